This is an optimization exercise on Yosys and OpenROAD, whose aim is small area and a short achievable clock period, not a production implementation.
At most, simulation tests tie the RTL to the original design; equivalence was not proved.
The runs stand in the order in which they began. Some may have run side by side, so a run need not build on the results above it, and the first need not be the original design.
Some runs may be left out. An edit can pass the tests and still lose a function that they never use.
Function not checked in runs 1 to 15, 22 to 25, 29, 31, 34, 35 and 40: the RTL went through the layout flow alone.
Power is estimated from default activity; no workload was simulated.

### design/flow/run.sh
#!/bin/bash
# synth_recipe.tcl (not shown) runs the flow's synth.tcl, then flattens the netlist and writes it again
# the make line also repeats each setting of config.mk as NAME=value (left out here)
make -C /OpenROAD-flow-scripts/flow DESIGN_CONFIG=/design/flow/config.mk WORK_HOME=/design/flow/orfs CLKGATE_MAP_FILE= SYNTH_SCRIPT=/design/flow/synth_recipe.tcl finish
### design/flow/config.mk
export PLATFORM = sky130hd
export DESIGN_NAME = datapathB_behavioral
export DESIGN_NICKNAME = datapathB_behavioral
export VERILOG_FILES = /design/flow/design.v
export SDC_FILE = /design/flow/constraint.sdc
export NUM_CORES = 4
export LEC_CHECK = 0
export CAP_MARGIN = 20
export CORE_MARGIN = 2
export CORE_UTILIZATION = 40
export SLEW_MARGIN = 20
### design/flow/constraint.sdc
create_clock -name core_clock -period 6.0 [get_ports {CLK}]
set_input_delay 1.2000 -clock core_clock [delete_from_list [all_inputs] [get_ports {CLK}]]
set_output_delay 1.2000 -clock core_clock [all_outputs]
set_load 0.01 [all_outputs]
### design/flow/design.v
module datapathB_behavioral
			#(parameter WLx = 8, parameter WLc = 8)
			( input signed [WLx-1:0] x,
			  input signed [WLc-1:0] a, b, c,
			  input CLK,
			  output reg signed [(WLx+WLc+WLc)+1:0] outR
			);
			reg signed [(WLx+WLc-1):0] mulR1;
			reg signed [(WLx+WLc):0] addR;
			reg signed [((WLx+WLc+WLc)):0] mulR2;
			reg signed [WLx-1:0] xD1, xD2;
			reg signed [WLc-1:0] bD1, cD1, cD2, cD3;
			always @(posedge CLK) begin
			xD1 <= x;
			xD2 <= xD1;
			bD1 <= b;
			cD1 <= c;
			cD2 <= cD1;
			cD3 <= cD2;
			mulR1 <= a * x;
			addR <= mulR1 + bD1;
			mulR2 <= addR * xD2;
			outR <= mulR2 + cD3;
			end
endmodule
==> results of run 1 <==
-- through the flow --
stage	hold WS, ns	util [%]	setup slack, ns	area, um2	std cells
finish	0.3214	45.92	0.7525	14010	1778
detailed placement	0.3121	43.91	0.3285	13400	1746
global placement	0.3116	43.91	0.3612	13400	1746
global route	0.3361	45.92	0.4984	14010	1778
floorplan	0.3096	-	1.062	12350	1303
CTS	0.3259	45.92	0.7867	14010	1778
-- per-layer routing --
metal / part of all wire (%) / vias up / wire, um / global-route usage [%]
met5: 0 / - / 0 / 0
met4: 1.8 / 0 / 423 / 4.943
met3: 2.5 / 24 / 574 / 2.674
met2: 49 / 105 / 11320 / 27.03
met1: 47 / 4044 / 10970 / 19.14
li1: - / 4304 / - / -
-- synthesized netlist by cell type, drive strengths merged (8+ instances only) --
| cell | number |
|---|---|
| nor3 | 17 |
| a21o | 23 |
| nand2 | 71 |
| o21ai | 41 |
| nor2 | 61 |
| inv | 250 |
| a21oi | 52 |
| nor2b | 8 |
| dfxtp | 132 |
| fa | 166 |
| clkbuf | 12 |
| xor2 | 14 |
| a311oi | 8 |
| a211oi | 9 |
| ha | 117 |
| or3 | 8 |
| o21a | 11 |
| nand3 | 15 |
| and2 | 139 |
| xnor2 | 48 |
| nand2b | 20 |
-- flip-flops by register name, indices dropped and copies added, names as in the netlist, 16 cells and up --
register	count
mulR1	16
outR	26
mulR2	25
addR	17
-- worst register-to-register path: cells and delay by family, from the launching register on --
family,cells,cell delay (ns)
buf+inv,1,0.13
flops,1,0.63
compound gates,3,0.83
fa+ha+maj,5,2.48
simple gates,4,0.78
-- kinds of logic (layout without fill, tap and decap cells) --
kind of cell	after synthesis	count (layout)	share of synthesized area [%]
buf+inv	265	344	8.074
simple gates	367	367	16.17
flops	132	132	21.40
fa+ha+maj	283	283	38.76
xor+xnor	62	62	4.397
compound gates	194	194	11.20
-- area by class of cell --
cell class	instances	area (um2)
clock buffers	18	439.2
fillers	2894	16500
inverters	250	938.4
repair buffers	62	610.6
clock inverters	14	173.9
multi-input cells	906	8711
well taps	396	495.5
flip-flops and latches	132	2643
-- worst paths after layout --
check	startpoint	endpoint	slack [ns]	depth (start not counted)
min	cD1[0]	cD2[0]	0.32	0
max reg2reg	xD2[2]	mulR2[24]	1.02	13
max	x[7]	mulR1[14]	0.75	16
min reg2reg	cD1[0]	cD2[0]	0.32	0
==> impl_metrics.json, run 1 <==
{
  "synth_cell_types": 76,
  "async_flop_share_pct": 0,
  "placeableCoreArea_mm2": 0.03051,
  "hold_viol_final": 0,
  "floorplan.die.height_um": 179.7,
  "post_cts_hold_buffer_count": 0,
  "detail_route.iter0.violations": 336,
  "remaining_drc_errors": 0,
  "global_route.usage.total_pct": 15.37,
  "timing.critical_path.required_ns": 6.34,
  "run_status": "no timing/DRC/antenna violations",
  "worst-path-max-fanout": 7,
  "crit_chain": "clkdlybuf4s50_1, inv_1, nor2_1, fa_1, inv_1, fa_1, inv_1, fa_1, inv_1, fa_1, inv_1, ha_1, or3_1, a311oi_1, nor2_1, o311ai_1",
  "setup_viol_count_final": 0,
  "period_share_pct": 87.46,
  "slowest_stage": "sky130_fd_sc_hd__clkdlybuf4s50_1",
  "critical-path-top-cell-by-count": "sky130_fd_sc_hd__inv_1",
  "rsz0062_at_grt": "false",
  "clock-skew-final_ns": 0.01025,
  "cts-htree-levels": 4,
  "largest_stage_delay_on_the_critical_path_ns": 0.55,
  "antenna-diode-count": 0,
  "finalSetupTns_ns": 0,
  "post_synthesis_average_cell_area_um2": 9.479,
  "slew_headroom_pct": 56.86,
  "clock-root-buffer": "sky130_fd_sc_hd__clkbuf_16",
  "placement_rows": 64,
  "nets": 1685,
  "synth_area_mm2": 0.01235,
  "clk-insertion-delay-late_ns": 0.43,
  "clk_pin_slew_ns": 0.06,
  "max_cap_viol_count": 0,
  "finalWeightedCongestion": 0.8176,
  "timing_max_transition_violations_final": 0,
  "largest_net_degree_at_the_start_of_global_routing": 19,
  "io_buffers": 58,
  "cts-root-to-sink-buffers": 2,
  "layout_commonest_cell": "sky130_fd_sc_hd__inv_1",
  "timing.setup.critical_path_class": "in -> reg",
  "fp.dieW_um": 179.7,
  "io_pins": 59,
  "netlist_instances": 1303,
  "cp_top_family": "adder cells",
  "grt_antenna_before_repair": 0,
  "share_of_cells_above_drive_strength_1_pct": 4.342,
  "detail-route-antenna-nets": 0,
  "ys_seq_area_share_pct": 21.40,
  "syn_to_final_growth_pct": 13.44,
  "critical_path.n_buffers_inverters": 6,
  "yosys_warnings": 1,
  "grt_first_pass_wirelength_um": 40840,
  "crit_path_start_kind": "input port",
  "vias_per_cell": 4.768,
  "synth_area_leader_cell": "sky130_fd_sc_hd__fa_1",
  "yosys.area.top_type_share_pct": 26.91,
  "initial_core_util_pct": 40.48,
  "drt_wl_total_um": 23280,
  "routed_wire_length_per_instance_um": 13.09,
  "layout.cells.most_common_list": "sky130_fd_sc_hd__inv_1 (250), sky130_fd_sc_hd__fa_1 (166), sky130_fd_sc_hd__and2_1 (139)",
  "routed-via-count": 8477,
  "first_global_vias": 8828,
  "synth_top_cells_by_area": "sky130_fd_sc_hd__fa_1 (27%), sky130_fd_sc_hd__dfxtp_1 (21%), sky130_fd_sc_hd__ha_1 (12%), sky130_fd_sc_hd__inv_1 (7.6%), sky130_fd_sc_hd__and2_1 (7.0%)",
  "drtPass1Iterations": 4,
  "cts_made_buffers": 17,
  "timing.critical_path.to_type": "flop",
  "cts_resized": 0,
  "final_period_minus_worst_setup_slack_ns": 5.247,
  "clock-sinks": 132,
  "tritoncts": "yes",
  "timing.hold.worst.class": "reg -> reg",
  "synth_seq_cells": 132,
  "tightest_slew_ns": 0.6463,
  "total_die_area_mm2": 0.03230,
  "clock.fmax_mhz": 190.6,
  "synth_enable_flop_cells": 0,
  "grt-ovfl-total": 0,
  "critical_path_arrival_ns": 5.58,
  "synth-main-ff-cell": "sky130_fd_sc_hd__dfxtp_1",
  "dp.final_hpwl_um": 19110,
  "cts_setup_buffers": 0
}
Power of run 1 is left out: the tool's default activity adds up to more than one toggle a clock period on the data nets, which glitch-free logic cannot reach.
==> inputs of run 2 (changes only) <==
==> design/flow/design.v (replaced) <==
module datapathB_behavioral
			#(parameter WLx = 8, parameter WLc = 8)
			( input signed [WLx-1:0] x,
			  input signed [WLc-1:0] a, b, c,
			  input CLK,
			  output signed [(WLx+WLc+WLc)+1:0] outR
			);
			reg signed [WLx-1:0] x1, x2;
			reg signed [WLc-1:0] a1, b1, c1, c2;
			reg signed [16:0] y2;
			reg signed [22:0] z3, z4;
			always @(posedge CLK) begin
			x1 <= x; a1 <= a; b1 <= b; c1 <= c;
			x2 <= x1; c2 <= c1;
			y2 <= a1 * x1 + b1;
			z3 <= y2 * x2 + c2;
			z4 <= z3;
			end
			assign outR = {{3{z4[22]}}, z4};
endmodule
==> impl_metrics.json, run 2 <==
{
  "floorplan.die.height_um": 160.5,
  "rsz0062_at_grt": "false",
  "detail_route.iter0.violations": 234,
  "worst-path-max-fanout": 17,
  "timing.critical_path.to_type": "flop",
  "dp.final_hpwl_um": 14100,
  "multi_input_comb_area_mm2": 0.006798,
  "placement_rows": 57,
  "clock-sinks": 111,
  "grt-ovfl-total": 0,
  "ys_seq_area_share_pct": 22.68,
  "timing.setup.critical_path_class": "reg -> reg",
  "finalSetupTns_ns": 0,
  "synth_area_leader_cell": "sky130_fd_sc_hd__fa_1",
  "timing.hold.worst.class": "reg -> reg",
  "routed_wire_length_per_instance_um": 12.95,
  "io_pins": 59,
  "placeableCoreArea_mm2": 0.02418,
  "finalWeightedCongestion": 0.8274,
  "cts_made_buffers": 9,
  "post_synthesis_average_cell_area_um2": 10.52,
  "io_buffers": 58,
  "first_global_vias": 6467,
  "layout_commonest_cell": "sky130_fd_sc_hd__inv_1",
  "period_share_pct": 88.95,
  "final_period_minus_worst_setup_slack_ns": 5.337,
  "synth_area_mm2": 0.009797,
  "clk_pin_slew_ns": 0.08,
  "share_of_cells_above_drive_strength_1_pct": 1.715,
  "slew_headroom_pct": 54.20,
  "run_status": "no timing/DRC/antenna violations",
  "remaining_drc_errors": 0,
  "max_cap_viol_count": 0,
  "cts_setup_buffers": 0,
  "tightest_slew_ns": 0.6863,
  "drtPass1Iterations": 4,
  "setup_viol_count_final": 0,
  "grt_first_pass_wirelength_um": 30870,
  "largest_net_degree_at_the_start_of_global_routing": 20,
  "initial_core_util_pct": 40.52,
  "yosys_warnings": 1,
  "grt_antenna_before_repair": 0,
  "synth-main-ff-cell": "sky130_fd_sc_hd__dfxtp_1",
  "yosys.area.top_type_share_pct": 37.80,
  "nets": 1291,
  "cts_resized": 0,
  "clock-skew-final_ns": 0.01147,
  "clock.fmax_mhz": 187.4,
  "critical_path_arrival_ns": 5.63,
  "synth_enable_flop_cells": 0,
  "detail-route-antenna-nets": 0,
  "hold_viol_final": 0,
  "antenna-diode-count": 0,
  "async_flop_share_pct": 0,
  "timing_max_transition_violations_final": 0,
  "final-seq-area_mm2": 0.002222,
  "cts-root-to-sink-buffers": 2,
  "timing.critical_path.required_ns": 6.30,
  "registers_with_the_most_flip_flops": "z3 (23), z4 (23), y2 (17)",
  "synthMostInstantiatedCell": "sky130_fd_sc_hd__inv_1",
  "n_fill_cell": 2273,
  "post_cts_hold_buffer_count": 0,
  "crit_path_start_kind": "flop",
  "layout.cells.most_common_list": "sky130_fd_sc_hd__inv_1 (190), sky130_fd_sc_hd__fa_1 (185), sky130_fd_sc_hd__dfxtp_1 (111)",
  "cts-htree-levels": 3,
  "global_route.usage.total_pct": 14.76,
  "tritoncts": "yes",
  "vias_per_cell": 4.544,
  "synth_cell_types": 34,
  "fp.dieW_um": 160.5,
  "clock-root-buffer": "sky130_fd_sc_hd__clkbuf_16",
  "synth_seq_cells": 111,
  "clk-insertion-delay-late_ns": 0.36,
  "syn_to_final_growth_pct": 12.31,
  "drt_wl_total_um": 17030,
  "routed-via-count": 5975,
  "netlist_instances": 931,
  "total_die_area_mm2": 0.02576,
  "synth_top_cells_by_area": "sky130_fd_sc_hd__fa_1 (38%), sky130_fd_sc_hd__dfxtp_1 (23%), sky130_fd_sc_hd__ha_1 (11%), sky130_fd_sc_hd__inv_1 (7.3%), sky130_fd_sc_hd__and2_1 (6.7%)",
  "synth.cells.most_frequent": "sky130_fd_sc_hd__inv_1 (190), sky130_fd_sc_hd__fa_1 (185), sky130_fd_sc_hd__dfxtp_1 (111)"
}
[run 2: layout make-up]
cell class / count / area share [%]
clock buffers: 10 / 2.081
clock inverters: 6 / 0.5003
inverters: 190 / 6.482
multi-input cells: 616 / 61.78
flip-flops and latches: 111 / 20.20
well taps: 324 / 3.684
repair buffers: 58 / 5.276
[run 2: metrics by stage]
stage          utilization (%)  hold slack, ns  std cells  worst slack, ns  cell area (um2)
2_1_floorplan                -          0.3096        931           0.9516             9797
3_3_place_gp             44.34          0.3103       1299           0.7895            10720
3_5_place_dp             44.34          0.3121       1299           0.6837            10720
4_1_cts                  45.51          0.3265       1315           0.6682            11000
5_1_grt                  45.51          0.3358       1315           0.3834            11000
6_report                 45.51          0.3283       1315           0.6632            11000
[run 2: cells by family (layout without fill, tap and decap cells)]
group	after synthesis	after routing	share of synthesized area, %
AO/OA/AOI/OAI	58	58	3.717
XOR/XNOR	43	43	3.844
flip-flops	111	111	22.68
buffers and inverters	204	264	7.931
adder cells (fa/ha/maj)	272	272	48.91
AND/OR/NAND/NOR	243	243	12.91
[run 2: per-layer routing]
layer	part of all wire, %	GRT usage, %	vias up
li1	-	-	2898
met1	48	20.23	2960
met2	47	24.71	101
met3	3.8	2.247	16
met4	1.2	3.604	0
met5	0	0	-
[run 2: worst max-delay path: stages, from the launching register on]
cell	delay, ns
sky130_fd_sc_hd__dfxtp_1	0.66
sky130_fd_sc_hd__nand2_1	0.14
sky130_fd_sc_hd__fa_1	0.52
sky130_fd_sc_hd__inv_1	0.05
sky130_fd_sc_hd__fa_1	0.50
sky130_fd_sc_hd__inv_1	0.05
sky130_fd_sc_hd__fa_1	0.44
sky130_fd_sc_hd__fa_1	0.51
sky130_fd_sc_hd__inv_1	0.05
sky130_fd_sc_hd__fa_1	0.43
sky130_fd_sc_hd__ha_1	0.36
sky130_fd_sc_hd__a21oi_1	0.17
sky130_fd_sc_hd__o22ai_1	0.14
sky130_fd_sc_hd__o41a_1	0.40
sky130_fd_sc_hd__a21o_1	0.22
sky130_fd_sc_hd__a2111o_1	0.42
sky130_fd_sc_hd__o211ai_2	0.09
sky130_fd_sc_hd__xnor2_1	0.12
[run 2: worst paths after layout]
| path | start | endpoint | slack (ns) | cells after the start |
|---|---|---|---|---|
| worst max-delay path | x2[0] | z3[15] | 0.66 | 17 |
| worst min-delay path | z3[0] | z4[0] | 0.33 | 0 |
| worst max register to register | x2[0] | z3[15] | 0.66 | 17 |
| worst min register to register | z3[0] | z4[0] | 0.33 | 0 |
Power of run 2 is left out for the same reason.
==> inputs of run 3 (changes only) <==
==> design/flow/design.v (replaced) <==
module datapathB_behavioral
  #(parameter WLx = 8, parameter WLc = 8)
  ( input signed [WLx-1:0] x,
    input signed [WLc-1:0] a, b, c,
    input CLK,
    output signed [(WLx+WLc+WLc)+1:0] outR
  );
  wire s1_1;
  wire s1_2;
  wire s1_3;
  wire s1_4;
  wire s1_5;
  wire s1_6;
  wire s1_7;
  wire s1_8;
  wire s1_9;
  wire s1_10;
  wire s1_11;
  wire s1_12;
  wire s1_13;
  wire s1_14;
  wire s1_15;
  wire s1_16;
  wire s1_17;
  wire s1_18;
  wire s1_19;
  wire s1_20;
  wire s1_21;
  wire s1_22;
  wire s1_23;
  wire s1_24;
  wire s1_25;
  wire s1_26;
  wire s1_27;
  wire s1_28;
  wire s1_29;
  wire s1_30;
  wire s1_31;
  wire s1_32;
  wire s1_33;
  wire s1_34;
  wire s1_35;
  wire s1_36;
  wire s1_37;
  wire s1_38;
  wire s1_39;
  wire s1_40;
  wire s1_41;
  wire s1_42;
  wire s1_43;
  wire s1_44;
  wire s1_45;
  wire s1_46;
  wire s1_47;
  wire s1_48;
  wire s1_49;
  wire s1_50;
  wire s1_51;
  wire s1_52;
  wire s1_53;
  wire s1_54;
  wire s1_55;
  wire s1_56;
  wire s1_57;
  wire s1_58;
  wire s1_59;
  wire s1_60;
  wire s1_61;
  wire s1_62;
  wire s1_63;
  wire s1_64;
  wire s1_65;
  wire s1_66;
  wire s1_67;
  wire s1_68;
  wire s1_69;
  wire s1_70;
  wire s1_71;
  wire s1_72;
  wire s1_73;
  wire s1_74;
  wire s1_75;
  wire s1_76;
  wire s1_77;
  wire s1_78;
  wire s1_79;
  wire s1_80;
  wire s1_81;
  wire s1_82;
  wire s1_83;
  wire s1_84;
  wire s1_85;
  wire s1_86;
  wire s1_87;
  wire s1_88;
  wire s1_89;
  wire s1_90;
  wire s1_91;
  wire s1_92;
  wire s1_93;
  wire s1_94;
  wire s1_95;
  wire s1_96;
  wire s1_97;
  wire s1_98;
  wire s1_99;
  wire s1_100;
  wire s1_101;
  wire s1_102;
  wire s1_103;
  wire s1_104;
  wire s1_105;
  wire s1_106;
  wire s1_107;
  wire s1_108;
  wire s1_109;
  wire s1_110;
  wire s1_111;
  wire s1_112;
  wire s1_113;
  wire s1_114;
  wire s1_115;
  wire s1_116;
  assign s1_1 = x1[0];
  assign s1_2 = x1[1] & ~x1[0];
  assign s1_3 = x1[1];
  assign s1_4 = ((a1[0] & s1_1) ^ s1_3);
  assign s1_5 = (((a1[1] & s1_1) | (a1[0] & s1_2)) ^ s1_3);
  assign s1_6 = (((a1[2] & s1_1) | (a1[1] & s1_2)) ^ s1_3);
  assign s1_7 = (((a1[3] & s1_1) | (a1[2] & s1_2)) ^ s1_3);
  assign s1_8 = (((a1[4] & s1_1) | (a1[3] & s1_2)) ^ s1_3);
  assign s1_9 = (((a1[5] & s1_1) | (a1[4] & s1_2)) ^ s1_3);
  assign s1_10 = (((a1[6] & s1_1) | (a1[5] & s1_2)) ^ s1_3);
  assign s1_11 = (((a1[7] & s1_1) | (a1[6] & s1_2)) ^ s1_3);
  assign s1_12 = (((a1[7] & s1_1) | (a1[7] & s1_2)) ^ s1_3);
  assign s1_13 = ~s1_12;
  assign s1_14 = x1[2] ^ x1[1];
  assign s1_15 = (x1[3] & ~x1[2] & ~x1[1]) | (~x1[3] & x1[2] & x1[1]);
  assign s1_16 = x1[3];
  assign s1_17 = ((a1[0] & s1_14) ^ s1_16);
  assign s1_18 = (((a1[1] & s1_14) | (a1[0] & s1_15)) ^ s1_16);
  assign s1_19 = (((a1[2] & s1_14) | (a1[1] & s1_15)) ^ s1_16);
  assign s1_20 = (((a1[3] & s1_14) | (a1[2] & s1_15)) ^ s1_16);
  assign s1_21 = (((a1[4] & s1_14) | (a1[3] & s1_15)) ^ s1_16);
  assign s1_22 = (((a1[5] & s1_14) | (a1[4] & s1_15)) ^ s1_16);
  assign s1_23 = (((a1[6] & s1_14) | (a1[5] & s1_15)) ^ s1_16);
  assign s1_24 = (((a1[7] & s1_14) | (a1[6] & s1_15)) ^ s1_16);
  assign s1_25 = (((a1[7] & s1_14) | (a1[7] & s1_15)) ^ s1_16);
  assign s1_26 = ~s1_25;
  assign s1_27 = x1[4] ^ x1[3];
  assign s1_28 = (x1[5] & ~x1[4] & ~x1[3]) | (~x1[5] & x1[4] & x1[3]);
  assign s1_29 = x1[5];
  assign s1_30 = ((a1[0] & s1_27) ^ s1_29);
  assign s1_31 = (((a1[1] & s1_27) | (a1[0] & s1_28)) ^ s1_29);
  assign s1_32 = (((a1[2] & s1_27) | (a1[1] & s1_28)) ^ s1_29);
  assign s1_33 = (((a1[3] & s1_27) | (a1[2] & s1_28)) ^ s1_29);
  assign s1_34 = (((a1[4] & s1_27) | (a1[3] & s1_28)) ^ s1_29);
  assign s1_35 = (((a1[5] & s1_27) | (a1[4] & s1_28)) ^ s1_29);
  assign s1_36 = (((a1[6] & s1_27) | (a1[5] & s1_28)) ^ s1_29);
  assign s1_37 = (((a1[7] & s1_27) | (a1[6] & s1_28)) ^ s1_29);
  assign s1_38 = (((a1[7] & s1_27) | (a1[7] & s1_28)) ^ s1_29);
  assign s1_39 = ~s1_38;
  assign s1_40 = x1[6] ^ x1[5];
  assign s1_41 = (x1[7] & ~x1[6] & ~x1[5]) | (~x1[7] & x1[6] & x1[5]);
  assign s1_42 = x1[7];
  assign s1_43 = ((a1[0] & s1_40) ^ s1_42);
  assign s1_44 = (((a1[1] & s1_40) | (a1[0] & s1_41)) ^ s1_42);
  assign s1_45 = (((a1[2] & s1_40) | (a1[1] & s1_41)) ^ s1_42);
  assign s1_46 = (((a1[3] & s1_40) | (a1[2] & s1_41)) ^ s1_42);
  assign s1_47 = (((a1[4] & s1_40) | (a1[3] & s1_41)) ^ s1_42);
  assign s1_48 = (((a1[5] & s1_40) | (a1[4] & s1_41)) ^ s1_42);
  assign s1_49 = (((a1[6] & s1_40) | (a1[5] & s1_41)) ^ s1_42);
  assign s1_50 = (((a1[7] & s1_40) | (a1[6] & s1_41)) ^ s1_42);
  assign s1_51 = (((a1[7] & s1_40) | (a1[7] & s1_41)) ^ s1_42);
  assign s1_52 = ~s1_51;
  assign s1_53 = s1_8 ^ s1_19;
  assign s1_54 = s1_8 & s1_19;
  assign s1_55 = s1_9 ^ s1_20;
  assign s1_56 = s1_9 & s1_20;
  assign s1_57 = s1_10 ^ s1_21 ^ s1_32;
  assign s1_58 = (s1_10 & s1_21) | (s1_10 & s1_32) | (s1_21 & s1_32);
  assign s1_59 = s1_43 ^ s1_42;
  assign s1_60 = s1_43 & s1_42;
  assign s1_61 = s1_11 ^ s1_22 ^ s1_33;
  assign s1_62 = (s1_11 & s1_22) | (s1_11 & s1_33) | (s1_22 & s1_33);
  assign s1_63 = s1_44 ^ ~b1[7] ^ 1'b1;
  assign s1_64 = (s1_44 & ~b1[7]) | (s1_44 & 1'b1) | (~b1[7] & 1'b1);
  assign s1_65 = s1_13 ^ s1_23 ^ s1_34;
  assign s1_66 = (s1_13 & s1_23) | (s1_13 & s1_34) | (s1_23 & s1_34);
  assign s1_67 = s1_24 ^ s1_35;
  assign s1_68 = s1_24 & s1_35;
  assign s1_69 = s1_6 ^ s1_17;
  assign s1_70 = s1_6 & s1_17;
  assign s1_71 = s1_7 ^ s1_18;
  assign s1_72 = s1_7 & s1_18;
  assign s1_73 = s1_30 ^ s1_29 ^ b1[4];
  assign s1_74 = (s1_30 & s1_29) | (s1_30 & b1[4]) | (s1_29 & b1[4]);
  assign s1_75 = s1_31 ^ b1[5] ^ s1_55;
  assign s1_76 = (s1_31 & b1[5]) | (s1_31 & s1_55) | (b1[5] & s1_55);
  assign s1_77 = b1[6] ^ s1_57 ^ s1_59;
  assign s1_78 = (b1[6] & s1_57) | (b1[6] & s1_59) | (s1_57 & s1_59);
  assign s1_79 = s1_61 ^ s1_63 ^ s1_58;
  assign s1_80 = (s1_61 & s1_63) | (s1_61 & s1_58) | (s1_63 & s1_58);
  assign s1_81 = s1_45 ^ s1_65 ^ s1_62;
  assign s1_82 = (s1_45 & s1_65) | (s1_45 & s1_62) | (s1_65 & s1_62);
  assign s1_83 = s1_46 ^ 1'b1 ^ s1_67;
  assign s1_84 = (s1_46 & 1'b1) | (s1_46 & s1_67) | (1'b1 & s1_67);
  assign s1_85 = s1_26 ^ s1_36 ^ s1_47;
  assign s1_86 = (s1_26 & s1_36) | (s1_26 & s1_47) | (s1_36 & s1_47);
  assign s1_87 = s1_37 ^ s1_48;
  assign s1_88 = s1_37 & s1_48;
  assign s1_89 = s1_4 ^ s1_3;
  assign s1_90 = s1_4 & s1_3;
  assign s1_91 = s1_5 ^ b1[1];
  assign s1_92 = s1_5 & b1[1];
  assign s1_93 = s1_16 ^ b1[2] ^ s1_69;
  assign s1_94 = (s1_16 & b1[2]) | (s1_16 & s1_69) | (b1[2] & s1_69);
  assign s1_95 = b1[3] ^ s1_71 ^ s1_70;
  assign s1_96 = (b1[3] & s1_71) | (b1[3] & s1_70) | (s1_71 & s1_70);
  assign s1_97 = s1_53 ^ s1_73 ^ s1_72;
  assign s1_98 = (s1_53 & s1_73) | (s1_53 & s1_72) | (s1_73 & s1_72);
  assign s1_99 = s1_54 ^ s1_75 ^ s1_74;
  assign s1_100 = (s1_54 & s1_75) | (s1_54 & s1_74) | (s1_75 & s1_74);
  assign s1_101 = s1_56 ^ s1_77 ^ s1_76;
  assign s1_102 = (s1_56 & s1_77) | (s1_56 & s1_76) | (s1_77 & s1_76);
  assign s1_103 = s1_60 ^ s1_79 ^ s1_78;
  assign s1_104 = (s1_60 & s1_79) | (s1_60 & s1_78) | (s1_79 & s1_78);
  assign s1_105 = s1_64 ^ s1_81 ^ s1_80;
  assign s1_106 = (s1_64 & s1_81) | (s1_64 & s1_80) | (s1_81 & s1_80);
  assign s1_107 = s1_66 ^ s1_83 ^ s1_82;
  assign s1_108 = (s1_66 & s1_83) | (s1_66 & s1_82) | (s1_83 & s1_82);
  assign s1_109 = s1_68 ^ s1_85 ^ s1_84;
  assign s1_110 = (s1_68 & s1_85) | (s1_68 & s1_84) | (s1_85 & s1_84);
  assign s1_111 = 1'b1 ^ s1_87 ^ s1_86;
  assign s1_112 = (1'b1 & s1_87) | (1'b1 & s1_86) | (s1_87 & s1_86);
  assign s1_113 = s1_39 ^ s1_49 ^ s1_88;
  assign s1_114 = (s1_39 & s1_49) | (s1_39 & s1_88) | (s1_49 & s1_88);
  assign s1_115 = s1_50 ^ 1'b1;
  assign s1_116 = s1_50 & 1'b1;
  wire s2_1;
  wire s2_2;
  wire s2_3;
  wire s2_4;
  wire s2_5;
  wire s2_6;
  wire s2_7;
  wire s2_8;
  wire s2_9;
  wire s2_10;
  wire s2_11;
  wire s2_12;
  wire s2_13;
  wire s2_14;
  wire s2_15;
  wire s2_16;
  wire s2_17;
  wire s2_18;
  wire s2_19;
  wire s2_20;
  wire s2_21;
  wire s2_22;
  wire s2_23;
  wire s2_24;
  wire s2_25;
  wire s2_26;
  wire s2_27;
  wire s2_28;
  wire s2_29;
  wire s2_30;
  wire s2_31;
  wire s2_32;
  wire s2_33;
  wire s2_34;
  wire s2_35;
  wire s2_36;
  wire s2_37;
  wire s2_38;
  wire s2_39;
  wire s2_40;
  wire s2_41;
  wire s2_42;
  wire s2_43;
  wire s2_44;
  wire s2_45;
  wire s2_46;
  wire s2_47;
  wire s2_48;
  wire s2_49;
  wire s2_50;
  wire s2_51;
  wire s2_52;
  wire s2_53;
  wire s2_54;
  wire s2_55;
  wire s2_56;
  wire s2_57;
  wire s2_58;
  wire s2_59;
  wire s2_60;
  wire s2_61;
  wire s2_62;
  wire s2_63;
  wire s2_64;
  wire s2_65;
  wire s2_66;
  wire s2_67;
  wire s2_68;
  wire s2_69;
  wire s2_70;
  wire s2_71;
  wire s2_72;
  wire s2_73;
  wire s2_74;
  wire s2_75;
  wire s2_76;
  wire s2_77;
  wire s2_78;
  wire s2_79;
  wire s2_80;
  wire s2_81;
  wire s2_82;
  wire s2_83;
  wire s2_84;
  wire s2_85;
  wire s2_86;
  wire s2_87;
  wire s2_88;
  wire s2_89;
  wire s2_90;
  wire s2_91;
  wire s2_92;
  wire s2_93;
  wire s2_94;
  wire s2_95;
  wire s2_96;
  wire s2_97;
  wire s2_98;
  wire s2_99;
  wire s2_100;
  wire s2_101;
  wire s2_102;
  wire s2_103;
  wire s2_104;
  wire s2_105;
  wire s2_106;
  wire s2_107;
  wire s2_108;
  wire s2_109;
  wire s2_110;
  wire s2_111;
  wire s2_112;
  wire s2_113;
  wire s2_114;
  wire s2_115;
  wire s2_116;
  wire s2_117;
  wire s2_118;
  wire s2_119;
  wire s2_120;
  wire s2_121;
  wire s2_122;
  wire s2_123;
  wire s2_124;
  wire s2_125;
  wire s2_126;
  wire s2_127;
  wire s2_128;
  wire s2_129;
  wire s2_130;
  wire s2_131;
  wire s2_132;
  wire s2_133;
  wire s2_134;
  wire s2_135;
  wire s2_136;
  wire s2_137;
  wire s2_138;
  wire s2_139;
  wire s2_140;
  wire s2_141;
  wire s2_142;
  wire s2_143;
  wire s2_144;
  wire s2_145;
  wire s2_146;
  wire s2_147;
  wire s2_148;
  wire s2_149;
  wire s2_150;
  wire s2_151;
  wire s2_152;
  wire s2_153;
  wire s2_154;
  wire s2_155;
  wire s2_156;
  wire s2_157;
  wire s2_158;
  wire s2_159;
  wire s2_160;
  wire s2_161;
  wire s2_162;
  wire s2_163;
  wire s2_164;
  wire s2_165;
  wire s2_166;
  wire s2_167;
  wire s2_168;
  wire s2_169;
  wire s2_170;
  wire s2_171;
  wire s2_172;
  wire s2_173;
  wire s2_174;
  wire s2_175;
  wire s2_176;
  wire s2_177;
  wire s2_178;
  wire s2_179;
  wire s2_180;
  wire s2_181;
  wire s2_182;
  wire s2_183;
  wire s2_184;
  wire s2_185;
  wire s2_186;
  wire s2_187;
  wire s2_188;
  wire s2_189;
  wire s2_190;
  wire s2_191;
  wire s2_192;
  wire s2_193;
  wire s2_194;
  wire s2_195;
  wire s2_196;
  wire s2_197;
  wire s2_198;
  wire s2_199;
  wire s2_200;
  wire s2_201;
  wire s2_202;
  wire s2_203;
  wire s2_204;
  wire s2_205;
  wire s2_206;
  wire s2_207;
  wire s2_208;
  wire s2_209;
  wire s2_210;
  wire s2_211;
  wire s2_212;
  assign s2_1 = x2[0];
  assign s2_2 = x2[1] & ~x2[0];
  assign s2_3 = x2[1];
  assign s2_4 = ((y2[0] & s2_1) ^ s2_3);
  assign s2_5 = (((y2[1] & s2_1) | (y2[0] & s2_2)) ^ s2_3);
  assign s2_6 = (((y2[2] & s2_1) | (y2[1] & s2_2)) ^ s2_3);
  assign s2_7 = (((y2[3] & s2_1) | (y2[2] & s2_2)) ^ s2_3);
  assign s2_8 = (((y2[4] & s2_1) | (y2[3] & s2_2)) ^ s2_3);
  assign s2_9 = (((y2[5] & s2_1) | (y2[4] & s2_2)) ^ s2_3);
  assign s2_10 = (((y2[6] & s2_1) | (y2[5] & s2_2)) ^ s2_3);
  assign s2_11 = (((y2[7] & s2_1) | (y2[6] & s2_2)) ^ s2_3);
  assign s2_12 = (((y2[8] & s2_1) | (y2[7] & s2_2)) ^ s2_3);
  assign s2_13 = (((y2[9] & s2_1) | (y2[8] & s2_2)) ^ s2_3);
  assign s2_14 = (((y2[10] & s2_1) | (y2[9] & s2_2)) ^ s2_3);
  assign s2_15 = (((y2[11] & s2_1) | (y2[10] & s2_2)) ^ s2_3);
  assign s2_16 = (((y2[12] & s2_1) | (y2[11] & s2_2)) ^ s2_3);
  assign s2_17 = (((y2[13] & s2_1) | (y2[12] & s2_2)) ^ s2_3);
  assign s2_18 = (((y2[14] & s2_1) | (y2[13] & s2_2)) ^ s2_3);
  assign s2_19 = (((y2[15] & s2_1) | (y2[14] & s2_2)) ^ s2_3);
  assign s2_20 = (((y2[15] & s2_1) | (y2[15] & s2_2)) ^ s2_3);
  assign s2_21 = ~s2_20;
  assign s2_22 = x2[2] ^ x2[1];
  assign s2_23 = (x2[3] & ~x2[2] & ~x2[1]) | (~x2[3] & x2[2] & x2[1]);
  assign s2_24 = x2[3];
  assign s2_25 = ((y2[0] & s2_22) ^ s2_24);
  assign s2_26 = (((y2[1] & s2_22) | (y2[0] & s2_23)) ^ s2_24);
  assign s2_27 = (((y2[2] & s2_22) | (y2[1] & s2_23)) ^ s2_24);
  assign s2_28 = (((y2[3] & s2_22) | (y2[2] & s2_23)) ^ s2_24);
  assign s2_29 = (((y2[4] & s2_22) | (y2[3] & s2_23)) ^ s2_24);
  assign s2_30 = (((y2[5] & s2_22) | (y2[4] & s2_23)) ^ s2_24);
  assign s2_31 = (((y2[6] & s2_22) | (y2[5] & s2_23)) ^ s2_24);
  assign s2_32 = (((y2[7] & s2_22) | (y2[6] & s2_23)) ^ s2_24);
  assign s2_33 = (((y2[8] & s2_22) | (y2[7] & s2_23)) ^ s2_24);
  assign s2_34 = (((y2[9] & s2_22) | (y2[8] & s2_23)) ^ s2_24);
  assign s2_35 = (((y2[10] & s2_22) | (y2[9] & s2_23)) ^ s2_24);
  assign s2_36 = (((y2[11] & s2_22) | (y2[10] & s2_23)) ^ s2_24);
  assign s2_37 = (((y2[12] & s2_22) | (y2[11] & s2_23)) ^ s2_24);
  assign s2_38 = (((y2[13] & s2_22) | (y2[12] & s2_23)) ^ s2_24);
  assign s2_39 = (((y2[14] & s2_22) | (y2[13] & s2_23)) ^ s2_24);
  assign s2_40 = (((y2[15] & s2_22) | (y2[14] & s2_23)) ^ s2_24);
  assign s2_41 = (((y2[15] & s2_22) | (y2[15] & s2_23)) ^ s2_24);
  assign s2_42 = ~s2_41;
  assign s2_43 = x2[4] ^ x2[3];
  assign s2_44 = (x2[5] & ~x2[4] & ~x2[3]) | (~x2[5] & x2[4] & x2[3]);
  assign s2_45 = x2[5];
  assign s2_46 = ((y2[0] & s2_43) ^ s2_45);
  assign s2_47 = (((y2[1] & s2_43) | (y2[0] & s2_44)) ^ s2_45);
  assign s2_48 = (((y2[2] & s2_43) | (y2[1] & s2_44)) ^ s2_45);
  assign s2_49 = (((y2[3] & s2_43) | (y2[2] & s2_44)) ^ s2_45);
  assign s2_50 = (((y2[4] & s2_43) | (y2[3] & s2_44)) ^ s2_45);
  assign s2_51 = (((y2[5] & s2_43) | (y2[4] & s2_44)) ^ s2_45);
  assign s2_52 = (((y2[6] & s2_43) | (y2[5] & s2_44)) ^ s2_45);
  assign s2_53 = (((y2[7] & s2_43) | (y2[6] & s2_44)) ^ s2_45);
  assign s2_54 = (((y2[8] & s2_43) | (y2[7] & s2_44)) ^ s2_45);
  assign s2_55 = (((y2[9] & s2_43) | (y2[8] & s2_44)) ^ s2_45);
  assign s2_56 = (((y2[10] & s2_43) | (y2[9] & s2_44)) ^ s2_45);
  assign s2_57 = (((y2[11] & s2_43) | (y2[10] & s2_44)) ^ s2_45);
  assign s2_58 = (((y2[12] & s2_43) | (y2[11] & s2_44)) ^ s2_45);
  assign s2_59 = (((y2[13] & s2_43) | (y2[12] & s2_44)) ^ s2_45);
  assign s2_60 = (((y2[14] & s2_43) | (y2[13] & s2_44)) ^ s2_45);
  assign s2_61 = (((y2[15] & s2_43) | (y2[14] & s2_44)) ^ s2_45);
  assign s2_62 = (((y2[15] & s2_43) | (y2[15] & s2_44)) ^ s2_45);
  assign s2_63 = ~s2_62;
  assign s2_64 = x2[6] ^ x2[5];
  assign s2_65 = (x2[7] & ~x2[6] & ~x2[5]) | (~x2[7] & x2[6] & x2[5]);
  assign s2_66 = x2[7];
  assign s2_67 = ((y2[0] & s2_64) ^ s2_66);
  assign s2_68 = (((y2[1] & s2_64) | (y2[0] & s2_65)) ^ s2_66);
  assign s2_69 = (((y2[2] & s2_64) | (y2[1] & s2_65)) ^ s2_66);
  assign s2_70 = (((y2[3] & s2_64) | (y2[2] & s2_65)) ^ s2_66);
  assign s2_71 = (((y2[4] & s2_64) | (y2[3] & s2_65)) ^ s2_66);
  assign s2_72 = (((y2[5] & s2_64) | (y2[4] & s2_65)) ^ s2_66);
  assign s2_73 = (((y2[6] & s2_64) | (y2[5] & s2_65)) ^ s2_66);
  assign s2_74 = (((y2[7] & s2_64) | (y2[6] & s2_65)) ^ s2_66);
  assign s2_75 = (((y2[8] & s2_64) | (y2[7] & s2_65)) ^ s2_66);
  assign s2_76 = (((y2[9] & s2_64) | (y2[8] & s2_65)) ^ s2_66);
  assign s2_77 = (((y2[10] & s2_64) | (y2[9] & s2_65)) ^ s2_66);
  assign s2_78 = (((y2[11] & s2_64) | (y2[10] & s2_65)) ^ s2_66);
  assign s2_79 = (((y2[12] & s2_64) | (y2[11] & s2_65)) ^ s2_66);
  assign s2_80 = (((y2[13] & s2_64) | (y2[12] & s2_65)) ^ s2_66);
  assign s2_81 = (((y2[14] & s2_64) | (y2[13] & s2_65)) ^ s2_66);
  assign s2_82 = (((y2[15] & s2_64) | (y2[14] & s2_65)) ^ s2_66);
  assign s2_83 = (((y2[15] & s2_64) | (y2[15] & s2_65)) ^ s2_66);
  assign s2_84 = ~s2_83;
  assign s2_85 = s2_8 ^ s2_27;
  assign s2_86 = s2_8 & s2_27;
  assign s2_87 = s2_9 ^ s2_28;
  assign s2_88 = s2_9 & s2_28;
  assign s2_89 = s2_10 ^ s2_29 ^ s2_48;
  assign s2_90 = (s2_10 & s2_29) | (s2_10 & s2_48) | (s2_29 & s2_48);
  assign s2_91 = s2_67 ^ s2_66;
  assign s2_92 = s2_67 & s2_66;
  assign s2_93 = s2_11 ^ s2_30 ^ s2_49;
  assign s2_94 = (s2_11 & s2_30) | (s2_11 & s2_49) | (s2_30 & s2_49);
  assign s2_95 = s2_68 ^ ~c2[7] ^ 1'b1;
  assign s2_96 = (s2_68 & ~c2[7]) | (s2_68 & 1'b1) | (~c2[7] & 1'b1);
  assign s2_97 = s2_12 ^ s2_31 ^ s2_50;
  assign s2_98 = (s2_12 & s2_31) | (s2_12 & s2_50) | (s2_31 & s2_50);
  assign s2_99 = s2_69 ^ 1'b1;
  assign s2_100 = s2_69 & 1'b1;
  assign s2_101 = s2_13 ^ s2_32 ^ s2_51;
  assign s2_102 = (s2_13 & s2_32) | (s2_13 & s2_51) | (s2_32 & s2_51);
  assign s2_103 = s2_70 ^ 1'b1;
  assign s2_104 = s2_70 & 1'b1;
  assign s2_105 = s2_14 ^ s2_33 ^ s2_52;
  assign s2_106 = (s2_14 & s2_33) | (s2_14 & s2_52) | (s2_33 & s2_52);
  assign s2_107 = s2_71 ^ 1'b1;
  assign s2_108 = s2_71 & 1'b1;
  assign s2_109 = s2_15 ^ s2_34 ^ s2_53;
  assign s2_110 = (s2_15 & s2_34) | (s2_15 & s2_53) | (s2_34 & s2_53);
  assign s2_111 = s2_72 ^ 1'b1;
  assign s2_112 = s2_72 & 1'b1;
  assign s2_113 = s2_16 ^ s2_35 ^ s2_54;
  assign s2_114 = (s2_16 & s2_35) | (s2_16 & s2_54) | (s2_35 & s2_54);
  assign s2_115 = s2_73 ^ 1'b1;
  assign s2_116 = s2_73 & 1'b1;
  assign s2_117 = s2_17 ^ s2_36 ^ s2_55;
  assign s2_118 = (s2_17 & s2_36) | (s2_17 & s2_55) | (s2_36 & s2_55);
  assign s2_119 = s2_74 ^ 1'b1;
  assign s2_120 = s2_74 & 1'b1;
  assign s2_121 = s2_18 ^ s2_37 ^ s2_56;
  assign s2_122 = (s2_18 & s2_37) | (s2_18 & s2_56) | (s2_37 & s2_56);
  assign s2_123 = s2_75 ^ 1'b1;
  assign s2_124 = s2_75 & 1'b1;
  assign s2_125 = s2_19 ^ s2_38 ^ s2_57;
  assign s2_126 = (s2_19 & s2_38) | (s2_19 & s2_57) | (s2_38 & s2_57);
  assign s2_127 = s2_76 ^ 1'b1;
  assign s2_128 = s2_76 & 1'b1;
  assign s2_129 = s2_21 ^ s2_39 ^ s2_58;
  assign s2_130 = (s2_21 & s2_39) | (s2_21 & s2_58) | (s2_39 & s2_58);
  assign s2_131 = s2_40 ^ s2_59;
  assign s2_132 = s2_40 & s2_59;
  assign s2_133 = s2_6 ^ s2_25;
  assign s2_134 = s2_6 & s2_25;
  assign s2_135 = s2_7 ^ s2_26;
  assign s2_136 = s2_7 & s2_26;
  assign s2_137 = s2_46 ^ s2_45 ^ c2[4];
  assign s2_138 = (s2_46 & s2_45) | (s2_46 & c2[4]) | (s2_45 & c2[4]);
  assign s2_139 = s2_47 ^ c2[5] ^ s2_87;
  assign s2_140 = (s2_47 & c2[5]) | (s2_47 & s2_87) | (c2[5] & s2_87);
  assign s2_141 = c2[6] ^ s2_89 ^ s2_91;
  assign s2_142 = (c2[6] & s2_89) | (c2[6] & s2_91) | (s2_89 & s2_91);
  assign s2_143 = s2_93 ^ s2_95 ^ s2_90;
  assign s2_144 = (s2_93 & s2_95) | (s2_93 & s2_90) | (s2_95 & s2_90);
  assign s2_145 = s2_97 ^ s2_99 ^ s2_94;
  assign s2_146 = (s2_97 & s2_99) | (s2_97 & s2_94) | (s2_99 & s2_94);
  assign s2_147 = s2_101 ^ s2_103 ^ s2_98;
  assign s2_148 = (s2_101 & s2_103) | (s2_101 & s2_98) | (s2_103 & s2_98);
  assign s2_149 = s2_105 ^ s2_107 ^ s2_102;
  assign s2_150 = (s2_105 & s2_107) | (s2_105 & s2_102) | (s2_107 & s2_102);
  assign s2_151 = s2_109 ^ s2_111 ^ s2_106;
  assign s2_152 = (s2_109 & s2_111) | (s2_109 & s2_106) | (s2_111 & s2_106);
  assign s2_153 = s2_113 ^ s2_115 ^ s2_110;
  assign s2_154 = (s2_113 & s2_115) | (s2_113 & s2_110) | (s2_115 & s2_110);
  assign s2_155 = s2_117 ^ s2_119 ^ s2_114;
  assign s2_156 = (s2_117 & s2_119) | (s2_117 & s2_114) | (s2_119 & s2_114);
  assign s2_157 = s2_121 ^ s2_123 ^ s2_118;
  assign s2_158 = (s2_121 & s2_123) | (s2_121 & s2_118) | (s2_123 & s2_118);
  assign s2_159 = s2_125 ^ s2_127 ^ s2_122;
  assign s2_160 = (s2_125 & s2_127) | (s2_125 & s2_122) | (s2_127 & s2_122);
  assign s2_161 = s2_77 ^ s2_129 ^ s2_126;
  assign s2_162 = (s2_77 & s2_129) | (s2_77 & s2_126) | (s2_129 & s2_126);
  assign s2_163 = s2_78 ^ 1'b1 ^ s2_131;
  assign s2_164 = (s2_78 & 1'b1) | (s2_78 & s2_131) | (1'b1 & s2_131);
  assign s2_165 = s2_42 ^ s2_60 ^ s2_79;
  assign s2_166 = (s2_42 & s2_60) | (s2_42 & s2_79) | (s2_60 & s2_79);
  assign s2_167 = s2_61 ^ s2_80;
  assign s2_168 = s2_61 & s2_80;
  assign s2_169 = s2_4 ^ s2_3;
  assign s2_170 = s2_4 & s2_3;
  assign s2_171 = s2_5 ^ c2[1];
  assign s2_172 = s2_5 & c2[1];
  assign s2_173 = s2_24 ^ c2[2] ^ s2_133;
  assign s2_174 = (s2_24 & c2[2]) | (s2_24 & s2_133) | (c2[2] & s2_133);
  assign s2_175 = c2[3] ^ s2_135 ^ s2_134;
  assign s2_176 = (c2[3] & s2_135) | (c2[3] & s2_134) | (s2_135 & s2_134);
  assign s2_177 = s2_85 ^ s2_137 ^ s2_136;
  assign s2_178 = (s2_85 & s2_137) | (s2_85 & s2_136) | (s2_137 & s2_136);
  assign s2_179 = s2_86 ^ s2_139 ^ s2_138;
  assign s2_180 = (s2_86 & s2_139) | (s2_86 & s2_138) | (s2_139 & s2_138);
  assign s2_181 = s2_88 ^ s2_141 ^ s2_140;
  assign s2_182 = (s2_88 & s2_141) | (s2_88 & s2_140) | (s2_141 & s2_140);
  assign s2_183 = s2_92 ^ s2_143 ^ s2_142;
  assign s2_184 = (s2_92 & s2_143) | (s2_92 & s2_142) | (s2_143 & s2_142);
  assign s2_185 = s2_96 ^ s2_145 ^ s2_144;
  assign s2_186 = (s2_96 & s2_145) | (s2_96 & s2_144) | (s2_145 & s2_144);
  assign s2_187 = s2_100 ^ s2_147 ^ s2_146;
  assign s2_188 = (s2_100 & s2_147) | (s2_100 & s2_146) | (s2_147 & s2_146);
  assign s2_189 = s2_104 ^ s2_149 ^ s2_148;
  assign s2_190 = (s2_104 & s2_149) | (s2_104 & s2_148) | (s2_149 & s2_148);
  assign s2_191 = s2_108 ^ s2_151 ^ s2_150;
  assign s2_192 = (s2_108 & s2_151) | (s2_108 & s2_150) | (s2_151 & s2_150);
  assign s2_193 = s2_112 ^ s2_153 ^ s2_152;
  assign s2_194 = (s2_112 & s2_153) | (s2_112 & s2_152) | (s2_153 & s2_152);
  assign s2_195 = s2_116 ^ s2_155 ^ s2_154;
  assign s2_196 = (s2_116 & s2_155) | (s2_116 & s2_154) | (s2_155 & s2_154);
  assign s2_197 = s2_120 ^ s2_157 ^ s2_156;
  assign s2_198 = (s2_120 & s2_157) | (s2_120 & s2_156) | (s2_157 & s2_156);
  assign s2_199 = s2_124 ^ s2_159 ^ s2_158;
  assign s2_200 = (s2_124 & s2_159) | (s2_124 & s2_158) | (s2_159 & s2_158);
  assign s2_201 = s2_128 ^ s2_161 ^ s2_160;
  assign s2_202 = (s2_128 & s2_161) | (s2_128 & s2_160) | (s2_161 & s2_160);
  assign s2_203 = s2_130 ^ s2_163 ^ s2_162;
  assign s2_204 = (s2_130 & s2_163) | (s2_130 & s2_162) | (s2_163 & s2_162);
  assign s2_205 = s2_132 ^ s2_165 ^ s2_164;
  assign s2_206 = (s2_132 & s2_165) | (s2_132 & s2_164) | (s2_165 & s2_164);
  assign s2_207 = 1'b1 ^ s2_167 ^ s2_166;
  assign s2_208 = (1'b1 & s2_167) | (1'b1 & s2_166) | (s2_167 & s2_166);
  assign s2_209 = s2_63 ^ s2_81 ^ s2_168;
  assign s2_210 = (s2_63 & s2_81) | (s2_63 & s2_168) | (s2_81 & s2_168);
  assign s2_211 = s2_82 ^ 1'b1;
  assign s2_212 = s2_82 & 1'b1;
  reg [7:0] x1, a1, b1, c1, x2, c2;
  reg [15:0] y2;
  reg [22:0] z3, z4;
  wire [15:0] yA = {1'b1, s1_52, s1_115, s1_113, s1_111, s1_109, s1_107, s1_105, s1_103, s1_101, s1_99, s1_97, s1_95, s1_93, s1_91, b1[0]};
  wire [15:0] yB = {1'b0, s1_116, s1_114, s1_112, s1_110, s1_108, s1_106, s1_104, s1_102, s1_100, s1_98, s1_96, s1_94, s1_92, s1_90, s1_89};
  wire [22:0] zA = {s2_84, s2_211, s2_209, s2_207, s2_205, s2_203, s2_201, s2_199, s2_197, s2_195, s2_193, s2_191, s2_189, s2_187, s2_185, s2_183, s2_181, s2_179, s2_177, s2_175, s2_173, s2_171, c2[0]};
  wire [22:0] zB = {s2_212, s2_210, s2_208, s2_206, s2_204, s2_202, s2_200, s2_198, s2_196, s2_194, s2_192, s2_190, s2_188, s2_186, s2_184, s2_182, s2_180, s2_178, s2_176, s2_174, s2_172, s2_170, s2_169};
  always @(posedge CLK) begin
    x1 <= x; a1 <= a; b1 <= b; c1 <= c;
    x2 <= x1; c2 <= c1;
    y2 <= yA + yB;
    z3 <= zA + zB;
    z4 <= z3;
  end
  assign outR = {{3{z4[22]}}, z4};
endmodule
==> impl_metrics.json, run 3 <==
{
  "run_status": "no timing/DRC/antenna violations",
  "antenna-diode-count": 0,
  "cp_top_family": "adder cells",
  "finalSetupTns_ns": 0,
  "critical-path-top-cell-by-count": "sky130_fd_sc_hd__fa_1",
  "netlist_instances": 1140,
  "synth_area_leader_cell": "sky130_fd_sc_hd__dfxtp_1",
  "layout_commonest_cell": "sky130_fd_sc_hd__a21oi_1",
  "rr_startpoint": "x2[3]",
  "clock-skew-final_ns": 0.01199,
  "rsz0062_at_grt": "false",
  "setup_slack_ns": 0.6859,
  "placed_cell_area_mm2": 0.009848,
  "yosys_warnings": 1,
  "yosys.area_share.simple_pct": 12.91,
  "io_pins": 59,
  "routed-via-count": 7787,
  "synth_fa_ha_area_share_pct": 24.38,
  "post_synthesis_average_cell_area_um2": 8.041,
  "min_from": "z3[18]",
  "cts_made_buffers": 9,
  "grt_first_pass_wirelength_um": 35670,
  "tritoncts": "yes",
  "post_cts_hold_buffer_count": 0,
  "synth_top_cells_by_area": "sky130_fd_sc_hd__dfxtp_1 (24%), sky130_fd_sc_hd__fa_1 (14%), sky130_fd_sc_hd__ha_1 (8.3%), sky130_fd_sc_hd__a21oi_1 (6.7%), sky130_fd_sc_hd__nand2_1 (4.5%)",
  "clk_pin_slew_ns": 0.08,
  "drt_wl_total_um": 21010,
  "grt_antenna_before_repair": 0,
  "async_flop_share_pct": 0,
  "total_die_area_mm2": 0.02414,
  "synth_seq_cells": 110,
  "place_worst_setup_slack_ns": 0.7144,
  "syn_to_final_growth_pct": 11.14,
  "routed_wire_length_per_instance_um": 14.80,
  "tightest_slew_ns": 0.8006,
  "crit_chain": "nand2_1, o22ai_1, nor2_1, o21ai_0, fa_1, inv_1, fa_1, fa_1, ha_1, a21oi_2, and2_4, or4b_1, a41o_1, o31a_1, xor2_1",
  "largest_net_degree_at_the_start_of_global_routing": 48,
  "remaining_drc_errors": 0,
  "synth_top_family_by_area": "adder cells",
  "slowest_stage": "sky130_fd_sc_hd__dfxtp_1",
  "timing.setup.critical_path_class": "reg -> reg",
  "setup_viol_count_final": 0,
  "placeableCoreArea_mm2": 0.02257,
  "registers_with_the_most_flip_flops": "z3 (23), z4 (23), y2 (16)",
  "r2r_cells": 15,
  "critical_path.n_buffers_inverters": 1,
  "detail_route.iter0.violations": 444,
  "clk-insertion-delay-late_ns": 0.36,
  "share_of_cells_above_drive_strength_1_pct": 3.524,
  "placement_rows": 55,
  "cts-root-to-sink-buffers": 2,
  "timing.critical_path.to_type": "flop",
  "max_cap_viol_count": 0,
  "fin_area_mm2": 0.01019,
  "layout.cells.most_common_list": "sky130_fd_sc_hd__a21oi_1 (123), sky130_fd_sc_hd__nand2_1 (111), sky130_fd_sc_hd__dfxtp_1 (109)",
  "timing.critical_path.required_ns": 6.25,
  "complex_gate_fraction_of_the_synthesized_area_pct": 24.09,
  "worst-path-max-fanout": 18,
  "cts_resized": 0,
  "dp.final_hpwl_um": 15600,
  "initial_core_util_pct": 40.61,
  "detail-route-antenna-nets": 0,
  "clock-root-buffer": "sky130_fd_sc_hd__clkbuf_16",
  "fp.dieW_um": 155.4,
  "slew_headroom_pct": 46.55,
  "synth_enable_flop_cells": 0,
  "io_buffers": 58,
  "timing.critical_path.from": "x2[3]",
  "first_global_vias": 7264,
  "finalWeightedCongestion": 0.8564,
  "cts-htree-levels": 3,
  "period_share_pct": 88.57,
  "global_route.usage.total_pct": 17.93,
  "ys_seq_area_share_pct": 24.02,
  "floorplan.die.height_um": 155.4,
  "yosys.area_share.xor_xnor_pct": 5.829,
  "synthMostInstantiatedCell": "sky130_fd_sc_hd__a21oi_1",
  "grt-ovfl-total": 0,
  "clock-sinks": 110,
  "nets": 1286,
  "synth_area_mm2": 0.009166,
  "worstHoldPathCells": 0,
  "synth_cell_types": 55,
  "yosys.area.top_type_share_pct": 24.02,
  "largest_stage_delay_on_the_critical_path_ns": 0.72,
  "synth-main-ff-cell": "sky130_fd_sc_hd__dfxtp_1",
  "crit_path_start_kind": "flop",
  "vias_per_cell": 5.484,
  "critical_path_arrival_ns": 5.56,
  "timing.hold.worst.class": "reg -> reg",
  "cts_setup_buffers": 0,
  "synth.cells.most_frequent": "sky130_fd_sc_hd__a21oi_1 (123), sky130_fd_sc_hd__nand2_1 (111), sky130_fd_sc_hd__dfxtp_1 (110)",
  "hold_viol_final": 0,
  "worstSetupPathDepth": 15,
  "timing_max_transition_violations_final": 0,
  "drtPass1Iterations": 5,
  "final_period_minus_worst_setup_slack_ns": 5.314,
  "clock.fmax_mhz": 188.2,
  "yosys-mux-area-fraction_pct": 0.5597,
  "fin_worst_hold_slack_ns": 0.3230
}
==> run 3: changes by cell type after synthesis, sizes merged, moves of 26 or more <==
cell and delta:
a21oi +101, nand2 +33, inv -88, fa -123
a22oi +30, and2 -97, o22ai +34, ha -26
nor2 +54, o21ai +56, clkbuf +65
==> run 3: layout make-up <==
cell class	count	area, um2
Tap cell	285	356.6
Inverter	104	390.4
Clock inverter	7	113.9
Fill cell	2224	12380
Multi-Input combinational cell	833	6212
Sequential cell	110	2203
Clock buffer	9	225.2
Timing Repair Buffer	72	685.7
==> run 3: path summary, 6_finish.rpt <==
check             endpoint  slack [ns]
setup reg to reg    z3[16]        0.69
hold reg to reg     z4[18]        0.32
setup / recovery    z3[16]        0.69
hold / removal      z4[18]        0.32
==> run 3: stage by stage <==
| stage | instances | util [%] |
|---|---|---|
| finish | 1420 | 45.13 |
| global route | 1420 | 45.13 |
| CTS | 1420 | 45.13 |
| detailed placement | 1404 | 43.63 |
| global placement | 1404 | 43.63 |
| floorplan | 1140 | - |
==> run 3: cell families after synthesis <==
group                      count (synthesis)
AOI/OAI and AO/OA                        353
xor gates and xnor gates                  61
adders and majority gates                146
buffers and inverters                    197
DFF                                      110
muxes                                      5
and+or+nand+nor                          268
==> run 3: worst reg2reg max path, cell delays in order (launching register included) <==
cell and delay (ns):
sky130_fd_sc_hd__dfxtp_1 0.72, sky130_fd_sc_hd__nand2_1 0.49, sky130_fd_sc_hd__o22ai_1 0.26, sky130_fd_sc_hd__nor2_1 0.08, sky130_fd_sc_hd__o21ai_0 0.37, sky130_fd_sc_hd__fa_1 0.49
sky130_fd_sc_hd__inv_1 0.09, sky130_fd_sc_hd__fa_1 0.41, sky130_fd_sc_hd__fa_1 0.46, sky130_fd_sc_hd__ha_1 0.36, sky130_fd_sc_hd__a21oi_2 0.18, sky130_fd_sc_hd__and2_4 0.18
sky130_fd_sc_hd__or4b_1 0.46, sky130_fd_sc_hd__a41o_1 0.27, sky130_fd_sc_hd__o31a_1 0.25, sky130_fd_sc_hd__xor2_1 0.14
==> run 3: metal layers <==
layer	routed length (um)	share of wire (%)	GRT usage, %	up-vias
met1	9849	47	23.58	3643
met2	9854	47	30.21	200
met3	848	4.0	2.591	36
li1	-	-	-	3908
met4	460	2.2	6.116	0
met5	0	0	0	-
Power of run 3 is left out for the same reason.
==> inputs of run 4 (changes only) <==
--- a/design/flow/config.mk
+++ b/design/flow/config.mk
@@ -6,6 +6,8 @@
 export NUM_CORES = 4
 export LEC_CHECK = 0
+export ABC_CLOCK_PERIOD_IN_PS = 4000
 export CAP_MARGIN = 20
 export CORE_MARGIN = 2
 export CORE_UTILIZATION = 40
+export SETUP_SLACK_MARGIN = 2.0
 export SLEW_MARGIN = 20
==> impl_metrics.json, run 4 <==
{
  "syn_to_final_growth_pct": 28.57,
  "floorplan.die.height_um": 155.4,
  "yosys-mux-area-fraction_pct": 0.5597,
  "final_period_minus_worst_setup_slack_ns": 4.545,
  "nets": 1367,
  "worst-path-max-fanout": 7,
  "registers_with_the_most_flip_flops": "z3 (23), z4 (23), y2 (16)",
  "global_route.usage.total_pct": 19.62,
  "initial_core_util_pct": 40.61,
  "tritoncts": "yes",
  "timing.reg2reg.setup_slack_ns": 1.46,
  "fin_worst_hold_slack_ns": 0.3243,
  "detail-route-antenna-nets": 0,
  "synth_enable_flop_cells": 0,
  "finalWeightedCongestion": 0.8742,
  "cts-root-to-sink-buffers": 2,
  "ys_seq_area_share_pct": 24.02,
  "post_synthesis_average_cell_area_um2": 8.041,
  "drt_wl_total_um": 24100,
  "grt-ovfl-total": 0,
  "period_share_pct": 75.75,
  "worstReg2RegEnd": "z3[16]",
  "antenna-diode-count": 0,
  "clk_pin_slew_ns": 0.08,
  "hold_viol_final": 0,
  "async_flop_share_pct": 0,
  "cts_made_buffers": 9,
  "synth_area_leader_cell": "sky130_fd_sc_hd__dfxtp_1",
  "detail_route.iter0.violations": 500,
  "yosys.area.top_type_share_pct": 24.02,
  "io_buffers": 58,
  "tightest_slew_ns": 0.7451,
  "max_cap_viol_count": 0,
  "clock-skew-final_ns": 0.01886,
  "yosys.area_share.simple_pct": 12.91,
  "placement_rows": 55,
  "routed-via-count": 8342,
  "clk-insertion-delay-late_ns": 0.36,
  "placeableCoreArea_mm2": 0.02257,
  "finalSetupTns_ns": 0,
  "synth_seq_cells": 110,
  "min_from": "z3[13]",
  "whs_endpoint": "z4[13]",
  "timing.hold.worst.class": "reg -> reg",
  "clock-sinks": 110,
  "yosys_warnings": 1,
  "dp.final_hpwl_um": 15740,
  "synth-main-ff-cell": "sky130_fd_sc_hd__dfxtp_1",
  "slew_headroom_pct": 50.26,
  "io_pins": 59,
  "layout_commonest_cell": "sky130_fd_sc_hd__a21oi_1",
  "synth_fa_ha_area_share_pct": 24.38,
  "synth_area_mm2": 0.009166,
  "synth_top_family_by_area": "adder cells",
  "synth_top_cells_by_area": "sky130_fd_sc_hd__dfxtp_1 (24%), sky130_fd_sc_hd__fa_1 (14%), sky130_fd_sc_hd__ha_1 (8.3%), sky130_fd_sc_hd__a21oi_1 (6.7%), sky130_fd_sc_hd__nand2_1 (4.5%)",
  "grt_antenna_before_repair": 0,
  "timing.critical_path.to_type": "flop",
  "timing.setup.critical_path_class": "reg -> reg",
  "r2r_cells": 17,
  "netlist_instances": 1140,
  "drtPass1Iterations": 5,
  "post_cts_hold_buffer_count": 0,
  "worstHoldPathCells": 0,
  "crit_path_start_kind": "flop",
  "total_die_area_mm2": 0.02414,
  "largest_net_degree_at_the_start_of_global_routing": 38,
  "critical_path_arrival_ns": 4.80,
  "layout.cells.most_common_list": "sky130_fd_sc_hd__a21oi_1 (109), sky130_fd_sc_hd__nand2_1 (102), sky130_fd_sc_hd__inv_1 (92)",
  "rr_startpoint": "x2[1]",
  "fp.dieW_um": 155.4,
  "timing.critical_path.required_ns": 6.25,
  "setup_viol_count_final": 0,
  "first_global_vias": 7726,
  "yosys.area_share.xor_xnor_pct": 5.829,
  "remaining_drc_errors": 0,
  "grt_first_pass_wirelength_um": 38730,
  "rsz0062_at_grt": "true",
  "timing_max_transition_violations_final": 0,
  "share_of_cells_above_drive_strength_1_pct": 22.45,
  "synth_cell_types": 55,
  "complex_gate_fraction_of_the_synthesized_area_pct": 24.09,
  "cts-htree-levels": 3,
  "clock.fmax_mhz": 220.0,
  "synth.cells.most_frequent": "sky130_fd_sc_hd__a21oi_1 (123), sky130_fd_sc_hd__nand2_1 (111), sky130_fd_sc_hd__dfxtp_1 (110)",
  "vias_per_cell": 5.558,
  "run_status": "no timing/DRC/antenna violations",
  "routed_wire_length_per_instance_um": 16.05,
  "clock-root-buffer": "sky130_fd_sc_hd__clkbuf_16",
  "synthMostInstantiatedCell": "sky130_fd_sc_hd__a21oi_1"
}
## run 4: cell type report
type	count	area, um2
fillers	2053	10790
multi-input cells	834	7010
flip-flops and latches	110	2261
repair buffers	152	1466
inverters	104	396.6
well taps	285	356.6
clock buffers	10	239.0
clock inverters	6	55.05
## run 4: how the worst max path moves through the flow
stage                     slack (ns)  endpoint   from  cells past startpoint
final                           1.46    z3[16]  x2[1]                     17
after global routing            1.35    z3[12]  x2[1]                     18
after CTS                       1.47    z3[16]  x2[1]                     17
after detailed placement        0.98    z3[22]  x2[4]                     15
after global placement          1.11    z3[16]  x2[1]                     16
after floorplan                 1.51    z3[16]  x2[2]                     18
## run 4: cell families (layout without fill, tap and decap cells)
family	after synthesis	count (layout)
flip-flops	110	110
multiplexers	5	5
XOR/XNOR	61	61
buffers and inverters	197	272
AO/OA/AOI/OAI	353	353
AND/OR/NAND/NOR	268	269
adder cells (fa/ha/maj)	146	146
## run 4: worst max-delay path, stage by stage, from the launching register on
cell                      delay (ns)
sky130_fd_sc_hd__dfxtp_4        0.35
sky130_fd_sc_hd__buf_12         0.13
sky130_fd_sc_hd__xor2_2         0.17
sky130_fd_sc_hd__and2_4         0.18
sky130_fd_sc_hd__buf_6          0.13
sky130_fd_sc_hd__a22oi_2        0.13
sky130_fd_sc_hd__o21ai_2        0.10
sky130_fd_sc_hd__fa_1           0.54
sky130_fd_sc_hd__inv_2          0.05
sky130_fd_sc_hd__fa_1           0.53
sky130_fd_sc_hd__fa_1           0.46
sky130_fd_sc_hd__ha_4           0.28
sky130_fd_sc_hd__a21oi_4        0.13
sky130_fd_sc_hd__and2_4         0.16
sky130_fd_sc_hd__or4b_4         0.46
sky130_fd_sc_hd__a41o_1         0.27
sky130_fd_sc_hd__o31a_1         0.26
sky130_fd_sc_hd__xor2_1         0.14
## run 4: timing repair
action                     CTS  global route
buffers inserted            45            29
resized for setup          146            77
cloned                       5             0
pin swaps                   73            78
setup endpoints to repair   26            22
## run 4: metrics by stage
step	util [%]	instances	setup WS, ns	instance area (um2)
2_1_floorplan	-	1140	1.511	9349
3_3_place_gp	44.17	1406	1.112	9971
3_5_place_dp	44.17	1406	0.9816	9971
4_1_cts	49.83	1472	1.474	11250
5_1_grt	52.21	1501	1.345	11790
6_report	52.21	1501	1.455	11790
## run 4: metal layers
metal | track usage, % | vias up | wire, um
li1 | - | 4076 | -
met1 | 25.44 | 3903 | 10540
met2 | 33.57 | 309 | 11680
met3 | 2.563 | 54 | 1202
met4 | 6.990 | 0 | 670
met5 | 0 | - | 0
Power of run 4 is left out for the same reason.
==> inputs of run 5 (changes only) <==
--- a/design/flow/config.mk
+++ b/design/flow/config.mk
@@ -6,8 +6,8 @@
 export NUM_CORES = 4
 export LEC_CHECK = 0
-export ABC_CLOCK_PERIOD_IN_PS = 4000
+export ABC_CLOCK_PERIOD_IN_PS = 3000
 export CAP_MARGIN = 20
 export CORE_MARGIN = 2
 export CORE_UTILIZATION = 40
-export SETUP_SLACK_MARGIN = 2.0
+export SETUP_SLACK_MARGIN = 3.0
 export SLEW_MARGIN = 20
==> impl_metrics.json, run 5 <==
{
  "n_fill_cell": 2031,
  "worstSetupPathDepth": 16,
  "crit_chain": "buf_6, buf_4, and2_4, a22oi_2, o21ai_1, fa_1, inv_2, fa_1, fa_1, ha_4, a21oi_4, and2_4, or4b_4, a41o_1, o31a_1, xor2_1",
  "detail-route-antenna-nets": 0,
  "synth_seq_cells": 110,
  "grt-ovfl-total": 0,
  "total_die_area_mm2": 0.02414,
  "timing.critical_path.to_type": "flop",
  "synth_area_mm2": 0.009166,
  "global_route.usage.total_pct": 19.69,
  "antenna-diode-count": 0,
  "timing.critical_path.required_ns": 6.25,
  "largest_net_degree_at_the_start_of_global_routing": 48,
  "tritoncts": "yes",
  "setup_viol_count_final": 0,
  "crit_path_start_kind": "flop",
  "clk_pin_slew_ns": 0.08,
  "largest_stage_delay_on_the_critical_path_ns": 0.55,
  "syn_to_final_growth_pct": 34.02,
  "timing.setup.critical_path_class": "reg -> reg",
  "r2r_cells": 16,
  "layout_commonest_cell": "sky130_fd_sc_hd__a21oi_1",
  "rr_startpoint": "x2[3]",
  "routed-via-count": 8357,
  "clk-insertion-delay-late_ns": 0.37,
  "timing.reg2reg.setup_slack_ns": 1.64,
  "synth.cells.most_frequent": "sky130_fd_sc_hd__a21oi_1 (123), sky130_fd_sc_hd__nand2_1 (111), sky130_fd_sc_hd__dfxtp_1 (110)",
  "initial_core_util_pct": 40.61,
  "most_crowded_layer_gr": "met2",
  "grt_antenna_before_repair": 0,
  "synth-main-ff-cell": "sky130_fd_sc_hd__dfxtp_1",
  "dp.final_hpwl_um": 15870,
  "final-seq-area_mm2": 0.002271,
  "drt_wl_total_um": 23760,
  "rsz0062_at_grt": "true",
  "place_worst_setup_slack_ns": 0.8042,
  "multi_input_comb_area_mm2": 0.007259,
  "critPathCapture": "z3[16]",
  "ys_seq_area_share_pct": 24.02,
  "detail_route.iter0.violations": 449,
  "post_synthesis_average_cell_area_um2": 8.041,
  "final-instance-count-excl-fill": 1527,
  "period_share_pct": 72.67,
  "placement_rows": 55,
  "hold_viol_final": 0,
  "run_status": "no timing/DRC/antenna violations",
  "clock-root-buffer": "sky130_fd_sc_hd__clkbuf_16",
  "critical-path-top-cell-by-count": "sky130_fd_sc_hd__fa_1",
  "synthMostInstantiatedCell": "sky130_fd_sc_hd__a21oi_1",
  "remaining_drc_errors": 0,
  "grt_use_met2_pct": 33.86,
  "max_cap_viol_count": 0,
  "fp.dieW_um": 155.4,
  "registers_with_the_most_flip_flops": "z3 (23), z4 (23), y2 (16)",
  "cp_top_family": "adder cells",
  "placeableCoreArea_mm2": 0.02257,
  "synth_cell_types": 55,
  "slew_headroom_pct": 56.25,
  "clock.fmax_mhz": 229.3,
  "io_buffers": 58,
  "worst-path-max-fanout": 7,
  "grt_first_pass_wirelength_um": 38880,
  "finalWeightedCongestion": 0.8943,
  "floorplan.die.height_um": 155.4,
  "met1_usage_pct": 25.21,
  "critical_path_arrival_ns": 4.61,
  "timing.hold.worst.class": "reg -> reg",
  "slowest_stage": "sky130_fd_sc_hd__fa_1",
  "routed_wire_length_per_instance_um": 15.56,
  "async_flop_share_pct": 0,
  "vias_per_cell": 5.473,
  "critical_path.n_buffers_inverters": 3,
  "yosys_warnings": 1,
  "drtPass1Iterations": 5,
  "dp_cells": 1407,
  "cts-root-to-sink-buffers": 2,
  "share_of_cells_above_drive_strength_1_pct": 27.05,
  "placed_cell_area_mm2": 0.01012,
  "finalSetupTns_ns": 0,
  "layout.cells.most_common_list": "sky130_fd_sc_hd__a21oi_1 (103), sky130_fd_sc_hd__nand2_1 (101), sky130_fd_sc_hd__inv_1 (85)",
  "synth_enable_flop_cells": 0,
  "post_cts_hold_buffer_count": 0,
  "fin_area_mm2": 0.01228,
  "tightest_slew_ns": 0.6553,
  "yosys.area.top_type_share_pct": 24.02,
  "cts-htree-levels": 3,
  "synth_top_cells_by_area": "sky130_fd_sc_hd__dfxtp_1 (24%), sky130_fd_sc_hd__fa_1 (14%), sky130_fd_sc_hd__ha_1 (8.3%), sky130_fd_sc_hd__a21oi_1 (6.7%), sky130_fd_sc_hd__nand2_1 (4.5%)",
  "clock-skew-final_ns": 0.01319,
  "timing.critical_path.from": "x2[3]",
  "min_from": "z3[9]",
  "netlist_instances": 1140,
  "setup_slack_ns": 1.640,
  "first_global_vias": 7899,
  "nets": 1393,
  "clock-sinks": 110,
  "worstReg2RegEnd": "z3[16]",
  "final_period_minus_worst_setup_slack_ns": 4.360,
  "cts_made_buffers": 9,
  "synth_area_leader_cell": "sky130_fd_sc_hd__dfxtp_1",
  "timing_max_transition_violations_final": 0,
  "gr-usage-met3_pct": 3.120,
  "io_pins": 59
}
## run 5: cell types whose count changed in the layout (fill, tap and decap cells not counted), sizes merged
cell | before | now
buf | 91 | 121
bufbuf | 3 | 0
clkbuf | 10 | 9
clkinv | 5 | 4
clkinvlp | 2 | 3
inv | 103 | 104
nor2 | 76 | 75
## run 5: per-layer routing
metal / routed length [um] / part of all wire, % / vias up
met3: 1021 / 4.3 / 37
li1: - / - / 4125
met5: 0 / 0 / -
met2: 11620 / 49 / 226
met1: 10570 / 44 / 3969
met4: 544 / 2.3 / 0
## run 5: logic make-up (layout without fill, tap and decap cells)
| family | count (synthesis) | in the layout | share of synthesized area (%) |
|---|---|---|---|
| AOI/OAI and AO/OA | 353 | 353 | 24.09 |
| and+or+nand+nor | 268 | 268 | 12.91 |
| buffers and inverters | 197 | 299 | 8.204 |
| adders and majority gates | 146 | 146 | 24.38 |
| DFF | 110 | 110 | 24.02 |
| xor gates and xnor gates | 61 | 61 | 5.829 |
| muxes | 5 | 5 | 0.5597 |
## run 5: what timing repair did
item	in CTS	in global routing
pin swaps	88	89
gates resized for setup	190	83
endpoints found under the setup margin	33	31
buffers inserted	72	32
## run 5: worst min path at each step
stage             end  cells after the start
2_1_floorplan   c2[0]                      0
3_3_place_gp   z4[14]                      0
3_5_place_dp    c2[2]                      0
4_1_cts         z4[2]                      0
5_1_grt         z4[3]                      0
6_report        z4[9]                      0
## run 5: stage by stage
stage | util (%) | hold slack [ns]
5_1_grt | 54.42 | 0.3345
6_report | 54.42 | 0.3278
2_1_floorplan | - | 0.3096
3_3_place_gp | 44.85 | 0.3101
4_1_cts | 51.78 | 0.3314
3_5_place_dp | 44.85 | 0.3121
## run 5: layout make-up
type / instances / area share, %
inverter: 104 / 3.310
tap: 285 / 2.903
timing repair buffer: 179 / 13.78
clock inverter: 7 / 0.5908
sequential: 110 / 18.49
clock buffer: 9 / 1.833
multi-input combinational: 833 / 59.10
Power of run 5 is left out for the same reason.
==> run 6: too many edits to list; what changed since run 5 <==
design/flow/design.v: 679 -> 613 lines; modules unchanged: 0
  datapathB_behavioral: edited, 679 -> 613 lines, shown in part
==> module datapathB_behavioral as of run 6, first 105 of 613 lines <==
module datapathB_behavioral
  #(parameter WLx = 8, parameter WLc = 8)
  ( input signed [WLx-1:0] x,
    input signed [WLc-1:0] a, b, c,
    input CLK,
    output signed [(WLx+WLc+WLc)+1:0] outR
  );
  reg [11:0] ex1, ex2; reg [7:0] c1, c2; reg [15:0] yA1, yB1, y2; reg [22:0] zA3, zB3, z4;
  wire [11:0] ex0 = {x[7], ((x[7] & ~x[6] & ~x[5]) | (~x[7] & x[6] & x[5])), (x[6] ^ x[5]), x[5], ((x[5] & ~x[4] & ~x[3]) | (~x[5] & x[4] & x[3])), (x[4] ^ x[3]), x[3], ((x[3] & ~x[2] & ~x[1]) | (~x[3] & x[2] & x[1])), (x[2] ^ x[1]), x[1], (x[1] & ~x[0]), x[0]};
  wire n_1;
  wire n_2;
  wire n_3;
  wire n_4;
  wire n_5;
  wire n_6;
  wire n_7;
  wire n_8;
  wire n_9;
  wire n_10;
  wire n_11;
  wire n_12;
  wire n_13;
  wire n_14;
  wire n_15;
  wire n_16;
  wire n_17;
  wire n_18;
  wire n_19;
  wire n_20;
  wire n_21;
  wire n_22;
  wire n_23;
  wire n_24;
  wire n_25;
  wire n_26;
  wire n_27;
  wire n_28;
  wire n_29;
  wire n_30;
  wire n_31;
  wire n_32;
  wire n_33;
  wire n_34;
  wire n_35;
  wire n_36;
  wire n_37;
  wire n_38;
  wire n_39;
  wire n_40;
  wire n_41;
  wire n_42;
  wire n_43;
  wire n_44;
  wire n_45;
  wire n_46;
  wire n_47;
  wire n_48;
  wire n_49;
  wire n_50;
  wire n_51;
  wire n_52;
  wire n_53;
  wire n_54;
  wire n_55;
  wire n_56;
  wire n_57;
  wire n_58;
  wire n_59;
  wire n_60;
  wire n_61;
  wire n_62;
  wire n_63;
  wire n_64;
  wire n_65;
  wire n_66;
  wire n_67;
  wire n_68;
  wire n_69;
  wire n_70;
  wire n_71;
  wire n_72;
  wire n_73;
  wire n_74;
  wire n_75;
  wire n_76;
  wire n_77;
  wire n_78;
  wire n_79;
  wire n_80;
  wire n_81;
  wire n_82;
  wire n_83;
  wire n_84;
  wire n_85;
  wire n_86;
  wire n_87;
  wire n_88;
  wire n_89;
  wire n_90;
  wire n_91;
  wire n_92;
  wire n_93;
  wire n_94;
  wire n_95;
  wire n_96;
--- a/design/flow/config.mk
+++ b/design/flow/config.mk
@@ -6,8 +6,7 @@
 export NUM_CORES = 4
 export LEC_CHECK = 0
-export ABC_CLOCK_PERIOD_IN_PS = 3000
 export CAP_MARGIN = 20
 export CORE_MARGIN = 2
 export CORE_UTILIZATION = 40
-export SETUP_SLACK_MARGIN = 3.0
+export SETUP_SLACK_MARGIN = 2.5
 export SLEW_MARGIN = 20
==> impl_metrics.json, run 6 <==
{
  "final_period_minus_worst_setup_slack_ns": 3.403,
  "synth_cell_types": 57,
  "worst-path-max-fanout": 20,
  "largest_net_degree_at_the_start_of_global_routing": 33,
  "timing_max_transition_violations_final": 0,
  "synth.cells.most_frequent": "sky130_fd_sc_hd__dfxtp_1 (155), sky130_fd_sc_hd__inv_1 (103), sky130_fd_sc_hd__xnor2_1 (86)",
  "final-instance-count-excl-fill": 1376,
  "power_switching_mw": 2.492,
  "netlist_instances": 1038,
  "grt-ovfl-total": 0,
  "io_pins": 59,
  "run_status": "no timing/DRC/antenna violations",
  "vias_per_cell": 4.951,
  "registers_with_the_most_flip_flops": "z4 (23), zA3 (23), zB3 (23)",
  "yosys.area.top_type_share_pct": 32.68,
  "setup_viol_count_final": 0,
  "first_global_vias": 6500,
  "timing.hold.worst.class": "reg -> reg",
  "synth_area_mm2": 0.009495,
  "intPower_mw": 3.815,
  "antenna-diode-count": 0,
  "post_cts_hold_buffer_count": 0,
  "detail_route.iter0.violations": 357,
  "clk-insertion-delay-late_ns": 0.43,
  "hold_viol_final": 0,
  "setup_slack_ns": 2.597,
  "cts_made_buffers": 17,
  "drt_wl_total_um": 18740,
  "share_of_cells_above_drive_strength_1_pct": 7.001,
  "synthMostInstantiatedCell": "sky130_fd_sc_hd__dfxtp_1",
  "timing.setup.critical_path_class": "in -> reg",
  "floorplan.die.height_um": 158.1,
  "tightest_slew_ns": 0.9877,
  "clock-skew-final_ns": 0.009540,
  "timing.critical_path.required_ns": 6.31,
  "placement_rows": 56,
  "critical_path_arrival_ns": 3.71,
  "crit_path_start_kind": "input port",
  "synth_seq_cells": 155,
  "ir_worst_vdd_v": 0.0002500,
  "routed-via-count": 6813,
  "slew_headroom_pct": 34.06,
  "dp_cells": 1337,
  "placed_cell_area_mm2": 0.01018,
  "power.combinational.fraction_pct": 54.0,
  "clock-sinks": 155,
  "async_flop_share_pct": 0,
  "ys_seq_area_share_pct": 32.68,
  "fp.dieW_um": 158.1,
  "tritoncts": "yes",
  "grt_antenna_before_repair": 0,
  "post_synthesis_average_cell_area_um2": 9.148,
  "leakage_nw": 4.657,
  "seq_power_share_pct": 27.3,
  "initial_core_util_pct": 40.57,
  "cts-root-to-sink-buffers": 2,
  "yosys_warnings": 1,
  "drtPass1Iterations": 5,
  "syn_to_final_growth_pct": 15.73,
  "finish.utilization_pct": 46.96,
  "synth-main-ff-cell": "sky130_fd_sc_hd__dfxtp_1",
  "rsz0062_at_grt": "false",
  "global_route.usage.total_pct": 16.00,
  "detail-route-antenna-nets": 0,
  "finalWeightedCongestion": 0.8362,
  "synth_top_cells_by_area": "sky130_fd_sc_hd__dfxtp_1 (33%), sky130_fd_sc_hd__fa_1 (13%), sky130_fd_sc_hd__xnor2_1 (7.9%), sky130_fd_sc_hd__ha_1 (7.6%), sky130_fd_sc_hd__a22oi_1 (4.7%)",
  "power.density_mw_per_mm2": 574.0,
  "io_buffers": 58,
  "layout.cells.most_common_list": "sky130_fd_sc_hd__dfxtp_1 (155), sky130_fd_sc_hd__inv_1 (103), sky130_fd_sc_hd__xnor2_1 (86)",
  "switching_share_pct": 39.51,
  "routed_wire_length_per_instance_um": 13.62,
  "grt_first_pass_wirelength_um": 31950,
  "finalSetupTns_ns": 0,
  "layout_commonest_cell": "sky130_fd_sc_hd__dfxtp_1",
  "timing.critical_path.to_type": "flop",
  "fin_area_mm2": 0.01099,
  "clk_pin_slew_ns": 0.06,
  "synth_enable_flop_cells": 0,
  "nets": 1197,
  "remaining_drc_errors": 0,
  "power_frac_clock_pct": 18.7,
  "cts-htree-levels": 4,
  "clock.fmax_mhz": 293.9,
  "place_worst_setup_slack_ns": 1.398,
  "placeableCoreArea_mm2": 0.02340,
  "max_cap_viol_count": 0,
  "synth_area_leader_cell": "sky130_fd_sc_hd__dfxtp_1",
  "period_share_pct": 56.72,
  "clock-root-buffer": "sky130_fd_sc_hd__clkbuf_16",
  "dp.final_hpwl_um": 13420,
  "total_die_area_mm2": 0.02499
}
## run 6: changes by cell type after synthesis, sizes merged, moves of 19 or more
cell	delta
nor2	-23
a22oi	+30
dfxtp	+45
xnor2	+53
o22ai	-19
a21oi	-59
nand2	-40
## run 6: layer usage
metal	vias to the layer above	GRT usage (%)	part of all wire [%]
met4	0	5.405	1.6
met5	-	0	0
met2	126	26.11	47
li1	3479	-	-
met3	22	3.312	3.3
met1	3186	21.14	48
## run 6: final timing paths
check                           slack, ns  startpoint  endpoint  cells past startpoint
worst max-delay path                 2.60        x[4]    yA1[8]                     10
worst min-delay path                 0.33       c1[2]     c2[2]                      0
worst max register to register       2.85      ex2[5]   zA3[16]                      6
worst min register to register       0.33       c1[2]     c2[2]                      0
## run 6: layout make-up
| class | count | area (um2) |
|---|---|---|
| multi-input cells | 695 | 5673 |
| clock inverters | 13 | 214.0 |
| fillers | 2224 | 12410 |
| inverters | 104 | 395.4 |
| clock buffers | 19 | 442.9 |
| repair buffers | 71 | 762.0 |
| flip-flops and latches | 155 | 3103 |
| well taps | 319 | 399.1 |
## run 6: repair_timing
action                                  4_1_cts  5_1_grt
endpoints found under the setup margin       16        7
hold endpoints to repair                      0        0
pin swaps                                     0        1
gates cloned                                  3        1
buffers inserted                              0        3
gates resized for setup                      27       26
## run 6: kinds of logic after synthesis
kind of cell,count (synthesis),synth area share (%)
buffers and inverters,188,7.722
AOI/OAI and AO/OA,257,17.49
muxes,6,0.6720
adders and majority gates,138,22.61
and+or+nand+nor,184,8.684
DFF,155,32.68
xor gates and xnor gates,110,10.15
## run 6: through the flow
stage,hold slack [ns],power (mW)
after floorplan,0.3096,4.360
after global placement,0.3103,5.107
after detailed placement,0.3121,5.156
after CTS,0.3264,6.367
after global routing,0.3306,6.970
final,0.3255,6.308
## run 6: worst max-delay path, stage by stage
cell,delay (ns)
sky130_fd_sc_hd__dlygate4sd2_1,0.28
sky130_fd_sc_hd__buf_12,0.17
sky130_fd_sc_hd__maj3_2,0.29
sky130_fd_sc_hd__o22ai_1,0.16
sky130_fd_sc_hd__a21oi_1,0.08
sky130_fd_sc_hd__fa_1,0.50
sky130_fd_sc_hd__inv_1,0.05
sky130_fd_sc_hd__fa_1,0.50
sky130_fd_sc_hd__inv_1,0.05
sky130_fd_sc_hd__fa_1,0.43
## run 6: power by group through the flow
stage	registers [mW]	logic, mW	clock network [mW]
floorplan	1.62	2.74	0
global placement	1.74	3.37	0
detailed placement	1.74	3.41	0
CTS	1.72	3.44	1.20
global route	1.76	3.96	1.25
finish	1.72	3.41	1.18
==> inputs of run 7 (changes only) <==
--- a/design/flow/design.v
+++ b/design/flow/design.v
@@ -6,6 +6,5 @@
     output signed [(WLx+WLc+WLc)+1:0] outR
   );
-  reg [11:0] ex1, ex2; reg [7:0] c1, c2; reg [15:0] yA1, yB1, y2; reg [22:0] zA3, zB3, z4;
-  wire [11:0] ex0 = {x[7], ((x[7] & ~x[6] & ~x[5]) | (~x[7] & x[6] & x[5])), (x[6] ^ x[5]), x[5], ((x[5] & ~x[4] & ~x[3]) | (~x[5] & x[4] & x[3])), (x[4] ^ x[3]), x[3], ((x[3] & ~x[2] & ~x[1]) | (~x[3] & x[2] & x[1])), (x[2] ^ x[1]), x[1], (x[1] & ~x[0]), x[0]};
+  reg [11:0] ex1, ex2; reg [7:0] a1, b1, c1, c2; reg [15:0] y2; reg [22:0] zA3, zB3, z4;
   wire n_1;
   wire n_2;
@@ -304,40 +303,40 @@
   wire n_295;
   wire n_296;
-  assign n_1 = ((a[0] & ex0[0]) ^ ex0[2]);
-  assign n_2 = (((a[1] & ex0[0]) | (a[0] & ex0[1])) ^ ex0[2]);
-  assign n_3 = (((a[2] & ex0[0]) | (a[1] & ex0[1])) ^ ex0[2]);
-  assign n_4 = (((a[3] & ex0[0]) | (a[2] & ex0[1])) ^ ex0[2]);
-  assign n_5 = (((a[4] & ex0[0]) | (a[3] & ex0[1])) ^ ex0[2]);
-  assign n_6 = (((a[5] & ex0[0]) | (a[4] & ex0[1])) ^ ex0[2]);
-  assign n_7 = (((a[6] & ex0[0]) | (a[5] & ex0[1])) ^ ex0[2]);
-  assign n_8 = (((a[7] & ex0[0]) | (a[6] & ex0[1])) ^ ex0[2]);
-  assign n_9 = ~((((a[7] & ex0[0]) | (a[7] & ex0[1])) ^ ex0[2]));
-  assign n_10 = ((a[0] & ex0[3]) ^ ex0[5]);
-  assign n_11 = (((a[1] & ex0[3]) | (a[0] & ex0[4])) ^ ex0[5]);
-  assign n_12 = (((a[2] & ex0[3]) | (a[1] & ex0[4])) ^ ex0[5]);
-  assign n_13 = (((a[3] & ex0[3]) | (a[2] & ex0[4])) ^ ex0[5]);
-  assign n_14 = (((a[4] & ex0[3]) | (a[3] & ex0[4])) ^ ex0[5]);
-  assign n_15 = (((a[5] & ex0[3]) | (a[4] & ex0[4])) ^ ex0[5]);
-  assign n_16 = (((a[6] & ex0[3]) | (a[5] & ex0[4])) ^ ex0[5]);
-  assign n_17 = (((a[7] & ex0[3]) | (a[6] & ex0[4])) ^ ex0[5]);
-  assign n_18 = ~((((a[7] & ex0[3]) | (a[7] & ex0[4])) ^ ex0[5]));
-  assign n_19 = ((a[0] & ex0[6]) ^ ex0[8]);
-  assign n_20 = (((a[1] & ex0[6]) | (a[0] & ex0[7])) ^ ex0[8]);
-  assign n_21 = (((a[2] & ex0[6]) | (a[1] & ex0[7])) ^ ex0[8]);
-  assign n_22 = (((a[3] & ex0[6]) | (a[2] & ex0[7])) ^ ex0[8]);
-  assign n_23 = (((a[4] & ex0[6]) | (a[3] & ex0[7])) ^ ex0[8]);
-  assign n_24 = (((a[5] & ex0[6]) | (a[4] & ex0[7])) ^ ex0[8]);
-  assign n_25 = (((a[6] & ex0[6]) | (a[5] & ex0[7])) ^ ex0[8]);
-  assign n_26 = (((a[7] & ex0[6]) | (a[6] & ex0[7])) ^ ex0[8]);
-  assign n_27 = ~((((a[7] & ex0[6]) | (a[7] & ex0[7])) ^ ex0[8]));
-  assign n_28 = ((a[0] & ex0[9]) ^ ex0[11]);
-  assign n_29 = (((a[1] & ex0[9]) | (a[0] & ex0[10])) ^ ex0[11]);
-  assign n_30 = (((a[2] & ex0[9]) | (a[1] & ex0[10])) ^ ex0[11]);
-  assign n_31 = (((a[3] & ex0[9]) | (a[2] & ex0[10])) ^ ex0[11]);
-  assign n_32 = (((a[4] & ex0[9]) | (a[3] & ex0[10])) ^ ex0[11]);
-  assign n_33 = (((a[5] & ex0[9]) | (a[4] & ex0[10])) ^ ex0[11]);
-  assign n_34 = (((a[6] & ex0[9]) | (a[5] & ex0[10])) ^ ex0[11]);
-  assign n_35 = (((a[7] & ex0[9]) | (a[6] & ex0[10])) ^ ex0[11]);
-  assign n_36 = ~((((a[7] & ex0[9]) | (a[7] & ex0[10])) ^ ex0[11]));
+  assign n_1 = ((a1[0] & ex1[0]) ^ ex1[2]);
+  assign n_2 = (((a1[1] & ex1[0]) | (a1[0] & ex1[1])) ^ ex1[2]);
+  assign n_3 = (((a1[2] & ex1[0]) | (a1[1] & ex1[1])) ^ ex1[2]);
+  assign n_4 = (((a1[3] & ex1[0]) | (a1[2] & ex1[1])) ^ ex1[2]);
+  assign n_5 = (((a1[4] & ex1[0]) | (a1[3] & ex1[1])) ^ ex1[2]);
+  assign n_6 = (((a1[5] & ex1[0]) | (a1[4] & ex1[1])) ^ ex1[2]);
+  assign n_7 = (((a1[6] & ex1[0]) | (a1[5] & ex1[1])) ^ ex1[2]);
+  assign n_8 = (((a1[7] & ex1[0]) | (a1[6] & ex1[1])) ^ ex1[2]);
+  assign n_9 = ~((((a1[7] & ex1[0]) | (a1[7] & ex1[1])) ^ ex1[2]));
+  assign n_10 = ((a1[0] & ex1[3]) ^ ex1[5]);
+  assign n_11 = (((a1[1] & ex1[3]) | (a1[0] & ex1[4])) ^ ex1[5]);
+  assign n_12 = (((a1[2] & ex1[3]) | (a1[1] & ex1[4])) ^ ex1[5]);
+  assign n_13 = (((a1[3] & ex1[3]) | (a1[2] & ex1[4])) ^ ex1[5]);
+  assign n_14 = (((a1[4] & ex1[3]) | (a1[3] & ex1[4])) ^ ex1[5]);
+  assign n_15 = (((a1[5] & ex1[3]) | (a1[4] & ex1[4])) ^ ex1[5]);
+  assign n_16 = (((a1[6] & ex1[3]) | (a1[5] & ex1[4])) ^ ex1[5]);
+  assign n_17 = (((a1[7] & ex1[3]) | (a1[6] & ex1[4])) ^ ex1[5]);
+  assign n_18 = ~((((a1[7] & ex1[3]) | (a1[7] & ex1[4])) ^ ex1[5]));
+  assign n_19 = ((a1[0] & ex1[6]) ^ ex1[8]);
+  assign n_20 = (((a1[1] & ex1[6]) | (a1[0] & ex1[7])) ^ ex1[8]);
+  assign n_21 = (((a1[2] & ex1[6]) | (a1[1] & ex1[7])) ^ ex1[8]);
+  assign n_22 = (((a1[3] & ex1[6]) | (a1[2] & ex1[7])) ^ ex1[8]);
+  assign n_23 = (((a1[4] & ex1[6]) | (a1[3] & ex1[7])) ^ ex1[8]);
+  assign n_24 = (((a1[5] & ex1[6]) | (a1[4] & ex1[7])) ^ ex1[8]);
+  assign n_25 = (((a1[6] & ex1[6]) | (a1[5] & ex1[7])) ^ ex1[8]);
+  assign n_26 = (((a1[7] & ex1[6]) | (a1[6] & ex1[7])) ^ ex1[8]);
+  assign n_27 = ~((((a1[7] & ex1[6]) | (a1[7] & ex1[7])) ^ ex1[8]));
+  assign n_28 = ((a1[0] & ex1[9]) ^ ex1[11]);
+  assign n_29 = (((a1[1] & ex1[9]) | (a1[0] & ex1[10])) ^ ex1[11]);
+  assign n_30 = (((a1[2] & ex1[9]) | (a1[1] & ex1[10])) ^ ex1[11]);
+  assign n_31 = (((a1[3] & ex1[9]) | (a1[2] & ex1[10])) ^ ex1[11]);
+  assign n_32 = (((a1[4] & ex1[9]) | (a1[3] & ex1[10])) ^ ex1[11]);
+  assign n_33 = (((a1[5] & ex1[9]) | (a1[4] & ex1[10])) ^ ex1[11]);
+  assign n_34 = (((a1[6] & ex1[9]) | (a1[5] & ex1[10])) ^ ex1[11]);
+  assign n_35 = (((a1[7] & ex1[9]) | (a1[6] & ex1[10])) ^ ex1[11]);
+  assign n_36 = ~((((a1[7] & ex1[9]) | (a1[7] & ex1[10])) ^ ex1[11]));
   assign n_37 = n_5 ^ n_12;
   assign n_38 = n_5 & n_12;
@@ -346,10 +345,10 @@
   assign n_41 = n_7 ^ n_14 ^ n_21;
   assign n_42 = (n_7 & n_14) | (n_7 & n_21) | (n_14 & n_21);
-  assign n_43 = n_28 ^ ex0[11];
-  assign n_44 = n_28 & ex0[11];
+  assign n_43 = n_28 ^ ex1[11];
+  assign n_44 = n_28 & ex1[11];
   assign n_45 = n_8 ^ n_15 ^ n_22;
   assign n_46 = (n_8 & n_15) | (n_8 & n_22) | (n_15 & n_22);
-  assign n_47 = n_29 ^ ~b[7] ^ 1'b1;
-  assign n_48 = (n_29 & ~b[7]) | (n_29 & 1'b1) | (~b[7] & 1'b1);
+  assign n_47 = n_29 ^ ~b1[7] ^ 1'b1;
+  assign n_48 = (n_29 & ~b1[7]) | (n_29 & 1'b1) | (~b1[7] & 1'b1);
   assign n_49 = n_9 ^ n_16 ^ n_23;
   assign n_50 = (n_9 & n_16) | (n_9 & n_23) | (n_16 & n_23);
@@ -360,10 +359,10 @@
   assign n_55 = n_4 ^ n_11;
   assign n_56 = n_4 & n_11;
-  assign n_57 = n_19 ^ ex0[8] ^ b[4];
-  assign n_58 = (n_19 & ex0[8]) | (n_19 & b[4]) | (ex0[8] & b[4]);
-  assign n_59 = n_20 ^ b[5] ^ n_39;
-  assign n_60 = (n_20 & b[5]) | (n_20 & n_39) | (b[5] & n_39);
-  assign n_61 = b[6] ^ n_41 ^ n_43;
-  assign n_62 = (b[6] & n_41) | (b[6] & n_43) | (n_41 & n_43);
+  assign n_57 = n_19 ^ ex1[8] ^ b1[4];
+  assign n_58 = (n_19 & ex1[8]) | (n_19 & b1[4]) | (ex1[8] & b1[4]);
+  assign n_59 = n_20 ^ b1[5] ^ n_39;
+  assign n_60 = (n_20 & b1[5]) | (n_20 & n_39) | (b1[5] & n_39);
+  assign n_61 = b1[6] ^ n_41 ^ n_43;
+  assign n_62 = (b1[6] & n_41) | (b1[6] & n_43) | (n_41 & n_43);
   assign n_63 = n_45 ^ n_47 ^ n_42;
   assign n_64 = (n_45 & n_47) | (n_45 & n_42) | (n_47 & n_42);
@@ -376,12 +375,12 @@
   assign n_71 = n_26 ^ n_33;
   assign n_72 = n_26 & n_33;
-  assign n_73 = n_1 ^ ex0[2];
-  assign n_74 = n_1 & ex0[2];
-  assign n_75 = n_2 ^ b[1];
-  assign n_76 = n_2 & b[1];
-  assign n_77 = ex0[5] ^ b[2] ^ n_53;
-  assign n_78 = (ex0[5] & b[2]) | (ex0[5] & n_53) | (b[2] & n_53);
-  assign n_79 = b[3] ^ n_55 ^ n_54;
-  assign n_80 = (b[3] & n_55) | (b[3] & n_54) | (n_55 & n_54);
+  assign n_73 = n_1 ^ ex1[2];
+  assign n_74 = n_1 & ex1[2];
+  assign n_75 = n_2 ^ b1[1];
+  assign n_76 = n_2 & b1[1];
+  assign n_77 = ex1[5] ^ b1[2] ^ n_53;
+  assign n_78 = (ex1[5] & b1[2]) | (ex1[5] & n_53) | (b1[2] & n_53);
+  assign n_79 = b1[3] ^ n_55 ^ n_54;
+  assign n_80 = (b1[3] & n_55) | (b1[3] & n_54) | (n_55 & n_54);
   assign n_81 = n_37 ^ n_57 ^ n_56;
   assign n_82 = (n_37 & n_57) | (n_37 & n_56) | (n_57 & n_56);
@@ -600,11 +599,11 @@
   assign n_295 = n_167 ^ 1'b1;
   assign n_296 = n_167 & 1'b1;
-  wire [15:0] yA = {1'b1, n_36, n_99, n_97, n_95, n_93, n_91, n_89, n_87, n_85, n_83, n_81, n_79, n_77, n_75, b[0]};
+  wire [15:0] yA = {1'b1, n_36, n_99, n_97, n_95, n_93, n_91, n_89, n_87, n_85, n_83, n_81, n_79, n_77, n_75, b1[0]};
   wire [15:0] yB = {1'b0, n_100, n_98, n_96, n_94, n_92, n_90, n_88, n_86, n_84, n_82, n_80, n_78, n_76, n_74, n_73};
   wire [22:0] zA = {n_168, n_295, n_293, n_291, n_289, n_287, n_285, n_283, n_281, n_279, n_277, n_275, n_273, n_271, n_269, n_267, n_265, n_263, n_261, n_259, n_257, n_255, c2[0]};
   wire [22:0] zB = {n_296, n_294, n_292, n_290, n_288, n_286, n_284, n_282, n_280, n_278, n_276, n_274, n_272, n_270, n_268, n_266, n_264, n_262, n_260, n_258, n_256, n_254, n_253};
   always @(posedge CLK) begin
-    ex1 <= ex0; c1 <= c; yA1 <= yA; yB1 <= yB;
-    ex2 <= ex1; c2 <= c1; y2 <= yA1 + yB1;
+    ex1 <= {x[7], ((x[7] & ~x[6] & ~x[5]) | (~x[7] & x[6] & x[5])), (x[6] ^ x[5]), x[5], ((x[5] & ~x[4] & ~x[3]) | (~x[5] & x[4] & x[3])), (x[4] ^ x[3]), x[3], ((x[3] & ~x[2] & ~x[1]) | (~x[3] & x[2] & x[1])), (x[2] ^ x[1]), x[1], (x[1] & ~x[0]), x[0]}; a1 <= a; b1 <= b; c1 <= c;
+    ex2 <= ex1; c2 <= c1; y2 <= yA + yB;
     zA3 <= zA; zB3 <= zB;
     z4 <= zA3 + zB3;
==> impl_metrics.json, run 7 <==
{
  "run_status": "no timing/DRC/antenna violations",
  "timing.critical_path.to_type": "flop",
  "placement_rows": 53,
  "remaining_drc_errors": 0,
  "drtPass1Iterations": 5,
  "cts-root-to-sink-buffers": 2,
  "yosys.area.top_type_share_pct": 33.50,
  "fp.dieW_um": 149.1,
  "drt_wl_total_um": 16220,
  "post_synthesis_average_cell_area_um2": 9.961,
  "slew_headroom_pct": 31.29,
  "synth_cell_types": 48,
  "place_worst_setup_slack_ns": 2.016,
  "syn_to_final_growth_pct": 18.81,
  "grt-ovfl-total": 0,
  "fin_worst_hold_slack_ns": 0.3244,
  "initial_core_util_pct": 40.47,
  "slowest_stage": "sky130_fd_sc_hd__fa_1",
  "rsz0062_at_grt": "true",
  "final_period_minus_worst_setup_slack_ns": 3.664,
  "detail_route.iter0.violations": 228,
  "finalWeightedCongestion": 0.7973,
  "global_route.usage.total_pct": 15.77,
  "timing.setup.critical_path_class": "reg -> reg",
  "layout_commonest_cell": "sky130_fd_sc_hd__dfxtp_1",
  "ys_seq_area_share_pct": 33.50,
  "cts_made_buffers": 17,
  "clk-insertion-delay-late_ns": 0.42,
  "grt_first_pass_wirelength_um": 27810,
  "routed-via-count": 5600,
  "synth_seq_cells": 141,
  "total_die_area_mm2": 0.02224,
  "tritoncts": "yes",
  "netlist_instances": 846,
  "synth.cells.most_frequent": "sky130_fd_sc_hd__dfxtp_1 (141), sky130_fd_sc_hd__inv_1 (110), sky130_fd_sc_hd__a22oi_1 (88)",
  "largest_stage_delay_on_the_critical_path_ns": 0.52,
  "synthMostInstantiatedCell": "sky130_fd_sc_hd__dfxtp_1",
  "async_flop_share_pct": 0,
  "crit_chain": "a22oi_2, xnor2_2, fa_1, fa_1, inv_1, fa_1, inv_2, ha_4, a2111oi_4, o21ai_2, a31o_4, a21oi_4, o21ai_2, xor2_1",
  "nets": 1019,
  "placeableCoreArea_mm2": 0.02082,
  "layout.cells.most_common_list": "sky130_fd_sc_hd__dfxtp_1 (125), sky130_fd_sc_hd__inv_1 (106), sky130_fd_sc_hd__a22oi_1 (81)",
  "synth_area_leader_cell": "sky130_fd_sc_hd__dfxtp_1",
  "registers_with_the_most_flip_flops": "z4 (23), zA3 (23), zB3 (23)",
  "period_share_pct": 61.07,
  "placed_cell_area_mm2": 0.009160,
  "io_pins": 59,
  "clock.fmax_mhz": 272.9,
  "critical-path-top-cell-by-count": "sky130_fd_sc_hd__fa_1",
  "clk_pin_slew_ns": 0.06,
  "critical_path_arrival_ns": 3.97,
  "vias_per_cell": 4.857,
  "antenna-diode-count": 0,
  "clock-skew-final_ns": 0.007987,
  "first_global_vias": 5659,
  "hold_viol_final": 0,
  "tightest_slew_ns": 1.029,
  "fin_area_mm2": 0.01001,
  "synth_top_cells_by_area": "sky130_fd_sc_hd__dfxtp_1 (33%), sky130_fd_sc_hd__fa_1 (15%), sky130_fd_sc_hd__ha_1 (8.5%), sky130_fd_sc_hd__xnor2_1 (8.4%), sky130_fd_sc_hd__a22oi_1 (7.8%)",
  "max_cap_viol_count": 0,
  "floorplan.die.height_um": 149.1,
  "finalSetupTns_ns": 0,
  "detail-route-antenna-nets": 0,
  "timing_max_transition_violations_final": 0,
  "post_cts_hold_buffer_count": 0,
  "yosys_warnings": 1,
  "dp.final_hpwl_um": 12310,
  "crit_path_start_kind": "flop",
  "setup_slack_ns": 2.336,
  "clock-sinks": 141,
  "largest_net_degree_at_the_start_of_global_routing": 18,
  "share_of_cells_above_drive_strength_1_pct": 10.25,
  "io_buffers": 58,
  "grt_antenna_before_repair": 0,
  "timing.hold.worst.class": "reg -> reg",
  "synth_area_mm2": 0.008427,
  "worst-path-max-fanout": 4,
  "routed_wire_length_per_instance_um": 14.07,
  "synth_enable_flop_cells": 0,
  "synth-main-ff-cell": "sky130_fd_sc_hd__dfxtp_1",
  "cts-htree-levels": 4,
  "timing.critical_path.required_ns": 6.31,
  "clock-root-buffer": "sky130_fd_sc_hd__clkbuf_16",
  "setup_viol_count_final": 0
}
## run 7: changes by cell type in the layout (fill, tap and decap cells not counted), moves of 11 or more
cell / before / now
sky130_fd_sc_hd__a21oi_1: 62 / 24
sky130_fd_sc_hd__a22oi_1: 60 / 81
sky130_fd_sc_hd__clkdlybuf4s50_1: 42 / 58
sky130_fd_sc_hd__dfxtp_1: 155 / 125
sky130_fd_sc_hd__dfxtp_4: 0 / 11
sky130_fd_sc_hd__maj3_1: 15 / 0
sky130_fd_sc_hd__nand2_1: 71 / 18
sky130_fd_sc_hd__nor2_1: 52 / 15
sky130_fd_sc_hd__o21ai_0: 56 / 23
sky130_fd_sc_hd__o22ai_1: 14 / 1
sky130_fd_sc_hd__xor2_1: 24 / 55
## run 7: cells by family (layout without fill, tap and decap cells)
family	Yosys count	in the layout	share of synthesized area, %
fa+ha+maj	119	119	23.19
simple gates	83	83	5.211
xor+xnor	137	137	14.24
flops	141	141	33.50
mux	2	2	0.2524
buf+inv	177	209	8.136
compound gates	187	187	15.47
## run 7: repair_timing
action                                 4_1_cts  5_1_grt
buffers inserted                             8        2
setup endpoints to repair                    7       13
pin swaps                                   14        5
endpoints found under the hold margin        0        0
resized for setup                           35       16
## run 7: critical path: cells and delay by family (launching register included)
family                     cells  cell delay, ns
AOI/OAI and AO/OA              6            1.13
adders and majority gates      4            1.72
buffers and inverters          2            0.09
DFF                            1            0.37
xor gates and xnor gates       2            0.24
## run 7: final cells by class
| type | instances | area [um2] |
|---|---|---|
| tap | 275 | 344.1 |
| sequential | 141 | 2870 |
| fill | 1951 | 10810 |
| multi-input combinational | 528 | 5096 |
| timing repair buffer | 68 | 655.6 |
| clock inverter | 11 | 192.7 |
| inverter | 111 | 420.4 |
| clock buffer | 19 | 432.9 |
## run 7: routing by layer
| layer | share of wire [%] | wire length [um] | track usage (%) | up-vias |
|---|---|---|---|---|
| met5 | 0 | 0 | 0 | - |
| li1 | - | - | - | 2837 |
| met2 | 47 | 7647 | 26.41 | 108 |
| met3 | 2.9 | 476 | 3.058 | 29 |
| met4 | 2.1 | 345 | 6.476 | 0 |
| met1 | 48 | 7752 | 20.00 | 2626 |
## run 7: worst paths after layout
check	endpoint	slack [ns]	start	cells after the start
max	y2[13]	2.34	a1[6]	14
min	c2[7]	0.32	c1[7]	0
max reg2reg	y2[13]	2.34	a1[6]	14
min reg2reg	c2[7]	0.32	c1[7]	0
## run 7: metrics by stage
| stage | util, % | cells |
|---|---|---|
| final | 48.08 | 1153 |
| after global routing | 48.08 | 1153 |
| after CTS | 47.73 | 1151 |
| after detailed placement | 43.99 | 1113 |
| after global placement | 43.99 | 1113 |
| after floorplan | - | 846 |
Power of run 7 is not shown: the default activity estimate is doubtful for this run.
==> inputs of run 8 (changes only) <==
--- a/design/flow/config.mk
+++ b/design/flow/config.mk
@@ -9,4 +9,6 @@
 export CORE_MARGIN = 2
 export CORE_UTILIZATION = 40
+export CTS_BUF_LIST = sky130_fd_sc_hd__clkbuf_4 sky130_fd_sc_hd__clkbuf_8
+export CTS_CLUSTER_SIZE = 20
 export SETUP_SLACK_MARGIN = 2.5
 export SLEW_MARGIN = 20
==> impl_metrics.json, run 8 <==
{
  "slowest_stage": "sky130_fd_sc_hd__fa_1",
  "fin_worst_hold_slack_ns": 0.3286,
  "grt_first_pass_wirelength_um": 27470,
  "rr_startpoint": "ex1[6]",
  "placement_rows": 53,
  "floorplan.die.height_um": 149.1,
  "yosys_warnings": 1,
  "timing.setup.critical_path_class": "reg -> reg",
  "run_status": "no timing/DRC/antenna violations",
  "routed_wire_length_per_instance_um": 14.00,
  "rsz0062_at_grt": "true",
  "global_route.usage.total_pct": 15.52,
  "share_of_cells_above_drive_strength_1_pct": 11.24,
  "layout_commonest_cell": "sky130_fd_sc_hd__dfxtp_1",
  "fp.dieW_um": 149.1,
  "synthMostInstantiatedCell": "sky130_fd_sc_hd__dfxtp_1",
  "most_crowded_layer_gr": "met2",
  "gr-usage-met3_pct": 3.242,
  "period_share_pct": 61.21,
  "finish.utilization_pct": 47.46,
  "yosys.area_share.xor_xnor_pct": 14.24,
  "yosys.area.top_type_share_pct": 33.50,
  "cts-htree-levels": 4,
  "clock.fmax_mhz": 272.3,
  "worst-path-max-fanout": 6,
  "timing.critical_path.to_type": "flop",
  "largest_stage_delay_on_the_critical_path_ns": 0.49,
  "timing.critical_path.required_ns": 6.34,
  "slew_headroom_pct": 30.25,
  "hold_viol_final": 0,
  "synth-main-ff-cell": "sky130_fd_sc_hd__dfxtp_1",
  "largest_net_degree_at_the_start_of_global_routing": 18,
  "vias_per_cell": 4.817,
  "synth_cell_types": 48,
  "drt_wl_total_um": 16190,
  "grt_antenna_before_repair": 0,
  "io_buffers": 58,
  "crit_path_start_kind": "flop",
  "netlist_instances": 846,
  "whs_endpoint": "c2[2]",
  "synth_fa_ha_area_share_pct": 23.19,
  "remaining_drc_errors": 0,
  "clk-insertion-delay-late_ns": 0.45,
  "nets": 1022,
  "worstReg2RegEnd": "y2[13]",
  "grt_use_met2_pct": 26.04,
  "grt-ovfl-total": 0,
  "antenna-diode-count": 0,
  "cts_made_buffers": 17,
  "timing_max_transition_violations_final": 0,
  "post_synthesis_average_cell_area_um2": 9.961,
  "timing.hold.worst.class": "reg -> reg",
  "cp_top_family": "adder cells",
  "initial_core_util_pct": 40.47,
  "final_period_minus_worst_setup_slack_ns": 3.672,
  "clock-root-buffer": "sky130_fd_sc_hd__clkbuf_8",
  "syn_to_final_growth_pct": 17.28,
  "finalSetupTns_ns": 0,
  "met1_usage_pct": 19.80,
  "io_pins": 59,
  "synth_top_cells_by_area": "sky130_fd_sc_hd__dfxtp_1 (33%), sky130_fd_sc_hd__fa_1 (15%), sky130_fd_sc_hd__ha_1 (8.5%), sky130_fd_sc_hd__xnor2_1 (8.4%), sky130_fd_sc_hd__a22oi_1 (7.8%)",
  "first_global_vias": 5671,
  "synth.cells.most_frequent": "sky130_fd_sc_hd__dfxtp_1 (141), sky130_fd_sc_hd__inv_1 (110), sky130_fd_sc_hd__a22oi_1 (88)",
  "placeableCoreArea_mm2": 0.02082,
  "detail_route.iter0.violations": 211,
  "drtPass1Iterations": 5,
  "dp.final_hpwl_um": 12310,
  "async_flop_share_pct": 0,
  "critical-path-top-cell-by-count": "sky130_fd_sc_hd__fa_1",
  "timing.reg2reg.setup_slack_ns": 2.33,
  "total_die_area_mm2": 0.02224,
  "synth_seq_cells": 141,
  "yosys.area_share.simple_pct": 5.212,
  "setup_viol_count_final": 0,
  "tritoncts": "yes",
  "synth_top_family_by_area": "adder cells",
  "synth_enable_flop_cells": 0,
  "registers_with_the_most_flip_flops": "z4 (23), zA3 (23), zB3 (23)",
  "min_from": "c1[2]",
  "clk_pin_slew_ns": 0.07,
  "tightest_slew_ns": 1.045,
  "detail-route-antenna-nets": 0,
  "r2r_cells": 14,
  "clock-skew-final_ns": 0.009876,
  "finalWeightedCongestion": 0.7973,
  "ys_seq_area_share_pct": 33.50,
  "critical_path.n_buffers_inverters": 2,
  "layout.cells.most_common_list": "sky130_fd_sc_hd__dfxtp_1 (125), sky130_fd_sc_hd__inv_1 (105), sky130_fd_sc_hd__xnor2_1 (80)",
  "yosys-mux-area-fraction_pct": 0.2524,
  "synth_area_leader_cell": "sky130_fd_sc_hd__dfxtp_1",
  "critical_path_arrival_ns": 4.01,
  "max_cap_viol_count": 0,
  "crit_chain": "a22oi_2, xnor2_1, fa_1, fa_1, inv_1, fa_1, inv_2, ha_4, a2111oi_4, o21ai_2, a31o_4, a21oi_4, o21ai_2, xor2_1",
  "routed-via-count": 5568,
  "worstHoldPathCells": 0,
  "synth_area_mm2": 0.008427,
  "cts-root-to-sink-buffers": 2,
  "worstSetupPathDepth": 14,
  "post_cts_hold_buffer_count": 0,
  "complex_gate_fraction_of_the_synthesized_area_pct": 15.47,
  "clock-sinks": 141
}
-- run 8: cell counts after synthesis --
Identical to the previous run, type by type.
-- run 8: layer usage --
metal / routed length (um) / part of all wire (%) / vias to the layer above
li1: - / - / 2840
met4: 295 / 1.8 / 0
met1: 7705 / 48 / 2609
met3: 480 / 3.0 / 21
met2: 7705 / 48 / 98
met5: 0 / 0 / -
-- run 8: worst max-delay path by stage --
stage | from | slack (ns) | endpoint
after floorplan | ex1[6] | 2.34 | y2[13]
after global placement | ex1[5] | 2.04 | y2[14]
after detailed placement | ex1[5] | 2.02 | y2[13]
after CTS | ex1[0] | 2.35 | y2[13]
after global routing | a1[3] | 2.22 | y2[13]
final | ex1[6] | 2.33 | y2[13]
-- run 8: worst register-to-register path, delay by kind of cell (launching register included) --
kind / cells / cell delay, ns
compound gates: 6 / 1.11
xor+xnor: 2 / 0.30
flops: 1 / 0.38
fa+ha+maj: 4 / 1.69
buf+inv: 2 / 0.09
-- run 8: per-stage QoR --
step / worst slack [ns] / cell area (um2) / instances
CTS: 2.346 / 9743 / 1152
finish: 2.328 / 9883 / 1156
floorplan: 2.340 / 8539 / 846
global route: 2.216 / 9883 / 1156
detailed placement: 2.016 / 9160 / 1113
global placement: 2.040 / 9160 / 1113
-- run 8: logic make-up (layout without fill, tap and decap cells) --
logic type,Yosys count,in the layout
XOR/XNOR,137,137
buffers and inverters,177,212
adder cells (fa/ha/maj),119,119
multiplexers,2,2
AND/OR/NAND/NOR,83,83
AO/OA/AOI/OAI,187,187
flip-flops,141,141
-- run 8: what timing repair did --
action                     CTS  global route
pin swaps                   14            19
buffers inserted             9             4
gates resized for setup     30            29
setup endpoints to repair    7            13
-- run 8: layout make-up --
| class | count | area [um2] |
|---|---|---|
| Clock buffer | 19 | 249.0 |
| Clock inverter | 11 | 192.7 |
| Fill cell | 1969 | 10940 |
| Inverter | 111 | 420.4 |
| Multi-Input combinational cell | 528 | 5122 |
| Sequential cell | 141 | 2873 |
| Tap cell | 275 | 344.1 |
| Timing Repair Buffer | 71 | 681.9 |
Power of run 8 is not shown: the default activity estimate is doubtful for this run.
==> inputs of run 9 (changes only) <==
--- a/design/flow/config.mk
+++ b/design/flow/config.mk
@@ -9,6 +9,6 @@
 export CORE_MARGIN = 2
 export CORE_UTILIZATION = 40
-export CTS_BUF_LIST = sky130_fd_sc_hd__clkbuf_4 sky130_fd_sc_hd__clkbuf_8
-export CTS_CLUSTER_SIZE = 20
+export CTS_BUF_LIST = sky130_fd_sc_hd__clkbuf_8
+export CTS_CLUSTER_SIZE = 40
 export SETUP_SLACK_MARGIN = 2.5
 export SLEW_MARGIN = 20
==> impl_metrics.json, run 9 <==
{
  "placement_rows": 53,
  "finalSetupTns_ns": 0,
  "cts_made_buffers": 17,
  "met1_usage_pct": 19.86,
  "global_route.usage.total_pct": 15.52,
  "worst-path-max-fanout": 6,
  "timing.setup.critical_path_class": "reg -> reg",
  "critical_path.n_buffers_inverters": 2,
  "io_buffers": 58,
  "yosys_warnings": 1,
  "rsz0062_at_grt": "true",
  "ys_seq_area_share_pct": 33.50,
  "dp_cells": 1113,
  "timing_max_transition_violations_final": 0,
  "initial_core_util_pct": 40.47,
  "detail-route-antenna-nets": 0,
  "synth-main-ff-cell": "sky130_fd_sc_hd__dfxtp_1",
  "clock.fmax_mhz": 272.3,
  "hold_viol_final": 0,
  "rr_startpoint": "ex1[6]",
  "timing.critical_path.to_type": "flop",
  "largest_stage_delay_on_the_critical_path_ns": 0.49,
  "synth_cell_types": 48,
  "run_status": "no timing/DRC/antenna violations",
  "tritoncts": "yes",
  "final-instance-count-excl-fill": 1156,
  "crit_chain": "a22oi_2, xnor2_1, fa_1, fa_1, inv_1, fa_1, inv_2, ha_4, a2111oi_4, o21ai_2, a31o_4, a21oi_4, o21ai_2, xor2_1",
  "clock-skew-final_ns": 0.01059,
  "synth_area_leader_cell": "sky130_fd_sc_hd__dfxtp_1",
  "grt_antenna_before_repair": 0,
  "timing.reg2reg.setup_slack_ns": 2.33,
  "fp.dieW_um": 149.1,
  "finalWeightedCongestion": 0.7973,
  "n_fill_cell": 1972,
  "routed-via-count": 5605,
  "registers_with_the_most_flip_flops": "z4 (23), zA3 (23), zB3 (23)",
  "post_synthesis_average_cell_area_um2": 9.961,
  "floorplan.die.height_um": 149.1,
  "worstSetupPathDepth": 14,
  "async_flop_share_pct": 0,
  "cts-root-to-sink-buffers": 2,
  "slowest_stage": "sky130_fd_sc_hd__fa_1",
  "netlist_instances": 846,
  "first_global_vias": 5683,
  "remaining_drc_errors": 0,
  "clk-insertion-delay-late_ns": 0.46,
  "clock-sinks": 141,
  "setup_viol_count_final": 0,
  "largest_net_degree_at_the_start_of_global_routing": 18,
  "timing.critical_path.from": "ex1[6]",
  "cts-htree-levels": 4,
  "synth_area_mm2": 0.008427,
  "synthMostInstantiatedCell": "sky130_fd_sc_hd__dfxtp_1",
  "placeableCoreArea_mm2": 0.02082,
  "routed_wire_length_per_instance_um": 14.02,
  "clk_pin_slew_ns": 0.08,
  "worstReg2RegEnd": "y2[13]",
  "slew_headroom_pct": 29.90,
  "final_period_minus_worst_setup_slack_ns": 3.672,
  "vias_per_cell": 4.849,
  "detail_route.iter0.violations": 214,
  "critical-path-top-cell-by-count": "sky130_fd_sc_hd__fa_1",
  "syn_to_final_growth_pct": 17.19,
  "period_share_pct": 61.20,
  "grt_use_met2_pct": 25.99,
  "clock-root-buffer": "sky130_fd_sc_hd__clkbuf_8",
  "timing.hold.worst.class": "reg -> reg",
  "nets": 1022,
  "layout_commonest_cell": "sky130_fd_sc_hd__dfxtp_1",
  "grt-ovfl-total": 0,
  "finish.utilization_pct": 47.43,
  "synth.cells.most_frequent": "sky130_fd_sc_hd__dfxtp_1 (141), sky130_fd_sc_hd__inv_1 (110), sky130_fd_sc_hd__a22oi_1 (88)",
  "most_crowded_layer_gr": "met2",
  "timing.critical_path.required_ns": 6.34,
  "gr-usage-met3_pct": 3.242,
  "yosys.area.top_type_share_pct": 33.50,
  "post_cts_hold_buffer_count": 0,
  "synth_seq_cells": 141,
  "max_cap_viol_count": 0,
  "drt_wl_total_um": 16210,
  "antenna-diode-count": 0,
  "r2r_cells": 14,
  "io_pins": 59,
  "synth_top_cells_by_area": "sky130_fd_sc_hd__dfxtp_1 (33%), sky130_fd_sc_hd__fa_1 (15%), sky130_fd_sc_hd__ha_1 (8.5%), sky130_fd_sc_hd__xnor2_1 (8.4%), sky130_fd_sc_hd__a22oi_1 (7.8%)",
  "grt_first_pass_wirelength_um": 27490,
  "critical_path_arrival_ns": 4.01,
  "layout.cells.most_common_list": "sky130_fd_sc_hd__dfxtp_1 (125), sky130_fd_sc_hd__inv_1 (107), sky130_fd_sc_hd__xnor2_1 (80)",
  "critPathCapture": "y2[13]",
  "drtPass1Iterations": 4,
  "cp_top_family": "adder cells",
  "tightest_slew_ns": 1.050,
  "synth_enable_flop_cells": 0,
  "share_of_cells_above_drive_strength_1_pct": 11.01,
  "total_die_area_mm2": 0.02224,
  "crit_path_start_kind": "flop",
  "dp.final_hpwl_um": 12310
}
-- run 9: cell counts after synthesis --
Identical to the previous run, type by type.
-- run 9: repair_timing --
action | CTS | global route
pin swaps | 14 | 19
buffers inserted | 9 | 4
resized for setup | 30 | 29
endpoints found under the setup margin | 7 | 13
-- run 9: final cells by class --
class / count / area (um2) / area share (%)
clock buffer: 17 / 234.0 / 2.369
clock inverter: 13 / 200.2 / 2.027
timing repair buffer: 71 / 681.9 / 6.905
tap: 275 / 344.1 / 3.484
multi-input combinational: 528 / 5122 / 51.87
inverter: 111 / 420.4 / 4.257
sequential: 141 / 2873 / 29.09
-- run 9: routing by layer --
layer / wire, um / vias to the layer above / part of all wire, %
li1: - / 2837 / -
met4: 301 / 0 / 1.9
met5: 0 / - / 0
met2: 7680 / 114 / 47
met3: 503 / 24 / 3.1
met1: 7726 / 2630 / 48
-- run 9: metrics by stage --
stage	hold slack [ns]	worst slack, ns	cell area, um2
2_1_floorplan	0.3096	2.340	8539
3_3_place_gp	0.3121	2.040	9160
3_5_place_dp	0.3132	2.016	9160
4_1_cts	0.3323	2.346	9736
5_1_grt	0.3381	2.216	9876
6_report	0.3287	2.328	9876
-- run 9: how the worst min path moves through the flow --
stage | from | to | slack (ns) | cells after the start
2_1_floorplan | c1[0] | c2[0] | 0.31 | 0
3_3_place_gp | c1[3] | c2[3] | 0.31 | 0
3_5_place_dp | c1[2] | c2[2] | 0.31 | 0
4_1_cts | c1[2] | c2[2] | 0.33 | 0
5_1_grt | c1[3] | c2[3] | 0.34 | 0
6_report | c1[2] | c2[2] | 0.33 | 0
-- run 9: worst register-to-register path, stage by stage (launching register included) --
cell	delay, ns
sky130_fd_sc_hd__dfxtp_4	0.38
sky130_fd_sc_hd__a22oi_2	0.20
sky130_fd_sc_hd__xnor2_1	0.16
sky130_fd_sc_hd__fa_1	0.48
sky130_fd_sc_hd__fa_1	0.49
sky130_fd_sc_hd__inv_1	0.05
sky130_fd_sc_hd__fa_1	0.49
sky130_fd_sc_hd__inv_2	0.04
sky130_fd_sc_hd__ha_4	0.23
sky130_fd_sc_hd__a2111oi_4	0.31
sky130_fd_sc_hd__o21ai_2	0.13
sky130_fd_sc_hd__a31o_4	0.25
sky130_fd_sc_hd__a21oi_4	0.14
sky130_fd_sc_hd__o21ai_2	0.09
sky130_fd_sc_hd__xor2_1	0.14
-- run 9: kinds of logic after synthesis --
kind of cell	after synthesis	synth area share, %
muxes	2	0.2524
DFF	141	33.50
AOI/OAI and AO/OA	187	15.47
adders and majority gates	119	23.19
xor gates and xnor gates	137	14.24
buffers and inverters	177	8.136
and+or+nand+nor	83	5.211
Power of run 9 is not shown: the default activity estimate is doubtful for this run.
==> inputs of run 10 (changes only) <==
--- a/design/flow/design.v
+++ b/design/flow/design.v
@@ -6,5 +6,8 @@
     output signed [(WLx+WLc+WLc)+1:0] outR
   );
-  reg [11:0] ex1, ex2; reg [7:0] a1, b1, c1, c2; reg [15:0] y2; reg [22:0] zA3, zB3, z4;
+  reg [11:0] ex1; reg [7:0] a1, b1, c1, c2;
+  reg [11:0] ex2;
+  reg [7:0] ylo2; reg [7:0] yhA2, yhB2; reg cy2;
+  reg [5:0] zlo3; reg [16:0] zhA3, zhB3; reg cz3; reg [22:0] z4;
   wire n_1;
   wire n_2;
@@ -601,11 +604,15 @@
   wire [15:0] yA = {1'b1, n_36, n_99, n_97, n_95, n_93, n_91, n_89, n_87, n_85, n_83, n_81, n_79, n_77, n_75, b1[0]};
   wire [15:0] yB = {1'b0, n_100, n_98, n_96, n_94, n_92, n_90, n_88, n_86, n_84, n_82, n_80, n_78, n_76, n_74, n_73};
+  wire [8:0] ylo = yA[7:0] + yB[7:0];
+  wire [15:0] y2 = {yhA2 + yhB2 + cy2, ylo2};
   wire [22:0] zA = {n_168, n_295, n_293, n_291, n_289, n_287, n_285, n_283, n_281, n_279, n_277, n_275, n_273, n_271, n_269, n_267, n_265, n_263, n_261, n_259, n_257, n_255, c2[0]};
   wire [22:0] zB = {n_296, n_294, n_292, n_290, n_288, n_286, n_284, n_282, n_280, n_278, n_276, n_274, n_272, n_270, n_268, n_266, n_264, n_262, n_260, n_258, n_256, n_254, n_253};
+  wire [6:0] zlo = zA[5:0] + zB[5:0];
   always @(posedge CLK) begin
     ex1 <= {x[7], ((x[7] & ~x[6] & ~x[5]) | (~x[7] & x[6] & x[5])), (x[6] ^ x[5]), x[5], ((x[5] & ~x[4] & ~x[3]) | (~x[5] & x[4] & x[3])), (x[4] ^ x[3]), x[3], ((x[3] & ~x[2] & ~x[1]) | (~x[3] & x[2] & x[1])), (x[2] ^ x[1]), x[1], (x[1] & ~x[0]), x[0]}; a1 <= a; b1 <= b; c1 <= c;
-    ex2 <= ex1; c2 <= c1; y2 <= yA + yB;
-    zA3 <= zA; zB3 <= zB;
-    z4 <= zA3 + zB3;
+    ex2 <= ex1; c2 <= c1;
+    ylo2 <= ylo[7:0]; cy2 <= ylo[8]; yhA2 <= yA[15:8]; yhB2 <= yB[15:8];
+    zlo3 <= zlo[5:0]; cz3 <= zlo[6]; zhA3 <= zA[22:6]; zhB3 <= zB[22:6];
+    z4 <= {zhA3 + zhB3 + cz3, zlo3};
   end
   assign outR = {{3{z4[22]}}, z4};
--- a/design/flow/config.mk
+++ b/design/flow/config.mk
@@ -11,4 +11,4 @@
 export CTS_BUF_LIST = sky130_fd_sc_hd__clkbuf_8
 export CTS_CLUSTER_SIZE = 40
-export SETUP_SLACK_MARGIN = 2.5
+export SETUP_SLACK_MARGIN = 3.0
 export SLEW_MARGIN = 20
==> impl_metrics.json, run 10 <==
{
  "period_share_pct": 59.41,
  "timing_max_transition_violations_final": 0,
  "run_status": "no timing/DRC/antenna violations",
  "yosys.area.top_type_share_pct": 33.19,
  "netlist_instances": 867,
  "synth_enable_flop_cells": 0,
  "drt_wl_total_um": 16660,
  "final_period_minus_worst_setup_slack_ns": 3.565,
  "placement_rows": 53,
  "clk_pin_slew_ns": 0.07,
  "finalWeightedCongestion": 0.8201,
  "remaining_drc_errors": 0,
  "synthMostInstantiatedCell": "sky130_fd_sc_hd__dfxtp_1",
  "total_die_area_mm2": 0.02276,
  "final-instance-count-excl-fill": 1199,
  "post_cts_hold_buffer_count": 0,
  "clock-sinks": 143,
  "routed_wire_length_per_instance_um": 13.89,
  "largest_net_degree_at_the_start_of_global_routing": 21,
  "detail-route-antenna-nets": 0,
  "drtPass1Iterations": 5,
  "clock.fmax_mhz": 280.5,
  "post_synthesis_average_cell_area_um2": 9.949,
  "synth_cell_types": 57,
  "largest_reg_flops": 23,
  "floorplan.die.height_um": 150.9,
  "synth-main-ff-cell": "sky130_fd_sc_hd__dfxtp_1",
  "rsz0062_at_grt": "true",
  "timing.critical_path.to_type": "flop",
  "io_buffers": 58,
  "slew_headroom_pct": 30.39,
  "crit_path_start_kind": "flop",
  "setup_viol_count_final": 0,
  "cts-htree-levels": 4,
  "global_route.usage.total_pct": 15.73,
  "antenna-diode-count": 0,
  "tritoncts": "yes",
  "timing.setup.critical_path_class": "reg -> reg",
  "timing.reg2reg.setup_slack_ns": 2.44,
  "detail_route.iter0.violations": 281,
  "async_flop_share_pct": 0,
  "placeableCoreArea_mm2": 0.02109,
  "clock-root-buffer": "sky130_fd_sc_hd__clkbuf_8",
  "first_global_vias": 5949,
  "n_fill_cell": 1970,
  "grt-ovfl-total": 0,
  "yosys_warnings": 1,
  "fp.dieW_um": 150.9,
  "hold_viol_final": 0,
  "max_cap_viol_count": 0,
  "layout_commonest_cell": "sky130_fd_sc_hd__dfxtp_1",
  "ys_seq_area_share_pct": 33.19,
  "grt_first_pass_wirelength_um": 28530,
  "clock-skew-final_ns": 0.009337,
  "worst-path-max-fanout": 5,
  "tightest_slew_ns": 1.043,
  "synth_area_leader_cell": "sky130_fd_sc_hd__dfxtp_1",
  "cts_made_buffers": 17,
  "synth_top_cells_by_area": "sky130_fd_sc_hd__dfxtp_1 (33%), sky130_fd_sc_hd__fa_1 (15%), sky130_fd_sc_hd__xnor2_1 (9.6%), sky130_fd_sc_hd__ha_1 (8.0%), sky130_fd_sc_hd__a22oi_1 (7.0%)",
  "dp.final_hpwl_um": 12320,
  "timing.hold.worst.class": "reg -> reg",
  "io_pins": 59,
  "max_flop_register": "z4",
  "finalSetupTns_ns": 0,
  "routed-via-count": 5881,
  "vias_per_cell": 4.905,
  "syn_to_final_growth_pct": 22.00,
  "timing.critical_path.required_ns": 6.39,
  "nets": 1066,
  "initial_core_util_pct": 40.90,
  "cts-root-to-sink-buffers": 2,
  "synth_area_mm2": 0.008626,
  "grt_antenna_before_repair": 0,
  "critical_path_arrival_ns": 3.95,
  "registers_with_the_most_flip_flops": "z4 (23), zhA3 (17), zhB3 (17)",
  "fin_worst_hold_slack_ns": 0.3294,
  "synth.cells.most_frequent": "sky130_fd_sc_hd__dfxtp_1 (143), sky130_fd_sc_hd__inv_1 (114), sky130_fd_sc_hd__xnor2_1 (95)",
  "synth_seq_cells": 143,
  "layout.cells.most_common_list": "sky130_fd_sc_hd__dfxtp_1 (116), sky130_fd_sc_hd__inv_1 (104), sky130_fd_sc_hd__xnor2_1 (84)",
  "dp_cells": 1143,
  "share_of_cells_above_drive_strength_1_pct": 18.29,
  "clk-insertion-delay-late_ns": 0.44
}
-- run 10: cell types whose count changed after synthesis, moves of 7 or more --
| cell | change |
|---|---|
| sky130_fd_sc_hd__xor2_1 | -20 |
| sky130_fd_sc_hd__clkbuf_1 | -15 |
| sky130_fd_sc_hd__xnor2_1 | +14 |
| sky130_fd_sc_hd__nand2_1 | +13 |
| sky130_fd_sc_hd__nor2_1 | +10 |
| sky130_fd_sc_hd__a22oi_1 | -8 |
| sky130_fd_sc_hd__a211oi_1 | +7 |
| sky130_fd_sc_hd__a31oi_1 | -7 |
| sky130_fd_sc_hd__nor3_1 | +7 |
| sky130_fd_sc_hd__o21ai_0 | -7 |
| sky130_fd_sc_hd__o221ai_1 | +7 |
-- run 10: cells by family after synthesis --
logic type / count (synthesis) / synth area share, %
buf+inv: 174 / 7.963
flops: 143 / 33.19
xor+xnor: 131 / 13.30
compound gates: 186 / 15.61
fa+ha+maj: 121 / 23.30
mux: 2 / 0.2466
simple gates: 110 / 6.397
-- run 10: worst paths after layout --
| path | from | to | cells after the start |
|---|---|---|---|
| max | cy2 | zhA3[10] | 13 |
| min | zlo3[5] | z4[5] | 0 |
| max reg2reg | cy2 | zhA3[10] | 13 |
| min reg2reg | zlo3[5] | z4[5] | 0 |
-- run 10: final cells by class --
cell class                 count  area (um2)  share of cell area, %
multi-input combinational    550        5509                  52.35
sequential                   143        2939                  27.93
timing repair buffer          84       787.0                  7.478
inverter                     116       446.7                  4.244
tap                          275       344.1                  3.270
clock inverter                14       264.0                  2.509
clock buffer                  17       234.0                  2.223
-- run 10: through the flow --
step,instance area (um2),setup WS [ns],util [%]
4_1_cts,10250,2.431,48.62
2_1_floorplan,8792,2.556,-
3_5_place_dp,9419,2.278,44.67
6_report,10520,2.435,49.91
5_1_grt,10520,2.304,49.91
3_3_place_gp,9419,2.300,44.67
-- run 10: critical path, stage by stage (launching register included) --
cell	delay, ns
sky130_fd_sc_hd__dfxtp_2	0.34
sky130_fd_sc_hd__fa_2	0.23
sky130_fd_sc_hd__inv_2	0.04
sky130_fd_sc_hd__fa_2	0.35
sky130_fd_sc_hd__nand2b_4	0.20
sky130_fd_sc_hd__a21o_4	0.25
sky130_fd_sc_hd__a211oi_2	0.21
sky130_fd_sc_hd__a21boi_2	0.23
sky130_fd_sc_hd__xnor2_2	0.09
sky130_fd_sc_hd__fa_1	0.55
sky130_fd_sc_hd__inv_1	0.05
sky130_fd_sc_hd__fa_2	0.52
sky130_fd_sc_hd__fa_1	0.40
sky130_fd_sc_hd__inv_1	0.06
-- run 10: timing repair --
action / CTS / global route
hold endpoints to repair: 0 / 0
pin swaps: 26 / 28
resized for setup: 68 / 41
setup endpoints to repair: 33 / 30
setup buffers: 15 / 10
-- run 10: routing by layer --
layer	wire [um]	global-route usage, %	vias to the layer above
met5	0	0	-
met4	272	5.701	0
met3	597	3.253	14
met2	8019	25.82	126
met1	7766	20.59	2784
li1	-	-	2957
Power of run 10 is not shown: the default activity estimate is doubtful for this run.
==> inputs of run 11 (changes only) <==
--- a/design/flow/design.v
+++ b/design/flow/design.v
@@ -6,8 +6,5 @@
     output signed [(WLx+WLc+WLc)+1:0] outR
   );
-  reg [11:0] ex1; reg [7:0] a1, b1, c1, c2;
-  reg [11:0] ex2;
-  reg [7:0] ylo2; reg [7:0] yhA2, yhB2; reg cy2;
-  reg [5:0] zlo3; reg [16:0] zhA3, zhB3; reg cz3; reg [22:0] z4;
+  reg [11:0] ex1, ex2; reg [7:0] a1, b1, c1, c2; reg [15:0] y2; reg [22:0] zA3, zB3, z4;
   wire n_1;
   wire n_2;
@@ -604,15 +601,11 @@
   wire [15:0] yA = {1'b1, n_36, n_99, n_97, n_95, n_93, n_91, n_89, n_87, n_85, n_83, n_81, n_79, n_77, n_75, b1[0]};
   wire [15:0] yB = {1'b0, n_100, n_98, n_96, n_94, n_92, n_90, n_88, n_86, n_84, n_82, n_80, n_78, n_76, n_74, n_73};
-  wire [8:0] ylo = yA[7:0] + yB[7:0];
-  wire [15:0] y2 = {yhA2 + yhB2 + cy2, ylo2};
   wire [22:0] zA = {n_168, n_295, n_293, n_291, n_289, n_287, n_285, n_283, n_281, n_279, n_277, n_275, n_273, n_271, n_269, n_267, n_265, n_263, n_261, n_259, n_257, n_255, c2[0]};
   wire [22:0] zB = {n_296, n_294, n_292, n_290, n_288, n_286, n_284, n_282, n_280, n_278, n_276, n_274, n_272, n_270, n_268, n_266, n_264, n_262, n_260, n_258, n_256, n_254, n_253};
-  wire [6:0] zlo = zA[5:0] + zB[5:0];
   always @(posedge CLK) begin
     ex1 <= {x[7], ((x[7] & ~x[6] & ~x[5]) | (~x[7] & x[6] & x[5])), (x[6] ^ x[5]), x[5], ((x[5] & ~x[4] & ~x[3]) | (~x[5] & x[4] & x[3])), (x[4] ^ x[3]), x[3], ((x[3] & ~x[2] & ~x[1]) | (~x[3] & x[2] & x[1])), (x[2] ^ x[1]), x[1], (x[1] & ~x[0]), x[0]}; a1 <= a; b1 <= b; c1 <= c;
-    ex2 <= ex1; c2 <= c1;
-    ylo2 <= ylo[7:0]; cy2 <= ylo[8]; yhA2 <= yA[15:8]; yhB2 <= yB[15:8];
-    zlo3 <= zlo[5:0]; cz3 <= zlo[6]; zhA3 <= zA[22:6]; zhB3 <= zB[22:6];
-    z4 <= {zhA3 + zhB3 + cz3, zlo3};
+    ex2 <= ex1; c2 <= c1; y2 <= yA + yB;
+    zA3 <= zA; zB3 <= zB;
+    z4 <= zA3 + zB3;
   end
   assign outR = {{3{z4[22]}}, z4};
==> design/flow/flow/run.sh (new file) <==
#!/bin/bash
# Standard ORFS layout, with two changes: full adders are left to ABC instead of being
# mapped to fa/ha cells, and the port buffers are buf_2 instead of the delay buffer
# buffer_ports picks by default. Every port still gets its own buffer.
set -euo pipefail
export ADDER_MAP_FILE=
export BUFFER_PORTS_ARGS="-buffer_cell sky130_fd_sc_hd__buf_2"
bash standard.sh > standard_flow.log 2>&1
==> design/flow/standard.sh (new file) <==
#!/bin/bash
# synth_recipe.tcl (not shown) runs the flow's synth.tcl, then flattens the netlist and writes it again
# the make line also repeats each setting of config.mk as NAME=value (left out here)
make -C /OpenROAD-flow-scripts/flow DESIGN_CONFIG=/design/flow/config.mk WORK_HOME=/design/flow/orfs CLKGATE_MAP_FILE= SYNTH_SCRIPT=/design/flow/synth_recipe.tcl "${@:-finish}"
--- a/design/flow/config.mk
+++ b/design/flow/config.mk
@@ -11,4 +11,4 @@
 export CTS_BUF_LIST = sky130_fd_sc_hd__clkbuf_8
 export CTS_CLUSTER_SIZE = 40
-export SETUP_SLACK_MARGIN = 3.0
+export SETUP_SLACK_MARGIN = 2.5
 export SLEW_MARGIN = 20
removed: design/flow/run.sh
==> impl_metrics.json, run 11 <==
{
  "timing.critical_path.required_ns": 6.34,
  "timing.setup.critical_path_class": "reg -> reg",
  "cts-root-to-sink-buffers": 2,
  "placeableCoreArea_mm2": 0.02089,
  "layout.cells.most_common_list": "sky130_fd_sc_hd__xnor2_1 (238), sky130_fd_sc_hd__dfxtp_1 (117), sky130_fd_sc_hd__a22oi_1 (81)",
  "timing.critical_path.to_type": "flop",
  "cts-htree-levels": 4,
  "critPathCapture": "z4[22]",
  "cts_made_buffers": 17,
  "registers_with_the_most_flip_flops": "z4 (23), zA3 (23), zB3 (23)",
  "post_synthesis_average_cell_area_um2": 9.217,
  "synthMostInstantiatedCell": "sky130_fd_sc_hd__xnor2_1",
  "async_flop_share_pct": 0,
  "netlist_instances": 919,
  "total_die_area_mm2": 0.02236,
  "tightest_slew_ns": 1.080,
  "p_total_mw": 6.578,
  "synth_area_leader_cell": "sky130_fd_sc_hd__dfxtp_1",
  "synth_enable_flop_cells": 0,
  "slew_headroom_pct": 27.89,
  "routed_wire_length_per_instance_um": 12.92,
  "period_share_pct": 64.25,
  "synth_cell_types": 58,
  "final_period_minus_worst_setup_slack_ns": 3.855,
  "synth.cells.most_frequent": "sky130_fd_sc_hd__xnor2_1 (248), sky130_fd_sc_hd__dfxtp_1 (141), sky130_fd_sc_hd__a22oi_1 (88)",
  "ir_worst_vdd_v": 0.0002266,
  "grt_first_pass_wirelength_um": 27410,
  "floorplan.die.height_um": 149.5,
  "timing.reg2reg.setup_slack_ns": 2.14,
  "power.density_mw_per_mm2": 650.8,
  "run_status": "no timing/DRC/antenna violations",
  "synth_seq_cells": 141,
  "detail_route.iter0.violations": 252,
  "clk-insertion-delay-late_ns": 0.45,
  "io_buffers": 58,
  "setup_viol_count_final": 0,
  "io_pins": 59,
  "layout_commonest_cell": "sky130_fd_sc_hd__xnor2_1",
  "yosys.area.top_type_share_pct": 33.32,
  "clock-root-buffer": "sky130_fd_sc_hd__clkbuf_8",
  "grt-ovfl-total": 0,
  "dp.final_hpwl_um": 11690,
  "finalWeightedCongestion": 0.8492,
  "clock.fmax_mhz": 259.4,
  "largest_net_degree_at_the_start_of_global_routing": 19,
  "ys_seq_area_share_pct": 33.32,
  "leakage_nw": 3.703,
  "clock-skew-final_ns": 0.01401,
  "drtPass1Iterations": 5,
  "timing_max_transition_violations_final": 0,
  "grt_antenna_before_repair": 1,
  "fp.dieW_um": 149.5,
  "nets": 1009,
  "worst-path-max-fanout": 3,
  "clk_pin_slew_ns": 0.08,
  "antenna-diode-count": 0,
  "max_cap_viol_count": 0,
  "remaining_drc_errors": 0,
  "crit_path_start_kind": "flop",
  "synth_top_cells_by_area": "sky130_fd_sc_hd__dfxtp_1 (33%), sky130_fd_sc_hd__xnor2_1 (26%), sky130_fd_sc_hd__a22oi_1 (7.8%), sky130_fd_sc_hd__maj3_1 (5.3%), sky130_fd_sc_hd__xor2_1 (5.1%)",
  "synth-main-ff-cell": "sky130_fd_sc_hd__dfxtp_1",
  "share_of_cells_above_drive_strength_1_pct": 23.86,
  "placement_rows": 53,
  "rsz0062_at_grt": "true",
  "r2r_cells": 14,
  "vias_per_cell": 4.922,
  "initial_core_util_pct": 40.55,
  "min_from": "c1[0]",
  "routed-via-count": 6221,
  "timing.critical_path.from": "zB3[10]",
  "syn_to_final_growth_pct": 19.32,
  "drt_wl_total_um": 16330,
  "n_fill_cell": 1954,
  "detail-route-antenna-nets": 0,
  "first_global_vias": 5765,
  "hold_viol_final": 0,
  "critical_path_arrival_ns": 4.20,
  "synth_area_mm2": 0.008471,
  "global_route.usage.total_pct": 15.07,
  "tritoncts": "yes",
  "timing.hold.worst.class": "reg -> reg",
  "rr_startpoint": "zB3[10]",
  "worstReg2RegEnd": "z4[22]",
  "yosys_warnings": 1,
  "clock-sinks": 141,
  "finalSetupTns_ns": 0
}
## run 11: worst min-delay path by stage
stage             end  slack [ns]  cells after the start
6_report        c2[0]        0.33                      0
5_1_grt        zA3[0]        0.34                      0
4_1_cts         c2[0]        0.33                      0
3_5_place_dp    c2[0]        0.31                      0
3_3_place_gp    c2[6]        0.31                      0
2_1_floorplan  zA3[0]        0.31                      0
## run 11: per-layer routing
| metal | vias up | GRT usage (%) | part of all wire, % |
|---|---|---|---|
| li1 | 3257 | - | - |
| met1 | 2833 | 19.44 | 47 |
| met2 | 115 | 25.02 | 47 |
| met3 | 16 | 3.598 | 4.0 |
| met4 | 0 | 4.429 | 1.2 |
| met5 | - | 0 | 0 |
## run 11: cells by family (layout without fill, tap and decap cells)
logic type      count (synthesis)  after routing  synth area share (%)
xor+xnor                      301            301                 31.73
flops                         141            141                 33.32
fa+ha+maj                      53             53                 6.381
mux                             6              6                0.7533
compound gates                197            197                 16.37
buf+inv                        74            144                 3.634
simple gates                  147            147                 7.814
## run 11: area by class of cell
cell class                 instances  area (um2)  share of cell area [%]
multi-input combinational        704        5753                   56.92
sequential                       141        2883                   28.52
timing repair buffer             100       629.4                   6.227
tap                              275       344.1                   3.404
clock buffer                      17       234.0                   2.315
clock inverter                    15       219.0                   2.166
inverter                          12       45.04                  0.4457
## run 11: critical path: stages (launching register included)
cell and delay (ns):
sky130_fd_sc_hd__dfxtp_4 0.36, sky130_fd_sc_hd__a31oi_4 0.16, sky130_fd_sc_hd__nor2_1 0.06, sky130_fd_sc_hd__maj3_1 0.35, sky130_fd_sc_hd__maj3_2 0.34, sky130_fd_sc_hd__a2111o_1 0.32, sky130_fd_sc_hd__o31ai_2 0.08, sky130_fd_sc_hd__nor3_2 0.07
sky130_fd_sc_hd__maj3_2 0.31, sky130_fd_sc_hd__maj3_2 0.31, sky130_fd_sc_hd__maj3_2 0.31, sky130_fd_sc_hd__maj3_2 0.32, sky130_fd_sc_hd__maj3_2 0.31, sky130_fd_sc_hd__maj3_2 0.30, sky130_fd_sc_hd__xnor2_1 0.12
## run 11: what timing repair did
item	CTS	global route
setup buffers	23	19
endpoints found under the setup margin	9	8
gates resized for setup	57	36
pin swaps	33	31
hold buffers	0	0
## run 11: power breakdown
group	switching, mW	internal (mW)	leakage [nW]
registers	0.344	1.32	1.19
clock network	0.372	0.494	0.228
logic	1.85	2.20	2.28
total	2.56	4.01	3.70
## run 11: metrics by stage
stage                     hold slack, ns  utilization (%)  cells  instance area (um2)  setup slack (ns)
after floorplan                   0.3095                -    919                 8597             2.238
after global placement            0.3095            42.79   1190                 8939             1.690
after detailed placement          0.3132            42.79   1190                 8939             1.637
after CTS                         0.3304            46.86   1245                 9789             2.118
after global routing              0.3370            48.39   1264                10110             2.009
final                             0.3277            48.39   1264                10110             2.145
==> run 12: too many edits to list; what changed since run 11 <==
design/flow/design.v: 612 -> 415 lines; modules unchanged: 0
  datapathB_behavioral: edited, 612 -> 415 lines, shown in part
==> module datapathB_behavioral, changes in run 12, first 90 of 632 lines <==
@@ -6,5 +6,8 @@
     output signed [(WLx+WLc+WLc)+1:0] outR
   );
-  reg [11:0] ex1, ex2; reg [7:0] a1, b1, c1, c2; reg [15:0] y2; reg [22:0] zA3, zB3, z4;
+  reg [11:0] ex1, ex2; reg [7:0] c1, c2; reg [8:0] w1;
+  reg [15:0] yA1, yB1, y2;
+  reg [22:0] zA3, zB3, z4; reg [8:0] w3;
+  wire [11:0] ex0 = {x[7], ((x[7] & ~x[6] & ~x[5]) | (~x[7] & x[6] & x[5])), (x[6] ^ x[5]), x[5], ((x[5] & ~x[4] & ~x[3]) | (~x[5] & x[4] & x[3])), (x[4] ^ x[3]), x[3], ((x[3] & ~x[2] & ~x[1]) | (~x[3] & x[2] & x[1])), (x[2] ^ x[1]), x[1], (x[1] & ~x[0]), x[0]};
   wire n_1;
   wire n_2;
@@ -199,413 +202,213 @@
   wire n_191;
   wire n_192;
-  wire n_193;
-  wire n_194;
-  wire n_195;
-  wire n_196;
-  wire n_197;
-  wire n_198;
-  wire n_199;
-  wire n_200;
-  wire n_201;
-  wire n_202;
-  wire n_203;
-  wire n_204;
-  wire n_205;
-  wire n_206;
-  wire n_207;
-  wire n_208;
-  wire n_209;
-  wire n_210;
-  wire n_211;
-  wire n_212;
-  wire n_213;
-  wire n_214;
-  wire n_215;
-  wire n_216;
-  wire n_217;
-  wire n_218;
-  wire n_219;
-  wire n_220;
-  wire n_221;
-  wire n_222;
-  wire n_223;
-  wire n_224;
-  wire n_225;
-  wire n_226;
-  wire n_227;
-  wire n_228;
-  wire n_229;
-  wire n_230;
-  wire n_231;
-  wire n_232;
-  wire n_233;
-  wire n_234;
-  wire n_235;
-  wire n_236;
-  wire n_237;
-  wire n_238;
-  wire n_239;
-  wire n_240;
-  wire n_241;
-  wire n_242;
-  wire n_243;
-  wire n_244;
-  wire n_245;
-  wire n_246;
-  wire n_247;
-  wire n_248;
-  wire n_249;
-  wire n_250;
-  wire n_251;
-  wire n_252;
-  wire n_253;
-  wire n_254;
-  wire n_255;
-  wire n_256;
-  wire n_257;
-  wire n_258;
-  wire n_259;
-  wire n_260;
-  wire n_261;
-  wire n_262;
-  wire n_263;
-  wire n_264;
-  wire n_265;
-  wire n_266;
-  wire n_267;
-  wire n_268;
-  wire n_269;
==> design/flow/flow/run.sh (replaced) <==
#!/bin/bash
# Standard ORFS layout (standard.sh), except that every port gets a buf_2 as its port
# buffer instead of the delay buffer that buffer_ports picks by default.
set -euo pipefail
export BUFFER_PORTS_ARGS="-buffer_cell sky130_fd_sc_hd__buf_2"
bash standard.sh > standard_flow.log 2>&1
--- a/design/flow/config.mk
+++ b/design/flow/config.mk
@@ -11,4 +11,4 @@
 export CTS_BUF_LIST = sky130_fd_sc_hd__clkbuf_8
 export CTS_CLUSTER_SIZE = 40
-export SETUP_SLACK_MARGIN = 2.5
+export SETUP_SLACK_MARGIN = 3.0
 export SLEW_MARGIN = 20
==> impl_metrics.json, run 12 <==
{
  "layout.cells.most_common_list": "sky130_fd_sc_hd__dfxtp_1 (166), sky130_fd_sc_hd__nand2_1 (85), sky130_fd_sc_hd__ha_1 (69)",
  "detail-route-antenna-nets": 0,
  "timing.reg2reg.setup_slack_ns": 3.19,
  "min_from": "ex1[10]",
  "cts-htree-levels": 4,
  "yosys_warnings": 1,
  "rsz0062_at_grt": "false",
  "vias_per_cell": 4.956,
  "r2r_cells": 9,
  "nets": 1178,
  "post_synthesis_average_cell_area_um2": 9.517,
  "layout_commonest_cell": "sky130_fd_sc_hd__dfxtp_1",
  "crit_path_start_kind": "input port",
  "timing.critical_path.required_ns": 6.34,
  "dp.final_hpwl_um": 13330,
  "p_total_mw": 6.080,
  "synth_enable_flop_cells": 0,
  "detail_route.iter0.violations": 331,
  "worstSetupPathDepth": 7,
  "worst-path-max-fanout": 35,
  "clk-insertion-delay-late_ns": 0.45,
  "remaining_drc_errors": 0,
  "ir_worst_vdd_v": 0.0002403,
  "clock-sinks": 167,
  "synth-main-ff-cell": "sky130_fd_sc_hd__dfxtp_1",
  "clock-skew-final_ns": 0.01636,
  "fp.dieW_um": 160.2,
  "io_buffers": 58,
  "yosys.area.top_type_share_pct": 34.24,
  "cts_made_buffers": 17,
  "placement_rows": 57,
  "n_fill_cell": 2353,
  "hold_viol_final": 0,
  "tightest_slew_ns": 1.111,
  "syn_to_final_growth_pct": 7.983,
  "synth.cells.most_frequent": "sky130_fd_sc_hd__dfxtp_1 (167), sky130_fd_sc_hd__nand2_1 (85), sky130_fd_sc_hd__ha_1 (69)",
  "clock.fmax_mhz": 353.3,
  "timing.hold.worst.class": "reg -> reg",
  "critPathCapture": "yA1[7]",
  "antenna-diode-count": 0,
  "rr_startpoint": "zA3[2]",
  "largest_net_degree_at_the_start_of_global_routing": 55,
  "floorplan.die.height_um": 160.2,
  "netlist_instances": 1026,
  "registers_with_the_most_flip_flops": "z4 (23), zA3 (23), zB3 (20)",
  "tritoncts": "yes",
  "share_of_cells_above_drive_strength_1_pct": 10.18,
  "finalSetupTns_ns": 0,
  "clock-root-buffer": "sky130_fd_sc_hd__clkbuf_8",
  "critical_path.n_buffers_inverters": 3,
  "global_route.usage.total_pct": 14.90,
  "power.density_mw_per_mm2": 576.6,
  "drt_wl_total_um": 18210,
  "timing.critical_path.to_type": "flop",
  "period_share_pct": 47.17,
  "timing_max_transition_violations_final": 0,
  "slew_headroom_pct": 25.85,
  "async_flop_share_pct": 0,
  "critical_path_arrival_ns": 3.17,
  "final_period_minus_worst_setup_slack_ns": 2.830,
  "cp_top_family": "adder cells",
  "crit_chain": "buf_4, inv_1, nor3_1, a21oi_1, fa_1, inv_1, fa_1",
  "io_pins": 59,
  "initial_core_util_pct": 40.39,
  "synth_seq_cells": 167,
  "drtPass1Iterations": 5,
  "cts_setup_buffers": 0,
  "leakage_nw": 4.448,
  "ys_seq_area_share_pct": 34.24,
  "routed-via-count": 6716,
  "first_global_vias": 6404,
  "setup_viol_count_final": 0,
  "max_cap_viol_count": 0,
  "slowest_stage": "sky130_fd_sc_hd__fa_1",
  "finalWeightedCongestion": 0.7832,
  "grt_antenna_before_repair": 0,
  "largest_stage_delay_on_the_critical_path_ns": 0.55,
  "run_status": "no timing/DRC/antenna violations",
  "timing.setup.critical_path_class": "in -> reg",
  "worstReg2RegEnd": "z4[15]",
  "timing.critical_path.from": "x[1]",
  "clk_pin_slew_ns": 0.09,
  "grt_first_pass_wirelength_um": 31350,
  "grt-ovfl-total": 0,
  "placeableCoreArea_mm2": 0.02418,
  "synth_area_mm2": 0.009764,
  "routed_wire_length_per_instance_um": 13.44,
  "synth_top_cells_by_area": "sky130_fd_sc_hd__dfxtp_1 (34%), sky130_fd_sc_hd__fa_1 (12%), sky130_fd_sc_hd__ha_1 (8.8%), sky130_fd_sc_hd__xnor2_1 (5.5%), sky130_fd_sc_hd__xor2_1 (5.4%)",
  "synth_area_leader_cell": "sky130_fd_sc_hd__dfxtp_1",
  "synth_cell_types": 57,
  "total_die_area_mm2": 0.02568,
  "synthMostInstantiatedCell": "sky130_fd_sc_hd__dfxtp_1",
  "cts-root-to-sink-buffers": 2
}
run 12: cell types whose count changed after synthesis, sizes merged, moves of 35 or more:
cell,delta
xnor2,-188
maj3,-35
nand2,+39
ha,+69
fa,+58
inv,+48
run 12: metrics by stage:
stage          cells  setup WS (ns)  util, %  instance area, um2  hold WS [ns]
2_1_floorplan   1026          3.004        -                9827        0.3096
3_3_place_gp    1323          2.400    41.81               10110        0.3105
3_5_place_dp    1323          2.361    41.81               10110        0.3121
4_1_cts         1355          3.043    43.59               10540        0.3325
5_1_grt         1355          3.049    43.61               10540        0.3395
6_report        1355          3.170    43.61               10540        0.3309
run 12: power by group:
part           internal, mW  switching, mW
Sequential             1.53          0.273
Combinational          1.56           1.87
Clock                 0.419          0.420
run 12: area by class of cell:
| type | count | area (um2) | share of cell area [%] |
|---|---|---|---|
| Clock buffer | 17 | 234.0 | 2.219 |
| Timing Repair Buffer | 59 | 309.0 | 2.931 |
| Clock inverter | 15 | 190.2 | 1.804 |
| Tap cell | 324 | 405.4 | 3.845 |
| Sequential cell | 167 | 3344 | 31.72 |
| Inverter | 60 | 225.2 | 2.136 |
| Multi-Input combinational cell | 713 | 5836 | 55.35 |
run 12: what timing repair did:
action / 4_1_cts / 5_1_grt
resized for setup: 3 / 2
hold buffers: 0 / 0
endpoints found under the setup margin: 4 / 3
run 12: worst min path at each step:
| stage | to | cells after the start | slack, ns |
|---|---|---|---|
| after floorplan | c2[0] | 0 | 0.31 |
| after global placement | ex2[1] | 0 | 0.31 |
| after detailed placement | c2[0] | 0 | 0.31 |
| after CTS | c2[5] | 0 | 0.33 |
| after global routing | ex2[10] | 0 | 0.34 |
| final | ex2[10] | 0 | 0.33 |
run 12: layer usage:
layer	global-route usage, %	vias to the layer above	share of wire, %
li1	-	3470	-
met1	20.35	3104	50
met2	24.07	132	46
met3	3.013	10	3.5
met4	4.136	0	0.97
met5	0	-	0
run 12: cell families (layout without fill, tap and decap cells):
| kind of cell | after synthesis | count (layout) | synth area share [%] |
|---|---|---|---|
| buffers and inverters | 146 | 151 | 6.035 |
| and+or+nand+nor | 189 | 189 | 8.842 |
| adders and majority gates | 145 | 145 | 22.58 |
| xor gates and xnor gates | 121 | 121 | 10.85 |
| muxes | 3 | 3 | 0.3075 |
| DFF | 167 | 167 | 34.24 |
| AOI/OAI and AO/OA | 255 | 255 | 17.15 |
==> inputs of run 13 (changes only) <==
==> design/flow/run.sh (new file) <==
#!/bin/bash
# synth_recipe.tcl (not shown) runs the flow's synth.tcl, then flattens the netlist and writes it again
# the make line also repeats each setting of config.mk as NAME=value (left out here)
make -C /OpenROAD-flow-scripts/flow DESIGN_CONFIG=/design/flow/config.mk WORK_HOME=/design/flow/orfs CLKGATE_MAP_FILE= SYNTH_SCRIPT=/design/flow/synth_recipe.tcl finish
removed: design/flow/flow/run.sh
removed: design/flow/standard.sh
==> impl_metrics.json, run 13 <==
{
  "run_status": "no timing/DRC/antenna violations",
  "timing_max_transition_violations_final": 0,
  "netlist_instances": 1026,
  "period_share_pct": 49.11,
  "timing.critical_path.required_ns": 6.33,
  "drt_wl_total_um": 17810,
  "rsz0062_at_grt": "true",
  "place_worst_setup_slack_ns": 1.822,
  "global_route.usage.total_pct": 14.42,
  "grt-ovfl-total": 0,
  "drtPass1Iterations": 7,
  "io_pins": 59,
  "yosys_warnings": 1,
  "clock-skew-final_ns": 0.01802,
  "vias_per_cell": 4.909,
  "worstHoldPathCells": 0,
  "tritoncts": "yes",
  "timing.hold.worst.class": "reg -> reg",
  "remaining_drc_errors": 0,
  "finalWeightedCongestion": 0.7954,
  "tightest_slew_ns": 1.083,
  "routed_wire_length_per_instance_um": 13.12,
  "nets": 1180,
  "clock-sinks": 167,
  "whs_endpoint": "c2[0]",
  "synth_top_cells_by_area": "sky130_fd_sc_hd__dfxtp_1 (34%), sky130_fd_sc_hd__fa_1 (12%), sky130_fd_sc_hd__ha_1 (8.8%), sky130_fd_sc_hd__xnor2_1 (5.5%), sky130_fd_sc_hd__xor2_1 (5.4%)",
  "dp.final_hpwl_um": 13170,
  "async_flop_share_pct": 0,
  "synth_area_mm2": 0.009764,
  "critical_path_arrival_ns": 3.28,
  "cts_setup_buffers": 0,
  "detail-route-antenna-nets": 0,
  "total_die_area_mm2": 0.02568,
  "first_global_vias": 6342,
  "grt_first_pass_wirelength_um": 30530,
  "timing.setup.critical_path_class": "in -> reg",
  "synthMostInstantiatedCell": "sky130_fd_sc_hd__dfxtp_1",
  "synth.cells.most_frequent": "sky130_fd_sc_hd__dfxtp_1 (167), sky130_fd_sc_hd__nand2_1 (85), sky130_fd_sc_hd__ha_1 (69)",
  "rr_startpoint": "zA3[2]",
  "clock.fmax_mhz": 339.3,
  "layout_commonest_cell": "sky130_fd_sc_hd__dfxtp_1",
  "dp_cells": 1325,
  "detail_route.iter0.violations": 381,
  "ir_worst_vdd_v": 0.0002496,
  "floorplan.die.height_um": 160.2,
  "initial_core_util_pct": 40.39,
  "worstReg2RegEnd": "z4[15]",
  "clk_pin_slew_ns": 0.09,
  "synth_enable_flop_cells": 0,
  "final_period_minus_worst_setup_slack_ns": 2.947,
  "placeableCoreArea_mm2": 0.02418,
  "setup_slack_ns": 3.053,
  "slew_headroom_pct": 27.70,
  "share_of_cells_above_drive_strength_1_pct": 5.518,
  "antenna-diode-count": 0,
  "timing.critical_path.from": "a[6]",
  "ys_seq_area_share_pct": 34.24,
  "crit_path_start_kind": "input port",
  "cts-htree-levels": 4,
  "routed-via-count": 6661,
  "p_total_mw": 6.077,
  "placement_rows": 57,
  "synth-main-ff-cell": "sky130_fd_sc_hd__dfxtp_1",
  "worst-path-max-fanout": 14,
  "leakage_nw": 4.455,
  "r2r_cells": 9,
  "final-instance-count-excl-fill": 1357,
  "min_from": "c1[0]",
  "synth_seq_cells": 167,
  "power.density_mw_per_mm2": 565.8,
  "finalSetupTns_ns": 0,
  "timing.reg2reg.setup_slack_ns": 3.22,
  "hold_viol_final": 0,
  "syn_to_final_growth_pct": 10.01,
  "synth_cell_types": 57,
  "post_synthesis_average_cell_area_um2": 9.517,
  "fp.dieW_um": 160.2,
  "cts-root-to-sink-buffers": 2,
  "registers_with_the_most_flip_flops": "z4 (23), zA3 (23), zB3 (20)",
  "synth_area_leader_cell": "sky130_fd_sc_hd__dfxtp_1",
  "clk-insertion-delay-late_ns": 0.46,
  "yosys.area.top_type_share_pct": 34.24,
  "cts_made_buffers": 17,
  "largest_net_degree_at_the_start_of_global_routing": 55,
  "grt_antenna_before_repair": 0,
  "max_cap_viol_count": 0,
  "layout.cells.most_common_list": "sky130_fd_sc_hd__dfxtp_1 (166), sky130_fd_sc_hd__nand2_1 (85), sky130_fd_sc_hd__ha_1 (69)",
  "clock-root-buffer": "sky130_fd_sc_hd__clkbuf_8",
  "io_buffers": 58,
  "timing.critical_path.to_type": "flop",
  "setup_viol_count_final": 0
}
==> run 13: logic make-up after synthesis <==
| logic type | Yosys count | synth area share (%) |
|---|---|---|
| and+or+nand+nor | 189 | 8.842 |
| buffers and inverters | 146 | 6.035 |
| xor gates and xnor gates | 121 | 10.85 |
| adders and majority gates | 145 | 22.58 |
| muxes | 3 | 0.3075 |
| AOI/OAI and AO/OA | 255 | 17.15 |
| DFF | 167 | 34.24 |
==> run 13: cell type report <==
cell class	count	area [um2]
clock inverters	15	133.9
fillers	2328	13440
well taps	324	405.4
repair buffers	61	563.0
inverters	60	225.2
flip-flops and latches	167	3344
clock buffers	17	234.0
multi-input cells	713	5836
==> run 13: repair_timing <==
action                     4_1_cts  5_1_grt
resized for setup               20       16
hold buffers                     0        0
setup endpoints to repair       18        9
==> run 13: worst max-delay path, stage by stage <==
cell and delay [ns]:
sky130_fd_sc_hd__dlygate4sd2_1 0.61, sky130_fd_sc_hd__nand2_1 0.16, sky130_fd_sc_hd__o211ai_1 0.18, sky130_fd_sc_hd__o21ai_0 0.13, sky130_fd_sc_hd__o21ai_2 0.09, sky130_fd_sc_hd__fa_1 0.42
sky130_fd_sc_hd__inv_1 0.08, sky130_fd_sc_hd__fa_1 0.41
==> run 13: stage by stage <==
step | utilization (%) | hold slack, ns | area (um2)
final | 44.43 | 0.3291 | 10740
after global routing | 44.43 | 0.3326 | 10740
after CTS | 44.54 | 0.3260 | 10770
after detailed placement | 43.03 | 0.3121 | 10400
after global placement | 43.03 | 0.3105 | 10400
after floorplan | - | 0.3096 | 9827
==> run 13: power breakdown <==
group / internal (mW) / leakage (nW) / switching [mW]
combinational: 1.65 / 2.86 / 1.88
clock: 0.305 / 0.186 / 0.437
sequential: 1.53 / 1.41 / 0.272
==> run 13: worst max path at each step <==
| stage | endpoint | cells past startpoint |
|---|---|---|
| floorplan | yA1[8] | 9 |
| global placement | yA1[7] | 7 |
| detailed placement | yA1[7] | 7 |
| CTS | yA1[7] | 7 |
| global route | yA1[8] | 8 |
| finish | yA1[8] | 8 |
==> run 13: routing by layer <==
layer / track usage (%) / part of all wire [%] / vias to the layer above
met5: 0 / 0 / -
met4: 4.177 / 0.94 / 0
met3: 2.883 / 2.9 / 12
met2: 23.14 / 46 / 105
met1: 19.75 / 50 / 3071
li1: - / - / 3473
==> inputs of run 14 (changes only) <==
--- a/design/flow/design.v
+++ b/design/flow/design.v
@@ -6,8 +6,9 @@
     output signed [(WLx+WLc+WLc)+1:0] outR
   );
-  reg [11:0] ex1, ex2; reg [7:0] c1, c2; reg [8:0] w1;
+  reg [11:0] ex2; reg [7:0] x1, c1, c2; reg [8:0] w1;
   reg [15:0] yA1, yB1, y2;
   reg [22:0] zA3, zB3, z4; reg [8:0] w3;
   wire [11:0] ex0 = {x[7], ((x[7] & ~x[6] & ~x[5]) | (~x[7] & x[6] & x[5])), (x[6] ^ x[5]), x[5], ((x[5] & ~x[4] & ~x[3]) | (~x[5] & x[4] & x[3])), (x[4] ^ x[3]), x[3], ((x[3] & ~x[2] & ~x[1]) | (~x[3] & x[2] & x[1])), (x[2] ^ x[1]), x[1], (x[1] & ~x[0]), x[0]};
+  wire [11:0] ex1 = {x1[7], ((x1[7] & ~x1[6] & ~x1[5]) | (~x1[7] & x1[6] & x1[5])), (x1[6] ^ x1[5]), x1[5], ((x1[5] & ~x1[4] & ~x1[3]) | (~x1[5] & x1[4] & x1[3])), (x1[4] ^ x1[3]), x1[3], ((x1[3] & ~x1[2] & ~x1[1]) | (~x1[3] & x1[2] & x1[1])), (x1[2] ^ x1[1]), x1[1], (x1[1] & ~x1[0]), x1[0]};
   wire n_1;
   wire n_2;
@@ -407,5 +408,5 @@
   wire [22:0] s3c = (zA3 & zB3) | (zA3 & W2) | (zB3 & W2);
   always @(posedge CLK) begin
-    ex1 <= ex0; w1 <= w0; c1 <= c; yA1 <= yA; yB1 <= yB;
+    x1 <= x; w1 <= w0; c1 <= c; yA1 <= yA; yB1 <= yB;
     ex2 <= ex1; c2 <= c1; y2 <= s1s + {s1c[14:0], 1'b0};
     zA3 <= zA; zB3 <= zB; w3 <= w2;
==> design/flow/flow/run.sh (new file) <==
#!/bin/bash
# Standard ORFS layout (standard.sh), except that every port gets a buf_2 as its port
# buffer instead of the delay buffer that buffer_ports picks by default.
set -euo pipefail
export BUFFER_PORTS_ARGS="-buffer_cell sky130_fd_sc_hd__buf_2"
bash standard.sh > standard_flow.log 2>&1
==> design/flow/standard.sh (new file) <==
#!/bin/bash
# synth_recipe.tcl (not shown) runs the flow's synth.tcl, then flattens the netlist and writes it again
# the make line also repeats each setting of config.mk as NAME=value (left out here)
make -C /OpenROAD-flow-scripts/flow DESIGN_CONFIG=/design/flow/config.mk WORK_HOME=/design/flow/orfs CLKGATE_MAP_FILE= SYNTH_SCRIPT=/design/flow/synth_recipe.tcl "${@:-finish}"
--- a/design/flow/config.mk
+++ b/design/flow/config.mk
@@ -11,4 +11,4 @@
 export CTS_BUF_LIST = sky130_fd_sc_hd__clkbuf_8
 export CTS_CLUSTER_SIZE = 40
-export SETUP_SLACK_MARGIN = 3.0
+export SETUP_SLACK_MARGIN = 3.7
 export SLEW_MARGIN = 20
removed: design/flow/run.sh
==> impl_metrics.json, run 14 <==
{
  "routed_wire_length_per_instance_um": 14.24,
  "grt-ovfl-total": 0,
  "placement_rows": 56,
  "synth_top_cells_by_area": "sky130_fd_sc_hd__dfxtp_1 (34%), sky130_fd_sc_hd__fa_1 (12%), sky130_fd_sc_hd__ha_1 (9.1%), sky130_fd_sc_hd__xnor2_1 (6.5%), sky130_fd_sc_hd__xor2_1 (5.3%)",
  "nets": 1162,
  "share_of_cells_above_drive_strength_1_pct": 23.94,
  "setup_slack_ns": 3.343,
  "timing.critical_path.required_ns": 6.40,
  "tightest_slew_ns": 1.025,
  "synth_area_mm2": 0.009467,
  "hold_viol_final": 0,
  "timing.hold.worst.class": "reg -> reg",
  "antenna-diode-count": 0,
  "detail_route.iter0.violations": 409,
  "post_synthesis_average_cell_area_um2": 9.800,
  "routed-via-count": 6709,
  "synth_fa_ha_area_share_pct": 22.55,
  "n_fill_cell": 2165,
  "setup_viol_count_final": 0,
  "yosys.area_share.simple_pct": 7.296,
  "complex_gate_fraction_of_the_synthesized_area_pct": 17.08,
  "dp_cells": 1269,
  "yosys.area.top_type_share_pct": 34.47,
  "synthMostInstantiatedCell": "sky130_fd_sc_hd__dfxtp_1",
  "netlist_instances": 966,
  "synth_cell_types": 57,
  "timing_max_transition_violations_final": 0,
  "clock-skew-final_ns": 0.01451,
  "synth_area_leader_cell": "sky130_fd_sc_hd__dfxtp_1",
  "final-instance-count-excl-fill": 1334,
  "yosys.area_share.xor_xnor_pct": 11.75,
  "placeableCoreArea_mm2": 0.02333,
  "critical_path_arrival_ns": 3.06,
  "yosys_warnings": 1,
  "timing.setup.critical_path_class": "in -> reg",
  "period_share_pct": 44.29,
  "rsz0062_at_grt": "true",
  "timing.critical_path.from": "x[3]",
  "async_flop_share_pct": 0,
  "synth-main-ff-cell": "sky130_fd_sc_hd__dfxtp_1",
  "worstReg2RegEnd": "z4[21]",
  "clock-sinks": 163,
  "crit_path_start_kind": "input port",
  "synth.cells.most_frequent": "sky130_fd_sc_hd__dfxtp_1 (163), sky130_fd_sc_hd__xnor2_1 (70), sky130_fd_sc_hd__ha_1 (69), sky130_fd_sc_hd__inv_1 (69), sky130_fd_sc_hd__nand2_1 (63)",
  "finalSetupTns_ns": 0,
  "cts_made_buffers": 17,
  "place_worst_setup_slack_ns": 2.265,
  "dp.final_hpwl_um": 13250,
  "registers_with_the_most_flip_flops": "z4 (23), zA3 (23), zB3 (20)",
  "fp.dieW_um": 157.8,
  "initial_core_util_pct": 40.57,
  "worst-path-max-fanout": 7,
  "syn_to_final_growth_pct": 18.12,
  "drtPass1Iterations": 6,
  "timing.reg2reg.setup_slack_ns": 3.45,
  "tritoncts": "yes",
  "r2r_cells": 9,
  "first_global_vias": 6412,
  "clock.fmax_mhz": 376.3,
  "post_cts_hold_buffer_count": 0,
  "total_die_area_mm2": 0.02491,
  "run_status": "no timing/DRC/antenna violations",
  "cts-root-to-sink-buffers": 2,
  "clk-insertion-delay-late_ns": 0.45,
  "clock-root-buffer": "sky130_fd_sc_hd__clkbuf_8",
  "ys_seq_area_share_pct": 34.47,
  "clk_pin_slew_ns": 0.10,
  "io_buffers": 58,
  "synth_enable_flop_cells": 0,
  "largest_net_degree_at_the_start_of_global_routing": 33,
  "synth_seq_cells": 163,
  "layout_commonest_cell": "sky130_fd_sc_hd__dfxtp_1",
  "slew_headroom_pct": 31.58,
  "grt_antenna_before_repair": 0,
  "layout.cells.most_common_list": "sky130_fd_sc_hd__dfxtp_1 (148), sky130_fd_sc_hd__xnor2_1 (69), sky130_fd_sc_hd__inv_1 (63)",
  "timing.critical_path.to_type": "flop",
  "floorplan.die.height_um": 157.8,
  "synth_top_family_by_area": "adder cells",
  "vias_per_cell": 5.029,
  "yosys-mux-area-fraction_pct": 0.2115,
  "drt_wl_total_um": 19000,
  "remaining_drc_errors": 0,
  "final_period_minus_worst_setup_slack_ns": 2.657,
  "finalWeightedCongestion": 0.8152,
  "grt_first_pass_wirelength_um": 31240,
  "cts-htree-levels": 4,
  "rr_startpoint": "w3[2]",
  "io_pins": 59,
  "max_cap_viol_count": 0,
  "critPathCapture": "yA1[8]",
  "global_route.usage.total_pct": 15.63,
  "detail-route-antenna-nets": 0
}
[run 14: changes by cell type after synthesis, sizes merged, moves of 4 or more]
| cell | delta |
|---|---|
| nor2 | -19 |
| o22ai | -9 |
| maj3 | -7 |
| clkbuf | -16 |
| dfxtp | -4 |
| xnor2 | +9 |
| inv | +9 |
| o21ai | -18 |
| nor3 | -5 |
| a221oi | +7 |
| nand3 | +12 |
| nand2 | -23 |
[run 14: logic make-up (layout without fill, tap and decap cells)]
logic type / Yosys count / count (layout)
xor gates and xnor gates: 127 / 127
muxes: 2 / 2
buffers and inverters: 143 / 192
DFF: 163 / 163
and+or+nand+nor: 150 / 150
AOI/OAI and AO/OA: 243 / 243
adders and majority gates: 138 / 138
[run 14: what timing repair did]
action | in CTS | in global routing
pin swaps | 47 | 31
setup buffers | 26 | 4
resized for setup | 95 | 50
endpoints found under the setup margin | 60 | 40
endpoints found under the hold margin | 0 | 0
gates cloned | 3 | 0
[run 14: layout make-up]
class | instances | area [um2] | area share [%]
multi-input cells | 660 | 6076 | 54.34
flip-flops and latches | 163 | 3284 | 29.37
clock inverters | 15 | 161.4 | 1.443
well taps | 319 | 399.1 | 3.569
inverters | 69 | 270.3 | 2.417
clock buffers | 17 | 234.0 | 2.092
repair buffers | 91 | 757.0 | 6.770
[run 14: critical path, cell delays in order]
cell and delay (ns):
sky130_fd_sc_hd__buf_16 0.12, sky130_fd_sc_hd__buf_4 0.14, sky130_fd_sc_hd__nand2_1 0.09, sky130_fd_sc_hd__nand2_1 0.06, sky130_fd_sc_hd__a21oi_1 0.23, sky130_fd_sc_hd__o21ai_1 0.13, sky130_fd_sc_hd__fa_2 0.55, sky130_fd_sc_hd__inv_2 0.04
sky130_fd_sc_hd__fa_2 0.50
[run 14: worst min path at each step]
stage                     cells past startpoint    end  slack (ns)  startpoint
after floorplan                               0  c2[0]        0.31       c1[0]
after global placement                        0  c2[0]        0.31       c1[0]
after detailed placement                      0  c2[1]        0.31       c1[1]
after CTS                                     0  c2[1]        0.34       c1[1]
after global routing                          0  c2[0]        0.35       c1[0]
final                                         0  c2[1]        0.34       c1[1]
[run 14: through the flow]
step	hold slack (ns)	utilization (%)	instance area [um2]
finish	0.3352	47.92	11180
floorplan	0.3096	-	9687
global placement	0.3117	42.41	9894
global route	0.3536	47.92	11180
detailed placement	0.3121	42.41	9894
CTS	0.3357	46.93	10950
[run 14: layer usage]
metal,routed length (um),global-route usage [%],up-vias
li1,-,-,3364
met1,8956,20.33,3198
met2,9202,26.81,133
met3,637,2.382,14
met4,198,4.589,0
met5,0,0,-
Power of run 14 is not shown: the default activity estimate is doubtful for this run.
==> inputs of run 15 (changes only) <==
--- a/design/flow/config.mk
+++ b/design/flow/config.mk
@@ -11,4 +11,4 @@
 export CTS_BUF_LIST = sky130_fd_sc_hd__clkbuf_8
 export CTS_CLUSTER_SIZE = 40
-export SETUP_SLACK_MARGIN = 3.7
+export SETUP_SLACK_MARGIN = 3.3
 export SLEW_MARGIN = 20
==> impl_metrics.json, run 15 <==
{
  "finalWeightedCongestion": 0.8206,
  "setup_viol_count_final": 0,
  "io_pins": 59,
  "worst-path-max-fanout": 23,
  "registers_with_the_most_flip_flops": "z4 (23), zA3 (23), zB3 (20)",
  "tightest_slew_ns": 1.095,
  "synth-main-ff-cell": "sky130_fd_sc_hd__dfxtp_1",
  "synth_area_leader_cell": "sky130_fd_sc_hd__dfxtp_1",
  "total_die_area_mm2": 0.02491,
  "share_of_cells_above_drive_strength_1_pct": 13.04,
  "grt_antenna_before_repair": 0,
  "timing.setup.critical_path_class": "in -> reg",
  "first_global_vias": 6145,
  "fp.dieW_um": 157.8,
  "clock-skew-final_ns": 0.01388,
  "cts_made_buffers": 17,
  "final_period_minus_worst_setup_slack_ns": 2.635,
  "remaining_drc_errors": 0,
  "io_buffers": 58,
  "clk_pin_slew_ns": 0.10,
  "clock-sinks": 163,
  "cts-root-to-sink-buffers": 2,
  "detail_route.iter0.violations": 455,
  "dp.final_hpwl_um": 13210,
  "fin_worst_hold_slack_ns": 0.3353,
  "timing_max_transition_violations_final": 0,
  "synth_cell_types": 57,
  "timing.critical_path.required_ns": 6.41,
  "run_status": "no timing/DRC/antenna violations",
  "clock.fmax_mhz": 379.5,
  "synthMostInstantiatedCell": "sky130_fd_sc_hd__dfxtp_1",
  "synth.cells.most_frequent": "sky130_fd_sc_hd__dfxtp_1 (163), sky130_fd_sc_hd__xnor2_1 (70), sky130_fd_sc_hd__ha_1 (69), sky130_fd_sc_hd__inv_1 (69), sky130_fd_sc_hd__nand2_1 (63)",
  "antenna-diode-count": 0,
  "rsz0062_at_grt": "true",
  "ys_seq_area_share_pct": 34.47,
  "synth_area_mm2": 0.009467,
  "critical_path_arrival_ns": 3.04,
  "largest_net_degree_at_the_start_of_global_routing": 39,
  "timing.critical_path.to_type": "flop",
  "timing.hold.worst.class": "reg -> reg",
  "synth_enable_flop_cells": 0,
  "crit_path_start_kind": "input port",
  "grt-ovfl-total": 0,
  "netlist_instances": 966,
  "period_share_pct": 43.92,
  "slew_headroom_pct": 26.93,
  "placeableCoreArea_mm2": 0.02333,
  "clk-insertion-delay-late_ns": 0.46,
  "syn_to_final_growth_pct": 10.51,
  "hold_viol_final": 0,
  "yosys.area.top_type_share_pct": 34.47,
  "clock-root-buffer": "sky130_fd_sc_hd__clkbuf_8",
  "grt_first_pass_wirelength_um": 29950,
  "yosys_warnings": 1,
  "drtPass1Iterations": 5,
  "layout.cells.most_common_list": "sky130_fd_sc_hd__dfxtp_1 (162), sky130_fd_sc_hd__xnor2_1 (70), sky130_fd_sc_hd__inv_1 (68)",
  "global_route.usage.total_pct": 15.15,
  "tritoncts": "yes",
  "max_cap_viol_count": 0,
  "finalSetupTns_ns": 0,
  "routed-via-count": 6472,
  "floorplan.die.height_um": 157.8,
  "post_cts_hold_buffer_count": 0,
  "post_synthesis_average_cell_area_um2": 9.800,
  "layout_commonest_cell": "sky130_fd_sc_hd__dfxtp_1",
  "synth_top_cells_by_area": "sky130_fd_sc_hd__dfxtp_1 (34%), sky130_fd_sc_hd__fa_1 (12%), sky130_fd_sc_hd__ha_1 (9.1%), sky130_fd_sc_hd__xnor2_1 (6.5%), sky130_fd_sc_hd__xor2_1 (5.3%)",
  "routed_wire_length_per_instance_um": 13.85,
  "cts-htree-levels": 4,
  "drt_wl_total_um": 18120,
  "initial_core_util_pct": 40.57,
  "async_flop_share_pct": 0,
  "detail-route-antenna-nets": 0,
  "placement_rows": 56,
  "synth_seq_cells": 163,
  "nets": 1136,
  "vias_per_cell": 4.948
}
run 15: cell counts after synthesis:
No cell type changed its count.
run 15: repair_timing:
| action | in CTS | in global routing |
|---|---|---|
| endpoints found under the setup margin | 17 | 18 |
| setup buffers | 0 | 5 |
| gates cloned | 0 | 1 |
| pin swaps | 0 | 5 |
| resized for setup | 14 | 23 |
run 15: worst paths after layout:
kind / start / end / slack (ns) / cells past startpoint
worst min-delay path: c1[1] / c2[1] / 0.34 / 0
worst max register to register: zA3[2] / z4[21] / 3.40 / 9
worst max-delay path: x[4] / yA1[8] / 3.36 / 8
worst min register to register: c1[1] / c2[1] / 0.34 / 0
run 15: critical path: stages:
cell and delay [ns]:
sky130_fd_sc_hd__buf_6 0.15, sky130_fd_sc_hd__xor2_2 0.19, sky130_fd_sc_hd__and2_4 0.15, sky130_fd_sc_hd__a22oi_1 0.15, sky130_fd_sc_hd__o21ai_1 0.12, sky130_fd_sc_hd__fa_1 0.52, sky130_fd_sc_hd__inv_1 0.05, sky130_fd_sc_hd__fa_2 0.50
run 15: final cells by class:
type                    count  area, um2
multi-input cells         660       5702
inverters                  69      262.8
clock buffers              17      234.0
flip-flops and latches    163       3267
clock inverters            15      190.2
well taps                 319      399.1
repair buffers             65      406.6
fillers                  2218      12870
run 15: cells by family after synthesis:
family / share of synthesized area (%)
xor+xnor: 11.75
fa+ha+maj: 22.55
compound gates: 17.08
buf+inv: 6.648
mux: 0.2115
simple gates: 7.296
flops: 34.47
run 15: layer usage:
layer  track usage (%)  up-vias  routed length [um]
li1                  -     3311                   -
met1             20.01     3008                8697
met2             24.62      132                8413
met3             2.820       21                 701
met4             5.758        0                 309
met5                 0        -                   0
run 15: stage by stage:
step,setup WS (ns),std cells,utilization [%],area [um2]
3_3_place_gp,2.342,1270,42.02,9803
3_5_place_dp,2.285,1270,42.02,9803
2_1_floorplan,3.003,966,-,9574
6_report,3.365,1308,44.84,10460
4_1_cts,3.291,1302,44.07,10280
5_1_grt,3.277,1308,44.84,10460
Power of run 15 is not shown: the default activity estimate is doubtful for this run.
==> inputs of run 16 (changes only) <==
--- a/design/flow/design.v
+++ b/design/flow/design.v
@@ -399,6 +399,6 @@
   wire [22:0] zA = {n_132, n_131, n_191, n_189, n_187, n_185, n_183, n_181, n_179, n_177, n_175, n_173, n_171, n_169, n_167, n_165, n_163, n_161, n_99, n_68, n_67, n_66, n_65};
   wire [22:0] zB = {1'b0, n_192, n_190, n_188, n_186, n_184, n_182, n_180, n_178, n_176, n_174, n_172, n_170, n_168, n_166, n_164, n_162, n_160, n_159, n_83, n_82, 1'b0, 1'b0};
-  wire signed [8:0] w0 = $signed({b[7], b}) + $signed({2'b00, {ex0[11], 1'b0, ex0[8], 1'b0, ex0[5], 1'b0, ex0[2]}});
-  wire signed [8:0] w2 = $signed({c2[7], c2}) + $signed({2'b00, {ex2[11], 1'b0, ex2[8], 1'b0, ex2[5], 1'b0, ex2[2]}});
+  wire [8:0] w0 = {b[7], b} + {2'b00, {ex0[11], 1'b0, ex0[8], 1'b0, ex0[5], 1'b0, ex0[2]}};
+  wire [8:0] w2 = {c2[7], c2} + {2'b00, {ex2[11], 1'b0, ex2[8], 1'b0, ex2[5], 1'b0, ex2[2]}};
   wire [15:0] W1 = {{7{w1[8]}}, w1} + 16'd43776;
   wire [22:0] W2 = {{14{w3[8]}}, w3} + 23'd2818048;
==> impl_metrics.json, run 16 <==
{
  "run_status": "no timing/DRC/antenna violations",
  "met1_usage_pct": 20.01,
  "timing.critical_path.to_type": "flop",
  "critical_path_arrival_ns": 3.04,
  "final_period_minus_worst_setup_slack_ns": 2.635,
  "total_die_area_mm2": 0.02491,
  "synth_enable_flop_cells": 0,
  "n_fill_cell": 2218,
  "nets": 1136,
  "placement_rows": 56,
  "complex_gate_fraction_of_the_synthesized_area_pct": 17.08,
  "largest_stage_delay_on_the_critical_path_ns": 0.52,
  "fp.dieW_um": 157.8,
  "registers_with_the_most_flip_flops": "z4 (23), zA3 (23), zB3 (20)",
  "synth-main-ff-cell": "sky130_fd_sc_hd__dfxtp_1",
  "timing.critical_path.required_ns": 6.41,
  "vias_per_cell": 4.948,
  "yosys.area_share.xor_xnor_pct": 11.75,
  "synthMostInstantiatedCell": "sky130_fd_sc_hd__dfxtp_1",
  "crit_path_start_kind": "input port",
  "synth_fa_ha_area_share_pct": 22.55,
  "ys_seq_area_share_pct": 34.47,
  "io_pins": 59,
  "grt_first_pass_wirelength_um": 29950,
  "synth_seq_cells": 163,
  "synth_top_cells_by_area": "sky130_fd_sc_hd__dfxtp_1 (34%), sky130_fd_sc_hd__fa_1 (12%), sky130_fd_sc_hd__ha_1 (9.1%), sky130_fd_sc_hd__xnor2_1 (6.5%), sky130_fd_sc_hd__xor2_1 (5.3%)",
  "tritoncts": "yes",
  "cts_made_buffers": 17,
  "initial_core_util_pct": 40.57,
  "grt_antenna_before_repair": 0,
  "period_share_pct": 43.92,
  "dp_cells": 1270,
  "netlist_instances": 966,
  "timing_max_transition_violations_final": 0,
  "slowest_stage": "sky130_fd_sc_hd__fa_1",
  "first_global_vias": 6145,
  "yosys.area.top_type_share_pct": 34.47,
  "routed-via-count": 6472,
  "async_flop_share_pct": 0,
  "remaining_drc_errors": 0,
  "post_synthesis_average_cell_area_um2": 9.800,
  "yosys-mux-area-fraction_pct": 0.2115,
  "worst-path-max-fanout": 23,
  "timing.setup.critical_path_class": "in -> reg",
  "crit_chain": "buf_6, xor2_2, and2_4, a22oi_1, o21ai_1, fa_1, inv_1, fa_2",
  "timing.hold.worst.class": "reg -> reg",
  "layout.cells.most_common_list": "sky130_fd_sc_hd__dfxtp_1 (162), sky130_fd_sc_hd__xnor2_1 (70), sky130_fd_sc_hd__inv_1 (68)",
  "clock.fmax_mhz": 379.5,
  "slew_headroom_pct": 26.93,
  "floorplan.die.height_um": 157.8,
  "routed_wire_length_per_instance_um": 13.85,
  "share_of_cells_above_drive_strength_1_pct": 13.04,
  "most_crowded_layer_gr": "met2",
  "synth_cell_types": 57,
  "rsz0062_at_grt": "true",
  "grt-ovfl-total": 0,
  "yosys_warnings": 1,
  "grt_use_met2_pct": 24.62,
  "dp.final_hpwl_um": 13210,
  "finalWeightedCongestion": 0.8206,
  "synth_top_family_by_area": "adder cells",
  "gr-usage-met3_pct": 2.820,
  "hold_viol_final": 0,
  "layout_commonest_cell": "sky130_fd_sc_hd__dfxtp_1",
  "final-instance-count-excl-fill": 1308,
  "cts-root-to-sink-buffers": 2,
  "antenna-diode-count": 0,
  "cts-htree-levels": 4,
  "r2r_cells": 9,
  "clock-root-buffer": "sky130_fd_sc_hd__clkbuf_8",
  "synth_area_leader_cell": "sky130_fd_sc_hd__dfxtp_1",
  "placeableCoreArea_mm2": 0.02333,
  "synth_area_mm2": 0.009467,
  "yosys.area_share.simple_pct": 7.296,
  "clock-sinks": 163,
  "drt_wl_total_um": 18120,
  "largest_net_degree_at_the_start_of_global_routing": 39,
  "worstHoldPathCells": 0,
  "global_route.usage.total_pct": 15.15,
  "syn_to_final_growth_pct": 10.51,
  "clk-insertion-delay-late_ns": 0.46,
  "max_cap_viol_count": 0,
  "finalSetupTns_ns": 0,
  "setup_viol_count_final": 0,
  "synth.cells.most_frequent": "sky130_fd_sc_hd__dfxtp_1 (163), sky130_fd_sc_hd__xnor2_1 (70), sky130_fd_sc_hd__ha_1 (69), sky130_fd_sc_hd__inv_1 (69), sky130_fd_sc_hd__nand2_1 (63)",
  "clock-skew-final_ns": 0.01388,
  "clk_pin_slew_ns": 0.10,
  "detail_route.iter0.violations": 455,
  "drtPass1Iterations": 5,
  "io_buffers": 58,
  "detail-route-antenna-nets": 0,
  "tightest_slew_ns": 1.095
}
## run 16: cell counts in the layout (fill, tap and decap cells not counted)
No cell type changed its count.
## run 16: path summary, 6_finish.rpt
path | startpoint | to | slack, ns
setup reg to reg | zA3[2] | z4[21] | 3.40
hold reg to reg | c1[1] | c2[1] | 0.34
hold / removal | c1[1] | c2[1] | 0.34
setup / recovery | x[4] | yA1[8] | 3.36
## run 16: worst max-delay path, delay by kind of cell
family / cells / cell delay (ns)
adder cells (fa/ha/maj): 2 / 1.02
AO/OA/AOI/OAI: 2 / 0.27
buffers and inverters: 2 / 0.20
XOR/XNOR: 1 / 0.19
AND/OR/NAND/NOR: 1 / 0.15
## run 16: cell families after synthesis
family / count (synthesis)
AOI/OAI and AO/OA: 243
xor gates and xnor gates: 127
adders and majority gates: 138
buffers and inverters: 143
DFF: 163
muxes: 2
and+or+nand+nor: 150
## run 16: timing repair
item	CTS	global route
endpoints found under the hold margin	0	0
gates cloned	0	1
hold buffers	0	0
setup endpoints to repair	17	18
gates resized for setup	14	23
setup buffers	0	5
pin swaps	0	5
## run 16: metrics by stage
step / setup WS, ns / area, um2 / hold WS, ns / util [%]
floorplan: 3.003 / 9574 / 0.3096 / -
finish: 3.365 / 10460 / 0.3353 / 44.84
global placement: 2.342 / 9803 / 0.3121 / 42.02
detailed placement: 2.285 / 9803 / 0.3128 / 42.02
global route: 3.277 / 10460 / 0.3396 / 44.84
CTS: 3.291 / 10280 / 0.3367 / 44.07
## run 16: layer usage
metal  wire length [um]  up-vias
li1                   -     3311
met1               8697     3008
met2               8413      132
met3                701       21
met4                309        0
met5                  0        -
## run 16: final cells by class
type | count | area (um2) | area share (%)
multi-input combinational | 660 | 5702 | 54.50
sequential | 163 | 3267 | 31.23
timing repair buffer | 65 | 406.6 | 3.887
tap | 319 | 399.1 | 3.815
inverter | 69 | 262.8 | 2.512
clock buffer | 17 | 234.0 | 2.237
clock inverter | 15 | 190.2 | 1.818
Power of run 16 is not shown: the default activity estimate is doubtful for this run.
==> inputs of run 17 (changes only) <==
--- a/design/flow/design.v
+++ b/design/flow/design.v
@@ -6,7 +6,8 @@
     output signed [(WLx+WLc+WLc)+1:0] outR
   );
-  reg [11:0] ex2; reg [7:0] x1, c1, c2; reg [8:0] w1;
+  reg [7:0] x1, c1, c2; reg [8:0] w1;
+  reg [11:0] ex2;
   reg [15:0] yA1, yB1, y2;
-  reg [22:0] zA3, zB3, z4; reg [8:0] w3;
+  reg [6:0] zlo3; reg [15:0] zA3, zB3; reg cyk3, clo3; reg [1:0] wh3; reg [22:0] z4;
   wire [11:0] ex0 = {x[7], ((x[7] & ~x[6] & ~x[5]) | (~x[7] & x[6] & x[5])), (x[6] ^ x[5]), x[5], ((x[5] & ~x[4] & ~x[3]) | (~x[5] & x[4] & x[3])), (x[4] ^ x[3]), x[3], ((x[3] & ~x[2] & ~x[1]) | (~x[3] & x[2] & x[1])), (x[2] ^ x[1]), x[1], (x[1] & ~x[0]), x[0]};
   wire [11:0] ex1 = {x1[7], ((x1[7] & ~x1[6] & ~x1[5]) | (~x1[7] & x1[6] & x1[5])), (x1[6] ^ x1[5]), x1[5], ((x1[5] & ~x1[4] & ~x1[3]) | (~x1[5] & x1[4] & x1[3])), (x1[4] ^ x1[3]), x1[3], ((x1[3] & ~x1[2] & ~x1[1]) | (~x1[3] & x1[2] & x1[1])), (x1[2] ^ x1[1]), x1[1], (x1[1] & ~x1[0]), x1[0]};
@@ -402,14 +403,20 @@
   wire [8:0] w2 = {c2[7], c2} + {2'b00, {ex2[11], 1'b0, ex2[8], 1'b0, ex2[5], 1'b0, ex2[2]}};
   wire [15:0] W1 = {{7{w1[8]}}, w1} + 16'd43776;
-  wire [22:0] W2 = {{14{w3[8]}}, w3} + 23'd2818048;
   wire [15:0] s1s = yA1 ^ yB1 ^ W1;
   wire [15:0] s1c = (yA1 & yB1) | (yA1 & W1) | (yB1 & W1);
-  wire [22:0] s3s = zA3 ^ zB3 ^ W2;
-  wire [22:0] s3c = (zA3 & zB3) | (zA3 & W2) | (zB3 & W2);
+  wire [6:0] Wl = w2[6:0];
+  wire [6:0] ls = zA[6:0] ^ zB[6:0] ^ Wl;
+  wire [6:0] lc = (zA[6:0] & zB[6:0]) | (zA[6:0] & Wl) | (zB[6:0] & Wl);
+  wire [7:0] lo = ls + {lc[5:0], 1'b0};
+  wire [22:0] W2f = {{14{wh3[1]}}, wh3, 7'd0} + 23'd2818048;
+  wire [15:0] Wh = W2f[22:7];
+  wire [15:0] hs = zA3 ^ zB3 ^ Wh;
+  wire [15:0] hc = (zA3 & zB3) | (zA3 & Wh) | (zB3 & Wh);
+  wire [16:0] hsum = {hs, 1'b1} + {hc[14:0], cyk3, clo3};
   always @(posedge CLK) begin
     x1 <= x; w1 <= w0; c1 <= c; yA1 <= yA; yB1 <= yB;
     ex2 <= ex1; c2 <= c1; y2 <= s1s + {s1c[14:0], 1'b0};
-    zA3 <= zA; zB3 <= zB; w3 <= w2;
-    z4 <= s3s + {s3c[21:0], 1'b0};
+    zlo3 <= lo[6:0]; clo3 <= lo[7]; cyk3 <= lc[6]; wh3 <= w2[8:7]; zA3 <= zA[22:7]; zB3 <= zB[22:7];
+    z4 <= {hsum[16:1], zlo3};
   end
   assign outR = {{3{z4[22]}}, z4};
==> design/flow/flow/run.sh (replaced) <==
#!/bin/bash
# Standard ORFS layout (standard.sh) with two changes: every port gets a buf_2 as its port
# buffer instead of the delay buffer that buffer_ports picks by default, and full adders
# are left to ABC instead of being mapped to fa/ha cells (ADDER_MAP_FILE empty).
set -euo pipefail
export BUFFER_PORTS_ARGS="-buffer_cell sky130_fd_sc_hd__buf_2"
export ADDER_MAP_FILE=
bash standard.sh > standard_flow.log 2>&1
==> impl_metrics.json, run 17 <==
{
  "post_synthesis_average_cell_area_um2": 8.396,
  "synth_area_leader_cell": "sky130_fd_sc_hd__dfxtp_1",
  "synth.cells.most_frequent": "sky130_fd_sc_hd__xnor2_1 (208), sky130_fd_sc_hd__dfxtp_1 (153), sky130_fd_sc_hd__nor2_1 (88)",
  "drt_wl_total_um": 21910,
  "crit_chain": "xnor3_2, nor2_2, a21oi_2, o311a_4, a21o_1, nand3b_1, buf_4, nand2_2, a31o_2, a22oi_2, o2111ai_2, a211oi_2, nand3b_1, xnor2_1",
  "synth_cell_types": 85,
  "nets": 1307,
  "fin_area_mm2": 0.01212,
  "synth_area_mm2": 0.01040,
  "largest_net_degree_at_the_start_of_global_routing": 44,
  "share_of_cells_above_drive_strength_1_pct": 22.38,
  "remaining_drc_errors": 0,
  "critical_path_arrival_ns": 3.48,
  "routed_wire_length_per_instance_um": 13.51,
  "syn_to_final_growth_pct": 16.54,
  "place_worst_setup_slack_ns": 2.484,
  "synth_enable_flop_cells": 0,
  "post_cts_hold_buffer_count": 0,
  "met1_usage_pct": 21.21,
  "timing.critical_path.required_ns": 6.32,
  "rr_startpoint": "w1[5]",
  "power.density_mw_per_mm2": 586.2,
  "finalSetupTns_ns": 0,
  "drtPass1Iterations": 5,
  "vias_per_cell": 5.285,
  "timing_max_transition_violations_final": 0,
  "layout_commonest_cell": "sky130_fd_sc_hd__xnor2_1",
  "netlist_instances": 1239,
  "io_pins": 59,
  "timing.setup.critical_path_class": "reg -> reg",
  "min_from": "c1[4]",
  "floorplan.die.height_um": 165.3,
  "synthMostInstantiatedCell": "sky130_fd_sc_hd__xnor2_1",
  "registers_with_the_most_flip_flops": "z4 (23), y2 (16), zA3 (16)",
  "io_buffers": 58,
  "timing.hold.worst.class": "reg -> reg",
  "max_cap_viol_count": 0,
  "worstHoldPathCells": 0,
  "placement_rows": 59,
  "rsz0062_at_grt": "true",
  "tightest_slew_ns": 0.6094,
  "r2r_cells": 14,
  "max_flop_register": "z4",
  "detail-route-antenna-nets": 0,
  "initial_core_util_pct": 40.38,
  "grt_antenna_before_repair": 0,
  "timing.critical_path.to_type": "flop",
  "clk-insertion-delay-late_ns": 0.45,
  "clock-root-buffer": "sky130_fd_sc_hd__clkbuf_8",
  "final_period_minus_worst_setup_slack_ns": 3.162,
  "synth-main-ff-cell": "sky130_fd_sc_hd__dfxtp_1",
  "cts-root-to-sink-buffers": 2,
  "grt_first_pass_wirelength_um": 36720,
  "whs_endpoint": "c2[4]",
  "placeableCoreArea_mm2": 0.02576,
  "crit_path_start_kind": "flop",
  "yosys.area.top_type_share_pct": 29.44,
  "detail_route.iter0.violations": 602,
  "synth_top_cells_by_area": "sky130_fd_sc_hd__dfxtp_1 (29%), sky130_fd_sc_hd__xnor2_1 (18%), sky130_fd_sc_hd__xor2_1 (5.6%), sky130_fd_sc_hd__maj3_1 (5.3%), sky130_fd_sc_hd__a22oi_1 (5.1%)",
  "clock.fmax_mhz": 316.3,
  "run_status": "no timing/DRC/antenna violations",
  "first_global_vias": 7814,
  "clock-skew-final_ns": 0.01540,
  "largest_stage_delay_on_the_critical_path_ns": 0.49,
  "worst-path-max-fanout": 6,
  "critical-path-top-cell-by-count": "sky130_fd_sc_hd__nand3b_1",
  "leakage_nw": 4.435,
  "ir_worst_vdd_v": 0.0002959,
  "tritoncts": "yes",
  "total_die_area_mm2": 0.02731,
  "clock-sinks": 153,
  "largest_reg_flops": 23,
  "antenna-diode-count": 0,
  "yosys_warnings": 1,
  "n_fill_cell": 2474,
  "global_route.usage.total_pct": 16.22,
  "synth_seq_cells": 153,
  "p_total_mw": 7.107,
  "grt_use_met2_pct": 27.46,
  "setup_viol_count_final": 0,
  "cp_top_family": "compound AO/OA/AOI/OAI gates",
  "worstReg2RegEnd": "y2[13]",
  "clk_pin_slew_ns": 0.09,
  "grt-ovfl-total": 0,
  "async_flop_share_pct": 0,
  "routed-via-count": 8573,
  "cts_made_buffers": 17,
  "dp.final_hpwl_um": 15340,
  "ys_seq_area_share_pct": 29.44,
  "timing.reg2reg.setup_slack_ns": 2.84,
  "finalWeightedCongestion": 0.8205,
  "cts-htree-levels": 4,
  "setup_slack_ns": 2.838,
  "placed_cell_area_mm2": 0.01088,
  "slew_headroom_pct": 59.22,
  "gr-usage-met3_pct": 2.997,
  "most_crowded_layer_gr": "met2",
  "layout.cells.most_common_list": "sky130_fd_sc_hd__xnor2_1 (205), sky130_fd_sc_hd__dfxtp_1 (115), sky130_fd_sc_hd__nor2_1 (83)",
  "fp.dieW_um": 165.3,
  "critical_path.n_buffers_inverters": 1,
  "hold_viol_final": 0,
  "slowest_stage": "sky130_fd_sc_hd__xnor3_2",
  "period_share_pct": 52.70
}
-- run 17: cell count changes after synthesis, moves of 10 or more --
| cell | previous run | this run |
|---|---|---|
| sky130_fd_sc_hd__a21oi_1 | 59 | 72 |
| sky130_fd_sc_hd__and2_1 | 3 | 16 |
| sky130_fd_sc_hd__clkbuf_1 | 44 | 69 |
| sky130_fd_sc_hd__dfxtp_1 | 163 | 153 |
| sky130_fd_sc_hd__fa_1 | 58 | 0 |
| sky130_fd_sc_hd__ha_1 | 69 | 0 |
| sky130_fd_sc_hd__inv_1 | 69 | 23 |
| sky130_fd_sc_hd__maj3_1 | 11 | 55 |
| sky130_fd_sc_hd__nand2_1 | 63 | 85 |
| sky130_fd_sc_hd__nor2_1 | 28 | 88 |
| sky130_fd_sc_hd__o21ai_0 | 38 | 51 |
| sky130_fd_sc_hd__o22ai_1 | 9 | 23 |
| sky130_fd_sc_hd__o31ai_1 | 4 | 15 |
| sky130_fd_sc_hd__xnor2_1 | 70 | 208 |
-- run 17: logic make-up after synthesis --
group / Yosys count / synth area share [%]
adders and majority gates: 59 / 5.725
DFF: 153 / 29.44
muxes: 10 / 1.010
xor gates and xnor gates: 277 / 23.74
buffers and inverters: 122 / 4.835
and+or+nand+nor: 281 / 12.69
AOI/OAI and AO/OA: 337 / 22.55
-- run 17: what timing repair did --
action / 4_1_cts / 5_1_grt
pin swaps: 27 / 32
endpoints found under the setup margin: 24 / 22
gates cloned: 2 / 0
resized for setup: 81 / 47
setup buffers: 30 / 22
-- run 17: where the power goes --
group | leakage, nW | internal [mW] | switching [mW] | total (mW)
clock network | 0.181 | 0.306 | 0.405 | 0.711
registers | 1.30 | 1.44 | 0.452 | 1.89
logic | 2.96 | 2.34 | 2.17 | 4.50
-- run 17: worst max-delay path by stage --
stage	start	depth (start not counted)	endpoint	slack (ns)
floorplan	yA1[2]	13	y2[13]	3.07
global route	w1[7]	14	y2[13]	2.62
detailed placement	ex2[2]	13	zlo3[6]	2.48
CTS	yA1[2]	13	y2[13]	2.80
finish	w1[5]	14	y2[13]	2.84
global placement	ex2[2]	13	zlo3[6]	2.57
-- run 17: per-layer routing --
layer | share of wire, % | vias to the layer above
met2 | 49 | 135
met1 | 47 | 4007
met4 | 1.0 | 0
met3 | 3.0 | 16
met5 | 0 | -
li1 | - | 4415
-- run 17: metrics by stage --
| step | hold WS (ns) | cells | utilization (%) |
|---|---|---|---|
| after floorplan | 0.3096 | 1239 | - |
| after global placement | 0.3120 | 1536 | 42.22 |
| after detailed placement | 0.3121 | 1536 | 42.22 |
| after CTS | 0.3288 | 1600 | 45.84 |
| after global routing | 0.3353 | 1622 | 47.05 |
| final | 0.3239 | 1622 | 47.05 |
-- run 17: area by class of cell --
cell class / instances / area, um2 / share of cell area, %
Timing Repair Buffer: 114 / 800.8 / 6.605
Tap cell: 335 / 419.2 / 3.458
Clock inverter: 14 / 112.6 / 0.9289
Inverter: 24 / 95.09 / 0.7844
Sequential cell: 153 / 3161 / 26.07
Multi-Input combinational cell: 964 / 7287 / 60.11
Clock buffer: 18 / 247.7 / 2.044
-- run 17: worst reg2reg max path, delay by kind of cell (launching register included) --
kind / cells / cell delay, ns
AOI/OAI and AO/OA: 7 / 1.42
and+or+nand+nor: 4 / 0.53
DFF: 1 / 0.35
xor gates and xnor gates: 2 / 0.57
buffers and inverters: 1 / 0.17
==> inputs of run 18 (changes only) <==
==> design/flow/flow/run.sh (replaced) <==
#!/bin/bash
# Standard ORFS layout (standard.sh), except that every port gets a buf_1 as its port
# buffer instead of the delay buffer that buffer_ports picks by default.
set -euo pipefail
export BUFFER_PORTS_ARGS="-buffer_cell sky130_fd_sc_hd__buf_1"
bash standard.sh > standard_flow.log 2>&1
--- a/design/flow/config.mk
+++ b/design/flow/config.mk
@@ -10,5 +10,6 @@
 export CORE_UTILIZATION = 40
 export CTS_BUF_LIST = sky130_fd_sc_hd__clkbuf_8
-export CTS_CLUSTER_SIZE = 40
+export CTS_CLUSTER_DIAMETER = 200
+export CTS_CLUSTER_SIZE = 80
 export SETUP_SLACK_MARGIN = 3.3
 export SLEW_MARGIN = 20
==> impl_metrics.json, run 18 <==
{
  "synth-main-ff-cell": "sky130_fd_sc_hd__dfxtp_1",
  "global_route.usage.total_pct": 15.47,
  "io_buffers": 58,
  "timing.hold.worst.class": "reg -> reg",
  "io_pins": 59,
  "initial_core_util_pct": 40.90,
  "registers_with_the_most_flip_flops": "z4 (23), y2 (16), zA3 (16)",
  "placeableCoreArea_mm2": 0.02271,
  "first_global_vias": 6286,
  "vias_per_cell": 5.035,
  "crit_path_start_kind": "input port",
  "cp_top_family": "adder cells",
  "yosys.area.top_type_share_pct": 32.97,
  "grt-ovfl-total": 0,
  "synth_top_cells_by_area": "sky130_fd_sc_hd__dfxtp_1 (33%), sky130_fd_sc_hd__fa_1 (13%), sky130_fd_sc_hd__ha_1 (9.3%), sky130_fd_sc_hd__xor2_1 (6.1%), sky130_fd_sc_hd__xnor2_1 (5.7%)",
  "largest_reg_flops": 23,
  "cts-htree-levels": 4,
  "multi_input_comb_area_mm2": 0.005707,
  "layout.cells.most_common_list": "sky130_fd_sc_hd__dfxtp_1 (135), sky130_fd_sc_hd__inv_1 (81), sky130_fd_sc_hd__ha_1 (69)",
  "post_cts_hold_buffer_count": 0,
  "floorplan.die.height_um": 156.4,
  "period_share_pct": 44.18,
  "detail-route-antenna-nets": 0,
  "power.density_mw_per_mm2": 570.7,
  "synthMostInstantiatedCell": "sky130_fd_sc_hd__dfxtp_1",
  "seq_power_share_pct": 28.4,
  "synth_area_leader_cell": "sky130_fd_sc_hd__dfxtp_1",
  "synth.cells.most_frequent": "sky130_fd_sc_hd__dfxtp_1 (153), sky130_fd_sc_hd__inv_1 (82), sky130_fd_sc_hd__ha_1 (69)",
  "timing.critical_path.required_ns": 6.40,
  "max_flop_register": "z4",
  "share_of_cells_above_drive_strength_1_pct": 11.39,
  "intPower_mw": 3.448,
  "p_total_mw": 5.966,
  "power_switching_mw": 2.517,
  "fp.dieW_um": 156.4,
  "routed_wire_length_per_instance_um": 14.06,
  "remaining_drc_errors": 0,
  "cts_made_buffers": 17,
  "drt_wl_total_um": 18210,
  "timing_max_transition_violations_final": 0,
  "synth_cell_types": 59,
  "total_die_area_mm2": 0.02446,
  "clk_pin_slew_ns": 0.07,
  "grt_antenna_before_repair": 0,
  "ir_worst_vdd_v": 0.0002283,
  "cts-root-to-sink-buffers": 2,
  "rsz0062_at_grt": "false",
  "leakage_nw": 4.399,
  "nets": 1158,
  "hold_viol_final": 0,
  "critical_path.n_buffers_inverters": 3,
  "clock.fmax_mhz": 377.2,
  "dp.final_hpwl_um": 13260,
  "tightest_slew_ns": 0.6874,
  "final_period_minus_worst_setup_slack_ns": 2.651,
  "run_status": "no timing/DRC/antenna violations",
  "tritoncts": "yes",
  "largest_stage_delay_on_the_critical_path_ns": 0.52,
  "clock-sinks": 153,
  "timing.setup.critical_path_class": "in -> reg",
  "synth_seq_cells": 153,
  "worst-path-max-fanout": 8,
  "synth_enable_flop_cells": 0,
  "n_fill_cell": 2177,
  "placement_rows": 55,
  "detail_route.iter0.violations": 326,
  "slowest_stage": "sky130_fd_sc_hd__fa_1",
  "timing.critical_path.to_type": "flop",
  "grt_first_pass_wirelength_um": 30480,
  "final-seq-area_mm2": 0.003108,
  "async_flop_share_pct": 0,
  "clock-skew-final_ns": 0.01583,
  "synth_area_mm2": 0.009289,
  "largest_net_degree_at_the_start_of_global_routing": 36,
  "clk-insertion-delay-late_ns": 0.46,
  "switching_share_pct": 42.20,
  "antenna-diode-count": 0,
  "finalWeightedCongestion": 0.8213,
  "finalSetupTns_ns": 0,
  "syn_to_final_growth_pct": 12.54,
  "crit_chain": "buf_6, buf_12, xor2_2, and2_4, a22oi_2, o21ai_2, fa_1, inv_2, fa_2",
  "ys_seq_area_share_pct": 32.97,
  "dp_cells": 1247,
  "routed-via-count": 6520,
  "post_synthesis_average_cell_area_um2": 9.586,
  "setup_viol_count_final": 0,
  "yosys_warnings": 1,
  "clock-root-buffer": "sky130_fd_sc_hd__clkbuf_8",
  "critical_path_arrival_ns": 3.05,
  "final-instance-count-excl-fill": 1295,
  "power.combinational.fraction_pct": 57.4,
  "slew_headroom_pct": 54.18,
  "drtPass1Iterations": 6,
  "netlist_instances": 969,
  "max_cap_viol_count": 0,
  "power_frac_clock_pct": 14.2,
  "layout_commonest_cell": "sky130_fd_sc_hd__dfxtp_1"
}
[run 18: changes by cell type in the layout (fill, tap and decap cells not counted), sizes merged, moves of 17 or more]
| cell | delta |
|---|---|
| a21oi | -17 |
| inv | +55 |
| nor2 | -63 |
| fa | +59 |
| ha | +69 |
| xnor2 | -148 |
| maj3 | -48 |
| nand2 | -22 |
| buf | -38 |
[run 18: cells by family after synthesis]
family          count (synthesis)  synth area share (%)
buf+inv                       153                 6.681
compound gates                243                 17.31
simple gates                  155                 7.947
mux                             1                0.1078
xor+xnor                      125                 11.79
flops                         153                 32.97
fa+ha+maj                     139                 23.20
[run 18: worst reg2reg max path, cell delays in order (launching register included)]
cell                       delay, ns
sky130_fd_sc_hd__dfxtp_4        0.45
sky130_fd_sc_hd__a22oi_2        0.11
sky130_fd_sc_hd__xnor2_1        0.14
sky130_fd_sc_hd__ha_1           0.33
sky130_fd_sc_hd__fa_1           0.49
sky130_fd_sc_hd__fa_1           0.50
sky130_fd_sc_hd__ha_1           0.32
sky130_fd_sc_hd__o21ai_1        0.09
sky130_fd_sc_hd__nand2b_1       0.06
[run 18: repair_timing]
item	CTS	global route
gates cloned	1	2
endpoints found under the setup margin	11	14
buffers inserted	7	6
gates resized for setup	26	55
pin swaps	0	6
[run 18: power by group through the flow]
stage	clock network [mW]	logic [mW]	registers (mW)
after floorplan	0	2.82	1.60
after global placement	0	3.32	1.72
after detailed placement	0	3.39	1.72
after CTS	0.876	3.43	1.69
after global routing	0.917	3.95	1.75
final	0.847	3.42	1.70
[run 18: layout make-up]
cell class                      count  share of cell area (%)
Clock buffer                       18                   2.370
Tap cell                          285                   3.411
Inverter                           83                   3.016
Multi-Input combinational cell    663                   54.59
Sequential cell                   153                   29.73
Timing Repair Buffer               79                   5.015
Clock inverter                     14                   1.867
[run 18: path summary, 6_finish.rpt]
check / from / slack (ns) / cells after the start / endpoint
setup / recovery: x[4] / 3.35 / 9 / yA1[7]
hold / removal: zlo3[3] / 0.33 / 0 / z4[3]
setup reg to reg: ex2[1] / 3.42 / 8 / clo3
hold reg to reg: zlo3[3] / 0.33 / 0 / z4[3]
[run 18: stage by stage]
step | area [um2] | setup slack, ns | hold WS, ns | utilization, %
2_1_floorplan | 9399 | 3.074 | 0.3096 | -
3_3_place_gp | 9620 | 2.568 | 0.3103 | 42.36
3_5_place_dp | 9620 | 2.541 | 0.3121 | 42.36
4_1_cts | 10200 | 3.292 | 0.3318 | 44.91
5_1_grt | 10450 | 3.293 | 0.3383 | 46.03
6_report | 10450 | 3.349 | 0.3297 | 46.03
[run 18: layer usage]
metal | wire length (um) | vias up | track usage [%]
met5 | 0 | - | 0
met4 | 305 | 0 | 7.602
met3 | 710 | 19 | 2.465
met2 | 8719 | 145 | 25.61
met1 | 8475 | 3000 | 19.67
li1 | - | 3356 | -
==> inputs of run 19 (changes only) <==
==> design/flow/flow/run.sh (replaced) <==
#!/bin/bash
# Standard ORFS layout (standard.sh) with two changes: every port gets a buf_1 as its port
# buffer instead of the delay buffer that buffer_ports picks by default, and Yosys's synth
# skips its generic ABC pass before full adders are extracted (SYNTH_ARGS=-noabc), so the
# adder cells are found on the design's own XOR/majority structure.
set -euo pipefail
export BUFFER_PORTS_ARGS="-buffer_cell sky130_fd_sc_hd__buf_1"
export SYNTH_ARGS="-noabc"
bash standard.sh > standard_flow.log 2>&1
--- a/design/flow/config.mk
+++ b/design/flow/config.mk
@@ -10,6 +10,5 @@
 export CORE_UTILIZATION = 40
 export CTS_BUF_LIST = sky130_fd_sc_hd__clkbuf_8
-export CTS_CLUSTER_DIAMETER = 200
-export CTS_CLUSTER_SIZE = 80
+export CTS_CLUSTER_SIZE = 40
 export SETUP_SLACK_MARGIN = 3.3
 export SLEW_MARGIN = 20
==> impl_metrics.json, run 19 <==
{
  "remaining_drc_errors": 0,
  "netlist_instances": 918,
  "timing.critical_path.required_ns": 6.33,
  "dp_cells": 1196,
  "routed_wire_length_per_instance_um": 14.23,
  "timing.reg2reg.setup_slack_ns": 3.39,
  "synth_cell_types": 48,
  "placed_cell_area_mm2": 0.009552,
  "worst-path-max-fanout": 51,
  "tightest_slew_ns": 0.7400,
  "cts-htree-levels": 4,
  "critical-path-top-cell-by-count": "sky130_fd_sc_hd__fa_1",
  "grt_first_pass_wirelength_um": 29730,
  "final_period_minus_worst_setup_slack_ns": 2.683,
  "critical_path_arrival_ns": 3.01,
  "largest_stage_delay_on_the_critical_path_ns": 0.54,
  "setup_slack_ns": 3.317,
  "clock-skew-final_ns": 0.01732,
  "registers_with_the_most_flip_flops": "z4 (23), y2 (16), zA3 (16)",
  "clock.fmax_mhz": 372.8,
  "cts-root-to-sink-buffers": 2,
  "finalWeightedCongestion": 0.8128,
  "finalSetupTns_ns": 0,
  "floorplan.die.height_um": 155.6,
  "synth_enable_flop_cells": 0,
  "timing_max_transition_violations_final": 0,
  "setup_viol_count_final": 0,
  "complex_gate_fraction_of_the_synthesized_area_pct": 17.92,
  "clock-sinks": 153,
  "total_die_area_mm2": 0.02420,
  "synth_area_mm2": 0.009188,
  "yosys.area.top_type_share_pct": 33.34,
  "n_fill_cell": 2150,
  "drt_wl_total_um": 17570,
  "ys_seq_area_share_pct": 33.34,
  "timing.critical_path.to_type": "flop",
  "clk-insertion-delay-late_ns": 0.45,
  "timing.setup.critical_path_class": "in -> reg",
  "place_worst_setup_slack_ns": 2.160,
  "largest_reg_flops": 23,
  "placeableCoreArea_mm2": 0.02257,
  "synth_fa_ha_area_share_pct": 25.03,
  "routed-via-count": 6420,
  "cp_top_family": "adder cells",
  "vias_per_cell": 5.198,
  "yosys_warnings": 1,
  "largest_net_degree_at_the_start_of_global_routing": 52,
  "power.density_mw_per_mm2": 573.1,
  "hold_viol_final": 0,
  "dp.final_hpwl_um": 12790,
  "drtPass1Iterations": 5,
  "io_pins": 59,
  "post_synthesis_average_cell_area_um2": 10.01,
  "first_global_vias": 6140,
  "initial_core_util_pct": 40.70,
  "slew_headroom_pct": 50.67,
  "run_status": "no timing/DRC/antenna violations",
  "synth_area_leader_cell": "sky130_fd_sc_hd__dfxtp_1",
  "layout_commonest_cell": "sky130_fd_sc_hd__dfxtp_1",
  "placement_rows": 55,
  "post_cts_hold_buffer_count": 0,
  "timing.hold.worst.class": "reg -> reg",
  "syn_to_final_growth_pct": 12.62,
  "synth_top_family_by_area": "adder cells",
  "synth.cells.most_frequent": "sky130_fd_sc_hd__dfxtp_1 (153), sky130_fd_sc_hd__xnor2_1 (90), sky130_fd_sc_hd__a21oi_1 (70)",
  "clock-root-buffer": "sky130_fd_sc_hd__clkbuf_8",
  "tritoncts": "yes",
  "period_share_pct": 44.71,
  "global_route.usage.total_pct": 15.02,
  "antenna-diode-count": 0,
  "grt-ovfl-total": 0,
  "critical_path.n_buffers_inverters": 1,
  "yosys.area_share.simple_pct": 7.667,
  "detail-route-antenna-nets": 0,
  "crit_path_start_kind": "input port",
  "slowest_stage": "sky130_fd_sc_hd__fa_1",
  "final-instance-count-excl-fill": 1235,
  "synth_seq_cells": 153,
  "layout.cells.most_common_list": "sky130_fd_sc_hd__dfxtp_1 (139), sky130_fd_sc_hd__xnor2_1 (88), sky130_fd_sc_hd__a21oi_1 (64)",
  "nets": 1098,
  "detail_route.iter0.violations": 348,
  "grt_antenna_before_repair": 0,
  "cts_made_buffers": 17,
  "ir_worst_vdd_v": 0.0002600,
  "yosys.area_share.xor_xnor_pct": 11.34,
  "synthMostInstantiatedCell": "sky130_fd_sc_hd__dfxtp_1",
  "clk_pin_slew_ns": 0.08,
  "yosys-mux-area-fraction_pct": 0.2179,
  "share_of_cells_above_drive_strength_1_pct": 11.79,
  "max_cap_viol_count": 0,
  "io_buffers": 58,
  "synth_top_cells_by_area": "sky130_fd_sc_hd__dfxtp_1 (33%), sky130_fd_sc_hd__fa_1 (14%), sky130_fd_sc_hd__ha_1 (8.6%), sky130_fd_sc_hd__xnor2_1 (8.6%), sky130_fd_sc_hd__a22oi_1 (4.9%)",
  "rsz0062_at_grt": "true",
  "fp.dieW_um": 155.6,
  "synth-main-ff-cell": "sky130_fd_sc_hd__dfxtp_1",
  "max_flop_register": "z4",
  "crit_chain": "buf_8, and2_4, a21oi_1, o22ai_1, a21oi_2, fa_1, fa_1",
  "async_flop_share_pct": 0,
  "fin_area_mm2": 0.01035,
  "leakage_nw": 4.047
}
## run 19: routing by layer
metal / vias to the layer above / GRT usage [%] / wire length (um)
li1: 3244 / - / -
met1: 3030 / 19.85 / 8341
met2: 126 / 24.72 / 8320
met3: 20 / 2.778 / 638
met4: 0 / 5.330 / 267
met5: - / 0 / 0
## run 19: kinds of logic (layout without fill, tap and decap cells)
logic type      count (synthesis)  count (layout)
flops                         153             153
fa+ha+maj                     149             149
mux                             2               2
other cells                     1               6
compound gates                250             250
simple gates                  143             143
buf+inv                       101             128
xor+xnor                      119             119
## run 19: power by group
part / internal, mW / switching [mW] / leakage, nW
Sequential: 1.44 / 0.267 / 1.29
Clock: 0.466 / 0.381 / 0.216
Combinational: 1.58 / 1.80 / 2.54
## run 19: path summary, 6_finish.rpt
path,start,endpoint,depth (start not counted)
max,x[5],yA1[7],7
min,zlo3[1],z4[1],0
max reg2reg,ex2[2],clo3,9
min reg2reg,zlo3[1],z4[1],0
## run 19: final cells by class
type / instances / area (um2) / share of cell area [%]
Clock inverter: 14 / 192.7 / 1.862
Multi-Input combinational cell: 669 / 5922 / 57.23
Tap cell: 285 / 356.6 / 3.446
Clock buffer: 18 / 247.7 / 2.394
Sequential cell: 153 / 3098 / 29.94
Inverter: 24 / 92.59 / 0.8948
Timing Repair Buffer: 72 / 437.9 / 4.232
## run 19: through the flow
stage	hold slack (ns)	total power, mW	utilization (%)
2_1_floorplan	0.3096	4.323	-
3_3_place_gp	0.3119	4.900	42.32
3_5_place_dp	0.3121	4.959	42.32
4_1_cts	0.3319	5.884	44.83
5_1_grt	0.3385	6.550	45.84
6_report	0.3279	5.931	45.84
## run 19: timing repair
action	CTS	global route
endpoints found under the hold margin	0	0
pin swaps	6	8
setup buffers	2	4
gates cloned	0	1
endpoints found under the setup margin	24	13
gates resized for setup	43	44
## run 19: worst reg2reg max path, delay by kind of cell (launching register included)
kind	cells	cell delay, ns
XOR/XNOR	1	0.15
AND/OR/NAND/NOR	1	0.07
AO/OA/AOI/OAI	1	0.10
flip-flops	1	0.33
adder cells (fa/ha/maj)	4	1.57
buffers and inverters	2	0.28
==> inputs of run 20 (changes only) <==
==> design/flow/flow/run.sh (replaced) <==
#!/bin/bash
# Standard ORFS layout (standard.sh), except that every port gets a buf_2 as its port
# buffer instead of the delay buffer that buffer_ports picks by default.
set -euo pipefail
export BUFFER_PORTS_ARGS="-buffer_cell sky130_fd_sc_hd__buf_2"
bash standard.sh > standard_flow.log 2>&1
==> impl_metrics.json, run 20 <==
{
  "run_status": "no timing/DRC/antenna violations",
  "timing.critical_path.to_type": "flop",
  "cts_made_buffers": 17,
  "routed_wire_length_per_instance_um": 13.74,
  "max_cap_viol_count": 0,
  "whs_endpoint": "c2[2]",
  "grt_first_pass_wirelength_um": 30730,
  "setup_slack_ns": 3.375,
  "hold_viol_final": 0,
  "worstReg2RegEnd": "clo3",
  "dp_cells": 1244,
  "cts-root-to-sink-buffers": 2,
  "synth_top_cells_by_area": "sky130_fd_sc_hd__dfxtp_1 (33%), sky130_fd_sc_hd__fa_1 (13%), sky130_fd_sc_hd__ha_1 (9.3%), sky130_fd_sc_hd__xor2_1 (6.1%), sky130_fd_sc_hd__xnor2_1 (5.7%)",
  "registers_with_the_most_flip_flops": "z4 (23), y2 (16), zA3 (16)",
  "finalWeightedCongestion": 0.8374,
  "period_share_pct": 43.76,
  "critical_path_arrival_ns": 3.03,
  "timing_max_transition_violations_final": 0,
  "share_of_cells_above_drive_strength_1_pct": 13.44,
  "post_synthesis_average_cell_area_um2": 9.586,
  "yosys.area.top_type_share_pct": 32.97,
  "clock-skew-final_ns": 0.01175,
  "place_worst_setup_slack_ns": 2.378,
  "remaining_drc_errors": 0,
  "io_pins": 59,
  "synth.cells.most_frequent": "sky130_fd_sc_hd__dfxtp_1 (153), sky130_fd_sc_hd__inv_1 (82), sky130_fd_sc_hd__ha_1 (69)",
  "layout_commonest_cell": "sky130_fd_sc_hd__dfxtp_1",
  "worst-path-max-fanout": 38,
  "synth_area_leader_cell": "sky130_fd_sc_hd__dfxtp_1",
  "tightest_slew_ns": 0.6353,
  "layout.cells.most_common_list": "sky130_fd_sc_hd__dfxtp_1 (138), sky130_fd_sc_hd__inv_1 (82), sky130_fd_sc_hd__ha_1 (69)",
  "final-instance-count-excl-fill": 1282,
  "synth_enable_flop_cells": 0,
  "synthMostInstantiatedCell": "sky130_fd_sc_hd__dfxtp_1",
  "power.density_mw_per_mm2": 576.7,
  "clk-insertion-delay-late_ns": 0.45,
  "clock.fmax_mhz": 380.9,
  "power.combinational.fraction_pct": 57.4,
  "initial_core_util_pct": 40.90,
  "timing.hold.worst.class": "reg -> reg",
  "setup_viol_count_final": 0,
  "intPower_mw": 3.437,
  "global_route.usage.total_pct": 15.43,
  "synth_area_mm2": 0.009289,
  "placeableCoreArea_mm2": 0.02271,
  "floorplan.die.height_um": 156.4,
  "yosys_warnings": 1,
  "total_die_area_mm2": 0.02446,
  "n_fill_cell": 2195,
  "grt_antenna_before_repair": 0,
  "syn_to_final_growth_pct": 10.67,
  "netlist_instances": 969,
  "power_frac_clock_pct": 14.1,
  "rsz0062_at_grt": "true",
  "rr_startpoint": "ex2[0]",
  "detail-route-antenna-nets": 0,
  "synth_cell_types": 59,
  "first_global_vias": 6436,
  "slew_headroom_pct": 57.49,
  "clock-sinks": 153,
  "ir_worst_vdd_v": 0.0002199,
  "seq_power_share_pct": 28.5,
  "largest_reg_flops": 23,
  "largest_net_degree_at_the_start_of_global_routing": 39,
  "final_period_minus_worst_setup_slack_ns": 2.625,
  "synth-main-ff-cell": "sky130_fd_sc_hd__dfxtp_1",
  "drt_wl_total_um": 17610,
  "vias_per_cell": 5.124,
  "clk_pin_slew_ns": 0.08,
  "finalSetupTns_ns": 0,
  "max_flop_register": "z4",
  "fp.dieW_um": 156.4,
  "nets": 1145,
  "tritoncts": "yes",
  "ys_seq_area_share_pct": 32.97,
  "drtPass1Iterations": 5,
  "detail_route.iter0.violations": 315,
  "async_flop_share_pct": 0,
  "power_switching_mw": 2.491,
  "worstHoldPathCells": 0,
  "dp.final_hpwl_um": 13240,
  "io_buffers": 58,
  "placement_rows": 55,
  "timing.reg2reg.setup_slack_ns": 3.39,
  "synth_seq_cells": 153,
  "antenna-diode-count": 0,
  "r2r_cells": 9,
  "switching_share_pct": 42.02,
  "p_total_mw": 5.929,
  "min_from": "c1[2]",
  "clock-root-buffer": "sky130_fd_sc_hd__clkbuf_8",
  "grt-ovfl-total": 0,
  "leakage_nw": 4.416,
  "routed-via-count": 6569,
  "crit_path_start_kind": "input port",
  "cts-htree-levels": 4,
  "timing.setup.critical_path_class": "in -> reg",
  "timing.critical_path.required_ns": 6.40,
  "post_cts_hold_buffer_count": 0
}
==> run 20: critical path, stage by stage <==
cell,delay [ns]
sky130_fd_sc_hd__buf_16,0.15
sky130_fd_sc_hd__xor2_2,0.19
sky130_fd_sc_hd__and2_4,0.15
sky130_fd_sc_hd__a22oi_1,0.14
sky130_fd_sc_hd__o21ai_1,0.11
sky130_fd_sc_hd__fa_1,0.49
sky130_fd_sc_hd__inv_1,0.05
sky130_fd_sc_hd__fa_2,0.51
==> run 20: final cells by class <==
type                            count  area, um2  area share, %
Inverter                           83      315.3          3.067
Sequential cell                   153       3102          30.17
Multi-Input combinational cell    663       5672          55.17
Tap cell                          285      356.6          3.469
Clock inverter                     15      200.2          1.947
Timing Repair Buffer               66      400.4          3.895
Clock buffer                       17      234.0          2.276
==> run 20: stage by stage <==
step	hold slack (ns)	util (%)	instance area, um2
5_1_grt	0.3352	45.27	10280
6_report	0.3285	45.27	10280
4_1_cts	0.3319	44.78	10170
2_1_floorplan	0.3096	-	9399
3_5_place_dp	0.3128	42.58	9671
3_3_place_gp	0.3119	42.58	9671
==> run 20: how the worst max path moves through the flow <==
stage          cells after the start  slack [ns]      to   start
6_report                           8        3.37  yA1[7]    x[3]
5_1_grt                           11        3.25    clo3  ex2[8]
4_1_cts                            9        3.30    clo3  ex2[0]
3_5_place_dp                       9        2.38  yA1[7]    x[3]
3_3_place_gp                       9        2.41  yA1[7]    x[3]
2_1_floorplan                      8        3.07  yA1[8]    x[5]
==> run 20: timing repair <==
item                                    in CTS  in global routing
resized for setup                           17                 28
endpoints found under the setup margin      14                  6
cloned                                       0                  0
setup buffers                                4                  2
==> run 20: power by group through the flow <==
stage,Clock [mW],Combinational (mW),Sequential [mW]
floorplan,0,2.82,1.60
global placement,0,3.36,1.71
detailed placement,0,3.40,1.71
CTS,0.862,3.43,1.69
global route,0.911,3.97,1.74
finish,0.837,3.40,1.69
==> run 20: per-layer routing <==
layer / vias up / GRT usage (%) / wire length [um]
met4: 0 / 6.247 / 396
met5: - / 0 / 0
met2: 152 / 25.28 / 8310
met1: 3070 / 20.20 / 8205
li1: 3322 / - / -
met3: 25 / 2.714 / 702
==> run 20: cell families after synthesis <==
family,Yosys count,synth area share (%)
AO/OA/AOI/OAI,243,17.31
XOR/XNOR,125,11.79
adder cells (fa/ha/maj),139,23.20
buffers and inverters,153,6.681
flip-flops,153,32.97
multiplexers,1,0.1078
AND/OR/NAND/NOR,155,7.947
==> inputs of run 21 (changes only) <==
--- a/design/flow/config.mk
+++ b/design/flow/config.mk
@@ -8,7 +8,7 @@
 export CAP_MARGIN = 20
 export CORE_MARGIN = 2
-export CORE_UTILIZATION = 40
+export CORE_UTILIZATION = 55
 export CTS_BUF_LIST = sky130_fd_sc_hd__clkbuf_8
 export CTS_CLUSTER_SIZE = 40
-export SETUP_SLACK_MARGIN = 3.3
+export SETUP_SLACK_MARGIN = 3.45
 export SLEW_MARGIN = 20
==> impl_metrics.json, run 21 <==
{
  "placeableCoreArea_mm2": 0.01652,
  "power_switching_mw": 2.603,
  "intPower_mw": 3.488,
  "synth_top_cells_by_area": "sky130_fd_sc_hd__dfxtp_1 (33%), sky130_fd_sc_hd__fa_1 (13%), sky130_fd_sc_hd__ha_1 (9.3%), sky130_fd_sc_hd__xor2_1 (6.1%), sky130_fd_sc_hd__xnor2_1 (5.7%)",
  "layout_commonest_cell": "sky130_fd_sc_hd__dfxtp_1",
  "setup_viol_count_final": 0,
  "largest_stage_delay_on_the_critical_path_ns": 0.52,
  "grt-ovfl-total": 0,
  "largest_reg_flops": 23,
  "drtPass1Iterations": 5,
  "registers_with_the_most_flip_flops": "z4 (23), y2 (16), zA3 (16)",
  "synth.cells.most_frequent": "sky130_fd_sc_hd__dfxtp_1 (153), sky130_fd_sc_hd__inv_1 (82), sky130_fd_sc_hd__ha_1 (69)",
  "nets": 1154,
  "tightest_slew_ns": 0.6842,
  "switching_share_pct": 42.73,
  "cts_made_buffers": 17,
  "final_period_minus_worst_setup_slack_ns": 2.558,
  "synth_area_mm2": 0.009289,
  "critical_path_arrival_ns": 2.94,
  "power_frac_clock_pct": 12.8,
  "clock-skew-final_ns": 0.01870,
  "clock-root-buffer": "sky130_fd_sc_hd__clkbuf_8",
  "layout.cells.most_common_list": "sky130_fd_sc_hd__dfxtp_1 (136), sky130_fd_sc_hd__inv_1 (80), sky130_fd_sc_hd__xor2_1 (63)",
  "share_of_cells_above_drive_strength_1_pct": 17.69,
  "io_buffers": 58,
  "slew_headroom_pct": 54.22,
  "fp.dieW_um": 134.0,
  "rr_startpoint": "ex2[5]",
  "crit_chain": "buf_16, xor2_2, and2_4, a22oi_2, o21ai_1, fa_1, inv_2, fa_2",
  "critical_path.n_buffers_inverters": 2,
  "max_flop_register": "z4",
  "cts-root-to-sink-buffers": 2,
  "first_global_vias": 6445,
  "netlist_instances": 969,
  "synth-main-ff-cell": "sky130_fd_sc_hd__dfxtp_1",
  "total_die_area_mm2": 0.01794,
  "clock-sinks": 153,
  "seq_power_share_pct": 27.8,
  "min_from": "zlo3[6]",
  "timing.reg2reg.setup_slack_ns": 3.47,
  "timing_max_transition_violations_final": 0,
  "grt_first_pass_wirelength_um": 30430,
  "timing.critical_path.required_ns": 6.38,
  "synth_area_leader_cell": "sky130_fd_sc_hd__dfxtp_1",
  "synth_seq_cells": 153,
  "post_cts_hold_buffer_count": 0,
  "yosys.area.top_type_share_pct": 32.97,
  "remaining_drc_errors": 0,
  "post_synthesis_average_cell_area_um2": 9.586,
  "cp_top_family": "adder cells",
  "timing.setup.critical_path_class": "in -> reg",
  "placement_rows": 47,
  "setup_slack_ns": 3.442,
  "dp_cells": 1179,
  "slowest_stage": "sky130_fd_sc_hd__fa_2",
  "syn_to_final_growth_pct": 13.55,
  "worstHoldPathCells": 0,
  "ir_worst_vdd_v": 0.0002752,
  "floorplan.die.height_um": 134.0,
  "worstReg2RegEnd": "clo3",
  "detail_route.iter0.violations": 298,
  "final-instance-count-excl-fill": 1226,
  "period_share_pct": 42.63,
  "detail-route-antenna-nets": 0,
  "drt_wl_total_um": 18330,
  "finalSetupTns_ns": 0,
  "hold_viol_final": 0,
  "finish.utilization_pct": 63.83,
  "yosys_warnings": 1,
  "finalWeightedCongestion": 0.9327,
  "tritoncts": "yes",
  "max_cap_viol_count": 0,
  "synth_enable_flop_cells": 0,
  "clock.fmax_mhz": 391.0,
  "vias_per_cell": 5.423,
  "whs_endpoint": "z4[6]",
  "async_flop_share_pct": 0,
  "synthMostInstantiatedCell": "sky130_fd_sc_hd__dfxtp_1",
  "antenna-diode-count": 0,
  "initial_core_util_pct": 56.21,
  "dp.final_hpwl_um": 13680,
  "power.density_mw_per_mm2": 577.4,
  "timing.critical_path.to_type": "flop",
  "largest_net_degree_at_the_start_of_global_routing": 36,
  "io_pins": 59,
  "ys_seq_area_share_pct": 32.97,
  "cts-htree-levels": 4,
  "power.combinational.fraction_pct": 59.4,
  "fin_worst_hold_slack_ns": 0.3319,
  "synth_cell_types": 59,
  "run_status": "no timing/DRC/antenna violations",
  "leakage_nw": 4.526,
  "place_worst_setup_slack_ns": 2.371,
  "global_route.usage.total_pct": 20.85,
  "timing.hold.worst.class": "reg -> reg",
  "routed_wire_length_per_instance_um": 14.95,
  "clk_pin_slew_ns": 0.08,
  "rsz0062_at_grt": "true",
  "routed-via-count": 6648,
  "grt_antenna_before_repair": 0,
  "crit_path_start_kind": "input port",
  "r2r_cells": 11,
  "clk-insertion-delay-late_ns": 0.44,
  "worst-path-max-fanout": 8
}
-- run 21: changes by cell type in the layout (fill, tap and decap cells not counted), moves of 4 or more --
cell	before	now
sky130_fd_sc_hd__ha_4	0	5
sky130_fd_sc_hd__nor2_1	26	22
sky130_fd_sc_hd__buf_4	8	13
sky130_fd_sc_hd__a22oi_1	60	54
sky130_fd_sc_hd__clkinvlp_4	4	0
sky130_fd_sc_hd__buf_2	52	48
sky130_fd_sc_hd__nor2_2	0	4
sky130_fd_sc_hd__ha_1	69	62
sky130_fd_sc_hd__a22oi_2	2	8
sky130_fd_sc_hd__a21oi_1	53	49
-- run 21: how the worst max path moves through the flow --
stage	from	end	slack (ns)	depth (start not counted)
floorplan	x[5]	yA1[8]	3.07	8
global placement	x[3]	yA1[7]	2.42	9
detailed placement	x[3]	yA1[7]	2.37	9
CTS	ex2[2]	clo3	3.37	11
global route	ex2[5]	clo3	3.37	11
finish	x[3]	yA1[7]	3.44	8
-- run 21: power groups by stage --
stage                     registers, mW  logic [mW]  clock network (mW)
final                              1.69        3.62               0.782
after global routing               1.74        4.12               0.843
after CTS                          1.69        3.49               0.811
after detailed placement           1.71        3.42                   0
after global placement             1.70        3.36                   0
after floorplan                    1.60        2.86                   0
-- run 21: area by class of cell --
| cell class | count | area [um2] |
|---|---|---|
| Timing Repair Buffer | 75 | 568.0 |
| Fill cell | 1386 | 5977 |
| Sequential cell | 153 | 3112 |
| Clock inverter | 14 | 162.7 |
| Inverter | 83 | 311.5 |
| Tap cell | 220 | 275.3 |
| Clock buffer | 18 | 247.7 |
| Multi-Input combinational cell | 663 | 5871 |
-- run 21: metal layers --
layer  share of wire, %  global-route usage, %
met1                 42                  24.07
met2                 53                  39.34
met3                3.4                  3.023
met4                1.2                  6.974
met5                  0                      0
-- run 21: cells by family after synthesis --
| group | Yosys count | share of synthesized area (%) |
|---|---|---|
| mux | 1 | 0.1078 |
| simple gates | 155 | 7.947 |
| fa+ha+maj | 139 | 23.20 |
| xor+xnor | 125 | 11.79 |
| compound gates | 243 | 17.31 |
| buf+inv | 153 | 6.681 |
| flops | 153 | 32.97 |
-- run 21: metrics by stage --
step | total power [mW] | cell area [um2]
finish | 6.090 | 10550
global route | 6.697 | 10550
CTS | 5.991 | 10230
detailed placement | 5.136 | 9619
global placement | 5.065 | 9619
floorplan | 4.460 | 9500
-- run 21: what timing repair did --
item / in CTS / in global routing
cloned: 1 / 1
buffers inserted: 4 / 9
setup endpoints to repair: 23 / 16
gates resized for setup: 46 / 55
pin swaps: 2 / 11
==> inputs of run 22 (changes only) <==
--- a/design/flow/design.v
+++ b/design/flow/design.v
@@ -204,4 +204,266 @@
   wire n_191;
   wire n_192;
+  wire n_193;
+  wire n_194;
+  wire n_195;
+  wire n_196;
+  wire n_197;
+  wire n_198;
+  wire n_199;
+  wire n_200;
+  wire n_201;
+  wire n_202;
+  wire n_203;
+  wire n_204;
+  wire n_205;
+  wire n_206;
+  wire n_207;
+  wire n_208;
+  wire n_209;
+  wire n_210;
+  wire n_211;
+  wire n_212;
+  wire n_213;
+  wire n_214;
+  wire n_215;
+  wire n_216;
+  wire n_217;
+  wire n_218;
+  wire n_219;
+  wire n_220;
+  wire n_221;
+  wire n_222;
+  wire n_223;
+  wire n_224;
+  wire n_225;
+  wire n_226;
+  wire n_227;
+  wire n_228;
+  wire n_229;
+  wire n_230;
+  wire n_231;
+  wire n_232;
+  wire n_233;
+  wire n_234;
+  wire n_235;
+  wire n_236;
+  wire n_237;
+  wire n_238;
+  wire n_239;
+  wire n_240;
+  wire n_241;
+  wire n_242;
+  wire n_243;
+  wire n_244;
+  wire n_245;
+  wire n_246;
+  wire n_247;
+  wire n_248;
+  wire n_249;
+  wire n_250;
+  wire n_251;
+  wire n_252;
+  wire n_253;
+  wire n_254;
+  wire n_255;
+  wire n_256;
+  wire n_257;
+  wire n_258;
+  wire n_259;
+  wire n_260;
+  wire n_261;
+  wire n_262;
+  wire n_263;
+  wire n_264;
+  wire n_265;
+  wire n_266;
+  wire n_267;
+  wire n_268;
+  wire n_269;
+  wire n_270;
+  wire n_271;
+  wire n_272;
+  wire n_273;
+  wire n_274;
+  wire n_275;
+  wire n_276;
+  wire n_277;
+  wire n_278;
+  wire n_279;
+  wire n_280;
+  wire n_281;
+  wire n_282;
+  wire n_283;
+  wire n_284;
+  wire n_285;
+  wire n_286;
+  wire n_287;
+  wire n_288;
+  wire n_289;
+  wire n_290;
+  wire n_291;
+  wire n_292;
+  wire n_293;
+  wire n_294;
+  wire n_295;
+  wire n_296;
+  wire n_297;
+  wire n_298;
+  wire n_299;
+  wire n_300;
+  wire n_301;
+  wire n_302;
+  wire n_303;
+  wire n_304;
+  wire n_305;
+  wire n_306;
+  wire n_307;
+  wire n_308;
+  wire n_309;
+  wire n_310;
+  wire n_311;
+  wire n_312;
+  wire n_313;
+  wire n_314;
+  wire n_315;
+  wire n_316;
+  wire n_317;
+  wire n_318;
+  wire n_319;
+  wire n_320;
+  wire n_321;
+  wire n_322;
+  wire n_323;
+  wire n_324;
+  wire n_325;
+  wire n_326;
+  wire n_327;
+  wire n_328;
+  wire n_329;
+  wire n_330;
+  wire n_331;
+  wire n_332;
+  wire n_333;
+  wire n_334;
+  wire n_335;
+  wire n_336;
+  wire n_337;
+  wire n_338;
+  wire n_339;
+  wire n_340;
+  wire n_341;
+  wire n_342;
+  wire n_343;
+  wire n_344;
+  wire n_345;
+  wire n_346;
+  wire n_347;
+  wire n_348;
+  wire n_349;
+  wire n_350;
+  wire n_351;
+  wire n_352;
+  wire n_353;
+  wire n_354;
+  wire n_355;
+  wire n_356;
+  wire n_357;
+  wire n_358;
+  wire n_359;
+  wire n_360;
+  wire n_361;
+  wire n_362;
+  wire n_363;
+  wire n_364;
+  wire n_365;
+  wire n_366;
+  wire n_367;
+  wire n_368;
+  wire n_369;
+  wire n_370;
+  wire n_371;
+  wire n_372;
+  wire n_373;
+  wire n_374;
+  wire n_375;
+  wire n_376;
+  wire n_377;
+  wire n_378;
+  wire n_379;
+  wire n_380;
+  wire n_381;
+  wire n_382;
+  wire n_383;
+  wire n_384;
+  wire n_385;
+  wire n_386;
+  wire n_387;
+  wire n_388;
+  wire n_389;
+  wire n_390;
+  wire n_391;
+  wire n_392;
+  wire n_393;
+  wire n_394;
+  wire n_395;
+  wire n_396;
+  wire n_397;
+  wire n_398;
+  wire n_399;
+  wire n_400;
+  wire n_401;
+  wire n_402;
+  wire n_403;
+  wire n_404;
+  wire n_405;
+  wire n_406;
+  wire n_407;
+  wire n_408;
+  wire n_409;
+  wire n_410;
+  wire n_411;
+  wire n_412;
+  wire n_413;
+  wire n_414;
+  wire n_415;
+  wire n_416;
+  wire n_417;
+  wire n_418;
+  wire n_419;
+  wire n_420;
+  wire n_421;
+  wire n_422;
+  wire n_423;
+  wire n_424;
+  wire n_425;
+  wire n_426;
+  wire n_427;
+  wire n_428;
+  wire n_429;
+  wire n_430;
+  wire n_431;
+  wire n_432;
+  wire n_433;
+  wire n_434;
+  wire n_435;
+  wire n_436;
+  wire n_437;
+  wire n_438;
+  wire n_439;
+  wire n_440;
+  wire n_441;
+  wire n_442;
+  wire n_443;
+  wire n_444;
+  wire n_445;
+  wire n_446;
+  wire n_447;
+  wire n_448;
+  wire n_449;
+  wire n_450;
+  wire n_451;
+  wire n_452;
+  wire n_453;
+  wire n_454;
   assign n_1 = ((a[0] & ex0[0]) ^ ex0[2]);
   assign n_2 = (((a[1] & ex0[0]) | (a[0] & ex0[1])) ^ ex0[2]);
@@ -396,4 +658,266 @@
   assign n_191 = n_115 ^ n_130;
   assign n_192 = n_115 & n_130;
+  assign n_193 = s1s[0] ^ 1'b0;
+  assign n_194 = s1s[1] ^ s1c[0];
+  assign n_195 = s1s[2] ^ s1c[1];
+  assign n_196 = s1s[3] ^ s1c[2];
+  assign n_197 = s1s[4] ^ s1c[3];
+  assign n_198 = s1s[5] ^ s1c[4];
+  assign n_199 = s1s[6] ^ s1c[5];
+  assign n_200 = s1s[7] ^ s1c[6];
+  assign n_201 = s1s[8] ^ s1c[7];
+  assign n_202 = s1s[9] ^ s1c[8];
+  assign n_203 = s1s[10] ^ s1c[9];
+  assign n_204 = s1s[11] ^ s1c[10];
+  assign n_205 = s1s[12] ^ s1c[11];
+  assign n_206 = s1s[13] ^ s1c[12];
+  assign n_207 = s1s[14] ^ s1c[13];
+  assign n_208 = s1s[15] ^ s1c[14];
+  assign n_209 = s1s[0] & 1'b0;
+  assign n_210 = s1s[1] & s1c[0];
+  assign n_211 = s1s[2] & s1c[1];
+  assign n_212 = s1s[3] & s1c[2];
+  assign n_213 = s1s[4] & s1c[3];
+  assign n_214 = s1s[5] & s1c[4];
+  assign n_215 = s1s[6] & s1c[5];
+  assign n_216 = s1s[7] & s1c[6];
+  assign n_217 = s1s[8] & s1c[7];
+  assign n_218 = s1s[9] & s1c[8];
+  assign n_219 = s1s[10] & s1c[9];
+  assign n_220 = s1s[11] & s1c[10];
+  assign n_221 = s1s[12] & s1c[11];
+  assign n_222 = s1s[13] & s1c[12];
+  assign n_223 = s1s[14] & s1c[13];
+  assign n_224 = s1s[15] & s1c[14];
+  assign n_225 = n_210 | (n_194 & n_209);
+  assign n_226 = n_194 & n_193;
+  assign n_227 = n_212 | (n_196 & n_211);
+  assign n_228 = n_196 & n_195;
+  assign n_229 = n_214 | (n_198 & n_213);
+  assign n_230 = n_198 & n_197;
+  assign n_231 = n_216 | (n_200 & n_215);
+  assign n_232 = n_200 & n_199;
+  assign n_233 = n_218 | (n_202 & n_217);
+  assign n_234 = n_202 & n_201;
+  assign n_235 = n_220 | (n_204 & n_219);
+  assign n_236 = n_204 & n_203;
+  assign n_237 = n_222 | (n_206 & n_221);
+  assign n_238 = n_206 & n_205;
+  assign n_239 = n_224 | (n_208 & n_223);
+  assign n_240 = n_208 & n_207;
+  assign n_241 = n_211 | (n_195 & n_225);
+  assign n_242 = n_195 & n_226;
+  assign n_243 = n_227 | (n_228 & n_225);
+  assign n_244 = n_228 & n_226;
+  assign n_245 = n_215 | (n_199 & n_229);
+  assign n_246 = n_199 & n_230;
+  assign n_247 = n_231 | (n_232 & n_229);
+  assign n_248 = n_232 & n_230;
+  assign n_249 = n_219 | (n_203 & n_233);
+  assign n_250 = n_203 & n_234;
+  assign n_251 = n_235 | (n_236 & n_233);
+  assign n_252 = n_236 & n_234;
+  assign n_253 = n_223 | (n_207 & n_237);
+  assign n_254 = n_207 & n_238;
+  assign n_255 = n_239 | (n_240 & n_237);
+  assign n_256 = n_240 & n_238;
+  assign n_257 = n_213 | (n_197 & n_243);
+  assign n_258 = n_197 & n_244;
+  assign n_259 = n_229 | (n_230 & n_243);
+  assign n_260 = n_230 & n_244;
+  assign n_261 = n_245 | (n_246 & n_243);
+  assign n_262 = n_246 & n_244;
+  assign n_263 = n_247 | (n_248 & n_243);
+  assign n_264 = n_248 & n_244;
+  assign n_265 = n_221 | (n_205 & n_251);
+  assign n_266 = n_205 & n_252;
+  assign n_267 = n_237 | (n_238 & n_251);
+  assign n_268 = n_238 & n_252;
+  assign n_269 = n_253 | (n_254 & n_251);
+  assign n_270 = n_254 & n_252;
+  assign n_271 = n_255 | (n_256 & n_251);
+  assign n_272 = n_256 & n_252;
+  assign n_273 = n_217 | (n_201 & n_263);
+  assign n_274 = n_201 & n_264;
+  assign n_275 = n_233 | (n_234 & n_263);
+  assign n_276 = n_234 & n_264;
+  assign n_277 = n_249 | (n_250 & n_263);
+  assign n_278 = n_250 & n_264;
+  assign n_279 = n_251 | (n_252 & n_263);
+  assign n_280 = n_252 & n_264;
+  assign n_281 = n_265 | (n_266 & n_263);
+  assign n_282 = n_266 & n_264;
+  assign n_283 = n_267 | (n_268 & n_263);
+  assign n_284 = n_268 & n_264;
+  assign n_285 = n_269 | (n_270 & n_263);
+  assign n_286 = n_270 & n_264;
+  assign n_287 = n_271 | (n_272 & n_263);
+  assign n_288 = n_272 & n_264;
+  assign n_289 = n_194 ^ n_209;
+  assign n_290 = n_195 ^ n_225;
+  assign n_291 = n_196 ^ n_241;
+  assign n_292 = n_197 ^ n_243;
+  assign n_293 = n_198 ^ n_257;
+  assign n_294 = n_199 ^ n_259;
+  assign n_295 = n_200 ^ n_261;
+  assign n_296 = n_201 ^ n_263;
+  assign n_297 = n_202 ^ n_273;
+  assign n_298 = n_203 ^ n_275;
+  assign n_299 = n_204 ^ n_277;
+  assign n_300 = n_205 ^ n_279;
+  assign n_301 = n_206 ^ n_281;
+  assign n_302 = n_207 ^ n_283;
+  assign n_303 = n_208 ^ n_285;
+  assign n_304 = ls[0] ^ 1'b0;
+  assign n_305 = ls[1] ^ lc[0];
+  assign n_306 = ls[2] ^ lc[1];
+  assign n_307 = ls[3] ^ lc[2];
+  assign n_308 = ls[4] ^ lc[3];
+  assign n_309 = ls[5] ^ lc[4];
+  assign n_310 = ls[6] ^ lc[5];
+  assign n_311 = ls[0] & 1'b0;
+  assign n_312 = ls[1] & lc[0];
+  assign n_313 = ls[2] & lc[1];
+  assign n_314 = ls[3] & lc[2];
+  assign n_315 = ls[4] & lc[3];
+  assign n_316 = ls[5] & lc[4];
+  assign n_317 = ls[6] & lc[5];
+  assign n_318 = n_312 | (n_305 & n_311);
+  assign n_319 = n_305 & n_304;
+  assign n_320 = n_314 | (n_307 & n_313);
+  assign n_321 = n_307 & n_306;
+  assign n_322 = n_316 | (n_309 & n_315);
+  assign n_323 = n_309 & n_308;
+  assign n_324 = n_313 | (n_306 & n_318);
+  assign n_325 = n_306 & n_319;
+  assign n_326 = n_320 | (n_321 & n_318);
+  assign n_327 = n_321 & n_319;
+  assign n_328 = n_317 | (n_310 & n_322);
+  assign n_329 = n_310 & n_323;
+  assign n_330 = n_315 | (n_308 & n_326);
+  assign n_331 = n_308 & n_327;
+  assign n_332 = n_322 | (n_323 & n_326);
+  assign n_333 = n_323 & n_327;
+  assign n_334 = n_328 | (n_329 & n_326);
+  assign n_335 = n_329 & n_327;
+  assign n_336 = n_305 ^ n_311;
+  assign n_337 = n_306 ^ n_318;
+  assign n_338 = n_307 ^ n_324;
+  assign n_339 = n_308 ^ n_326;
+  assign n_340 = n_309 ^ n_330;
+  assign n_341 = n_310 ^ n_332;
+  assign n_342 = hs[0] ^ cyk3;
+  assign n_343 = hs[1] ^ hc[0];
+  assign n_344 = hs[2] ^ hc[1];
+  assign n_345 = hs[3] ^ hc[2];
+  assign n_346 = hs[4] ^ hc[3];
+  assign n_347 = hs[5] ^ hc[4];
+  assign n_348 = hs[6] ^ hc[5];
+  assign n_349 = hs[7] ^ hc[6];
+  assign n_350 = hs[8] ^ hc[7];
+  assign n_351 = hs[9] ^ hc[8];
+  assign n_352 = hs[10] ^ hc[9];
+  assign n_353 = hs[11] ^ hc[10];
+  assign n_354 = hs[12] ^ hc[11];
+  assign n_355 = hs[13] ^ hc[12];
+  assign n_356 = hs[14] ^ hc[13];
+  assign n_357 = hs[15] ^ hc[14];
+  assign n_358 = hs[0] & cyk3;
+  assign n_359 = hs[1] & hc[0];
+  assign n_360 = hs[2] & hc[1];
+  assign n_361 = hs[3] & hc[2];
+  assign n_362 = hs[4] & hc[3];
+  assign n_363 = hs[5] & hc[4];
+  assign n_364 = hs[6] & hc[5];
+  assign n_365 = hs[7] & hc[6];
+  assign n_366 = hs[8] & hc[7];
+  assign n_367 = hs[9] & hc[8];
+  assign n_368 = hs[10] & hc[9];
+  assign n_369 = hs[11] & hc[10];
+  assign n_370 = hs[12] & hc[11];
+  assign n_371 = hs[13] & hc[12];
+  assign n_372 = hs[14] & hc[13];
+  assign n_373 = hs[15] & hc[14];
+  assign n_374 = n_358 | (n_342 & clo3);
+  assign n_375 = n_359 | (n_343 & n_374);
+  assign n_376 = n_343 & n_342;
+  assign n_377 = n_361 | (n_345 & n_360);
+  assign n_378 = n_345 & n_344;
+  assign n_379 = n_363 | (n_347 & n_362);
+  assign n_380 = n_347 & n_346;
+  assign n_381 = n_365 | (n_349 & n_364);
+  assign n_382 = n_349 & n_348;
+  assign n_383 = n_367 | (n_351 & n_366);
+  assign n_384 = n_351 & n_350;
+  assign n_385 = n_369 | (n_353 & n_368);
+  assign n_386 = n_353 & n_352;
+  assign n_387 = n_371 | (n_355 & n_370);
+  assign n_388 = n_355 & n_354;
+  assign n_389 = n_373 | (n_357 & n_372);
+  assign n_390 = n_357 & n_356;
+  assign n_391 = n_360 | (n_344 & n_375);
+  assign n_392 = n_344 & n_376;
+  assign n_393 = n_377 | (n_378 & n_375);
+  assign n_394 = n_378 & n_376;
+  assign n_395 = n_364 | (n_348 & n_379);
+  assign n_396 = n_348 & n_380;
+  assign n_397 = n_381 | (n_382 & n_379);
+  assign n_398 = n_382 & n_380;
+  assign n_399 = n_368 | (n_352 & n_383);
+  assign n_400 = n_352 & n_384;
+  assign n_401 = n_385 | (n_386 & n_383);
+  assign n_402 = n_386 & n_384;
+  assign n_403 = n_372 | (n_356 & n_387);
+  assign n_404 = n_356 & n_388;
+  assign n_405 = n_389 | (n_390 & n_387);
+  assign n_406 = n_390 & n_388;
+  assign n_407 = n_362 | (n_346 & n_393);
+  assign n_408 = n_346 & n_394;
+  assign n_409 = n_379 | (n_380 & n_393);
+  assign n_410 = n_380 & n_394;
+  assign n_411 = n_395 | (n_396 & n_393);
+  assign n_412 = n_396 & n_394;
+  assign n_413 = n_397 | (n_398 & n_393);
+  assign n_414 = n_398 & n_394;
+  assign n_415 = n_370 | (n_354 & n_401);
+  assign n_416 = n_354 & n_402;
+  assign n_417 = n_387 | (n_388 & n_401);
+  assign n_418 = n_388 & n_402;
+  assign n_419 = n_403 | (n_404 & n_401);
+  assign n_420 = n_404 & n_402;
+  assign n_421 = n_405 | (n_406 & n_401);
+  assign n_422 = n_406 & n_402;
+  assign n_423 = n_366 | (n_350 & n_413);
+  assign n_424 = n_350 & n_414;
+  assign n_425 = n_383 | (n_384 & n_413);
+  assign n_426 = n_384 & n_414;
+  assign n_427 = n_399 | (n_400 & n_413);
+  assign n_428 = n_400 & n_414;
+  assign n_429 = n_401 | (n_402 & n_413);
+  assign n_430 = n_402 & n_414;
+  assign n_431 = n_415 | (n_416 & n_413);
+  assign n_432 = n_416 & n_414;
+  assign n_433 = n_417 | (n_418 & n_413);
+  assign n_434 = n_418 & n_414;
+  assign n_435 = n_419 | (n_420 & n_413);
+  assign n_436 = n_420 & n_414;
+  assign n_437 = n_421 | (n_422 & n_413);
+  assign n_438 = n_422 & n_414;
+  assign n_439 = n_342 ^ clo3;
+  assign n_440 = n_343 ^ n_374;
+  assign n_441 = n_344 ^ n_375;
+  assign n_442 = n_345 ^ n_391;
+  assign n_443 = n_346 ^ n_393;
+  assign n_444 = n_347 ^ n_407;
+  assign n_445 = n_348 ^ n_409;
+  assign n_446 = n_349 ^ n_411;
+  assign n_447 = n_350 ^ n_413;
+  assign n_448 = n_351 ^ n_423;
+  assign n_449 = n_352 ^ n_425;
+  assign n_450 = n_353 ^ n_427;
+  assign n_451 = n_354 ^ n_429;
+  assign n_452 = n_355 ^ n_431;
+  assign n_453 = n_356 ^ n_433;
+  assign n_454 = n_357 ^ n_435;
   wire [15:0] yA = {1'b0, n_36, n_35, n_63, n_61, n_59, n_57, n_55, n_53, n_51, n_49, n_19, n_4, n_3, n_2, n_1};
   wire [15:0] yB = {1'b0, 1'b0, n_64, n_62, n_60, n_58, n_56, n_54, n_52, n_50, n_48, n_47, n_11, n_10, 1'b0, 1'b0};
@@ -408,13 +932,14 @@
   wire [6:0] ls = zA[6:0] ^ zB[6:0] ^ Wl;
   wire [6:0] lc = (zA[6:0] & zB[6:0]) | (zA[6:0] & Wl) | (zB[6:0] & Wl);
-  wire [7:0] lo = ls + {lc[5:0], 1'b0};
   wire [22:0] W2f = {{14{wh3[1]}}, wh3, 7'd0} + 23'd2818048;
   wire [15:0] Wh = W2f[22:7];
   wire [15:0] hs = zA3 ^ zB3 ^ Wh;
   wire [15:0] hc = (zA3 & zB3) | (zA3 & Wh) | (zB3 & Wh);
-  wire [16:0] hsum = {hs, 1'b1} + {hc[14:0], cyk3, clo3};
+  wire [15:0] ysum = {n_303, n_302, n_301, n_300, n_299, n_298, n_297, n_296, n_295, n_294, n_293, n_292, n_291, n_290, n_289, n_193};
+  wire [7:0] lo = {n_334, n_341, n_340, n_339, n_338, n_337, n_336, n_304};
+  wire [16:1] hsum = {n_454, n_453, n_452, n_451, n_450, n_449, n_448, n_447, n_446, n_445, n_444, n_443, n_442, n_441, n_440, n_439};
   always @(posedge CLK) begin
     x1 <= x; w1 <= w0; c1 <= c; yA1 <= yA; yB1 <= yB;
-    ex2 <= ex1; c2 <= c1; y2 <= s1s + {s1c[14:0], 1'b0};
+    ex2 <= ex1; c2 <= c1; y2 <= ysum;
     zlo3 <= lo[6:0]; clo3 <= lo[7]; cyk3 <= lc[6]; wh3 <= w2[8:7]; zA3 <= zA[22:7]; zB3 <= zB[22:7];
     z4 <= {hsum[16:1], zlo3};
--- a/design/flow/config.mk
+++ b/design/flow/config.mk
@@ -8,7 +8,7 @@
 export CAP_MARGIN = 20
 export CORE_MARGIN = 2
-export CORE_UTILIZATION = 55
+export CORE_UTILIZATION = 40
 export CTS_BUF_LIST = sky130_fd_sc_hd__clkbuf_8
 export CTS_CLUSTER_SIZE = 40
-export SETUP_SLACK_MARGIN = 3.45
+export SETUP_SLACK_MARGIN = 3.3
 export SLEW_MARGIN = 20
==> impl_metrics.json, run 22 <==
{
  "switching_share_pct": 41.30,
  "clock-root-buffer": "sky130_fd_sc_hd__clkbuf_8",
  "timing_max_transition_violations_final": 0,
  "hold_viol_final": 0,
  "synth_area_mm2": 0.009071,
  "period_share_pct": 45.83,
  "fp.dieW_um": 154.6,
  "timing.critical_path.required_ns": 6.35,
  "timing.setup.critical_path_class": "reg -> reg",
  "clock-sinks": 153,
  "synth_top_cells_by_area": "sky130_fd_sc_hd__dfxtp_1 (34%), sky130_fd_sc_hd__fa_1 (15%), sky130_fd_sc_hd__ha_1 (9.2%), sky130_fd_sc_hd__xnor2_1 (5.6%), sky130_fd_sc_hd__a22oi_1 (5.2%)",
  "yosys.area.top_type_share_pct": 33.77,
  "synth_seq_cells": 153,
  "initial_core_util_pct": 40.44,
  "worst-path-max-fanout": 3,
  "first_global_vias": 5877,
  "synth_enable_flop_cells": 0,
  "timing.critical_path.to_type": "flop",
  "global_route.usage.total_pct": 14.55,
  "synthMostInstantiatedCell": "sky130_fd_sc_hd__dfxtp_1",
  "ir_worst_vdd_v": 0.0002069,
  "detail_route.iter0.violations": 312,
  "slew_headroom_pct": 63.06,
  "io_buffers": 58,
  "max_flop_register": "z4",
  "async_flop_share_pct": 0,
  "clk_pin_slew_ns": 0.10,
  "finalWeightedCongestion": 0.7980,
  "vias_per_cell": 4.942,
  "grt_antenna_before_repair": 0,
  "synth_cell_types": 56,
  "nets": 1116,
  "tightest_slew_ns": 0.5534,
  "intPower_mw": 3.389,
  "registers_with_the_most_flip_flops": "z4 (23), y2 (16), zA3 (16)",
  "leakage_nw": 4.548,
  "synth.cells.most_frequent": "sky130_fd_sc_hd__dfxtp_1 (153), sky130_fd_sc_hd__inv_1 (108), sky130_fd_sc_hd__ha_1 (67)",
  "setup_viol_count_final": 0,
  "max_cap_viol_count": 0,
  "n_fill_cell": 2103,
  "synth_area_leader_cell": "sky130_fd_sc_hd__dfxtp_1",
  "layout_commonest_cell": "sky130_fd_sc_hd__dfxtp_1",
  "syn_to_final_growth_pct": 13.85,
  "share_of_cells_above_drive_strength_1_pct": 19.11,
  "final_period_minus_worst_setup_slack_ns": 2.750,
  "cts_made_buffers": 17,
  "critical_path_arrival_ns": 3.10,
  "netlist_instances": 925,
  "power.combinational.fraction_pct": 55.6,
  "dp.final_hpwl_um": 12490,
  "placeableCoreArea_mm2": 0.02243,
  "ys_seq_area_share_pct": 33.77,
  "synth-main-ff-cell": "sky130_fd_sc_hd__dfxtp_1",
  "crit_path_start_kind": "flop",
  "drt_wl_total_um": 16900,
  "placement_rows": 55,
  "run_status": "no timing/DRC/antenna violations",
  "power_frac_clock_pct": 15.2,
  "tritoncts": "yes",
  "drtPass1Iterations": 5,
  "clock-skew-final_ns": 0.01884,
  "io_pins": 59,
  "cts-htree-levels": 4,
  "grt_first_pass_wirelength_um": 28260,
  "finalSetupTns_ns": 0,
  "timing.reg2reg.setup_slack_ns": 3.25,
  "cts-root-to-sink-buffers": 2,
  "seq_power_share_pct": 29.1,
  "clk-insertion-delay-late_ns": 0.46,
  "clock.fmax_mhz": 363.7,
  "remaining_drc_errors": 0,
  "yosys_warnings": 1,
  "grt-ovfl-total": 0,
  "layout.cells.most_common_list": "sky130_fd_sc_hd__dfxtp_1 (135), sky130_fd_sc_hd__inv_1 (105), sky130_fd_sc_hd__ha_1 (63)",
  "detail-route-antenna-nets": 0,
  "timing.hold.worst.class": "reg -> reg",
  "p_total_mw": 5.774,
  "post_synthesis_average_cell_area_um2": 9.807,
  "routed_wire_length_per_instance_um": 13.54,
  "largest_reg_flops": 23,
  "rsz0062_at_grt": "true",
  "power.density_mw_per_mm2": 559.1,
  "power_switching_mw": 2.385,
  "antenna-diode-count": 0,
  "largest_net_degree_at_the_start_of_global_routing": 36,
  "total_die_area_mm2": 0.02390,
  "routed-via-count": 6167,
  "floorplan.die.height_um": 154.6
}
run 22: changes by cell type after synthesis, moves of 8 or more:
cell	delta
sky130_fd_sc_hd__inv_1	+26
sky130_fd_sc_hd__nor2_1	+9
sky130_fd_sc_hd__nand2_1	-12
sky130_fd_sc_hd__buf_2	-8
sky130_fd_sc_hd__clkbuf_1	+13
sky130_fd_sc_hd__xor2_1	-12
sky130_fd_sc_hd__o21ai_1	-14
sky130_fd_sc_hd__a21oi_1	-20
run 22: metrics by stage:
step                      worst slack [ns]  cells  cell area [um2]  hold WS (ns)  utilization, %
after global placement               2.562   1200             9480        0.3108           42.26
final                                3.250   1248            10330        0.3281           46.03
after global routing                 3.131   1248            10330        0.3390           46.03
after floorplan                      3.021    925             9210        0.3096               -
after detailed placement             2.486   1200             9480        0.3121           42.26
after CTS                            3.262   1238            10050        0.3346           44.81
run 22: logic make-up after synthesis:
| group | share of synthesized area [%] |
|---|---|
| AND/OR/NAND/NOR | 6.607 |
| AO/OA/AOI/OAI | 15.43 |
| buffers and inverters | 7.779 |
| XOR/XNOR | 10.72 |
| adder cells (fa/ha/maj) | 24.80 |
| flip-flops | 33.77 |
| multiplexers | 0.8966 |
run 22: power groups by stage:
stage	Clock, mW	Combinational [mW]	Sequential, mW
after floorplan	0	2.50	1.59
after global placement	0	2.94	1.70
after detailed placement	0	3.02	1.70
after CTS	0.906	3.11	1.67
after global routing	0.949	3.72	1.72
final	0.880	3.21	1.68
run 22: routing by layer:
layer	wire length [um]	part of all wire, %	global-route usage [%]	vias up
li1	-	-	-	3126
met3	606	3.6	3.418	15
met2	8114	48	24.15	117
met1	7998	47	18.86	2909
met4	175	1.0	4.541	0
met5	0	0	0	-
run 22: final timing paths:
check,from,end,cells after the start
setup reg to reg,zA3[0],z4[16],10
hold / removal,zlo3[2],z4[2],0
hold reg to reg,zlo3[2],z4[2],0
setup / recovery,zA3[0],z4[16],10
run 22: cell type report:
type,instances,area [um2],share of cell area (%)
Multi-Input combinational cell,594,5514,53.39
Clock buffer,17,234.0,2.266
Tap cell,285,356.6,3.453
Clock inverter,15,227.7,2.205
Sequential cell,153,3113,30.14
Timing Repair Buffer,76,474.2,4.592
Inverter,108,407.9,3.950
run 22: timing repair:
item	CTS	global route
pin swaps	4	18
gates resized for setup	30	53
cloned	0	0
endpoints found under the setup margin	21	17
hold buffers	0	0
buffers inserted	6	10
run 22: worst max-delay path, stage by stage, from the launching register on:
cell and delay, ns:
sky130_fd_sc_hd__dfxtp_2 0.33, sky130_fd_sc_hd__fa_1 0.55, sky130_fd_sc_hd__fa_2 0.19, sky130_fd_sc_hd__inv_2 0.04, sky130_fd_sc_hd__fa_2 0.33, sky130_fd_sc_hd__nand3b_1 0.22, sky130_fd_sc_hd__a21oi_2 0.23, sky130_fd_sc_hd__o21ai_2 0.08
sky130_fd_sc_hd__and2_4 0.17, sky130_fd_sc_hd__fa_1 0.37, sky130_fd_sc_hd__xnor2_1 0.13
==> run 23: too many edits to list; what changed since run 22 <==
design/flow/design.v: 948 -> 896 lines; modules unchanged: 0
  datapathB_behavioral: edited, 948 -> 896 lines, shown in part
==> module datapathB_behavioral, changes in run 23, first 64 of 448 lines <==
@@ -440,30 +440,4 @@
   wire n_427;
   wire n_428;
-  wire n_429;
-  wire n_430;
-  wire n_431;
-  wire n_432;
-  wire n_433;
-  wire n_434;
-  wire n_435;
-  wire n_436;
-  wire n_437;
-  wire n_438;
-  wire n_439;
-  wire n_440;
-  wire n_441;
-  wire n_442;
-  wire n_443;
-  wire n_444;
-  wire n_445;
-  wire n_446;
-  wire n_447;
-  wire n_448;
-  wire n_449;
-  wire n_450;
-  wire n_451;
-  wire n_452;
-  wire n_453;
-  wire n_454;
   assign n_1 = ((a[0] & ex0[0]) ^ ex0[2]);
   assign n_2 = (((a[1] & ex0[0]) | (a[0] & ex0[1])) ^ ex0[2]);
@@ -706,218 +680,192 @@
   assign n_239 = n_224 | (n_208 & n_223);
   assign n_240 = n_208 & n_207;
-  assign n_241 = n_211 | (n_195 & n_225);
-  assign n_242 = n_195 & n_226;
-  assign n_243 = n_227 | (n_228 & n_225);
-  assign n_244 = n_228 & n_226;
-  assign n_245 = n_215 | (n_199 & n_229);
-  assign n_246 = n_199 & n_230;
-  assign n_247 = n_231 | (n_232 & n_229);
-  assign n_248 = n_232 & n_230;
-  assign n_249 = n_219 | (n_203 & n_233);
-  assign n_250 = n_203 & n_234;
-  assign n_251 = n_235 | (n_236 & n_233);
-  assign n_252 = n_236 & n_234;
-  assign n_253 = n_223 | (n_207 & n_237);
-  assign n_254 = n_207 & n_238;
-  assign n_255 = n_239 | (n_240 & n_237);
-  assign n_256 = n_240 & n_238;
-  assign n_257 = n_213 | (n_197 & n_243);
-  assign n_258 = n_197 & n_244;
-  assign n_259 = n_229 | (n_230 & n_243);
-  assign n_260 = n_230 & n_244;
-  assign n_261 = n_245 | (n_246 & n_243);
-  assign n_262 = n_246 & n_244;
-  assign n_263 = n_247 | (n_248 & n_243);
-  assign n_264 = n_248 & n_244;
-  assign n_265 = n_221 | (n_205 & n_251);
-  assign n_266 = n_205 & n_252;
-  assign n_267 = n_237 | (n_238 & n_251);
-  assign n_268 = n_238 & n_252;
-  assign n_269 = n_253 | (n_254 & n_251);
-  assign n_270 = n_254 & n_252;
==> impl_metrics.json, run 23 <==
{
  "run_status": "no timing/DRC/antenna violations",
  "initial_core_util_pct": 40.97,
  "cts_made_buffers": 17,
  "synth_seq_cells": 153,
  "syn_to_final_growth_pct": 15.38,
  "synth.cells.most_frequent": "sky130_fd_sc_hd__dfxtp_1 (153), sky130_fd_sc_hd__inv_1 (109), sky130_fd_sc_hd__fa_1 (75)",
  "dp_cells": 1155,
  "timing_max_transition_violations_final": 0,
  "detail-route-antenna-nets": 0,
  "clock-sinks": 153,
  "drt_wl_total_um": 16710,
  "floorplan.die.height_um": 154.0,
  "routed_wire_length_per_instance_um": 13.71,
  "largest_reg_flops": 23,
  "rr_startpoint": "y2[1]",
  "placement_rows": 54,
  "synthMostInstantiatedCell": "sky130_fd_sc_hd__dfxtp_1",
  "max_flop_register": "z4",
  "worstReg2RegEnd": "zlo3[6]",
  "fin_area_mm2": 0.01038,
  "detail_route.iter0.violations": 323,
  "min_from": "c1[2]",
  "period_share_pct": 48.40,
  "largest_net_degree_at_the_start_of_global_routing": 34,
  "synth_cell_types": 48,
  "crit_path_start_kind": "flop",
  "power.density_mw_per_mm2": 538.9,
  "ir_worst_vdd_v": 0.0001860,
  "synth_enable_flop_cells": 0,
  "fp.dieW_um": 154.0,
  "finalSetupTns_ns": 0,
  "nets": 1098,
  "dp.final_hpwl_um": 12220,
  "ys_seq_area_share_pct": 34.05,
  "netlist_instances": 880,
  "post_cts_hold_buffer_count": 0,
  "grt-ovfl-total": 0,
  "cts-htree-levels": 4,
  "post_synthesis_average_cell_area_um2": 10.22,
  "setup_viol_count_final": 0,
  "io_pins": 59,
  "worstHoldPathCells": 0,
  "layout.cells.most_common_list": "sky130_fd_sc_hd__dfxtp_1 (133), sky130_fd_sc_hd__inv_1 (105), sky130_fd_sc_hd__fa_1 (66)",
  "yosys.area.top_type_share_pct": 34.05,
  "clk-insertion-delay-late_ns": 0.46,
  "final_period_minus_worst_setup_slack_ns": 2.904,
  "synth-main-ff-cell": "sky130_fd_sc_hd__dfxtp_1",
  "layout_commonest_cell": "sky130_fd_sc_hd__dfxtp_1",
  "total_die_area_mm2": 0.02371,
  "critical_path_arrival_ns": 3.26,
  "antenna-diode-count": 0,
  "clock.fmax_mhz": 344.3,
  "io_buffers": 58,
  "r2r_cells": 11,
  "drtPass1Iterations": 4,
  "placed_cell_area_mm2": 0.009390,
  "remaining_drc_errors": 0,
  "timing.critical_path.required_ns": 6.36,
  "global_route.usage.total_pct": 14.70,
  "registers_with_the_most_flip_flops": "z4 (23), y2 (16), zA3 (16)",
  "finalWeightedCongestion": 0.8499,
  "vias_per_cell": 4.858,
  "tightest_slew_ns": 0.5520,
  "slew_headroom_pct": 63.15,
  "final-instance-count-excl-fill": 1219,
  "yosys_warnings": 1,
  "synth_top_cells_by_area": "sky130_fd_sc_hd__dfxtp_1 (34%), sky130_fd_sc_hd__fa_1 (17%), sky130_fd_sc_hd__ha_1 (8.9%), sky130_fd_sc_hd__xor2_1 (5.7%), sky130_fd_sc_hd__xnor2_1 (5.3%)",
  "placeableCoreArea_mm2": 0.02196,
  "fin_worst_hold_slack_ns": 0.3302,
  "worst-path-max-fanout": 7,
  "rsz0062_at_grt": "true",
  "first_global_vias": 5907,
  "routed-via-count": 5922,
  "timing.critical_path.to_type": "flop",
  "async_flop_share_pct": 0,
  "hold_viol_final": 0,
  "clock-skew-final_ns": 0.01689,
  "timing.reg2reg.setup_slack_ns": 3.10,
  "grt_antenna_before_repair": 0,
  "whs_endpoint": "c2[2]",
  "clock-root-buffer": "sky130_fd_sc_hd__clkbuf_8",
  "synth_area_leader_cell": "sky130_fd_sc_hd__dfxtp_1",
  "leakage_nw": 4.567,
  "tritoncts": "yes",
  "clk_pin_slew_ns": 0.09,
  "share_of_cells_above_drive_strength_1_pct": 23.32,
  "grt_first_pass_wirelength_um": 28400,
  "timing.setup.critical_path_class": "reg -> reg",
  "cts-root-to-sink-buffers": 2,
  "synth_area_mm2": 0.008996,
  "n_fill_cell": 2027,
  "max_cap_viol_count": 0,
  "timing.hold.worst.class": "reg -> reg"
}
## run 23: changes by cell type in the layout (fill, tap and decap cells not counted), sizes merged, moves of 5 or more
cell / previous run / this run
xor2: 53 / 59
nand3: 17 / 2
mux2: 1 / 11
buf: 75 / 91
mux2i: 7 / 2
nand2: 52 / 43
nor2: 36 / 16
fa: 66 / 75
a21oi: 38 / 45
## run 23: per-stage QoR
stage	setup WS [ns]	utilization (%)	total power, mW
global route	2.945	47.27	6.281
CTS	3.096	46.23	5.428
global placement	2.310	42.76	4.451
finish	3.096	47.27	5.594
floorplan	2.962	-	3.921
detailed placement	2.248	42.76	4.529
## run 23: final cells by class
cell class | instances | area, um2 | area share, %
clock buffer | 18 | 247.7 | 2.387
clock inverter | 14 | 127.6 | 1.229
inverter | 109 | 409.1 | 3.942
multi-input combinational | 553 | 5525 | 53.23
sequential | 153 | 3123 | 30.09
tap | 280 | 350.3 | 3.375
timing repair buffer | 92 | 596.8 | 5.750
## run 23: per-layer routing
metal | track usage (%) | up-vias | wire [um]
met2 | 24.45 | 95 | 8080
met5 | 0 | - | 0
met4 | 5.518 | 0 | 308
met1 | 19.07 | 2815 | 7844
li1 | - | 2991 | -
met3 | 2.706 | 21 | 474
## run 23: critical path: stages, from the launching register on
cell and delay, ns:
sky130_fd_sc_hd__dfxtp_4 0.38, sky130_fd_sc_hd__a22oi_2 0.19, sky130_fd_sc_hd__xor2_1 0.18, sky130_fd_sc_hd__fa_1 0.45, sky130_fd_sc_hd__inv_1 0.09, sky130_fd_sc_hd__fa_1 0.45, sky130_fd_sc_hd__ha_4 0.30, sky130_fd_sc_hd__nand2_1 0.05
sky130_fd_sc_hd__nor2_1 0.10, sky130_fd_sc_hd__a211oi_2 0.05, sky130_fd_sc_hd__fa_2 0.52, sky130_fd_sc_hd__inv_1 0.03
## run 23: how the worst max path moves through the flow
stage	start	endpoint	depth (start not counted)
floorplan	x[1]	yA1[8]	7
CTS	y2[5]	zlo3[6]	11
global placement	ex2[5]	zlo3[6]	11
finish	y2[1]	zlo3[6]	11
global route	ex2[0]	zlo3[6]	11
detailed placement	ex2[5]	zlo3[6]	11
## run 23: logic make-up after synthesis
| family | after synthesis | synth area share (%) |
|---|---|---|
| mux | 13 | 1.599 |
| flops | 153 | 34.05 |
| xor+xnor | 113 | 11.00 |
| buf+inv | 174 | 8.136 |
| compound gates | 190 | 14.12 |
| fa+ha+maj | 147 | 26.48 |
| simple gates | 90 | 4.618 |
## run 23: power by group
| part | switching, mW | internal (mW) | leakage [nW] |
|---|---|---|---|
| Sequential | 0.225 | 1.45 | 1.30 |
| Combinational | 1.66 | 1.53 | 3.08 |
| Clock | 0.410 | 0.315 | 0.188 |
## run 23: what timing repair did
action | 4_1_cts | 5_1_grt
buffers inserted | 24 | 8
gates resized for setup | 61 | 46
endpoints found under the setup margin | 29 | 23
pin swaps | 13 | 18
==> inputs of run 24 (changes only) <==
--- a/design/flow/design.v
+++ b/design/flow/design.v
@@ -9,5 +9,5 @@
   reg [11:0] ex2;
   reg [15:0] yA1, yB1, y2;
-  reg [6:0] zlo3; reg [15:0] zA3, zB3; reg cyk3, clo3; reg [1:0] wh3; reg [22:0] z4;
+  reg [5:0] zlo3; reg [16:0] zA3, zB3; reg cyk3, clo3; reg [2:0] wh3; reg [22:0] z4;
   wire [11:0] ex0 = {x[7], ((x[7] & ~x[6] & ~x[5]) | (~x[7] & x[6] & x[5])), (x[6] ^ x[5]), x[5], ((x[5] & ~x[4] & ~x[3]) | (~x[5] & x[4] & x[3])), (x[4] ^ x[3]), x[3], ((x[3] & ~x[2] & ~x[1]) | (~x[3] & x[2] & x[1])), (x[2] ^ x[1]), x[1], (x[1] & ~x[0]), x[0]};
   wire [11:0] ex1 = {x1[7], ((x1[7] & ~x1[6] & ~x1[5]) | (~x1[7] & x1[6] & x1[5])), (x1[6] ^ x1[5]), x1[5], ((x1[5] & ~x1[4] & ~x1[3]) | (~x1[5] & x1[4] & x1[3])), (x1[4] ^ x1[3]), x1[3], ((x1[3] & ~x1[2] & ~x1[1]) | (~x1[3] & x1[2] & x1[1])), (x1[2] ^ x1[1]), x1[1], (x1[1] & ~x1[0]), x1[0]};
@@ -204,240 +204,4 @@
   wire n_191;
   wire n_192;
-  wire n_193;
-  wire n_194;
-  wire n_195;
-  wire n_196;
-  wire n_197;
-  wire n_198;
-  wire n_199;
-  wire n_200;
-  wire n_201;
-  wire n_202;
-  wire n_203;
-  wire n_204;
-  wire n_205;
-  wire n_206;
-  wire n_207;
-  wire n_208;
-  wire n_209;
-  wire n_210;
-  wire n_211;
-  wire n_212;
-  wire n_213;
-  wire n_214;
-  wire n_215;
-  wire n_216;
-  wire n_217;
-  wire n_218;
-  wire n_219;
-  wire n_220;
-  wire n_221;
-  wire n_222;
-  wire n_223;
-  wire n_224;
-  wire n_225;
-  wire n_226;
-  wire n_227;
-  wire n_228;
-  wire n_229;
-  wire n_230;
-  wire n_231;
-  wire n_232;
-  wire n_233;
-  wire n_234;
-  wire n_235;
-  wire n_236;
-  wire n_237;
-  wire n_238;
-  wire n_239;
-  wire n_240;
-  wire n_241;
-  wire n_242;
-  wire n_243;
-  wire n_244;
-  wire n_245;
-  wire n_246;
-  wire n_247;
-  wire n_248;
-  wire n_249;
-  wire n_250;
-  wire n_251;
-  wire n_252;
-  wire n_253;
-  wire n_254;
-  wire n_255;
-  wire n_256;
-  wire n_257;
-  wire n_258;
-  wire n_259;
-  wire n_260;
-  wire n_261;
-  wire n_262;
-  wire n_263;
-  wire n_264;
-  wire n_265;
-  wire n_266;
-  wire n_267;
-  wire n_268;
-  wire n_269;
-  wire n_270;
-  wire n_271;
-  wire n_272;
-  wire n_273;
-  wire n_274;
-  wire n_275;
-  wire n_276;
-  wire n_277;
-  wire n_278;
-  wire n_279;
-  wire n_280;
-  wire n_281;
-  wire n_282;
-  wire n_283;
-  wire n_284;
-  wire n_285;
-  wire n_286;
-  wire n_287;
-  wire n_288;
-  wire n_289;
-  wire n_290;
-  wire n_291;
-  wire n_292;
-  wire n_293;
-  wire n_294;
-  wire n_295;
-  wire n_296;
-  wire n_297;
-  wire n_298;
-  wire n_299;
-  wire n_300;
-  wire n_301;
-  wire n_302;
-  wire n_303;
-  wire n_304;
-  wire n_305;
-  wire n_306;
-  wire n_307;
-  wire n_308;
-  wire n_309;
-  wire n_310;
-  wire n_311;
-  wire n_312;
-  wire n_313;
-  wire n_314;
-  wire n_315;
-  wire n_316;
-  wire n_317;
-  wire n_318;
-  wire n_319;
-  wire n_320;
-  wire n_321;
-  wire n_322;
-  wire n_323;
-  wire n_324;
-  wire n_325;
-  wire n_326;
-  wire n_327;
-  wire n_328;
-  wire n_329;
-  wire n_330;
-  wire n_331;
-  wire n_332;
-  wire n_333;
-  wire n_334;
-  wire n_335;
-  wire n_336;
-  wire n_337;
-  wire n_338;
-  wire n_339;
-  wire n_340;
-  wire n_341;
-  wire n_342;
-  wire n_343;
-  wire n_344;
-  wire n_345;
-  wire n_346;
-  wire n_347;
-  wire n_348;
-  wire n_349;
-  wire n_350;
-  wire n_351;
-  wire n_352;
-  wire n_353;
-  wire n_354;
-  wire n_355;
-  wire n_356;
-  wire n_357;
-  wire n_358;
-  wire n_359;
-  wire n_360;
-  wire n_361;
-  wire n_362;
-  wire n_363;
-  wire n_364;
-  wire n_365;
-  wire n_366;
-  wire n_367;
-  wire n_368;
-  wire n_369;
-  wire n_370;
-  wire n_371;
-  wire n_372;
-  wire n_373;
-  wire n_374;
-  wire n_375;
-  wire n_376;
-  wire n_377;
-  wire n_378;
-  wire n_379;
-  wire n_380;
-  wire n_381;
-  wire n_382;
-  wire n_383;
-  wire n_384;
-  wire n_385;
-  wire n_386;
-  wire n_387;
-  wire n_388;
-  wire n_389;
-  wire n_390;
-  wire n_391;
-  wire n_392;
-  wire n_393;
-  wire n_394;
-  wire n_395;
-  wire n_396;
-  wire n_397;
-  wire n_398;
-  wire n_399;
-  wire n_400;
-  wire n_401;
-  wire n_402;
-  wire n_403;
-  wire n_404;
-  wire n_405;
-  wire n_406;
-  wire n_407;
-  wire n_408;
-  wire n_409;
-  wire n_410;
-  wire n_411;
-  wire n_412;
-  wire n_413;
-  wire n_414;
-  wire n_415;
-  wire n_416;
-  wire n_417;
-  wire n_418;
-  wire n_419;
-  wire n_420;
-  wire n_421;
-  wire n_422;
-  wire n_423;
-  wire n_424;
-  wire n_425;
-  wire n_426;
-  wire n_427;
-  wire n_428;
   assign n_1 = ((a[0] & ex0[0]) ^ ex0[2]);
   assign n_2 = (((a[1] & ex0[0]) | (a[0] & ex0[1])) ^ ex0[2]);
@@ -632,240 +396,4 @@
   assign n_191 = n_115 ^ n_130;
   assign n_192 = n_115 & n_130;
-  assign n_193 = s1s[0] ^ 1'b0;
-  assign n_194 = s1s[1] ^ s1c[0];
-  assign n_195 = s1s[2] ^ s1c[1];
-  assign n_196 = s1s[3] ^ s1c[2];
-  assign n_197 = s1s[4] ^ s1c[3];
-  assign n_198 = s1s[5] ^ s1c[4];
-  assign n_199 = s1s[6] ^ s1c[5];
-  assign n_200 = s1s[7] ^ s1c[6];
-  assign n_201 = s1s[8] ^ s1c[7];
-  assign n_202 = s1s[9] ^ s1c[8];
-  assign n_203 = s1s[10] ^ s1c[9];
-  assign n_204 = s1s[11] ^ s1c[10];
-  assign n_205 = s1s[12] ^ s1c[11];
-  assign n_206 = s1s[13] ^ s1c[12];
-  assign n_207 = s1s[14] ^ s1c[13];
-  assign n_208 = s1s[15] ^ s1c[14];
-  assign n_209 = s1s[0] & 1'b0;
-  assign n_210 = s1s[1] & s1c[0];
-  assign n_211 = s1s[2] & s1c[1];
-  assign n_212 = s1s[3] & s1c[2];
-  assign n_213 = s1s[4] & s1c[3];
-  assign n_214 = s1s[5] & s1c[4];
-  assign n_215 = s1s[6] & s1c[5];
-  assign n_216 = s1s[7] & s1c[6];
-  assign n_217 = s1s[8] & s1c[7];
-  assign n_218 = s1s[9] & s1c[8];
-  assign n_219 = s1s[10] & s1c[9];
-  assign n_220 = s1s[11] & s1c[10];
-  assign n_221 = s1s[12] & s1c[11];
-  assign n_222 = s1s[13] & s1c[12];
-  assign n_223 = s1s[14] & s1c[13];
-  assign n_224 = s1s[15] & s1c[14];
-  assign n_225 = n_210 | (n_194 & n_209);
-  assign n_226 = n_194 & n_193;
-  assign n_227 = n_212 | (n_196 & n_211);
-  assign n_228 = n_196 & n_195;
-  assign n_229 = n_214 | (n_198 & n_213);
-  assign n_230 = n_198 & n_197;
-  assign n_231 = n_216 | (n_200 & n_215);
-  assign n_232 = n_200 & n_199;
-  assign n_233 = n_218 | (n_202 & n_217);
-  assign n_234 = n_202 & n_201;
-  assign n_235 = n_220 | (n_204 & n_219);
-  assign n_236 = n_204 & n_203;
-  assign n_237 = n_222 | (n_206 & n_221);
-  assign n_238 = n_206 & n_205;
-  assign n_239 = n_224 | (n_208 & n_223);
-  assign n_240 = n_208 & n_207;
-  assign n_241 = n_227 | (n_228 & n_225);
-  assign n_242 = n_228 & n_226;
-  assign n_243 = n_231 | (n_232 & n_229);
-  assign n_244 = n_232 & n_230;
-  assign n_245 = n_235 | (n_236 & n_233);
-  assign n_246 = n_236 & n_234;
-  assign n_247 = n_239 | (n_240 & n_237);
-  assign n_248 = n_240 & n_238;
-  assign n_249 = n_243 | (n_244 & n_241);
-  assign n_250 = n_244 & n_242;
-  assign n_251 = n_247 | (n_248 & n_245);
-  assign n_252 = n_248 & n_246;
-  assign n_253 = n_251 | (n_252 & n_249);
-  assign n_254 = n_252 & n_250;
-  assign n_255 = n_245 | (n_246 & n_249);
-  assign n_256 = n_246 & n_250;
-  assign n_257 = n_229 | (n_230 & n_241);
-  assign n_258 = n_230 & n_242;
-  assign n_259 = n_233 | (n_234 & n_249);
-  assign n_260 = n_234 & n_250;
-  assign n_261 = n_237 | (n_238 & n_255);
-  assign n_262 = n_238 & n_256;
-  assign n_263 = n_211 | (n_195 & n_225);
-  assign n_264 = n_195 & n_226;
-  assign n_265 = n_213 | (n_197 & n_241);
-  assign n_266 = n_197 & n_242;
-  assign n_267 = n_215 | (n_199 & n_257);
-  assign n_268 = n_199 & n_258;
-  assign n_269 = n_217 | (n_201 & n_249);
-  assign n_270 = n_201 & n_250;
-  assign n_271 = n_219 | (n_203 & n_259);
-  assign n_272 = n_203 & n_260;
-  assign n_273 = n_221 | (n_205 & n_255);
-  assign n_274 = n_205 & n_256;
-  assign n_275 = n_223 | (n_207 & n_261);
-  assign n_276 = n_207 & n_262;
-  assign n_277 = n_194 ^ n_209;
-  assign n_278 = n_195 ^ n_225;
-  assign n_279 = n_196 ^ n_263;
-  assign n_280 = n_197 ^ n_241;
-  assign n_281 = n_198 ^ n_265;
-  assign n_282 = n_199 ^ n_257;
-  assign n_283 = n_200 ^ n_267;
-  assign n_284 = n_201 ^ n_249;
-  assign n_285 = n_202 ^ n_269;
-  assign n_286 = n_203 ^ n_259;
-  assign n_287 = n_204 ^ n_271;
-  assign n_288 = n_205 ^ n_255;
-  assign n_289 = n_206 ^ n_273;
-  assign n_290 = n_207 ^ n_261;
-  assign n_291 = n_208 ^ n_275;
-  assign n_292 = ls[0] ^ 1'b0;
-  assign n_293 = ls[1] ^ lc[0];
-  assign n_294 = ls[2] ^ lc[1];
-  assign n_295 = ls[3] ^ lc[2];
-  assign n_296 = ls[4] ^ lc[3];
-  assign n_297 = ls[5] ^ lc[4];
-  assign n_298 = ls[6] ^ lc[5];
-  assign n_299 = ls[0] & 1'b0;
-  assign n_300 = ls[1] & lc[0];
-  assign n_301 = ls[2] & lc[1];
-  assign n_302 = ls[3] & lc[2];
-  assign n_303 = ls[4] & lc[3];
-  assign n_304 = ls[5] & lc[4];
-  assign n_305 = ls[6] & lc[5];
-  assign n_306 = n_300 | (n_293 & n_299);
-  assign n_307 = n_293 & n_292;
-  assign n_308 = n_302 | (n_295 & n_301);
-  assign n_309 = n_295 & n_294;
-  assign n_310 = n_304 | (n_297 & n_303);
-  assign n_311 = n_297 & n_296;
-  assign n_312 = n_308 | (n_309 & n_306);
-  assign n_313 = n_309 & n_307;
-  assign n_314 = n_310 | (n_311 & n_312);
-  assign n_315 = n_311 & n_313;
-  assign n_316 = n_301 | (n_294 & n_306);
-  assign n_317 = n_294 & n_307;
-  assign n_318 = n_303 | (n_296 & n_312);
-  assign n_319 = n_296 & n_313;
-  assign n_320 = n_305 | (n_298 & n_314);
-  assign n_321 = n_298 & n_315;
-  assign n_322 = n_293 ^ n_299;
-  assign n_323 = n_294 ^ n_306;
-  assign n_324 = n_295 ^ n_316;
-  assign n_325 = n_296 ^ n_312;
-  assign n_326 = n_297 ^ n_318;
-  assign n_327 = n_298 ^ n_314;
-  assign n_328 = hs[0] ^ cyk3;
-  assign n_329 = hs[1] ^ hc[0];
-  assign n_330 = hs[2] ^ hc[1];
-  assign n_331 = hs[3] ^ hc[2];
-  assign n_332 = hs[4] ^ hc[3];
-  assign n_333 = hs[5] ^ hc[4];
-  assign n_334 = hs[6] ^ hc[5];
-  assign n_335 = hs[7] ^ hc[6];
-  assign n_336 = hs[8] ^ hc[7];
-  assign n_337 = hs[9] ^ hc[8];
-  assign n_338 = hs[10] ^ hc[9];
-  assign n_339 = hs[11] ^ hc[10];
-  assign n_340 = hs[12] ^ hc[11];
-  assign n_341 = hs[13] ^ hc[12];
-  assign n_342 = hs[14] ^ hc[13];
-  assign n_343 = hs[15] ^ hc[14];
-  assign n_344 = hs[0] & cyk3;
-  assign n_345 = hs[1] & hc[0];
-  assign n_346 = hs[2] & hc[1];
-  assign n_347 = hs[3] & hc[2];
-  assign n_348 = hs[4] & hc[3];
-  assign n_349 = hs[5] & hc[4];
-  assign n_350 = hs[6] & hc[5];
-  assign n_351 = hs[7] & hc[6];
-  assign n_352 = hs[8] & hc[7];
-  assign n_353 = hs[9] & hc[8];
-  assign n_354 = hs[10] & hc[9];
-  assign n_355 = hs[11] & hc[10];
-  assign n_356 = hs[12] & hc[11];
-  assign n_357 = hs[13] & hc[12];
-  assign n_358 = hs[14] & hc[13];
-  assign n_359 = hs[15] & hc[14];
-  assign n_360 = n_344 | (n_328 & clo3);
-  assign n_361 = n_345 | (n_329 & n_360);
-  assign n_362 = n_329 & n_328;
-  assign n_363 = n_347 | (n_331 & n_346);
-  assign n_364 = n_331 & n_330;
-  assign n_365 = n_349 | (n_333 & n_348);
-  assign n_366 = n_333 & n_332;
-  assign n_367 = n_351 | (n_335 & n_350);
-  assign n_368 = n_335 & n_334;
-  assign n_369 = n_353 | (n_337 & n_352);
-  assign n_370 = n_337 & n_336;
-  assign n_371 = n_355 | (n_339 & n_354);
-  assign n_372 = n_339 & n_338;
-  assign n_373 = n_357 | (n_341 & n_356);
-  assign n_374 = n_341 & n_340;
-  assign n_375 = n_359 | (n_343 & n_358);
-  assign n_376 = n_343 & n_342;
-  assign n_377 = n_363 | (n_364 & n_361);
-  assign n_378 = n_364 & n_362;
-  assign n_379 = n_367 | (n_368 & n_365);
-  assign n_380 = n_368 & n_366;
-  assign n_381 = n_371 | (n_372 & n_369);
-  assign n_382 = n_372 & n_370;
-  assign n_383 = n_375 | (n_376 & n_373);
-  assign n_384 = n_376 & n_374;
-  assign n_385 = n_379 | (n_380 & n_377);
-  assign n_386 = n_380 & n_378;
-  assign n_387 = n_383 | (n_384 & n_381);
-  assign n_388 = n_384 & n_382;
-  assign n_389 = n_387 | (n_388 & n_385);
-  assign n_390 = n_388 & n_386;
-  assign n_391 = n_381 | (n_382 & n_385);
-  assign n_392 = n_382 & n_386;
-  assign n_393 = n_365 | (n_366 & n_377);
-  assign n_394 = n_366 & n_378;
-  assign n_395 = n_369 | (n_370 & n_385);
-  assign n_396 = n_370 & n_386;
-  assign n_397 = n_373 | (n_374 & n_391);
-  assign n_398 = n_374 & n_392;
-  assign n_399 = n_346 | (n_330 & n_361);
-  assign n_400 = n_330 & n_362;
-  assign n_401 = n_348 | (n_332 & n_377);
-  assign n_402 = n_332 & n_378;
-  assign n_403 = n_350 | (n_334 & n_393);
-  assign n_404 = n_334 & n_394;
-  assign n_405 = n_352 | (n_336 & n_385);
-  assign n_406 = n_336 & n_386;
-  assign n_407 = n_354 | (n_338 & n_395);
-  assign n_408 = n_338 & n_396;
-  assign n_409 = n_356 | (n_340 & n_391);
-  assign n_410 = n_340 & n_392;
-  assign n_411 = n_358 | (n_342 & n_397);
-  assign n_412 = n_342 & n_398;
-  assign n_413 = n_328 ^ clo3;
-  assign n_414 = n_329 ^ n_360;
-  assign n_415 = n_330 ^ n_361;
-  assign n_416 = n_331 ^ n_399;
-  assign n_417 = n_332 ^ n_377;
-  assign n_418 = n_333 ^ n_401;
-  assign n_419 = n_334 ^ n_393;
-  assign n_420 = n_335 ^ n_403;
-  assign n_421 = n_336 ^ n_385;
-  assign n_422 = n_337 ^ n_405;
-  assign n_423 = n_338 ^ n_395;
-  assign n_424 = n_339 ^ n_407;
-  assign n_425 = n_340 ^ n_391;
-  assign n_426 = n_341 ^ n_409;
-  assign n_427 = n_342 ^ n_397;
-  assign n_428 = n_343 ^ n_411;
   wire [15:0] yA = {1'b0, n_36, n_35, n_63, n_61, n_59, n_57, n_55, n_53, n_51, n_49, n_19, n_4, n_3, n_2, n_1};
   wire [15:0] yB = {1'b0, 1'b0, n_64, n_62, n_60, n_58, n_56, n_54, n_52, n_50, n_48, n_47, n_11, n_10, 1'b0, 1'b0};
@@ -877,19 +405,18 @@
   wire [15:0] s1s = yA1 ^ yB1 ^ W1;
   wire [15:0] s1c = (yA1 & yB1) | (yA1 & W1) | (yB1 & W1);
-  wire [6:0] Wl = w2[6:0];
-  wire [6:0] ls = zA[6:0] ^ zB[6:0] ^ Wl;
-  wire [6:0] lc = (zA[6:0] & zB[6:0]) | (zA[6:0] & Wl) | (zB[6:0] & Wl);
-  wire [22:0] W2f = {{14{wh3[1]}}, wh3, 7'd0} + 23'd2818048;
-  wire [15:0] Wh = W2f[22:7];
-  wire [15:0] hs = zA3 ^ zB3 ^ Wh;
-  wire [15:0] hc = (zA3 & zB3) | (zA3 & Wh) | (zB3 & Wh);
-  wire [15:0] ysum = {n_291, n_290, n_289, n_288, n_287, n_286, n_285, n_284, n_283, n_282, n_281, n_280, n_279, n_278, n_277, n_193};
-  wire [7:0] lo = {n_320, n_327, n_326, n_325, n_324, n_323, n_322, n_292};
-  wire [16:1] hsum = {n_428, n_427, n_426, n_425, n_424, n_423, n_422, n_421, n_420, n_419, n_418, n_417, n_416, n_415, n_414, n_413};
+  wire [5:0] Wl = w2[5:0];
+  wire [5:0] ls = zA[5:0] ^ zB[5:0] ^ Wl;
+  wire [5:0] lc = (zA[5:0] & zB[5:0]) | (zA[5:0] & Wl) | (zB[5:0] & Wl);
+  wire [6:0] lo = ls + {lc[4:0], 1'b0};
+  wire [22:0] W2f = {{14{wh3[2]}}, wh3, 6'd0} + 23'd2818048;
+  wire [16:0] Wh = W2f[22:6];
+  wire [16:0] hs = zA3 ^ zB3 ^ Wh;
+  wire [16:0] hc = (zA3 & zB3) | (zA3 & Wh) | (zB3 & Wh);
+  wire [17:0] hsum = {hs, 1'b1} + {hc[15:0], cyk3, clo3};
   always @(posedge CLK) begin
     x1 <= x; w1 <= w0; c1 <= c; yA1 <= yA; yB1 <= yB;
-    ex2 <= ex1; c2 <= c1; y2 <= ysum;
-    zlo3 <= lo[6:0]; clo3 <= lo[7]; cyk3 <= lc[6]; wh3 <= w2[8:7]; zA3 <= zA[22:7]; zB3 <= zB[22:7];
-    z4 <= {hsum[16:1], zlo3};
+    ex2 <= ex1; c2 <= c1; y2 <= s1s + {s1c[14:0], 1'b0};
+    zlo3 <= lo[5:0]; clo3 <= lo[6]; cyk3 <= lc[5]; wh3 <= w2[8:6]; zA3 <= zA[22:6]; zB3 <= zB[22:6];
+    z4 <= {hsum[17:1], zlo3};
   end
   assign outR = {{3{z4[22]}}, z4};
==> impl_metrics.json, run 24 <==
{
  "run_status": "no timing/DRC/antenna violations",
  "share_of_cells_above_drive_strength_1_pct": 12.49,
  "post_cts_hold_buffer_count": 0,
  "period_share_pct": 43.52,
  "synth.cells.most_frequent": "sky130_fd_sc_hd__dfxtp_1 (155), sky130_fd_sc_hd__inv_1 (82), sky130_fd_sc_hd__ha_1 (69)",
  "cts-htree-levels": 4,
  "vias_per_cell": 5.024,
  "timing.critical_path.to_type": "flop",
  "floorplan.die.height_um": 157.6,
  "detail_route.iter0.violations": 385,
  "grt_first_pass_wirelength_um": 31040,
  "rsz0062_at_grt": "true",
  "slowest_stage": "sky130_fd_sc_hd__fa_1",
  "total_die_area_mm2": 0.02483,
  "layout.cells.most_common_list": "sky130_fd_sc_hd__dfxtp_1 (145), sky130_fd_sc_hd__inv_1 (81), sky130_fd_sc_hd__nand2_1 (64), sky130_fd_sc_hd__ha_1 (64)",
  "drt_wl_total_um": 18280,
  "max_flop_register": "z4",
  "synth_enable_flop_cells": 0,
  "final_period_minus_worst_setup_slack_ns": 2.611,
  "async_flop_share_pct": 0,
  "critical_path.n_buffers_inverters": 3,
  "cts_made_buffers": 17,
  "remaining_drc_errors": 0,
  "tightest_slew_ns": 1.028,
  "clk-insertion-delay-late_ns": 0.46,
  "synth_seq_cells": 155,
  "largest_stage_delay_on_the_critical_path_ns": 0.42,
  "placeableCoreArea_mm2": 0.02333,
  "crit_path_start_kind": "input port",
  "finalWeightedCongestion": 0.8254,
  "synth_area_mm2": 0.009435,
  "routed-via-count": 6752,
  "timing.critical_path.required_ns": 6.34,
  "crit_chain": "buf_16, clkinvlp_4, buf_4, or3_1, o21ai_0, a21oi_1, ha_2, fa_1",
  "yosys.area.top_type_share_pct": 32.89,
  "timing_max_transition_violations_final": 0,
  "nets": 1173,
  "hold_viol_final": 0,
  "slew_headroom_pct": 31.37,
  "grt-ovfl-total": 0,
  "cp_top_family": "adder cells",
  "clk_pin_slew_ns": 0.09,
  "timing.hold.worst.class": "reg -> reg",
  "timing.setup.critical_path_class": "in -> reg",
  "post_synthesis_average_cell_area_um2": 9.464,
  "synth_area_leader_cell": "sky130_fd_sc_hd__dfxtp_1",
  "max_cap_viol_count": 0,
  "io_pins": 59,
  "grt_antenna_before_repair": 0,
  "first_global_vias": 6499,
  "clock.fmax_mhz": 382.9,
  "worst-path-max-fanout": 19,
  "setup_viol_count_final": 0,
  "fin_area_mm2": 0.01045,
  "critical_path_arrival_ns": 2.95,
  "ys_seq_area_share_pct": 32.89,
  "global_route.usage.total_pct": 15.47,
  "tritoncts": "yes",
  "placed_cell_area_mm2": 0.009829,
  "synth-main-ff-cell": "sky130_fd_sc_hd__dfxtp_1",
  "final-instance-count-excl-fill": 1344,
  "registers_with_the_most_flip_flops": "z4 (23), zA3 (17)",
  "antenna-diode-count": 0,
  "yosys_warnings": 1,
  "initial_core_util_pct": 40.44,
  "finalSetupTns_ns": 0,
  "synthMostInstantiatedCell": "sky130_fd_sc_hd__dfxtp_1",
  "clock-skew-final_ns": 0.01143,
  "drtPass1Iterations": 5,
  "fp.dieW_um": 157.6,
  "routed_wire_length_per_instance_um": 13.60,
  "largest_net_degree_at_the_start_of_global_routing": 39,
  "io_buffers": 58,
  "netlist_instances": 997,
  "synth_top_cells_by_area": "sky130_fd_sc_hd__dfxtp_1 (33%), sky130_fd_sc_hd__fa_1 (13%), sky130_fd_sc_hd__ha_1 (9.1%), sky130_fd_sc_hd__xnor2_1 (5.8%), sky130_fd_sc_hd__xor2_1 (5.6%)",
  "dp_cells": 1302,
  "dp.final_hpwl_um": 13560,
  "syn_to_final_growth_pct": 10.73,
  "largest_reg_flops": 23,
  "synth_cell_types": 58,
  "detail-route-antenna-nets": 0,
  "cts-root-to-sink-buffers": 2,
  "clock-root-buffer": "sky130_fd_sc_hd__clkbuf_8",
  "clock-sinks": 155,
  "placement_rows": 56,
  "layout_commonest_cell": "sky130_fd_sc_hd__dfxtp_1"
}
==> run 24: metal layers <==
metal / wire [um] / vias up / share of wire (%) / GRT usage (%)
met3: 695 / 21 / 3.8 / 2.874
li1: - / 3434 / - / -
met4: 270 / 0 / 1.5 / 5.281
met1: 8746 / 3167 / 48 / 20.30
met2: 8566 / 130 / 47 / 25.64
met5: 0 / - / 0 / 0
==> run 24: area by class of cell <==
| class | count | area [um2] |
|---|---|---|
| fillers | 2259 | 12880 |
| multi-input cells | 688 | 5774 |
| flip-flops and latches | 155 | 3123 |
| repair buffers | 68 | 431.7 |
| well taps | 319 | 399.1 |
| inverters | 82 | 311.5 |
| clock buffers | 17 | 234.0 |
| clock inverters | 15 | 173.9 |
==> run 24: per-stage QoR <==
stage,utilization (%),setup WS (ns),hold WS (ns)
final,44.78,3.389,0.3318
after global routing,44.78,3.274,0.3363
after CTS,44.18,3.275,0.3348
after detailed placement,42.13,2.281,0.3121
after global placement,42.13,2.365,0.3106
after floorplan,-,3.005,0.3096
==> run 24: cell families (layout without fill, tap and decap cells) <==
group	Yosys count	after routing	synth area share (%)
XOR/XNOR	122	122	11.32
adder cells (fa/ha/maj)	139	139	22.84
AO/OA/AOI/OAI	249	249	17.21
multiplexers	1	1	0.1061
flip-flops	155	155	32.89
AND/OR/NAND/NOR	177	177	9.097
buffers and inverters	154	182	6.538
==> run 24: timing repair <==
action	CTS	global route
setup buffers	4	5
resized for setup	17	19
cloned	0	1
pin swaps	0	4
endpoints found under the setup margin	18	10
==> run 24: worst paths after layout <==
kind | slack, ns | to | cells past startpoint | from
worst max-delay path | 3.39 | yA1[9] | 8 | x[3]
worst min-delay path | 0.33 | z4[3] | 0 | zlo3[3]
worst max register to register | 3.40 | clo3 | 8 | ex2[8]
worst min register to register | 0.33 | z4[3] | 0 | zlo3[3]
Power of run 24 is not shown: the default activity estimate is doubtful for this run.
==> inputs of run 25 (changes only) <==
--- a/design/flow/config.mk
+++ b/design/flow/config.mk
@@ -6,4 +6,5 @@
 export NUM_CORES = 4
 export LEC_CHECK = 0
+export ABC_AREA = 1
 export CAP_MARGIN = 20
 export CORE_MARGIN = 2
==> impl_metrics.json, run 25 <==
{
  "run_status": "no timing/DRC/antenna violations",
  "remaining_drc_errors": 0,
  "synth.cells.most_frequent": "sky130_fd_sc_hd__inv_1 (169), sky130_fd_sc_hd__dfxtp_1 (155), sky130_fd_sc_hd__nand2_1 (151)",
  "route.layer.met1.wl_um": 7954,
  "io_buffers": 58,
  "synth_cell_types": 32,
  "max_cap_viol_count": 0,
  "synth-main-ff-cell": "sky130_fd_sc_hd__dfxtp_1",
  "largest_reg_flops": 23,
  "clock-sinks": 155,
  "period_share_pct": 44.36,
  "grt-ovfl-total": 0,
  "synth_area_leader_cell": "sky130_fd_sc_hd__dfxtp_1",
  "final_period_minus_worst_setup_slack_ns": 2.662,
  "tritoncts": "yes",
  "timing.setup.critical_path_class": "in -> reg",
  "finalWeightedCongestion": 0.8771,
  "max_flop_register": "z4",
  "clk-insertion-delay-late_ns": 0.46,
  "cts_made_buffers": 17,
  "nets": 1233,
  "highest_layer": "met4",
  "registers_with_the_most_flip_flops": "z4 (23), zA3 (17)",
  "share_of_cells_above_drive_strength_1_pct": 13.46,
  "ys_seq_area_share_pct": 34.52,
  "grt_first_pass_wirelength_um": 28650,
  "largest_net_degree_at_the_start_of_global_routing": 19,
  "antenna-diode-count": 0,
  "vias_per_cell": 4.748,
  "clock.fmax_mhz": 375.7,
  "tightest_slew_ns": 1.007,
  "floorplan.die.height_um": 153.9,
  "worst-path-max-fanout": 7,
  "syn_to_final_growth_pct": 13.25,
  "rr_startpoint": "ex2[5]",
  "crit_path_start_kind": "input port",
  "synth_area_mm2": 0.008989,
  "global_route.usage.total_pct": 15.08,
  "drt_wl_total_um": 17340,
  "total_die_area_mm2": 0.02369,
  "critical_path_arrival_ns": 3.01,
  "met3_routed_wirelength_um": 607,
  "fp.dieW_um": 153.9,
  "routed_wire_length_per_instance_um": 12.70,
  "synth_seq_cells": 155,
  "dp.final_hpwl_um": 13590,
  "rsz0062_at_grt": "false",
  "hold_viol_final": 0,
  "yosys.area.top_type_share_pct": 34.52,
  "detail_route.iter0.violations": 376,
  "fin_worst_hold_slack_ns": 0.3266,
  "first_global_vias": 6250,
  "layout.cells.most_common_list": "sky130_fd_sc_hd__inv_1 (162), sky130_fd_sc_hd__dfxtp_1 (151), sky130_fd_sc_hd__nand2_1 (150)",
  "setup_slack_ns": 3.338,
  "finalSetupTns_ns": 0,
  "clock-root-buffer": "sky130_fd_sc_hd__clkbuf_8",
  "clock-skew-final_ns": 0.007666,
  "clk_pin_slew_ns": 0.08,
  "setup_viol_count_final": 0,
  "timing.critical_path.to_type": "flop",
  "drtPass1Iterations": 4,
  "layout_commonest_cell": "sky130_fd_sc_hd__inv_1",
  "post_synthesis_average_cell_area_um2": 8.980,
  "post_cts_hold_buffer_count": 0,
  "slew_headroom_pct": 32.75,
  "placeableCoreArea_mm2": 0.02196,
  "route.met2.wl_um": 8462,
  "timing_max_transition_violations_final": 0,
  "synth_top_cells_by_area": "sky130_fd_sc_hd__dfxtp_1 (35%), sky130_fd_sc_hd__fa_1 (13%), sky130_fd_sc_hd__xor2_1 (12%), sky130_fd_sc_hd__ha_1 (9.6%), sky130_fd_sc_hd__inv_1 (7.1%)",
  "detail-route-antenna-nets": 0,
  "timing.hold.worst.class": "reg -> reg",
  "synthMostInstantiatedCell": "sky130_fd_sc_hd__inv_1",
  "yosys_warnings": 1,
  "routed-via-count": 6481,
  "timing.critical_path.required_ns": 6.35,
  "netlist_instances": 1001,
  "min_from": "c1[4]",
  "synth_enable_flop_cells": 0,
  "place_worst_setup_slack_ns": 2.738,
  "io_pins": 59,
  "placement_rows": 54,
  "cts-root-to-sink-buffers": 2,
  "grt_antenna_before_repair": 0,
  "cts-htree-levels": 4,
  "initial_core_util_pct": 40.93,
  "timing.critical_path.from": "x[2]",
  "async_flop_share_pct": 0
}
==> run 25: worst max-delay path, cell delays in order <==
cell                      delay (ns)
sky130_fd_sc_hd__buf_2          0.12
sky130_fd_sc_hd__or2_4          0.27
sky130_fd_sc_hd__nand2_4        0.08
sky130_fd_sc_hd__nand2_4        0.08
sky130_fd_sc_hd__o22ai_2        0.11
sky130_fd_sc_hd__xor2_1         0.11
sky130_fd_sc_hd__fa_1           0.56
sky130_fd_sc_hd__inv_2          0.04
sky130_fd_sc_hd__fa_1           0.43
==> run 25: area by class of cell <==
class	instances	area, um2
inverter	171	670.6
clock buffer	18	247.7
timing repair buffer	74	434.2
multi-input combinational	653	5185
sequential	155	3113
tap	280	350.3
clock inverter	14	178.9
fill	2114	11780
==> run 25: cells by family (layout without fill, tap and decap cells) <==
| group | count (synthesis) | count (layout) | share of synthesized area (%) |
|---|---|---|---|
| compound gates | 152 | 152 | 10.02 |
| xor+xnor | 126 | 126 | 12.28 |
| flops | 155 | 155 | 34.52 |
| simple gates | 244 | 244 | 11.32 |
| mux | 3 | 3 | 0.3758 |
| buf+inv | 193 | 277 | 8.742 |
| fa+ha+maj | 128 | 128 | 22.74 |
==> run 25: metal layers <==
| metal | GRT usage (%) | up-vias |
|---|---|---|
| met5 | 0 | - |
| met4 | 5.563 | 0 |
| met3 | 3.326 | 19 |
| met2 | 26.77 | 137 |
| met1 | 17.89 | 2976 |
| li1 | - | 3349 |
==> run 25: per-stage QoR <==
step	cells	util, %	instance area, um2
3_3_place_gp	1317	43.36	9520
4_1_cts	1351	45.42	9973
3_5_place_dp	1317	43.36	9520
2_1_floorplan	1001	-	9024
5_1_grt	1365	46.36	10180
6_report	1365	46.36	10180
==> run 25: worst paths after layout <==
kind / slack [ns] / end / depth (start not counted)
max: 3.34 / yA1[7] / 9
min: 0.33 / c2[4] / 0
max reg2reg: 3.45 / clo3 / 12
min reg2reg: 0.33 / c2[4] / 0
==> run 25: timing repair <==
action / CTS / global route
setup buffers: 2 / 14
resized for setup: 5 / 27
setup endpoints to repair: 6 / 4
pin swaps: 0 / 12
Power of run 25 is not shown: the default activity estimate is doubtful for this run.
==> inputs of run 26 (changes only) <==
--- a/design/flow/design.v
+++ b/design/flow/design.v
@@ -9,5 +9,5 @@
   reg [11:0] ex2;
   reg [15:0] yA1, yB1, y2;
-  reg [5:0] zlo3; reg [16:0] zA3, zB3; reg cyk3, clo3; reg [2:0] wh3; reg [22:0] z4;
+  reg [6:0] zlo3; reg [15:0] zA3, zB3; reg cyk3, clo3; reg [1:0] wh3; reg [22:0] z4;
   wire [11:0] ex0 = {x[7], ((x[7] & ~x[6] & ~x[5]) | (~x[7] & x[6] & x[5])), (x[6] ^ x[5]), x[5], ((x[5] & ~x[4] & ~x[3]) | (~x[5] & x[4] & x[3])), (x[4] ^ x[3]), x[3], ((x[3] & ~x[2] & ~x[1]) | (~x[3] & x[2] & x[1])), (x[2] ^ x[1]), x[1], (x[1] & ~x[0]), x[0]};
   wire [11:0] ex1 = {x1[7], ((x1[7] & ~x1[6] & ~x1[5]) | (~x1[7] & x1[6] & x1[5])), (x1[6] ^ x1[5]), x1[5], ((x1[5] & ~x1[4] & ~x1[3]) | (~x1[5] & x1[4] & x1[3])), (x1[4] ^ x1[3]), x1[3], ((x1[3] & ~x1[2] & ~x1[1]) | (~x1[3] & x1[2] & x1[1])), (x1[2] ^ x1[1]), x1[1], (x1[1] & ~x1[0]), x1[0]};
@@ -405,18 +405,18 @@
   wire [15:0] s1s = yA1 ^ yB1 ^ W1;
   wire [15:0] s1c = (yA1 & yB1) | (yA1 & W1) | (yB1 & W1);
-  wire [5:0] Wl = w2[5:0];
-  wire [5:0] ls = zA[5:0] ^ zB[5:0] ^ Wl;
-  wire [5:0] lc = (zA[5:0] & zB[5:0]) | (zA[5:0] & Wl) | (zB[5:0] & Wl);
-  wire [6:0] lo = ls + {lc[4:0], 1'b0};
-  wire [22:0] W2f = {{14{wh3[2]}}, wh3, 6'd0} + 23'd2818048;
-  wire [16:0] Wh = W2f[22:6];
-  wire [16:0] hs = zA3 ^ zB3 ^ Wh;
-  wire [16:0] hc = (zA3 & zB3) | (zA3 & Wh) | (zB3 & Wh);
-  wire [17:0] hsum = {hs, 1'b1} + {hc[15:0], cyk3, clo3};
+  wire [6:0] Wl = w2[6:0];
+  wire [6:0] ls = zA[6:0] ^ zB[6:0] ^ Wl;
+  wire [6:0] lc = (zA[6:0] & zB[6:0]) | (zA[6:0] & Wl) | (zB[6:0] & Wl);
+  wire [7:0] lo = ls + {lc[5:0], 1'b0};
+  wire [22:0] W2f = {{14{wh3[1]}}, wh3, 7'd0} + 23'd2818048;
+  wire [15:0] Wh = W2f[22:7];
+  wire [15:0] hs = zA3 ^ zB3 ^ Wh;
+  wire [15:0] hc = (zA3 & zB3) | (zA3 & Wh) | (zB3 & Wh);
+  wire [16:0] hsum = {hs, 1'b1} + {hc[14:0], cyk3, clo3};
   always @(posedge CLK) begin
     x1 <= x; w1 <= w0; c1 <= c; yA1 <= yA; yB1 <= yB;
     ex2 <= ex1; c2 <= c1; y2 <= s1s + {s1c[14:0], 1'b0};
-    zlo3 <= lo[5:0]; clo3 <= lo[6]; cyk3 <= lc[5]; wh3 <= w2[8:6]; zA3 <= zA[22:6]; zB3 <= zB[22:6];
-    z4 <= {hsum[17:1], zlo3};
+    zlo3 <= lo[6:0]; clo3 <= lo[7]; cyk3 <= lc[6]; wh3 <= w2[8:7]; zA3 <= zA[22:7]; zB3 <= zB[22:7];
+    z4 <= {hsum[16:1], zlo3};
   end
   assign outR = {{3{z4[22]}}, z4};
==> impl_metrics.json, run 26 <==
{
  "synth_top_cells_by_area": "sky130_fd_sc_hd__dfxtp_1 (33%), sky130_fd_sc_hd__fa_1 (13%), sky130_fd_sc_hd__nand2_1 (11%), sky130_fd_sc_hd__ha_1 (9.3%), sky130_fd_sc_hd__xor2_1 (9.2%)",
  "grt_antenna_before_repair": 0,
  "io_pins": 59,
  "synth.cells.most_frequent": "sky130_fd_sc_hd__nand2_1 (264), sky130_fd_sc_hd__inv_1 (224), sky130_fd_sc_hd__dfxtp_1 (153)",
  "antenna-diode-count": 0,
  "finish.utilization_pct": 46.22,
  "ys_seq_area_share_pct": 33.13,
  "first_global_vias": 6869,
  "dp_cells": 1441,
  "share_of_cells_above_drive_strength_1_pct": 13.38,
  "largest_net_degree_at_the_start_of_global_routing": 19,
  "layout.cells.most_common_list": "sky130_fd_sc_hd__nand2_1 (262), sky130_fd_sc_hd__inv_1 (209), sky130_fd_sc_hd__dfxtp_1 (142)",
  "max_flop_register": "z4",
  "tightest_slew_ns": 0.5788,
  "yosys.area.top_type_share_pct": 33.13,
  "timing_max_transition_violations_final": 0,
  "grt-ovfl-total": 0,
  "nets": 1351,
  "largest_stage_delay_on_the_critical_path_ns": 0.55,
  "yosys_warnings": 1,
  "syn_to_final_growth_pct": 13.18,
  "placeableCoreArea_mm2": 0.02264,
  "grt_first_pass_wirelength_um": 31250,
  "timing.critical_path.required_ns": 6.35,
  "io_buffers": 58,
  "synth_area_leader_cell": "sky130_fd_sc_hd__dfxtp_1",
  "async_flop_share_pct": 0,
  "drt_wl_total_um": 18330,
  "cts-root-to-sink-buffers": 2,
  "synthMostInstantiatedCell": "sky130_fd_sc_hd__nand2_1",
  "remaining_drc_errors": 0,
  "post_cts_hold_buffer_count": 0,
  "n_fill_cell": 2250,
  "total_die_area_mm2": 0.02435,
  "dp.final_hpwl_um": 14590,
  "finalWeightedCongestion": 0.9011,
  "final_period_minus_worst_setup_slack_ns": 2.702,
  "netlist_instances": 1121,
  "synth_seq_cells": 153,
  "worst-path-max-fanout": 4,
  "slew_headroom_pct": 61.42,
  "clock-skew-final_ns": 0.01122,
  "clock.fmax_mhz": 370.1,
  "detail_route.iter0.violations": 333,
  "rsz0062_at_grt": "true",
  "timing.hold.worst.class": "reg -> reg",
  "routed_wire_length_per_instance_um": 12.32,
  "final-seq-area_mm2": 0.003092,
  "initial_core_util_pct": 40.84,
  "clock-root-buffer": "sky130_fd_sc_hd__clkbuf_8",
  "tritoncts": "yes",
  "drtPass1Iterations": 5,
  "clock-sinks": 153,
  "routed-via-count": 6954,
  "cts-htree-levels": 4,
  "timing.setup.critical_path_class": "reg -> reg",
  "clk-insertion-delay-late_ns": 0.46,
  "synth_area_mm2": 0.009246,
  "floorplan.die.height_um": 156.0,
  "finalSetupTns_ns": 0,
  "run_status": "no timing/DRC/antenna violations",
  "max_cap_viol_count": 0,
  "post_synthesis_average_cell_area_um2": 8.248,
  "largest_reg_flops": 23,
  "synth_enable_flop_cells": 0,
  "critical_path_arrival_ns": 3.06,
  "clk_pin_slew_ns": 0.08,
  "detail-route-antenna-nets": 0,
  "timing.critical_path.to_type": "flop",
  "final-instance-count-excl-fill": 1488,
  "hold_viol_final": 0,
  "multi_input_comb_area_mm2": 0.005308,
  "crit_chain": "clkinvlp_4, o22ai_4, xor2_2, fa_1, inv_1, fa_1, ha_4, a21o_1, inv_1, nand2_1, xor2_1",
  "slowest_stage": "sky130_fd_sc_hd__fa_1",
  "global_route.usage.total_pct": 16.18,
  "crit_path_start_kind": "flop",
  "fp.dieW_um": 156.0,
  "synth_cell_types": 29,
  "setup_viol_count_final": 0,
  "layout_commonest_cell": "sky130_fd_sc_hd__nand2_1",
  "placement_rows": 55,
  "synth-main-ff-cell": "sky130_fd_sc_hd__dfxtp_1",
  "cts_made_buffers": 17,
  "registers_with_the_most_flip_flops": "z4 (23), y2 (16), zA3 (16)",
  "period_share_pct": 45.03,
  "vias_per_cell": 4.673
}
-- run 26: per-stage QoR --
stage	setup WS, ns	hold WS (ns)	cell area (um2)
after floorplan	3.127	0.3096	9333
after CTS	3.269	0.3276	10380
after global placement	2.748	0.3118	9806
after detailed placement	2.699	0.3121	9806
final	3.298	0.3261	10470
after global routing	3.209	0.3381	10470
-- run 26: routing by layer --
layer	vias up	routed length, um	part of all wire (%)	global-route usage (%)
li1	3631	-	-	-
met1	3159	8208	45	18.69
met2	121	8976	49	28.95
met3	43	566	3.1	3.083
met4	0	582	3.2	7.383
met5	-	0	0	0
-- run 26: worst max-delay path: cells and delay by family (launching register included) --
kind	cells	cell delay, ns
compound gates	2	0.38
xor+xnor	2	0.25
fa+ha+maj	3	1.28
buf+inv	3	0.25
flops	1	0.37
simple gates	1	0.06
-- run 26: logic make-up (layout without fill, tap and decap cells) --
group	Yosys count	in the layout	synth area share, %
AOI/OAI and AO/OA	128	128	8.214
buffers and inverters	251	333	10.85
DFF	153	153	33.13
xor gates and xnor gates	106	106	10.04
muxes	3	3	0.3653
and+or+nand+nor	352	352	15.29
adders and majority gates	128	128	22.11
-- run 26: final timing paths --
check               start      end  slack (ns)  depth (start not counted)
setup reg to reg   ex2[0]  zlo3[6]        3.30                         11
setup / recovery   ex2[0]  zlo3[6]        3.30                         11
hold reg to reg   zlo3[6]    z4[6]        0.33                          0
hold / removal    zlo3[6]    z4[6]        0.33                          0
-- run 26: timing repair --
item	CTS	global route
pin swaps	1	10
resized for setup	19	32
endpoints found under the setup margin	7	9
buffers inserted	14	1
-- run 26: final cells by class --
class	instances	share of cell area [%]
inverters	228	8.620
well taps	285	3.407
clock inverters	15	1.483
multi-input cells	717	50.72
clock buffers	17	2.236
flip-flops and latches	153	29.54
repair buffers	73	3.993
Power of run 26 is not shown: the default activity estimate is doubtful for this run.
--- run 27: outline of the changes from run 26 ---
design/flow/design.v: 423 -> 474 lines; modules unchanged: 0
  datapathB_behavioral: edited, 423 -> 474 lines, shown in part
==> module datapathB_behavioral, changes in run 27, first 74 of 442 lines <==
@@ -8,8 +8,52 @@
   reg [7:0] x1, c1, c2; reg [8:0] w1;
   reg [11:0] ex2;
-  reg [15:0] yA1, yB1, y2;
-  reg [6:0] zlo3; reg [15:0] zA3, zB3; reg cyk3, clo3; reg [1:0] wh3; reg [22:0] z4;
+  reg [15:0] y2; reg [33:0] t1r;
+  reg [5:0] zlo3; reg [16:0] zA3, zB3; reg cyk3, clo3; reg [2:0] wh3; reg [22:0] z4;
   wire [11:0] ex0 = {x[7], ((x[7] & ~x[6] & ~x[5]) | (~x[7] & x[6] & x[5])), (x[6] ^ x[5]), x[5], ((x[5] & ~x[4] & ~x[3]) | (~x[5] & x[4] & x[3])), (x[4] ^ x[3]), x[3], ((x[3] & ~x[2] & ~x[1]) | (~x[3] & x[2] & x[1])), (x[2] ^ x[1]), x[1], (x[1] & ~x[0]), x[0]};
   wire [11:0] ex1 = {x1[7], ((x1[7] & ~x1[6] & ~x1[5]) | (~x1[7] & x1[6] & x1[5])), (x1[6] ^ x1[5]), x1[5], ((x1[5] & ~x1[4] & ~x1[3]) | (~x1[5] & x1[4] & x1[3])), (x1[4] ^ x1[3]), x1[3], ((x1[3] & ~x1[2] & ~x1[1]) | (~x1[3] & x1[2] & x1[1])), (x1[2] ^ x1[1]), x1[1], (x1[1] & ~x1[0]), x1[0]};
+  wire m_1;
+  wire m_2;
+  wire m_3;
+  wire m_4;
+  wire m_5;
+  wire m_6;
+  wire m_7;
+  wire m_8;
+  wire m_9;
+  wire m_10;
+  wire m_11;
+  wire m_12;
+  wire m_13;
+  wire m_14;
+  wire m_15;
+  wire m_16;
+  wire m_17;
+  wire m_18;
+  wire m_19;
+  wire m_20;
+  wire m_21;
+  wire m_22;
+  wire m_23;
+  wire m_24;
+  wire m_25;
+  wire m_26;
+  wire m_27;
+  wire m_28;
+  wire m_29;
+  wire m_30;
+  wire m_31;
+  wire m_32;
+  wire m_33;
+  wire m_34;
+  wire m_35;
+  wire m_36;
+  wire m_37;
+  wire m_38;
+  wire m_39;
+  wire m_40;
+  wire m_41;
+  wire m_42;
+  wire m_43;
+  wire m_44;
   wire n_1;
   wire n_2;
@@ -186,22 +230,4 @@
   wire n_173;
   wire n_174;
-  wire n_175;
-  wire n_176;
-  wire n_177;
-  wire n_178;
-  wire n_179;
-  wire n_180;
-  wire n_181;
-  wire n_182;
-  wire n_183;
-  wire n_184;
-  wire n_185;
-  wire n_186;
-  wire n_187;
-  wire n_188;
-  wire n_189;
-  wire n_190;
--- a/design/flow/config.mk
+++ b/design/flow/config.mk
@@ -12,4 +12,4 @@
 export CTS_BUF_LIST = sky130_fd_sc_hd__clkbuf_8
 export CTS_CLUSTER_SIZE = 40
-export SETUP_SLACK_MARGIN = 3.3
+export SETUP_SLACK_MARGIN = 3.5
 export SLEW_MARGIN = 20
==> impl_metrics.json, run 27 <==
{
  "clock-skew-final_ns": 0.009191,
  "final_period_minus_worst_setup_slack_ns": 2.497,
  "routed-via-count": 6561,
  "grt_antenna_before_repair": 0,
  "io_pins": 59,
  "layout_commonest_cell": "sky130_fd_sc_hd__inv_1",
  "synth.cells.most_frequent": "sky130_fd_sc_hd__inv_1 (182), sky130_fd_sc_hd__dfxtp_1 (162), sky130_fd_sc_hd__nand2_1 (145)",
  "tritoncts": "yes",
  "placed_cell_area_mm2": 0.009694,
  "first_global_vias": 6535,
  "post_cts_hold_buffer_count": 0,
  "place_worst_setup_slack_ns": 3.138,
  "syn_to_final_growth_pct": 14.95,
  "dp.final_hpwl_um": 14140,
  "antenna-diode-count": 0,
  "max_cap_viol_count": 0,
  "registers_with_the_most_flip_flops": "t1r (34), z4 (23), zA3 (17)",
  "routed_wire_length_per_instance_um": 12.94,
  "cts-htree-levels": 4,
  "synth_area_leader_cell": "sky130_fd_sc_hd__dfxtp_1",
  "hold_viol_final": 0,
  "largest_stage_delay_on_the_critical_path_ns": 0.52,
  "timing_max_transition_violations_final": 0,
  "run_status": "no timing/DRC/antenna violations",
  "clk_pin_slew_ns": 0.10,
  "timing.hold.worst.class": "reg -> reg",
  "clock-root-buffer": "sky130_fd_sc_hd__clkbuf_8",
  "synth_enable_flop_cells": 0,
  "async_flop_share_pct": 0,
  "remaining_drc_errors": 0,
  "placement_rows": 55,
  "detail_route.iter0.violations": 321,
  "route.met2.wl_um": 8973,
  "detail-route-antenna-nets": 0,
  "tightest_slew_ns": 0.9645,
  "finalWeightedCongestion": 0.9087,
  "crit_chain": "fa_1, inv_1, fa_1, inv_2, ha_4, nand2_4, nor2_1, nand3_1, nand3_2, nand2_1, inv_1, nor2_1",
  "worst-path-max-fanout": 4,
  "timing.setup.critical_path_class": "reg -> reg",
  "synthMostInstantiatedCell": "sky130_fd_sc_hd__inv_1",
  "cts_made_buffers": 17,
  "vias_per_cell": 4.703,
  "initial_core_util_pct": 40.64,
  "drtPass1Iterations": 4,
  "synth_seq_cells": 162,
  "drt_wl_total_um": 18050,
  "rsz0062_at_grt": "true",
  "layout.cells.most_common_list": "sky130_fd_sc_hd__inv_1 (171), sky130_fd_sc_hd__dfxtp_1 (151), sky130_fd_sc_hd__nand2_1 (141)",
  "highest_layer": "met4",
  "total_die_area_mm2": 0.02416,
  "fin_worst_hold_slack_ns": 0.3312,
  "global_route.usage.total_pct": 15.65,
  "fin_area_mm2": 0.01054,
  "post_synthesis_average_cell_area_um2": 8.975,
  "netlist_instances": 1022,
  "clock.fmax_mhz": 400.5,
  "grt-ovfl-total": 0,
  "ys_seq_area_share_pct": 35.36,
  "largest_reg_flops": 34,
  "floorplan.die.height_um": 155.4,
  "crit_path_start_kind": "flop",
  "fp.dieW_um": 155.4,
  "yosys.area.top_type_share_pct": 35.36,
  "cts-root-to-sink-buffers": 2,
  "slowest_stage": "sky130_fd_sc_hd__fa_1",
  "io_buffers": 58,
  "route.layer.met1.wl_um": 8146,
  "grt_first_pass_wirelength_um": 30200,
  "synth-main-ff-cell": "sky130_fd_sc_hd__dfxtp_1",
  "slew_headroom_pct": 35.61,
  "clock-sinks": 162,
  "critical_path_arrival_ns": 2.86,
  "finalSetupTns_ns": 0,
  "synth_cell_types": 34,
  "max_flop_register": "t1r",
  "timing.critical_path.required_ns": 6.36,
  "yosys_warnings": 1,
  "nets": 1257,
  "placeableCoreArea_mm2": 0.02257,
  "cp_top_family": "adder cells",
  "period_share_pct": 41.61,
  "share_of_cells_above_drive_strength_1_pct": 16.76,
  "synth_top_cells_by_area": "sky130_fd_sc_hd__dfxtp_1 (35%), sky130_fd_sc_hd__fa_1 (13%), sky130_fd_sc_hd__xor2_1 (12%), sky130_fd_sc_hd__ha_1 (9.4%), sky130_fd_sc_hd__inv_1 (7.4%)",
  "critical_path.n_buffers_inverters": 3,
  "synth_area_mm2": 0.009173,
  "largest_net_degree_at_the_start_of_global_routing": 19,
  "timing.critical_path.to_type": "flop",
  "setup_slack_ns": 3.503,
  "clk-insertion-delay-late_ns": 0.47,
  "met3_routed_wirelength_um": 554,
  "setup_viol_count_final": 0
}
-- run 27: stage by stage --
step	std cells	util, %
3_5_place_dp	1344	42.95
2_1_floorplan	1022	-
4_1_cts	1385	45.41
3_3_place_gp	1344	42.95
6_report	1395	46.71
5_1_grt	1395	46.71
-- run 27: final cells by class --
class                           count  area (um2)
Clock buffer                       17       234.0
Sequential cell                   162        3264
Inverter                          185       716.9
Multi-Input combinational cell    654        5364
Tap cell                          285       356.6
Clock inverter                     15       172.7
Timing Repair Buffer               77       435.4
Fill cell                        2192       12030
-- run 27: timing repair --
item	4_1_cts	5_1_grt
endpoints found under the setup margin	11	21
setup buffers	9	10
gates resized for setup	25	48
cloned	0	0
pin swaps	5	19
-- run 27: per-layer routing --
metal	track usage, %	vias up
met1	18.22	3003
li1	-	3415
met5	0	-
met3	3.649	24
met4	5.767	0
met2	28.00	119
-- run 27: cell families after synthesis --
family / synth area share (%)
simple gates: 11.12
buf+inv: 8.935
flops: 35.36
compound gates: 9.835
xor+xnor: 12.32
fa+ha+maj: 22.07
mux: 0.3683
-- run 27: final timing paths --
path | start | end | slack (ns) | cells past startpoint
max | t1r[18] | y2[11] | 3.50 | 12
min | zlo3[3] | z4[3] | 0.33 | 0
max reg2reg | t1r[18] | y2[11] | 3.50 | 12
min reg2reg | zlo3[3] | z4[3] | 0.33 | 0
Power of run 27 is not shown: the default activity estimate is doubtful for this run.
==> inputs of run 28 (changes only) <==
--- a/design/flow/config.mk
+++ b/design/flow/config.mk
@@ -6,5 +6,4 @@
 export NUM_CORES = 4
 export LEC_CHECK = 0
-export ABC_AREA = 1
 export CAP_MARGIN = 20
 export CORE_MARGIN = 2
==> impl_metrics.json, run 28 <==
{
  "run_status": "no timing/DRC/antenna violations",
  "post_synthesis_average_cell_area_um2": 9.537,
  "finalSetupTns_ns": 0,
  "io_pins": 59,
  "crit_path_start_kind": "flop",
  "synth_top_cells_by_area": "sky130_fd_sc_hd__dfxtp_1 (34%), sky130_fd_sc_hd__fa_1 (12%), sky130_fd_sc_hd__ha_1 (9.1%), sky130_fd_sc_hd__xnor2_1 (6.6%), sky130_fd_sc_hd__xor2_1 (4.9%)",
  "clk_pin_slew_ns": 0.09,
  "async_flop_share_pct": 0,
  "clock.fmax_mhz": 350.5,
  "max_flop_register": "t1r",
  "timing.critical_path.to_type": "flop",
  "syn_to_final_growth_pct": 13.16,
  "io_buffers": 58,
  "post_cts_hold_buffer_count": 0,
  "synth_area_mm2": 0.009499,
  "detail-route-antenna-nets": 0,
  "vias_per_cell": 4.901,
  "synth-main-ff-cell": "sky130_fd_sc_hd__dfxtp_1",
  "n_fill_cell": 2269,
  "whs_endpoint": "z4[0]",
  "routed-via-count": 6606,
  "netlist_instances": 996,
  "setup_viol_count_final": 0,
  "synth_seq_cells": 162,
  "synth_cell_types": 57,
  "synth.cells.most_frequent": "sky130_fd_sc_hd__dfxtp_1 (162), sky130_fd_sc_hd__inv_1 (101), sky130_fd_sc_hd__xnor2_1 (72)",
  "max_cap_viol_count": 0,
  "worstReg2RegEnd": "y2[14]",
  "routed_wire_length_per_instance_um": 13.63,
  "grt_first_pass_wirelength_um": 30820,
  "r2r_cells": 11,
  "placement_rows": 56,
  "nets": 1176,
  "rsz0062_at_grt": "true",
  "layout_commonest_cell": "sky130_fd_sc_hd__dfxtp_1",
  "first_global_vias": 6371,
  "largest_net_degree_at_the_start_of_global_routing": 44,
  "timing.hold.worst.class": "reg -> reg",
  "synth_enable_flop_cells": 0,
  "min_from": "zlo3[0]",
  "antenna-diode-count": 0,
  "initial_core_util_pct": 40.59,
  "critical_path_arrival_ns": 3.23,
  "drt_wl_total_um": 18370,
  "share_of_cells_above_drive_strength_1_pct": 16.72,
  "tritoncts": "yes",
  "slew_headroom_pct": 33.69,
  "ys_seq_area_share_pct": 34.14,
  "dp.final_hpwl_um": 13570,
  "yosys_warnings": 1,
  "global_route.usage.total_pct": 15.43,
  "finalWeightedCongestion": 0.7907,
  "rr_startpoint": "t1r[11]",
  "detail_route.iter0.violations": 297,
  "hold_viol_final": 0,
  "clk-insertion-delay-late_ns": 0.45,
  "synth_area_leader_cell": "sky130_fd_sc_hd__dfxtp_1",
  "largest_reg_flops": 34,
  "total_die_area_mm2": 0.02500,
  "clock-sinks": 162,
  "layout.cells.most_common_list": "sky130_fd_sc_hd__dfxtp_1 (144), sky130_fd_sc_hd__inv_1 (99), sky130_fd_sc_hd__xnor2_1 (72)",
  "drtPass1Iterations": 5,
  "clock-root-buffer": "sky130_fd_sc_hd__clkbuf_8",
  "timing.reg2reg.setup_slack_ns": 3.15,
  "grt-ovfl-total": 0,
  "timing.critical_path.required_ns": 6.38,
  "worstHoldPathCells": 0,
  "remaining_drc_errors": 0,
  "placeableCoreArea_mm2": 0.02340,
  "grt_antenna_before_repair": 0,
  "yosys.area.top_type_share_pct": 34.14,
  "cts_made_buffers": 17,
  "timing.setup.critical_path_class": "reg -> reg",
  "clock-skew-final_ns": 0.01800,
  "floorplan.die.height_um": 158.1,
  "registers_with_the_most_flip_flops": "t1r (34), z4 (23), zA3 (17)",
  "worst-path-max-fanout": 2,
  "timing_max_transition_violations_final": 0,
  "tightest_slew_ns": 0.9933,
  "cts-root-to-sink-buffers": 2,
  "synthMostInstantiatedCell": "sky130_fd_sc_hd__dfxtp_1",
  "fp.dieW_um": 158.1,
  "cts-htree-levels": 4,
  "period_share_pct": 47.55,
  "final_period_minus_worst_setup_slack_ns": 2.853
}
## run 28: what timing repair did
item	in CTS	in global routing
resized for setup	32	33
pin swaps	22	21
endpoints found under the setup margin	23	23
buffers inserted	11	2
## run 28: cell families after synthesis
kind of cell / after synthesis / share of synthesized area, %
DFF: 162 / 34.14
xor gates and xnor gates: 125 / 11.53
adders and majority gates: 140 / 22.68
buffers and inverters: 172 / 7.152
muxes: 1 / 0.1054
AOI/OAI and AO/OA: 237 / 16.60
and+or+nand+nor: 159 / 7.798
## run 28: how the worst max path moves through the flow
| stage | start | to | depth (start not counted) |
|---|---|---|---|
| after floorplan | t1r[11] | y2[14] | 11 |
| after global placement | ex2[5] | clo3 | 9 |
| after detailed placement | ex2[2] | clo3 | 10 |
| after CTS | t1r[11] | y2[14] | 11 |
| after global routing | t1r[11] | y2[14] | 11 |
| final | t1r[11] | y2[14] | 11 |
## run 28: stage by stage
step | setup WS [ns] | hold slack (ns) | instances | area (um2) | utilization [%]
global route | 2.991 | 0.3332 | 1348 | 10750 | 45.93
floorplan | 3.316 | 0.3096 | 996 | 9642 | -
global placement | 2.895 | 0.3106 | 1303 | 9978 | 42.64
CTS | 3.115 | 0.3312 | 1346 | 10610 | 45.35
finish | 3.147 | 0.3236 | 1348 | 10750 | 45.93
detailed placement | 2.832 | 0.3128 | 1303 | 9978 | 42.64
## run 28: critical path: stages (launching register included)
cell and delay [ns]:
sky130_fd_sc_hd__dfxtp_2 0.33, sky130_fd_sc_hd__inv_2 0.03, sky130_fd_sc_hd__fa_1 0.51, sky130_fd_sc_hd__fa_1 0.50
sky130_fd_sc_hd__inv_1 0.04, sky130_fd_sc_hd__ha_2 0.16, sky130_fd_sc_hd__or3_4 0.36, sky130_fd_sc_hd__o211ai_1 0.26
sky130_fd_sc_hd__a31oi_2 0.15, sky130_fd_sc_hd__a21o_1 0.19, sky130_fd_sc_hd__a21oi_2 0.12, sky130_fd_sc_hd__xnor2_1 0.12
## run 28: routing by layer
layer / routed length, um / track usage, %
met1: 8591 / 19.64
met5: 0 / 0
met2: 8923 / 26.85
met4: 160 / 3.432
met3: 694 / 3.312
## run 28: area by class of cell
type / count / area (um2) / share of cell area [%]
well taps: 319 / 399.1 / 3.713
flip-flops and latches: 162 / 3288 / 30.59
clock buffers: 19 / 261.5 / 2.433
clock inverters: 13 / 182.7 / 1.699
repair buffers: 72 / 420.4 / 3.911
multi-input cells: 662 / 5818 / 54.13
inverters: 101 / 379.1 / 3.527
Power of run 28 is not shown: the default activity estimate is doubtful for this run.
==> inputs of run 29 (changes only) <==
--- a/design/flow/design.v
+++ b/design/flow/design.v
@@ -9,5 +9,5 @@
   reg [11:0] ex2;
   reg [15:0] y2; reg [33:0] t1r;
-  reg [5:0] zlo3; reg [16:0] zA3, zB3; reg cyk3, clo3; reg [2:0] wh3; reg [22:0] z4;
+  reg [4:0] zlo3; reg [17:0] zA3, zB3; reg cyk3, clo3; reg [3:0] wh3; reg [22:0] z4;
   wire [11:0] ex0 = {x[7], ((x[7] & ~x[6] & ~x[5]) | (~x[7] & x[6] & x[5])), (x[6] ^ x[5]), x[5], ((x[5] & ~x[4] & ~x[3]) | (~x[5] & x[4] & x[3])), (x[4] ^ x[3]), x[3], ((x[3] & ~x[2] & ~x[1]) | (~x[3] & x[2] & x[1])), (x[2] ^ x[1]), x[1], (x[1] & ~x[0]), x[0]};
   wire [11:0] ex1 = {x1[7], ((x1[7] & ~x1[6] & ~x1[5]) | (~x1[7] & x1[6] & x1[5])), (x1[6] ^ x1[5]), x1[5], ((x1[5] & ~x1[4] & ~x1[3]) | (~x1[5] & x1[4] & x1[3])), (x1[4] ^ x1[3]), x1[3], ((x1[3] & ~x1[2] & ~x1[1]) | (~x1[3] & x1[2] & x1[1])), (x1[2] ^ x1[1]), x1[1], (x1[1] & ~x1[0]), x1[0]};
@@ -454,13 +454,13 @@
   wire [8:0] w2 = {c2[7], c2} + {2'b00, {ex2[11], 1'b0, ex2[8], 1'b0, ex2[5], 1'b0, ex2[2]}};
   wire [15:0] W1 = {{7{w1[8]}}, w1} + 16'd43776;
-  wire [5:0] Wl = w2[5:0];
-  wire [5:0] ls = zA[5:0] ^ zB[5:0] ^ Wl;
-  wire [5:0] lc = (zA[5:0] & zB[5:0]) | (zA[5:0] & Wl) | (zB[5:0] & Wl);
-  wire [6:0] lo = ls + {lc[4:0], 1'b0};
-  wire [22:0] W2f = {{14{wh3[2]}}, wh3, 6'd0} + 23'd2818048;
-  wire [16:0] Wh = W2f[22:6];
-  wire [16:0] hs = zA3 ^ zB3 ^ Wh;
-  wire [16:0] hc = (zA3 & zB3) | (zA3 & Wh) | (zB3 & Wh);
-  wire [17:0] hsum = {hs, 1'b1} + {hc[15:0], cyk3, clo3};
+  wire [4:0] Wl = w2[4:0];
+  wire [4:0] ls = zA[4:0] ^ zB[4:0] ^ Wl;
+  wire [4:0] lc = (zA[4:0] & zB[4:0]) | (zA[4:0] & Wl) | (zB[4:0] & Wl);
+  wire [5:0] lo = ls + {lc[3:0], 1'b0};
+  wire [22:0] W2f = {{14{wh3[3]}}, wh3, 5'd0} + 23'd2818048;
+  wire [17:0] Wh = W2f[22:5];
+  wire [17:0] hs = zA3 ^ zB3 ^ Wh;
+  wire [17:0] hc = (zA3 & zB3) | (zA3 & Wh) | (zB3 & Wh);
+  wire [18:0] hsum = {hs, 1'b1} + {hc[16:0], cyk3, clo3};
   wire [15:0] yS = {W1[15], m_43, m_41, m_39, m_37, m_35, m_33, m_31, m_29, m_27, m_25, m_23, m_21, W1[2], t1r[1], t1r[0]};
   wire [15:0] yT = {m_44, m_42, m_40, m_38, m_36, m_34, m_32, m_30, m_28, m_26, m_24, m_22, m_20, m_19, W1[1], W1[0]};
@@ -468,6 +468,6 @@
     x1 <= x; w1 <= w0; c1 <= c; t1r <= t1w;
     ex2 <= ex1; c2 <= c1; y2 <= yS + yT;
-    zlo3 <= lo[5:0]; clo3 <= lo[6]; cyk3 <= lc[5]; wh3 <= w2[8:6]; zA3 <= zA[22:6]; zB3 <= zB[22:6];
-    z4 <= {hsum[17:1], zlo3};
+    zlo3 <= lo[4:0]; clo3 <= lo[5]; cyk3 <= lc[4]; wh3 <= w2[8:5]; zA3 <= zA[22:5]; zB3 <= zB[22:5];
+    z4 <= {hsum[18:1], zlo3};
   end
   assign outR = {{3{z4[22]}}, z4};
--- a/design/flow/config.mk
+++ b/design/flow/config.mk
@@ -6,4 +6,5 @@
 export NUM_CORES = 4
 export LEC_CHECK = 0
+export ABC_AREA = 1
 export CAP_MARGIN = 20
 export CORE_MARGIN = 2
==> impl_metrics.json, run 29 <==
{
  "run_status": "no timing/DRC/antenna violations",
  "antenna-diode-count": 0,
  "synth_top_family_by_area": "adder cells",
  "final_period_minus_worst_setup_slack_ns": 2.434,
  "slowest_stage": "sky130_fd_sc_hd__fa_1",
  "syn_to_final_growth_pct": 13.93,
  "clk-insertion-delay-late_ns": 0.46,
  "synth_area_mm2": 0.009269,
  "drtPass1Iterations": 4,
  "remaining_drc_errors": 0,
  "rsz0062_at_grt": "true",
  "vias_per_cell": 4.708,
  "synth_fa_ha_area_share_pct": 21.84,
  "synth_area_leader_cell": "sky130_fd_sc_hd__dfxtp_1",
  "timing.critical_path.to_type": "flop",
  "io_buffers": 58,
  "tightest_slew_ns": 0.9656,
  "rr_startpoint": "t1r[18]",
  "timing.critical_path.from": "t1r[18]",
  "clock.fmax_mhz": 410.9,
  "fin_worst_hold_slack_ns": 0.3274,
  "placeableCoreArea_mm2": 0.02271,
  "floorplan.die.height_um": 156.2,
  "yosys-mux-area-fraction_pct": 0.3645,
  "tritoncts": "yes",
  "synth_enable_flop_cells": 0,
  "slew_headroom_pct": 35.54,
  "critical_path_arrival_ns": 2.80,
  "timing_max_transition_violations_final": 0,
  "layout_commonest_cell": "sky130_fd_sc_hd__inv_1",
  "period_share_pct": 40.56,
  "netlist_instances": 1030,
  "detail-route-antenna-nets": 0,
  "synth_top_cells_by_area": "sky130_fd_sc_hd__dfxtp_1 (35%), sky130_fd_sc_hd__fa_1 (13%), sky130_fd_sc_hd__xor2_1 (11%), sky130_fd_sc_hd__ha_1 (9.3%), sky130_fd_sc_hd__inv_1 (7.2%)",
  "max_cap_viol_count": 0,
  "timing.hold.worst.class": "reg -> reg",
  "cts-htree-levels": 4,
  "timing.setup.critical_path_class": "reg -> reg",
  "clock-root-buffer": "sky130_fd_sc_hd__clkbuf_8",
  "grt_antenna_before_repair": 0,
  "placed_cell_area_mm2": 0.009797,
  "finalSetupTns_ns": 0,
  "routed_wire_length_per_instance_um": 12.67,
  "yosys.area_share.xor_xnor_pct": 11.91,
  "crit_chain": "fa_1, inv_1, fa_1, inv_2, ha_4, nand2_1, nor2_2, nand4_1, nand4_1, nand2_1",
  "first_global_vias": 6307,
  "min_from": "zlo3[3]",
  "grt_first_pass_wirelength_um": 29540,
  "complex_gate_fraction_of_the_synthesized_area_pct": 10.38,
  "timing.critical_path.required_ns": 6.36,
  "largest_net_degree_at_the_start_of_global_routing": 19,
  "setup_viol_count_final": 0,
  "yosys_warnings": 1,
  "largest_reg_flops": 34,
  "crit_path_start_kind": "flop",
  "placement_rows": 55,
  "clock-skew-final_ns": 0.01188,
  "global_route.usage.total_pct": 15.23,
  "fin_area_mm2": 0.01056,
  "post_cts_hold_buffer_count": 0,
  "initial_core_util_pct": 40.82,
  "drt_wl_total_um": 17730,
  "cts-root-to-sink-buffers": 2,
  "nets": 1261,
  "async_flop_share_pct": 0,
  "post_synthesis_average_cell_area_um2": 8.999,
  "detail_route.iter0.violations": 212,
  "routed-via-count": 6586,
  "worst-path-max-fanout": 4,
  "synth_seq_cells": 164,
  "max_flop_register": "t1r",
  "yosys.area.top_type_share_pct": 35.42,
  "synth_cell_types": 35,
  "cts_made_buffers": 17,
  "largest_stage_delay_on_the_critical_path_ns": 0.52,
  "share_of_cells_above_drive_strength_1_pct": 15.80,
  "synth.cells.most_frequent": "sky130_fd_sc_hd__inv_1 (179), sky130_fd_sc_hd__dfxtp_1 (164), sky130_fd_sc_hd__nand2_1 (153)",
  "ys_seq_area_share_pct": 35.42,
  "total_die_area_mm2": 0.02441,
  "setup_slack_ns": 3.566,
  "grt-ovfl-total": 0,
  "io_pins": 59,
  "place_worst_setup_slack_ns": 3.162,
  "yosys.area_share.simple_pct": 11.43,
  "clk_pin_slew_ns": 0.10,
  "layout.cells.most_common_list": "sky130_fd_sc_hd__inv_1 (173), sky130_fd_sc_hd__dfxtp_1 (157), sky130_fd_sc_hd__nand2_1 (148)",
  "dp.final_hpwl_um": 13940,
  "hold_viol_final": 0,
  "synth-main-ff-cell": "sky130_fd_sc_hd__dfxtp_1",
  "synthMostInstantiatedCell": "sky130_fd_sc_hd__inv_1",
  "registers_with_the_most_flip_flops": "t1r (34), z4 (23), zA3 (18)",
  "clock-sinks": 164,
  "finalWeightedCongestion": 0.8722,
  "fp.dieW_um": 156.2
}
==> run 29: changes by cell type after synthesis, moves of 13 or more <==
cell | previous run | this run
sky130_fd_sc_hd__nand2_1 | 55 | 153
sky130_fd_sc_hd__inv_1 | 101 | 179
sky130_fd_sc_hd__o22ai_1 | 12 | 80
sky130_fd_sc_hd__xor2_1 | 53 | 121
sky130_fd_sc_hd__xnor2_1 | 72 | 5
sky130_fd_sc_hd__a22oi_1 | 60 | 0
sky130_fd_sc_hd__clkbuf_1 | 47 | 0
sky130_fd_sc_hd__nand3_1 | 13 | 31
sky130_fd_sc_hd__o21ai_0 | 36 | 21
sky130_fd_sc_hd__maj3_1 | 13 | 0
==> run 29: critical path: cells and delay by family, from the launching register on <==
kind          cells  cell delay, ns
flops             1            0.33
buf+inv           2            0.08
fa+ha+maj         3            1.29
simple gates      5            0.61
==> run 29: area by class of cell <==
cell class                      instances  area [um2]
Fill cell                            2205       12150
Multi-Input combinational cell        664        5389
Sequential cell                       164        3297
Inverter                              182       698.2
Timing Repair Buffer                   72       395.4
Tap cell                              285       356.6
Clock buffer                           17       234.0
Clock inverter                         15       190.2
==> run 29: worst paths after layout <==
kind / to / slack (ns) / cells after the start
setup / recovery: y2[12] / 3.57 / 10
setup reg to reg: y2[12] / 3.57 / 10
hold reg to reg: z4[3] / 0.33 / 0
hold / removal: z4[3] / 0.33 / 0
==> run 29: metrics by stage <==
stage	std cells	util, %
6_report	1399	46.50
4_1_cts	1385	45.27
5_1_grt	1399	46.50
3_5_place_dp	1353	43.14
2_1_floorplan	1030	-
3_3_place_gp	1353	43.14
==> run 29: kinds of logic after synthesis <==
kind of cell | after synthesis
AO/OA/AOI/OAI | 158
XOR/XNOR | 126
adder cells (fa/ha/maj) | 127
buffers and inverters | 202
flip-flops | 164
multiplexers | 3
AND/OR/NAND/NOR | 250
==> run 29: routing by layer <==
| metal | up-vias | part of all wire (%) | GRT usage, % |
|---|---|---|---|
| met2 | 129 | 49 | 26.53 |
| met4 | 0 | 2.0 | 5.111 |
| met3 | 25 | 3.5 | 3.572 |
| met5 | - | 0 | 0 |
| li1 | 3436 | - | - |
| met1 | 2996 | 46 | 18.55 |
==> run 29: timing repair <==
item | CTS | global route
resized for setup | 12 | 48
gates cloned | 0 | 0
setup buffers | 0 | 14
pin swaps | 1 | 23
setup endpoints to repair | 10 | 22
Power of run 29 is not shown: the default activity estimate is doubtful for this run.
==> inputs of run 30 (changes only) <==
==> design/flow/design.v: back to that of run 27 <==
==> design/flow/flow/run.sh (replaced) <==
#!/bin/bash
# Standard ORFS layout (standard.sh) with two changes: every port gets a buf_2 as its port
# buffer instead of the delay buffer that buffer_ports picks by default, and Yosys's synth
# skips its generic ABC pass before full adders are extracted (SYNTH_ARGS=-noabc).
set -euo pipefail
export BUFFER_PORTS_ARGS="-buffer_cell sky130_fd_sc_hd__buf_2"
export SYNTH_ARGS="-noabc"
bash standard.sh > standard_flow.log 2>&1
==> impl_metrics.json, run 30 <==
{
  "timing_max_transition_violations_final": 0,
  "grt_antenna_before_repair": 0,
  "drtPass1Iterations": 4,
  "placeableCoreArea_mm2": 0.02196,
  "syn_to_final_growth_pct": 14.12,
  "layout.cells.most_common_list": "sky130_fd_sc_hd__dfxtp_1 (152), sky130_fd_sc_hd__nand2_1 (138), sky130_fd_sc_hd__xor2_1 (122)",
  "synth_area_mm2": 0.008986,
  "netlist_instances": 943,
  "share_of_cells_above_drive_strength_1_pct": 16.75,
  "synth_top_cells_by_area": "sky130_fd_sc_hd__dfxtp_1 (36%), sky130_fd_sc_hd__fa_1 (14%), sky130_fd_sc_hd__xor2_1 (12%), sky130_fd_sc_hd__ha_1 (8.8%), sky130_fd_sc_hd__o22ai_1 (6.1%)",
  "tritoncts": "yes",
  "largest_stage_delay_on_the_critical_path_ns": 0.59,
  "grt_first_pass_wirelength_um": 29300,
  "setup_slack_ns": 3.574,
  "yosys_warnings": 1,
  "nets": 1180,
  "crit_chain": "clkinvlp_4, o22ai_2, xor2_1, fa_1, fa_1, ha_4, xor2_1",
  "synthMostInstantiatedCell": "sky130_fd_sc_hd__dfxtp_1",
  "initial_core_util_pct": 40.92,
  "cp_top_family": "adder cells",
  "clock.fmax_mhz": 412.2,
  "io_pins": 59,
  "crit_path_start_kind": "flop",
  "vias_per_cell": 4.876,
  "placement_rows": 54,
  "setup_viol_count_final": 0,
  "clk-insertion-delay-late_ns": 0.46,
  "finalSetupTns_ns": 0,
  "layout_commonest_cell": "sky130_fd_sc_hd__dfxtp_1",
  "max_cap_viol_count": 0,
  "io_buffers": 58,
  "finalWeightedCongestion": 0.8567,
  "rsz0062_at_grt": "true",
  "synth-main-ff-cell": "sky130_fd_sc_hd__dfxtp_1",
  "synth.cells.most_frequent": "sky130_fd_sc_hd__dfxtp_1 (162), sky130_fd_sc_hd__nand2_1 (140), sky130_fd_sc_hd__xor2_1 (125)",
  "timing.setup.critical_path_class": "reg -> reg",
  "timing.hold.worst.class": "reg -> reg",
  "critical_path.n_buffers_inverters": 1,
  "worst-path-max-fanout": 5,
  "routed_wire_length_per_instance_um": 13.55,
  "remaining_drc_errors": 0,
  "final_period_minus_worst_setup_slack_ns": 2.426,
  "yosys.area.top_type_share_pct": 36.09,
  "total_die_area_mm2": 0.02368,
  "slowest_stage": "sky130_fd_sc_hd__fa_1",
  "antenna-diode-count": 0,
  "synth_area_leader_cell": "sky130_fd_sc_hd__dfxtp_1",
  "timing.critical_path.to_type": "flop",
  "fin_area_mm2": 0.01025,
  "period_share_pct": 40.43,
  "dp.final_hpwl_um": 13610,
  "ys_seq_area_share_pct": 36.09,
  "hold_viol_final": 0,
  "largest_reg_flops": 34,
  "tightest_slew_ns": 0.9509,
  "detail_route.iter0.violations": 261,
  "clk_pin_slew_ns": 0.08,
  "cts_made_buffers": 17,
  "synth_cell_types": 35,
  "slew_headroom_pct": 36.52,
  "largest_net_degree_at_the_start_of_global_routing": 19,
  "grt-ovfl-total": 0,
  "synth_seq_cells": 162,
  "timing.critical_path.required_ns": 6.35,
  "fp.dieW_um": 153.9,
  "placed_cell_area_mm2": 0.009518,
  "detail-route-antenna-nets": 0,
  "cts-root-to-sink-buffers": 2,
  "post_cts_hold_buffer_count": 0,
  "first_global_vias": 6267,
  "cts-htree-levels": 4,
  "max_flop_register": "t1r",
  "synth_enable_flop_cells": 0,
  "routed-via-count": 6402,
  "post_synthesis_average_cell_area_um2": 9.529,
  "clock-root-buffer": "sky130_fd_sc_hd__clkbuf_8",
  "run_status": "no timing/DRC/antenna violations",
  "drt_wl_total_um": 17790,
  "clock-sinks": 162,
  "place_worst_setup_slack_ns": 2.908,
  "critical_path_arrival_ns": 2.77,
  "clock-skew-final_ns": 0.01110,
  "registers_with_the_most_flip_flops": "t1r (34), z4 (23), zA3 (17)",
  "async_flop_share_pct": 0,
  "global_route.usage.total_pct": 15.41,
  "fin_worst_hold_slack_ns": 0.3296,
  "floorplan.die.height_um": 153.9
}
-- run 30: cell families after synthesis --
| family | after synthesis | share of synthesized area [%] |
|---|---|---|
| adder cells (fa/ha/maj) | 127 | 23.03 |
| XOR/XNOR | 130 | 12.67 |
| flip-flops | 162 | 36.09 |
| other | 1 | 0.04173 |
| AND/OR/NAND/NOR | 229 | 11.10 |
| multiplexers | 3 | 0.3759 |
| buffers and inverters | 135 | 6.349 |
| AO/OA/AOI/OAI | 156 | 10.35 |
-- run 30: worst reg2reg max path: stages, from the launching register on --
cell                         delay (ns)
sky130_fd_sc_hd__dfxtp_4           0.37
sky130_fd_sc_hd__clkinvlp_4        0.13
sky130_fd_sc_hd__o22ai_2           0.18
sky130_fd_sc_hd__xor2_1            0.22
sky130_fd_sc_hd__fa_1              0.48
sky130_fd_sc_hd__fa_1              0.59
sky130_fd_sc_hd__ha_4              0.21
sky130_fd_sc_hd__xor2_1            0.13
-- run 30: layer usage --
metal  global-route usage, %  wire length [um]  vias to the layer above
met5                       0                 0                        -
met4                   7.566               605                        0
met3                   3.467               640                       45
met2                   26.81              8650                      147
met1                   17.97              7893                     2979
li1                        -                 -                     3231
-- run 30: cell type report --
type                       count  area [um2]
sequential                   162        3266
tap                          280       350.3
timing repair buffer          76       431.7
clock inverter                15       121.4
multi-input combinational    651        5405
fill                        2064       11700
inverter                     112       446.7
clock buffer                  17       234.0
-- run 30: final timing paths --
check	startpoint	to	slack, ns	depth (start not counted)
worst max-delay path	ex2[0]	zlo3[5]	3.57	7
worst min-delay path	c1[0]	c2[0]	0.33	0
worst max register to register	ex2[0]	zlo3[5]	3.57	7
worst min register to register	c1[0]	c2[0]	0.33	0
-- run 30: what timing repair did --
action	in CTS	in global routing
gates resized for setup	16	44
endpoints found under the setup margin	11	19
pin swaps	0	19
setup buffers	13	4
-- run 30: per-stage QoR --
step	cells	utilization, %
after floorplan	948	-
after global placement	1264	43.34
after detailed placement	1264	43.34
after CTS	1309	45.64
after global routing	1313	46.70
final	1313	46.70
Power of run 30 is not shown: the default activity estimate is doubtful for this run.
==> inputs of run 31 (changes only) <==
==> design/flow/design.v: back to that of run 29 <==
==> impl_metrics.json, run 31 <==
{
  "run_status": "no timing/DRC/antenna violations",
  "final_period_minus_worst_setup_slack_ns": 2.447,
  "vias_per_cell": 4.791,
  "timing_max_transition_violations_final": 0,
  "drtPass1Iterations": 4,
  "timing.critical_path.required_ns": 6.34,
  "max_cap_viol_count": 0,
  "final-seq-area_mm2": 0.003296,
  "tritoncts": "yes",
  "tightest_slew_ns": 0.9282,
  "critical-path-top-cell-by-count": "sky130_fd_sc_hd__fa_1",
  "clk-insertion-delay-late_ns": 0.46,
  "clock.fmax_mhz": 408.7,
  "post_synthesis_average_cell_area_um2": 9.416,
  "synth_top_cells_by_area": "sky130_fd_sc_hd__dfxtp_1 (36%), sky130_fd_sc_hd__fa_1 (14%), sky130_fd_sc_hd__xor2_1 (12%), sky130_fd_sc_hd__ha_1 (8.7%), sky130_fd_sc_hd__nand2_1 (6.3%)",
  "io_buffers": 58,
  "timing.hold.worst.class": "reg -> reg",
  "yosys_warnings": 1,
  "grt_first_pass_wirelength_um": 29370,
  "timing.reg2reg.setup_slack_ns": 3.55,
  "critical_path.n_buffers_inverters": 2,
  "route.met2.wl_um": 8551,
  "nets": 1199,
  "io_pins": 59,
  "slowest_stage": "sky130_fd_sc_hd__fa_1",
  "worst-path-max-fanout": 6,
  "layout_commonest_cell": "sky130_fd_sc_hd__dfxtp_1",
  "crit_chain": "fa_1, inv_1, fa_1, inv_2, ha_4, nand2_4, nor2_4, nand4_1, nand3_2, a21oi_1",
  "setup_viol_count_final": 0,
  "largest_stage_delay_on_the_critical_path_ns": 0.52,
  "synth_cell_types": 32,
  "placeableCoreArea_mm2": 0.02196,
  "clk_pin_slew_ns": 0.10,
  "period_share_pct": 40.78,
  "share_of_cells_above_drive_strength_1_pct": 15.87,
  "cts-root-to-sink-buffers": 2,
  "synthMostInstantiatedCell": "sky130_fd_sc_hd__dfxtp_1",
  "finalSetupTns_ns": 0,
  "registers_with_the_most_flip_flops": "t1r (34), z4 (23), zA3 (18)",
  "place_worst_setup_slack_ns": 2.987,
  "layout.cells.most_common_list": "sky130_fd_sc_hd__dfxtp_1 (158), sky130_fd_sc_hd__nand2_1 (144), sky130_fd_sc_hd__xor2_1 (126)",
  "grt_antenna_before_repair": 0,
  "met3_routed_wirelength_um": 645,
  "dp.final_hpwl_um": 13780,
  "cp_top_family": "adder cells",
  "n_fill_cell": 2085,
  "synth_area_leader_cell": "sky130_fd_sc_hd__dfxtp_1",
  "setup_slack_ns": 3.553,
  "post_cts_hold_buffer_count": 0,
  "route.layer.met1.wl_um": 7964,
  "timing.setup.critical_path_class": "reg -> reg",
  "detail_route.iter0.violations": 213,
  "cts_made_buffers": 17,
  "multi_input_comb_area_mm2": 0.005381,
  "clock-sinks": 164,
  "largest_net_degree_at_the_start_of_global_routing": 19,
  "cts-htree-levels": 4,
  "async_flop_share_pct": 0,
  "synth_area_mm2": 0.009030,
  "total_die_area_mm2": 0.02379,
  "antenna-diode-count": 0,
  "synth.cells.most_frequent": "sky130_fd_sc_hd__dfxtp_1 (164), sky130_fd_sc_hd__nand2_1 (151), sky130_fd_sc_hd__xor2_1 (126)",
  "placement_rows": 54,
  "remaining_drc_errors": 0,
  "global_route.usage.total_pct": 15.38,
  "clock-root-buffer": "sky130_fd_sc_hd__clkbuf_8",
  "grt-ovfl-total": 0,
  "yosys.area.top_type_share_pct": 36.36,
  "fin_worst_hold_slack_ns": 0.3320,
  "floorplan.die.height_um": 154.3,
  "synth_enable_flop_cells": 0,
  "synth-main-ff-cell": "sky130_fd_sc_hd__dfxtp_1",
  "fp.dieW_um": 154.3,
  "finalWeightedCongestion": 0.8747,
  "timing.critical_path.to_type": "flop",
  "synth_seq_cells": 164,
  "drt_wl_total_um": 17710,
  "hold_viol_final": 0,
  "max_flop_register": "t1r",
  "detail-route-antenna-nets": 0,
  "rsz0062_at_grt": "true",
  "critical_path_arrival_ns": 2.79,
  "initial_core_util_pct": 41.12,
  "highest_layer": "met4",
  "crit_path_start_kind": "flop",
  "final-instance-count-excl-fill": 1332,
  "first_global_vias": 6267,
  "routed-via-count": 6381,
  "dp_cells": 1280,
  "routed_wire_length_per_instance_um": 13.30,
  "slew_headroom_pct": 38.03,
  "syn_to_final_growth_pct": 14.27,
  "ys_seq_area_share_pct": 36.36,
  "largest_reg_flops": 34,
  "clock-skew-final_ns": 0.01409,
  "netlist_instances": 959
}
## run 31: cell count changes in the layout (fill, tap and decap cells not counted), moves of 5 or more
| cell | delta |
|---|---|
| sky130_fd_sc_hd__nor2_1 | +7 |
| sky130_fd_sc_hd__clkinvlp_4 | -5 |
| sky130_fd_sc_hd__dfxtp_1 | +6 |
| sky130_fd_sc_hd__o22ai_1 | +5 |
| sky130_fd_sc_hd__nand2_1 | +6 |
| sky130_fd_sc_hd__inv_6 | +6 |
| sky130_fd_sc_hd__o22ai_2 | -5 |
| sky130_fd_sc_hd__o21ai_0 | -7 |
## run 31: metrics by stage
stage	instance area (um2)	utilization, %
floorplan	9070	-
global placement	9578	43.62
detailed placement	9578	43.62
CTS	10010	45.57
global route	10320	46.99
finish	10320	46.99
## run 31: area by class of cell
class,instances,area share (%)
Multi-Input combinational cell,665,52.15
Sequential cell,164,31.94
Timing Repair Buffer,79,4.365
Inverter,112,4.256
Tap cell,280,3.395
Clock buffer,17,2.267
Clock inverter,15,1.625
## run 31: cell families (layout without fill, tap and decap cells)
kind of cell | after synthesis | count (layout) | share of synthesized area, %
AND/OR/NAND/NOR | 247 | 247 | 11.39
flip-flops | 164 | 164 | 36.36
XOR/XNOR | 131 | 131 | 12.71
adder cells (fa/ha/maj) | 127 | 127 | 22.92
buffers and inverters | 135 | 223 | 6.166
AO/OA/AOI/OAI | 151 | 151 | 10.05
multiplexers | 3 | 3 | 0.3741
other | 1 | 6 | 0.04153
## run 31: path summary, 6_finish.rpt
| path | from | to | cells after the start |
|---|---|---|---|
| min | zlo3[0] | z4[0] | 0 |
| min reg2reg | zlo3[0] | z4[0] | 0 |
| max | t1r[18] | y2[15] | 10 |
| max reg2reg | t1r[18] | y2[15] | 10 |
## run 31: timing repair
action | CTS | global route
endpoints found under the setup margin | 10 | 23
resized for setup | 8 | 40
pin swaps | 0 | 14
setup buffers | 0 | 20
## run 31: layer usage
layer | GRT usage, % | vias up
li1 | - | 3288
met1 | 18.38 | 2930
met2 | 26.37 | 133
met3 | 3.699 | 30
met4 | 6.878 | 0
met5 | 0 | -
Power of run 31 is not shown: the default activity estimate is doubtful for this run.
==> inputs of run 32 (changes only) <==
==> design/flow/design.v: back to that of run 27 <==
--- a/design/flow/config.mk
+++ b/design/flow/config.mk
@@ -9,5 +9,5 @@
 export CAP_MARGIN = 20
 export CORE_MARGIN = 2
-export CORE_UTILIZATION = 40
+export CORE_UTILIZATION = 55
 export CTS_BUF_LIST = sky130_fd_sc_hd__clkbuf_8
 export CTS_CLUSTER_SIZE = 40
==> impl_metrics.json, run 32 <==
{
  "run_status": "no timing/DRC/antenna violations",
  "finalWeightedCongestion": 0.9059,
  "min_from": "c1[0]",
  "clock-root-buffer": "sky130_fd_sc_hd__clkbuf_8",
  "synth_cell_types": 35,
  "r2r_cells": 8,
  "layout_commonest_cell": "sky130_fd_sc_hd__dfxtp_1",
  "grt-ovfl-total": 0,
  "yosys_warnings": 1,
  "total_die_area_mm2": 0.01738,
  "yosys.area.top_type_share_pct": 36.09,
  "cp_top_family": "adder cells",
  "slew_headroom_pct": 33.59,
  "detail-route-antenna-nets": 0,
  "setup_viol_count_final": 0,
  "clock.fmax_mhz": 401.2,
  "detail_route.iter0.violations": 266,
  "cts-htree-levels": 4,
  "remaining_drc_errors": 0,
  "critical-path-top-cell-by-count": "sky130_fd_sc_hd__fa_1",
  "synth_top_cells_by_area": "sky130_fd_sc_hd__dfxtp_1 (36%), sky130_fd_sc_hd__fa_1 (14%), sky130_fd_sc_hd__xor2_1 (12%), sky130_fd_sc_hd__ha_1 (8.8%), sky130_fd_sc_hd__o22ai_1 (6.1%)",
  "final-seq-area_mm2": 0.003267,
  "synth-main-ff-cell": "sky130_fd_sc_hd__dfxtp_1",
  "cts_made_buffers": 17,
  "first_global_vias": 6356,
  "clock-sinks": 162,
  "timing.reg2reg.setup_slack_ns": 3.51,
  "tritoncts": "yes",
  "layout.cells.most_common_list": "sky130_fd_sc_hd__dfxtp_1 (151), sky130_fd_sc_hd__nand2_1 (139), sky130_fd_sc_hd__xor2_1 (123)",
  "cts-root-to-sink-buffers": 2,
  "slowest_stage": "sky130_fd_sc_hd__fa_1",
  "largest_reg_flops": 34,
  "synth_enable_flop_cells": 0,
  "clk_pin_slew_ns": 0.09,
  "registers_with_the_most_flip_flops": "t1r (34), z4 (23), zA3 (17)",
  "rr_startpoint": "ex2[0]",
  "tightest_slew_ns": 0.9948,
  "whs_endpoint": "c2[0]",
  "crit_path_start_kind": "flop",
  "crit_chain": "clkinvlp_4, o22ai_2, xor2_1, fa_1, fa_1, ha_4, inv_1, o21bai_1",
  "post_cts_hold_buffer_count": 0,
  "timing.critical_path.required_ns": 6.39,
  "synthMostInstantiatedCell": "sky130_fd_sc_hd__dfxtp_1",
  "antenna-diode-count": 0,
  "timing.setup.critical_path_class": "reg -> reg",
  "placement_rows": 46,
  "grt_first_pass_wirelength_um": 29270,
  "dp_cells": 1200,
  "clk-insertion-delay-late_ns": 0.46,
  "finalSetupTns_ns": 0,
  "post_synthesis_average_cell_area_um2": 9.529,
  "fp.dieW_um": 131.8,
  "synth_seq_cells": 162,
  "multi_input_comb_area_mm2": 0.005421,
  "hold_viol_final": 0,
  "fin_worst_hold_slack_ns": 0.3321,
  "synth_area_leader_cell": "sky130_fd_sc_hd__dfxtp_1",
  "critical_path_arrival_ns": 2.88,
  "dp.final_hpwl_um": 14330,
  "grt_antenna_before_repair": 0,
  "largest_net_degree_at_the_start_of_global_routing": 19,
  "final_period_minus_worst_setup_slack_ns": 2.492,
  "synth_area_mm2": 0.008986,
  "routed-via-count": 6409,
  "ys_seq_area_share_pct": 36.09,
  "critical_path.n_buffers_inverters": 2,
  "initial_core_util_pct": 56.36,
  "io_buffers": 58,
  "worstHoldPathCells": 0,
  "async_flop_share_pct": 0,
  "nets": 1181,
  "worstReg2RegEnd": "clo3",
  "io_pins": 59,
  "n_fill_cell": 1356,
  "syn_to_final_growth_pct": 14.19,
  "rsz0062_at_grt": "true",
  "clock-skew-final_ns": 0.01204,
  "max_flop_register": "t1r",
  "floorplan.die.height_um": 131.8,
  "timing.critical_path.to_type": "flop",
  "global_route.usage.total_pct": 21.22,
  "period_share_pct": 41.54,
  "final-instance-count-excl-fill": 1249,
  "worst-path-max-fanout": 6,
  "max_cap_viol_count": 0,
  "netlist_instances": 943,
  "largest_stage_delay_on_the_critical_path_ns": 0.53,
  "share_of_cells_above_drive_strength_1_pct": 17.33,
  "drt_wl_total_um": 18380,
  "placeableCoreArea_mm2": 0.01594,
  "timing_max_transition_violations_final": 0,
  "routed_wire_length_per_instance_um": 14.71,
  "vias_per_cell": 5.131,
  "synth.cells.most_frequent": "sky130_fd_sc_hd__dfxtp_1 (162), sky130_fd_sc_hd__nand2_1 (140), sky130_fd_sc_hd__xor2_1 (125)",
  "timing.hold.worst.class": "reg -> reg",
  "drtPass1Iterations": 5
}
run 32: cell types whose count changed after synthesis, sizes merged, moves of 2 or more:
cell / change
and2: -2
dfxtp: -2
nand2: -8
nor2: -7
o21ai: +6
run 32: logic make-up (layout without fill, tap and decap cells):
| family | count (synthesis) | after routing | synth area share, % |
|---|---|---|---|
| AND/OR/NAND/NOR | 229 | 229 | 11.10 |
| flip-flops | 162 | 162 | 36.09 |
| AO/OA/AOI/OAI | 156 | 156 | 10.35 |
| buffers and inverters | 135 | 220 | 6.349 |
| XOR/XNOR | 130 | 130 | 12.67 |
| adder cells (fa/ha/maj) | 127 | 127 | 23.03 |
| multiplexers | 3 | 3 | 0.3759 |
| other | 1 | 6 | 0.04173 |
run 32: what timing repair did:
action	4_1_cts	5_1_grt
pin swaps	2	16
resized for setup	16	46
buffers inserted	12	6
endpoints found under the setup margin	11	22
run 32: worst max path at each step:
| stage | from | to | slack [ns] | cells after the start |
|---|---|---|---|---|
| floorplan | x[3] | t1r[19] | 3.50 | 7 |
| global placement | x[1] | t1r[19] | 3.04 | 9 |
| global route | ex2[8] | zlo3[5] | 3.44 | 9 |
| detailed placement | ex2[2] | zlo3[5] | 2.94 | 11 |
| CTS | x[1] | t1r[19] | 3.50 | 9 |
| finish | ex2[0] | clo3 | 3.51 | 8 |
run 32: final cells by class:
class	count	share of cell area [%]
Sequential cell	162	31.84
Multi-Input combinational cell	651	52.83
Inverter	112	4.353
Timing Repair Buffer	77	4.317
Clock inverter	13	1.610
Tap cell	216	2.634
Clock buffer	18	2.414
run 32: metal layers:
layer | share of wire, % | track usage [%]
met5 | 0 | 0
met4 | 2.1 | 9.481
met3 | 2.9 | 4.229
met2 | 54 | 40.40
met1 | 40 | 22.52
run 32: metrics by stage:
stage | area, um2 | setup WS, ns | utilization [%]
floorplan | 9024 | 3.504 | -
global placement | 9438 | 3.042 | 59.20
detailed placement | 9438 | 2.941 | 59.20
CTS | 9992 | 3.503 | 62.67
global route | 10260 | 3.444 | 64.36
finish | 10260 | 3.508 | 64.36
Power of run 32 is not shown: the default activity estimate is doubtful for this run.
==> inputs of run 33 (changes only) <==
--- a/design/flow/config.mk
+++ b/design/flow/config.mk
@@ -9,7 +9,7 @@
 export CAP_MARGIN = 20
 export CORE_MARGIN = 2
-export CORE_UTILIZATION = 55
+export CORE_UTILIZATION = 40
 export CTS_BUF_LIST = sky130_fd_sc_hd__clkbuf_8
 export CTS_CLUSTER_SIZE = 40
-export SETUP_SLACK_MARGIN = 3.5
+export SETUP_SLACK_MARGIN = 3.7
 export SLEW_MARGIN = 20
==> impl_metrics.json, run 33 <==
{
  "synthMostInstantiatedCell": "sky130_fd_sc_hd__dfxtp_1",
  "yosys.area.top_type_share_pct": 36.09,
  "ys_seq_area_share_pct": 36.09,
  "drt_wl_total_um": 17450,
  "initial_core_util_pct": 40.92,
  "rsz0062_at_grt": "true",
  "max_flop_register": "t1r",
  "timing.hold.worst.class": "reg -> reg",
  "netlist_instances": 943,
  "synth.cells.most_frequent": "sky130_fd_sc_hd__dfxtp_1 (162), sky130_fd_sc_hd__nand2_1 (140), sky130_fd_sc_hd__xor2_1 (125)",
  "synth_top_cells_by_area": "sky130_fd_sc_hd__dfxtp_1 (36%), sky130_fd_sc_hd__fa_1 (14%), sky130_fd_sc_hd__xor2_1 (12%), sky130_fd_sc_hd__ha_1 (8.8%), sky130_fd_sc_hd__o22ai_1 (6.1%)",
  "crit_path_start_kind": "flop",
  "timing.critical_path.to_type": "flop",
  "critical_path_arrival_ns": 2.79,
  "clock-root-buffer": "sky130_fd_sc_hd__clkbuf_8",
  "worst-path-max-fanout": 5,
  "yosys.area_share.simple_pct": 11.10,
  "hold_viol_final": 0,
  "cts-root-to-sink-buffers": 2,
  "cts-htree-levels": 4,
  "run_status": "no timing/DRC/antenna violations",
  "timing.critical_path.from": "t1r[27]",
  "io_pins": 59,
  "finalWeightedCongestion": 0.8611,
  "synth_area_mm2": 0.008986,
  "tritoncts": "yes",
  "timing.critical_path.required_ns": 6.37,
  "min_from": "c1[5]",
  "grt_first_pass_wirelength_um": 28690,
  "synth_seq_cells": 162,
  "fp.dieW_um": 153.9,
  "layout.cells.most_common_list": "sky130_fd_sc_hd__dfxtp_1 (146), sky130_fd_sc_hd__nand2_1 (130), sky130_fd_sc_hd__xor2_1 (120)",
  "tightest_slew_ns": 0.9425,
  "detail-route-antenna-nets": 0,
  "final_period_minus_worst_setup_slack_ns": 2.421,
  "antenna-diode-count": 0,
  "clk-insertion-delay-late_ns": 0.47,
  "timing.reg2reg.setup_slack_ns": 3.58,
  "nets": 1183,
  "synth_cell_types": 35,
  "floorplan.die.height_um": 153.9,
  "yosys_warnings": 1,
  "clk_pin_slew_ns": 0.09,
  "setup_slack_ns": 3.579,
  "yosys.area_share.xor_xnor_pct": 12.67,
  "setup_viol_count_final": 0,
  "synth_enable_flop_cells": 0,
  "clock.fmax_mhz": 413.0,
  "complex_gate_fraction_of_the_synthesized_area_pct": 10.35,
  "grt-ovfl-total": 0,
  "vias_per_cell": 4.799,
  "placement_rows": 54,
  "placed_cell_area_mm2": 0.009589,
  "synth_top_family_by_area": "adder cells",
  "slew_headroom_pct": 37.08,
  "total_die_area_mm2": 0.02368,
  "r2r_cells": 9,
  "fin_area_mm2": 0.01050,
  "routed-via-count": 6316,
  "syn_to_final_growth_pct": 16.79,
  "post_cts_hold_buffer_count": 0,
  "place_worst_setup_slack_ns": 3.009,
  "largest_net_degree_at_the_start_of_global_routing": 19,
  "first_global_vias": 6240,
  "period_share_pct": 40.35,
  "grt_antenna_before_repair": 0,
  "timing_max_transition_violations_final": 0,
  "global_route.usage.total_pct": 15.17,
  "remaining_drc_errors": 0,
  "whs_endpoint": "c2[5]",
  "synth_fa_ha_area_share_pct": 23.03,
  "synth-main-ff-cell": "sky130_fd_sc_hd__dfxtp_1",
  "async_flop_share_pct": 0,
  "io_buffers": 58,
  "drtPass1Iterations": 4,
  "yosys-mux-area-fraction_pct": 0.3759,
  "clock-sinks": 162,
  "registers_with_the_most_flip_flops": "t1r (34), z4 (23), zA3 (17)",
  "rr_startpoint": "t1r[27]",
  "layout_commonest_cell": "sky130_fd_sc_hd__dfxtp_1",
  "worstReg2RegEnd": "y2[13]",
  "largest_reg_flops": 34,
  "dp.final_hpwl_um": 13560,
  "detail_route.iter0.violations": 190,
  "synth_area_leader_cell": "sky130_fd_sc_hd__dfxtp_1",
  "share_of_cells_above_drive_strength_1_pct": 20.75,
  "cts_made_buffers": 17,
  "finalSetupTns_ns": 0,
  "routed_wire_length_per_instance_um": 13.26,
  "post_synthesis_average_cell_area_um2": 9.529,
  "timing.setup.critical_path_class": "reg -> reg",
  "max_cap_viol_count": 0,
  "worstHoldPathCells": 0,
  "placeableCoreArea_mm2": 0.02196,
  "clock-skew-final_ns": 0.009509
}
## run 33: cell counts after synthesis
No cell type changed its count.
## run 33: worst max path at each step
stage,end,depth (start not counted)
2_1_floorplan,t1r[19],8
3_3_place_gp,t1r[19],9
3_5_place_dp,t1r[19],9
4_1_cts,y2[13],12
5_1_grt,y2[13],12
6_report,y2[13],9
## run 33: through the flow
step,hold slack [ns],instances,util [%]
after detailed placement,0.3121,1264,43.67
after global placement,0.3105,1264,43.67
after floorplan,0.3096,948,-
after global routing,0.3353,1316,47.79
final,0.3295,1316,47.79
after CTS,0.3321,1309,46.70
## run 33: layer usage
layer / up-vias / part of all wire [%] / GRT usage [%]
met5: - / 0 / 0
met4: 0 / 2.8 / 6.854
met3: 32 / 3.6 / 3.439
met2: 113 / 49 / 26.75
met1: 2926 / 44 / 17.62
li1: 3245 / - / -
## run 33: critical path, cell delays in order (launching register included)
cell and delay (ns):
sky130_fd_sc_hd__dfxtp_1 0.32, sky130_fd_sc_hd__fa_1 0.49, sky130_fd_sc_hd__fa_1 0.42, sky130_fd_sc_hd__ha_1 0.37, sky130_fd_sc_hd__a21oi_1 0.26, sky130_fd_sc_hd__o21ai_0 0.16, sky130_fd_sc_hd__a21oi_2 0.14, sky130_fd_sc_hd__nand2_1 0.06
sky130_fd_sc_hd__nand2_1 0.05, sky130_fd_sc_hd__nand2_1 0.04
## run 33: area by class of cell
| cell class | count | area [um2] |
|---|---|---|
| Clock buffer | 18 | 247.7 |
| Clock inverter | 14 | 165.2 |
| Fill cell | 2034 | 11460 |
| Inverter | 112 | 447.9 |
| Multi-Input combinational cell | 651 | 5544 |
| Sequential cell | 162 | 3273 |
| Tap cell | 280 | 350.3 |
| Timing Repair Buffer | 79 | 466.7 |
## run 33: cells by family after synthesis
logic type | after synthesis
mux | 3
compound gates | 156
buf+inv | 135
other cells | 1
simple gates | 229
fa+ha+maj | 127
flops | 162
xor+xnor | 130
## run 33: what timing repair did
action	in CTS	in global routing
setup buffers	13	7
setup endpoints to repair	31	20
pin swaps	22	17
gates resized for setup	40	54
Power of run 33 is not shown: the default activity estimate is doubtful for this run.
==> inputs of run 34 (changes only) <==
--- a/design/flow/design.v
+++ b/design/flow/design.v
@@ -52,8 +52,4 @@
   wire m_39;
   wire m_40;
-  wire m_41;
-  wire m_42;
-  wire m_43;
-  wire m_44;
   wire n_1;
   wire n_2;
@@ -416,36 +412,32 @@
     assign m_11 = t1r[21] ^ t1r[22] ^ t1r[23];
     assign m_12 = (t1r[21] & t1r[22]) | (t1r[21] & t1r[23]) | (t1r[22] & t1r[23]);
-    assign m_13 = t1r[24] ^ t1r[25] ^ t1r[26];
-    assign m_14 = (t1r[24] & t1r[25]) | (t1r[24] & t1r[26]) | (t1r[25] & t1r[26]);
+    assign m_13 = t1r[24] ^ t1r[25];
+    assign m_14 = t1r[24] & t1r[25];
     assign m_15 = t1r[27] ^ t1r[28] ^ t1r[29];
     assign m_16 = (t1r[27] & t1r[28]) | (t1r[27] & t1r[29]) | (t1r[28] & t1r[29]);
-    assign m_17 = t1r[30] ^ t1r[31];
-    assign m_18 = t1r[30] & t1r[31];
-    assign m_19 = t1r[2] ^ t1r[3];
-    assign m_20 = t1r[2] & t1r[3];
-    assign m_21 = t1r[4] ^ t1r[5] ^ W1[3];
-    assign m_22 = (t1r[4] & t1r[5]) | (t1r[4] & W1[3]) | (t1r[5] & W1[3]);
-    assign m_23 = t1r[8] ^ W1[4] ^ m_1;
-    assign m_24 = (t1r[8] & W1[4]) | (t1r[8] & m_1) | (W1[4] & m_1);
-    assign m_25 = W1[5] ^ m_3 ^ m_2;
-    assign m_26 = (W1[5] & m_3) | (W1[5] & m_2) | (m_3 & m_2);
-    assign m_27 = W1[6] ^ m_5 ^ m_4;
-    assign m_28 = (W1[6] & m_5) | (W1[6] & m_4) | (m_5 & m_4);
-    assign m_29 = W1[7] ^ m_7 ^ m_6;
-    assign m_30 = (W1[7] & m_7) | (W1[7] & m_6) | (m_7 & m_6);
-    assign m_31 = W1[8] ^ m_9 ^ m_8;
-    assign m_32 = (W1[8] & m_9) | (W1[8] & m_8) | (m_9 & m_8);
-    assign m_33 = W1[9] ^ m_11 ^ m_10;
-    assign m_34 = (W1[9] & m_11) | (W1[9] & m_10) | (m_11 & m_10);
-    assign m_35 = W1[10] ^ m_13 ^ m_12;
-    assign m_36 = (W1[10] & m_13) | (W1[10] & m_12) | (m_13 & m_12);
-    assign m_37 = W1[11] ^ m_15 ^ m_14;
-    assign m_38 = (W1[11] & m_15) | (W1[11] & m_14) | (m_15 & m_14);
-    assign m_39 = W1[12] ^ m_17 ^ m_16;
-    assign m_40 = (W1[12] & m_17) | (W1[12] & m_16) | (m_17 & m_16);
-    assign m_41 = t1r[32] ^ W1[13] ^ m_18;
-    assign m_42 = (t1r[32] & W1[13]) | (t1r[32] & m_18) | (W1[13] & m_18);
-    assign m_43 = t1r[33] ^ W1[14];
-    assign m_44 = t1r[33] & W1[14];
+    assign m_17 = t1r[2] ^ t1r[3];
+    assign m_18 = t1r[2] & t1r[3];
+    assign m_19 = t1r[4] ^ t1r[5] ^ w1[3];
+    assign m_20 = (t1r[4] & t1r[5]) | (t1r[4] & w1[3]) | (t1r[5] & w1[3]);
+    assign m_21 = t1r[8] ^ w1[4] ^ m_1;
+    assign m_22 = (t1r[8] & w1[4]) | (t1r[8] & m_1) | (w1[4] & m_1);
+    assign m_23 = w1[5] ^ m_3 ^ m_2;
+    assign m_24 = (w1[5] & m_3) | (w1[5] & m_2) | (m_3 & m_2);
+    assign m_25 = w1[6] ^ m_5 ^ m_4;
+    assign m_26 = (w1[6] & m_5) | (w1[6] & m_4) | (m_5 & m_4);
+    assign m_27 = w1[7] ^ m_7 ^ m_6;
+    assign m_28 = (w1[7] & m_7) | (w1[7] & m_6) | (m_7 & m_6);
+    assign m_29 = ~w1[8] ^ m_9 ^ m_8;
+    assign m_30 = (~w1[8] & m_9) | (~w1[8] & m_8) | (m_9 & m_8);
+    assign m_31 = 1'b1 ^ m_11 ^ m_10;
+    assign m_32 = (1'b1 & m_11) | (1'b1 & m_10) | (m_11 & m_10);
+    assign m_33 = t1r[26] ^ m_13 ^ m_12;
+    assign m_34 = (t1r[26] & m_13) | (t1r[26] & m_12) | (m_13 & m_12);
+    assign m_35 = 1'b1 ^ m_15 ^ m_14;
+    assign m_36 = (1'b1 & m_15) | (1'b1 & m_14) | (m_15 & m_14);
+    assign m_37 = t1r[30] ^ t1r[31] ^ m_16;
+    assign m_38 = (t1r[30] & t1r[31]) | (t1r[30] & m_16) | (t1r[31] & m_16);
+    assign m_39 = t1r[32] ^ 1'b1;
+    assign m_40 = t1r[32] & 1'b1;
   wire [33:0] t1w = {n_36, n_35, n_34, n_27, n_46, n_33, n_26, n_44, n_45, n_32, n_42, n_43, n_31, n_40, n_41, n_30, n_38, n_39, n_29, n_37, n_28, n_21, n_20, n_13, n_6, n_19, n_12, n_5, n_11, n_4, n_10, n_3, n_2, n_1};
   wire [22:0] zA = {n_114, n_113, n_173, n_171, n_169, n_167, n_165, n_163, n_161, n_159, n_157, n_155, n_153, n_151, n_149, n_147, n_145, n_143, n_81, n_50, n_49, n_48, n_47};
@@ -458,11 +450,10 @@
   wire [5:0] lc = (zA[5:0] & zB[5:0]) | (zA[5:0] & Wl) | (zB[5:0] & Wl);
   wire [6:0] lo = ls + {lc[4:0], 1'b0};
-  wire [22:0] W2f = {{14{wh3[2]}}, wh3, 6'd0} + 23'd2818048;
-  wire [16:0] Wh = W2f[22:6];
+  wire [16:0] Wh = {1'b0, 1'b1, 1'b0, 1'b1, 1'b0, 1'b1, ~wh3[2], wh3[2], wh3[2], wh3[2], wh3[2], wh3[2], wh3[2], wh3[2], wh3[2], wh3[1], wh3[0]};
   wire [16:0] hs = zA3 ^ zB3 ^ Wh;
   wire [16:0] hc = (zA3 & zB3) | (zA3 & Wh) | (zB3 & Wh);
   wire [17:0] hsum = {hs, 1'b1} + {hc[15:0], cyk3, clo3};
-  wire [15:0] yS = {W1[15], m_43, m_41, m_39, m_37, m_35, m_33, m_31, m_29, m_27, m_25, m_23, m_21, W1[2], t1r[1], t1r[0]};
-  wire [15:0] yT = {m_44, m_42, m_40, m_38, m_36, m_34, m_32, m_30, m_28, m_26, m_24, m_22, m_20, m_19, W1[1], W1[0]};
+  wire [15:0] yS = {1'b1, t1r[33], m_39, m_37, m_35, m_33, m_31, m_29, m_27, m_25, m_23, m_21, m_19, w1[2], t1r[1], t1r[0]};
+  wire [15:0] yT = {1'b0, m_40, m_38, m_36, m_34, m_32, m_30, m_28, m_26, m_24, m_22, m_20, m_18, m_17, w1[1], w1[0]};
   always @(posedge CLK) begin
     x1 <= x; w1 <= w0; c1 <= c; t1r <= t1w;
--- a/design/flow/config.mk
+++ b/design/flow/config.mk
@@ -12,4 +12,4 @@
 export CTS_BUF_LIST = sky130_fd_sc_hd__clkbuf_8
 export CTS_CLUSTER_SIZE = 40
-export SETUP_SLACK_MARGIN = 3.7
+export SETUP_SLACK_MARGIN = 3.5
 export SLEW_MARGIN = 20
==> impl_metrics.json, run 34 <==
{
  "setup_slack_ns": 3.553,
  "finalSetupTns_ns": 0,
  "worst-path-max-fanout": 4,
  "floorplan.die.height_um": 154.1,
  "timing.setup.critical_path_class": "reg -> reg",
  "timing.hold.worst.class": "reg -> reg",
  "syn_to_final_growth_pct": 14.74,
  "rsz0062_at_grt": "true",
  "synth_seq_cells": 162,
  "async_flop_share_pct": 0,
  "clock-root-buffer": "sky130_fd_sc_hd__clkbuf_8",
  "slew_headroom_pct": 35.62,
  "final_period_minus_worst_setup_slack_ns": 2.447,
  "antenna-diode-count": 0,
  "netlist_instances": 965,
  "layout.cells.most_common_list": "sky130_fd_sc_hd__dfxtp_1 (151), sky130_fd_sc_hd__nand2_1 (136), sky130_fd_sc_hd__xor2_1 (121)",
  "synth.cells.most_frequent": "sky130_fd_sc_hd__dfxtp_1 (162), sky130_fd_sc_hd__nand2_1 (141), sky130_fd_sc_hd__xor2_1 (122)",
  "critical_path_arrival_ns": 2.81,
  "synth_area_leader_cell": "sky130_fd_sc_hd__dfxtp_1",
  "place_worst_setup_slack_ns": 2.921,
  "synth_area_mm2": 0.009009,
  "drtPass1Iterations": 5,
  "routed-via-count": 6443,
  "whs_endpoint": "c2[5]",
  "cts-root-to-sink-buffers": 2,
  "first_global_vias": 6252,
  "drt_wl_total_um": 17540,
  "synth_top_cells_by_area": "sky130_fd_sc_hd__dfxtp_1 (36%), sky130_fd_sc_hd__fa_1 (13%), sky130_fd_sc_hd__xor2_1 (12%), sky130_fd_sc_hd__ha_1 (9.2%), sky130_fd_sc_hd__o22ai_1 (6.0%)",
  "timing.critical_path.to_type": "flop",
  "max_cap_viol_count": 0,
  "routed_wire_length_per_instance_um": 13.15,
  "timing_max_transition_violations_final": 0,
  "post_synthesis_average_cell_area_um2": 9.335,
  "timing.reg2reg.setup_slack_ns": 3.55,
  "synth_cell_types": 38,
  "cts_made_buffers": 17,
  "worstReg2RegEnd": "y2[11]",
  "synthMostInstantiatedCell": "sky130_fd_sc_hd__dfxtp_1",
  "cts-htree-levels": 4,
  "tritoncts": "yes",
  "timing.critical_path.required_ns": 6.36,
  "period_share_pct": 40.78,
  "run_status": "no timing/DRC/antenna violations",
  "remaining_drc_errors": 0,
  "registers_with_the_most_flip_flops": "t1r (34), z4 (23), zA3 (17)",
  "io_pins": 59,
  "detail_route.iter0.violations": 221,
  "clock.fmax_mhz": 408.7,
  "synth-main-ff-cell": "sky130_fd_sc_hd__dfxtp_1",
  "grt_antenna_before_repair": 0,
  "rr_startpoint": "t1r[12]",
  "tightest_slew_ns": 0.9643,
  "r2r_cells": 10,
  "min_from": "c1[5]",
  "placement_rows": 54,
  "setup_viol_count_final": 0,
  "largest_net_degree_at_the_start_of_global_routing": 19,
  "dp.final_hpwl_um": 13450,
  "yosys_warnings": 1,
  "fp.dieW_um": 154.1,
  "synth_enable_flop_cells": 0,
  "clock-skew-final_ns": 0.01208,
  "largest_reg_flops": 34,
  "crit_path_start_kind": "flop",
  "initial_core_util_pct": 41.03,
  "worstHoldPathCells": 0,
  "io_buffers": 58,
  "layout_commonest_cell": "sky130_fd_sc_hd__dfxtp_1",
  "clock-sinks": 162,
  "global_route.usage.total_pct": 15.06,
  "nets": 1200,
  "hold_viol_final": 0,
  "grt-ovfl-total": 0,
  "max_flop_register": "t1r",
  "share_of_cells_above_drive_strength_1_pct": 17.93,
  "finalWeightedCongestion": 0.8633,
  "detail-route-antenna-nets": 0,
  "clk-insertion-delay-late_ns": 0.46,
  "vias_per_cell": 4.830,
  "grt_first_pass_wirelength_um": 28800,
  "clk_pin_slew_ns": 0.08,
  "placeableCoreArea_mm2": 0.02196,
  "total_die_area_mm2": 0.02374,
  "yosys.area.top_type_share_pct": 36.00,
  "ys_seq_area_share_pct": 36.00
}
## run 34: critical path: stages (launching register included)
cell and delay (ns):
sky130_fd_sc_hd__dfxtp_1 0.33, sky130_fd_sc_hd__fa_1 0.56, sky130_fd_sc_hd__fa_1 0.46, sky130_fd_sc_hd__ha_4 0.32, sky130_fd_sc_hd__nand2_1 0.12, sky130_fd_sc_hd__nor2_1 0.19, sky130_fd_sc_hd__nand3_1 0.12, sky130_fd_sc_hd__nand3_2 0.13
sky130_fd_sc_hd__nand2_1 0.06, sky130_fd_sc_hd__inv_1 0.05, sky130_fd_sc_hd__nor2_1 0.03
## run 34: cell type report
class / instances / area [um2]
fill: 2067 / 11620
multi-input combinational: 656 / 5393
sequential: 162 / 3269
inverter: 124 / 488.0
timing repair buffer: 81 / 469.2
tap: 280 / 350.3
clock buffer: 17 / 234.0
clock inverter: 14 / 132.6
## run 34: logic make-up (layout without fill, tap and decap cells)
logic type	Yosys count	count (layout)	share of synthesized area [%]
buffers and inverters	147	236	6.792
and+or+nand+nor	243	243	11.51
xor gates and xnor gates	129	129	12.54
DFF	162	162	36.00
muxes	3	3	0.3750
adders and majority gates	125	125	22.28
AOI/OAI and AO/OA	156	156	10.50
## run 34: metrics by stage
step                instances  instance area (um2)  hold WS [ns]  utilization [%]
finish                   1334                10340        0.3259            47.07
global route             1334                10340        0.3273            47.07
CTS                      1320                 9993        0.3269            45.51
detailed placement       1280                 9509        0.3121            43.30
global placement         1280                 9509        0.3111            43.30
floorplan                 965                 9015        0.3096                -
## run 34: worst max-delay path by stage
stage	from	end	depth (start not counted)
6_report	t1r[12]	y2[11]	10
5_1_grt	t1r[12]	y2[11]	10
4_1_cts	y2[0]	zlo3[5]	7
3_5_place_dp	ex2[2]	zlo3[5]	10
3_3_place_gp	ex2[2]	zlo3[5]	10
2_1_floorplan	x[1]	t1r[19]	8
## run 34: per-layer routing
layer	vias up	wire [um]	track usage [%]	part of all wire, %
met4	0	361	5.474	2.1
met2	132	8715	26.65	50
li1	3307	-	-	-
met1	2974	7898	17.81	45
met5	-	0	0	0
met3	30	563	3.523	3.2
## run 34: timing repair
action / 4_1_cts / 5_1_grt
pin swaps: 2 / 16
hold buffers: 0 / 0
endpoints found under the setup margin: 11 / 19
resized for setup: 15 / 56
buffers inserted: 9 / 14
Power of run 34 is not shown: the default activity estimate is doubtful for this run.
==> inputs of run 35 (changes only) <==
--- a/design/flow/design.v
+++ b/design/flow/design.v
@@ -9,5 +9,5 @@
   reg [11:0] ex2;
   reg [15:0] y2; reg [33:0] t1r;
-  reg [5:0] zlo3; reg [16:0] zA3, zB3; reg cyk3, clo3; reg [2:0] wh3; reg [22:0] z4;
+  reg [6:0] zlo3; reg [15:0] zA3, zB3; reg cyk3, clo3; reg [1:0] wh3; reg [22:0] z4;
   wire [11:0] ex0 = {x[7], ((x[7] & ~x[6] & ~x[5]) | (~x[7] & x[6] & x[5])), (x[6] ^ x[5]), x[5], ((x[5] & ~x[4] & ~x[3]) | (~x[5] & x[4] & x[3])), (x[4] ^ x[3]), x[3], ((x[3] & ~x[2] & ~x[1]) | (~x[3] & x[2] & x[1])), (x[2] ^ x[1]), x[1], (x[1] & ~x[0]), x[0]};
   wire [11:0] ex1 = {x1[7], ((x1[7] & ~x1[6] & ~x1[5]) | (~x1[7] & x1[6] & x1[5])), (x1[6] ^ x1[5]), x1[5], ((x1[5] & ~x1[4] & ~x1[3]) | (~x1[5] & x1[4] & x1[3])), (x1[4] ^ x1[3]), x1[3], ((x1[3] & ~x1[2] & ~x1[1]) | (~x1[3] & x1[2] & x1[1])), (x1[2] ^ x1[1]), x1[1], (x1[1] & ~x1[0]), x1[0]};
@@ -446,12 +446,12 @@
   wire [8:0] w2 = {c2[7], c2} + {2'b00, {ex2[11], 1'b0, ex2[8], 1'b0, ex2[5], 1'b0, ex2[2]}};
   wire [15:0] W1 = {{7{w1[8]}}, w1} + 16'd43776;
-  wire [5:0] Wl = w2[5:0];
-  wire [5:0] ls = zA[5:0] ^ zB[5:0] ^ Wl;
-  wire [5:0] lc = (zA[5:0] & zB[5:0]) | (zA[5:0] & Wl) | (zB[5:0] & Wl);
-  wire [6:0] lo = ls + {lc[4:0], 1'b0};
-  wire [16:0] Wh = {1'b0, 1'b1, 1'b0, 1'b1, 1'b0, 1'b1, ~wh3[2], wh3[2], wh3[2], wh3[2], wh3[2], wh3[2], wh3[2], wh3[2], wh3[2], wh3[1], wh3[0]};
-  wire [16:0] hs = zA3 ^ zB3 ^ Wh;
-  wire [16:0] hc = (zA3 & zB3) | (zA3 & Wh) | (zB3 & Wh);
-  wire [17:0] hsum = {hs, 1'b1} + {hc[15:0], cyk3, clo3};
+  wire [6:0] Wl = w2[6:0];
+  wire [6:0] ls = zA[6:0] ^ zB[6:0] ^ Wl;
+  wire [6:0] lc = (zA[6:0] & zB[6:0]) | (zA[6:0] & Wl) | (zB[6:0] & Wl);
+  wire [7:0] lo = ls + {lc[5:0], 1'b0};
+  wire [15:0] Wh = {1'b0, 1'b1, 1'b0, 1'b1, 1'b0, 1'b1, ~wh3[1], wh3[1], wh3[1], wh3[1], wh3[1], wh3[1], wh3[1], wh3[1], wh3[1], wh3[0]};
+  wire [15:0] hs = zA3 ^ zB3 ^ Wh;
+  wire [15:0] hc = (zA3 & zB3) | (zA3 & Wh) | (zB3 & Wh);
+  wire [16:0] hsum = {hs, 1'b1} + {hc[14:0], cyk3, clo3};
   wire [15:0] yS = {1'b1, t1r[33], m_39, m_37, m_35, m_33, m_31, m_29, m_27, m_25, m_23, m_21, m_19, w1[2], t1r[1], t1r[0]};
   wire [15:0] yT = {1'b0, m_40, m_38, m_36, m_34, m_32, m_30, m_28, m_26, m_24, m_22, m_20, m_18, m_17, w1[1], w1[0]};
@@ -459,6 +459,6 @@
     x1 <= x; w1 <= w0; c1 <= c; t1r <= t1w;
     ex2 <= ex1; c2 <= c1; y2 <= yS + yT;
-    zlo3 <= lo[5:0]; clo3 <= lo[6]; cyk3 <= lc[5]; wh3 <= w2[8:6]; zA3 <= zA[22:6]; zB3 <= zB[22:6];
-    z4 <= {hsum[17:1], zlo3};
+    zlo3 <= lo[6:0]; clo3 <= lo[7]; cyk3 <= lc[6]; wh3 <= w2[8:7]; zA3 <= zA[22:7]; zB3 <= zB[22:7];
+    z4 <= {hsum[16:1], zlo3};
   end
   assign outR = {{3{z4[22]}}, z4};
==> impl_metrics.json, run 35 <==
{
  "largest_net_degree_at_the_start_of_global_routing": 19,
  "layout.cells.most_common_list": "sky130_fd_sc_hd__nand2_1 (256), sky130_fd_sc_hd__inv_1 (171), sky130_fd_sc_hd__dfxtp_1 (147)",
  "placeableCoreArea_mm2": 0.02271,
  "critical_path.n_buffers_inverters": 1,
  "registers_with_the_most_flip_flops": "t1r (34), z4 (23)",
  "timing.critical_path.to_type": "flop",
  "worst-path-max-fanout": 8,
  "cts-root-to-sink-buffers": 2,
  "timing.setup.critical_path_class": "reg -> reg",
  "nets": 1332,
  "global_route.usage.total_pct": 15.90,
  "tightest_slew_ns": 0.4938,
  "crit_chain": "inv_2, o22ai_4, xor2_1, ha_1, fa_1, fa_1, ha_4, xor2_1",
  "largest_reg_flops": 34,
  "clock-skew-final_ns": 0.01482,
  "first_global_vias": 6802,
  "synth.cells.most_frequent": "sky130_fd_sc_hd__nand2_1 (262), sky130_fd_sc_hd__inv_1 (182), sky130_fd_sc_hd__dfxtp_1 (160)",
  "final_period_minus_worst_setup_slack_ns": 2.530,
  "synthMostInstantiatedCell": "sky130_fd_sc_hd__nand2_1",
  "clock-sinks": 160,
  "synth_area_mm2": 0.009308,
  "clock.fmax_mhz": 395.2,
  "timing.reg2reg.setup_slack_ns": 3.47,
  "io_pins": 59,
  "clk_pin_slew_ns": 0.09,
  "routed_wire_length_per_instance_um": 12.63,
  "antenna-diode-count": 0,
  "dp.final_hpwl_um": 14220,
  "synth_enable_flop_cells": 0,
  "critical_path_arrival_ns": 2.89,
  "share_of_cells_above_drive_strength_1_pct": 16.76,
  "finalWeightedCongestion": 0.8888,
  "synth_area_leader_cell": "sky130_fd_sc_hd__dfxtp_1",
  "largest_stage_delay_on_the_critical_path_ns": 0.56,
  "slew_headroom_pct": 67.05,
  "remaining_drc_errors": 0,
  "async_flop_share_pct": 0,
  "initial_core_util_pct": 40.99,
  "grt-ovfl-total": 0,
  "rsz0062_at_grt": "true",
  "finalSetupTns_ns": 0,
  "slowest_stage": "sky130_fd_sc_hd__fa_1",
  "synth_seq_cells": 160,
  "cp_top_family": "adder cells",
  "yosys_warnings": 1,
  "grt_antenna_before_repair": 0,
  "crit_path_start_kind": "flop",
  "vias_per_cell": 4.779,
  "max_cap_viol_count": 0,
  "timing_max_transition_violations_final": 0,
  "drtPass1Iterations": 5,
  "total_die_area_mm2": 0.02450,
  "tritoncts": "yes",
  "post_synthesis_average_cell_area_um2": 8.531,
  "layout_commonest_cell": "sky130_fd_sc_hd__nand2_1",
  "placement_rows": 55,
  "floorplan.die.height_um": 156.5,
  "synth-main-ff-cell": "sky130_fd_sc_hd__dfxtp_1",
  "routed-via-count": 7034,
  "n_fill_cell": 2147,
  "hold_viol_final": 0,
  "io_buffers": 58,
  "ys_seq_area_share_pct": 34.41,
  "syn_to_final_growth_pct": 15.41,
  "run_status": "no timing/DRC/antenna violations",
  "cts-htree-levels": 4,
  "clock-root-buffer": "sky130_fd_sc_hd__clkbuf_8",
  "clk-insertion-delay-late_ns": 0.46,
  "grt_first_pass_wirelength_um": 31070,
  "fp.dieW_um": 156.5,
  "period_share_pct": 42.17,
  "detail-route-antenna-nets": 0,
  "setup_viol_count_final": 0,
  "timing.hold.worst.class": "reg -> reg",
  "drt_wl_total_um": 18590,
  "yosys.area.top_type_share_pct": 34.41,
  "netlist_instances": 1091,
  "post_cts_hold_buffer_count": 0,
  "timing.critical_path.required_ns": 6.36,
  "synth_cell_types": 31,
  "max_flop_register": "t1r",
  "synth_top_cells_by_area": "sky130_fd_sc_hd__dfxtp_1 (34%), sky130_fd_sc_hd__fa_1 (13%), sky130_fd_sc_hd__nand2_1 (11%), sky130_fd_sc_hd__xor2_1 (9.5%), sky130_fd_sc_hd__ha_1 (8.9%)",
  "detail_route.iter0.violations": 348,
  "cts_made_buffers": 17
}
-- run 35: changes by cell type after synthesis, moves of 7 or more --
cell	change
sky130_fd_sc_hd__a21oi_1	-11
sky130_fd_sc_hd__inv_1	+62
sky130_fd_sc_hd__nand2_1	+121
sky130_fd_sc_hd__nand3_1	-11
sky130_fd_sc_hd__nor2_1	-8
sky130_fd_sc_hd__o21ai_0	-7
sky130_fd_sc_hd__xor2_1	-21
-- run 35: logic make-up after synthesis --
group,synth area share [%]
flops,34.41
mux,0.3629
simple gates,15.71
fa+ha+maj,21.56
xor+xnor,10.16
compound gates,8.603
buf+inv,9.181
-- run 35: worst reg2reg max path: stages (launching register included) --
cell and delay (ns):
sky130_fd_sc_hd__dfxtp_1 0.31, sky130_fd_sc_hd__inv_2 0.18, sky130_fd_sc_hd__o22ai_4 0.12, sky130_fd_sc_hd__xor2_1 0.16
sky130_fd_sc_hd__ha_1 0.29, sky130_fd_sc_hd__fa_1 0.46, sky130_fd_sc_hd__fa_1 0.56, sky130_fd_sc_hd__ha_4 0.21
sky130_fd_sc_hd__xor2_1 0.15
-- run 35: worst paths after layout --
path	startpoint	endpoint	depth (start not counted)
worst max-delay path	y2[4]	zlo3[6]	8
worst min-delay path	zlo3[4]	z4[4]	0
worst max register to register	y2[4]	zlo3[6]	8
worst min register to register	zlo3[4]	z4[4]	0
-- run 35: timing repair --
| action | 4_1_cts | 5_1_grt |
|---|---|---|
| gates resized for setup | 41 | 30 |
| buffers inserted | 16 | 11 |
| pin swaps | 7 | 6 |
| endpoints found under the setup margin | 8 | 18 |
-- run 35: stage by stage --
stage                     setup WS, ns  util [%]  instances  hold WS, ns  cell area (um2)
after floorplan                  3.444         -       1091       0.3096             9423
after global placement           2.859     43.46       1413       0.3120             9869
after detailed placement         2.872     43.46       1413       0.3121             9869
after CTS                        3.482     46.33       1461       0.3353            10520
after global routing             3.361     47.30       1472       0.3402            10740
final                            3.470     47.30       1472       0.3332            10740
-- run 35: per-layer routing --
| metal | global-route usage (%) | share of wire, % |
|---|---|---|
| met1 | 19.00 | 44 |
| met2 | 27.71 | 49 |
| met3 | 3.046 | 3.5 |
| met4 | 7.121 | 3.0 |
| met5 | 0 | 0 |
-- run 35: layout make-up --
class	instances	area, um2	area share, %
clock buffers	17	234.0	2.178
clock inverters	15	166.4	1.549
inverters	186	748.2	6.966
flip-flops and latches	160	3234	30.11
multi-input cells	722	5466	50.89
repair buffers	87	535.5	4.985
well taps	285	356.6	3.320
Power of run 35 is not shown: the default activity estimate is doubtful for this run.
==> inputs of run 36 (changes only) <==
==> design/flow/design.v: back to that of run 27 <==
==> design/flow/flow/run.sh (replaced) <==
#!/bin/bash
# Standard ORFS layout (standard.sh) with two changes: every port gets a buf_1 as its port
# buffer instead of the delay buffer that buffer_ports picks by default, and Yosys's synth
# skips its generic ABC pass before full adders are extracted (SYNTH_ARGS=-noabc).
set -euo pipefail
export BUFFER_PORTS_ARGS="-buffer_cell sky130_fd_sc_hd__buf_1"
export SYNTH_ARGS="-noabc"
bash standard.sh > standard_flow.log 2>&1
==> impl_metrics.json, run 36 <==
{
  "largest_net_degree_at_the_start_of_global_routing": 19,
  "detail-route-antenna-nets": 0,
  "fp.dieW_um": 153.9,
  "synth_seq_cells": 162,
  "ys_seq_area_share_pct": 36.09,
  "floorplan.die.height_um": 153.9,
  "routed-via-count": 6318,
  "dp.final_hpwl_um": 13450,
  "timing.critical_path.required_ns": 6.34,
  "crit_chain": "clkinvlp_4, buf_4, o22ai_1, xor2_1, fa_1, ha_1, nand3_1, nand3_1, a21oi_2, o21bai_1",
  "n_fill_cell": 2092,
  "synth_top_cells_by_area": "sky130_fd_sc_hd__dfxtp_1 (36%), sky130_fd_sc_hd__fa_1 (14%), sky130_fd_sc_hd__xor2_1 (12%), sky130_fd_sc_hd__ha_1 (8.8%), sky130_fd_sc_hd__o22ai_1 (6.1%)",
  "netlist_instances": 943,
  "yosys_warnings": 1,
  "timing_max_transition_violations_final": 0,
  "fin_area_mm2": 0.01021,
  "max_cap_viol_count": 0,
  "synth_cell_types": 35,
  "syn_to_final_growth_pct": 13.58,
  "run_status": "no timing/DRC/antenna violations",
  "synth_area_leader_cell": "sky130_fd_sc_hd__dfxtp_1",
  "registers_with_the_most_flip_flops": "t1r (34), z4 (23), zA3 (17)",
  "layout_commonest_cell": "sky130_fd_sc_hd__dfxtp_1",
  "layout.cells.most_common_list": "sky130_fd_sc_hd__dfxtp_1 (154), sky130_fd_sc_hd__nand2_1 (138), sky130_fd_sc_hd__xor2_1 (122)",
  "critical-path-top-cell-by-count": "sky130_fd_sc_hd__nand3_1",
  "timing.hold.worst.class": "reg -> reg",
  "rsz0062_at_grt": "true",
  "cts-root-to-sink-buffers": 2,
  "total_die_area_mm2": 0.02368,
  "async_flop_share_pct": 0,
  "io_buffers": 58,
  "clk-insertion-delay-late_ns": 0.46,
  "first_global_vias": 6159,
  "finalWeightedCongestion": 0.8443,
  "clock-skew-final_ns": 0.01503,
  "largest_stage_delay_on_the_critical_path_ns": 0.49,
  "io_pins": 59,
  "final_period_minus_worst_setup_slack_ns": 2.460,
  "slew_headroom_pct": 33.11,
  "fin_worst_hold_slack_ns": 0.3322,
  "setup_viol_count_final": 0,
  "finalSetupTns_ns": 0,
  "drtPass1Iterations": 5,
  "grt-ovfl-total": 0,
  "hold_viol_final": 0,
  "tightest_slew_ns": 1.002,
  "synth-main-ff-cell": "sky130_fd_sc_hd__dfxtp_1",
  "timing.setup.critical_path_class": "reg -> reg",
  "post_cts_hold_buffer_count": 0,
  "placement_rows": 54,
  "detail_route.iter0.violations": 319,
  "clock-sinks": 162,
  "antenna-diode-count": 0,
  "nets": 1178,
  "drt_wl_total_um": 17690,
  "largest_reg_flops": 34,
  "post_synthesis_average_cell_area_um2": 9.529,
  "placed_cell_area_mm2": 0.009445,
  "crit_path_start_kind": "flop",
  "synth.cells.most_frequent": "sky130_fd_sc_hd__dfxtp_1 (162), sky130_fd_sc_hd__nand2_1 (140), sky130_fd_sc_hd__xor2_1 (125)",
  "worst-path-max-fanout": 3,
  "synth_area_mm2": 0.008986,
  "tritoncts": "yes",
  "critical_path_arrival_ns": 2.80,
  "share_of_cells_above_drive_strength_1_pct": 11.17,
  "slowest_stage": "sky130_fd_sc_hd__fa_1",
  "remaining_drc_errors": 0,
  "critical_path.n_buffers_inverters": 2,
  "grt_first_pass_wirelength_um": 29280,
  "cts-htree-levels": 4,
  "period_share_pct": 41.01,
  "finish.utilization_pct": 46.48,
  "timing.critical_path.to_type": "flop",
  "yosys.area.top_type_share_pct": 36.09,
  "vias_per_cell": 4.823,
  "cp_top_family": "adder cells",
  "routed_wire_length_per_instance_um": 13.50,
  "clk_pin_slew_ns": 0.08,
  "clock-root-buffer": "sky130_fd_sc_hd__clkbuf_8",
  "grt_antenna_before_repair": 0,
  "synth_enable_flop_cells": 0,
  "max_flop_register": "t1r",
  "placeableCoreArea_mm2": 0.02196,
  "cts_made_buffers": 17,
  "global_route.usage.total_pct": 15.51,
  "synthMostInstantiatedCell": "sky130_fd_sc_hd__dfxtp_1",
  "initial_core_util_pct": 40.92,
  "clock.fmax_mhz": 406.4
}
==> run 36: per-layer routing <==
layer / up-vias / track usage (%) / share of wire [%]
met5: - / 0 / 0
met4: 0 / 6.231 / 2.1
met3: 28 / 3.439 / 3.3
met2: 120 / 27.20 / 50
met1: 2937 / 18.48 / 44
li1: 3233 / - / -
==> run 36: final timing paths <==
kind | slack [ns] | start | cells after the start | to
max | 3.54 | ex2[0] | 10 | clo3
max reg2reg | 3.54 | ex2[0] | 10 | clo3
min | 0.33 | zlo3[2] | 0 | z4[2]
min reg2reg | 0.33 | zlo3[2] | 0 | z4[2]
==> run 36: kinds of logic (layout without fill, tap and decap cells) <==
logic type	after synthesis	after routing	synth area share (%)
AOI/OAI and AO/OA	156	156	10.35
xor gates and xnor gates	130	130	12.67
adders and majority gates	127	127	23.03
buffers and inverters	135	217	6.349
DFF	162	162	36.09
muxes	3	3	0.3759
other	1	6	0.04173
and+or+nand+nor	229	229	11.10
==> run 36: area by class of cell <==
class,count,area [um2],area share [%]
clock inverter,13,137.6,1.349
clock buffer,18,247.7,2.427
timing repair buffer,74,356.6,3.494
sequential,162,3261,31.95
multi-input combinational,651,5406,52.97
tap,280,350.3,3.433
inverter,112,446.7,4.377
==> run 36: worst reg2reg max path: stages (launching register included) <==
cell and delay, ns:
sky130_fd_sc_hd__dfxtp_4 0.37, sky130_fd_sc_hd__clkinvlp_4 0.11, sky130_fd_sc_hd__buf_4 0.16, sky130_fd_sc_hd__o22ai_1 0.19, sky130_fd_sc_hd__xor2_1 0.21, sky130_fd_sc_hd__fa_1 0.49, sky130_fd_sc_hd__ha_1 0.32, sky130_fd_sc_hd__nand3_1 0.08
sky130_fd_sc_hd__nand3_1 0.14, sky130_fd_sc_hd__a21oi_2 0.19, sky130_fd_sc_hd__o21bai_1 0.09
==> run 36: through the flow <==
stage | setup slack, ns | std cells
after global placement | 2.560 | 1264
after global routing | 3.387 | 1310
final | 3.540 | 1310
after floorplan | 3.504 | 948
after CTS | 3.493 | 1310
after detailed placement | 2.455 | 1264
==> run 36: timing repair <==
action                     CTS  global route
setup buffers               15             0
pin swaps                    3            13
setup endpoints to repair   27            18
gates resized for setup     28            36
Power of run 36 is not shown: the default activity estimate is doubtful for this run.
==> inputs of run 37 (changes only) <==
==> design/flow/flow/run.sh (replaced) <==
#!/bin/bash
# Standard ORFS layout (standard.sh) with two changes: every port gets a buf_2 as its port
# buffer instead of the delay buffer that buffer_ports picks by default, and Yosys's synth
# skips its generic ABC pass before full adders are extracted (SYNTH_ARGS=-noabc).
set -euo pipefail
export BUFFER_PORTS_ARGS="-buffer_cell sky130_fd_sc_hd__buf_2"
export SYNTH_ARGS="-noabc"
bash standard.sh > standard_flow.log 2>&1
--- a/design/flow/config.mk
+++ b/design/flow/config.mk
@@ -12,4 +12,4 @@
 export CTS_BUF_LIST = sky130_fd_sc_hd__clkbuf_8
 export CTS_CLUSTER_SIZE = 40
-export SETUP_SLACK_MARGIN = 3.5
+export SETUP_SLACK_MARGIN = 3.4
 export SLEW_MARGIN = 20
==> impl_metrics.json, run 37 <==
{
  "worst-path-max-fanout": 13,
  "synth-main-ff-cell": "sky130_fd_sc_hd__dfxtp_1",
  "layout_commonest_cell": "sky130_fd_sc_hd__dfxtp_1",
  "synthMostInstantiatedCell": "sky130_fd_sc_hd__dfxtp_1",
  "total_die_area_mm2": 0.02368,
  "share_of_cells_above_drive_strength_1_pct": 14.19,
  "period_share_pct": 41.32,
  "initial_core_util_pct": 40.92,
  "floorplan.die.height_um": 153.9,
  "cts-root-to-sink-buffers": 2,
  "crit_path_start_kind": "input port",
  "complex_gate_fraction_of_the_synthesized_area_pct": 10.35,
  "yosys.area.top_type_share_pct": 36.09,
  "clk-insertion-delay-late_ns": 0.47,
  "largest_net_degree_at_the_start_of_global_routing": 19,
  "final_period_minus_worst_setup_slack_ns": 2.479,
  "highest_layer": "met4",
  "clock-root-buffer": "sky130_fd_sc_hd__clkbuf_8",
  "synth.cells.most_frequent": "sky130_fd_sc_hd__dfxtp_1 (162), sky130_fd_sc_hd__nand2_1 (140), sky130_fd_sc_hd__xor2_1 (125)",
  "largest_reg_flops": 34,
  "layout.cells.most_common_list": "sky130_fd_sc_hd__dfxtp_1 (155), sky130_fd_sc_hd__nand2_1 (140), sky130_fd_sc_hd__xor2_1 (125)",
  "synth_top_family_by_area": "adder cells",
  "yosys_warnings": 1,
  "grt_antenna_before_repair": 0,
  "fp.dieW_um": 153.9,
  "registers_with_the_most_flip_flops": "t1r (34), z4 (23), zA3 (17)",
  "max_flop_register": "t1r",
  "largest_stage_delay_on_the_critical_path_ns": 0.53,
  "timing.critical_path.to_type": "flop",
  "remaining_drc_errors": 0,
  "route.layer.met1.wl_um": 7758,
  "post_synthesis_average_cell_area_um2": 9.529,
  "tritoncts": "yes",
  "io_buffers": 58,
  "synth_seq_cells": 162,
  "max_cap_viol_count": 0,
  "synth_area_leader_cell": "sky130_fd_sc_hd__dfxtp_1",
  "drt_wl_total_um": 17190,
  "cts-htree-levels": 4,
  "dp.final_hpwl_um": 13340,
  "yosys.area_share.simple_pct": 11.10,
  "run_status": "no timing/DRC/antenna violations",
  "drtPass1Iterations": 4,
  "detail_route.iter0.violations": 223,
  "finalSetupTns_ns": 0,
  "nets": 1177,
  "ys_seq_area_share_pct": 36.09,
  "routed-via-count": 6311,
  "synth_enable_flop_cells": 0,
  "grt_first_pass_wirelength_um": 28240,
  "route.met2.wl_um": 8425,
  "hold_viol_final": 0,
  "critical-path-top-cell-by-count": "sky130_fd_sc_hd__inv_1",
  "timing.hold.worst.class": "reg -> reg",
  "setup_viol_count_final": 0,
  "yosys-mux-area-fraction_pct": 0.3759,
  "netlist_instances": 943,
  "grt-ovfl-total": 0,
  "cp_top_family": "adder cells",
  "critical_path_arrival_ns": 2.86,
  "clock.fmax_mhz": 403.3,
  "timing.setup.critical_path_class": "in -> reg",
  "async_flop_share_pct": 0,
  "first_global_vias": 6027,
  "synth_top_cells_by_area": "sky130_fd_sc_hd__dfxtp_1 (36%), sky130_fd_sc_hd__fa_1 (14%), sky130_fd_sc_hd__xor2_1 (12%), sky130_fd_sc_hd__ha_1 (8.8%), sky130_fd_sc_hd__o22ai_1 (6.1%)",
  "io_pins": 59,
  "detail-route-antenna-nets": 0,
  "clock-sinks": 162,
  "slowest_stage": "sky130_fd_sc_hd__fa_1",
  "global_route.usage.total_pct": 14.96,
  "syn_to_final_growth_pct": 12.34,
  "timing.critical_path.required_ns": 6.38,
  "placeableCoreArea_mm2": 0.02196,
  "critical_path.n_buffers_inverters": 3,
  "synth_area_mm2": 0.008986,
  "slew_headroom_pct": 35.32,
  "antenna-diode-count": 0,
  "tightest_slew_ns": 0.9689,
  "synth_fa_ha_area_share_pct": 23.03,
  "placement_rows": 54,
  "vias_per_cell": 4.821,
  "finalWeightedCongestion": 0.8475,
  "synth_cell_types": 35,
  "timing_max_transition_violations_final": 0,
  "yosys.area_share.xor_xnor_pct": 12.67,
  "cts_made_buffers": 17,
  "crit_chain": "buf_2, inv_1, nand2_2, nand2_8, o21ai_4, o22ai_1, xor2_1, fa_1, inv_1",
  "routed_wire_length_per_instance_um": 13.13,
  "met3_routed_wirelength_um": 550,
  "clk_pin_slew_ns": 0.09,
  "clock-skew-final_ns": 0.008001,
  "rsz0062_at_grt": "true"
}
run 37: metal layers:
metal | global-route usage [%] | vias to the layer above
met4 | 6.765 | 0
met1 | 17.72 | 2931
met2 | 26.08 | 126
met3 | 3.241 | 26
met5 | 0 | -
li1 | - | 3228
run 37: area by class of cell:
cell class	count	area, um2
multi-input cells	651	5241
repair buffers	73	402.9
well taps	280	350.3
fillers	2119	11860
clock inverters	14	166.4
inverters	112	442.9
flip-flops and latches	162	3257
clock buffers	17	234.0
run 37: logic make-up after synthesis:
family / after synthesis
simple gates: 229
buf+inv: 135
compound gates: 156
mux: 3
other cells: 1
xor+xnor: 130
flops: 162
fa+ha+maj: 127
run 37: path summary, 6_finish.rpt:
kind	cells past startpoint	from	slack, ns	endpoint
hold / removal	0	c1[6]	0.33	c2[6]
hold reg to reg	0	c1[6]	0.33	c2[6]
setup reg to reg	7	ex2[0]	3.52	zlo3[5]
setup / recovery	9	x[1]	3.52	t1r[19]
run 37: timing repair:
item                       4_1_cts  5_1_grt
gates resized for setup         10       17
hold buffers                     0        0
pin swaps                        0        7
setup endpoints to repair        5        9
hold endpoints to repair         0        0
setup buffers                    9        5
run 37: worst reg2reg max path, cell delays in order (launching register included):
cell and delay [ns]:
sky130_fd_sc_hd__dfxtp_2 0.37, sky130_fd_sc_hd__clkinvlp_4 0.12, sky130_fd_sc_hd__o22ai_2 0.19, sky130_fd_sc_hd__xor2_1 0.26, sky130_fd_sc_hd__fa_1 0.46, sky130_fd_sc_hd__fa_1 0.48, sky130_fd_sc_hd__ha_1 0.33, sky130_fd_sc_hd__xor2_1 0.17
run 37: per-stage QoR:
step                      cells  util, %  area [um2]  setup WS (ns)  hold WS, ns
after detailed placement   1264    43.28        9503          2.956       0.3121
after global routing       1309    45.97       10090          3.388       0.3345
final                      1309    45.97       10090          3.521       0.3288
after floorplan             948        -        9005          3.476       0.3096
after CTS                  1304    45.54       10000          3.437       0.3312
after global placement     1264    43.28        9503          3.029       0.3107
Power of run 37 is not shown: the default activity estimate is doubtful for this run.
==> inputs of run 38 (changes only) <==
--- a/design/flow/config.mk
+++ b/design/flow/config.mk
@@ -11,5 +11,5 @@
 export CORE_UTILIZATION = 40
 export CTS_BUF_LIST = sky130_fd_sc_hd__clkbuf_8
-export CTS_CLUSTER_SIZE = 40
-export SETUP_SLACK_MARGIN = 3.4
+export CTS_CLUSTER_SIZE = 30
+export SETUP_SLACK_MARGIN = 3.5
 export SLEW_MARGIN = 20
==> impl_metrics.json, run 38 <==
{
  "run_status": "no timing/DRC/antenna violations",
  "clock-sinks": 162,
  "route.layer.met1.wl_um": 7893,
  "critical_path_arrival_ns": 2.77,
  "clock.fmax_mhz": 412.2,
  "rr_startpoint": "ex2[0]",
  "share_of_cells_above_drive_strength_1_pct": 16.75,
  "route.met2.wl_um": 8650,
  "met3_routed_wirelength_um": 640,
  "critPathCapture": "zlo3[5]",
  "yosys.area.top_type_share_pct": 36.09,
  "synth_seq_cells": 162,
  "highest_layer": "met4",
  "setup_viol_count_final": 0,
  "placeableCoreArea_mm2": 0.02196,
  "max_flop_register": "t1r",
  "grt_first_pass_wirelength_um": 29300,
  "layout_commonest_cell": "sky130_fd_sc_hd__dfxtp_1",
  "clock-root-buffer": "sky130_fd_sc_hd__clkbuf_8",
  "antenna-diode-count": 0,
  "r2r_cells": 7,
  "synth.cells.most_frequent": "sky130_fd_sc_hd__dfxtp_1 (162), sky130_fd_sc_hd__nand2_1 (140), sky130_fd_sc_hd__xor2_1 (125)",
  "floorplan.die.height_um": 153.9,
  "synth-main-ff-cell": "sky130_fd_sc_hd__dfxtp_1",
  "finalSetupTns_ns": 0,
  "grt_antenna_before_repair": 0,
  "synth_top_cells_by_area": "sky130_fd_sc_hd__dfxtp_1 (36%), sky130_fd_sc_hd__fa_1 (14%), sky130_fd_sc_hd__xor2_1 (12%), sky130_fd_sc_hd__ha_1 (8.8%), sky130_fd_sc_hd__o22ai_1 (6.1%)",
  "initial_core_util_pct": 40.92,
  "hold_viol_final": 0,
  "finalWeightedCongestion": 0.8567,
  "ys_seq_area_share_pct": 36.09,
  "grt-ovfl-total": 0,
  "clk-insertion-delay-late_ns": 0.46,
  "cts_made_buffers": 17,
  "yosys_warnings": 1,
  "syn_to_final_growth_pct": 14.12,
  "tritoncts": "yes",
  "cts-htree-levels": 4,
  "synthMostInstantiatedCell": "sky130_fd_sc_hd__dfxtp_1",
  "tightest_slew_ns": 0.9509,
  "rsz0062_at_grt": "true",
  "dp.final_hpwl_um": 13610,
  "drtPass1Iterations": 4,
  "detail-route-antenna-nets": 0,
  "post_synthesis_average_cell_area_um2": 9.529,
  "final_period_minus_worst_setup_slack_ns": 2.426,
  "netlist_instances": 943,
  "async_flop_share_pct": 0,
  "io_pins": 59,
  "timing_max_transition_violations_final": 0,
  "synth_area_leader_cell": "sky130_fd_sc_hd__dfxtp_1",
  "total_die_area_mm2": 0.02368,
  "routed-via-count": 6402,
  "cts-root-to-sink-buffers": 2,
  "timing.critical_path.to_type": "flop",
  "timing.setup.critical_path_class": "reg -> reg",
  "layout.cells.most_common_list": "sky130_fd_sc_hd__dfxtp_1 (152), sky130_fd_sc_hd__nand2_1 (138), sky130_fd_sc_hd__xor2_1 (122)",
  "crit_path_start_kind": "flop",
  "timing.reg2reg.setup_slack_ns": 3.57,
  "placement_rows": 54,
  "largest_reg_flops": 34,
  "timing.hold.worst.class": "reg -> reg",
  "detail_route.iter0.violations": 261,
  "max_cap_viol_count": 0,
  "slew_headroom_pct": 36.52,
  "drt_wl_total_um": 17790,
  "timing.critical_path.required_ns": 6.35,
  "period_share_pct": 40.43,
  "vias_per_cell": 4.876,
  "synth_cell_types": 35,
  "synth_enable_flop_cells": 0,
  "synth_area_mm2": 0.008986,
  "worstReg2RegEnd": "zlo3[5]",
  "routed_wire_length_per_instance_um": 13.55,
  "first_global_vias": 6267,
  "worst-path-max-fanout": 5,
  "clk_pin_slew_ns": 0.08,
  "registers_with_the_most_flip_flops": "t1r (34), z4 (23), zA3 (17)",
  "io_buffers": 58,
  "global_route.usage.total_pct": 15.41,
  "remaining_drc_errors": 0,
  "timing.critical_path.from": "ex2[0]",
  "nets": 1180,
  "fp.dieW_um": 153.9,
  "clock-skew-final_ns": 0.01110,
  "largest_net_degree_at_the_start_of_global_routing": 19
}
==> run 38: timing repair <==
item	in CTS	in global routing
gates resized for setup	16	44
buffers inserted	13	4
pin swaps	0	19
gates cloned	0	0
hold endpoints to repair	0	0
hold buffers	0	0
endpoints found under the setup margin	11	19
==> run 38: worst max-delay path, stage by stage (launching register included) <==
cell	delay (ns)
sky130_fd_sc_hd__dfxtp_4	0.37
sky130_fd_sc_hd__clkinvlp_4	0.13
sky130_fd_sc_hd__o22ai_2	0.18
sky130_fd_sc_hd__xor2_1	0.22
sky130_fd_sc_hd__fa_1	0.48
sky130_fd_sc_hd__fa_1	0.59
sky130_fd_sc_hd__ha_4	0.21
sky130_fd_sc_hd__xor2_1	0.13
==> run 38: layer usage <==
| metal | global-route usage, % | vias to the layer above |
|---|---|---|
| li1 | - | 3231 |
| met1 | 17.97 | 2979 |
| met2 | 26.81 | 147 |
| met3 | 3.467 | 45 |
| met4 | 7.566 | 0 |
| met5 | 0 | - |
==> run 38: worst min path at each step <==
stage          cells after the start     to  startpoint
2_1_floorplan                      0  c2[0]       c1[0]
3_3_place_gp                       0  z4[0]     zlo3[0]
3_5_place_dp                       0  c2[3]       c1[3]
4_1_cts                            0  c2[2]       c1[2]
5_1_grt                            0  z4[5]     zlo3[5]
6_report                           0  c2[0]       c1[0]
==> run 38: cell type report <==
class | instances | area [um2]
clock buffer | 17 | 234.0
clock inverter | 15 | 121.4
fill | 2064 | 11700
inverter | 112 | 446.7
multi-input combinational | 651 | 5405
sequential | 162 | 3266
tap | 280 | 350.3
timing repair buffer | 76 | 431.7
==> run 38: cells by family (layout without fill, tap and decap cells) <==
logic type               Yosys count  after routing  synth area share [%]
AND/OR/NAND/NOR                  229            229                 11.10
flip-flops                       162            162                 36.09
AO/OA/AOI/OAI                    156            156                 10.35
buffers and inverters            135            220                 6.349
XOR/XNOR                         130            130                 12.67
adder cells (fa/ha/maj)          127            127                 23.03
multiplexers                       3              3                0.3759
other                              1              6               0.04173
==> run 38: stage by stage <==
stage	utilization (%)	hold slack [ns]	cells	cell area [um2]	setup WS, ns
2_1_floorplan	-	0.3096	948	9024	3.504
3_3_place_gp	43.34	0.3097	1264	9518	3.016
3_5_place_dp	43.34	0.3121	1264	9518	2.908
4_1_cts	45.64	0.3320	1309	10020	3.502
5_1_grt	46.70	0.3355	1313	10250	3.439
6_report	46.70	0.3296	1313	10250	3.574
Power of run 38 is not shown: the default activity estimate is doubtful for this run.
==> inputs of run 39 (changes only) <==
--- a/design/flow/config.mk
+++ b/design/flow/config.mk
@@ -11,5 +11,6 @@
 export CORE_UTILIZATION = 40
 export CTS_BUF_LIST = sky130_fd_sc_hd__clkbuf_8
-export CTS_CLUSTER_SIZE = 30
+export CTS_CLUSTER_SIZE = 40
+export PLACE_DENSITY = 0.7
 export SETUP_SLACK_MARGIN = 3.5
 export SLEW_MARGIN = 20
==> impl_metrics.json, run 39 <==
{
  "cts-root-to-sink-buffers": 2,
  "n_fill_cell": 2004,
  "rsz0062_at_grt": "true",
  "largest_stage_delay_on_the_critical_path_ns": 0.53,
  "registers_with_the_most_flip_flops": "t1r (34), z4 (23), zA3 (17)",
  "clock-sinks": 162,
  "synth_seq_cells": 162,
  "worst-path-max-fanout": 6,
  "post_cts_hold_buffer_count": 0,
  "timing.critical_path.to_type": "flop",
  "antenna-diode-count": 0,
  "remaining_drc_errors": 0,
  "worstSetupPathDepth": 10,
  "detail-route-antenna-nets": 0,
  "timing.reg2reg.setup_slack_ns": 3.53,
  "yosys.area.top_type_share_pct": 36.09,
  "placeableCoreArea_mm2": 0.02196,
  "vias_per_cell": 4.850,
  "critical_path_arrival_ns": 2.82,
  "worstHoldPathCells": 0,
  "clock-skew-final_ns": 0.009817,
  "share_of_cells_above_drive_strength_1_pct": 17.15,
  "grt-ovfl-total": 0,
  "run_status": "no timing/DRC/antenna violations",
  "syn_to_final_growth_pct": 14.17,
  "period_share_pct": 41.24,
  "post_synthesis_average_cell_area_um2": 9.529,
  "synth_top_cells_by_area": "sky130_fd_sc_hd__dfxtp_1 (36%), sky130_fd_sc_hd__fa_1 (14%), sky130_fd_sc_hd__xor2_1 (12%), sky130_fd_sc_hd__ha_1 (8.8%), sky130_fd_sc_hd__o22ai_1 (6.1%)",
  "cts-htree-levels": 4,
  "fin_worst_hold_slack_ns": 0.3258,
  "floorplan.die.height_um": 153.9,
  "synth_area_leader_cell": "sky130_fd_sc_hd__dfxtp_1",
  "yosys_warnings": 1,
  "dp_cells": 1263,
  "synthMostInstantiatedCell": "sky130_fd_sc_hd__dfxtp_1",
  "final-instance-count-excl-fill": 1312,
  "synth_area_mm2": 0.008986,
  "fp.dieW_um": 153.9,
  "largest_reg_flops": 34,
  "fin_area_mm2": 0.01026,
  "drt_wl_total_um": 17270,
  "crit_path_start_kind": "flop",
  "drtPass1Iterations": 7,
  "tightest_slew_ns": 0.9416,
  "finalWeightedCongestion": 0.9193,
  "grt_first_pass_wirelength_um": 28820,
  "slowest_stage": "sky130_fd_sc_hd__fa_1",
  "clock-root-buffer": "sky130_fd_sc_hd__clkbuf_8",
  "slew_headroom_pct": 37.14,
  "global_route.usage.total_pct": 15.05,
  "total_die_area_mm2": 0.02368,
  "synth_enable_flop_cells": 0,
  "clock.fmax_mhz": 404.1,
  "cts_made_buffers": 17,
  "final_period_minus_worst_setup_slack_ns": 2.475,
  "layout.cells.most_common_list": "sky130_fd_sc_hd__dfxtp_1 (151), sky130_fd_sc_hd__nand2_1 (140), sky130_fd_sc_hd__xor2_1 (124)",
  "layout_commonest_cell": "sky130_fd_sc_hd__dfxtp_1",
  "synth_cell_types": 35,
  "r2r_cells": 10,
  "nets": 1179,
  "crit_chain": "fa_1, inv_1, fa_1, inv_2, ha_4, nand2_1, nor2_1, nand4_1, nand3_2, a21oi_1",
  "timing.setup.critical_path_class": "reg -> reg",
  "io_pins": 59,
  "setup_viol_count_final": 0,
  "netlist_instances": 943,
  "synth.cells.most_frequent": "sky130_fd_sc_hd__dfxtp_1 (162), sky130_fd_sc_hd__nand2_1 (140), sky130_fd_sc_hd__xor2_1 (125)",
  "io_buffers": 58,
  "cp_top_family": "adder cells",
  "timing_max_transition_violations_final": 0,
  "critical_path.n_buffers_inverters": 2,
  "max_flop_register": "t1r",
  "placed_cell_area_mm2": 0.009510,
  "max_cap_viol_count": 0,
  "timing.critical_path.required_ns": 6.34,
  "finalSetupTns_ns": 0,
  "routed_wire_length_per_instance_um": 13.16,
  "routed-via-count": 6363,
  "clk-insertion-delay-late_ns": 0.46,
  "dp.final_hpwl_um": 13230,
  "tritoncts": "yes",
  "async_flop_share_pct": 0,
  "grt_antenna_before_repair": 0,
  "largest_net_degree_at_the_start_of_global_routing": 19,
  "timing.hold.worst.class": "reg -> reg",
  "first_global_vias": 6241,
  "hold_viol_final": 0,
  "initial_core_util_pct": 40.92,
  "ys_seq_area_share_pct": 36.09,
  "detail_route.iter0.violations": 425,
  "final-seq-area_mm2": 0.003267,
  "multi_input_comb_area_mm2": 0.005403,
  "critical-path-top-cell-by-count": "sky130_fd_sc_hd__fa_1",
  "clk_pin_slew_ns": 0.09,
  "synth-main-ff-cell": "sky130_fd_sc_hd__dfxtp_1",
  "placement_rows": 54
}
run 39: metal layers:
layer	track usage, %	vias up	share of wire, %
li1	-	3237	-
met4	4.762	0	1.7
met5	0	-	0
met1	18.26	2958	45
met3	3.467	23	3.9
met2	26.51	145	50
run 39: cell families after synthesis:
family	count (synthesis)	share of synthesized area [%]
compound gates	156	10.35
xor+xnor	130	12.67
fa+ha+maj	127	23.03
buf+inv	135	6.349
flops	162	36.09
mux	3	0.3759
other cells	1	0.04173
simple gates	229	11.10
run 39: worst paths after layout:
path	start	endpoint
worst max register to register	t1r[18]	y2[15]
worst min register to register	zlo3[5]	z4[5]
worst max-delay path	t1r[18]	y2[15]
worst min-delay path	zlo3[5]	z4[5]
run 39: worst register-to-register path: cells and delay by family, from the launching register on:
kind            cells  cell delay, ns
flops               1            0.33
buf+inv             2            0.10
simple gates        4            0.56
compound gates      1            0.07
fa+ha+maj           3            1.31
run 39: cell type report:
class                      instances  area share (%)
multi-input combinational        651           52.66
sequential                       162           31.84
inverter                         112           4.354
timing repair buffer              75           4.122
tap                              280           3.415
clock buffer                      17           2.280
clock inverter                    15           1.329
run 39: per-stage QoR:
stage	setup WS, ns	util, %
finish	3.525	46.72
global route	3.407	46.72
CTS	3.492	45.73
floorplan	3.504	-
detailed placement	2.980	43.31
global placement	3.031	43.31
run 39: timing repair:
| action | 4_1_cts | 5_1_grt |
|---|---|---|
| gates resized for setup | 19 | 41 |
| pin swaps | 1 | 10 |
| buffers inserted | 12 | 5 |
| endpoints found under the setup margin | 12 | 17 |
| hold endpoints to repair | 0 | 0 |
Power of run 39 is not shown: the default activity estimate is doubtful for this run.
==> run 40: too many edits to list; what changed since run 39 <==
design/flow/design.v: 474 -> 498 lines; modules unchanged: 0
  datapathB_behavioral: edited, 474 -> 498 lines, shown in part
==> module datapathB_behavioral, changes in run 40, first 47 of 427 lines <==
@@ -8,5 +8,5 @@
   reg [7:0] x1, c1, c2; reg [8:0] w1;
   reg [11:0] ex2;
-  reg [15:0] y2; reg [33:0] t1r;
+  reg [15:0] y2; reg [35:0] t1r;
   reg [5:0] zlo3; reg [16:0] zA3, zB3; reg cyk3, clo3; reg [2:0] wh3; reg [22:0] z4;
   wire [11:0] ex0 = {x[7], ((x[7] & ~x[6] & ~x[5]) | (~x[7] & x[6] & x[5])), (x[6] ^ x[5]), x[5], ((x[5] & ~x[4] & ~x[3]) | (~x[5] & x[4] & x[3])), (x[4] ^ x[3]), x[3], ((x[3] & ~x[2] & ~x[1]) | (~x[3] & x[2] & x[1])), (x[2] ^ x[1]), x[1], (x[1] & ~x[0]), x[0]};
@@ -56,4 +56,12 @@
   wire m_43;
   wire m_44;
+  wire m_45;
+  wire m_46;
+  wire m_47;
+  wire m_48;
+  wire m_49;
+  wire m_50;
+  wire m_51;
+  wire m_52;
   wire n_1;
   wire n_2;
@@ -230,4 +238,8 @@
   wire n_173;
   wire n_174;
+  wire n_175;
+  wire n_176;
+  wire n_177;
+  wire n_178;
   assign n_1 = ((a[0] & ex0[0]) ^ ex0[2]);
   assign n_2 = (((a[1] & ex0[0]) | (a[0] & ex0[1])) ^ ex0[2]);
@@ -266,190 +278,202 @@
   assign n_35 = (((a[7] & ex0[9]) | (a[6] & ex0[10])) ^ ex0[11]);
   assign n_36 = ~((((a[7] & ex0[9]) | (a[7] & ex0[10])) ^ ex0[11]));
-  assign n_37 = n_7 ^ n_14;
-  assign n_38 = n_7 & n_14;
-  assign n_39 = n_8 ^ n_15 ^ n_22;
-  assign n_40 = (n_8 & n_15) | (n_8 & n_22) | (n_15 & n_22);
-  assign n_41 = n_9 ^ n_16 ^ n_23;
-  assign n_42 = (n_9 & n_16) | (n_9 & n_23) | (n_16 & n_23);
-  assign n_43 = n_17 ^ n_24;
-  assign n_44 = n_17 & n_24;
-  assign n_45 = n_18 ^ n_25;
-  assign n_46 = n_18 & n_25;
-  assign n_47 = ((y2[0] & ex2[0]) ^ ex2[2]);
-  assign n_48 = (((y2[1] & ex2[0]) | (y2[0] & ex2[1])) ^ ex2[2]);
-  assign n_49 = (((y2[2] & ex2[0]) | (y2[1] & ex2[1])) ^ ex2[2]);
-  assign n_50 = (((y2[3] & ex2[0]) | (y2[2] & ex2[1])) ^ ex2[2]);
-  assign n_51 = (((y2[4] & ex2[0]) | (y2[3] & ex2[1])) ^ ex2[2]);
--- a/design/flow/config.mk
+++ b/design/flow/config.mk
@@ -12,5 +12,4 @@
 export CTS_BUF_LIST = sky130_fd_sc_hd__clkbuf_8
 export CTS_CLUSTER_SIZE = 40
-export PLACE_DENSITY = 0.7
 export SETUP_SLACK_MARGIN = 3.5
 export SLEW_MARGIN = 20
==> impl_metrics.json, run 40 <==
{
  "initial_core_util_pct": 40.95,
  "io_pins": 59,
  "setup_viol_count_final": 0,
  "max_cap_viol_count": 0,
  "vias_per_cell": 4.829,
  "fp.dieW_um": 153.7,
  "critical_path_arrival_ns": 2.86,
  "async_flop_share_pct": 0,
  "detail_route.iter0.violations": 288,
  "fin_area_mm2": 0.01035,
  "tritoncts": "yes",
  "drt_wl_total_um": 17500,
  "clock.fmax_mhz": 400.0,
  "placement_rows": 54,
  "worst-path-max-fanout": 6,
  "layout.cells.most_common_list": "sky130_fd_sc_hd__dfxtp_1 (149), sky130_fd_sc_hd__nand2_1 (133), sky130_fd_sc_hd__xor2_1 (117)",
  "global_route.usage.total_pct": 15.04,
  "grt-ovfl-total": 0,
  "drtPass1Iterations": 5,
  "timing.critical_path.to_type": "flop",
  "placeableCoreArea_mm2": 0.02189,
  "largest_net_degree_at_the_start_of_global_routing": 19,
  "clk_pin_slew_ns": 0.09,
  "synth_cell_types": 36,
  "timing.setup.critical_path_class": "reg -> reg",
  "yosys_warnings": 1,
  "clock-root-buffer": "sky130_fd_sc_hd__clkbuf_8",
  "routed-via-count": 6259,
  "ys_seq_area_share_pct": 35.96,
  "io_buffers": 58,
  "yosys.area.top_type_share_pct": 35.96,
  "nets": 1167,
  "antenna-diode-count": 0,
  "final_period_minus_worst_setup_slack_ns": 2.500,
  "registers_with_the_most_flip_flops": "t1r (36), z4 (23), zA3 (17)",
  "finalSetupTns_ns": 0,
  "run_status": "no timing/DRC/antenna violations",
  "tightest_slew_ns": 0.9324,
  "clock-sinks": 161,
  "netlist_instances": 932,
  "synth-main-ff-cell": "sky130_fd_sc_hd__dfxtp_1",
  "synthMostInstantiatedCell": "sky130_fd_sc_hd__dfxtp_1",
  "rsz0062_at_grt": "true",
  "n_fill_cell": 2066,
  "cts-root-to-sink-buffers": 2,
  "syn_to_final_growth_pct": 15.52,
  "floorplan.die.height_um": 153.7,
  "max_flop_register": "t1r",
  "synth.cells.most_frequent": "sky130_fd_sc_hd__dfxtp_1 (161), sky130_fd_sc_hd__nand2_1 (136), sky130_fd_sc_hd__xor2_1 (117)",
  "first_global_vias": 6192,
  "multi_input_comb_area_mm2": 0.005493,
  "cts_made_buffers": 17,
  "placed_cell_area_mm2": 0.009493,
  "layout_commonest_cell": "sky130_fd_sc_hd__dfxtp_1",
  "largest_reg_flops": 36,
  "synth_area_mm2": 0.008964,
  "slew_headroom_pct": 37.76,
  "clk-insertion-delay-late_ns": 0.46,
  "clock-skew-final_ns": 0.01161,
  "cts-htree-levels": 4,
  "synth_enable_flop_cells": 0,
  "synth_seq_cells": 161,
  "grt_antenna_before_repair": 0,
  "timing.critical_path.required_ns": 6.36,
  "synth_area_leader_cell": "sky130_fd_sc_hd__dfxtp_1",
  "final-seq-area_mm2": 0.003248,
  "timing.hold.worst.class": "reg -> reg",
  "dp.final_hpwl_um": 13580,
  "share_of_cells_above_drive_strength_1_pct": 18.50,
  "grt_first_pass_wirelength_um": 28680,
  "period_share_pct": 41.67,
  "timing_max_transition_violations_final": 0,
  "finalWeightedCongestion": 0.8826,
  "synth_top_cells_by_area": "sky130_fd_sc_hd__dfxtp_1 (36%), sky130_fd_sc_hd__fa_1 (15%), sky130_fd_sc_hd__xor2_1 (11%), sky130_fd_sc_hd__ha_1 (8.8%), sky130_fd_sc_hd__o22ai_1 (6.1%)",
  "crit_path_start_kind": "flop",
  "routed_wire_length_per_instance_um": 13.51,
  "total_die_area_mm2": 0.02362,
  "hold_viol_final": 0,
  "post_synthesis_average_cell_area_um2": 9.618,
  "remaining_drc_errors": 0,
  "detail-route-antenna-nets": 0
}
run 40: layout make-up:
cell class / count / area share [%]
clock inverters: 13 / 1.921
flip-flops and latches: 161 / 31.37
well taps: 280 / 3.383
multi-input cells: 646 / 53.05
clock buffers: 18 / 2.392
inverters: 107 / 4.120
repair buffers: 71 / 3.770
run 40: what timing repair did:
action,4_1_cts,5_1_grt
endpoints found under the setup margin,17,24
pin swaps,1,17
setup buffers,11,1
hold buffers,0,0
gates resized for setup,17,60
run 40: path summary, 6_finish.rpt:
check	from	slack, ns	to	cells after the start
worst min register to register	c1[5]	0.33	c2[5]	0
worst max register to register	t1r[23]	3.50	y2[13]	8
worst min-delay path	c1[5]	0.33	c2[5]	0
worst max-delay path	t1r[23]	3.50	y2[13]	8
run 40: critical path: stages (launching register included):
cell and delay, ns:
sky130_fd_sc_hd__dfxtp_1 0.33, sky130_fd_sc_hd__fa_1 0.58, sky130_fd_sc_hd__fa_1 0.46, sky130_fd_sc_hd__ha_4 0.33, sky130_fd_sc_hd__nand2_1 0.14, sky130_fd_sc_hd__nor2_1 0.21, sky130_fd_sc_hd__nand3_1 0.17, sky130_fd_sc_hd__nand3_1 0.12
sky130_fd_sc_hd__nand2_1 0.05
run 40: metrics by stage:
| step | utilization (%) | setup slack (ns) | hold slack [ns] | cells |
|---|---|---|---|---|
| global route | 47.30 | 3.421 | 0.3392 | 1296 |
| finish | 47.30 | 3.500 | 0.3272 | 1296 |
| detailed placement | 43.36 | 2.955 | 0.3121 | 1253 |
| CTS | 46.08 | 3.469 | 0.3316 | 1295 |
| global placement | 43.36 | 3.019 | 0.3108 | 1253 |
| floorplan | - | 3.508 | 0.3096 | 937 |
run 40: layer usage:
metal  global-route usage, %  up-vias  part of all wire [%]
li1                        -     3197                     -
met4                   6.640        0                   2.5
met2                   26.46      117                    50
met5                       0        -                     0
met3                   3.326       33                   2.8
met1                   17.58     2912                    44
run 40: logic make-up (layout without fill, tap and decap cells):
logic type                 Yosys count  after routing  share of synthesized area [%]
buffers and inverters              130            209                          6.184
other                                1              6                        0.04184
AOI/OAI and AO/OA                  154            154                          10.43
xor gates and xnor gates           123            123                          12.02
and+or+nand+nor                    230            230                          11.24
DFF                                161            161                          35.96
muxes                                3              3                         0.3769
adders and majority gates          130            130                          23.76
Power of run 40 is not shown: the default activity estimate is doubtful for this run.
==> inputs of run 41 (changes only) <==
==> design/flow/design.v: back to that of run 27 <==
--- a/design/flow/config.mk
+++ b/design/flow/config.mk
@@ -7,9 +7,9 @@
 export LEC_CHECK = 0
 export ABC_AREA = 1
-export CAP_MARGIN = 20
+export CAP_MARGIN = 5
 export CORE_MARGIN = 2
 export CORE_UTILIZATION = 40
 export CTS_BUF_LIST = sky130_fd_sc_hd__clkbuf_8
 export CTS_CLUSTER_SIZE = 40
-export SETUP_SLACK_MARGIN = 3.5
-export SLEW_MARGIN = 20
+export SETUP_SLACK_MARGIN = 3.6
+export SLEW_MARGIN = 5
==> impl_metrics.json, run 41 <==
{
  "run_status": "no timing/DRC/antenna violations",
  "worstReg2RegEnd": "y2[13]",
  "worst-path-max-fanout": 5,
  "finalSetupTns_ns": 0,
  "cts_made_buffers": 17,
  "synth_top_cells_by_area": "sky130_fd_sc_hd__dfxtp_1 (36%), sky130_fd_sc_hd__fa_1 (14%), sky130_fd_sc_hd__xor2_1 (12%), sky130_fd_sc_hd__ha_1 (8.8%), sky130_fd_sc_hd__o22ai_1 (6.1%)",
  "slowest_stage": "sky130_fd_sc_hd__fa_1",
  "dp.final_hpwl_um": 13570,
  "async_flop_share_pct": 0,
  "clk-insertion-delay-late_ns": 0.46,
  "largest_reg_flops": 34,
  "share_of_cells_above_drive_strength_1_pct": 19.69,
  "timing.critical_path.to_type": "flop",
  "synth_cell_types": 35,
  "synthMostInstantiatedCell": "sky130_fd_sc_hd__dfxtp_1",
  "slew_headroom_pct": 36.72,
  "layout_commonest_cell": "sky130_fd_sc_hd__dfxtp_1",
  "global_route.usage.total_pct": 15.46,
  "initial_core_util_pct": 40.92,
  "crit_path_start_kind": "flop",
  "cts-htree-levels": 4,
  "clock-root-buffer": "sky130_fd_sc_hd__clkbuf_8",
  "registers_with_the_most_flip_flops": "t1r (34), z4 (23), zA3 (17)",
  "clock-skew-final_ns": 0.009048,
  "synth_area_mm2": 0.008986,
  "total_die_area_mm2": 0.02368,
  "critical_path_arrival_ns": 2.79,
  "yosys.area.top_type_share_pct": 36.09,
  "synth_enable_flop_cells": 0,
  "drtPass1Iterations": 5,
  "timing.hold.worst.class": "reg -> reg",
  "min_from": "zlo3[5]",
  "max_cap_viol_count": 0,
  "critical_path.n_buffers_inverters": 2,
  "setup_viol_count_final": 0,
  "max_flop_register": "t1r",
  "fp.dieW_um": 153.9,
  "io_buffers": 58,
  "routed_wire_length_per_instance_um": 13.28,
  "timing_max_transition_violations_final": 0,
  "post_synthesis_average_cell_area_um2": 9.529,
  "r2r_cells": 12,
  "antenna-diode-count": 0,
  "io_pins": 59,
  "hold_viol_final": 0,
  "vias_per_cell": 4.791,
  "routed-via-count": 6305,
  "yosys_warnings": 1,
  "fin_worst_hold_slack_ns": 0.3325,
  "nets": 1184,
  "layout.cells.most_common_list": "sky130_fd_sc_hd__dfxtp_1 (148), sky130_fd_sc_hd__nand2_1 (134), sky130_fd_sc_hd__xor2_1 (123)",
  "netlist_instances": 943,
  "grt_antenna_before_repair": 0,
  "rr_startpoint": "t1r[20]",
  "cp_top_family": "adder cells",
  "worstHoldPathCells": 0,
  "timing.critical_path.required_ns": 6.36,
  "tightest_slew_ns": 0.9478,
  "clk_pin_slew_ns": 0.09,
  "drt_wl_total_um": 17480,
  "timing.setup.critical_path_class": "reg -> reg",
  "timing.reg2reg.setup_slack_ns": 3.57,
  "crit_chain": "fa_1, inv_2, fa_1, inv_2, ha_4, nand2_2, nand2_2, o21bai_4, a21oi_2, nand2_1, nand2_1, nand2_1",
  "ys_seq_area_share_pct": 36.09,
  "remaining_drc_errors": 0,
  "grt-ovfl-total": 0,
  "grt_first_pass_wirelength_um": 29460,
  "largest_net_degree_at_the_start_of_global_routing": 19,
  "detail-route-antenna-nets": 0,
  "placeableCoreArea_mm2": 0.02196,
  "period_share_pct": 40.49,
  "largest_stage_delay_on_the_critical_path_ns": 0.55,
  "synth.cells.most_frequent": "sky130_fd_sc_hd__dfxtp_1 (162), sky130_fd_sc_hd__nand2_1 (140), sky130_fd_sc_hd__xor2_1 (125)",
  "detail_route.iter0.violations": 247,
  "finalWeightedCongestion": 0.8567,
  "synth-main-ff-cell": "sky130_fd_sc_hd__dfxtp_1",
  "n_fill_cell": 2051,
  "synth_seq_cells": 162,
  "post_cts_hold_buffer_count": 0,
  "clock-sinks": 162,
  "first_global_vias": 6370,
  "cts-root-to-sink-buffers": 2,
  "floorplan.die.height_um": 153.9,
  "synth_area_leader_cell": "sky130_fd_sc_hd__dfxtp_1",
  "whs_endpoint": "z4[5]",
  "clock.fmax_mhz": 411.7,
  "rsz0062_at_grt": "true",
  "final_period_minus_worst_setup_slack_ns": 2.429,
  "tritoncts": "yes",
  "syn_to_final_growth_pct": 16.23,
  "critical-path-top-cell-by-count": "sky130_fd_sc_hd__nand2_1",
  "placement_rows": 54
}
## run 41: what timing repair did
action                     in CTS  in global routing
pin swaps                      15                 41
gates resized for setup        37                 50
buffers inserted               16                  5
setup endpoints to repair      19                 22
## run 41: layout make-up
type	instances	area, um2	share of cell area (%)
repair buffers	80	467.9	4.480
clock buffers	17	234.0	2.240
inverters	112	446.7	4.276
multi-input cells	651	5490	52.56
well taps	280	350.3	3.354
clock inverters	14	182.7	1.749
flip-flops and latches	162	3273	31.34
## run 41: how the worst max path moves through the flow
stage | startpoint | end | cells after the start
6_report | t1r[20] | y2[13] | 12
5_1_grt | t1r[20] | y2[13] | 12
4_1_cts | t1r[18] | y2[13] | 12
3_5_place_dp | x[1] | t1r[16] | 7
3_3_place_gp | x[1] | t1r[19] | 9
2_1_floorplan | x[3] | t1r[16] | 6
## run 41: worst register-to-register path, cell delays in order, from the launching register on
cell	delay (ns)
sky130_fd_sc_hd__dfxtp_2	0.33
sky130_fd_sc_hd__fa_1	0.55
sky130_fd_sc_hd__inv_2	0.04
sky130_fd_sc_hd__fa_1	0.52
sky130_fd_sc_hd__inv_2	0.05
sky130_fd_sc_hd__ha_4	0.26
sky130_fd_sc_hd__nand2_2	0.06
sky130_fd_sc_hd__nand2_2	0.05
sky130_fd_sc_hd__o21bai_4	0.17
sky130_fd_sc_hd__a21oi_2	0.14
sky130_fd_sc_hd__nand2_1	0.06
sky130_fd_sc_hd__nand2_1	0.05
sky130_fd_sc_hd__nand2_1	0.04
## run 41: logic make-up (layout without fill, tap and decap cells)
group / after synthesis / count (layout) / synth area share (%)
other: 1 / 6 / 0.04173
DFF: 162 / 162 / 36.09
adders and majority gates: 127 / 127 / 23.03
buffers and inverters: 135 / 223 / 6.349
xor gates and xnor gates: 130 / 130 / 12.67
muxes: 3 / 3 / 0.3759
and+or+nand+nor: 229 / 229 / 11.10
AOI/OAI and AO/OA: 156 / 156 / 10.35
## run 41: routing by layer
metal | vias to the layer above | GRT usage (%) | wire (um)
met2 | 109 | 27.28 | 8739
li1 | 3241 | - | -
met5 | - | 0 | 0
met4 | 0 | 6.453 | 423
met3 | 27 | 3.269 | 508
met1 | 2928 | 18.30 | 7803
## run 41: stage by stage
step | setup slack (ns) | instance area [um2] | instances | utilization, %
floorplan | 3.531 | 9051 | 948 | -
global placement | 3.049 | 9527 | 1264 | 43.38
detailed placement | 2.981 | 9527 | 1264 | 43.38
CTS | 3.512 | 10220 | 1311 | 46.56
global route | 3.446 | 10450 | 1316 | 47.57
finish | 3.571 | 10450 | 1316 | 47.57
Power of run 41 is not shown: the default activity estimate is doubtful for this run.
==> inputs of run 42 (changes only) <==
--- a/design/flow/config.mk
+++ b/design/flow/config.mk
@@ -12,4 +12,4 @@
 export CTS_BUF_LIST = sky130_fd_sc_hd__clkbuf_8
 export CTS_CLUSTER_SIZE = 40
-export SETUP_SLACK_MARGIN = 3.6
+export SETUP_SLACK_MARGIN = 3.5
 export SLEW_MARGIN = 5
==> impl_metrics.json, run 42 <==
{
  "synth_cell_types": 35,
  "largest_net_degree_at_the_start_of_global_routing": 19,
  "min_from": "c1[0]",
  "period_share_pct": 40.43,
  "antenna-diode-count": 0,
  "largest_stage_delay_on_the_critical_path_ns": 0.59,
  "cts-root-to-sink-buffers": 2,
  "finalWeightedCongestion": 0.8567,
  "crit_chain": "clkinvlp_4, o22ai_2, xor2_1, fa_1, fa_1, ha_4, xor2_1",
  "netlist_instances": 943,
  "ys_seq_area_share_pct": 36.09,
  "clock-root-buffer": "sky130_fd_sc_hd__clkbuf_8",
  "floorplan.die.height_um": 153.9,
  "cts-htree-levels": 4,
  "vias_per_cell": 4.876,
  "synth.cells.most_frequent": "sky130_fd_sc_hd__dfxtp_1 (162), sky130_fd_sc_hd__nand2_1 (140), sky130_fd_sc_hd__xor2_1 (125)",
  "detail-route-antenna-nets": 0,
  "post_cts_hold_buffer_count": 0,
  "max_cap_viol_count": 0,
  "synth_top_cells_by_area": "sky130_fd_sc_hd__dfxtp_1 (36%), sky130_fd_sc_hd__fa_1 (14%), sky130_fd_sc_hd__xor2_1 (12%), sky130_fd_sc_hd__ha_1 (8.8%), sky130_fd_sc_hd__o22ai_1 (6.1%)",
  "timing.hold.worst.class": "reg -> reg",
  "synth_area_leader_cell": "sky130_fd_sc_hd__dfxtp_1",
  "drt_wl_total_um": 17790,
  "timing_max_transition_violations_final": 0,
  "placement_rows": 54,
  "first_global_vias": 6267,
  "synth-main-ff-cell": "sky130_fd_sc_hd__dfxtp_1",
  "worst-path-max-fanout": 5,
  "final-seq-area_mm2": 0.003266,
  "clock-sinks": 162,
  "synth_enable_flop_cells": 0,
  "multi_input_comb_area_mm2": 0.005405,
  "critical_path_arrival_ns": 2.77,
  "setup_viol_count_final": 0,
  "clock-skew-final_ns": 0.01110,
  "max_flop_register": "t1r",
  "drtPass1Iterations": 4,
  "global_route.usage.total_pct": 15.41,
  "dp.final_hpwl_um": 13610,
  "cts_made_buffers": 17,
  "registers_with_the_most_flip_flops": "t1r (34), z4 (23), zA3 (17)",
  "rr_startpoint": "ex2[0]",
  "timing.critical_path.required_ns": 6.35,
  "whs_endpoint": "c2[0]",
  "layout_commonest_cell": "sky130_fd_sc_hd__dfxtp_1",
  "share_of_cells_above_drive_strength_1_pct": 16.75,
  "n_fill_cell": 2064,
  "finalSetupTns_ns": 0,
  "slew_headroom_pct": 36.52,
  "io_buffers": 58,
  "synth_area_mm2": 0.008986,
  "worstHoldPathCells": 0,
  "layout.cells.most_common_list": "sky130_fd_sc_hd__dfxtp_1 (152), sky130_fd_sc_hd__nand2_1 (138), sky130_fd_sc_hd__xor2_1 (122)",
  "timing.reg2reg.setup_slack_ns": 3.57,
  "routed-via-count": 6402,
  "worstReg2RegEnd": "zlo3[5]",
  "clock.fmax_mhz": 412.2,
  "r2r_cells": 7,
  "yosys_warnings": 1,
  "crit_path_start_kind": "flop",
  "largest_reg_flops": 34,
  "rsz0062_at_grt": "true",
  "tritoncts": "yes",
  "timing.critical_path.from": "ex2[0]",
  "detail_route.iter0.violations": 261,
  "synth_seq_cells": 162,
  "synthMostInstantiatedCell": "sky130_fd_sc_hd__dfxtp_1",
  "nets": 1180,
  "total_die_area_mm2": 0.02368,
  "initial_core_util_pct": 40.92,
  "final_period_minus_worst_setup_slack_ns": 2.426,
  "slowest_stage": "sky130_fd_sc_hd__fa_1",
  "io_pins": 59,
  "tightest_slew_ns": 0.9509,
  "remaining_drc_errors": 0,
  "hold_viol_final": 0,
  "grt_first_pass_wirelength_um": 29300,
  "routed_wire_length_per_instance_um": 13.55,
  "fp.dieW_um": 153.9,
  "placeableCoreArea_mm2": 0.02196,
  "timing.setup.critical_path_class": "reg -> reg",
  "grt_antenna_before_repair": 0,
  "run_status": "no timing/DRC/antenna violations",
  "post_synthesis_average_cell_area_um2": 9.529,
  "clk_pin_slew_ns": 0.08,
  "grt-ovfl-total": 0,
  "yosys.area.top_type_share_pct": 36.09,
  "syn_to_final_growth_pct": 14.12,
  "timing.critical_path.to_type": "flop",
  "async_flop_share_pct": 0,
  "clk-insertion-delay-late_ns": 0.46
}
==> run 42: cell counts after synthesis <==
Identical to the previous run, type by type.
==> run 42: timing repair <==
item                       in CTS  in global routing
setup endpoints to repair      11                 19
pin swaps                       0                 19
resized for setup              16                 44
setup buffers                  13                  4
gates cloned                    0                  0
==> run 42: worst max path at each step <==
stage,endpoint,slack (ns)
2_1_floorplan,t1r[19],3.50
3_3_place_gp,zlo3[5],3.02
3_5_place_dp,zlo3[5],2.91
4_1_cts,zlo3[5],3.50
5_1_grt,y2[14],3.44
6_report,zlo3[5],3.57
==> run 42: worst max-delay path, delay by kind of cell, from the launching register on <==
kind / cells / cell delay [ns]
AOI/OAI and AO/OA: 1 / 0.18
xor gates and xnor gates: 2 / 0.35
adders and majority gates: 3 / 1.28
buffers and inverters: 1 / 0.13
DFF: 1 / 0.37
==> run 42: routing by layer <==
| layer | track usage (%) | up-vias | part of all wire (%) |
|---|---|---|---|
| li1 | - | 3231 | - |
| met1 | 17.97 | 2979 | 44 |
| met2 | 26.81 | 147 | 49 |
| met3 | 3.467 | 45 | 3.6 |
| met4 | 7.566 | 0 | 3.4 |
| met5 | 0 | - | 0 |
==> run 42: cell families after synthesis <==
kind of cell,after synthesis,synth area share (%)
mux,3,0.3759
simple gates,229,11.10
buf+inv,135,6.349
xor+xnor,130,12.67
fa+ha+maj,127,23.03
compound gates,156,10.35
other cells,1,0.04173
flops,162,36.09
==> run 42: area by class of cell <==
class	instances	share of cell area [%]
flip-flops and latches	162	31.84
clock inverters	15	1.184
inverters	112	4.356
well taps	280	3.416
repair buffers	76	4.209
multi-input cells	651	52.71
clock buffers	17	2.282
==> run 42: metrics by stage <==
step | cell area, um2 | hold slack, ns | utilization [%] | cells | setup WS, ns
after detailed placement | 9518 | 0.3121 | 43.34 | 1264 | 2.908
after global placement | 9518 | 0.3097 | 43.34 | 1264 | 3.016
after CTS | 10020 | 0.3320 | 45.64 | 1309 | 3.502
after global routing | 10250 | 0.3355 | 46.70 | 1313 | 3.439
final | 10250 | 0.3296 | 46.70 | 1313 | 3.574
after floorplan | 9024 | 0.3096 | - | 948 | 3.504
Power of run 42 is not shown: the default activity estimate is doubtful for this run.

what the ideal ports hide:
The results above use ideal ports. As a check the final layouts listed here were re-extracted and re-timed, cells and wires unchanged. Step 1 (the two cells are an assumption about what drives the block):
set clk [get_ports {CLK}]
set_driving_cell -lib_cell sky130_fd_sc_hd__clkbuf_16 $clk
set_driving_cell -lib_cell sky130_fd_sc_hd__buf_2 [delete_from_list [all_inputs] $clk]
Step 2 also shifts input and output timing later by t, the mid clock arrival at the registers, as if the neighbouring blocks saw the same clock. a / b / c = no drivers / after step 1 / after step 2; a / b = the first two.
run	t, ns	setup slack, ns	worst setup path at the end	latest minus earliest clock arrival (ns)	worst register clock-pin slew, ns
run 1	0.476	0.753 / 0.779 / 0.303	input to register	0.012 / 0.012	0.06 / 0.06
run 2	0.397	0.663 / 0.663 / 0.663	register to register	0.012 / 0.011	0.08 / 0.08
run 3	0.399	0.686 / 0.686 / 0.686	register to register	0.012 / 0.012	0.08 / 0.08
run 4	0.393	1.455 / 1.455 / 1.455	register to register	0.019 / 0.019	0.08 / 0.08
run 5	0.405	1.640 / 1.640 / 1.640	register to register	0.013 / 0.013	0.08 / 0.08
run 6	0.472	2.597 / 2.627 / 2.155	input to register	0.009 / 0.010	0.06 / 0.06
run 7	0.462	2.336 / 2.336 / 2.336	register to register	0.009 / 0.008	0.06 / 0.06
run 8	0.489	2.328 / 2.328 / 2.328	register to register	0.010 / 0.010	0.08 / 0.08
run 9	0.490	2.328 / 2.328 / 2.328	register to register	0.011 / 0.011	0.08 / 0.08
run 10	0.473	2.435 / 2.435 / 2.435	register to register	0.010 / 0.010	0.08 / 0.08
run 11	0.480	2.145 / 2.145 / 2.145	register to register	0.015 / 0.014	0.08 / 0.08
run 12	0.485	3.170 / 3.186 / 2.701	input to register	0.020 / 0.020	0.10 / 0.10
run 13	0.484	3.053 / 3.070 / 2.585	input to register	0.021 / 0.021	0.10 / 0.10
run 14	0.489	3.343 / 3.292 / 2.803	input to register	0.015 / 0.015	0.10 / 0.10
run 15	0.491	3.365 / 3.293 / 2.801	input to register	0.014 / 0.015	0.10 / 0.10
run 16	0.491	3.365 / 3.293 / 2.801	input to register	0.014 / 0.015	0.10 / 0.10
run 17	0.493	2.838 / 2.838 / 2.838	register to register	0.019 / 0.019	0.09 / 0.09
run 18	0.490	3.349 / 3.357 / 2.867	input to register	0.018 / 0.017	0.09 / 0.09
run 19	0.477	3.317 / 3.301 / 2.824	input to register	0.017 / 0.018	0.09 / 0.09
run 20	0.483	3.375 / 3.333 / 2.850	input to register	0.012 / 0.012	0.08 / 0.08
run 21	0.469	3.442 / 3.370 / 2.901	input to register	0.018 / 0.019	0.09 / 0.09
run 22	0.493	3.250 / 3.250 / 2.850	input to register	0.019 / 0.019	0.10 / 0.10
run 23	0.487	3.096 / 3.096 / 2.851	input to register	0.018 / 0.018	0.09 / 0.09
run 24	0.494	3.389 / 3.283 / 2.789	input to register	0.012 / 0.012	0.09 / 0.09
run 25	0.495	3.338 / 3.337 / 2.842	input to register	0.007 / 0.007	0.08 / 0.08
run 26	0.494	3.298 / 3.298 / 2.897	input to register	0.013 / 0.013	0.09 / 0.09
run 27	0.504	3.503 / 3.503 / 3.113	input to register	0.014 / 0.015	0.10 / 0.10
run 28	0.475	3.147 / 3.147 / 3.141	input to register	0.019 / 0.019	0.09 / 0.09
run 29	0.499	3.566 / 3.566 / 3.163	input to register	0.016 / 0.016	0.10 / 0.10
run 30	0.496	3.574 / 3.574 / 3.144	input to register	0.017 / 0.017	0.09 / 0.09
run 31	0.496	3.553 / 3.553 / 3.097	input to register	0.016 / 0.016	0.10 / 0.10
run 32	0.498	3.508 / 3.508 / 3.104	input to register	0.014 / 0.013	0.09 / 0.09
run 33	0.504	3.579 / 3.579 / 3.256	input to register	0.011 / 0.011	0.09 / 0.09
run 34	0.493	3.553 / 3.553 / 3.107	input to register	0.015 / 0.015	0.09 / 0.09
run 35	0.492	3.470 / 3.470 / 3.161	input to register	0.019 / 0.019	0.11 / 0.11
run 36	0.493	3.540 / 3.540 / 3.128	input to register	0.019 / 0.019	0.09 / 0.09
run 37	0.502	3.521 / 3.524 / 3.036	input to register	0.011 / 0.011	0.09 / 0.09
run 38	0.496	3.574 / 3.574 / 3.144	input to register	0.017 / 0.017	0.09 / 0.09
run 39	0.489	3.525 / 3.525 / 3.105	input to register	0.013 / 0.013	0.09 / 0.09
run 40	0.491	3.500 / 3.500 / 3.093	input to register	0.012 / 0.012	0.09 / 0.09
run 41	0.497	3.571 / 3.571 / 3.191	input to register	0.014 / 0.014	0.09 / 0.09
run 42	0.496	3.574 / 3.574 / 3.144	input to register	0.017 / 0.017	0.09 / 0.09
After both steps setup and hold are still met in every run listed. For run 24, which loses most, drivers alone change the setup slack by -0.106 ns; drivers and shift together by -0.600 ns.
